Background: an optimization exercise with open tools, aiming at small area, a short achievable clock period and few clock cycles per item. Do not read the settings as production practice.
Where RTL was checked, it was by simulation tests only, not by an equivalence proof against the original.
Order is by start time. A run may have started before the one above it ended, and the first run may already hold edits.
Not every run is shown, and edits may drop behaviour that the tests do not exercise.
Function not checked in runs 1 to 3, 7, 8, 11, 12, 14, 20, 21, 23, 24, 28, 30, 31, 36, 42 and 43: the RTL went through the layout flow alone.
No activity file was given, so power comes from the tool's default toggle rates.

==> flow/design.v <==
`timescale 1ns/10ps
module mpadd32_shift (CLK, RST_N, s_out, a_in, b_in, write, start, ready);
	input CLK, RST_N;
	input [255:0] a_in, b_in;
	input write, start;
	output [256:0] s_out;
	output ready;
	localparam K  = 8;
	localparam NB = 256 / K;
	reg [255:0]  q;
	reg [NB-1:0] g;      
	reg          cout;
	reg          ready;
	assign s_out = {cout, q};
	wire [NB-1:0] p;
	genvar j, i;
	generate
		for (j = 0; j < NB; j = j + 1) begin : blk
			assign p[j] = &q[j*K +: K];
		end
	endgenerate
	localparam L = $clog2(NB);
	wire [NB-1:0] pg [0:L];
	wire [NB-1:0] pp [0:L];
	assign pg[0] = g;
	assign pp[0] = p;
	generate
		for (j = 0; j < L; j = j + 1) begin : lvl
			for (i = 0; i < NB; i = i + 1) begin : node
				if ((i >> j) & 1) begin : comb
					localparam integer S = ((i >> j) << j) - 1;
					assign pg[j+1][i] = pg[j][i] | (pp[j][i] & pg[j][S]);
					assign pp[j+1][i] = pp[j][i] & pp[j][S];
				end else begin : pass
					assign pg[j+1][i] = pg[j][i];
					assign pp[j+1][i] = pp[j][i];
				end
			end
		end
	endgenerate
	wire [NB:0] c = {pg[L], 1'b0} & {(NB+1){start}};
	wire [255:0] t;
	generate
		for (j = 0; j < NB; j = j + 1) begin : inc
			for (i = 0; i < K; i = i + 1) begin : bit_
				if (j == 0) begin : first
					assign t[i] = 1'b0;
				end else if (i == 0) begin : lsb
					assign t[j*K] = c[j];
				end else begin : up
					assign t[j*K+i] = c[j] & (&q[j*K +: i]);
				end
			end
		end
	endgenerate
	wire [255:0]  ws;
	wire [NB-1:0] wg;
	generate
		for (j = 0; j < NB; j = j + 1) begin : add
			assign {wg[j], ws[j*K +: K]} = {1'b0, a_in[j*K +: K]} + {1'b0, b_in[j*K +: K]};
		end
	endgenerate
	always @(posedge CLK) begin
		q    <= write ? ws : q ^ t;
		g    <= write ? wg : (start ? {NB{1'b0}} : g);
		cout <= write ? 1'b0 : cout | c[NB];
		if (~RST_N)
			ready <= 1'b0;
		else
			ready <= start;
	end
endmodule
==> flow/run.sh <==
#!/bin/bash
# synth_recipe.tcl (not shown) runs the flow's synth.tcl, then flattens the netlist and writes it again
# the make line also repeats each setting of config.mk as NAME=value (left out here)
make -C /OpenROAD-flow-scripts/flow DESIGN_CONFIG=/design/flow/config.mk WORK_HOME=/design/flow/orfs CLKGATE_MAP_FILE= SYNTH_SCRIPT=/design/flow/synth_recipe.tcl finish
==> flow/config.mk <==
export PLATFORM = sky130hd
export DESIGN_NAME = mpadd32_shift
export DESIGN_NICKNAME = mpadd32_shift
export VERILOG_FILES = /design/flow/design.v
export SDC_FILE = /design/flow/constraint.sdc
export NUM_CORES = 4
export LEC_CHECK = 0
export CAP_MARGIN = 20
export CORE_MARGIN = 2
export CORE_UTILIZATION = 40
export SLEW_MARGIN = 20
==> flow/constraint.sdc <==
create_clock -name core_clock -period 5.0 [get_ports {CLK}]
set_input_delay 1.0000 -clock core_clock [delete_from_list [all_inputs] [get_ports {CLK}]]
set_output_delay 1.0000 -clock core_clock [all_outputs]
set_load 0.01 [all_outputs]
==> impl_metrics.toml, run 1 <==
[critical_path]
critPathArrivalTime_ns = 3.93
rrSetupSlack_ns = 1.50
path_delay_family = "compound AO/OA/AOI/OAI gates"
end_kind = "flip-flop"
r2r_end = "q[216]"
worst-path-buf-inv = 1
setup.worst_path.start_class = "flip-flop"
cp_data_required_time_ns = 5.43
cp_slowest_cell = "o31ai_1"
path_max_fanout = 8
reg2reg_from = "q[82]"
worstSetupPathType = "flip-flop to flip-flop"
crit_path_max_incr_delay_ns = 0.69
reg2reg_depth = 10
crit_cells = 10
crit_path_cell_trace = "and3_1 -> and3_1 -> a21oi_1 -> o221ai_2 -> o31ai_1 -> a21boi_1 -> o31ai_1 -> inv_1 -> ha_1 -> mux2_2"

[floorplanning]
placementRows = 87
dieArea_um2 = 58600
dieHeight_um = 242
initial_utilization_pct = 40.3
num_io_pins = 774
core-area_um2 = 56200
die_x_um = 242

[sta]
rsz0062_at_grt = "false"
fmax_mhz = 286
clock_skew_ns = 0.0208
fin_crit_ns = 3.50
final_hold_viol_count = 0
finalSetupViolations = 0
setup_tns_ns = 0
worst_pin_slew_ns = 0.875
maxSlewHeadroom_pct = 41.2
drv_slew = 0
finalCritPeriodShare_pct = 69.9

[grt]
overflow = 0
antenna_found_initial = 18
grt_pass1_wl_um = 134000
track_usage_pct = 29.8
grt_pass1_vias = 22200
grt_start_max_net_pins = 174

[cts]
post_cts_buffers = 0
cts_repair_resize_count = 0
cts_root_buffer = "clkbuf_16"
cts.path.max_buffers = 3
cts-hold-fix-buffers = 0
cts_tree = "built"
cts.sink_count = 290
numCtsBuffers = 38
insertion_delay_ns = 0.56
cts_htree_levels = 2
cts.clk_slew.worst_paths_ns = 0.06

[layout]
seq_area_um2 = 6210
num-fill-cells = 5148
multi_input_area_um2 = 15400
fin_nets = 4229
layout_common_cells = "771 x clkdlybuf4s50_1, 287 x ha_1, 253 x nand2_1, 250 x dfxtp_1, 235 x a21oi_1"
syn_to_final_growth_pct = 43.0
layout-drive-gt1-share_pct = 3.71
stdcell_area_um2 = 32400
final_common_cell = "clkdlybuf4s50_1"

[place]
io_buffers = 773
place_area_um2 = 31100
post-dp-hpwl_um = 75500
place_congestion = 0.949

[hold_path]
worstHoldStart = "q[119]"
min_path_type = "flip-flop to flip-flop"
min_delay_path_depth = 2
whs_endpoint = "q[119]"

[route]
ant_nets = 0
drt-vias-per-instance = 5.17
vias = 21700
routed_wl_um = 89600
drt_iter0_drc = 1043
drc = 0
firstDrtPassIters = 5
avgRoutedWirePerCell_um = 21.4

[synthesis]
synth-edff-count = 40
ys_seq_elements = 290
synth_area_per_cell_um2 = 8.58
synthesis.nets = 3476
synth_flop_cell = "dfxtp_1"
synth_seq_area_share_pct = 27.4
synth_area_um2 = 22700
syn_inst = 2641
ys_types = 71
synth_warnings = 1
synthArstFlopShare_pct = 0

[status]
status = "finished clean"

[pwr]
ir_worst_vdd_mv = 0.271
p_leak_nw = 13.8
power_density_nw_per_um2 = 309

[flow_run]
cap_violations = 0
tightest hold or removal path: stages, from the launching register on:
cell	delay, ns
dfxtp_1	0.36
xnor2_1	0.08
o21ai_1	0.10
layer usage:
metal  part of all wire, %  track usage [%]
met3                   7.0             8.31
met4                   4.1             11.5
met1                    40             33.6
met2                    49             53.0
met5                  0.13                0
metrics by stage:
step           instances  total power [mW]  setup WS [ns]  utilization (%)  hold WS [ns]
2_1_floorplan       2641              5.15           2.02                -         0.527
3_3_place_gp        4110              7.22           1.54             55.5         0.546
3_5_place_dp        4110              7.27           1.50             55.5         0.562
4_1_cts             4178              10.1           1.50             57.7         0.576
5_1_grt             4184              10.6           1.19             57.7         0.597
6_report            4187              10.0           1.50             57.7         0.574
cells by family after synthesis:
family,synth area share (%)
xor gates and xnor gates,15.8
buffers and inverters,4.74
AOI/OAI and AO/OA,18.3
DFF,27.4
adders and majority gates,18.7
muxes,1.68
and+or+nand+nor,13.5
state kept, by name (all words and copies together) (netlist names):
signal,flops
q,256
g,32
cout,1
ready,1
synth_stat cells (32+ instances only):
library cell	instances	area share, %
fa_1	32	2.8
mux2_2	32	1.6
nor2_1	99	1.6
nor2b_1	39	1.1
dfxtp_1	250	22
nand2_1	253	4.2
nand3_1	62	1.4
and3_1	36	0.99
nand4_1	53	1.5
a21o_1	75	2.5
edfxtp_1	40	5.3
a21oi_1	235	5.2
o21ai_0	173	3.8
inv_1	218	3.6
clkbuf_1	57	0.94
xor2_1	210	8.1
ha_1	287	16
o21bai_1	124	4.1
xnor2_1	198	7.7
where the power goes:
| group | internal [mW] | leakage [nW] | switching (mW) |
|---|---|---|---|
| registers | 2.84 | 2.52 | 0.552 |
| logic | 2.00 | 10.7 | 1.84 |
| clock network | 1.66 | 0.612 | 1.11 |
cell type report:
cell class                      instances  share of cell area, %
Clock inverter                         16                  0.494
Antenna cell                            9                 0.0695
Tap cell                              756                   2.92
Sequential cell                       290                   19.1
Inverter                              218                   2.53
Timing Repair Buffer                  779                   24.1
Multi-Input combinational cell       2067                   47.5
Clock buffer                           52                   3.32
how the worst max path moves through the flow:
stage / to / slack (ns) / start
2_1_floorplan: g[0] / 2.02 / write
3_3_place_gp: g[31] / 1.54 / a_in[248]
3_5_place_dp: g[31] / 1.50 / a_in[248]
4_1_cts: q[216] / 1.50 / q[82]
5_1_grt: q[233] / 1.19 / q[138]
6_report: q[216] / 1.50 / q[82]
==> run 2: changes to the inputs <==
--- a/flow/design.v
+++ b/flow/design.v
@@ -58,5 +58,12 @@
 	generate
 		for (j = 0; j < NB; j = j + 1) begin : add
-			assign {wg[j], ws[j*K +: K]} = {1'b0, a_in[j*K +: K]} + {1'b0, b_in[j*K +: K]};
+			wire [K:0] cc;
+			assign cc[0] = 1'b0;
+			for (i = 0; i < K; i = i + 1) begin : fa
+				wire x = a_in[j*K+i] ^ b_in[j*K+i];
+				assign ws[j*K+i] = x ^ cc[i];
+				assign cc[i+1] = (a_in[j*K+i] & b_in[j*K+i]) | (cc[i] & x);
+			end
+			assign wg[j] = cc[K];
 		end
 	endgenerate
==> impl_metrics.toml, run 2 <==
[place]
place_area_um2 = 28400
io_buffers = 773
place_ws_ns = 0.176
place_congestion = 0.945
post-dp-hpwl_um = 65700

[layout]
fin_nets = 3608
reg_top3 = "q x256, g x32"
final_common_cell = "clkdlybuf4s50_1"
seq_area_um2 = 6210
largest-register = "q"
syn_to_final_growth_pct = 48.3
num-fill-cells = 4451
multi_input_area_um2 = 12600
stdcell_area_um2 = 29700
layout_common_cells = "771 x clkdlybuf4s50_1, 261 x inv_1, 250 x dfxtp_1, 229 x nand2_1, 224 x fa_1"
layout-drive-gt1-share_pct = 4.80
largest_register_ffs = 256

[synthesis]
ys_types = 75
synth_warnings = 1
synth-edff-count = 40
synth_fa_ha_area_share_pct = 26.3
synth_area_um2 = 20100
ys_top_cells_by_count = "263 x inv_1, 250 x dfxtp_1, 230 x nand2_1"
synth_area_per_cell_um2 = 9.74
synth_top_area_share_pct = 25.0
synth_flop_cell = "dfxtp_1"
syn_inst = 2060
synth_compound_area_share_pct = 8.98
synth_top_family_by_area = "adder cells"
synth.most_common_cell = "inv_1"
synthArstFlopShare_pct = 0
synth_top_area_cell = "dfxtp_1"
synth_mux_area_share_pct = 4.35
yosys-top-cells-area = "dfxtp_1 25%, fa_1 22%, edfxtp_1 6.0%"
synthesis.nets = 2863
synth_seq_area_share_pct = 30.9
synth_xor_area_share_pct = 8.78
ys_seq_elements = 290
synthSimpleGateAreaFrac_pct = 14.3

[floorplanning]
die_x_um = 228
placementRows = 82
dieHeight_um = 228
dieArea_um2 = 52000
num_io_pins = 774
core-area_um2 = 49900
initial_utilization_pct = 40.2

[route]
vias = 17600
firstDrtPassIters = 6
drt-vias-per-instance = 5.01
avgRoutedWirePerCell_um = 22.4
routed_wl_um = 78900
ant_nets = 0
drc = 0
drt_iter0_drc = 779

[critical_path]
crit_cells = 14
worstSetupPathType = "input pin to flip-flop"
cp-startpoint = "a_in[240]"
cp_slowest_cell = "clkdlybuf4s50_1"
cp_data_required_time_ns = 5.49
reg2reg_from = "q[18]"
path_delay_family = "adder cells"
setup.worst_path.start_class = "input pin"
cp_common_cell = "fa_1"
path_max_fanout = 1
end_kind = "flip-flop"
worst-path-buf-inv = 4
reg2reg_depth = 9
critPathArrivalTime_ns = 4.81
crit_path_max_incr_delay_ns = 0.49
crit_path_cell_trace = "clkdlybuf4s50_1 -> ha_1 -> fa_1 -> fa_1 -> fa_1 -> fa_1 -> inv_1 -> fa_1 -> inv_1 -> fa_1 -> inv_1 -> fa_1 -> and2_1 -> a31oi_1"

[cts]
cts.sink_count = 290
cts_repair_resize_count = 0
cts_htree_levels = 2
cts_tree = "built"
cts.clk_slew.worst_paths_ns = 0.06
post_cts_buffers = 0
insertion_delay_ns = 0.56
numCtsBuffers = 37
cts-hold-fix-buffers = 0
cts.path.max_buffers = 3
cts_root_buffer = "clkbuf_16"

[status]
status = "finished clean"

[pwr]
power_density_nw_per_um2 = 327
p_leak_nw = 12.2
ir_worst_vdd_mv = 0.212

[sta]
setup_tns_ns = 0
fmax_mhz = 232
clock_skew_ns = 0.0265
finalCritPeriodShare_pct = 86.3
fin_crit_ns = 4.31
drv_slew = 0
maxSlewHeadroom_pct = 30.2
rsz0062_at_grt = "false"
worst_slack_ns = 0.685
finalSetupViolations = 0
worst_pin_slew_ns = 1.05
final_hold_viol_count = 0

[grt]
grt_pass1_vias = 18600
overflow = 0
antenna_found_initial = 26
grt_pass1_wl_um = 117000
grt_start_max_net_pins = 214
track_usage_pct = 30.3

[flow_run]
cap_violations = 0

[hold_path]
min_delay_path_depth = 2
min_path_type = "flip-flop to flip-flop"
worstHoldStart = "q[255]"
-- run 2: cell count changes after synthesis, sizes merged, moves of 72 or more --
cell    change
xor2       -96
xnor2     -111
fa        +192
a21o       -72
o21bai    -124
a21oi     -211
ha        -224
-- run 2: final timing paths --
check	end	slack, ns
hold / removal	cout	0.54
setup / recovery	q[247]	0.69
hold reg to reg	cout	0.54
setup reg to reg	q[184]	1.48
-- run 2: logic make-up after synthesis --
group | Yosys count
multiplexers | 83
AO/OA/AOI/OAI | 275
flip-flops | 290
XOR/XNOR | 201
AND/OR/NAND/NOR | 590
buffers and inverters | 334
adder cells (fa/ha/maj) | 287
-- run 2: through the flow --
stage	std cells	total power, mW	utilization (%)	hold WS, ns
2_1_floorplan	2060	4.76	-	0.473
3_3_place_gp	3438	6.83	57.0	0.515
3_5_place_dp	3438	6.88	57.0	0.522
4_1_cts	3506	9.81	59.6	0.535
5_1_grt	3518	10.2	59.6	0.565
6_report	3522	9.72	59.7	0.535
-- run 2: area by class of cell --
class	count	share of cell area (%)
flip-flops and latches	290	20.9
diodes	16	0.135
inverters	263	3.34
clock inverters	16	0.618
clock buffers	52	3.75
repair buffers	777	26.2
multi-input cells	1436	42.3
well taps	672	2.83
-- run 2: power breakdown --
group | internal (mW) | total [mW] | switching [mW]
sequential | 2.86 | 3.42 | 0.559
clock | 1.77 | 2.89 | 1.12
combinational | 1.83 | 3.42 | 1.59
total | 6.46 | 9.72 | 3.27
-- run 2: per-layer routing --
layer  GRT usage (%)  up-vias  share of wire (%)
met3            10.5      150                8.5
met1            33.4     8562                 37
li1                -     8330                  -
met4            12.9       16                4.4
met2            52.8      579                 50
met5               0        -               0.13
-- run 2: worst min-delay path: cells and delay by family (launching register included) --
kind             cells  cell delay, ns
AND/OR/NAND/NOR      1            0.10
flip-flops           1            0.33
AO/OA/AOI/OAI        1            0.06
==> run 3: changes to the inputs <==
--- a/flow/design.v
+++ b/flow/design.v
@@ -58,12 +58,5 @@
 	generate
 		for (j = 0; j < NB; j = j + 1) begin : add
-			wire [K:0] cc;
-			assign cc[0] = 1'b0;
-			for (i = 0; i < K; i = i + 1) begin : fa
-				wire x = a_in[j*K+i] ^ b_in[j*K+i];
-				assign ws[j*K+i] = x ^ cc[i];
-				assign cc[i+1] = (a_in[j*K+i] & b_in[j*K+i]) | (cc[i] & x);
-			end
-			assign wg[j] = cc[K];
+			assign {wg[j], ws[j*K +: K]} = {1'b0, a_in[j*K +: K]} + {1'b0, b_in[j*K +: K]};
 		end
 	endgenerate
==> flow/flow/run.sh (new file) <==
#!/bin/bash
# The standard layout, with the port buffers made from buf_1 cells
# instead of the default delay buffers.
set -euo pipefail
export BUFFER_PORTS_ARGS="-buffer_cell sky130_fd_sc_hd__buf_1"
bash standard.sh > standard.log 2>&1
==> flow/standard.sh (new file) <==
#!/bin/bash
# synth_recipe.tcl (not shown) runs the flow's synth.tcl, then flattens the netlist and writes it again
# the make line also repeats each setting of config.mk as NAME=value (left out here)
make -C /OpenROAD-flow-scripts/flow DESIGN_CONFIG=/design/flow/config.mk WORK_HOME=/design/flow/orfs CLKGATE_MAP_FILE= SYNTH_SCRIPT=/design/flow/synth_recipe.tcl "${@:-finish}"
removed: flow/run.sh
==> impl_metrics.toml, run 3 <==
[synthesis]
syn_inst = 2641
synth_area_per_cell_um2 = 8.58
synth_flop_cell = "dfxtp_1"
synth-edff-count = 40
ys_types = 71
synthArstFlopShare_pct = 0
ys_top_cells_by_count = "287 x ha_1, 253 x nand2_1, 250 x dfxtp_1"
synth_warnings = 1
synth_top_area_cell = "dfxtp_1"
synth.most_common_cell = "ha_1"
synth_seq_area_share_pct = 27.4
synth_top_area_share_pct = 22.1
synth_area_um2 = 22700
yosys-top-cells-area = "dfxtp_1 22%, ha_1 16%, xor2_1 8.1%"
ys_seq_elements = 290
synthesis.nets = 3476

[layout]
stdcell_area_um2 = 27600
syn_to_final_growth_pct = 21.8
final_util_pct = 49.2
final_common_cell = "buf_1"
fin_cells = 4184
multi_input_area_um2 = 15400
seq_area_um2 = 6210
largest_register_ffs = 256
num-fill-cells = 5641
layout-drive-gt1-share_pct = 3.71
reg_top3 = "q x256, g x32"
fin_nets = 4231
largest-register = "q"
layout_common_cells = "771 x buf_1, 287 x ha_1, 253 x nand2_1, 250 x dfxtp_1, 235 x a21oi_1"

[hold_path]
min_path_type = "flip-flop to flip-flop"
min_delay_path_depth = 2

[cts]
cts_repair_resize_count = 0
cts-hold-fix-buffers = 0
insertion_delay_ns = 0.54
cts_htree_levels = 2
post_cts_buffers = 0
cts.path.max_buffers = 3
cts_root_buffer = "clkbuf_16"
cts_tree = "built"
cts.clk_slew.worst_paths_ns = 0.06
numCtsBuffers = 37
cts.sink_count = 290

[sta]
final_hold_viol_count = 0
drv_slew = 0
rsz0062_at_grt = "false"
maxSlewHeadroom_pct = 24.0
worst_pin_slew_ns = 1.14
fin_crit_ns = 3.47
finalSetupViolations = 0
holdWs_ns = 0.574
fmax_mhz = 288
finalCritPeriodShare_pct = 69.4
setup_tns_ns = 0
worst_slack_ns = 1.53
clock_skew_ns = 0.0182

[place]
io_buffers = 773
post-dp-hpwl_um = 62600
place_area_um2 = 26400
dp_cells = 4113
place_ws_ns = 1.44
place_congestion = 0.945

[route]
drt_iter0_drc = 766
drt-vias-per-instance = 4.96
avgRoutedWirePerCell_um = 17.8
routed_wl_um = 74500
drc = 0
firstDrtPassIters = 5
ant_nets = 0
vias = 20700

[critical_path]
reg2reg_from = "q[114]"
worstSetupPathType = "flip-flop to flip-flop"
r2r_end = "q[248]"
crit_end = "q[248]"
cp_data_required_time_ns = 5.43
rrSetupSlack_ns = 1.53
setup.worst_path.start_class = "flip-flop"
reg2reg_depth = 10
cp-startpoint = "q[114]"
critPathArrivalTime_ns = 3.90
path_max_fanout = 8
end_kind = "flip-flop"

[floorplanning]
dieArea_um2 = 58600
num_io_pins = 774
core-area_um2 = 56200
dieHeight_um = 242
initial_utilization_pct = 40.3
placementRows = 87
die_x_um = 242

[pwr]
p_leak_nw = 11.7
ir_worst_vdd_mv = 0.202
power_density_nw_per_um2 = 327
p_total_mw = 9.03

[grt]
antenna_found_initial = 4
grt_pass1_wl_um = 113000
track_usage_pct = 24.6
grt_pass1_vias = 20000
grt_start_max_net_pins = 243
overflow = 0

[status]
status = "finished clean"

[flow_run]
cap_violations = 0
run 3: changes by cell type after synthesis, sizes merged, moves of 48 or more:
cell    before  now
ha          63  287
a21oi       26  237
fa         224   32
o21bai       0  124
xnor2       87  198
xor2       114  210
a21o         3   75
mux2i       50    2
run 3: how the worst min path moves through the flow:
stage                 from      to  slack (ns)
finish              q[214]  q[214]        0.57
global route        q[167]  q[167]        0.60
CTS                 q[214]  q[214]        0.58
detailed placement  q[214]  q[214]        0.56
global placement    q[159]  q[159]        0.56
floorplan             cout    cout        0.53
run 3: cells by family after synthesis:
group,Yosys count,share of synthesized area [%]
xor+xnor,408,15.8
fa+ha+maj,319,18.7
buf+inv,284,4.74
flops,290,27.4
simple gates,629,13.5
compound gates,677,18.3
mux,34,1.68
run 3: report_power, final:
part	switching [mW]	internal [mW]
registers	0.522	2.84
clock network	1.06	1.68
logic	1.70	1.22
run 3: per-layer routing:
metal / up-vias / track usage [%] / wire, um
met2: 526 / 43.8 / 36700
met3: 97 / 5.95 / 4770
met4: 4 / 6.66 / 2010
li1: 10700 / - / -
met5: - / 0 / 30
met1: 9445 / 29.4 / 31000
run 3: final cells by class:
class	instances	area share, %
Clock buffer	54	3.99
Clock inverter	14	0.535
Inverter	218	2.96
Antenna cell	3	0.0272
Sequential cell	290	22.5
Timing Repair Buffer	782	10.9
Tap cell	756	3.43
Multi-Input combinational cell	2067	55.7
run 3: worst max-delay path: stages, from the launching register on:
cell and delay (ns):
dfxtp_1 0.41, nand4_2 0.21, nor4_1 0.70, a21oi_1 0.25, nor4_2 0.37, o31a_1 0.27
o2111ai_2 0.18, a31oi_4 0.32, and2_1 0.17, ha_1 0.21, mux2_2 0.25
==> run 4: changes to the inputs <==
--- a/flow/design.v
+++ b/flow/design.v
@@ -20,5 +20,5 @@
 		end
 	endgenerate
-	localparam L = $clog2(NB);
+	localparam L = 5;   
 	wire [NB-1:0] pg [0:L];
 	wire [NB-1:0] pp [0:L];
==> flow/run.sh (new file) <==
#!/bin/bash
# synth_recipe.tcl (not shown) runs the flow's synth.tcl, then flattens the netlist and writes it again
# the make line also repeats each setting of config.mk as NAME=value (left out here)
make -C /OpenROAD-flow-scripts/flow DESIGN_CONFIG=/design/flow/config.mk WORK_HOME=/design/flow/orfs CLKGATE_MAP_FILE= SYNTH_SCRIPT=/design/flow/synth_recipe.tcl finish
removed: flow/flow/run.sh
removed: flow/standard.sh
==> impl_metrics.toml, run 4 <==
[status]
status = "finished clean"

[route]
wl_met2_um = 44000
drt_iter0_drc = 1043
ant_nets = 0
wl_met1_um = 35500
top_layer_used = "met5"
routed_wl_um = 89600
vias = 21700
drc = 0
route.met3.wl_um = 6230
avgRoutedWirePerCell_um = 21.4
drt-vias-per-instance = 5.17
firstDrtPassIters = 5

[grt]
antenna_found_initial = 18
grt_pass1_vias = 22200
overflow = 0
track_usage_pct = 29.8
grt_pass1_wl_um = 134000
grt_start_max_net_pins = 174

[critical_path]
cp_slowest_cell = "o31ai_1"
setup.worst_path.start_class = "flip-flop"
worstSetupPathType = "flip-flop to flip-flop"
reg2reg_from = "q[82]"
crit_end = "q[216]"
end_kind = "flip-flop"
critPathArrivalTime_ns = 3.93
crit_path_max_incr_delay_ns = 0.69
reg2reg_depth = 10
cp_data_required_time_ns = 5.43
path_max_fanout = 8
crit_path_cell_trace = "and3_1 -> and3_1 -> a21oi_1 -> o221ai_2 -> o31ai_1 -> a21boi_1 -> o31ai_1 -> inv_1 -> ha_1 -> mux2_2"
r2r_end = "q[216]"
cp-startpoint = "q[82]"
rrSetupSlack_ns = 1.50

[cts]
post_cts_buffers = 0
cts_repair_resize_count = 0
insertion_delay_ns = 0.56
cts_root_buffer = "clkbuf_16"
numCtsBuffers = 38
cts_htree_levels = 2
cts.path.max_buffers = 3
cts-hold-fix-buffers = 0
cts_tree = "built"
cts.clk_slew.worst_paths_ns = 0.06
cts.sink_count = 290

[synthesis]
synth_flop_cell = "dfxtp_1"
synth_top_family_by_area = "adder cells"
synth_fa_ha_area_share_pct = 18.7
synthesis.nets = 3476
synthArstFlopShare_pct = 0
yosys-top-cells-area = "dfxtp_1 22%, ha_1 16%, xor2_1 8.1%"
synth_area_um2 = 22700
synth_area_per_cell_um2 = 8.58
synth_seq_area_share_pct = 27.4
synth_xor_area_share_pct = 15.8
synth_top_area_cell = "dfxtp_1"
synth_warnings = 1
ys_seq_elements = 290
ys_top_cells_by_count = "287 x ha_1, 253 x nand2_1, 250 x dfxtp_1"
synth-edff-count = 40
synth_compound_area_share_pct = 18.3
synth_top_area_share_pct = 22.1
synth_mux_area_share_pct = 1.68
ys_types = 71
synth.most_common_cell = "ha_1"
syn_inst = 2641
synthSimpleGateAreaFrac_pct = 13.5

[pwr]
p_leak_nw = 13.8
p_seq_share_pct = 33.9
p_comb_share_pct = 38.4
p_int_mw = 6.51
p_switching_mw = 3.50
p_total_mw = 10.0
ir_worst_vdd_mv = 0.271
swShare_pct = 35.0
pwr-share-clk_pct = 27.7
power_density_nw_per_um2 = 309

[flow_run]
cap_violations = 0

[place]
post-dp-hpwl_um = 75500
dp_cells = 4110
place_area_um2 = 31100
io_buffers = 773
place_congestion = 0.949

[layout]
layout_common_cells = "771 x clkdlybuf4s50_1, 287 x ha_1, 253 x nand2_1, 250 x dfxtp_1, 235 x a21oi_1"
fin_cells = 4187
fin_nets = 4229
syn_to_final_growth_pct = 43.0
final_util_pct = 57.7
final_common_cell = "clkdlybuf4s50_1"
largest-register = "q"
largest_register_ffs = 256
layout-drive-gt1-share_pct = 3.71
stdcell_area_um2 = 32400
num-fill-cells = 5148
reg_top3 = "q x256, g x32"

[floorplanning]
die_x_um = 242
dieArea_um2 = 58600
initial_utilization_pct = 40.3
core-area_um2 = 56200
num_io_pins = 774
placementRows = 87
dieHeight_um = 242

[sta]
clock_skew_ns = 0.0208
finalCritPeriodShare_pct = 69.9
fin_crit_ns = 3.50
finalSetupViolations = 0
drv_slew = 0
fmax_mhz = 286
final_hold_viol_count = 0
rsz0062_at_grt = "false"
setup_tns_ns = 0
worst_pin_slew_ns = 0.875
maxSlewHeadroom_pct = 41.2

[hold_path]
min_path_type = "flip-flop to flip-flop"
==> run 4: worst min-delay path by stage <==
stage                  end    from  slack [ns]  depth (start not counted)
floorplan             cout    cout        0.53                          3
global placement      cout    cout        0.55                          3
detailed placement  q[119]  q[119]        0.56                          2
CTS                 q[214]  q[214]        0.58                          2
global route        q[119]  q[119]        0.60                          2
finish              q[119]  q[119]        0.57                          2
==> run 4: critical path: cells and delay by family, from the launching register on <==
kind	cells	cell delay, ns
AO/OA/AOI/OAI	5	1.87
adder cells (fa/ha/maj)	1	0.29
buffers and inverters	1	0.11
flip-flops	1	0.33
multiplexers	1	0.25
AND/OR/NAND/NOR	2	0.53
==> run 4: power groups by stage <==
stage	Clock (mW)	Sequential (mW)	Combinational [mW]
after floorplan	0	3.52	1.64
after global placement	0	3.39	3.83
after detailed placement	0	3.43	3.84
after CTS	2.82	3.39	3.87
after global routing	2.92	3.47	4.16
final	2.77	3.40	3.84
==> run 4: final cells by class <==
type | count | area (um^2) | share of cell area (%)
antenna | 9 | 22.5 | 0.0695
clock buffer | 52 | 1070 | 3.32
clock inverter | 16 | 160 | 0.494
inverter | 218 | 818 | 2.53
multi-input combinational | 2067 | 15400 | 47.5
sequential | 290 | 6210 | 19.1
tap | 756 | 946 | 2.92
timing repair buffer | 779 | 7790 | 24.1
==> run 4: through the flow <==
stage	worst slack (ns)	hold WS (ns)
CTS	1.50	0.576
floorplan	2.02	0.527
detailed placement	1.50	0.562
finish	1.50	0.574
global route	1.19	0.597
global placement	1.54	0.546
==> run 4: metal layers <==
metal,track usage (%),up-vias
li1,-,10700
met1,33.6,10200
met2,53.0,615
met3,8.31,150
met4,11.5,20
met5,0,-
==> run 4: logic make-up (layout without fill, tap and decap cells) <==
group,count (synthesis),after routing
XOR/XNOR,408,408
buffers and inverters,284,1065
multiplexers,34,34
other,0,9
adder cells (fa/ha/maj),319,319
AND/OR/NAND/NOR,629,629
flip-flops,290,290
AO/OA/AOI/OAI,677,677
Testbench counts for the RTL of run 4, summed over its fixed seeds: cycles 1,032, items 512.
==> run 5: changes to the inputs <==
==> flow/flow/run.sh (new file) <==
#!/bin/bash
# The standard layout, with the port buffers made from buf_1 cells
# instead of the default delay buffers.
set -euo pipefail
export BUFFER_PORTS_ARGS="-buffer_cell sky130_fd_sc_hd__buf_1"
bash standard.sh > standard.log 2>&1
==> flow/standard.sh (new file) <==
#!/bin/bash
# synth_recipe.tcl (not shown) runs the flow's synth.tcl, then flattens the netlist and writes it again
# the make line also repeats each setting of config.mk as NAME=value (left out here)
make -C /OpenROAD-flow-scripts/flow DESIGN_CONFIG=/design/flow/config.mk WORK_HOME=/design/flow/orfs CLKGATE_MAP_FILE= SYNTH_SCRIPT=/design/flow/synth_recipe.tcl "${@:-finish}"
--- a/flow/config.mk
+++ b/flow/config.mk
@@ -9,3 +9,4 @@
 export CORE_MARGIN = 2
 export CORE_UTILIZATION = 40
+export SETUP_SLACK_MARGIN = 2.5
 export SLEW_MARGIN = 20
removed: flow/run.sh
==> impl_metrics.toml, run 5 <==
[route]
drt-vias-per-instance = 5.00
vias = 21600
drt_iter0_drc = 858
avgRoutedWirePerCell_um = 18.2
routed_wl_um = 78800
drc = 0
firstDrtPassIters = 5
ant_nets = 0

[hold_path]
min_path_type = "flip-flop to flip-flop"

[synthesis]
synth-edff-count = 40
synth_flop_cell = "dfxtp_1"
synth_area_per_cell_um2 = 8.58
ys_seq_elements = 290
yosys-top-cells-area = "dfxtp_1 22%, ha_1 16%, xor2_1 8.1%"
ys_top_cells_by_count = "287 x ha_1, 253 x nand2_1, 250 x dfxtp_1"
synth_top_area_share_pct = 22.1
synthArstFlopShare_pct = 0
ys_types = 71
syn_inst = 2641
synthesis.nets = 3476
synth_area_um2 = 22700
synth_warnings = 1
synth_seq_area_share_pct = 27.4
synth_top_area_cell = "dfxtp_1"
synth.most_common_cell = "ha_1"

[sta]
finalCritPeriodShare_pct = 56.7
setup_tns_ns = 0
worst_pin_slew_ns = 0.876
maxSlewHeadroom_pct = 41.6
worst_slack_ns = 2.16
finalSetupViolations = 0
drv_slew = 0
fin_crit_ns = 2.84
rsz0062_at_grt = "true"
final_hold_viol_count = 0
clock_skew_ns = 0.0182
fmax_mhz = 352

[cts]
cts.sink_count = 290
cts-hold-fix-buffers = 0
insertion_delay_ns = 0.55
cts_tree = "built"
cts_htree_levels = 2
numCtsBuffers = 37
cts_root_buffer = "clkbuf_16"
cts.clk_slew.worst_paths_ns = 0.06
cts.path.max_buffers = 3

[layout]
reg_top3 = "q x256, g x32"
final_common_cell = "buf_1"
multi_input_area_um2 = 17400
fin_nets = 4372
num-fill-cells = 5315
largest-register = "q"
seq_area_um2 = 6400
syn_to_final_growth_pct = 37.0
largest_register_ffs = 256
layout_common_cells = "769 x buf_1, 239 x ha_1, 227 x a21oi_1, 226 x nand2_1, 205 x xor2_1"
layout-drive-gt1-share_pct = 19.4

[grt]
grt_start_max_net_pins = 141
grt_pass1_wl_um = 117000
track_usage_pct = 25.4
antenna_found_initial = 11
overflow = 0
grt_pass1_vias = 20700

[critical_path]
end_kind = "flip-flop"
crit_path_max_incr_delay_ns = 0.40
worstSetupPathType = "flip-flop to flip-flop"
setup.worst_path.start_class = "flip-flop"
critPathArrivalTime_ns = 3.28
path_max_fanout = 5
crit_path_cell_trace = "nand4_1 -> nor2_2 -> o211ai_1 -> o221ai_4 -> buf_6 -> o31ai_4 -> a21boi_4 -> o31ai_4 -> inv_2 -> ha_4 -> mux2_4"
cp_data_required_time_ns = 5.44
cp_slowest_cell = "o211ai_1"
cp_common_cell = "o31ai_4"

[pwr]
power_density_nw_per_um2 = 308
p_leak_nw = 12.8
ir_worst_vdd_mv = 0.256

[floorplanning]
dieArea_um2 = 58600
core-area_um2 = 56200
die_x_um = 242
placementRows = 87
dieHeight_um = 242
num_io_pins = 774
initial_utilization_pct = 40.3

[place]
post-dp-hpwl_um = 63100
place_ws_ns = 1.45
place_congestion = 0.906
io_buffers = 773

[flow_run]
cap_violations = 0

[status]
status = "finished clean"
==> run 5: cell types whose count changed in the layout (fill, tap and decap cells not counted), sizes merged <==
cell / delta
diode: -7
clkdlybuf4s50: -771
clkinv: -2
buf: +911
inv: -1
clkinvlp: -1
clkbuf: +4
==> run 5: worst paths after layout <==
kind               start      to  slack, ns  depth (start not counted)
setup / recovery   q[58]  q[216]       2.16                         11
hold / removal    q[135]  q[135]       0.54                          2
setup reg to reg   q[58]  q[216]       2.16                         11
hold reg to reg   q[135]  q[135]       0.54                          2
==> run 5: cell type report <==
| type | count | area share, % |
|---|---|---|
| clock inverters | 12 | 0.459 |
| diodes | 2 | 0.0161 |
| multi-input cells | 2067 | 56.0 |
| inverters | 218 | 2.65 |
| repair buffers | 923 | 13.7 |
| well taps | 756 | 3.05 |
| clock buffers | 52 | 3.45 |
| flip-flops and latches | 290 | 20.6 |
==> run 5: repair_timing <==
item                       4_1_cts  5_1_grt
gates resized for setup        175      307
setup endpoints to repair      193      211
buffers inserted                66       76
pin swaps                       71      145
==> run 5: power by group <==
group          switching, mW  internal, mW
clock                   1.06          1.65
combinational           1.93          1.49
sequential             0.550          2.89
total                   3.54          6.03
==> run 5: worst max-delay path: cells and delay by family, from the launching register on <==
| family | cells | cell delay [ns] |
|---|---|---|
| fa+ha+maj | 1 | 0.22 |
| simple gates | 2 | 0.21 |
| mux | 1 | 0.26 |
| compound gates | 5 | 1.43 |
| buf+inv | 2 | 0.26 |
| flops | 1 | 0.34 |
==> run 5: cells by family (layout without fill, tap and decap cells) <==
logic type,count (synthesis),in the layout,synth area share [%]
compound gates,677,677,18.3
simple gates,629,629,13.5
xor+xnor,408,408,15.8
fa+ha+maj,319,319,18.7
flops,290,290,27.4
buf+inv,284,1205,4.74
mux,34,34,1.68
other cells,0,2,0
==> run 5: through the flow <==
step,instance area (um^2),hold slack [ns],std cells,utilization [%],total power [mW]
2_1_floorplan,23400,0.527,2641,-,5.23
3_3_place_gp,27100,0.530,4112,48.2,6.42
3_5_place_dp,27100,0.546,4112,48.2,6.43
4_1_cts,29400,0.548,4242,52.4,9.35
5_1_grt,31000,0.563,4320,55.3,10.1
6_report,31000,0.541,4320,55.3,9.57
==> run 5: routing by layer <==
metal	global-route usage, %	wire length [um]	part of all wire, %
met5	0	103	0.13
met4	6.06	1670	2.1
met3	6.51	4820	6.1
met2	46.2	40200	51
met1	29.6	32000	41
==> run 6: changes to the inputs <==
--- a/flow/config.mk
+++ b/flow/config.mk
@@ -9,4 +9,4 @@
 export CORE_MARGIN = 2
 export CORE_UTILIZATION = 40
-export SETUP_SLACK_MARGIN = 2.5
+export SETUP_SLACK_MARGIN = 3.0
 export SLEW_MARGIN = 20
==> impl_metrics.toml, run 6 <==
[place]
dp_cells = 4111
io_buffers = 773
place_congestion = 1.01
post-dp-hpwl_um = 70000

[floorplanning]
dieArea_um2 = 58600
placementRows = 87
initial_utilization_pct = 40.3
die_x_um = 242
dieHeight_um = 242
core-area_um2 = 56200
num_io_pins = 774

[synthesis]
synthArstFlopShare_pct = 0
synth_area_per_cell_um2 = 8.58
synth-edff-count = 40
ys_top_cells_by_count = "287 x ha_1, 253 x nand2_1, 250 x dfxtp_1"
synth_warnings = 1
synth_top_area_share_pct = 22.1
synth_top_area_cell = "dfxtp_1"
syn_inst = 2641
yosys-top-cells-area = "dfxtp_1 22%, ha_1 16%, xor2_1 8.1%"
ys_seq_elements = 290
synth.most_common_cell = "ha_1"
synthesis.nets = 3476
synth_seq_area_share_pct = 27.4
ys_types = 71
synth_area_um2 = 22700
synth_flop_cell = "dfxtp_1"

[hold_path]
min_path_type = "flip-flop to flip-flop"

[cts]
cts_tree = "built"
numCtsBuffers = 36
cts.path.max_buffers = 3
insertion_delay_ns = 0.54
cts_htree_levels = 2
cts_root_buffer = "clkbuf_16"
cts-hold-fix-buffers = 0
cts.sink_count = 290
cts.clk_slew.worst_paths_ns = 0.06

[route]
drt_iter0_drc = 1186
drt-vias-per-instance = 5.18
firstDrtPassIters = 5
routed_wl_um = 90400
vias = 23300
drc = 0
avgRoutedWirePerCell_um = 20.1
ant_nets = 0

[flow_run]
cap_violations = 0

[sta]
fin_crit_ns = 2.92
rsz0062_at_grt = "true"
clock_skew_ns = 0.0159
maxSlewHeadroom_pct = 55.0
setup_tns_ns = 0
finalSetupViolations = 0
fmax_mhz = 342
drv_slew = 0
worst_pin_slew_ns = 0.676
final_hold_viol_count = 0
holdWs_ns = 0.544
finalCritPeriodShare_pct = 58.5

[layout]
final_common_cell = "buf_1"
syn_to_final_growth_pct = 56.7
layout_common_cells = "412 x buf_1, 325 x buf_4, 291 x buf_6, 234 x nand2_1, 219 x ha_1"
final_util_pct = 63.2
fin_cells = 4505
largest-register = "q"
largest_register_ffs = 256
layout-drive-gt1-share_pct = 40.2
fin_nets = 4551
reg_top3 = "q x256, g x32"

[critical_path]
cp_common_cell = "buf_4"
cp_data_required_time_ns = 5.42
critPathArrivalTime_ns = 3.35
end_kind = "flip-flop"
worstSetupPathType = "flip-flop to flip-flop"
rrSetupSlack_ns = 2.08
cp_slowest_cell = "edfxtp_1"
path_max_fanout = 7
crit_path_cell_trace = "nor3_2 -> o31ai_2 -> o211ai_1 -> buf_4 -> o221ai_4 -> buf_12 -> o31a_1 -> buf_4 -> buf_4 -> o31ai_4 -> buf_6 -> inv_4 -> ha_4 -> mux2_2"
setup.worst_path.start_class = "flip-flop"
crit_path_max_incr_delay_ns = 0.43

[pwr]
p_total_mw = 10.7
power_density_nw_per_um2 = 301
p_seq_share_pct = 33.7
p_switching_mw = 3.84
ir_worst_vdd_mv = 0.236
p_leak_nw = 15.2
p_int_mw = 6.84
pwr-share-clk_pct = 23.6
p_comb_share_pct = 42.8
swShare_pct = 35.9

[grt]
antenna_found_initial = 16
track_usage_pct = 29.1
overflow = 0
grt_pass1_vias = 23400
grt_start_max_net_pins = 153
grt_pass1_wl_um = 134000

[status]
status = "finished clean"
-- run 6: cells by family after synthesis --
| group | after synthesis | share of synthesized area [%] |
|---|---|---|
| AO/OA/AOI/OAI | 677 | 18.3 |
| AND/OR/NAND/NOR | 629 | 13.5 |
| XOR/XNOR | 408 | 15.8 |
| adder cells (fa/ha/maj) | 319 | 18.7 |
| flip-flops | 290 | 27.4 |
| buffers and inverters | 284 | 4.74 |
| multiplexers | 34 | 1.68 |
-- run 6: what timing repair did --
action	in CTS	in global routing
setup endpoints to repair	571	540
pin swaps	297	212
buffers inserted	188	134
gates cloned	1	0
gates resized for setup	1240	298
-- run 6: area by class of cell --
class | instances | area, um^2
timing repair buffer | 1102 | 7870
antenna | 7 | 17.5
sequential | 290 | 6930
fill | 4739 | 20700
clock inverter | 6 | 33.8
clock buffer | 58 | 1060
multi-input combinational | 2068 | 17800
inverter | 218 | 831
tap | 756 | 946
-- run 6: critical path, delay by kind of cell, from the launching register on --
family	cells	cell delay, ns
DFF	1	0.43
muxes	1	0.25
AOI/OAI and AO/OA	5	0.85
and+or+nand+nor	1	0.24
buffers and inverters	6	0.82
adders and majority gates	1	0.20
-- run 6: worst paths after layout --
| check | startpoint | to | cells past startpoint |
|---|---|---|---|
| min reg2reg | q[127] | q[127] | 2 |
| max | g[6] | q[200] | 14 |
| min | q[127] | q[127] | 2 |
| max reg2reg | g[6] | q[200] | 14 |
-- run 6: per-stage QoR --
stage                     setup WS [ns]  instance area (um^2)
after floorplan                    2.27                 24300
after global placement             1.54                 27800
after detailed placement           1.42                 27800
after CTS                          2.15                 33500
after global routing               1.95                 35500
final                              2.08                 35500
-- run 6: metal layers --
metal,up-vias,global-route usage [%],routed length (um)
li1,11300,-,-
met4,16,10.9,3920
met2,728,52.6,45300
met3,200,7.63,6550
met1,11000,32.6,34500
met5,-,0,105
-- run 6: power by group through the flow --
stage	clock network, mW	logic [mW]	registers, mW
floorplan	0	1.78	3.57
global placement	0	3.15	3.42
detailed placement	0	3.18	3.47
CTS	2.56	4.10	3.55
global route	2.66	4.92	3.66
finish	2.51	4.57	3.60
==> run 7: changes to the inputs <==
--- a/flow/design.v
+++ b/flow/design.v
@@ -10,14 +10,9 @@
 	reg [255:0]  q;
 	reg [NB-1:0] g;      
+	reg [NB-1:0] p;      
 	reg          cout;
 	reg          ready;
 	assign s_out = {cout, q};
-	wire [NB-1:0] p;
 	genvar j, i;
-	generate
-		for (j = 0; j < NB; j = j + 1) begin : blk
-			assign p[j] = &q[j*K +: K];
-		end
-	endgenerate
 	localparam L = 5;   
 	wire [NB-1:0] pg [0:L];
@@ -56,6 +51,8 @@
 	wire [255:0]  ws;
 	wire [NB-1:0] wg;
+	wire [NB-1:0] wp;
 	generate
 		for (j = 0; j < NB; j = j + 1) begin : add
+			assign wp[j] = &(a_in[j*K +: K] ^ b_in[j*K +: K]);
 			assign {wg[j], ws[j*K +: K]} = {1'b0, a_in[j*K +: K]} + {1'b0, b_in[j*K +: K]};
 		end
@@ -64,4 +61,6 @@
 		q    <= write ? ws : q ^ t;
 		g    <= write ? wg : (start ? {NB{1'b0}} : g);
+		if (write)
+			p <= wp;
 		cout <= write ? 1'b0 : cout | c[NB];
 		if (~RST_N)
--- a/flow/config.mk
+++ b/flow/config.mk
@@ -9,4 +9,4 @@
 export CORE_MARGIN = 2
 export CORE_UTILIZATION = 40
-export SETUP_SLACK_MARGIN = 3.0
+export SETUP_SLACK_MARGIN = 2.5
 export SLEW_MARGIN = 20
==> impl_metrics.toml, run 7 <==
[sta]
drv_slew = 0
worst_pin_slew_ns = 0.937
fmax_mhz = 391
clock_skew_ns = 0.0273
maxSlewHeadroom_pct = 37.6
setup_tns_ns = 0
fin_crit_ns = 2.56
final_hold_viol_count = 0
finalCritPeriodShare_pct = 51.1
finalSetupViolations = 0
holdWs_ns = 0.513
rsz0062_at_grt = "true"

[route]
vias = 24100
avgRoutedWirePerCell_um = 19.1
routed_wl_um = 88000
ant_nets = 0
firstDrtPassIters = 5
drt-vias-per-instance = 5.23
drc = 0
drt_iter0_drc = 1444

[cts]
cts.sink_count = 321
cts.clk_slew.worst_paths_ns = 0.06
insertion_delay_ns = 0.56
cts-hold-fix-buffers = 0
cts_root_buffer = "clkbuf_16"
numCtsBuffers = 40
cts.path.max_buffers = 3
cts_htree_levels = 2
cts_tree = "built"

[synthesis]
synth_seq_area_share_pct = 28.7
synth_warnings = 1
synth_top_area_share_pct = 20.1
yosys-top-cells-area = "dfxtp_1 20%, ha_1 14%, edfxtp_1 8.6%"
synth.most_common_cell = "ha_1"
synthesis.nets = 3745
syn_inst = 2910
synth_area_per_cell_um2 = 8.55
synth_flop_cell = "dfxtp_1"
synth_area_um2 = 24900
ys_types = 78
synthArstFlopShare_pct = 0
synth-edff-count = 71
ys_seq_elements = 321
synth_top_area_cell = "dfxtp_1"
ys_top_cells_by_count = "287 x ha_1, 265 x o21ai_0, 264 x nand2_1"

[layout]
layout_common_cells = "771 x buf_1, 276 x ha_1, 262 x nand2_1, 250 x dfxtp_1, 245 x o21ai_0"
fin_nets = 4565
largest_register_ffs = 256
syn_to_final_growth_pct = 26.2
final_util_pct = 50.9
reg_top3 = "q x256, g x32, p x31"
largest-register = "q"
final_common_cell = "buf_1"
fin_cells = 4607
layout-drive-gt1-share_pct = 7.97
stdcell_area_um2 = 31400

[grt]
grt_start_max_net_pins = 163
track_usage_pct = 25.9
grt_pass1_vias = 22600
antenna_found_initial = 9
grt.busiest_layer = "met2"
grt_use_met2_pct = 44.9
grt_pass1_wl_um = 129000
grt_use_met1_pct = 31.7
overflow = 0
gr-usage-met3_pct = 6.06

[critical_path]
cp_data_required_time_ns = 5.45
critPathArrivalTime_ns = 3.01
setup.worst_path.start_class = "flip-flop"
end_kind = "flip-flop"
cp-startpoint = "p[9]"
reg2reg_from = "p[9]"
path_max_fanout = 7
worstSetupPathType = "flip-flop to flip-flop"

[place]
io_buffers = 773
place_congestion = 0.899
post-dp-hpwl_um = 70800
place_area_um2 = 28800
dp_cells = 4455

[floorplanning]
placementRows = 91
num_io_pins = 774
dieArea_um2 = 64200
initial_utilization_pct = 40.4
dieHeight_um = 253
die_x_um = 253
core-area_um2 = 61600

[pwr]
power_density_nw_per_um2 = 327
p_leak_nw = 12.7
ir_worst_vdd_mv = 0.206

[hold_path]
min_path_type = "flip-flop to flip-flop"
worstHoldStart = "q[151]"

[status]
status = "finished clean"

[flow_run]
cap_violations = 0
run 7: changes by cell type after synthesis, sizes merged, moves of 16 or more:
cell,change
edfxtp,+31
o21ai,+86
o21bai,-72
mux2i,+34
and3,-22
nand4,+47
nor2,+59
o211ai,+46
xor2,-62
a211oi,+16
or4,+17
run 7: through the flow:
stage,total power [mW],worst slack [ns]
2_1_floorplan,5.83,2.43
3_3_place_gp,7.15,1.57
3_5_place_dp,7.16,1.51
4_1_cts,10.2,2.41
5_1_grt,10.9,2.31
6_report,10.3,2.44
run 7: cell type report:
cell class | instances | area, um^2
timing repair buffer | 852 | 3680
antenna | 8 | 20.0
clock inverter | 10 | 91.3
clock buffer | 64 | 1220
inverter | 224 | 850
sequential | 321 | 7140
tap | 837 | 1050
multi-input combinational | 2291 | 17300
fill | 6063 | 30200
run 7: report_power, final:
group	switching, mW	internal (mW)
Clock	1.19	1.74
Sequential	0.585	3.19
Combinational	2.07	1.49
run 7: repair_timing:
item,CTS,global route
endpoints found under the setup margin,130,113
pin swaps,18,63
resized for setup,57,95
buffers inserted,37,30
gates cloned,1,2
run 7: final timing paths:
| check | end | slack [ns] | depth (start not counted) |
|---|---|---|---|
| min | q[151] | 0.51 | 2 |
| max reg2reg | q[248] | 2.44 | 10 |
| min reg2reg | q[151] | 0.51 | 2 |
| max | q[248] | 2.44 | 10 |
run 7: cells by family (layout without fill, tap and decap cells):
family / Yosys count / in the layout / share of synthesized area, %
other: 0 / 8 / 0
buffers and inverters: 299 / 1150 / 4.60
muxes: 69 / 69 / 2.94
and+or+nand+nor: 765 / 765 / 14.9
adders and majority gates: 319 / 319 / 17.0
AOI/OAI and AO/OA: 794 / 795 / 19.8
xor gates and xnor gates: 343 / 343 / 12.1
DFF: 321 / 321 / 28.7
run 7: layer usage:
| metal | share of wire, % | routed length (um) |
|---|---|---|
| met5 | 0.025 | 22 |
| met4 | 2.5 | 2200 |
| met3 | 7.3 | 6430 |
| met2 | 49 | 42800 |
| met1 | 42 | 36500 |
run 7: worst max-delay path, stage by stage (launching register included):
cell       delay, ns
edfxtp_1        0.45
a21oi_1         0.21
o21a_2          0.24
a2bb2oi_4       0.17
buf_12          0.15
buf_16          0.16
a211oi_4        0.07
or2_4           0.25
a32o_1          0.22
ha_1            0.27
mux2_2          0.25
==> run 8: changes to the inputs <==
--- a/flow/design.v
+++ b/flow/design.v
@@ -6,5 +6,5 @@
 	output [256:0] s_out;
 	output ready;
-	localparam K  = 8;
+	localparam K  = 16;
 	localparam NB = 256 / K;
 	reg [255:0]  q;
@@ -15,5 +15,5 @@
 	assign s_out = {cout, q};
 	genvar j, i;
-	localparam L = 5;   
+	localparam L = 4;   
 	wire [NB-1:0] pg [0:L];
 	wire [NB-1:0] pp [0:L];
==> impl_metrics.toml, run 8 <==
[critical_path]
rrSetupSlack_ns = 2.45
worstSetupPathType = "input pin to flip-flop"
path_delay_family = "compound AO/OA/AOI/OAI gates"
critPathArrivalTime_ns = 3.33
reg2reg_from = "p[8]"
setup.worst_path.start_class = "input pin"
cp-startpoint = "b_in[128]"
cp_slowest_cell = "a2111oi_2"
cp_data_required_time_ns = 5.47
crit_path_cell_trace = "buf_6 -> ha_4 -> fa_2 -> a21o_1 -> a21oi_2 -> o211ai_1 -> a21oi_2 -> o211ai_1 -> a2111oi_2 -> o32ai_1 -> a311oi_1"
path_max_fanout = 3
worst-path-buf-inv = 1
crit_path_max_incr_delay_ns = 0.43
end_kind = "flip-flop"

[floorplanning]
dieArea_um2 = 61700
num_io_pins = 774
placementRows = 89
core-area_um2 = 59000
dieHeight_um = 248
initial_utilization_pct = 40.5
die_x_um = 248

[layout]
reg_top3 = "q x256, g x16, p x15"
largest-register = "q"
fin_nets = 4571
num-fill-cells = 5728
final_common_cell = "buf_1"
largest_register_ffs = 256
syn_to_final_growth_pct = 36.8
layout-drive-gt1-share_pct = 15.7
layout_common_cells = "716 x buf_1, 303 x nand2_1, 242 x dfxtp_1, 217 x ha_1, 197 x xnor2_1"

[cts]
numCtsBuffers = 37
cts.sink_count = 289
cts-hold-fix-buffers = 0
cts_htree_levels = 2
cts_tree = "built"
insertion_delay_ns = 0.55
cts.clk_slew.worst_paths_ns = 0.05
cts.path.max_buffers = 3
cts_root_buffer = "clkbuf_16"

[sta]
maxSlewHeadroom_pct = 18.0
clock_skew_ns = 0.0203
fin_crit_ns = 2.86
finalCritPeriodShare_pct = 57.2
rsz0062_at_grt = "true"
worst_pin_slew_ns = 1.23
setup_tns_ns = 0
final_hold_viol_count = 0
drv_slew = 0
fmax_mhz = 349
holdWs_ns = 0.492
finalSetupViolations = 0

[synthesis]
yosys-top-cells-area = "dfxtp_1 20%, ha_1 14%, xnor2_1 7.7%"
synth-edff-count = 47
synth_seq_area_share_pct = 26.2
ys_seq_elements = 289
ys_top_cells_by_count = "306 x nand2_1, 271 x ha_1, 257 x o21ai_0"
synthArstFlopShare_pct = 0
synth_area_per_cell_um2 = 8.31
synth_top_area_cell = "dfxtp_1"
synth_area_um2 = 23900
synth.most_common_cell = "nand2_1"
synth_top_area_share_pct = 20.3
synth_warnings = 1
ys_types = 75
synth_flop_cell = "dfxtp_1"
syn_inst = 2875
synthesis.nets = 3678

[route]
drt-vias-per-instance = 5.47
top_layer_used = "met5"
wl_met1_um = 37600
wl_met2_um = 44700
drt_iter0_drc = 1162
routed_wl_um = 93500
firstDrtPassIters = 5
avgRoutedWirePerCell_um = 20.4
route.met3.wl_um = 7070
drc = 0
vias = 25000
ant_nets = 0

[grt]
overflow = 0
antenna_found_initial = 16
grt_pass1_vias = 23600
grt_pass1_wl_um = 135000
grt_start_max_net_pins = 242
track_usage_pct = 28.2

[pwr]
ir_worst_vdd_mv = 0.207
power_density_nw_per_um2 = 311
p_leak_nw = 12.8

[hold_path]
worstHoldStart = "q[219]"
min_path_type = "flip-flop to flip-flop"

[status]
status = "finished clean"

[place]
io_buffers = 773
place_congestion = 0.966
post-dp-hpwl_um = 73500

[flow_run]
cap_violations = 0
[run 8: changes by cell type after synthesis, sizes merged, moves of 27 or more]
cell,before,now
nand3,58,100
nor2,158,192
nor3,26,75
nand4,102,73
o211ai,51,13
a21oi,232,169
inv,223,69
xor2,148,188
nand2,264,306
and4,9,37
nor2b,45,18
[run 8: area by class of cell]
type                            instances  area (um^2)  area share, %
Antenna cell                            9         22.5         0.0689
Clock buffer                           57         1120           3.44
Clock inverter                         11          135          0.414
Inverter                               70          273          0.835
Multi-Input combinational cell       2446        19300           59.1
Sequential cell                       289         6260           19.1
Tap cell                              773          967           2.96
Timing Repair Buffer                  924         4580           14.0
[run 8: where the power goes]
part	switching, mW	total, mW	internal, mW
registers	0.545	3.39	2.85
clock network	1.09	2.80	1.71
logic	2.22	3.96	1.73
[run 8: final timing paths]
kind / depth (start not counted) / endpoint
worst max-delay path: 11 / q[142]
worst min-delay path: 1 / q[219]
worst max register to register: 9 / q[252]
worst min register to register: 1 / q[219]
[run 8: stage by stage]
step	setup slack [ns]	std cells	total power, mW	utilization, %	cell area [um^2]
6_report	2.14	4579	10.1	55.4	32700
5_1_grt	1.98	4576	10.7	55.3	32700
4_1_cts	2.17	4517	10.0	53.3	31500
3_5_place_dp	1.15	4357	6.93	48.8	28800
3_3_place_gp	1.20	4357	6.92	48.8	28800
2_1_floorplan	1.83	2875	5.58	-	25100
[run 8: what timing repair did]
action                                 4_1_cts  5_1_grt
setup endpoints to repair                  196      135
setup buffers                               92       53
gates cloned                                 0        0
resized for setup                          156      187
pin swaps                                  114      167
endpoints found under the hold margin        0        0
[run 8: layer usage]
metal	GRT usage, %	up-vias
met2	48.3	733
met4	12.1	18
met3	7.78	204
met5	0	-
li1	-	12300
met1	32.9	11800
[run 8: worst register-to-register path, delay by kind of cell, from the launching register on]
kind	cells	cell delay (ns)
AO/OA/AOI/OAI	4	1.01
AND/OR/NAND/NOR	3	0.62
XOR/XNOR	1	0.16
flip-flops	1	0.51
buffers and inverters	1	0.12
[run 8: kinds of logic after synthesis]
group	share of synthesized area (%)
flip-flops	26.2
XOR/XNOR	14.6
buffers and inverters	2.23
AO/OA/AOI/OAI	20.2
AND/OR/NAND/NOR	19.3
multiplexers	1.98
adder cells (fa/ha/maj)	15.5
==> run 9: changes to the inputs <==
--- a/flow/design.v
+++ b/flow/design.v
@@ -6,6 +6,7 @@
 	output [256:0] s_out;
 	output ready;
-	localparam K  = 16;
+	localparam K  = 8;
 	localparam NB = 256 / K;
+	localparam L  = 5;   
 	reg [255:0]  q;
 	reg [NB-1:0] g;      
@@ -15,5 +16,4 @@
 	assign s_out = {cout, q};
 	genvar j, i;
-	localparam L = 4;   
 	wire [NB-1:0] pg [0:L];
 	wire [NB-1:0] pp [0:L];
@@ -34,5 +34,5 @@
 		end
 	endgenerate
-	wire [NB:0] c = {pg[L], 1'b0} & {(NB+1){start}};
+	wire [NB:0] c = {pg[L], 1'b0};
 	wire [255:0] t;
 	generate
@@ -54,14 +54,14 @@
 	generate
 		for (j = 0; j < NB; j = j + 1) begin : add
+			assign {wg[j], ws[j*K +: K]} = {1'b0, a_in[j*K +: K]} + {1'b0, b_in[j*K +: K]};
 			assign wp[j] = &(a_in[j*K +: K] ^ b_in[j*K +: K]);
-			assign {wg[j], ws[j*K +: K]} = {1'b0, a_in[j*K +: K]} + {1'b0, b_in[j*K +: K]};
 		end
 	endgenerate
 	always @(posedge CLK) begin
 		q    <= write ? ws : q ^ t;
-		g    <= write ? wg : (start ? {NB{1'b0}} : g);
+		g    <= write ? wg : {NB{1'b0}};
+		cout <= write ? 1'b0 : cout | c[NB];
 		if (write)
 			p <= wp;
-		cout <= write ? 1'b0 : cout | c[NB];
 		if (~RST_N)
 			ready <= 1'b0;
--- a/flow/config.mk
+++ b/flow/config.mk
@@ -8,5 +8,5 @@
 export CAP_MARGIN = 20
 export CORE_MARGIN = 2
-export CORE_UTILIZATION = 40
+export CORE_UTILIZATION = 55
 export SETUP_SLACK_MARGIN = 2.5
 export SLEW_MARGIN = 20
==> impl_metrics.toml, run 9 <==
[synthesis]
synth_top_area_share_pct = 24.1
synth_area_per_cell_um2 = 8.51
ys_seq_elements = 321
synth_warnings = 1
synth.most_common_cell = "nand2_1"
synthesis.nets = 3587
synth_seq_area_share_pct = 29.1
ys_top_cells_by_count = "314 x nand2_1, 287 x ha_1, 282 x dfxtp_1"
synth_area_um2 = 23400
yosys-top-cells-area = "dfxtp_1 24%, ha_1 15%, xor2_1 7.6%"
ys_types = 63
synth_flop_cell = "dfxtp_1"
synthArstFlopShare_pct = 0
syn_inst = 2752
synth_top_area_cell = "dfxtp_1"
synth-edff-count = 39

[floorplanning]
placementRows = 75
dieHeight_um = 210
die_x_um = 210
initial_utilization_pct = 55.8

[status]
status = "stopped before the end"
tool.error = "[ERROR PPL-0024] Number of IO pins (774) exceeds maximum number of available positions (756). Increase the die perimeter from 841.32um to 1052.64um."
haltStage = "I/O pin placement"
run 9: cell types whose count changed after synthesis, sizes merged, moves of 20 or more:
cell    previous run  this run
a211oi            34         9
mux2i             27         3
nor3              75         9
inv               69       206
dfxtp            242       282
a21oi            169       281
o21bai            37        66
and4              37        13
nor4              26         2
a31oi             26         6
nor2             192        85
nand3            100        59
run 9: kinds of logic after synthesis:
group / after synthesis / share of synthesized area (%)
AOI/OAI and AO/OA: 743 / 18.3
xor gates and xnor gates: 401 / 15.0
adders and majority gates: 319 / 18.1
buffers and inverters: 268 / 4.37
DFF: 321 / 29.1
muxes: 35 / 1.68
and+or+nand+nor: 665 / 13.4
Testbench counts for the RTL of run 9, summed over its fixed seeds: cycles 1,032, items 512.
==> run 10: changes to the inputs <==
--- a/flow/config.mk
+++ b/flow/config.mk
@@ -8,5 +8,5 @@
 export CAP_MARGIN = 20
 export CORE_MARGIN = 2
-export CORE_UTILIZATION = 55
+export CORE_UTILIZATION = 40
 export SETUP_SLACK_MARGIN = 2.5
 export SLEW_MARGIN = 20
==> impl_metrics.toml, run 10 <==
[status]
status = "finished clean"

[route]
firstDrtPassIters = 5
vias = 22000
drt_iter0_drc = 783
drt-vias-per-instance = 5.05
drc = 0
routed_wl_um = 81200
ant_nets = 0
avgRoutedWirePerCell_um = 18.7

[layout]
syn_to_final_growth_pct = 24.9
largest_register_ffs = 256
final_common_cell = "buf_1"
stdcell_area_um2 = 29300
largest-register = "q"
fin_nets = 4387
layout_common_cells = "772 x buf_1, 310 x nand2_1, 282 x dfxtp_1, 279 x ha_1, 271 x a21oi_1"
layout-drive-gt1-share_pct = 6.29
num_antenna_cells = 0
reg_top3 = "q x256, g x32, p x31"

[critical_path]
setup.worst_path.start_class = "flip-flop"
path_max_fanout = 4
path_delay_family = "simple AND/OR/NAND/NOR gates"
cp_data_required_time_ns = 5.42
worstSetupPathType = "flip-flop to flip-flop"
crit_path_cell_trace = "and4_4 -> and2_4 -> a32o_4 -> o21a_4 -> or3_4 -> a21o_1 -> ha_4 -> mux2_4"
cp_slowest_cell = "edfxtp_1"
critPathArrivalTime_ns = 3.01
worst-path-buf-inv = 0
crit_path_max_incr_delay_ns = 0.46
end_kind = "flip-flop"

[place]
io_buffers = 773
place_area_um2 = 27100
place_congestion = 0.953
post-dp-hpwl_um = 66500

[synthesis]
synthArstFlopShare_pct = 0
synth_flop_cell = "dfxtp_1"
synthesis.nets = 3587
ys_top_cells_by_count = "314 x nand2_1, 287 x ha_1, 282 x dfxtp_1"
synth_area_um2 = 23400
ys_types = 63
synth_top_area_cell = "dfxtp_1"
ys_seq_elements = 321
synth_seq_area_share_pct = 29.1
synth-edff-count = 39
synth_area_per_cell_um2 = 8.51
synth.most_common_cell = "nand2_1"
yosys-top-cells-area = "dfxtp_1 24%, ha_1 15%, xor2_1 7.6%"
synth_top_area_share_pct = 24.1
syn_inst = 2752
synth_warnings = 1

[floorplanning]
initial_utilization_pct = 40.5
die_x_um = 246
num_io_pins = 774
placementRows = 88
dieArea_um2 = 60500
dieHeight_um = 246
core-area_um2 = 57800

[pwr]
ir_worst_vdd_mv = 0.228
power_density_nw_per_um2 = 341
pwr-share-clk_pct = 28.5
p_switching_mw = 3.70
p_total_mw = 9.98
p_int_mw = 6.27
p_leak_nw = 12.3
p_comb_share_pct = 34.4
swShare_pct = 37.1
p_seq_share_pct = 37.2

[cts]
cts_htree_levels = 2
insertion_delay_ns = 0.55
cts_tree = "built"
cts.sink_count = 321
cts.clk_slew.worst_paths_ns = 0.06
cts-hold-fix-buffers = 0
cts.path.max_buffers = 3
numCtsBuffers = 41
cts_root_buffer = "clkbuf_16"

[sta]
rsz0062_at_grt = "true"
finalSetupViolations = 0
drv_slew = 0
holdWs_ns = 0.451
setup_tns_ns = 0
clock_skew_ns = 0.0185
worst_pin_slew_ns = 0.761
final_hold_viol_count = 0
maxSlewHeadroom_pct = 49.3
finalCritPeriodShare_pct = 51.7
fmax_mhz = 387
fin_crit_ns = 2.58

[grt]
grt_pass1_wl_um = 120000
overflow = 0
grt_pass1_vias = 21200
grt_start_max_net_pins = 157
antenna_found_initial = 3
track_usage_pct = 25.5

[flow_run]
cap_violations = 0

[hold_path]
min_path_type = "flip-flop to flip-flop"
[run 10: repair_timing]
| action | in CTS | in global routing |
|---|---|---|
| cloned | 1 | 0 |
| endpoints found under the hold margin | 0 | 0 |
| setup buffers | 30 | 9 |
| setup endpoints to repair | 122 | 111 |
| gates resized for setup | 68 | 68 |
| pin swaps | 30 | 51 |
[run 10: worst paths after layout]
path	start	to	slack (ns)	depth (start not counted)
worst min-delay path	g[31]	cout	0.45	2
worst max-delay path	p[8]	q[232]	2.42	8
worst max register to register	p[8]	q[232]	2.42	8
worst min register to register	g[31]	cout	0.45	2
[run 10: metrics by stage]
step                cells  setup WS [ns]  util, %
finish               4343           2.42     50.6
floorplan            2752           2.47        -
global route         4343           2.37     50.6
detailed placement   4234           2.07     46.9
global placement     4234           2.14     46.9
CTS                  4334           2.38     50.0
[run 10: tightest hold or removal path, delay by kind of cell, from the launching register on]
family / cells / cell delay [ns]
flops: 1 / 0.32
simple gates: 1 / 0.07
compound gates: 1 / 0.03
[run 10: area by class of cell]
class | count | area [um^2]
multi-input combinational | 2164 | 16100
fill | 5759 | 28600
inverter | 207 | 782
sequential | 321 | 6820
clock inverter | 6 | 55.1
clock buffer | 63 | 1200
tap | 765 | 957
timing repair buffer | 817 | 3350
[run 10: cells by family (layout without fill, tap and decap cells)]
family	count (synthesis)	in the layout	synth area share, %
buffers and inverters	268	1093	4.37
DFF	321	321	29.1
adders and majority gates	319	319	18.1
and+or+nand+nor	665	665	13.4
xor gates and xnor gates	401	401	15.0
AOI/OAI and AO/OA	743	744	18.3
muxes	35	35	1.68
[run 10: power by group through the flow]
stage          clock [mW]  combinational (mW)  sequential (mW)
5_1_grt              3.02                3.79             3.78
2_1_floorplan           0                1.85             3.85
3_5_place_dp            0                3.26             3.74
4_1_cts              2.91                3.38             3.69
3_3_place_gp            0                3.26             3.73
6_report             2.84                3.43             3.71
[run 10: per-layer routing]
metal  up-vias  wire length [um]  track usage (%)
met5         -                41                0
met4         6              1990             6.72
met3        98              6150             6.94
met2       613             40200             45.6
met1     10100             32800             29.7
li1      11200                 -                -
==> run 11: changes to the inputs <==
--- a/flow/design.v
+++ b/flow/design.v
@@ -35,4 +35,5 @@
 	endgenerate
 	wire [NB:0] c = {pg[L], 1'b0};
+	wire [NB:0] cn = c & {(NB+1){~write}};
 	wire [255:0] t;
 	generate
@@ -42,7 +43,7 @@
 					assign t[i] = 1'b0;
 				end else if (i == 0) begin : lsb
-					assign t[j*K] = c[j];
+					assign t[j*K] = cn[j];
 				end else begin : up
-					assign t[j*K+i] = c[j] & (&q[j*K +: i]);
+					assign t[j*K+i] = cn[j] & (&q[j*K +: i]);
 				end
 			end
@@ -59,5 +60,5 @@
 	endgenerate
 	always @(posedge CLK) begin
-		q    <= write ? ws : q ^ t;
+		q    <= (write ? ws : q) ^ t;
 		g    <= write ? wg : {NB{1'b0}};
 		cout <= write ? 1'b0 : cout | c[NB];
==> impl_metrics.toml, run 11 <==
[cts]
cts_root_buffer = "clkbuf_16"
numCtsBuffers = 41
insertion_delay_ns = 0.56
cts.path.max_buffers = 3
cts_htree_levels = 2
cts.clk_slew.worst_paths_ns = 0.06
cts_tree = "built"
cts.sink_count = 321

[sta]
finalSetupViolations = 0
rsz0062_at_grt = "true"
final_hold_viol_count = 0
drv_slew = 0
setup_tns_ns = 0
fmax_mhz = 384
fin_crit_ns = 2.60
clock_skew_ns = 0.0276
maxSlewHeadroom_pct = 25.6
worst_slack_ns = 2.40
finalCritPeriodShare_pct = 52.1
worst_pin_slew_ns = 1.12

[layout]
largest_register_ffs = 256
layout_common_cells = "772 x buf_1, 295 x nand2_1, 282 x dfxtp_1, 255 x ha_1, 235 x o21ai_0"
num-fill-cells = 5781
multi_input_area_um2 = 16300
layout-drive-gt1-share_pct = 6.33
seq_area_um2 = 6820
final_common_cell = "buf_1"
fin_nets = 4375
reg_top3 = "q x256, g x32, p x31"
largest-register = "q"
syn_to_final_growth_pct = 25.6

[synthesis]
syn_inst = 2777
synthArstFlopShare_pct = 0
synth_warnings = 1
synth_seq_area_share_pct = 29.0
synth.most_common_cell = "nand2_1"
synthesis.nets = 3581
ys_top_cells_by_count = "300 x nand2_1, 282 x dfxtp_1, 256 x ha_1"
ys_seq_elements = 321
synth_top_area_cell = "dfxtp_1"
yosys-top-cells-area = "dfxtp_1 24%, ha_1 14%, xor2_1 7.7%"
synth_area_per_cell_um2 = 8.47
ys_types = 74
synth_flop_cell = "dfxtp_1"
synth_top_area_share_pct = 24.0
synth_area_um2 = 23500
synth-edff-count = 39

[grt]
antenna_found_initial = 4
overflow = 0
grt_pass1_wl_um = 121000
grt_pass1_vias = 21500
grt_start_max_net_pins = 239
track_usage_pct = 25.5

[floorplanning]
num_io_pins = 774
dieArea_um2 = 60700
core-area_um2 = 57900
initial_utilization_pct = 40.6
die_x_um = 246
placementRows = 88
dieHeight_um = 246

[hold_path]
min_path_type = "flip-flop to flip-flop"
whs_endpoint = "cout"
worstHoldStart = "g[31]"
min_delay_path_depth = 2

[flow_run]
cap_violations = 0

[pwr]
p_switching_mw = 3.71
p_comb_share_pct = 33.2
pwr-share-clk_pct = 30.5
power_density_nw_per_um2 = 342
p_leak_nw = 12.4
swShare_pct = 36.8
p_seq_share_pct = 36.3
p_int_mw = 6.38
ir_worst_vdd_mv = 0.247

[route]
drt-vias-per-instance = 5.17
firstDrtPassIters = 5
ant_nets = 0
vias = 22600
avgRoutedWirePerCell_um = 18.8
routed_wl_um = 82100
drc = 0
drt_iter0_drc = 922

[critical_path]
critPathArrivalTime_ns = 3.00
cp_data_required_time_ns = 5.39
path_max_fanout = 6
reg2reg_depth = 9
worstSetupPathType = "flip-flop to flip-flop"
reg2reg_from = "p[13]"
rrSetupSlack_ns = 2.40
r2r_end = "q[199]"
setup.worst_path.start_class = "flip-flop"
end_kind = "flip-flop"

[place]
place_ws_ns = 1.83
post-dp-hpwl_um = 67400
io_buffers = 773
place_congestion = 0.965

[status]
status = "finished clean"
==> run 11: routing by layer <==
layer  vias up  part of all wire, %  track usage [%]
met4         2                  2.9             8.13
met5         -                0.016                0
li1      11400                    -                -
met2       661                   49             45.3
met3       113                  6.6             5.28
met1     10400                   41             30.4
==> run 11: worst max path at each step <==
stage	from	endpoint	slack [ns]
floorplan	a_in[9]	q[15]	2.45
global placement	p[7]	q[159]	1.85
detailed placement	p[8]	q[159]	1.83
CTS	p[1]	q[238]	2.40
global route	p[13]	q[236]	2.29
finish	p[13]	q[199]	2.40
==> run 11: timing repair <==
item,CTS,global route
hold buffers,0,0
buffers inserted,12,26
endpoints found under the setup margin,168,161
pin swaps,17,46
resized for setup,43,72
==> run 11: final cells by class <==
class                      count  share of cell area, %
clock buffer                  65                   4.27
tap                          765                   3.24
sequential                   321                   23.1
antenna                        3                 0.0254
timing repair buffer         815                   11.3
clock inverter                11                  0.462
multi-input combinational   2199                   55.1
inverter                     193                   2.46
==> run 11: through the flow <==
stage | area (um^2) | power [mW] | hold slack (ns) | utilization, % | cells
2_1_floorplan | 23600 | 5.62 | 0.417 | - | 2777
3_3_place_gp | 27200 | 6.88 | 0.454 | 47.0 | 4255
3_5_place_dp | 27200 | 6.89 | 0.453 | 47.0 | 4255
4_1_cts | 29000 | 10.1 | 0.464 | 50.0 | 4343
5_1_grt | 29500 | 10.7 | 0.499 | 51.0 | 4370
6_report | 29500 | 10.1 | 0.467 | 51.0 | 4372
==> run 11: power groups by stage <==
stage / Clock [mW] / Sequential [mW] / Combinational (mW)
2_1_floorplan: 0 / 3.79 / 1.83
3_5_place_dp: 0 / 3.70 / 3.19
3_3_place_gp: 0 / 3.69 / 3.19
4_1_cts: 3.14 / 3.65 / 3.27
6_report: 3.08 / 3.66 / 3.34
5_1_grt: 3.24 / 3.74 / 3.68
==> run 11: kinds of logic after synthesis <==
group,after synthesis,synth area share (%)
AO/OA/AOI/OAI,768,20.1
buffers and inverters,257,4.19
flip-flops,321,29.0
AND/OR/NAND/NOR,725,14.7
adder cells (fa/ha/maj),288,16.3
multiplexers,21,0.904
XOR/XNOR,397,14.8
==> run 11: critical path, stage by stage, from the launching register on <==
cell and delay, ns:
edfxtp_1 0.43, buf_4 0.17, a21oi_4 0.19, o21ai_4 0.14, a22o_4 0.32, or3_1 0.48
and4_2 0.34, nand4_1 0.13, xor2_1 0.15, o21ai_0 0.09
==> run 12: changes to the inputs <==
==> flow/design.v (replaced) <==
`timescale 1ns/10ps
module mpadd32_shift (CLK, RST_N, s_out, a_in, b_in, write, start, ready);
	input CLK, RST_N;
	input [255:0] a_in, b_in;
	input write, start;
	output [256:0] s_out;
	output ready;
	localparam K  = 8;
	localparam NB = 256 / K;
	localparam L  = 5;   
	localparam LW = 3;   
	reg [255:0]  q;
	reg [NB-1:0] g;      
	reg [NB-1:0] p;      
	reg          cout;
	reg          ready;
	assign s_out = {cout, q};
	genvar j, i;
	wire [255:0]  ws;
	wire [NB-1:0] bg;
	wire [NB-1:0] bp;
	generate
		for (j = 0; j < NB; j = j + 1) begin : add
			assign {bg[j], ws[j*K +: K]} = {1'b0, a_in[j*K +: K]} + {1'b0, b_in[j*K +: K]};
			assign bp[j] = &(a_in[j*K +: K] ^ b_in[j*K +: K]);
		end
	endgenerate
	wire [NB-1:0] pg [0:L];
	wire [NB-1:0] pp [0:L];
	generate
		for (j = 0; j < L; j = j + 1) begin : lvl
			wire [NB-1:0] gi, pi;
			if (j == 0) begin : in0
				assign gi = bg;
				assign pi = bp;
			end else if (j == LW) begin : inr
				assign gi = g;
				assign pi = p;
			end else begin : inl
				assign gi = pg[j];
				assign pi = pp[j];
			end
			for (i = 0; i < NB; i = i + 1) begin : node
				if (i >= (1 << j)) begin : comb
					assign pg[j+1][i] = gi[i] | (pi[i] & gi[i - (1 << j)]);
					assign pp[j+1][i] = pi[i] & pi[i - (1 << j)];
				end else begin : pass
					assign pg[j+1][i] = gi[i];
					assign pp[j+1][i] = pi[i];
				end
			end
		end
	endgenerate
	wire [NB:0] c = {pg[L], 1'b0};
	wire [255:0] t;
	generate
		for (j = 0; j < NB; j = j + 1) begin : inc
			for (i = 0; i < K; i = i + 1) begin : bit_
				if (j == 0) begin : first
					assign t[i] = 1'b0;
				end else if (i == 0) begin : lsb
					assign t[j*K] = c[j];
				end else begin : up
					assign t[j*K+i] = c[j] & (&q[j*K +: i]);
				end
			end
		end
	endgenerate
	always @(posedge CLK) begin
		q    <= write ? ws : q ^ t;
		g    <= write ? pg[LW] : {NB{1'b0}};
		p    <= pp[LW];
		cout <= write ? 1'b0 : cout | c[NB];
		if (~RST_N)
			ready <= 1'b0;
		else
			ready <= start;
	end
endmodule
==> impl_metrics.toml, run 12 <==
[pwr]
p_total_mw = 10.0
p_seq_share_pct = 35.2
p_switching_mw = 3.63
p_leak_nw = 12.1
pwr-share-clk_pct = 32.2
p_comb_share_pct = 32.6
power_density_nw_per_um2 = 333
p_int_mw = 6.41
swShare_pct = 36.1
ir_worst_vdd_mv = 0.209

[critical_path]
cp-startpoint = "b_in[200]"
end_kind = "flip-flop"
worstSetupPathType = "input pin to flip-flop"
critPathArrivalTime_ns = 2.88
path_max_fanout = 3
setup.worst_path.start_class = "input pin"
reg2reg_from = "g[6]"
cp_data_required_time_ns = 5.43

[floorplanning]
dieHeight_um = 251
placementRows = 90
initial_utilization_pct = 40.4
dieArea_um2 = 63000
num_io_pins = 774
core-area_um2 = 60400
die_x_um = 251

[synthesis]
ys_top_cells_by_count = "306 x dfxtp_1, 287 x ha_1, 283 x nand2_1"
syn_inst = 2776
synth_flop_cell = "dfxtp_1"
ys_types = 71
synth_area_um2 = 24400
synth_top_area_share_pct = 25.1
synth.most_common_cell = "dfxtp_1"
synth_area_per_cell_um2 = 8.79
ys_seq_elements = 314
synthArstFlopShare_pct = 0
synth_top_area_cell = "dfxtp_1"
synth-edff-count = 8
synth_seq_area_share_pct = 26.1
yosys-top-cells-area = "dfxtp_1 25%, ha_1 15%, xor2_1 6.7%"
synth_warnings = 1
synthesis.nets = 3611

[cts]
cts.path.max_buffers = 3
cts.sink_count = 314
insertion_delay_ns = 0.56
cts_tree = "built"
cts_htree_levels = 2
cts.clk_slew.worst_paths_ns = 0.05
cts_root_buffer = "clkbuf_16"
numCtsBuffers = 42

[route]
avgRoutedWirePerCell_um = 20.2
ant_nets = 0
vias = 23500
drt-vias-per-instance = 5.39
firstDrtPassIters = 5
drt_iter0_drc = 1041
routed_wl_um = 88000
drc = 0

[status]
status = "finished clean"

[hold_path]
min_path_type = "flip-flop to flip-flop"
worstHoldStart = "g[31]"

[layout]
largest-register = "q"
largest_register_ffs = 256
layout_common_cells = "771 x buf_1, 306 x dfxtp_1, 283 x nand2_1, 263 x ha_1, 199 x o21ai_0"
final_util_pct = 49.9
num-fill-cells = 6040
final_common_cell = "buf_1"
reg_top3 = "q x256, g x32, p x24"
layout-drive-gt1-share_pct = 9.90
syn_to_final_growth_pct = 23.5
stdcell_area_um2 = 30100
fin_nets = 4379

[grt]
track_usage_pct = 26.9
grt_pass1_wl_um = 132000
grt_pass1_vias = 22800
overflow = 0
antenna_found_initial = 5
grt_start_max_net_pins = 159

[sta]
rsz0062_at_grt = "true"
worst_pin_slew_ns = 0.922
setup_tns_ns = 0
finalCritPeriodShare_pct = 49.0
fmax_mhz = 408
holdWs_ns = 0.445
finalSetupViolations = 0
clock_skew_ns = 0.0124
drv_slew = 0
maxSlewHeadroom_pct = 38.5
final_hold_viol_count = 0
fin_crit_ns = 2.45

[place]
place_area_um2 = 28500
post-dp-hpwl_um = 73200
io_buffers = 773
place_congestion = 0.944

[flow_run]
cap_violations = 0
-- run 12: logic make-up (layout without fill, tap and decap cells) --
| kind of cell | after synthesis | count (layout) | share of synthesized area, % |
|---|---|---|---|
| compound gates | 788 | 788 | 21.0 |
| xor+xnor | 367 | 367 | 13.2 |
| fa+ha+maj | 319 | 319 | 17.3 |
| buf+inv | 154 | 952 | 2.55 |
| flops | 314 | 314 | 26.1 |
| mux | 54 | 54 | 2.37 |
| other cells | 0 | 2 | 0 |
| simple gates | 780 | 780 | 17.5 |
-- run 12: power by group through the flow --
stage | sequential, mW | clock, mW | combinational (mW)
3_3_place_gp | 3.56 | 0 | 3.24
4_1_cts | 3.52 | 3.31 | 3.27
5_1_grt | 3.60 | 3.40 | 3.62
6_report | 3.53 | 3.23 | 3.27
3_5_place_dp | 3.57 | 0 | 3.25
2_1_floorplan | 3.67 | 0 | 1.89
-- run 12: stage by stage --
stage	instances	worst slack, ns
floorplan	2776	2.39
global placement	4277	1.75
detailed placement	4277	1.75
CTS	4351	2.50
global route	4356	2.42
finish	4358	2.55
-- run 12: per-layer routing --
layer	global-route usage, %	wire length [um]
met5	0	56
met4	9.71	3000
met3	5.79	5580
met2	48.5	43900
met1	31.1	35500
-- run 12: worst max-delay path: stages --
cell	delay [ns]
buf_1	0.10
ha_4	0.17
fa_2	0.36
a21o_1	0.20
a21oi_2	0.20
o211a_1	0.24
o21ai_1	0.15
a31oi_2	0.33
o22ai_2	0.13
-- run 12: timing repair --
action / in CTS / in global routing
hold buffers: 0 / 0
setup endpoints to repair: 8 / 23
gates resized for setup: 5 / 17
buffers inserted: 0 / 5
pin swaps: 2 / 8
-- run 12: path summary, 6_finish.rpt --
check,to,slack [ns],cells past startpoint
hold reg to reg,cout,0.45,2
setup reg to reg,q[248],2.80,6
setup / recovery,g[27],2.55,9
hold / removal,cout,0.45,2
-- run 12: final cells by class --
cell class                      instances  area, um^2  area share, %
Antenna cell                            2        5.00         0.0166
Clock buffer                           60        1280           4.26
Clock inverter                         14         199          0.660
Sequential cell                       314        6370           21.1
Tap cell                              782         978           3.25
Multi-Input combinational cell       2308       17900           59.5
Inverter                               95         362           1.20
Timing Repair Buffer                  783        3010           9.98
==> run 13: changes to the inputs <==
--- a/flow/design.v
+++ b/flow/design.v
@@ -9,5 +9,5 @@
 	localparam NB = 256 / K;
 	localparam L  = 5;   
-	localparam LW = 3;   
+	localparam LW = 2;   
 	reg [255:0]  q;
 	reg [NB-1:0] g;      
--- a/flow/config.mk
+++ b/flow/config.mk
@@ -9,4 +9,4 @@
 export CORE_MARGIN = 2
 export CORE_UTILIZATION = 40
-export SETUP_SLACK_MARGIN = 2.5
+export SETUP_SLACK_MARGIN = 2.8
 export SLEW_MARGIN = 20
==> impl_metrics.toml, run 13 <==
[critical_path]
setup.worst_path.start_class = "input pin"
crit_path_max_incr_delay_ns = 0.37
critPathArrivalTime_ns = 2.82
crit_path_cell_trace = "buf_6 -> ha_4 -> fa_2 -> a211oi_2 -> nor2_2 -> o31ai_4 -> a21oi_2 -> nand3b_1 -> a31o_2"
cp_slowest_cell = "fa_2"
worst-path-buf-inv = 1
cp_data_required_time_ns = 5.44
path_max_fanout = 3
worstSetupPathType = "input pin to flip-flop"
path_delay_family = "compound AO/OA/AOI/OAI gates"
end_kind = "flip-flop"

[cts]
cts_htree_levels = 2
cts_tree = "built"
cts-hold-fix-buffers = 0
cts.path.max_buffers = 3
insertion_delay_ns = 0.56
cts.sink_count = 318
cts_root_buffer = "clkbuf_16"
numCtsBuffers = 40
cts.clk_slew.worst_paths_ns = 0.06

[synthesis]
synthArstFlopShare_pct = 0
synth_warnings = 1
ys_top_cells_by_count = "310 x dfxtp_1, 287 x ha_1, 270 x o21ai_0"
synth_flop_cell = "dfxtp_1"
synthSimpleGateAreaFrac_pct = 16.5
synth_seq_area_share_pct = 27.1
synth.most_common_cell = "dfxtp_1"
synth_mux_area_share_pct = 2.48
synth_top_area_share_pct = 26.1
synth_top_family_by_area = "compound AO/OA/AOI/OAI gates"
synth_xor_area_share_pct = 12.0
yosys-top-cells-area = "dfxtp_1 26%, ha_1 15%, xor2_1 6.5%"
synth_area_per_cell_um2 = 8.48
ys_types = 76
synth_fa_ha_area_share_pct = 17.8
ys_seq_elements = 318
synth_top_area_cell = "dfxtp_1"
syn_inst = 2805
synth_area_um2 = 23800
synthesis.nets = 3640
synth_compound_area_share_pct = 21.9
synth-edff-count = 8

[pwr]
p_total_mw = 10.2
p_leak_nw = 12.8
power_density_nw_per_um2 = 314
ir_worst_vdd_mv = 0.224

[sta]
fin_crit_ns = 2.37
rsz0062_at_grt = "true"
setup_tns_ns = 0
fmax_mhz = 421
worst_slack_ns = 2.63
worst_pin_slew_ns = 0.841
clock_skew_ns = 0.0214
holdWs_ns = 0.490
finalSetupViolations = 0
maxSlewHeadroom_pct = 43.5
final_hold_viol_count = 0
finalCritPeriodShare_pct = 47.5
drv_slew = 0

[place]
io_buffers = 773
place_congestion = 0.959
dp_cells = 4309
place_ws_ns = 1.89
post-dp-hpwl_um = 77100

[layout]
seq_area_um2 = 6490
largest-register = "q"
syn_to_final_growth_pct = 36.1
largest_register_ffs = 256
layout_common_cells = "623 x buf_1, 275 x dfxtp_1, 251 x o21ai_0, 231 x nand2_1, 202 x nor2_1"
fin_nets = 4483
num-fill-cells = 5683
reg_top3 = "q x256, g x32, p x28"
fin_cells = 4465
final_common_cell = "buf_1"
multi_input_area_um2 = 19100
layout-drive-gt1-share_pct = 20.8

[route]
routed_wl_um = 93300
drt-vias-per-instance = 5.47
wl_met2_um = 44500
top_layer_used = "met5"
wl_met1_um = 38100
firstDrtPassIters = 6
drc = 0
ant_nets = 0
vias = 24400
route.met3.wl_um = 6950
avgRoutedWirePerCell_um = 20.9
drt_iter0_drc = 1329

[floorplanning]
dieArea_um2 = 61400
initial_utilization_pct = 40.4
die_x_um = 248
num_io_pins = 774
placementRows = 89
core-area_um2 = 58900
dieHeight_um = 248

[grt]
grt_pass1_wl_um = 136000
antenna_found_initial = 16
track_usage_pct = 28.8
grt_pass1_vias = 23200
overflow = 0
grt_start_max_net_pins = 99

[status]
status = "finished clean"

[flow_run]
cap_violations = 0

[hold_path]
min_path_type = "flip-flop to flip-flop"
-- run 13: cell count changes after synthesis, moves of 22 or more --
cell | previous run | this run
buf_2 | 33 | 7
nor2_1 | 114 | 221
clkbuf_1 | 22 | 44
nand2_1 | 283 | 233
o22ai_1 | 24 | 65
a211oi_1 | 9 | 36
o21ai_1 | 41 | 13
o21ai_0 | 206 | 270
xnor2_1 | 180 | 149
o211a_1 | 27 | 0
-- run 13: path summary, 6_finish.rpt --
path,from,endpoint,slack [ns],cells past startpoint
min reg2reg,g[31],cout,0.49,2
min,g[31],cout,0.49,2
max,a_in[8],g[3],2.63,9
max reg2reg,g[3],q[165],2.88,7
-- run 13: per-stage QoR --
step	area (um^2)	util (%)
4_1_cts	31600	53.7
3_3_place_gp	29200	49.6
3_5_place_dp	29200	49.6
6_report	32400	55.0
5_1_grt	32400	55.0
2_1_floorplan	25500	-
-- run 13: routing by layer --
metal,global-route usage [%],up-vias
li1,-,11900
met1,35.2,11500
met2,48.5,842
met3,6.69,189
met4,12.2,2
met5,0,-
-- run 13: repair_timing --
action | 4_1_cts | 5_1_grt
gates resized for setup | 227 | 181
endpoints found under the setup margin | 178 | 110
setup buffers | 43 | 27
pin swaps | 118 | 98
-- run 13: worst min-delay path, cell delays in order, from the launching register on --
cell	delay, ns
dfxtp_1	0.33
a211oi_1	0.05
nor2_1	0.08
-- run 13: kinds of logic (layout without fill, tap and decap cells) --
family          Yosys count  in the layout
compound gates          840            840
xor+xnor                325            325
fa+ha+maj               319            319
buf+inv                 136           1008
flops                   318            318
mux                      55             55
other cells               0             15
simple gates            812            812
-- run 13: area by class of cell --
cell class / instances / area share, %
timing repair buffer: 858 / 12.6
inverter: 79 / 0.923
sequential: 318 / 20.0
antenna: 15 / 0.116
tap: 773 / 2.99
clock buffer: 58 / 3.80
multi-input combinational: 2351 / 59.0
clock inverter: 13 / 0.518
-- run 13: report_power, final --
part | leakage [nW] | total (mW) | internal [mW] | switching, mW
clock network | 0.698 | 3.11 | 1.91 | 1.20
registers | 2.68 | 3.51 | 3.01 | 0.493
logic | 9.47 | 3.56 | 1.58 | 1.98
total | 12.8 | 10.2 | 6.50 | 3.67
Testbench counts for the RTL of run 13, summed over its fixed seeds: cycles 1,032, items 512.
==> run 14: changes to the inputs <==
--- a/flow/design.v
+++ b/flow/design.v
@@ -9,5 +9,5 @@
 	localparam NB = 256 / K;
 	localparam L  = 5;   
-	localparam LW = 2;   
+	localparam LW = 3;   
 	reg [255:0]  q;
 	reg [NB-1:0] g;      
==> impl_metrics.toml, run 14 <==
[place]
post-dp-hpwl_um = 74700
dp_cells = 4277
io_buffers = 773
place_congestion = 0.929
place_ws_ns = 1.85

[pwr]
power_density_nw_per_um2 = 303
p_comb_share_pct = 37.3
swShare_pct = 37.4
p_total_mw = 10.2
p_seq_share_pct = 34.7
p_switching_mw = 3.83
p_int_mw = 6.41
pwr-share-clk_pct = 28.0
ir_worst_vdd_mv = 0.243
p_leak_nw = 13.4

[status]
status = "finished clean"

[grt]
overflow = 0
antenna_found_initial = 7
grt_start_max_net_pins = 198
grt_pass1_wl_um = 136000
track_usage_pct = 27.6
grt_pass1_vias = 23200

[synthesis]
synth.most_common_cell = "dfxtp_1"
synth_area_um2 = 24400
synth_seq_area_share_pct = 26.1
synth_warnings = 1
synth_top_area_cell = "dfxtp_1"
ys_types = 71
synth_area_per_cell_um2 = 8.79
syn_inst = 2776
ys_top_cells_by_count = "306 x dfxtp_1, 287 x ha_1, 283 x nand2_1"
synthArstFlopShare_pct = 0
synthesis.nets = 3611
synth_top_area_share_pct = 25.1
ys_seq_elements = 314
synth_flop_cell = "dfxtp_1"
synth-edff-count = 8
yosys-top-cells-area = "dfxtp_1 25%, ha_1 15%, xor2_1 6.7%"

[critical_path]
end_kind = "flip-flop"
cp_data_required_time_ns = 5.42
path_max_fanout = 3
worstSetupPathType = "input pin to flip-flop"
setup.worst_path.start_class = "input pin"
reg2reg_depth = 6
critPathArrivalTime_ns = 2.72

[route]
vias = 24100
top_layer_used = "met5"
route.met3.wl_um = 5360
drc = 0
wl_met2_um = 46500
wl_met1_um = 36900
firstDrtPassIters = 5
routed_wl_um = 92100
drt-vias-per-instance = 5.38
avgRoutedWirePerCell_um = 20.6
drt_iter0_drc = 1138
ant_nets = 0

[layout]
layout-drive-gt1-share_pct = 25.7
fin_cells = 4482
num-fill-cells = 5647
reg_top3 = "q x256, g x32, p x24"
layout_common_cells = "590 x buf_1, 280 x nand2_1, 236 x dfxtp_1, 187 x xor2_1, 180 x xnor2_1"
largest-register = "q"
syn_to_final_growth_pct = 38.6
fin_nets = 4498
final_common_cell = "buf_1"
largest_register_ffs = 256

[sta]
worst_slack_ns = 2.70
clock_skew_ns = 0.0175
fin_crit_ns = 2.30
finalCritPeriodShare_pct = 46.1
final_hold_viol_count = 0
finalSetupViolations = 0
maxSlewHeadroom_pct = 28.4
setup_tns_ns = 0
worst_pin_slew_ns = 1.07
fmax_mhz = 434
rsz0062_at_grt = "true"
drv_slew = 0

[cts]
cts_root_buffer = "clkbuf_16"
numCtsBuffers = 40
cts.sink_count = 314
cts_tree = "built"
cts-hold-fix-buffers = 0
cts.path.max_buffers = 3
cts.clk_slew.worst_paths_ns = 0.06
cts_htree_levels = 2
insertion_delay_ns = 0.57

[hold_path]
min_path_type = "flip-flop to flip-flop"
min_delay_path_depth = 2

[floorplanning]
initial_utilization_pct = 40.4
die_x_um = 251
placementRows = 90
core-area_um2 = 60400
dieArea_um2 = 63000
dieHeight_um = 251
num_io_pins = 774

[flow_run]
cap_violations = 0
-- run 14: through the flow --
stage	instance area (um^2)	hold WS [ns]	utilization, %
floorplan	25900	0.417	-
global placement	29600	0.465	49.0
detailed placement	29600	0.455	49.0
CTS	32100	0.476	53.2
global route	33800	0.536	56.0
finish	33800	0.478	56.0
-- run 14: per-layer routing --
layer / up-vias / track usage [%]
met5: - / 0
met4: 4 / 8.28
met3: 166 / 5.66
met2: 673 / 51.1
met1: 11300 / 31.8
li1: 12000 / -
-- run 14: logic make-up (layout without fill, tap and decap cells) --
group           count (synthesis)  count (layout)  synth area share [%]
other cells                     0               6                     0
flops                         314             314                  26.1
fa+ha+maj                     319             319                  17.3
simple gates                  780             780                  17.5
compound gates                788             788                  21.0
buf+inv                       154            1072                  2.55
mux                            54              54                  2.37
xor+xnor                      367             367                  13.2
-- run 14: worst max-delay path, cell delays in order --
cell and delay (ns):
buf_6 0.09, ha_4 0.16, fa_2 0.37, a21o_1 0.21, a21oi_4 0.15, o211a_4 0.25
o31ai_4 0.11, a21oi_2 0.26, o22ai_1 0.11
-- run 14: final cells by class --
type | instances | area, um^2 | share of cell area [%]
Antenna cell | 6 | 15.0 | 0.0444
Clock buffer | 61 | 1160 | 3.43
Clock inverter | 12 | 97.6 | 0.289
Inverter | 95 | 364 | 1.08
Multi-Input combinational cell | 2308 | 20300 | 60.0
Sequential cell | 314 | 6450 | 19.1
Tap cell | 782 | 978 | 2.89
Timing Repair Buffer | 904 | 4440 | 13.1
-- run 14: timing repair --
action | CTS | global route
endpoints found under the hold margin | 0 | 0
pin swaps | 116 | 194
resized for setup | 226 | 345
setup endpoints to repair | 148 | 180
setup buffers | 69 | 57
-- run 14: path summary, 6_finish.rpt --
check                               to  slack, ns  startpoint
worst max-delay path             g[21]       2.70   a_in[144]
worst min-delay path              cout       0.48       g[31]
worst min register to register    cout       0.48       g[31]
worst max register to register  q[222]       2.90        g[2]
-- run 14: power groups by stage --
stage / clock network [mW] / logic, mW / registers (mW)
floorplan: 0 / 1.98 / 3.67
global placement: 0 / 3.40 / 3.55
detailed placement: 0 / 3.41 / 3.57
CTS: 2.93 / 3.61 / 3.52
global route: 3.04 / 4.17 / 3.62
finish: 2.87 / 3.82 / 3.55
==> run 15: changes to the inputs <==
--- a/flow/design.v
+++ b/flow/design.v
@@ -9,5 +9,5 @@
 	localparam NB = 256 / K;
 	localparam L  = 5;   
-	localparam LW = 3;   
+	localparam LW = 2;   
 	reg [255:0]  q;
 	reg [NB-1:0] g;      
--- a/flow/config.mk
+++ b/flow/config.mk
@@ -9,4 +9,4 @@
 export CORE_MARGIN = 2
 export CORE_UTILIZATION = 40
-export SETUP_SLACK_MARGIN = 2.8
+export SETUP_SLACK_MARGIN = 2.5
 export SLEW_MARGIN = 20
==> impl_metrics.toml, run 15 <==
[status]
status = "finished clean"

[synthesis]
synth-edff-count = 8
syn_inst = 2805
synth_warnings = 1
synth_top_area_cell = "dfxtp_1"
synth_area_per_cell_um2 = 8.48
synthArstFlopShare_pct = 0
synthesis.nets = 3640
ys_seq_elements = 318
synth_area_um2 = 23800
ys_types = 76
yosys-top-cells-area = "dfxtp_1 26%, ha_1 15%, xor2_1 6.5%"
synth_top_area_share_pct = 26.1
synth_flop_cell = "dfxtp_1"
synth.most_common_cell = "dfxtp_1"
ys_top_cells_by_count = "310 x dfxtp_1, 287 x ha_1, 270 x o21ai_0"
synth_seq_area_share_pct = 27.1

[critical_path]
reg2reg_from = "g[3]"
critPathArrivalTime_ns = 2.89
cp-startpoint = "b_in[64]"
path_max_fanout = 3
end_kind = "flip-flop"
rrSetupSlack_ns = 2.56
cp_data_required_time_ns = 5.45
reg2reg_depth = 6
crit_end = "g[8]"
setup.worst_path.start_class = "input pin"
worstSetupPathType = "input pin to flip-flop"
r2r_end = "q[192]"

[grt]
grt.busiest_layer = "met2"
track_usage_pct = 27.6
grt_start_max_net_pins = 91
grt_use_met2_pct = 48.1
gr-usage-met3_pct = 5.51
grt_use_met1_pct = 33.6
overflow = 0
grt_pass1_wl_um = 130000
grt_pass1_vias = 22700
antenna_found_initial = 3

[flow_run]
cap_violations = 0

[sta]
finalSetupViolations = 0
drv_slew = 0
fin_crit_ns = 2.44
worst_slack_ns = 2.56
clock_skew_ns = 0.0154
rsz0062_at_grt = "true"
final_hold_viol_count = 0
maxSlewHeadroom_pct = 39.6
finalCritPeriodShare_pct = 48.8
fmax_mhz = 410
setup_tns_ns = 0
worst_pin_slew_ns = 0.898

[layout]
syn_to_final_growth_pct = 25.1
fin_nets = 4414
layout_common_cells = "772 x buf_1, 310 x dfxtp_1, 263 x ha_1, 260 x o21ai_0, 233 x nand2_1"
final_common_cell = "buf_1"
largest-register = "q"
layout-drive-gt1-share_pct = 8.73
largest_register_ffs = 256
reg_top3 = "q x256, g x32, p x28"

[cts]
cts_tree = "built"
cts.path.max_buffers = 3
cts_root_buffer = "clkbuf_16"
numCtsBuffers = 40
cts_htree_levels = 2
cts.sink_count = 318
cts.clk_slew.worst_paths_ns = 0.06
insertion_delay_ns = 0.56
cts-hold-fix-buffers = 0

[route]
drt_iter0_drc = 1269
avgRoutedWirePerCell_um = 20.3
drt-vias-per-instance = 5.43
routed_wl_um = 88900
firstDrtPassIters = 5
ant_nets = 0
vias = 23800
drc = 0

[pwr]
power_density_nw_per_um2 = 331
p_leak_nw = 11.9
p_switching_mw = 3.50
p_seq_share_pct = 35.3
p_int_mw = 6.34
swShare_pct = 35.6
pwr-share-clk_pct = 32.7
ir_worst_vdd_mv = 0.259
p_comb_share_pct = 32.0

[floorplanning]
placementRows = 89
num_io_pins = 774
dieArea_um2 = 61400
die_x_um = 248
initial_utilization_pct = 40.4
dieHeight_um = 248
core-area_um2 = 58900

[place]
post-dp-hpwl_um = 74600
io_buffers = 773
place_ws_ns = 1.85
place_congestion = 0.986

[hold_path]
min_path_type = "flip-flop to flip-flop"
==> run 15: cell families (layout without fill, tap and decap cells) <==
kind of cell	Yosys count	after routing	share of synthesized area [%]
compound gates	840	840	21.9
xor+xnor	325	325	12.0
fa+ha+maj	319	319	17.8
buf+inv	136	939	2.20
flops	318	318	27.1
mux	55	55	2.48
other cells	0	4	0
simple gates	812	812	16.5
==> run 15: power by group through the flow <==
| stage | combinational (mW) | clock, mW | sequential [mW] |
|---|---|---|---|
| floorplan | 1.76 | 0 | 3.62 |
| detailed placement | 3.09 | 0 | 3.53 |
| global placement | 3.10 | 0 | 3.52 |
| CTS | 3.13 | 3.28 | 3.47 |
| finish | 3.15 | 3.22 | 3.48 |
| global route | 3.48 | 3.37 | 3.54 |
==> run 15: worst min path at each step <==
stage,start,slack [ns],end,cells past startpoint
floorplan,g[31],0.42,cout,2
global placement,g[31],0.43,cout,2
detailed placement,g[31],0.45,cout,2
CTS,g[31],0.46,cout,2
global route,g[31],0.47,cout,2
finish,g[31],0.45,cout,2
==> run 15: worst max-delay path, stage by stage <==
cell and delay (ns):
buf_1 0.12, ha_4 0.18, fa_2 0.39, a211oi_2 0.27, nor2_1 0.10, o31ai_2 0.27, a21oi_2 0.14, a21o_1 0.20
a31o_2 0.21
==> run 15: per-stage QoR <==
| stage | instance area (um^2) | hold slack, ns | cells | power, mW | utilization (%) |
|---|---|---|---|---|---|
| 2_1_floorplan | 24300 | 0.417 | 2805 | 5.38 | - |
| 3_3_place_gp | 28100 | 0.433 | 4307 | 6.62 | 47.7 |
| 3_5_place_dp | 28100 | 0.448 | 4307 | 6.62 | 47.7 |
| 4_1_cts | 29600 | 0.459 | 4380 | 9.88 | 50.2 |
| 5_1_grt | 29700 | 0.468 | 4383 | 10.4 | 50.5 |
| 6_report | 29800 | 0.452 | 4385 | 9.85 | 50.5 |
==> run 15: final cells by class <==
class	count	area, um^2
inverter	79	299
antenna	4	10.0
fill	5856	29200
clock inverter	13	240
tap	773	967
multi-input combinational	2351	17500
timing repair buffer	789	3060
sequential	318	6450
clock buffer	58	1200
==> run 15: timing repair <==
action,in CTS,in global routing
gates resized for setup,3,35
setup endpoints to repair,9,31
pin swaps,1,9
setup buffers,2,1
==> run 15: layer usage <==
metal / part of all wire (%) / routed length [um] / vias to the layer above
li1: - / - / 11800
met1: 41 / 36700 / 11100
met2: 48 / 43000 / 778
met3: 7.0 / 6190 / 142
met4: 3.4 / 3010 / 0
met5: 0 / 0 / -
Testbench counts for the RTL of run 15, summed over its fixed seeds: cycles 1,032, items 512.
==> run 16: changes to the inputs <==
--- a/flow/config.mk
+++ b/flow/config.mk
@@ -9,4 +9,5 @@
 export CORE_MARGIN = 2
 export CORE_UTILIZATION = 40
+export CTS_BUF_LIST = sky130_fd_sc_hd__clkbuf_4 sky130_fd_sc_hd__clkbuf_8
 export SETUP_SLACK_MARGIN = 2.5
 export SLEW_MARGIN = 20
==> impl_metrics.toml, run 16 <==
[grt]
grt_pass1_wl_um = 131000
antenna_found_initial = 3
grt_start_max_net_pins = 91
track_usage_pct = 27.6
grt_pass1_vias = 22800
overflow = 0

[synthesis]
synth-edff-count = 8
synth_warnings = 1
synthesis.nets = 3640
synth_fa_ha_area_share_pct = 17.8
yosys-top-cells-area = "dfxtp_1 26%, ha_1 15%, xor2_1 6.5%"
synth_top_area_cell = "dfxtp_1"
ys_types = 76
synthArstFlopShare_pct = 0
ys_top_cells_by_count = "310 x dfxtp_1, 287 x ha_1, 270 x o21ai_0"
syn_inst = 2805
synth_top_family_by_area = "compound AO/OA/AOI/OAI gates"
synth_compound_area_share_pct = 21.9
synth_xor_area_share_pct = 12.0
synth_mux_area_share_pct = 2.48
synth_flop_cell = "dfxtp_1"
synth_area_per_cell_um2 = 8.48
synth_area_um2 = 23800
synthSimpleGateAreaFrac_pct = 16.5
ys_seq_elements = 318
synth_seq_area_share_pct = 27.1
synth.most_common_cell = "dfxtp_1"
synth_top_area_share_pct = 26.1

[sta]
worst_pin_slew_ns = 0.885
fin_crit_ns = 2.46
finalSetupViolations = 0
clock_skew_ns = 0.0296
setup_tns_ns = 0
rsz0062_at_grt = "true"
finalCritPeriodShare_pct = 49.2
drv_slew = 0
maxSlewHeadroom_pct = 40.5
final_hold_viol_count = 0
fmax_mhz = 406
worst_slack_ns = 2.54

[floorplanning]
die_x_um = 248
dieHeight_um = 248
num_io_pins = 774
dieArea_um2 = 61400
initial_utilization_pct = 40.4
core-area_um2 = 58900
placementRows = 89

[layout]
fin_nets = 4434
syn_to_final_growth_pct = 24.6
largest_register_ffs = 256
final_common_cell = "buf_1"
seq_area_um2 = 6450
largest-register = "q"
reg_top3 = "q x256, g x32, p x28"
layout_common_cells = "770 x buf_1, 310 x dfxtp_1, 263 x ha_1, 260 x o21ai_0, 233 x nand2_1"
multi_input_area_um2 = 17400
num-fill-cells = 5885
layout-drive-gt1-share_pct = 9.23

[cts]
cts_root_buffer = "clkbuf_8"
cts_tree = "built"
cts-hold-fix-buffers = 0
insertion_delay_ns = 0.67
cts.sink_count = 318
cts.path.max_buffers = 3
numCtsBuffers = 61
cts.clk_slew.worst_paths_ns = 0.06
cts_htree_levels = 2

[critical_path]
worstSetupPathType = "flip-flop to flip-flop"
cp_data_required_time_ns = 5.54
critPathArrivalTime_ns = 3.00
setup.worst_path.start_class = "flip-flop"
path_max_fanout = 7
end_kind = "flip-flop"

[flow_run]
cap_violations = 0

[hold_path]
min_path_type = "flip-flop to flip-flop"

[place]
place_ws_ns = 1.85
post-dp-hpwl_um = 74600
io_buffers = 773
place_congestion = 0.986

[route]
drc = 0
vias = 23900
routed_wl_um = 89100
drt-vias-per-instance = 5.39
firstDrtPassIters = 5
drt_iter0_drc = 1249
avgRoutedWirePerCell_um = 20.1
ant_nets = 0

[pwr]
p_leak_nw = 12.0
power_density_nw_per_um2 = 327
ir_worst_vdd_mv = 0.250

[status]
status = "finished clean"
-- run 16: cell counts after synthesis --
No cell type changed its count.
-- run 16: kinds of logic after synthesis --
group,after synthesis
fa+ha+maj,319
mux,55
flops,318
xor+xnor,325
simple gates,812
buf+inv,136
compound gates,840
-- run 16: worst max-delay path, stage by stage, from the launching register on --
cell	delay, ns
dfxtp_1	0.39
a21o_2	0.31
nand4_2	0.41
a21boi_1	0.56
or2_2	0.21
ha_1	0.21
mux2_2	0.25
-- run 16: stage by stage --
| step | instances | power, mW | utilization [%] | area (um^2) | hold WS [ns] |
|---|---|---|---|---|---|
| 2_1_floorplan | 2805 | 5.38 | - | 24300 | 0.417 |
| 3_3_place_gp | 4307 | 6.62 | 47.7 | 28100 | 0.433 |
| 3_5_place_dp | 4307 | 6.62 | 47.7 | 28100 | 0.448 |
| 4_1_cts | 4425 | 9.74 | 50.2 | 29600 | 0.459 |
| 5_1_grt | 4427 | 10.3 | 50.3 | 29600 | 0.469 |
| 6_report | 4429 | 9.68 | 50.3 | 29600 | 0.451 |
-- run 16: cell type report --
| type | count | area share, % |
|---|---|---|
| antenna | 4 | 0.0338 |
| clock buffer | 96 | 4.18 |
| clock inverter | 20 | 0.777 |
| inverter | 79 | 1.01 |
| multi-input combinational | 2351 | 58.7 |
| sequential | 318 | 21.8 |
| tap | 773 | 3.26 |
| timing repair buffer | 788 | 10.3 |
-- run 16: path summary, 6_finish.rpt --
path / to / startpoint / slack [ns] / cells past startpoint
max: q[192] / g[3] / 2.54 / 6
min: cout / g[31] / 0.45 / 2
max reg2reg: q[192] / g[3] / 2.54 / 6
min reg2reg: cout / g[31] / 0.45 / 2
-- run 16: timing repair --
item	4_1_cts	5_1_grt
gates resized for setup	2	7
setup endpoints to repair	3	12
setup buffers	2	0
pin swaps	1	0
hold endpoints to repair	0	0
-- run 16: per-layer routing --
metal	GRT usage, %	up-vias	share of wire, %
li1	-	11800	-
met1	33.4	11100	41
met2	48.3	755	48
met3	5.85	153	7.2
met4	9.56	0	3.2
met5	0	-	0
-- run 16: power breakdown --
| part | internal, mW | switching, mW | total, mW |
|---|---|---|---|
| Sequential | 3.00 | 0.482 | 3.48 |
| Clock | 1.83 | 1.24 | 3.07 |
| Combinational | 1.32 | 1.81 | 3.13 |
| Total | 6.15 | 3.53 | 9.68 |
==> run 17: changes to the inputs <==
--- a/flow/config.mk
+++ b/flow/config.mk
@@ -9,5 +9,6 @@
 export CORE_MARGIN = 2
 export CORE_UTILIZATION = 40
-export CTS_BUF_LIST = sky130_fd_sc_hd__clkbuf_4 sky130_fd_sc_hd__clkbuf_8
+export CTS_CLUSTER_DIAMETER = 100
+export CTS_CLUSTER_SIZE = 20
 export SETUP_SLACK_MARGIN = 2.5
 export SLEW_MARGIN = 20
==> impl_metrics.toml, run 17 <==
[critical_path]
worst-path-buf-inv = 1
crit_path_cell_trace = "buf_1 -> ha_4 -> fa_2 -> a211oi_2 -> nor2_1 -> o31ai_2 -> a21oi_1 -> a21o_1 -> a31o_2"
r2r_end = "q[192]"
critPathArrivalTime_ns = 2.90
reg2reg_depth = 6
rrSetupSlack_ns = 2.58
path_max_fanout = 3
path_delay_family = "compound AO/OA/AOI/OAI gates"
crit_path_max_incr_delay_ns = 0.39
cp_slowest_cell = "fa_2"
setup.worst_path.start_class = "input pin"
cp_data_required_time_ns = 5.45
reg2reg_from = "g[3]"
worstSetupPathType = "input pin to flip-flop"
end_kind = "flip-flop"

[route]
drt-vias-per-instance = 5.43
vias = 23600
avgRoutedWirePerCell_um = 20.2
drt_iter0_drc = 1239
firstDrtPassIters = 5
drc = 0
ant_nets = 0
routed_wl_um = 88000

[sta]
worst_slack_ns = 2.55
finalSetupViolations = 0
drv_slew = 0
worst_pin_slew_ns = 0.970
finalCritPeriodShare_pct = 48.9
clock_skew_ns = 0.0249
final_hold_viol_count = 0
fmax_mhz = 409
setup_tns_ns = 0
maxSlewHeadroom_pct = 34.8
rsz0062_at_grt = "true"
fin_crit_ns = 2.45

[cts]
cts_root_buffer = "clkbuf_16"
cts.sink_count = 318
cts_tree = "built"
insertion_delay_ns = 0.56
cts.clk_slew.worst_paths_ns = 0.09
cts_htree_levels = 1
numCtsBuffers = 22
cts.path.max_buffers = 3
cts-hold-fix-buffers = 0

[grt]
grt_pass1_wl_um = 129000
overflow = 0
grt_start_max_net_pins = 91
antenna_found_initial = 5
track_usage_pct = 27.2
grt_pass1_vias = 22400

[synthesis]
ys_top_cells_by_count = "310 x dfxtp_1, 287 x ha_1, 270 x o21ai_0"
synth_top_area_share_pct = 26.1
synth_seq_area_share_pct = 27.1
ys_seq_elements = 318
yosys-top-cells-area = "dfxtp_1 26%, ha_1 15%, xor2_1 6.5%"
ys_types = 76
synth.most_common_cell = "dfxtp_1"
synth_top_area_cell = "dfxtp_1"
synthesis.nets = 3640
synth-edff-count = 8
synthArstFlopShare_pct = 0
synth_flop_cell = "dfxtp_1"
syn_inst = 2805
synth_area_um2 = 23800
synth_warnings = 1
synth_area_per_cell_um2 = 8.48

[hold_path]
min_delay_path_depth = 2
whs_endpoint = "cout"
min_path_type = "flip-flop to flip-flop"
worstHoldStart = "g[31]"

[pwr]
p_total_mw = 8.52
power_density_nw_per_um2 = 294
p_leak_nw = 11.5
ir_worst_vdd_mv = 0.233

[place]
post-dp-hpwl_um = 74600
place_ws_ns = 1.85
place_congestion = 0.986
io_buffers = 773

[layout]
layout-drive-gt1-share_pct = 7.84
layout_common_cells = "772 x buf_1, 310 x dfxtp_1, 263 x ha_1, 260 x o21ai_0, 233 x nand2_1"
largest-register = "q"
reg_top3 = "q x256, g x32, p x28"
final_util_pct = 49.2
syn_to_final_growth_pct = 21.8
largest_register_ffs = 256
final_common_cell = "buf_1"
fin_nets = 4396

[floorplanning]
dieArea_um2 = 61400
core-area_um2 = 58900
die_x_um = 248
num_io_pins = 774
initial_utilization_pct = 40.4
dieHeight_um = 248
placementRows = 89

[flow_run]
cap_violations = 0

[status]
status = "finished clean"
-- run 17: cell types whose count changed in the layout (fill, tap and decap cells not counted), moves of 13 or more --
cell / before / now
clkbuf_16: 0 / 23
o31ai_2: 3 / 23
o31ai_1: 28 / 8
clkbuf_8: 83 / 1
clkbuf_4: 14 / 1
clkinv_2: 13 / 0
-- run 17: report_power, final --
group	internal, mW	leakage (nW)	switching [mW]
combinational	1.32	8.52	1.82
clock	0.875	0.322	1.02
sequential	2.99	2.67	0.481
total	5.19	11.5	3.33
-- run 17: routing by layer --
layer	part of all wire [%]	vias to the layer above	track usage (%)
met1	41	11000	33.5
met3	6.7	131	4.84
li1	-	11700	-
met5	0	-	0
met2	49	723	47.9
met4	3.1	0	8.75
-- run 17: area by class of cell --
| type | instances | area, um^2 |
|---|---|---|
| Clock inverter | 7 | 73.8 |
| Clock buffer | 27 | 601 |
| Fill cell | 5942 | 29900 |
| Antenna cell | 5 | 12.5 |
| Inverter | 79 | 299 |
| Sequential cell | 318 | 6450 |
| Multi-Input combinational cell | 2351 | 17500 |
| Tap cell | 773 | 967 |
| Timing Repair Buffer | 789 | 3060 |
-- run 17: repair_timing --
item / in CTS / in global routing
setup endpoints to repair: 10 / 31
pin swaps: 1 / 7
gates resized for setup: 4 / 32
buffers inserted: 2 / 1
-- run 17: worst max-delay path by stage --
stage,from,end,slack [ns],depth (start not counted)
6_report,a_in[120],g[17],2.55,9
5_1_grt,g[3],q[192],2.49,6
4_1_cts,a_in[112],g[17],2.51,9
3_5_place_dp,a_in[200],g[26],1.85,9
3_3_place_gp,a_in[200],g[26],1.84,9
2_1_floorplan,a_in[168],g[22],2.30,8
-- run 17: kinds of logic after synthesis --
logic type                 after synthesis  synth area share [%]
DFF                                    318                  27.1
and+or+nand+nor                        812                  16.5
AOI/OAI and AO/OA                      840                  21.9
xor gates and xnor gates               325                  12.0
buffers and inverters                  136                  2.20
adders and majority gates              319                  17.8
muxes                                   55                  2.48
-- run 17: stage by stage --
step / std cells / hold WS (ns) / area (um^2)
2_1_floorplan: 2805 / 0.417 / 24300
3_3_place_gp: 4307 / 0.433 / 28100
3_5_place_dp: 4307 / 0.448 / 28100
4_1_cts: 4343 / 0.468 / 28800
5_1_grt: 4348 / 0.478 / 29000
6_report: 4349 / 0.460 / 29000
-- run 17: worst min-delay path: stages (launching register included) --
cell and delay, ns:
dfxtp_1 0.32, a211oi_1 0.04, nor2_1 0.07
==> run 18: changes to the inputs <==
--- a/flow/config.mk
+++ b/flow/config.mk
@@ -9,6 +9,6 @@
 export CORE_MARGIN = 2
 export CORE_UTILIZATION = 40
-export CTS_CLUSTER_DIAMETER = 100
-export CTS_CLUSTER_SIZE = 20
+export CTS_CLUSTER_DIAMETER = 80
+export CTS_CLUSTER_SIZE = 25
 export SETUP_SLACK_MARGIN = 2.5
 export SLEW_MARGIN = 20
==> impl_metrics.toml, run 18 <==
[critical_path]
setup.worst_path.start_class = "input pin"
worstSetupPathType = "input pin to flip-flop"
crit_end = "g[6]"
reg2reg_from = "g[3]"
rrSetupSlack_ns = 2.59
reg2reg_depth = 6
cp-startpoint = "a_in[40]"
path_max_fanout = 3
cp_data_required_time_ns = 5.49
end_kind = "flip-flop"
r2r_end = "q[192]"
critPathArrivalTime_ns = 2.94

[layout]
largest_register_ffs = 256
multi_input_area_um2 = 17500
seq_area_um2 = 6450
num-fill-cells = 5910
layout-drive-gt1-share_pct = 8.13
syn_to_final_growth_pct = 22.9
final_common_cell = "buf_1"
reg_top3 = "q x256, g x32, p x28"
largest-register = "q"
layout_common_cells = "772 x buf_1, 310 x dfxtp_1, 263 x ha_1, 260 x o21ai_0, 233 x nand2_1"
fin_nets = 4402
fin_cells = 4367

[route]
avgRoutedWirePerCell_um = 20.2
ant_nets = 0
drc = 0
firstDrtPassIters = 5
drt_iter0_drc = 1234
vias = 23800
routed_wl_um = 88400
drt-vias-per-instance = 5.45

[sta]
fin_crit_ns = 2.45
setup_tns_ns = 0
finalSetupViolations = 0
worst_slack_ns = 2.55
maxSlewHeadroom_pct = 35.6
finalCritPeriodShare_pct = 48.9
drv_slew = 0
worst_pin_slew_ns = 0.957
clock_skew_ns = 0.0155
rsz0062_at_grt = "true"
fmax_mhz = 409
final_hold_viol_count = 0

[grt]
grt_start_max_net_pins = 91
track_usage_pct = 27.3
grt_pass1_wl_um = 130000
grt_pass1_vias = 22600
overflow = 0
antenna_found_initial = 4

[synthesis]
synth_area_um2 = 23800
ys_top_cells_by_count = "310 x dfxtp_1, 287 x ha_1, 270 x o21ai_0"
ys_types = 76
syn_inst = 2805
synth_seq_area_share_pct = 27.1
synth_area_per_cell_um2 = 8.48
synth_flop_cell = "dfxtp_1"
synth_top_area_cell = "dfxtp_1"
synthesis.nets = 3640
ys_seq_elements = 318
synth_warnings = 1
synth.most_common_cell = "dfxtp_1"
synth-edff-count = 8
synth_top_area_share_pct = 26.1
yosys-top-cells-area = "dfxtp_1 26%, ha_1 15%, xor2_1 6.5%"
synthArstFlopShare_pct = 0

[place]
io_buffers = 773
dp_cells = 4307
place_ws_ns = 1.85
place_congestion = 0.986
post-dp-hpwl_um = 74600

[pwr]
p_leak_nw = 11.7
pwr-share-clk_pct = 26.4
p_seq_share_pct = 38.6
swShare_pct = 38.9
p_switching_mw = 3.50
p_int_mw = 5.50
ir_worst_vdd_mv = 0.262
p_comb_share_pct = 34.9
power_density_nw_per_um2 = 308

[cts]
cts.sink_count = 318
cts.path.max_buffers = 3
cts_root_buffer = "clkbuf_16"
cts_htree_levels = 1
cts.clk_slew.worst_paths_ns = 0.07
cts_tree = "built"
cts-hold-fix-buffers = 0
numCtsBuffers = 29
insertion_delay_ns = 0.59

[floorplanning]
dieHeight_um = 248
core-area_um2 = 58900
placementRows = 89
initial_utilization_pct = 40.4
num_io_pins = 774
die_x_um = 248
dieArea_um2 = 61400

[hold_path]
min_delay_path_depth = 2
min_path_type = "flip-flop to flip-flop"

[status]
status = "finished clean"

[flow_run]
cap_violations = 0
run 18: cell types whose count changed in the layout (fill, tap and decap cells not counted), sizes merged:
cell and change:
inv +7, clkinv +6, clkbuf +4, clkinvlp +2, buf -1, bufinv +1, diode -1
run 18: per-stage QoR:
| step | hold WS (ns) | power, mW | instance area (um^2) | utilization (%) |
|---|---|---|---|---|
| after floorplan | 0.417 | 5.38 | 24300 | - |
| after global placement | 0.433 | 6.62 | 28100 | 47.7 |
| after detailed placement | 0.448 | 6.62 | 28100 | 47.7 |
| after CTS | 0.464 | 9.03 | 29100 | 49.4 |
| after global routing | 0.473 | 9.54 | 29200 | 49.6 |
| final | 0.456 | 9.00 | 29200 | 49.6 |
run 18: repair_timing:
| item | 4_1_cts | 5_1_grt |
|---|---|---|
| endpoints found under the setup margin | 4 | 31 |
| buffers inserted | 2 | 0 |
| pin swaps | 1 | 2 |
| resized for setup | 1 | 26 |
run 18: power groups by stage:
stage	clock (mW)	combinational [mW]	sequential, mW
after global placement	0	3.10	3.52
after detailed placement	0	3.09	3.53
after CTS	2.43	3.13	3.47
after floorplan	0	1.76	3.62
final	2.38	3.14	3.48
after global routing	2.52	3.47	3.54
run 18: area by class of cell:
| class | instances | area share, % |
|---|---|---|
| Tap cell | 773 | 3.31 |
| Antenna cell | 4 | 0.0342 |
| Clock inverter | 23 | 0.813 |
| Sequential cell | 318 | 22.0 |
| Inverter | 79 | 1.02 |
| Timing Repair Buffer | 788 | 10.5 |
| Multi-Input combinational cell | 2351 | 59.8 |
| Clock buffer | 31 | 2.54 |
run 18: metal layers:
metal  global-route usage [%]  vias to the layer above  part of all wire (%)
met2                     48.1                      753                    48
met4                     8.33                        0                   3.3
met1                     33.5                    11200                    41
li1                         -                    11700                     -
met3                     5.09                      144                   6.9
met5                        0                        -                     0
run 18: worst min-delay path by stage:
| stage | to | slack (ns) | startpoint |
|---|---|---|---|
| floorplan | cout | 0.42 | g[31] |
| global placement | cout | 0.43 | g[31] |
| detailed placement | cout | 0.45 | g[31] |
| CTS | cout | 0.46 | g[31] |
| global route | cout | 0.47 | g[31] |
| finish | cout | 0.46 | g[31] |
run 18: cell families after synthesis:
group | after synthesis | share of synthesized area (%)
AO/OA/AOI/OAI | 840 | 21.9
AND/OR/NAND/NOR | 812 | 16.5
XOR/XNOR | 325 | 12.0
adder cells (fa/ha/maj) | 319 | 17.8
flip-flops | 318 | 27.1
buffers and inverters | 136 | 2.20
multiplexers | 55 | 2.48
run 18: worst max-delay path, stage by stage:
cell      delay, ns
buf_1          0.10
ha_4           0.17
fa_2           0.39
a211oi_2       0.25
nor2_1         0.10
o31ai_2        0.26
a21oi_1        0.21
a21o_1         0.24
a31o_2         0.22
==> run 19: changes to the inputs <==
--- a/flow/config.mk
+++ b/flow/config.mk
@@ -9,6 +9,6 @@
 export CORE_MARGIN = 2
 export CORE_UTILIZATION = 40
-export CTS_CLUSTER_DIAMETER = 80
-export CTS_CLUSTER_SIZE = 25
+export CTS_CLUSTER_DIAMETER = 150
+export CTS_CLUSTER_SIZE = 20
 export SETUP_SLACK_MARGIN = 2.5
 export SLEW_MARGIN = 20
==> impl_metrics.toml, run 19 <==
[sta]
worst_slack_ns = 2.53
finalSetupViolations = 0
clock_skew_ns = 0.0160
rsz0062_at_grt = "false"
finalCritPeriodShare_pct = 49.4
maxSlewHeadroom_pct = 34.9
drv_slew = 0
worst_pin_slew_ns = 0.968
setup_tns_ns = 0
fin_crit_ns = 2.47
fmax_mhz = 405
final_hold_viol_count = 0

[place]
place_area_um2 = 28100
place_ws_ns = 1.85
post-dp-hpwl_um = 74600
io_buffers = 773
place_congestion = 0.986

[synthesis]
synth.most_common_cell = "dfxtp_1"
synth_compound_area_share_pct = 21.9
synth_area_per_cell_um2 = 8.48
synth_seq_area_share_pct = 27.1
synth_top_area_share_pct = 26.1
ys_seq_elements = 318
ys_top_cells_by_count = "310 x dfxtp_1, 287 x ha_1, 270 x o21ai_0"
synthSimpleGateAreaFrac_pct = 16.5
synth_mux_area_share_pct = 2.48
syn_inst = 2805
synth_top_area_cell = "dfxtp_1"
synth_fa_ha_area_share_pct = 17.8
synth-edff-count = 8
yosys-top-cells-area = "dfxtp_1 26%, ha_1 15%, xor2_1 6.5%"
synth_area_um2 = 23800
synthesis.nets = 3640
ys_types = 76
synth_xor_area_share_pct = 12.0
synth_top_family_by_area = "compound AO/OA/AOI/OAI gates"
synth_warnings = 1
synth_flop_cell = "dfxtp_1"
synthArstFlopShare_pct = 0

[critical_path]
critPathArrivalTime_ns = 2.90
setup.worst_path.start_class = "input pin"
path_max_fanout = 3
end_kind = "flip-flop"
worstSetupPathType = "input pin to flip-flop"
cp_data_required_time_ns = 5.43

[layout]
largest_register_ffs = 256
layout_common_cells = "772 x buf_1, 310 x dfxtp_1, 263 x ha_1, 260 x o21ai_0, 233 x nand2_1"
stdcell_area_um2 = 28800
fin_nets = 4394
final_common_cell = "buf_1"
num-fill-cells = 5942
syn_to_final_growth_pct = 21.2
largest-register = "q"
layout-drive-gt1-share_pct = 7.81
reg_top3 = "q x256, g x32, p x28"

[grt]
grt_pass1_vias = 22400
grt_start_max_net_pins = 91
grt_pass1_wl_um = 129000
grt_use_met2_pct = 48.1
overflow = 0
antenna_found_initial = 3
track_usage_pct = 27.2
gr-usage-met3_pct = 5.06
grt_use_met1_pct = 33.4
grt.busiest_layer = "met2"

[pwr]
ir_worst_vdd_mv = 0.252
power_density_nw_per_um2 = 286
p_total_mw = 8.25
p_leak_nw = 11.4

[floorplanning]
dieHeight_um = 248
placementRows = 89
die_x_um = 248
core-area_um2 = 58900
initial_utilization_pct = 40.4
num_io_pins = 774
dieArea_um2 = 61400

[route]
firstDrtPassIters = 5
vias = 23500
drt_iter0_drc = 1199
ant_nets = 0
drt-vias-per-instance = 5.43
avgRoutedWirePerCell_um = 20.3
drc = 0
routed_wl_um = 88200

[cts]
cts.sink_count = 318
cts_root_buffer = "clkbuf_16"
cts.clk_slew.worst_paths_ns = 0.09
cts-hold-fix-buffers = 0
cts_htree_levels = 1
cts.path.max_buffers = 3
numCtsBuffers = 19
insertion_delay_ns = 0.54
cts_tree = "built"

[status]
status = "finished clean"

[hold_path]
min_path_type = "flip-flop to flip-flop"

[flow_run]
cap_violations = 0
run 19: metrics by stage:
step / std cells / util (%) / hold slack, ns
6_report: 4335 / 48.9 / 0.457
5_1_grt: 4334 / 48.9 / 0.477
4_1_cts: 4330 / 48.6 / 0.467
3_5_place_dp: 4307 / 47.7 / 0.448
3_3_place_gp: 4307 / 47.7 / 0.433
2_1_floorplan: 2805 / - / 0.417
run 19: final timing paths:
check	from	depth (start not counted)	endpoint	slack [ns]
worst max-delay path	b_in[40]	9	g[6]	2.53
worst min-delay path	g[31]	2	cout	0.46
worst max register to register	g[3]	6	q[192]	2.60
worst min register to register	g[31]	2	cout	0.46
run 19: logic make-up (layout without fill, tap and decap cells):
family | after synthesis | in the layout
AOI/OAI and AO/OA | 840 | 840
and+or+nand+nor | 812 | 812
xor gates and xnor gates | 325 | 325
adders and majority gates | 319 | 319
DFF | 318 | 318
buffers and inverters | 136 | 890
muxes | 55 | 55
other | 0 | 3
run 19: timing repair:
item | CTS | global route
buffers inserted | 2 | 2
pin swaps | 1 | 10
gates resized for setup | 5 | 39
endpoints found under the setup margin | 10 | 32
run 19: worst max-delay path, stage by stage:
cell and delay, ns:
buf_1 0.10, ha_4 0.17, fa_2 0.39, a211oi_2 0.25, nor2_1 0.10, o31ai_2 0.30, a21oi_2 0.15, a21o_1 0.22
a31o_2 0.22
run 19: layout make-up:
cell class                      count  area, um^2  share of cell area, %
Antenna cell                        3        7.51                 0.0260
Clock buffer                       21         493                   1.71
Inverter                           79         299                   1.04
Multi-Input combinational cell   2351       17500                   60.9
Sequential cell                   318        6450                   22.4
Tap cell                          773         967                   3.35
Timing Repair Buffer              790        3070                   10.6
run 19: routing by layer:
| layer | vias to the layer above | share of wire [%] |
|---|---|---|
| met5 | - | 0 |
| met4 | 0 | 3.3 |
| met1 | 11100 | 42 |
| met2 | 683 | 49 |
| li1 | 11700 | - |
| met3 | 117 | 6.4 |
run 19: power breakdown:
group	internal (mW)	switching (mW)	leakage, nW
combinational	1.33	1.83	8.52
sequential	2.99	0.482	2.67
clock	0.701	0.923	0.243
==> run 20: changes to the inputs <==
--- a/flow/design.v
+++ b/flow/design.v
@@ -22,6 +22,37 @@
 	generate
 		for (j = 0; j < NB; j = j + 1) begin : add
-			assign {bg[j], ws[j*K +: K]} = {1'b0, a_in[j*K +: K]} + {1'b0, b_in[j*K +: K]};
-			assign bp[j] = &(a_in[j*K +: K] ^ b_in[j*K +: K]);
+			wire [K-1:0] x = a_in[j*K +: K] ^ b_in[j*K +: K];
+			wire [K-1:0] y = a_in[j*K +: K] & b_in[j*K +: K];
+			wire [K-1:0] G1, P1, G2, P2, G3, P3;
+			for (i = 0; i < K; i = i + 1) begin : l1
+				if (i % 2) begin : c1
+					assign G1[i] = y[i] | x[i] & y[i-1];
+					assign P1[i] = x[i] & x[i-1];
+				end else begin : n1
+					assign G1[i] = y[i];
+					assign P1[i] = x[i];
+				end
+			end
+			for (i = 0; i < K; i = i + 1) begin : l2
+				if (i % 4 >= 2) begin : c2
+					assign G2[i] = G1[i] | P1[i] & G1[(i/4)*4+1];
+					assign P2[i] = P1[i] & P1[(i/4)*4+1];
+				end else begin : n2
+					assign G2[i] = G1[i];
+					assign P2[i] = P1[i];
+				end
+			end
+			for (i = 0; i < K; i = i + 1) begin : l3
+				if (i >= 4) begin : c3
+					assign G3[i] = G2[i] | P2[i] & G2[3];
+					assign P3[i] = P2[i] & P2[3];
+				end else begin : n3
+					assign G3[i] = G2[i];
+					assign P3[i] = P2[i];
+				end
+			end
+			assign ws[j*K +: K] = x ^ {G3[K-2:0], 1'b0};
+			assign bg[j] = G3[K-1];
+			assign bp[j] = P3[K-1];
 		end
 	endgenerate
--- a/flow/config.mk
+++ b/flow/config.mk
@@ -9,5 +9,5 @@
 export CORE_MARGIN = 2
 export CORE_UTILIZATION = 40
-export CTS_CLUSTER_DIAMETER = 150
+export CTS_CLUSTER_DIAMETER = 100
 export CTS_CLUSTER_SIZE = 20
 export SETUP_SLACK_MARGIN = 2.5
==> impl_metrics.toml, run 20 <==
[layout]
largest_register_ffs = 256
layout-drive-gt1-share_pct = 6.25
reg_top3 = "q x256, g x32, p x28"
largest-register = "q"
final_common_cell = "buf_1"
stdcell_area_um2 = 28200
layout_common_cells = "772 x buf_1, 339 x nand2_1, 310 x dfxtp_1, 272 x ha_1, 232 x o21ai_0"
fin_nets = 4248
syn_to_final_growth_pct = 20.9

[sta]
fin_crit_ns = 2.43
setup_tns_ns = 0
clock_skew_ns = 0.0203
final_hold_viol_count = 0
drv_slew = 0
rsz0062_at_grt = "false"
worst_pin_slew_ns = 0.728
finalCritPeriodShare_pct = 48.7
finalSetupViolations = 0
fmax_mhz = 411
maxSlewHeadroom_pct = 51.4

[cts]
cts.path.max_buffers = 3
numCtsBuffers = 22
cts-hold-fix-buffers = 0
insertion_delay_ns = 0.56
cts.sink_count = 318
cts_htree_levels = 1
cts_root_buffer = "clkbuf_16"
cts.clk_slew.worst_paths_ns = 0.09
cts_tree = "built"

[synthesis]
synth_top_area_share_pct = 26.7
synth.most_common_cell = "nand2_1"
yosys-top-cells-area = "dfxtp_1 27%, ha_1 15%, fa_1 8.3%"
synth_warnings = 1
synth_area_per_cell_um2 = 8.89
synth_top_area_cell = "dfxtp_1"
synthesis.nets = 3518
synth_flop_cell = "dfxtp_1"
syn_inst = 2620
synth_seq_area_share_pct = 27.7
synth-edff-count = 8
ys_top_cells_by_count = "339 x nand2_1, 310 x dfxtp_1, 286 x ha_1"
synth_area_um2 = 23300
ys_seq_elements = 318
synthArstFlopShare_pct = 0
ys_types = 63

[floorplanning]
placementRows = 88
core-area_um2 = 57600
die_x_um = 245
num_io_pins = 774
dieHeight_um = 245
initial_utilization_pct = 40.4
dieArea_um2 = 60200

[route]
drt_iter0_drc = 905
drc = 0
avgRoutedWirePerCell_um = 19.9
firstDrtPassIters = 5
drt-vias-per-instance = 5.19
vias = 21400
ant_nets = 0
routed_wl_um = 82200

[grt]
grt_pass1_vias = 20400
antenna_found_initial = 2
track_usage_pct = 26.3
grt_pass1_wl_um = 122000
overflow = 0
grt_start_max_net_pins = 165

[critical_path]
cp_data_required_time_ns = 5.46
critPathArrivalTime_ns = 2.89
path_max_fanout = 3
worstSetupPathType = "input pin to flip-flop"
setup.worst_path.start_class = "input pin"
end_kind = "flip-flop"

[place]
place_congestion = 0.943
place_area_um2 = 27400
post-dp-hpwl_um = 69600
io_buffers = 773

[hold_path]
min_path_type = "flip-flop to flip-flop"

[status]
status = "finished clean"

[pwr]
p_total_mw = 8.44
power_density_nw_per_um2 = 300
ir_worst_vdd_mv = 0.199
p_leak_nw = 11.1

[flow_run]
cap_violations = 0
## run 20: cell types whose count changed after synthesis, moves of 62 or more
cell / delta
o22ai_1: -62
a21oi_1: -68
a21o_1: -77
nand2_1: +106
fa_1: +64
nor2_1: -107
## run 20: layout make-up
| type | count | area, um^2 |
|---|---|---|
| Antenna cell | 5 | 12.5 |
| Clock buffer | 26 | 587 |
| Clock inverter | 8 | 83.8 |
| Fill cell | 5774 | 29400 |
| Inverter | 119 | 449 |
| Multi-Input combinational cell | 2111 | 16600 |
| Sequential cell | 318 | 6450 |
| Tap cell | 765 | 957 |
| Timing Repair Buffer | 778 | 2980 |
## run 20: worst paths after layout
kind	startpoint	endpoint	slack, ns	cells past startpoint
hold reg to reg	g[31]	cout	0.46	2
setup / recovery	a_in[8]	g[3]	2.57	9
setup reg to reg	g[2]	q[248]	2.65	6
hold / removal	g[31]	cout	0.46	2
## run 20: report_power, final
part / leakage, nW / internal (mW) / total, mW / switching (mW)
combinational: 8.07 / 1.27 / 3.03 / 1.75
clock: 0.322 / 0.863 / 1.89 / 1.03
sequential: 2.67 / 3.02 / 3.52 / 0.498
## run 20: critical path, stage by stage
cell      delay (ns)
buf_1           0.10
ha_4            0.17
fa_2            0.38
a21o_1          0.23
a221oi_4        0.29
a21oi_1         0.17
a31o_2          0.24
a21o_1          0.16
a21o_1          0.15
## run 20: per-stage QoR
stage / hold slack [ns] / cells / setup WS (ns) / util [%]
floorplan: 0.417 / 2620 / 2.26 / -
global placement: 0.435 / 4091 / 1.89 / 47.5
detailed placement: 0.439 / 4091 / 1.84 / 47.5
CTS: 0.460 / 4125 / 2.50 / 48.8
global route: 0.488 / 4127 / 2.50 / 48.9
finish: 0.456 / 4130 / 2.57 / 48.9
## run 20: cells by family after synthesis
| group | Yosys count | share of synthesized area, % |
|---|---|---|
| xor+xnor | 341 | 12.8 |
| buf+inv | 191 | 3.10 |
| flops | 318 | 27.7 |
| mux | 68 | 3.10 |
| fa+ha+maj | 382 | 23.6 |
| simple gates | 762 | 15.3 |
| compound gates | 558 | 14.3 |
## run 20: repair_timing
action                                  CTS  global route
pin swaps                                 1             0
endpoints found under the setup margin   38            15
gates resized for setup                   8            11
setup buffers                             0             0
## run 20: per-layer routing
metal	up-vias	GRT usage, %	share of wire [%]
met5	-	0	0
met4	0	8.36	3.1
met3	110	4.14	6.1
met2	656	45.3	48
met1	10100	33.5	43
li1	10600	-	-
==> run 21: changes to the inputs <==
--- a/flow/config.mk
+++ b/flow/config.mk
@@ -11,4 +11,4 @@
 export CTS_CLUSTER_DIAMETER = 100
 export CTS_CLUSTER_SIZE = 20
-export SETUP_SLACK_MARGIN = 2.5
+export SETUP_SLACK_MARGIN = 2.6
 export SLEW_MARGIN = 20
==> impl_metrics.toml, run 21 <==
[status]
status = "finished clean"

[layout]
syn_to_final_growth_pct = 23.3
layout_common_cells = "768 x buf_1, 338 x nand2_1, 310 x dfxtp_1, 254 x ha_1, 212 x o21ai_0"
fin_nets = 4255
largest_register_ffs = 256
final_common_cell = "buf_1"
largest-register = "q"
layout-drive-gt1-share_pct = 8.19
reg_top3 = "q x256, g x32, p x28"
stdcell_area_um2 = 28700

[route]
firstDrtPassIters = 5
avgRoutedWirePerCell_um = 20.0
vias = 21500
drt_iter0_drc = 865
ant_nets = 0
drt-vias-per-instance = 5.19
routed_wl_um = 83000
drc = 0

[synthesis]
synth_warnings = 1
ys_top_cells_by_count = "339 x nand2_1, 310 x dfxtp_1, 286 x ha_1"
synth.most_common_cell = "nand2_1"
synth_area_um2 = 23300
syn_inst = 2620
synth_area_per_cell_um2 = 8.89
synth_top_area_cell = "dfxtp_1"
synth_top_area_share_pct = 26.7
ys_seq_elements = 318
ys_types = 63
synthesis.nets = 3518
synth_seq_area_share_pct = 27.7
synth-edff-count = 8
synthArstFlopShare_pct = 0
yosys-top-cells-area = "dfxtp_1 27%, ha_1 15%, fa_1 8.3%"
synth_flop_cell = "dfxtp_1"

[critical_path]
cp-startpoint = "a_in[40]"
setup.worst_path.start_class = "input pin"
crit_path_cell_trace = "buf_1 -> ha_4 -> fa_2 -> a21oi_2 -> o2111ai_1 -> a31o_2 -> a221o_1 -> nand2_1 -> o21ai_1"
worstSetupPathType = "input pin to flip-flop"
crit_end = "g[6]"
r2r_end = "q[200]"
reg2reg_from = "g[0]"
cp_data_required_time_ns = 5.44
crit_path_max_incr_delay_ns = 0.38
end_kind = "flip-flop"
worst-path-buf-inv = 1
crit_cells = 9
cp_slowest_cell = "fa_2"
reg2reg_depth = 6
rrSetupSlack_ns = 2.69
critPathArrivalTime_ns = 2.80
path_delay_family = "compound AO/OA/AOI/OAI gates"
path_max_fanout = 3

[pwr]
p_leak_nw = 11.2
ir_worst_vdd_mv = 0.223
power_density_nw_per_um2 = 303
p_total_mw = 8.69

[sta]
setup_tns_ns = 0
worst_pin_slew_ns = 1.10
drv_slew = 0
final_hold_viol_count = 0
maxSlewHeadroom_pct = 26.5
clock_skew_ns = 0.0213
fin_crit_ns = 2.36
finalCritPeriodShare_pct = 47.2
rsz0062_at_grt = "true"
fmax_mhz = 424
worst_slack_ns = 2.64
finalSetupViolations = 0

[cts]
cts_tree = "built"
cts.path.max_buffers = 3
cts.sink_count = 318
cts-hold-fix-buffers = 0
insertion_delay_ns = 0.57
cts_htree_levels = 1
numCtsBuffers = 23
cts_root_buffer = "clkbuf_16"
cts.clk_slew.worst_paths_ns = 0.09

[place]
post-dp-hpwl_um = 70000
place_congestion = 0.950
place_ws_ns = 1.92
place_area_um2 = 27600
io_buffers = 773

[grt]
grt_pass1_wl_um = 123000
track_usage_pct = 26.4
grt_pass1_vias = 20700
grt_start_max_net_pins = 193
antenna_found_initial = 6
overflow = 0

[hold_path]
min_path_type = "flip-flop to flip-flop"
worstHoldStart = "g[31]"

[floorplanning]
core-area_um2 = 57600
dieHeight_um = 245
num_io_pins = 774
die_x_um = 245
initial_utilization_pct = 40.4
dieArea_um2 = 60200
placementRows = 88

[flow_run]
cap_violations = 0
## run 21: worst register-to-register path, delay by kind of cell (launching register included)
kind                     cells  cell delay (ns)
AO/OA/AOI/OAI                2             0.84
flip-flops                   1             0.43
AND/OR/NAND/NOR              2             0.41
adder cells (fa/ha/maj)      1             0.27
multiplexers                 1             0.25
## run 21: timing repair
| item | 4_1_cts | 5_1_grt |
|---|---|---|
| gates resized for setup | 16 | 35 |
| pin swaps | 0 | 12 |
| setup endpoints to repair | 69 | 39 |
| buffers inserted | 0 | 6 |
## run 21: how the worst min path moves through the flow
| stage | depth (start not counted) | end | slack, ns |
|---|---|---|---|
| after global placement | 2 | cout | 0.44 |
| after global routing | 2 | cout | 0.53 |
| after detailed placement | 2 | cout | 0.44 |
| after floorplan | 2 | cout | 0.42 |
| after CTS | 2 | cout | 0.46 |
| final | 2 | cout | 0.46 |
## run 21: cells by family after synthesis
group                      after synthesis  synth area share, %
xor gates and xnor gates               341                 12.8
muxes                                   68                 3.10
buffers and inverters                  191                 3.10
and+or+nand+nor                        762                 15.3
AOI/OAI and AO/OA                      558                 14.3
DFF                                    318                 27.7
adders and majority gates              382                 23.6
## run 21: where the power goes
part | internal, mW | switching (mW) | total [mW]
sequential | 3.02 | 0.496 | 3.52
clock | 1.02 | 1.07 | 2.09
combinational | 1.31 | 1.77 | 3.08
## run 21: layout make-up
class	count	area [um^2]
fillers	5782	28900
multi-input cells	2111	17100
inverters	119	449
clock buffers	26	618
well taps	765	957
diodes	4	10.0
flip-flops and latches	318	6450
clock inverters	12	161
repair buffers	784	3010
## run 21: routing by layer
metal	global-route usage [%]	up-vias	routed length [um]
met1	33.4	10100	35100
met5	0	-	23
met3	4.22	100	5110
li1	-	10600	-
met4	7.66	4	2400
met2	46.3	605	40300
## run 21: stage by stage
stage	hold slack, ns	cells	util, %
floorplan	0.417	2620	-
finish	0.460	4139	49.9
detailed placement	0.442	4091	48.0
CTS	0.464	4129	49.5
global route	0.525	4139	49.9
global placement	0.444	4091	48.0
==> run 22: changes to the inputs <==
==> flow/design.v (replaced) <==
`timescale 1ns/10ps
module mpadd32_shift (CLK, RST_N, s_out, a_in, b_in, write, start, ready);
	input CLK, RST_N;
	input [255:0] a_in, b_in;
	input write, start;
	output [256:0] s_out;
	output ready;
	localparam K  = 8;
	localparam LK = 3;   
	localparam NB = 256 / K;
	localparam L  = 5;   
	localparam LW = 2;   
	reg [255:0]  q;
	reg [NB-1:0] g;      
	reg [NB-1:0] p;      
	reg          cout;
	reg          ready;
	assign s_out = {cout, q};
	genvar j, i, l;
	wire [255:0]  ws;
	wire [NB-1:0] bg;
	wire [NB-1:0] bp;
	generate
		for (j = 0; j < NB; j = j + 1) begin : add
			wire [K-1:0] x = a_in[j*K +: K] ^ b_in[j*K +: K];
			wire [K-1:0] y = a_in[j*K +: K] & b_in[j*K +: K];
			wire [K-1:0] G [0:LK];
			wire [K-1:0] P [0:LK];
			assign G[0] = y;
			assign P[0] = x;
			for (l = 0; l < LK; l = l + 1) begin : lvl
				for (i = 0; i < K; i = i + 1) begin : node
					if ((i >> l) & 1) begin : comb
						assign G[l+1][i] = G[l][i] | P[l][i] & G[l][((i >> l) << l) - 1];
						assign P[l+1][i] = P[l][i] & P[l][((i >> l) << l) - 1];
					end else begin : pass
						assign G[l+1][i] = G[l][i];
						assign P[l+1][i] = P[l][i];
					end
				end
			end
			assign ws[j*K +: K] = x ^ {G[LK][K-2:0], 1'b0};
			assign bg[j] = G[LK][K-1];
			assign bp[j] = P[LK][K-1];
		end
	endgenerate
	wire [NB-1:0] pg [0:L];
	wire [NB-1:0] pp [0:L];
	assign pg[0] = bg;
	assign pp[0] = bp;
	generate
		for (l = 0; l < L; l = l + 1) begin : lvl
			wire [NB-1:0] gi, pi;
			if (l == LW) begin : inr
				assign gi = g;
				assign pi = p;
			end else begin : inw
				assign gi = pg[l];
				assign pi = pp[l];
			end
			for (i = 0; i < NB; i = i + 1) begin : node
				if (i >= (1 << l)) begin : comb
					assign pg[l+1][i] = gi[i] | (pi[i] & gi[i - (1 << l)]);
					assign pp[l+1][i] = pi[i] & pi[i - (1 << l)];
				end else begin : pass
					assign pg[l+1][i] = gi[i];
					assign pp[l+1][i] = pi[i];
				end
			end
		end
	endgenerate
	wire [NB:0] c = {pg[L], 1'b0};
	wire [255:0] t;
	generate
		for (j = 0; j < NB; j = j + 1) begin : inc
			for (i = 0; i < K; i = i + 1) begin : bit_
				if (j == 0) begin : first
					assign t[i] = 1'b0;
				end else if (i == 0) begin : lsb
					assign t[j*K] = c[j];
				end else begin : up
					assign t[j*K+i] = c[j] & (&q[j*K +: i]);
				end
			end
		end
	endgenerate
	always @(posedge CLK) begin
		q    <= write ? ws : q ^ t;
		g    <= write ? pg[LW] : {NB{1'b0}};
		p    <= pp[LW];
		cout <= write ? 1'b0 : cout | c[NB];
		if (~RST_N)
			ready <= 1'b0;
		else
			ready <= start;
	end
endmodule
==> impl_metrics.toml, run 22 <==
[status]
status = "finished clean"

[hold_path]
worstHoldStart = "g[31]"
min_delay_path_depth = 2
min_path_type = "flip-flop to flip-flop"

[route]
routed_wl_um = 87700
drt-vias-per-instance = 5.30
ant_nets = 0
drt_iter0_drc = 947
avgRoutedWirePerCell_um = 21.4
vias = 21700
drc = 0
firstDrtPassIters = 5

[pwr]
p_seq_share_pct = 40.3
p_int_mw = 5.33
ir_worst_vdd_mv = 0.211
p_leak_nw = 11.7
p_comb_share_pct = 37.4
p_switching_mw = 3.35
power_density_nw_per_um2 = 295
pwr-share-clk_pct = 22.3
swShare_pct = 38.6

[cts]
cts_root_buffer = "clkbuf_16"
cts_tree = "built"
insertion_delay_ns = 0.56
cts_htree_levels = 1
cts.sink_count = 318
cts.path.max_buffers = 3
cts.clk_slew.worst_paths_ns = 0.08
numCtsBuffers = 22

[layout]
largest-register = "q"
syn_to_final_growth_pct = 27.8
final_common_cell = "buf_1"
layout_common_cells = "745 x buf_1, 310 x dfxtp_1, 263 x nand2_1, 254 x ha_1, 172 x xnor2_1"
largest_register_ffs = 256
layout-drive-gt1-share_pct = 12.1
final_util_pct = 52.0
reg_top3 = "q x256, g x32, p x28"
fin_nets = 4219

[critical_path]
critPathArrivalTime_ns = 3.14
worstSetupPathType = "input pin to flip-flop"
reg2reg_from = "g[0]"
reg2reg_depth = 7
cp-startpoint = "b_in[8]"
cp_common_cell = "a21o_1"
crit_path_cell_trace = "buf_8 -> ha_4 -> fa_2 -> a21o_1 -> a311o_1 -> or3_4 -> a31oi_4 -> o31ai_4 -> a21o_1 -> a22o_1"
crit_path_max_incr_delay_ns = 0.36
end_kind = "flip-flop"
path_max_fanout = 2
setup.worst_path.start_class = "input pin"
cp_slowest_cell = "fa_2"
cp_data_required_time_ns = 5.44

[synthesis]
synth.most_common_cell = "dfxtp_1"
synth_top_area_cell = "dfxtp_1"
ys_types = 69
synth_xor_area_share_pct = 12.5
synth_top_area_share_pct = 27.0
synth_warnings = 1
yosys-top-cells-area = "dfxtp_1 27%, ha_1 16%, fa_1 8.4%"
synth_flop_cell = "dfxtp_1"
synthArstFlopShare_pct = 0
synth_compound_area_share_pct = 15.4
synth_mux_area_share_pct = 2.40
synthSimpleGateAreaFrac_pct = 14.8
synth_top_family_by_area = "adder cells"
ys_seq_elements = 318
syn_inst = 2527
synth_area_per_cell_um2 = 9.11
synth_fa_ha_area_share_pct = 23.9
synthesis.nets = 3425
synth-edff-count = 8
synth_seq_area_share_pct = 28.0
ys_top_cells_by_count = "310 x dfxtp_1, 286 x ha_1, 263 x nand2_1"
synth_area_um2 = 23000

[grt]
track_usage_pct = 28.0
grt_start_max_net_pins = 208
grt_pass1_wl_um = 128000
antenna_found_initial = 12
grt_pass1_vias = 22100
overflow = 0

[sta]
finalCritPeriodShare_pct = 54.1
fin_crit_ns = 2.71
worst_pin_slew_ns = 0.968
final_hold_viol_count = 0
clock_skew_ns = 0.0227
finalSetupViolations = 0
maxSlewHeadroom_pct = 35.5
worst_slack_ns = 2.30
rsz0062_at_grt = "true"
drv_slew = 0
setup_tns_ns = 0
fmax_mhz = 370

[floorplanning]
initial_utilization_pct = 40.7
die_x_um = 244
num_io_pins = 774
dieHeight_um = 244
dieArea_um2 = 59500
placementRows = 87
core-area_um2 = 56600

[place]
post-dp-hpwl_um = 73800
place_congestion = 0.969
io_buffers = 773
place_ws_ns = 1.42

[flow_run]
cap_violations = 0
run 22: changes by cell type after synthesis, moves of 15 or more:
cell / delta
nand2_1: -76
a21o_1: +52
o211ai_1: -29
o21bai_1: +22
a21oi_1: -20
o21ai_0: -19
inv_1: -18
mux2i_1: -18
nand4_1: +16
or2_2: +15
run 22: logic make-up (layout without fill, tap and decap cells):
kind of cell	after synthesis	after routing
xor gates and xnor gates	328	328
AOI/OAI and AO/OA	568	568
DFF	318	318
buffers and inverters	173	979
other	0	13
muxes	51	51
and+or+nand+nor	707	707
adders and majority gates	382	382
run 22: worst max-delay path, delay by kind of cell:
family	cells	cell delay [ns]
compound gates	6	1.18
buf+inv	1	0.10
fa+ha+maj	2	0.51
simple gates	1	0.35
run 22: stage by stage:
stage / hold WS, ns / cells / power [mW] / cell area, um^2
detailed placement: 0.444 / 3987 / 6.59 / 27500
global placement: 0.428 / 3987 / 6.52 / 27500
finish: 0.453 / 4102 / 8.67 / 29400
CTS: 0.452 / 4060 / 8.65 / 28900
floorplan: 0.417 / 2527 / 5.29 / 23800
global route: 0.477 / 4097 / 9.19 / 29400
run 22: final timing paths:
check             endpoint  slack, ns
setup / recovery      g[3]       2.30
hold / removal        cout       0.45
setup reg to reg    q[232]       2.67
hold reg to reg       cout       0.45
run 22: area by class of cell:
type,count,area (um^2)
antenna,13,32.5
clock buffer,26,587
clock inverter,10,100
fill,5439,27200
inverter,101,382
multi-input combinational,2036,17300
sequential,318,6450
tap,756,946
timing repair buffer,842,3660
run 22: timing repair:
item                       4_1_cts  5_1_grt
pin swaps                       76       67
gates resized for setup        100       75
setup buffers                   37       29
hold buffers                     0        0
setup endpoints to repair       69       61
cloned                           0        0
run 22: layer usage:
layer / vias to the layer above / GRT usage, % / routed length, um
met3: 170 / 5.14 / 5040
met1: 10400 / 32.2 / 34400
met4: 4 / 11.5 / 3880
met2: 650 / 50.6 / 44300
li1: 10500 / - / -
met5: - / 0 / 28
run 22: power groups by stage:
stage          registers (mW)  logic, mW  clock network (mW)
6_report                 3.50       3.24                1.94
5_1_grt                  3.56       3.56                2.07
4_1_cts                  3.49       3.17                1.99
3_5_place_dp             3.54       3.05                   0
3_3_place_gp             3.51       3.00                   0
2_1_floorplan            3.65       1.64                   0
Testbench counts for the RTL of run 22, summed over its fixed seeds: cycles 1,032, items 512.
==> run 23: changes to the inputs <==
--- a/flow/design.v
+++ b/flow/design.v
@@ -10,5 +10,5 @@
 	localparam NB = 256 / K;
 	localparam L  = 5;   
-	localparam LW = 2;   
+	localparam LW = 1;   
 	reg [255:0]  q;
 	reg [NB-1:0] g;      
==> impl_metrics.toml, run 23 <==
[status]
status = "finished clean"

[cts]
cts_htree_levels = 1
cts.clk_slew.worst_paths_ns = 0.09
cts_root_buffer = "clkbuf_16"
numCtsBuffers = 20
insertion_delay_ns = 0.55
cts.sink_count = 320
cts.path.max_buffers = 3
cts_tree = "built"

[grt]
track_usage_pct = 28.4
antenna_found_initial = 14
grt_start_max_net_pins = 206
overflow = 0
grt_pass1_wl_um = 129000
grt_pass1_vias = 21500

[pwr]
p_comb_share_pct = 37.1
p_total_mw = 8.37
pwr-share-clk_pct = 20.6
ir_worst_vdd_mv = 0.199
p_leak_nw = 11.6
power_density_nw_per_um2 = 294
p_switching_mw = 3.28
swShare_pct = 39.1
p_int_mw = 5.09
p_seq_share_pct = 42.2

[critical_path]
end_kind = "flip-flop"
setup.worst_path.start_class = "input pin"
rrSetupSlack_ns = 2.62
cp_common_cell = "a21o_1"
reg2reg_depth = 6
cp_slowest_cell = "fa_2"
critPathArrivalTime_ns = 2.91
cp_data_required_time_ns = 5.44
crit_path_cell_trace = "buf_6 -> ha_4 -> fa_2 -> a21o_1 -> a21o_1 -> a21o_1 -> o31a_1 -> xnor2_1 -> o21ai_1 -> a311o_1"
worstSetupPathType = "input pin to flip-flop"
crit_path_max_incr_delay_ns = 0.34
path_max_fanout = 2
reg2reg_from = "g[1]"
r2r_end = "q[240]"

[sta]
finalCritPeriodShare_pct = 49.3
drv_slew = 0
maxSlewHeadroom_pct = 37.9
fmax_mhz = 406
setup_tns_ns = 0
fin_crit_ns = 2.46
clock_skew_ns = 0.0198
rsz0062_at_grt = "true"
worst_pin_slew_ns = 0.931
final_hold_viol_count = 0
finalSetupViolations = 0

[synthesis]
synth_top_area_share_pct = 27.3
synthesis.nets = 3424
syn_inst = 2526
ys_types = 71
synthArstFlopShare_pct = 0
synth-edff-count = 8
synth_flop_cell = "dfxtp_1"
ys_seq_elements = 320
yosys-top-cells-area = "dfxtp_1 27%, ha_1 16%, fa_1 8.4%"
synth_area_um2 = 22900
synth_top_area_cell = "dfxtp_1"
synth_seq_area_share_pct = 28.4
synth.most_common_cell = "dfxtp_1"
synth_area_per_cell_um2 = 9.05
ys_top_cells_by_count = "312 x dfxtp_1, 295 x nand2_1, 286 x ha_1"
synth_warnings = 1

[route]
routed_wl_um = 87200
drt_iter0_drc = 1062
vias = 21300
drc = 0
drt-vias-per-instance = 5.25
avgRoutedWirePerCell_um = 21.5
firstDrtPassIters = 5
ant_nets = 0

[hold_path]
min_path_type = "flip-flop to flip-flop"
min_delay_path_depth = 2
worstHoldStart = "g[31]"
whs_endpoint = "cout"

[layout]
final_common_cell = "buf_1"
seq_area_um2 = 6490
largest-register = "q"
num-fill-cells = 5589
reg_top3 = "q x256, g x32, p x30"
fin_cells = 4059
layout_common_cells = "757 x buf_1, 309 x dfxtp_1, 294 x nand2_1, 254 x ha_1, 187 x xor2_1"
largest_register_ffs = 256
fin_nets = 4182
stdcell_area_um2 = 28400
layout-drive-gt1-share_pct = 9.73
syn_to_final_growth_pct = 24.4
multi_input_area_um2 = 16600

[floorplanning]
placementRows = 87
num_io_pins = 774
die_x_um = 243
dieArea_um2 = 59100
dieHeight_um = 243
core-area_um2 = 56400
initial_utilization_pct = 40.5

[place]
place_area_um2 = 27300
io_buffers = 773
post-dp-hpwl_um = 74200
dp_cells = 3997
place_congestion = 0.972

[flow_run]
cap_violations = 0
[run 23: changes by cell type after synthesis, moves of 22 or more]
cell	change
xor2_1	+35
xnor2_1	-31
inv_1	+51
nor2_1	-27
o21ai_0	-27
nand2_1	+32
o21a_1	-22
[run 23: power by group through the flow]
stage               Clock [mW]  Sequential, mW  Combinational, mW
floorplan                    0            3.68               1.62
global placement             0            3.56               3.01
detailed placement           0            3.58               3.04
CTS                       1.78            3.53               3.08
global route              1.85            3.60               3.43
finish                    1.73            3.54               3.11
[run 23: per-layer routing]
layer | routed length [um] | vias up | global-route usage [%]
li1 | - | 10300 | -
met5 | 52 | - | 0
met2 | 44300 | 626 | 51.9
met1 | 34700 | 10300 | 33.3
met4 | 3030 | 8 | 8.91
met3 | 5140 | 116 | 5.27
[run 23: cell type report]
class | instances | area share [%]
diodes | 14 | 0.123
repair buffers | 799 | 11.5
clock inverters | 3 | 0.0880
clock buffers | 24 | 1.89
multi-input cells | 1990 | 58.3
inverters | 153 | 2.03
well taps | 756 | 3.33
flip-flops and latches | 320 | 22.8
[run 23: worst max-delay path: cells and delay by family]
| kind | cells | cell delay, ns |
|---|---|---|
| XOR/XNOR | 1 | 0.14 |
| buffers and inverters | 1 | 0.10 |
| AO/OA/AOI/OAI | 6 | 1.19 |
| adder cells (fa/ha/maj) | 2 | 0.48 |
[run 23: kinds of logic (layout without fill, tap and decap cells)]
| kind of cell | Yosys count | in the layout | share of synthesized area [%] |
|---|---|---|---|
| AND/OR/NAND/NOR | 669 | 669 | 13.9 |
| multiplexers | 45 | 45 | 2.14 |
| AO/OA/AOI/OAI | 562 | 562 | 15.2 |
| buffers and inverters | 216 | 979 | 3.58 |
| other | 0 | 14 | 0 |
| adder cells (fa/ha/maj) | 382 | 382 | 24.1 |
| XOR/XNOR | 332 | 332 | 12.7 |
| flip-flops | 320 | 320 | 28.4 |
[run 23: worst max path at each step]
stage | start | endpoint | cells after the start
after floorplan | a_in[208] | q[215] | 9
after global placement | a_in[208] | q[215] | 10
after detailed placement | a_in[240] | q[245] | 10
after CTS | p[8] | q[111] | 8
after global routing | a_in[208] | q[215] | 10
final | a_in[208] | q[215] | 10
[run 23: timing repair]
| action | in CTS | in global routing |
|---|---|---|
| hold buffers | 0 | 0 |
| buffers inserted | 7 | 14 |
| setup endpoints to repair | 67 | 69 |
| pin swaps | 9 | 63 |
| resized for setup | 18 | 80 |
| gates cloned | 0 | 0 |
[run 23: per-stage QoR]
step | hold WS [ns] | util (%) | worst slack [ns]
after CTS | 0.467 | 49.6 | 2.49
after floorplan | 0.417 | - | 2.19
final | 0.473 | 50.4 | 2.54
after global placement | 0.425 | 48.4 | 1.95
after detailed placement | 0.446 | 48.4 | 1.95
after global routing | 0.504 | 50.4 | 2.49
==> run 24: changes to the inputs <==
--- a/flow/config.mk
+++ b/flow/config.mk
@@ -11,4 +11,4 @@
 export CTS_CLUSTER_DIAMETER = 100
 export CTS_CLUSTER_SIZE = 20
-export SETUP_SLACK_MARGIN = 2.6
+export SETUP_SLACK_MARGIN = 2.7
 export SLEW_MARGIN = 20
==> impl_metrics.toml, run 24 <==
[status]
status = "finished clean"

[floorplanning]
initial_utilization_pct = 40.5
dieArea_um2 = 59100
die_x_um = 243
dieHeight_um = 243
placementRows = 87
num_io_pins = 774
core-area_um2 = 56400

[layout]
syn_to_final_growth_pct = 27.9
fin_nets = 4226
final_common_cell = "buf_1"
multi_input_area_um2 = 16800
largest-register = "q"
stdcell_area_um2 = 29200
num-fill-cells = 5555
layout_common_cells = "722 x buf_1, 308 x dfxtp_1, 292 x nand2_1, 253 x ha_1, 181 x xor2_1"
reg_top3 = "q x256, g x32, p x30"
seq_area_um2 = 6490
largest_register_ffs = 256
layout-drive-gt1-share_pct = 13.2
final_util_pct = 51.8

[cts]
cts_root_buffer = "clkbuf_16"
cts.path.max_buffers = 3
cts_htree_levels = 1
numCtsBuffers = 21
cts_tree = "built"
cts-hold-fix-buffers = 0
cts.clk_slew.worst_paths_ns = 0.09
cts.sink_count = 320
insertion_delay_ns = 0.55

[synthesis]
yosys-top-cells-area = "dfxtp_1 27%, ha_1 16%, fa_1 8.4%"
syn_inst = 2526
ys_top_cells_by_count = "312 x dfxtp_1, 295 x nand2_1, 286 x ha_1"
synth_warnings = 1
synth_top_area_share_pct = 27.3
synth_top_area_cell = "dfxtp_1"
synthesis.nets = 3424
synthArstFlopShare_pct = 0
synth_area_um2 = 22900
ys_seq_elements = 320
ys_types = 71
synth_seq_area_share_pct = 28.4
synth_flop_cell = "dfxtp_1"
synth_area_per_cell_um2 = 9.05
synth.most_common_cell = "dfxtp_1"
synth-edff-count = 8

[critical_path]
setup.worst_path.start_class = "input pin"
cp-startpoint = "b_in[192]"
end_kind = "flip-flop"
reg2reg_from = "g[0]"
path_max_fanout = 2
cp_data_required_time_ns = 5.42
critPathArrivalTime_ns = 2.86
worstSetupPathType = "input pin to flip-flop"

[place]
io_buffers = 773
place_ws_ns = 1.88
place_area_um2 = 27300
place_congestion = 1.00
post-dp-hpwl_um = 74100

[grt]
track_usage_pct = 28.2
grt_pass1_vias = 21700
overflow = 0
antenna_found_initial = 14
grt_pass1_wl_um = 129000
grt_start_max_net_pins = 170

[sta]
worst_slack_ns = 2.56
maxSlewHeadroom_pct = 49.6
finalCritPeriodShare_pct = 48.8
drv_slew = 0
fin_crit_ns = 2.44
final_hold_viol_count = 0
fmax_mhz = 409
rsz0062_at_grt = "true"
worst_pin_slew_ns = 0.756
finalSetupViolations = 0
setup_tns_ns = 0
clock_skew_ns = 0.0198
holdWs_ns = 0.458

[route]
vias = 21500
avgRoutedWirePerCell_um = 21.3
drc = 0
drt-vias-per-instance = 5.25
routed_wl_um = 87500
ant_nets = 0
firstDrtPassIters = 5
drt_iter0_drc = 1007

[flow_run]
cap_violations = 0

[pwr]
p_leak_nw = 12.1
ir_worst_vdd_mv = 0.219
power_density_nw_per_um2 = 293

[hold_path]
worstHoldStart = "g[31]"
min_path_type = "flip-flop to flip-flop"
[run 24: cell counts after synthesis]
No cell type changed its count.
[run 24: timing repair]
action,4_1_cts,5_1_grt
gates resized for setup,74,151
buffers inserted,29,35
setup endpoints to repair,132,151
pin swaps,75,133
[run 24: cell families (layout without fill, tap and decap cells)]
kind of cell | Yosys count | in the layout | share of synthesized area [%]
AOI/OAI and AO/OA | 562 | 562 | 15.2
xor gates and xnor gates | 332 | 332 | 12.7
adders and majority gates | 382 | 382 | 24.1
buffers and inverters | 216 | 1024 | 3.58
DFF | 320 | 320 | 28.4
muxes | 45 | 45 | 2.14
other | 0 | 9 | 0
and+or+nand+nor | 669 | 669 | 13.9
[run 24: area by class of cell]
type                       instances  area share, %
antenna                            9         0.0770
clock buffer                      23           1.82
clock inverter                     6          0.278
inverter                         153           1.98
multi-input combinational       1990           57.3
sequential                       320           22.2
tap                              756           3.24
timing repair buffer             842           13.1
[run 24: worst max-delay path: stages]
cell     delay (ns)
buf_6          0.10
ha_4           0.15
fa_2           0.34
a21o_1         0.17
a21o_1         0.18
a21o_1         0.19
o31a_1         0.34
a21oi_2        0.21
or3_1          0.15
a21oi_2        0.05
[run 24: path summary, 6_finish.rpt]
path / end / slack [ns] / cells past startpoint
setup / recovery: g[25] / 2.56 / 10
hold / removal: cout / 0.46 / 2
setup reg to reg: q[232] / 2.67 / 10
hold reg to reg: cout / 0.46 / 2
[run 24: per-stage QoR]
stage	power [mW]	instances
floorplan	5.30	2526
global placement	6.56	3997
finish	8.56	4099
global route	9.06	4098
detailed placement	6.62	3997
CTS	8.50	4055
[run 24: where the power goes]
| group | internal [mW] | switching (mW) | leakage, nW | total, mW |
|---|---|---|---|---|
| registers | 3.03 | 0.518 | 2.69 | 3.55 |
| clock network | 0.829 | 0.973 | 0.301 | 1.80 |
| logic | 1.37 | 1.83 | 9.10 | 3.20 |
| total | 5.23 | 3.32 | 12.1 | 8.56 |
[run 24: metal layers]
layer | GRT usage [%] | routed length, um
met5 | 0 | 65
met1 | 33.5 | 35600
met4 | 9.82 | 3460
met2 | 50.4 | 43300
met3 | 5.46 | 5000
==> run 25: changes to the inputs <==
--- a/flow/design.v
+++ b/flow/design.v
@@ -10,5 +10,5 @@
 	localparam NB = 256 / K;
 	localparam L  = 5;   
-	localparam LW = 1;   
+	localparam LW = 2;   
 	reg [255:0]  q;
 	reg [NB-1:0] g;      
@@ -31,7 +31,7 @@
 			for (l = 0; l < LK; l = l + 1) begin : lvl
 				for (i = 0; i < K; i = i + 1) begin : node
-					if ((i >> l) & 1) begin : comb
-						assign G[l+1][i] = G[l][i] | P[l][i] & G[l][((i >> l) << l) - 1];
-						assign P[l+1][i] = P[l][i] & P[l][((i >> l) << l) - 1];
+					if (i >= (1 << l)) begin : comb
+						assign G[l+1][i] = G[l][i] | P[l][i] & G[l][i - (1 << l)];
+						assign P[l+1][i] = P[l][i] & P[l][i - (1 << l)];
 					end else begin : pass
 						assign G[l+1][i] = G[l][i];
--- a/flow/config.mk
+++ b/flow/config.mk
@@ -11,4 +11,4 @@
 export CTS_CLUSTER_DIAMETER = 100
 export CTS_CLUSTER_SIZE = 20
-export SETUP_SLACK_MARGIN = 2.7
+export SETUP_SLACK_MARGIN = 2.6
 export SLEW_MARGIN = 20
==> impl_metrics.toml, run 25 <==
[layout]
syn_to_final_growth_pct = 21.2
num-fill-cells = 5790
largest-register = "q"
fin_nets = 4324
seq_area_um2 = 6450
reg_top3 = "q x256, g x32, p x28"
final_common_cell = "buf_1"
stdcell_area_um2 = 28500
layout_common_cells = "771 x buf_1, 310 x dfxtp_1, 290 x nand2_1, 261 x ha_1, 231 x xor2_1"
multi_input_area_um2 = 17200
layout-drive-gt1-share_pct = 5.86
largest_register_ffs = 256

[synthesis]
synth_compound_area_share_pct = 18.3
synth_top_family_by_area = "compound AO/OA/AOI/OAI gates"
synthesis.nets = 3579
syn_inst = 2744
synth-edff-count = 8
synth_fa_ha_area_share_pct = 18.0
synth.most_common_cell = "dfxtp_1"
synth_seq_area_share_pct = 27.4
synth_top_area_cell = "dfxtp_1"
ys_types = 72
synth_xor_area_share_pct = 15.0
synth_area_per_cell_um2 = 8.57
yosys-top-cells-area = "dfxtp_1 26%, ha_1 15%, xor2_1 8.6%"
synthSimpleGateAreaFrac_pct = 15.9
synth_mux_area_share_pct = 3.36
synth_warnings = 1
synth_flop_cell = "dfxtp_1"
synth_area_um2 = 23500
ys_seq_elements = 318
synthArstFlopShare_pct = 0
synth_top_area_share_pct = 26.4
ys_top_cells_by_count = "310 x dfxtp_1, 290 x nand2_1, 287 x ha_1"

[sta]
setup_tns_ns = 0
fin_crit_ns = 2.35
finalSetupViolations = 0
rsz0062_at_grt = "true"
clock_skew_ns = 0.0263
drv_slew = 0
worst_slack_ns = 2.65
worst_pin_slew_ns = 1.05
maxSlewHeadroom_pct = 30.0
finalCritPeriodShare_pct = 47.0
fmax_mhz = 425
final_hold_viol_count = 0

[route]
firstDrtPassIters = 5
vias = 22500
routed_wl_um = 83200
drt_iter0_drc = 954
ant_nets = 0
avgRoutedWirePerCell_um = 19.5
drt-vias-per-instance = 5.27
drc = 0

[critical_path]
cp-startpoint = "q[248]"
path_max_fanout = 6
critPathArrivalTime_ns = 1.35
path_delay_family = "flip-flops"
end_kind = "primary output"
setup.worst_path.start_class = "flip-flop"
worst-path-buf-inv = 1
reg2reg_from = "g[10]"
cp_slowest_cell = "dfxtp_1"
cp_data_required_time_ns = 4.00
crit_path_cell_trace = "buf_1"
worstSetupPathType = "flip-flop to primary output"
crit_path_max_incr_delay_ns = 0.43

[cts]
cts_tree = "built"
cts-hold-fix-buffers = 0
cts_htree_levels = 1
cts.sink_count = 318
insertion_delay_ns = 0.57
numCtsBuffers = 22
cts.path.max_buffers = 3
cts_root_buffer = "clkbuf_16"
cts.clk_slew.worst_paths_ns = 0.09

[place]
place_congestion = 0.939
post-dp-hpwl_um = 70000
io_buffers = 773
place_ws_ns = 1.93
place_area_um2 = 27800

[floorplanning]
num_io_pins = 774
initial_utilization_pct = 40.6
placementRows = 88
die_x_um = 246
core-area_um2 = 57900
dieArea_um2 = 60700
dieHeight_um = 246

[hold_path]
worstHoldStart = "g[31]"
min_path_type = "flip-flop to flip-flop"

[grt]
track_usage_pct = 26.2
grt_start_max_net_pins = 158
grt_pass1_vias = 21700
overflow = 0
grt_pass1_wl_um = 124000
antenna_found_initial = 10

[pwr]
ir_worst_vdd_mv = 0.200
power_density_nw_per_um2 = 305
p_leak_nw = 11.1
p_total_mw = 8.70

[flow_run]
cap_violations = 0

[status]
status = "finished clean"
## run 25: final timing paths
| check | endpoint | slack, ns | cells past startpoint |
|---|---|---|---|
| max reg2reg | q[249] | 2.76 | 8 |
| min | cout | 0.46 | 2 |
| min reg2reg | cout | 0.46 | 2 |
| max | s_out[248] | 2.65 | 1 |
## run 25: per-layer routing
metal	up-vias	track usage (%)	routed length, um
li1	11300	-	-
met1	10500	30.6	34000
met2	587	47.7	41800
met3	119	5.53	4980
met4	10	7.25	2260
met5	-	0	76
## run 25: cells by family after synthesis
family / after synthesis
buf+inv: 125
mux: 75
compound gates: 707
xor+xnor: 402
simple gates: 798
flops: 318
fa+ha+maj: 319
## run 25: tightest hold or removal path: cells and delay by family (launching register included)
family	cells	cell delay (ns)
AND/OR/NAND/NOR	1	0.07
AO/OA/AOI/OAI	1	0.04
flip-flops	1	0.32
## run 25: final cells by class
class / instances / area share (%)
Clock inverter: 7 / 0.268
Tap cell: 765 / 3.36
Antenna cell: 6 / 0.0527
Clock buffer: 25 / 2.08
Inverter: 67 / 0.900
Multi-Input combinational cell: 2301 / 60.3
Sequential cell: 318 / 22.6
Timing Repair Buffer: 779 / 10.4
## run 25: timing repair
item                       CTS  global route
setup endpoints to repair    4            17
setup buffers                0             0
gates resized for setup      3            11
## run 25: through the flow
step | hold WS, ns | utilization, % | instances
floorplan | 0.417 | - | 2744
global placement | 0.440 | 47.9 | 4230
detailed placement | 0.454 | 47.9 | 4230
CTS | 0.469 | 49.1 | 4262
global route | 0.517 | 49.2 | 4267
finish | 0.464 | 49.2 | 4268
## run 25: report_power, final
part	switching (mW)	internal [mW]
Sequential	0.516	3.04
Clock	1.03	0.873
Combinational	1.87	1.37
Testbench counts for the RTL of run 25, summed over its fixed seeds: cycles 1,032, items 512.
==> run 26: changes to the inputs <==
--- a/flow/config.mk
+++ b/flow/config.mk
@@ -11,4 +11,4 @@
 export CTS_CLUSTER_DIAMETER = 100
 export CTS_CLUSTER_SIZE = 20
-export SETUP_SLACK_MARGIN = 2.6
+export SETUP_SLACK_MARGIN = 2.8
 export SLEW_MARGIN = 20
==> impl_metrics.toml, run 26 <==
[grt]
overflow = 0
grt_pass1_vias = 21600
grt_start_max_net_pins = 185
track_usage_pct = 26.9
grt_pass1_wl_um = 126000
antenna_found_initial = 9

[route]
avgRoutedWirePerCell_um = 20.1
ant_nets = 0
drt-vias-per-instance = 5.26
firstDrtPassIters = 5
drt_iter0_drc = 978
routed_wl_um = 86600
drc = 0
vias = 22600

[layout]
layout_common_cells = "631 x buf_1, 289 x nand2_1, 253 x dfxtp_1, 231 x xor2_1, 206 x ha_1"
largest-register = "q"
reg_top3 = "q x256, g x32, p x28"
final_common_cell = "buf_1"
layout-drive-gt1-share_pct = 16.6
largest_register_ffs = 256
stdcell_area_um2 = 30300
fin_nets = 4357
syn_to_final_growth_pct = 29.0

[place]
place_congestion = 0.960
post-dp-hpwl_um = 72400
io_buffers = 773
place_area_um2 = 28700
place_ws_ns = 2.03

[sta]
setup_tns_ns = 0
fin_crit_ns = 2.21
finalSetupViolations = 0
fmax_mhz = 452
finalCritPeriodShare_pct = 44.2
worst_slack_ns = 2.79
worst_pin_slew_ns = 0.940
clock_skew_ns = 0.0330
drv_slew = 0
final_hold_viol_count = 0
maxSlewHeadroom_pct = 37.3
rsz0062_at_grt = "true"

[synthesis]
ys_types = 72
ys_seq_elements = 318
synthesis.nets = 3579
yosys-top-cells-area = "dfxtp_1 26%, ha_1 15%, xor2_1 8.6%"
synth_seq_area_share_pct = 27.4
synth-edff-count = 8
synth_area_um2 = 23500
synth_top_area_cell = "dfxtp_1"
synthArstFlopShare_pct = 0
synth_warnings = 1
synth_area_per_cell_um2 = 8.57
synth.most_common_cell = "dfxtp_1"
syn_inst = 2744
ys_top_cells_by_count = "310 x dfxtp_1, 290 x nand2_1, 287 x ha_1"
synth_flop_cell = "dfxtp_1"
synth_top_area_share_pct = 26.4

[floorplanning]
num_io_pins = 774
dieArea_um2 = 60700
placementRows = 88
core-area_um2 = 57900
dieHeight_um = 246
initial_utilization_pct = 40.6
die_x_um = 246

[hold_path]
min_delay_path_depth = 2
min_path_type = "flip-flop to flip-flop"

[cts]
cts.clk_slew.worst_paths_ns = 0.09
cts.sink_count = 318
numCtsBuffers = 21
cts_htree_levels = 1
cts_root_buffer = "clkbuf_16"
cts_tree = "built"
insertion_delay_ns = 0.58
cts.path.max_buffers = 3

[pwr]
ir_worst_vdd_mv = 0.222
p_leak_nw = 11.8
p_total_mw = 9.00
power_density_nw_per_um2 = 297

[critical_path]
critPathArrivalTime_ns = 2.66
setup.worst_path.start_class = "input pin"
end_kind = "flip-flop"
path_max_fanout = 3
cp_data_required_time_ns = 5.45
worstSetupPathType = "input pin to flip-flop"
reg2reg_depth = 5

[flow_run]
cap_violations = 0

[status]
status = "finished clean"
==> run 26: logic make-up after synthesis <==
logic type / after synthesis / synth area share (%)
simple gates: 798 / 15.9
buf+inv: 125 / 2.05
mux: 75 / 3.36
compound gates: 707 / 18.3
fa+ha+maj: 319 / 18.0
flops: 318 / 27.4
xor+xnor: 402 / 15.0
==> run 26: worst paths after layout <==
path              slack [ns]     start     end
setup / recovery        2.79  b_in[16]    g[3]
hold / removal          0.49     p[31]    cout
setup reg to reg        2.89      g[3]  q[192]
hold reg to reg         0.49     p[31]    cout
==> run 26: through the flow <==
stage                     utilization, %  std cells  hold slack (ns)
after global routing                52.4       4299            0.532
after floorplan                        -       2744            0.417
after CTS                           51.4       4275            0.486
final                               52.4       4299            0.487
after global placement              49.5       4228            0.444
after detailed placement            49.5       4228            0.465
==> run 26: routing by layer <==
metal	up-vias	GRT usage (%)	share of wire [%]
li1	11400	-	-
met1	10500	31.6	40
met2	621	47.4	49
met3	145	6.45	6.8
met4	12	9.25	3.7
met5	-	0	0.085
==> run 26: repair_timing <==
action,4_1_cts,5_1_grt
gates resized for setup,158,151
hold buffers,0,0
setup endpoints to repair,132,123
buffers inserted,15,21
pin swaps,37,94
==> run 26: layout make-up <==
class / count / area, um^2
Multi-Input combinational cell: 2301 / 18400
Timing Repair Buffer: 813 / 3510
Sequential cell: 318 / 6520
Fill cell: 5629 / 27600
Inverter: 67 / 265
Antenna cell: 3 / 7.51
Clock buffer: 24 / 537
Clock inverter: 8 / 91.3
Tap cell: 765 / 957
==> run 26: worst max-delay path, stage by stage <==
cell and delay, ns:
buf_1 0.13, ha_4 0.19, fa_2 0.36, a21o_1 0.17, a21oi_2 0.17, nor2_1 0.06
o21a_1 0.22, a31o_1 0.20, a21o_1 0.15
==> run 26: where the power goes <==
group	internal (mW)	switching (mW)	total [mW]
sequential	3.06	0.519	3.58
clock	0.835	1.02	1.85
combinational	1.57	1.99	3.56
==> run 27: changes to the inputs <==
--- a/flow/config.mk
+++ b/flow/config.mk
@@ -11,4 +11,4 @@
 export CTS_CLUSTER_DIAMETER = 100
 export CTS_CLUSTER_SIZE = 20
-export SETUP_SLACK_MARGIN = 2.8
+export SETUP_SLACK_MARGIN = 2.7
 export SLEW_MARGIN = 20
==> impl_metrics.toml, run 27 <==
[status]
status = "finished clean"

[synthesis]
synth_seq_area_share_pct = 27.4
synth_area_um2 = 23500
ys_seq_elements = 318
syn_inst = 2744
synth_warnings = 1
synth_flop_cell = "dfxtp_1"
synth.most_common_cell = "dfxtp_1"
synthArstFlopShare_pct = 0
synth_area_per_cell_um2 = 8.57
synthesis.nets = 3579
synth-edff-count = 8
yosys-top-cells-area = "dfxtp_1 26%, ha_1 15%, xor2_1 8.6%"
ys_types = 72
synth_top_area_cell = "dfxtp_1"
ys_top_cells_by_count = "310 x dfxtp_1, 290 x nand2_1, 287 x ha_1"
synth_top_area_share_pct = 26.4

[critical_path]
crit_path_max_incr_delay_ns = 0.37
end_kind = "flip-flop"
critPathArrivalTime_ns = 2.72
rrSetupSlack_ns = 2.82
cp_common_cell = "a21o_1"
worstSetupPathType = "input pin to flip-flop"
reg2reg_depth = 6
crit_path_cell_trace = "buf_1 -> ha_4 -> fa_2 -> a21o_1 -> a21oi_2 -> o211a_1 -> o31ai_2 -> a31o_1 -> a21o_1"
setup.worst_path.start_class = "input pin"
path_max_fanout = 2
cp_slowest_cell = "fa_2"
cp_data_required_time_ns = 5.44

[sta]
maxSlewHeadroom_pct = 50.5
rsz0062_at_grt = "false"
setup_tns_ns = 0
clock_skew_ns = 0.0166
worst_slack_ns = 2.73
worst_pin_slew_ns = 0.737
finalSetupViolations = 0
final_hold_viol_count = 0
fin_crit_ns = 2.27
fmax_mhz = 440
holdWs_ns = 0.483
drv_slew = 0
finalCritPeriodShare_pct = 45.5

[layout]
final_common_cell = "buf_1"
syn_to_final_growth_pct = 23.4
largest_register_ffs = 256
num-fill-cells = 5779
stdcell_area_um2 = 29000
layout-drive-gt1-share_pct = 7.77
fin_nets = 4330
largest-register = "q"
layout_common_cells = "758 x buf_1, 310 x dfxtp_1, 290 x nand2_1, 241 x ha_1, 231 x xor2_1"
reg_top3 = "q x256, g x32, p x28"

[cts]
cts.path.max_buffers = 3
cts-hold-fix-buffers = 0
cts.sink_count = 318
cts_htree_levels = 1
cts_tree = "built"
cts.clk_slew.worst_paths_ns = 0.09
cts_root_buffer = "clkbuf_16"
insertion_delay_ns = 0.56
numCtsBuffers = 21

[floorplanning]
initial_utilization_pct = 40.6
dieArea_um2 = 60700
die_x_um = 246
dieHeight_um = 246
placementRows = 88
num_io_pins = 774
core-area_um2 = 57900

[place]
io_buffers = 773
place_area_um2 = 28100
place_ws_ns = 2.01
post-dp-hpwl_um = 70700
place_congestion = 0.923

[pwr]
p_total_mw = 8.76
ir_worst_vdd_mv = 0.185
power_density_nw_per_um2 = 302
p_leak_nw = 11.2

[grt]
grt_pass1_vias = 21600
grt_start_max_net_pins = 140
grt_pass1_wl_um = 124000
overflow = 0
antenna_found_initial = 2
track_usage_pct = 26.2

[route]
vias = 22400
routed_wl_um = 83600
avgRoutedWirePerCell_um = 19.6
ant_nets = 0
drt-vias-per-instance = 5.26
firstDrtPassIters = 4
drt_iter0_drc = 797
drc = 0

[flow_run]
cap_violations = 0

[hold_path]
min_path_type = "flip-flop to flip-flop"
min_delay_path_depth = 2
-- run 27: cell counts after synthesis --
Identical to the previous run, type by type.
-- run 27: cell type report --
class / instances / area, um^2 / area share, %
Antenna cell: 1 / 2.50 / 0.00862
Clock buffer: 24 / 547 / 1.88
Clock inverter: 6 / 75.1 / 0.259
Inverter: 67 / 259 / 0.893
Multi-Input combinational cell: 2301 / 17700 / 60.9
Sequential cell: 318 / 6450 / 22.2
Tap cell: 765 / 957 / 3.30
Timing Repair Buffer: 786 / 3060 / 10.5
-- run 27: where the power goes --
part           switching, mW  total, mW  leakage (nW)  internal [mW]
sequential             0.517       3.56          2.67           3.04
clock                   1.00       1.85         0.302          0.847
combinational           1.92       3.35          8.23           1.43
total                   3.44       8.76          11.2           5.31
-- run 27: metal layers --
metal	global-route usage, %	routed length [um]	vias to the layer above	share of wire, %
met5	0	11	-	0.013
li1	-	-	11300	-
met1	31.3	34500	10400	41
met4	7.30	2440	2	2.9
met2	47.2	41400	616	50
met3	5.31	5190	109	6.2
-- run 27: cells by family after synthesis --
group,Yosys count,share of synthesized area [%]
AND/OR/NAND/NOR,798,15.9
AO/OA/AOI/OAI,707,18.3
XOR/XNOR,402,15.0
adder cells (fa/ha/maj),319,18.0
flip-flops,318,27.4
buffers and inverters,125,2.05
multiplexers,75,3.36
-- run 27: worst paths after layout --
| path | start | endpoint |
|---|---|---|
| max | a_in[8] | g[3] |
| min | g[31] | cout |
| max reg2reg | g[2] | q[248] |
| min reg2reg | g[31] | cout |
-- run 27: worst max-delay path: cells and delay by family --
kind	cells	cell delay [ns]
buffers and inverters	1	0.10
adder cells (fa/ha/maj)	2	0.54
AO/OA/AOI/OAI	6	1.07
-- run 27: repair_timing --
item | CTS | global route
buffers inserted | 0 | 7
gates resized for setup | 20 | 26
endpoints found under the setup margin | 26 | 47
pin swaps | 0 | 22
-- run 27: through the flow --
| stage | std cells | utilization (%) |
|---|---|---|
| floorplan | 2744 | - |
| global placement | 4230 | 48.6 |
| detailed placement | 4230 | 48.6 |
| CTS | 4260 | 49.8 |
| global route | 4268 | 50.1 |
| finish | 4268 | 50.1 |
==> run 28: changes to the inputs <==
--- a/flow/design.v
+++ b/flow/design.v
@@ -10,5 +10,5 @@
 	localparam NB = 256 / K;
 	localparam L  = 5;   
-	localparam LW = 2;   
+	localparam LW = 3;   
 	reg [255:0]  q;
 	reg [NB-1:0] g;      
==> impl_metrics.toml, run 28 <==
[status]
status = "finished clean"

[synthesis]
ys_seq_elements = 314
yosys-top-cells-area = "dfxtp_1 25%, ha_1 15%, xor2_1 6.7%"
synth_warnings = 1
synth.most_common_cell = "dfxtp_1"
synth_top_area_cell = "dfxtp_1"
ys_top_cells_by_count = "306 x dfxtp_1, 293 x nand2_1, 287 x ha_1"
synthArstFlopShare_pct = 0
synth_flop_cell = "dfxtp_1"
synth_top_family_by_area = "compound AO/OA/AOI/OAI gates"
ys_types = 75
synth-edff-count = 8
synth_xor_area_share_pct = 13.1
synth_area_um2 = 24600
synth_area_per_cell_um2 = 8.84
synth_compound_area_share_pct = 21.1
synthSimpleGateAreaFrac_pct = 17.8
synthesis.nets = 3619
synth_fa_ha_area_share_pct = 17.2
syn_inst = 2784
synth_mux_area_share_pct = 2.35
synth_top_area_share_pct = 24.9
synth_seq_area_share_pct = 25.9

[sta]
drv_slew = 0
rsz0062_at_grt = "true"
fmax_mhz = 433
clock_skew_ns = 0.0207
final_hold_viol_count = 0
finalSetupViolations = 0
finalCritPeriodShare_pct = 46.2
fin_crit_ns = 2.31
holdWs_ns = 0.471
worst_slack_ns = 2.69
maxSlewHeadroom_pct = 33.9
worst_pin_slew_ns = 0.991
setup_tns_ns = 0

[critical_path]
end_kind = "flip-flop"
crit_path_max_incr_delay_ns = 0.41
cp_data_required_time_ns = 5.47
setup.worst_path.start_class = "input pin"
critPathArrivalTime_ns = 2.78
worstSetupPathType = "input pin to flip-flop"
crit_path_cell_trace = "buf_1 -> ha_4 -> fa_2 -> a21o_1 -> a21oi_2 -> o211a_1 -> o31ai_1 -> nand4_1 -> o311ai_1"
cp_slowest_cell = "o31ai_1"
path_max_fanout = 2

[route]
routed_wl_um = 90600
firstDrtPassIters = 6
ant_nets = 0
avgRoutedWirePerCell_um = 20.7
drt-vias-per-instance = 5.43
vias = 23700
drt_iter0_drc = 1273
drc = 0

[layout]
final_common_cell = "buf_1"
multi_input_area_um2 = 19500
seq_area_um2 = 6370
num-fill-cells = 5941
layout-drive-gt1-share_pct = 14.5
largest-register = "q"
reg_top3 = "q x256, g x32, p x24"
syn_to_final_growth_pct = 27.4
layout_common_cells = "744 x buf_1, 304 x dfxtp_1, 290 x nand2_1, 202 x ha_1, 187 x xor2_1"
fin_nets = 4408
largest_register_ffs = 256

[cts]
numCtsBuffers = 23
insertion_delay_ns = 0.56
cts_root_buffer = "clkbuf_16"
cts_htree_levels = 1
cts_tree = "built"
cts.clk_slew.worst_paths_ns = 0.09
cts.path.max_buffers = 3
cts.sink_count = 314

[grt]
grt_pass1_wl_um = 133000
grt_start_max_net_pins = 188
grt_pass1_vias = 23100
overflow = 0
antenna_found_initial = 13
track_usage_pct = 26.8

[place]
post-dp-hpwl_um = 75200
place_ws_ns = 1.85
place_congestion = 0.995
io_buffers = 773

[pwr]
p_total_mw = 9.10
p_leak_nw = 12.2
power_density_nw_per_um2 = 290
ir_worst_vdd_mv = 0.233

[floorplanning]
num_io_pins = 774
initial_utilization_pct = 40.6
die_x_um = 252
dieHeight_um = 252
dieArea_um2 = 63500
core-area_um2 = 60600
placementRows = 90

[flow_run]
cap_violations = 0

[hold_path]
min_path_type = "flip-flop to flip-flop"
==> run 28: final timing paths <==
kind | startpoint | to | slack (ns) | cells after the start
setup / recovery | a_in[216] | g[30] | 2.69 | 9
hold / removal | g[31] | cout | 0.47 | 2
setup reg to reg | g[6] | q[191] | 2.84 | 7
hold reg to reg | g[31] | cout | 0.47 | 2
==> run 28: worst max-delay path, delay by kind of cell <==
kind                       cells  cell delay [ns]
buffers and inverters          1             0.20
and+or+nand+nor                1             0.16
AOI/OAI and AO/OA              5             0.99
adders and majority gates      2             0.42
==> run 28: routing by layer <==
layer	global-route usage (%)	routed length [um]	part of all wire, %	up-vias
li1	-	-	-	11800
met1	31.3	36500	40	11100
met2	48.7	45100	50	709
met3	5.21	5640	6.2	153
met4	9.33	3390	3.7	10
met5	0	54	0.060	-
==> run 28: per-stage QoR <==
step	util (%)	instance area, um^2	instances
floorplan	-	25800	2784
global placement	48.6	29500	4285
detailed placement	48.6	29500	4285
CTS	50.6	30600	4342
global route	51.8	31400	4372
finish	51.8	31400	4372
==> run 28: report_power, final <==
| group | internal (mW) | switching [mW] | leakage, nW | total [mW] |
|---|---|---|---|---|
| registers | 2.99 | 0.521 | 2.64 | 3.51 |
| clock network | 0.926 | 1.07 | 0.350 | 1.99 |
| logic | 1.54 | 2.05 | 9.18 | 3.59 |
==> run 28: cell type report <==
type | instances | area share [%]
well taps | 782 | 3.12
multi-input cells | 2315 | 62.3
diodes | 7 | 0.0558
clock inverters | 11 | 0.447
flip-flops and latches | 314 | 20.3
inverters | 96 | 1.16
clock buffers | 24 | 1.85
repair buffers | 823 | 10.8
==> run 28: logic make-up (layout without fill, tap and decap cells) <==
group / after synthesis / count (layout)
flip-flops: 314 / 314
AO/OA/AOI/OAI: 794 / 794
buffers and inverters: 155 / 954
XOR/XNOR: 367 / 367
other: 0 / 7
AND/OR/NAND/NOR: 781 / 781
multiplexers: 54 / 54
adder cells (fa/ha/maj): 319 / 319
==> run 28: repair_timing <==
action | 4_1_cts | 5_1_grt
hold buffers | 0 | 0
pin swaps | 34 | 72
buffers inserted | 22 | 23
gates resized for setup | 55 | 104
endpoints found under the setup margin | 47 | 49
==> run 29: changes to the inputs <==
--- a/flow/design.v
+++ b/flow/design.v
@@ -10,5 +10,5 @@
 	localparam NB = 256 / K;
 	localparam L  = 5;   
-	localparam LW = 3;   
+	localparam LW = 1;   
 	reg [255:0]  q;
 	reg [NB-1:0] g;      
==> impl_metrics.toml, run 29 <==
[grt]
grt_pass1_wl_um = 124000
grt_start_max_net_pins = 161
antenna_found_initial = 8
track_usage_pct = 26.3
overflow = 0
grt_pass1_vias = 21400

[layout]
syn_to_final_growth_pct = 24.6
num-fill-cells = 5817
layout_common_cells = "757 x buf_1, 313 x nand2_1, 300 x dfxtp_1, 233 x xnor2_1, 232 x ha_1"
fin_nets = 4339
final_common_cell = "buf_1"
reg_top3 = "q x256, g x32, p x30"
largest_register_ffs = 256
fin_cells = 4280
layout-drive-gt1-share_pct = 10.3
largest-register = "q"
final_util_pct = 50.5

[floorplanning]
initial_utilization_pct = 40.5
dieArea_um2 = 60400
num_io_pins = 774
core-area_um2 = 57700
die_x_um = 246
dieHeight_um = 246
placementRows = 88

[sta]
finalCritPeriodShare_pct = 45.3
drv_slew = 0
fmax_mhz = 442
fin_crit_ns = 2.26
maxSlewHeadroom_pct = 52.8
rsz0062_at_grt = "true"
final_hold_viol_count = 0
setup_tns_ns = 0
clock_skew_ns = 0.0315
worst_pin_slew_ns = 0.707
finalSetupViolations = 0

[status]
status = "finished clean"

[synthesis]
synth_compound_area_share_pct = 18.2
synth_xor_area_share_pct = 14.5
synth_seq_area_share_pct = 27.7
synth_area_per_cell_um2 = 8.51
yosys-top-cells-area = "dfxtp_1 27%, ha_1 15%, xnor2_1 8.7%"
synth.most_common_cell = "nand2_1"
synth_top_area_cell = "dfxtp_1"
synthArstFlopShare_pct = 0
synthSimpleGateAreaFrac_pct = 16.5
ys_types = 65
synth_warnings = 1
synth-edff-count = 8
synthesis.nets = 3583
ys_top_cells_by_count = "314 x nand2_1, 312 x dfxtp_1, 287 x ha_1"
synth_top_family_by_area = "compound AO/OA/AOI/OAI gates"
ys_seq_elements = 320
synth_mux_area_share_pct = 2.61
syn_inst = 2748
synth_fa_ha_area_share_pct = 18.1
synth_area_um2 = 23400
synth_top_area_share_pct = 26.7
synth_flop_cell = "dfxtp_1"

[cts]
cts.sink_count = 320
cts_tree = "built"
insertion_delay_ns = 0.56
cts_htree_levels = 1
numCtsBuffers = 21
cts.clk_slew.worst_paths_ns = 0.09
cts.path.max_buffers = 3
cts_root_buffer = "clkbuf_16"

[critical_path]
end_kind = "flip-flop"
rrSetupSlack_ns = 2.74
crit_path_cell_trace = "a211oi_4 -> o21ai_4 -> nand4_1 -> buf_4 -> nand2_1 -> a31o_2 -> ha_1 -> mux2_2"
cp_data_required_time_ns = 5.46
crit_path_max_incr_delay_ns = 0.38
path_max_fanout = 4
critPathArrivalTime_ns = 2.72
cp_slowest_cell = "dfxtp_4"
reg2reg_depth = 8
worstSetupPathType = "flip-flop to flip-flop"
setup.worst_path.start_class = "flip-flop"

[route]
drc = 0
avgRoutedWirePerCell_um = 19.5
vias = 22400
routed_wl_um = 83600
firstDrtPassIters = 7
drt_iter0_drc = 889
drt-vias-per-instance = 5.22
ant_nets = 0

[pwr]
p_leak_nw = 11.2
power_density_nw_per_um2 = 293
ir_worst_vdd_mv = 0.212
p_total_mw = 8.55

[place]
dp_cells = 4233
place_congestion = 0.922
io_buffers = 773
post-dp-hpwl_um = 70900

[hold_path]
min_path_type = "flip-flop to flip-flop"
min_delay_path_depth = 2

[flow_run]
cap_violations = 0
[run 29: cell types whose count changed after synthesis, moves of 36 or more]
cell,previous run,this run
o21ai_1,49,4
xnor2_1,180,233
o21ai_0,196,253
or3_1,40,2
a21oi_1,168,204
nor2_1,116,163
or2_2,2,39
[run 29: final timing paths]
kind / start / endpoint
max: g[0] / q[200]
min: g[31] / cout
max reg2reg: g[0] / q[200]
min reg2reg: g[31] / cout
[run 29: final cells by class]
class,count,area (um^2),area share (%)
Antenna cell,6,15.0,0.0515
Multi-Input combinational cell,2289,17600,60.6
Timing Repair Buffer,793,3100,10.7
Clock buffer,23,543,1.86
Clock inverter,5,62.6,0.215
Tap cell,765,957,3.29
Sequential cell,320,6510,22.3
Inverter,79,304,1.04
[run 29: what timing repair did]
| item | in CTS | in global routing |
|---|---|---|
| hold buffers | 0 | 0 |
| setup buffers | 10 | 3 |
| resized for setup | 37 | 46 |
| endpoints found under the setup margin | 93 | 55 |
| pin swaps | 8 | 7 |
| hold endpoints to repair | 0 | 0 |
[run 29: power breakdown]
part           leakage, nW  switching, mW  internal (mW)
sequential            2.70          0.490           3.04
combinational         8.25           1.85           1.38
clock                0.296          0.989          0.795
total                 11.2           3.33           5.22
[run 29: layer usage]
| layer | vias up | global-route usage [%] | share of wire, % |
|---|---|---|---|
| li1 | 11300 | - | - |
| met1 | 10400 | 31.7 | 41 |
| met2 | 610 | 48.0 | 50 |
| met3 | 93 | 5.36 | 6.6 |
| met4 | 2 | 5.60 | 2.3 |
| met5 | - | 0 | 0.012 |
[run 29: logic make-up (layout without fill, tap and decap cells)]
family / after synthesis / after routing
other: 0 / 6
adders and majority gates: 319 / 319
AOI/OAI and AO/OA: 710 / 710
DFF: 320 / 320
muxes: 57 / 57
xor gates and xnor gates: 387 / 387
buffers and inverters: 139 / 900
and+or+nand+nor: 816 / 816
[run 29: worst max-delay path: cells and delay by family (launching register included)]
kind	cells	cell delay, ns
fa+ha+maj	1	0.26
buf+inv	1	0.17
flops	1	0.38
mux	1	0.26
compound gates	3	0.75
simple gates	2	0.35
[run 29: stage by stage]
stage	hold slack [ns]	cell area [um^2]	setup slack [ns]
after floorplan	0.417	24400	2.50
after global placement	0.435	28100	2.11
after detailed placement	0.438	28100	2.08
after CTS	0.459	29000	2.55
after global routing	0.501	29100	2.61
final	0.456	29100	2.74
Testbench counts for the RTL of run 29, summed over its fixed seeds: cycles 1,032, items 512.
==> run 30: changes to the inputs <==
--- a/flow/design.v
+++ b/flow/design.v
@@ -10,5 +10,5 @@
 	localparam NB = 256 / K;
 	localparam L  = 5;   
-	localparam LW = 1;   
+	localparam LW = 0;   
 	reg [255:0]  q;
 	reg [NB-1:0] g;      
==> impl_metrics.toml, run 30 <==
[layout]
syn_to_final_growth_pct = 31.7
num-fill-cells = 5655
multi_input_area_um2 = 18400
layout-drive-gt1-share_pct = 15.7
largest_register_ffs = 256
seq_area_um2 = 6560
stdcell_area_um2 = 31200
fin_nets = 4435
layout_common_cells = "762 x buf_1, 285 x dfxtp_1, 258 x nand2_1, 199 x xor2_1, 199 x ha_1"
reg_top3 = "q x256, g x32, p x31"
final_common_cell = "buf_1"
largest-register = "q"

[pwr]
p_leak_nw = 12.6
power_density_nw_per_um2 = 284
ir_worst_vdd_mv = 0.194

[synthesis]
synth.most_common_cell = "dfxtp_1"
synth_seq_area_share_pct = 27.5
synth-edff-count = 8
ys_seq_elements = 321
synth_flop_cell = "dfxtp_1"
ys_top_cells_by_count = "313 x dfxtp_1, 287 x ha_1, 286 x a21oi_1"
ys_types = 71
synth_top_area_share_pct = 26.5
synthArstFlopShare_pct = 0
yosys-top-cells-area = "dfxtp_1 26%, ha_1 15%, xnor2_1 7.6%"
synth_area_per_cell_um2 = 8.53
synthesis.nets = 3607
synth_area_um2 = 23700
syn_inst = 2772
synth_top_area_cell = "dfxtp_1"
synth_warnings = 1

[place]
place_congestion = 0.957
io_buffers = 773
post-dp-hpwl_um = 69900
place_area_um2 = 28900

[floorplanning]
num_io_pins = 774
die_x_um = 247
placementRows = 89
dieHeight_um = 247
dieArea_um2 = 61100
core-area_um2 = 58700
initial_utilization_pct = 40.3

[cts]
cts_tree = "built"
cts.clk_slew.worst_paths_ns = 0.09
cts.path.max_buffers = 3
numCtsBuffers = 21
cts_root_buffer = "clkbuf_16"
insertion_delay_ns = 0.55
cts-hold-fix-buffers = 0
cts_htree_levels = 1
cts.sink_count = 321

[critical_path]
critPathArrivalTime_ns = 2.92
end_kind = "flip-flop"
path_max_fanout = 4
cp-startpoint = "g[0]"
worstSetupPathType = "flip-flop to flip-flop"
setup.worst_path.start_class = "flip-flop"
reg2reg_from = "g[0]"
cp_data_required_time_ns = 5.44

[grt]
antenna_found_initial = 12
grt_pass1_wl_um = 122000
grt_pass1_vias = 21500
track_usage_pct = 25.7
overflow = 0
grt_start_max_net_pins = 80

[sta]
fin_crit_ns = 2.48
rsz0062_at_grt = "true"
finalCritPeriodShare_pct = 49.6
final_hold_viol_count = 0
drv_slew = 0
maxSlewHeadroom_pct = 47.4
worst_pin_slew_ns = 0.789
setup_tns_ns = 0
fmax_mhz = 403
clock_skew_ns = 0.0237
finalSetupViolations = 0

[route]
route.met3.wl_um = 5870
wl_met1_um = 33200
avgRoutedWirePerCell_um = 19.0
drt_iter0_drc = 870
drc = 0
top_layer_used = "met5"
firstDrtPassIters = 5
ant_nets = 0
vias = 22400
wl_met2_um = 41800
drt-vias-per-instance = 5.09
routed_wl_um = 83300

[hold_path]
min_path_type = "flip-flop to flip-flop"
worstHoldStart = "g[31]"

[flow_run]
cap_violations = 0

[status]
status = "finished clean"
-- run 30: kinds of logic (layout without fill, tap and decap cells) --
kind of cell | count (synthesis) | in the layout | synth area share, %
AO/OA/AOI/OAI | 743 | 743 | 19.1
AND/OR/NAND/NOR | 640 | 640 | 13.1
XOR/XNOR | 403 | 403 | 14.9
flip-flops | 321 | 321 | 27.5
adder cells (fa/ha/maj) | 319 | 319 | 17.9
buffers and inverters | 281 | 1118 | 4.55
multiplexers | 65 | 65 | 2.91
other | 0 | 9 | 0
-- run 30: power breakdown --
part / internal (mW) / total [mW] / leakage [nW] / switching (mW)
Sequential: 3.06 / 3.59 / 2.71 / 0.530
Clock: 0.853 / 1.85 / 0.307 / 0.999
Combinational: 1.48 / 3.40 / 9.62 / 1.91
-- run 30: path summary, 6_finish.rpt --
check | end | slack, ns | cells past startpoint
worst max register to register | q[248] | 2.52 | 9
worst min register to register | cout | 0.50 | 2
worst max-delay path | q[248] | 2.52 | 9
worst min-delay path | cout | 0.50 | 2
-- run 30: through the flow --
stage	cells	utilization [%]	hold WS, ns	worst slack (ns)	power [mW]
2_1_floorplan	2772	-	0.461	2.53	5.62
3_3_place_gp	4278	49.3	0.499	1.76	6.85
3_5_place_dp	4278	49.3	0.488	1.77	6.86
4_1_cts	4355	52.0	0.504	2.49	8.83
5_1_grt	4386	53.1	0.564	2.38	9.41
6_report	4391	53.1	0.497	2.52	8.84
-- run 30: per-layer routing --
layer,vias to the layer above,GRT usage (%)
li1,11300,-
met1,10400,29.6
met2,544,47.1
met3,106,6.16
met4,12,7.15
met5,-,0
-- run 30: worst max-delay path, stage by stage, from the launching register on --
cell,delay (ns)
dfxtp_4,0.39
nand3_4,0.07
a211o_4,0.37
a2111oi_4,0.39
o2111a_2,0.34
o21ai_4,0.08
nand2_2,0.08
a21o_1,0.16
ha_1,0.23
mux2_2,0.25
-- run 30: area by class of cell --
cell class,instances,share of cell area (%)
diodes,9,0.0723
clock buffers,27,1.79
clock inverters,5,0.213
inverters,225,2.71
multi-input cells,2170,59.2
flip-flops and latches,321,21.1
well taps,773,3.10
repair buffers,861,11.9
-- run 30: what timing repair did --
item | 4_1_cts | 5_1_grt
endpoints found under the setup margin | 166 | 151
resized for setup | 150 | 120
pin swaps | 73 | 61
endpoints found under the hold margin | 0 | 0
setup buffers | 45 | 27
gates cloned | 0 | 0
==> run 31: changes to the inputs <==
--- a/flow/design.v
+++ b/flow/design.v
@@ -10,5 +10,5 @@
 	localparam NB = 256 / K;
 	localparam L  = 5;   
-	localparam LW = 0;   
+	localparam LW = 1;   
 	reg [255:0]  q;
 	reg [NB-1:0] g;      
@@ -18,5 +18,6 @@
 	assign s_out = {cout, q};
 	genvar j, i, l;
-	wire [255:0]  ws;
+	wire [255:0]  wx;    
+	wire [255:0]  wc;    
 	wire [NB-1:0] bg;
 	wire [NB-1:0] bp;
@@ -40,5 +41,6 @@
 				end
 			end
-			assign ws[j*K +: K] = x ^ {G[LK][K-2:0], 1'b0};
+			assign wx[j*K +: K] = x;
+			assign wc[j*K +: K] = {G[LK][K-2:0], 1'b0};
 			assign bg[j] = G[LK][K-1];
 			assign bp[j] = P[LK][K-1];
@@ -86,5 +88,5 @@
 	endgenerate
 	always @(posedge CLK) begin
-		q    <= write ? ws : q ^ t;
+		q    <= (write ? wx : q) ^ (write ? wc : t);
 		g    <= write ? pg[LW] : {NB{1'b0}};
 		p    <= pp[LW];
==> impl_metrics.toml, run 31 <==
[status]
status = "finished clean"

[cts]
cts.clk_slew.worst_paths_ns = 0.09
insertion_delay_ns = 0.55
numCtsBuffers = 20
cts_tree = "built"
cts.path.max_buffers = 3
cts_htree_levels = 1
cts.sink_count = 320
cts_root_buffer = "clkbuf_16"

[pwr]
p_int_mw = 5.12
pwr-share-clk_pct = 21.1
p_leak_nw = 11.3
ir_worst_vdd_mv = 0.176
p_comb_share_pct = 37.1
p_switching_mw = 3.23
swShare_pct = 38.7
p_seq_share_pct = 41.8
power_density_nw_per_um2 = 297

[floorplanning]
core-area_um2 = 53700
dieArea_um2 = 56100
initial_utilization_pct = 40.3
die_x_um = 237
num_io_pins = 774
placementRows = 85
dieHeight_um = 237

[synthesis]
synth.most_common_cell = "dfxtp_1"
syn_inst = 2560
ys_types = 70
synth_area_um2 = 21700
ys_top_cells_by_count = "319 x dfxtp_1, 309 x nand2_1, 257 x xor2_1"
ys_seq_elements = 320
synth_flop_cell = "dfxtp_1"
synth_top_area_share_pct = 29.5
synth_top_area_cell = "dfxtp_1"
synth_seq_area_share_pct = 29.6
yosys-top-cells-area = "dfxtp_1 29%, ha_1 15%, xor2_1 10%"
synthesis.nets = 3332
synth_warnings = 1
synth-edff-count = 1
synthArstFlopShare_pct = 0
synth_area_per_cell_um2 = 8.47

[layout]
syn_to_final_growth_pct = 29.7
seq_area_um2 = 6430
layout_common_cells = "737 x buf_1, 310 x dfxtp_1, 304 x nand2_1, 256 x xor2_1, 215 x ha_1"
num-fill-cells = 5200
largest_register_ffs = 256
fin_cells = 4077
largest-register = "q"
fin_nets = 4141
multi_input_area_um2 = 16200
layout-drive-gt1-share_pct = 12.7
final_common_cell = "buf_1"
reg_top3 = "q x256, g x32, p x30"

[route]
top_layer_used = "met5"
drt_iter0_drc = 897
drt-vias-per-instance = 5.19
wl_met1_um = 32900
drc = 0
wl_met2_um = 41100
vias = 21200
route.met3.wl_um = 5800
ant_nets = 0
avgRoutedWirePerCell_um = 20.2
firstDrtPassIters = 5
routed_wl_um = 82300

[grt]
overflow = 0
grt_pass1_wl_um = 122000
grt_start_max_net_pins = 170
track_usage_pct = 27.9
grt_pass1_vias = 21000
antenna_found_initial = 11

[sta]
final_hold_viol_count = 0
fin_crit_ns = 2.47
worst_pin_slew_ns = 0.944
drv_slew = 0
maxSlewHeadroom_pct = 36.6
finalSetupViolations = 0
finalCritPeriodShare_pct = 49.4
setup_tns_ns = 0
rsz0062_at_grt = "true"
fmax_mhz = 405
clock_skew_ns = 0.0171

[critical_path]
critPathArrivalTime_ns = 2.89
cp_data_required_time_ns = 5.42
worstSetupPathType = "flip-flop to flip-flop"
path_max_fanout = 5
reg2reg_depth = 12
setup.worst_path.start_class = "flip-flop"
end_kind = "flip-flop"

[place]
dp_cells = 3971
io_buffers = 773
post-dp-hpwl_um = 69200
place_congestion = 0.982

[flow_run]
cap_violations = 0

[hold_path]
min_path_type = "flip-flop to flip-flop"
min_delay_path_depth = 2
-- run 31: cell count changes in the layout (fill, tap and decap cells not counted), moves of 26 or more --
| cell | before | now |
|---|---|---|
| inv_1 | 195 | 88 |
| a21oi_1 | 175 | 76 |
| o21ai_0 | 117 | 175 |
| xor2_1 | 199 | 256 |
| ha_4 | 87 | 34 |
| nand2_1 | 258 | 304 |
| o21bai_1 | 72 | 27 |
| fa_2 | 32 | 0 |
| a21oi_2 | 106 | 75 |
| inv_2 | 30 | 0 |
| o21bai_2 | 1 | 28 |
| mux2i_1 | 34 | 8 |
-- run 31: critical path: stages (launching register included) --
cell	delay, ns
dfxtp_2	0.36
and2_4	0.16
buf_6	0.10
nand3_4	0.10
a21oi_4	0.22
o2111ai_4	0.22
buf_4	0.20
buf_4	0.13
a21boi_4	0.26
o2111a_2	0.28
nand3_1	0.10
xor2_1	0.15
o21ai_1	0.07
-- run 31: final timing paths --
path,startpoint,end,slack (ns)
max,p[9],q[183],2.53
min reg2reg,g[31],cout,0.48
max reg2reg,p[9],q[183],2.53
min,g[31],cout,0.48
-- run 31: area by class of cell --
cell class | instances | area share [%]
Timing Repair Buffer | 851 | 13.1
Antenna cell | 9 | 0.0801
Inverter | 88 | 1.18
Tap cell | 696 | 3.10
Clock inverter | 4 | 0.183
Clock buffer | 21 | 1.87
Multi-Input combinational cell | 2088 | 57.7
Sequential cell | 320 | 22.9
-- run 31: metrics by stage --
step	power, mW	worst slack, ns	hold WS, ns	cell area [um^2]	util (%)
2_1_floorplan	5.25	2.34	0.417	22400	-
5_1_grt	8.85	2.44	0.513	28100	52.3
4_1_cts	8.29	2.54	0.464	27200	50.6
3_5_place_dp	6.43	1.86	0.441	26000	48.4
3_3_place_gp	6.39	1.94	0.443	26000	48.4
6_report	8.35	2.53	0.475	28100	52.3
-- run 31: metal layers --
metal	GRT usage [%]	vias to the layer above
li1	-	10500
met1	32.4	9923
met2	50.3	587
met3	6.85	114
met4	8.52	6
met5	0	-
-- run 31: logic make-up after synthesis --
family	count (synthesis)	share of synthesized area [%]
multiplexers	14	0.681
flip-flops	320	29.6
adder cells (fa/ha/maj)	256	14.8
AND/OR/NAND/NOR	718	15.7
buffers and inverters	152	2.66
AO/OA/AOI/OAI	645	18.2
XOR/XNOR	455	18.4
-- run 31: timing repair --
| action | 4_1_cts | 5_1_grt |
|---|---|---|
| gates resized for setup | 92 | 172 |
| setup endpoints to repair | 140 | 162 |
| endpoints found under the hold margin | 0 | 0 |
| buffers inserted | 25 | 47 |
| pin swaps | 41 | 111 |
| hold buffers | 0 | 0 |
-- run 31: power groups by stage --
stage	clock, mW	combinational [mW]	sequential [mW]
final	1.76	3.10	3.49
after floorplan	0	1.62	3.63
after CTS	1.82	2.99	3.47
after global routing	1.90	3.39	3.55
after global placement	0	2.90	3.49
after detailed placement	0	2.91	3.52
==> run 32: changes to the inputs <==
--- a/flow/design.v
+++ b/flow/design.v
@@ -18,6 +18,5 @@
 	assign s_out = {cout, q};
 	genvar j, i, l;
-	wire [255:0]  wx;    
-	wire [255:0]  wc;    
+	wire [255:0]  ws;
 	wire [NB-1:0] bg;
 	wire [NB-1:0] bp;
@@ -41,6 +40,5 @@
 				end
 			end
-			assign wx[j*K +: K] = x;
-			assign wc[j*K +: K] = {G[LK][K-2:0], 1'b0};
+			assign ws[j*K +: K] = x ^ {G[LK][K-2:0], 1'b0};
 			assign bg[j] = G[LK][K-1];
 			assign bp[j] = P[LK][K-1];
@@ -88,5 +86,5 @@
 	endgenerate
 	always @(posedge CLK) begin
-		q    <= (write ? wx : q) ^ (write ? wc : t);
+		q    <= write ? ws : q ^ t;
 		g    <= write ? pg[LW] : {NB{1'b0}};
 		p    <= pp[LW];
--- a/flow/config.mk
+++ b/flow/config.mk
@@ -11,4 +11,4 @@
 export CTS_CLUSTER_DIAMETER = 100
 export CTS_CLUSTER_SIZE = 20
-export SETUP_SLACK_MARGIN = 2.7
+export SETUP_SLACK_MARGIN = 2.75
 export SLEW_MARGIN = 20
==> impl_metrics.toml, run 32 <==
[critical_path]
cp_data_required_time_ns = 4.00
rrSetupSlack_ns = 2.78
worstSetupPathType = "flip-flop to primary output"
reg2reg_from = "g[0]"
setup.worst_path.start_class = "flip-flop"
crit_path_max_incr_delay_ns = 0.40
path_delay_family = "flip-flops"
crit_cells = 1
worst-path-buf-inv = 1
r2r_end = "q[239]"
critPathArrivalTime_ns = 1.22
crit_path_cell_trace = "buf_1"
cp_slowest_cell = "dfxtp_1"
end_kind = "primary output"
path_max_fanout = 3
reg2reg_depth = 7

[route]
drt_iter0_drc = 908
firstDrtPassIters = 5
ant_nets = 0
avgRoutedWirePerCell_um = 19.8
routed_wl_um = 84900
drc = 0
drt-vias-per-instance = 5.26
vias = 22600

[synthesis]
yosys-top-cells-area = "dfxtp_1 27%, ha_1 15%, xnor2_1 8.7%"
synth_area_per_cell_um2 = 8.51
ys_seq_elements = 320
synth_seq_area_share_pct = 27.7
synthSimpleGateAreaFrac_pct = 16.5
synth_top_area_cell = "dfxtp_1"
synth.most_common_cell = "nand2_1"
synth_top_area_share_pct = 26.7
synth_warnings = 1
synth_fa_ha_area_share_pct = 18.1
synthesis.nets = 3583
synth_top_family_by_area = "compound AO/OA/AOI/OAI gates"
ys_top_cells_by_count = "314 x nand2_1, 312 x dfxtp_1, 287 x ha_1"
synth-edff-count = 8
synth_compound_area_share_pct = 18.2
ys_types = 65
synthArstFlopShare_pct = 0
synth_mux_area_share_pct = 2.61
synth_area_um2 = 23400
synth_flop_cell = "dfxtp_1"
syn_inst = 2748
synth_xor_area_share_pct = 14.5

[layout]
final_common_cell = "buf_1"
largest-register = "q"
fin_cells = 4295
layout_common_cells = "725 x buf_1, 311 x nand2_1, 292 x dfxtp_1, 233 x xnor2_1, 212 x ha_1"
largest_register_ffs = 256
layout-drive-gt1-share_pct = 12.7
reg_top3 = "q x256, g x32, p x30"
final_util_pct = 51.6
fin_nets = 4351
syn_to_final_growth_pct = 27.4
stdcell_area_um2 = 29800

[status]
status = "finished clean"

[cts]
cts.clk_slew.worst_paths_ns = 0.09
insertion_delay_ns = 0.55
cts_root_buffer = "clkbuf_16"
cts.path.max_buffers = 3
numCtsBuffers = 21
cts.sink_count = 320
cts-hold-fix-buffers = 0
cts_tree = "built"
cts_htree_levels = 1

[grt]
track_usage_pct = 26.6
grt_pass1_wl_um = 125000
overflow = 0
grt_start_max_net_pins = 172
grt_pass1_vias = 21700
antenna_found_initial = 12

[sta]
worst_slack_ns = 2.78
drv_slew = 0
maxSlewHeadroom_pct = 54.9
rsz0062_at_grt = "true"
holdWs_ns = 0.454
finalSetupViolations = 0
final_hold_viol_count = 0
finalCritPeriodShare_pct = 44.4
fmax_mhz = 450
worst_pin_slew_ns = 0.676
clock_skew_ns = 0.0221
fin_crit_ns = 2.22
setup_tns_ns = 0

[place]
post-dp-hpwl_um = 71300
place_area_um2 = 28400
dp_cells = 4232
place_congestion = 0.923
place_ws_ns = 2.11
io_buffers = 773

[hold_path]
worstHoldStart = "g[31]"
whs_endpoint = "cout"
min_path_type = "flip-flop to flip-flop"
min_delay_path_depth = 2

[pwr]
ir_worst_vdd_mv = 0.199
p_switching_mw = 3.36
pwr-share-clk_pct = 21.5
p_leak_nw = 11.4
power_density_nw_per_um2 = 292
swShare_pct = 38.6
p_seq_share_pct = 40.5
p_int_mw = 5.35
p_total_mw = 8.71
p_comb_share_pct = 38.0

[floorplanning]
placementRows = 88
dieHeight_um = 246
core-area_um2 = 57700
die_x_um = 246
initial_utilization_pct = 40.5
num_io_pins = 774
dieArea_um2 = 60400

[flow_run]
cap_violations = 0
==> run 32: cell count changes after synthesis, moves of 31 or more <==
cell,change
ha_1,+31
nor2_1,+46
a21oi_1,+40
fa_1,+32
xnor2_1,+35
xor2_1,-103
==> run 32: per-layer routing <==
| layer | wire length [um] | track usage [%] | share of wire [%] |
|---|---|---|---|
| met1 | 35100 | 32.1 | 41 |
| met4 | 2790 | 7.66 | 3.3 |
| met5 | 38 | 0 | 0.045 |
| met3 | 5490 | 5.69 | 6.5 |
| met2 | 41500 | 47.1 | 49 |
==> run 32: repair_timing <==
item | in CTS | in global routing
buffers inserted | 12 | 13
gates cloned | 0 | 1
gates resized for setup | 77 | 82
setup endpoints to repair | 142 | 103
pin swaps | 8 | 24
==> run 32: power by group through the flow <==
stage / clock network, mW / logic [mW] / registers, mW
6_report: 1.88 / 3.31 / 3.52
5_1_grt: 2.02 / 3.65 / 3.59
4_1_cts: 1.93 / 3.28 / 3.51
2_1_floorplan: 0 / 1.83 / 3.69
3_3_place_gp: 0 / 3.21 / 3.56
3_5_place_dp: 0 / 3.22 / 3.57
==> run 32: logic make-up (layout without fill, tap and decap cells) <==
logic type,after synthesis,in the layout
buf+inv,139,914
flops,320,320
mux,57,57
compound gates,710,710
fa+ha+maj,319,319
simple gates,816,816
other cells,0,7
xor+xnor,387,387
==> run 32: area by class of cell <==
| cell class | instances | area [um^2] |
|---|---|---|
| multi-input cells | 2289 | 18100 |
| clock buffers | 23 | 533 |
| repair buffers | 805 | 3270 |
| clock inverters | 7 | 100 |
| well taps | 765 | 957 |
| fillers | 5684 | 27900 |
| flip-flops and latches | 320 | 6520 |
| diodes | 7 | 17.5 |
| inverters | 79 | 304 |
==> run 32: how the worst max path moves through the flow <==
stage	startpoint	endpoint	slack, ns
global route	a_in[73]	q[79]	2.68
finish	q[249]	s_out[249]	2.78
detailed placement	write	q[175]	2.11
floorplan	a_in[208]	q[214]	2.50
CTS	p[14]	q[248]	2.70
global placement	g[9]	q[160]	2.10
Testbench counts for the RTL of run 32, summed over its fixed seeds: cycles 1,032, items 512.
==> run 33: changes to the inputs <==
--- a/flow/config.mk
+++ b/flow/config.mk
@@ -11,4 +11,5 @@
 export CTS_CLUSTER_DIAMETER = 100
 export CTS_CLUSTER_SIZE = 20
-export SETUP_SLACK_MARGIN = 2.75
+export PLACE_DENSITY = 0.7
+export SETUP_SLACK_MARGIN = 2.7
 export SLEW_MARGIN = 20
==> impl_metrics.toml, run 33 <==
[grt]
overflow = 0
grt_pass1_vias = 22000
antenna_found_initial = 11
track_usage_pct = 26.7
grt_start_max_net_pins = 226
grt_pass1_wl_um = 126000

[synthesis]
synthSimpleGateAreaFrac_pct = 16.5
synth_area_um2 = 23400
synthArstFlopShare_pct = 0
synthesis.nets = 3583
synth_top_area_cell = "dfxtp_1"
synth_mux_area_share_pct = 2.61
synth_fa_ha_area_share_pct = 18.1
ys_seq_elements = 320
synth_top_area_share_pct = 26.7
yosys-top-cells-area = "dfxtp_1 27%, ha_1 15%, xnor2_1 8.7%"
ys_types = 65
synth_compound_area_share_pct = 18.2
synth_flop_cell = "dfxtp_1"
synth_seq_area_share_pct = 27.7
synth-edff-count = 8
synth.most_common_cell = "nand2_1"
synth_area_per_cell_um2 = 8.51
ys_top_cells_by_count = "314 x nand2_1, 312 x dfxtp_1, 287 x ha_1"
syn_inst = 2748
synth_top_family_by_area = "compound AO/OA/AOI/OAI gates"
synth_warnings = 1
synth_xor_area_share_pct = 14.5

[critical_path]
end_kind = "flip-flop"
cp_data_required_time_ns = 5.41
critPathArrivalTime_ns = 2.69
path_max_fanout = 2
worstSetupPathType = "input pin to flip-flop"
setup.worst_path.start_class = "input pin"

[sta]
holdWs_ns = 0.493
worst_pin_slew_ns = 1.15
fin_crit_ns = 2.28
drv_slew = 0
final_hold_viol_count = 0
worst_slack_ns = 2.72
fmax_mhz = 438
clock_skew_ns = 0.0241
finalSetupViolations = 0
rsz0062_at_grt = "true"
setup_tns_ns = 0
finalCritPeriodShare_pct = 45.7
maxSlewHeadroom_pct = 23.0

[layout]
layout_common_cells = "762 x buf_1, 312 x nand2_1, 297 x dfxtp_1, 233 x xnor2_1, 231 x ha_1"
largest_register_ffs = 256
final_util_pct = 50.7
reg_top3 = "q x256, g x32, p x30"
syn_to_final_growth_pct = 25.1
stdcell_area_um2 = 29200
fin_nets = 4340
largest-register = "q"
layout-drive-gt1-share_pct = 10.5
final_common_cell = "buf_1"

[floorplanning]
initial_utilization_pct = 40.5
num_io_pins = 774
dieHeight_um = 246
dieArea_um2 = 60400
placementRows = 88
core-area_um2 = 57700
die_x_um = 246

[cts]
cts-hold-fix-buffers = 0
numCtsBuffers = 21
cts_htree_levels = 1
cts_tree = "built"
insertion_delay_ns = 0.55
cts.sink_count = 320
cts.clk_slew.worst_paths_ns = 0.09
cts_root_buffer = "clkbuf_16"
cts.path.max_buffers = 3

[route]
drc = 0
ant_nets = 0
routed_wl_um = 84900
drt_iter0_drc = 960
avgRoutedWirePerCell_um = 19.8
firstDrtPassIters = 5
vias = 22800
drt-vias-per-instance = 5.31

[pwr]
p_int_mw = 5.23
p_leak_nw = 11.2
p_seq_share_pct = 41.3
power_density_nw_per_um2 = 294
ir_worst_vdd_mv = 0.194
pwr-share-clk_pct = 20.8
p_switching_mw = 3.36
p_comb_share_pct = 37.9
swShare_pct = 39.1

[flow_run]
cap_violations = 0

[place]
io_buffers = 773
place_area_um2 = 28100
place_congestion = 0.950
place_ws_ns = 1.86
post-dp-hpwl_um = 71200

[status]
status = "finished clean"

[hold_path]
min_path_type = "flip-flop to flip-flop"
## run 33: cell counts after synthesis
No cell type changed its count.
## run 33: worst paths after layout
path                               start     end  slack [ns]  cells after the start
worst max-delay path            a_in[81]   q[87]        2.72                      9
worst min-delay path               p[31]    cout        0.49                      2
worst max register to register      g[1]  q[160]        2.77                      8
worst min register to register     p[31]    cout        0.49                      2
## run 33: worst max-delay path: stages
cell and delay (ns):
buf_1 0.21, ha_4 0.25, a21o_1 0.16, a21oi_2 0.16, o21bai_1 0.13, a2111oi_0 0.45
nor3_1 0.11, xnor2_1 0.17, a21oi_1 0.07
## run 33: logic make-up after synthesis
logic type / after synthesis
and+or+nand+nor: 816
AOI/OAI and AO/OA: 710
xor gates and xnor gates: 387
DFF: 320
adders and majority gates: 319
buffers and inverters: 139
muxes: 57
## run 33: metrics by stage
stage                     std cells  power (mW)
after global placement         4230        6.74
final                          4286        8.59
after floorplan                2748        5.51
after global routing           4283        9.13
after detailed placement       4230        6.77
after CTS                      4269        8.61
## run 33: area by class of cell
class	instances	area (um^2)
clock buffers	26	554
inverters	79	299
well taps	765	957
repair buffers	794	3130
multi-input cells	2289	17700
flip-flops and latches	320	6520
clock inverters	5	47.5
diodes	8	20.0
fillers	5549	28500
## run 33: power by group through the flow
stage | Clock, mW | Combinational (mW) | Sequential, mW
2_1_floorplan | 0 | 1.81 | 3.69
3_3_place_gp | 0 | 3.16 | 3.57
3_5_place_dp | 0 | 3.18 | 3.59
4_1_cts | 1.85 | 3.23 | 3.54
5_1_grt | 1.93 | 3.59 | 3.61
6_report | 1.78 | 3.26 | 3.55
## run 33: layer usage
layer | part of all wire [%] | global-route usage, % | up-vias
met5 | 0.027 | 0 | -
met4 | 3.8 | 9.16 | 4
met3 | 6.8 | 5.38 | 156
met2 | 48 | 46.8 | 751
met1 | 41 | 32.5 | 10600
li1 | - | - | 11300
## run 33: timing repair
action / CTS / global route
pin swaps: 10 / 20
gates resized for setup: 43 / 53
setup buffers: 8 / 9
setup endpoints to repair: 127 / 56
==> run 34: changes to the inputs <==
--- a/flow/config.mk
+++ b/flow/config.mk
@@ -10,6 +10,5 @@
 export CORE_UTILIZATION = 40
 export CTS_CLUSTER_DIAMETER = 100
-export CTS_CLUSTER_SIZE = 20
-export PLACE_DENSITY = 0.7
+export CTS_CLUSTER_SIZE = 25
 export SETUP_SLACK_MARGIN = 2.7
 export SLEW_MARGIN = 20
==> impl_metrics.toml, run 34 <==
[critical_path]
rrSetupSlack_ns = 2.72
cp_data_required_time_ns = 5.45
end_kind = "flip-flop"
worst-path-buf-inv = 1
crit_path_max_incr_delay_ns = 0.37
critPathArrivalTime_ns = 2.72
setup.worst_path.start_class = "flip-flop"
path_delay_family = "compound AO/OA/AOI/OAI gates"
reg2reg_depth = 8
worstSetupPathType = "flip-flop to flip-flop"
cp_slowest_cell = "dfxtp_4"
path_max_fanout = 4
crit_path_cell_trace = "a211oi_4 -> o21ai_4 -> nand4_1 -> buf_4 -> nand2_1 -> a31o_2 -> ha_1 -> mux2_2"
reg2reg_from = "g[0]"
r2r_end = "q[200]"

[layout]
largest_register_ffs = 256
layout-drive-gt1-share_pct = 10.5
layout_common_cells = "759 x buf_1, 313 x nand2_1, 299 x dfxtp_1, 233 x xnor2_1, 232 x ha_1"
final_common_cell = "buf_1"
num-fill-cells = 5796
fin_cells = 4283
reg_top3 = "q x256, g x32, p x30"
stdcell_area_um2 = 29200
fin_nets = 4341
syn_to_final_growth_pct = 24.9
final_util_pct = 50.6
largest-register = "q"

[synthesis]
ys_types = 65
synth_top_area_cell = "dfxtp_1"
synth_flop_cell = "dfxtp_1"
syn_inst = 2748
synthesis.nets = 3583
ys_seq_elements = 320
synth_area_um2 = 23400
synth-edff-count = 8
synth_warnings = 1
synth_seq_area_share_pct = 27.7
yosys-top-cells-area = "dfxtp_1 27%, ha_1 15%, xnor2_1 8.7%"
ys_top_cells_by_count = "314 x nand2_1, 312 x dfxtp_1, 287 x ha_1"
synth.most_common_cell = "nand2_1"
synth_top_area_share_pct = 26.7
synth_area_per_cell_um2 = 8.51
synthArstFlopShare_pct = 0

[sta]
final_hold_viol_count = 0
fmax_mhz = 439
drv_slew = 0
finalSetupViolations = 0
finalCritPeriodShare_pct = 45.6
worst_pin_slew_ns = 0.714
clock_skew_ns = 0.0240
fin_crit_ns = 2.28
rsz0062_at_grt = "true"
setup_tns_ns = 0
maxSlewHeadroom_pct = 52.4

[cts]
cts.path.max_buffers = 3
numCtsBuffers = 18
cts_tree = "built"
cts-hold-fix-buffers = 0
cts_htree_levels = 1
cts.sink_count = 320
cts_root_buffer = "clkbuf_16"
cts.clk_slew.worst_paths_ns = 0.11
insertion_delay_ns = 0.55

[pwr]
power_density_nw_per_um2 = 294
p_total_mw = 8.58
ir_worst_vdd_mv = 0.210
p_leak_nw = 11.2

[floorplanning]
core-area_um2 = 57700
die_x_um = 246
num_io_pins = 774
placementRows = 88
initial_utilization_pct = 40.5
dieHeight_um = 246
dieArea_um2 = 60400

[route]
avgRoutedWirePerCell_um = 19.5
drc = 0
routed_wl_um = 83600
drt_iter0_drc = 847
ant_nets = 0
drt-vias-per-instance = 5.22
vias = 22400
firstDrtPassIters = 5

[grt]
antenna_found_initial = 7
track_usage_pct = 26.3
overflow = 0
grt_pass1_vias = 21300
grt_start_max_net_pins = 161
grt_pass1_wl_um = 124000

[place]
post-dp-hpwl_um = 70900
place_congestion = 0.922
dp_cells = 4233
io_buffers = 773
place_area_um2 = 28100

[flow_run]
cap_violations = 0

[status]
status = "finished clean"

[hold_path]
min_path_type = "flip-flop to flip-flop"
whs_endpoint = "cout"
worstHoldStart = "g[31]"
min_delay_path_depth = 2
run 34: cell counts after synthesis:
No cell type changed its count.
run 34: worst max path at each step:
stage                         start  cells after the start  slack [ns]  endpoint
after floorplan           a_in[208]                      9        2.50    q[214]
after global placement        write                      5        2.11    q[239]
after detailed placement      write                      5        2.08    q[239]
after CTS                     p[14]                      8        2.55    q[248]
after global routing       a_in[97]                      9        2.60    q[103]
final                          g[0]                      8        2.72    q[200]
run 34: cells by family after synthesis:
group,synth area share [%]
adders and majority gates,18.1
muxes,2.61
buffers and inverters,2.28
DFF,27.7
xor gates and xnor gates,14.5
AOI/OAI and AO/OA,18.2
and+or+nand+nor,16.5
run 34: power breakdown:
group          total, mW  internal [mW]  leakage, nW  switching, mW
Clock               1.81          0.836        0.296          0.972
Sequential          3.53           3.04         2.70          0.491
Combinational       3.24           1.39         8.26           1.86
run 34: layout make-up:
type,count,area (um^2),share of cell area [%]
Inverter,79,304,1.04
Clock buffer,21,493,1.69
Sequential cell,320,6510,22.3
Multi-Input combinational cell,2289,17700,60.5
Clock inverter,6,113,0.386
Antenna cell,5,12.5,0.0429
Timing Repair Buffer,798,3140,10.8
Tap cell,765,957,3.28
run 34: metal layers:
metal	part of all wire, %	up-vias	GRT usage (%)	wire [um]
met5	0.016	-	0	13
met4	2.5	2	5.81	2130
met3	6.2	89	5.04	5170
met2	50	561	47.9	41400
met1	42	10500	31.8	34900
li1	-	11300	-	-
run 34: worst reg2reg max path, cell delays in order (launching register included):
cell and delay (ns):
dfxtp_4 0.37, a211oi_4 0.36, o21ai_4 0.15, nand4_1 0.23, buf_4 0.18, nand2_1 0.12, a31o_2 0.26, ha_1 0.26
mux2_2 0.26
run 34: what timing repair did:
action | 4_1_cts | 5_1_grt
setup buffers | 12 | 6
pin swaps | 9 | 11
setup endpoints to repair | 98 | 49
gates resized for setup | 41 | 45
run 34: metrics by stage:
stage / setup WS, ns / hold WS (ns)
6_report: 2.72 / 0.461
5_1_grt: 2.60 / 0.504
4_1_cts: 2.55 / 0.462
3_5_place_dp: 2.08 / 0.438
3_3_place_gp: 2.11 / 0.435
2_1_floorplan: 2.50 / 0.417
==> run 35: changes to the inputs <==
--- a/flow/config.mk
+++ b/flow/config.mk
@@ -10,5 +10,6 @@
 export CORE_UTILIZATION = 40
 export CTS_CLUSTER_DIAMETER = 100
-export CTS_CLUSTER_SIZE = 25
+export CTS_CLUSTER_SIZE = 20
+export GPL_ROUTABILITY_DRIVEN = 0
 export SETUP_SLACK_MARGIN = 2.7
 export SLEW_MARGIN = 20
==> impl_metrics.toml, run 35 <==
[cts]
cts.sink_count = 320
cts_root_buffer = "clkbuf_16"
cts.path.max_buffers = 3
cts_htree_levels = 1
insertion_delay_ns = 0.56
cts.clk_slew.worst_paths_ns = 0.09
cts_tree = "built"
cts-hold-fix-buffers = 0
numCtsBuffers = 21

[layout]
reg_top3 = "q x256, g x32, p x30"
layout-drive-gt1-share_pct = 10.3
fin_nets = 4339
num-fill-cells = 5817
final_util_pct = 50.5
largest_register_ffs = 256
syn_to_final_growth_pct = 24.6
final_common_cell = "buf_1"
largest-register = "q"
layout_common_cells = "757 x buf_1, 313 x nand2_1, 300 x dfxtp_1, 233 x xnor2_1, 232 x ha_1"

[synthesis]
ys_seq_elements = 320
synth_warnings = 1
synth_top_area_cell = "dfxtp_1"
syn_inst = 2748
yosys-top-cells-area = "dfxtp_1 27%, ha_1 15%, xnor2_1 8.7%"
synth_area_um2 = 23400
synth.most_common_cell = "nand2_1"
synthesis.nets = 3583
synth-edff-count = 8
synth_flop_cell = "dfxtp_1"
ys_types = 65
synth_area_per_cell_um2 = 8.51
synthArstFlopShare_pct = 0
synth_seq_area_share_pct = 27.7
synth_top_area_share_pct = 26.7
ys_top_cells_by_count = "314 x nand2_1, 312 x dfxtp_1, 287 x ha_1"

[grt]
antenna_found_initial = 8
grt_pass1_wl_um = 124000
grt_start_max_net_pins = 161
track_usage_pct = 26.3
overflow = 0
grt_pass1_vias = 21400

[route]
drt_iter0_drc = 889
wl_met2_um = 41500
routed_wl_um = 83600
wl_met1_um = 34600
firstDrtPassIters = 7
vias = 22400
top_layer_used = "met5"
drc = 0
drt-vias-per-instance = 5.22
avgRoutedWirePerCell_um = 19.5
route.met3.wl_um = 5530
ant_nets = 0

[floorplanning]
core-area_um2 = 57700
die_x_um = 246
dieHeight_um = 246
initial_utilization_pct = 40.5
dieArea_um2 = 60400
num_io_pins = 774
placementRows = 88

[place]
post-dp-hpwl_um = 70900
io_buffers = 773

[critical_path]
setup.worst_path.start_class = "flip-flop"
worstSetupPathType = "flip-flop to flip-flop"
cp_slowest_cell = "dfxtp_4"
end_kind = "flip-flop"
path_delay_family = "compound AO/OA/AOI/OAI gates"
reg2reg_from = "g[0]"
reg2reg_depth = 8
worst-path-buf-inv = 1
crit_path_max_incr_delay_ns = 0.38
path_max_fanout = 4
crit_path_cell_trace = "a211oi_4 -> o21ai_4 -> nand4_1 -> buf_4 -> nand2_1 -> a31o_2 -> ha_1 -> mux2_2"
critPathArrivalTime_ns = 2.72
cp_data_required_time_ns = 5.46
cp-startpoint = "g[0]"
crit_cells = 8

[sta]
final_hold_viol_count = 0
finalCritPeriodShare_pct = 45.3
worst_pin_slew_ns = 0.707
setup_tns_ns = 0
finalSetupViolations = 0
drv_slew = 0
fmax_mhz = 442
fin_crit_ns = 2.26
clock_skew_ns = 0.0315
rsz0062_at_grt = "true"
maxSlewHeadroom_pct = 52.8

[hold_path]
min_path_type = "flip-flop to flip-flop"
min_delay_path_depth = 2
worstHoldStart = "g[31]"

[status]
status = "finished clean"

[pwr]
power_density_nw_per_um2 = 293
ir_worst_vdd_mv = 0.212
p_leak_nw = 11.2

[flow_run]
cap_violations = 0
## run 35: cell types whose count changed in the layout (fill, tap and decap cells not counted), sizes merged
cell / previous run / this run
clkbuf: 25 / 30
diode: 5 / 6
inv: 82 / 80
bufinv: 2 / 0
clkinv: 1 / 4
buf: 794 / 786
## run 35: cells by family after synthesis
| family | share of synthesized area [%] |
|---|---|
| compound gates | 18.2 |
| buf+inv | 2.28 |
| flops | 27.7 |
| fa+ha+maj | 18.1 |
| mux | 2.61 |
| simple gates | 16.5 |
| xor+xnor | 14.5 |
## run 35: worst min-delay path: stages (launching register included)
cell and delay [ns]:
dfxtp_1 0.32, a211oi_1 0.04, nor2_1 0.07
## run 35: final cells by class
type,count,area [um^2],share of cell area (%)
Multi-Input combinational cell,2289,17600,60.6
Sequential cell,320,6510,22.3
Timing Repair Buffer,793,3100,10.7
Tap cell,765,957,3.29
Clock buffer,23,543,1.86
Inverter,79,304,1.04
Clock inverter,5,62.6,0.215
Antenna cell,6,15.0,0.0515
## run 35: through the flow
stage	std cells	hold WS, ns	total power, mW	setup slack [ns]	instance area [um^2]
floorplan	2748	0.417	5.51	2.50	24400
global placement	4233	0.435	6.76	2.11	28100
detailed placement	4233	0.438	6.77	2.08	28100
CTS	4271	0.459	8.60	2.55	29000
global route	4276	0.501	9.10	2.61	29100
finish	4280	0.456	8.55	2.74	29100
## run 35: where the power goes
| group | total [mW] | switching [mW] | internal [mW] |
|---|---|---|---|
| registers | 3.53 | 0.490 | 3.04 |
| clock network | 1.78 | 0.989 | 0.795 |
| logic | 3.23 | 1.85 | 1.38 |
## run 35: final timing paths
check | slack (ns) | endpoint
worst max-delay path | 2.74 | q[200]
worst min-delay path | 0.46 | cout
worst max register to register | 2.74 | q[200]
worst min register to register | 0.46 | cout
## run 35: per-layer routing
metal	GRT usage [%]	vias up
met2	48.0	610
met5	0	-
met1	31.7	10400
li1	-	11300
met3	5.36	93
met4	5.60	2
## run 35: repair_timing
item | 4_1_cts | 5_1_grt
gates resized for setup | 37 | 46
gates cloned | 0 | 0
endpoints found under the hold margin | 0 | 0
setup buffers | 10 | 3
pin swaps | 8 | 7
setup endpoints to repair | 93 | 55
==> run 36: changes to the inputs <==
--- a/flow/design.v
+++ b/flow/design.v
@@ -60,7 +60,10 @@
 			end
 			for (i = 0; i < NB; i = i + 1) begin : node
-				if (i >= (1 << l)) begin : comb
+				if (l < LW && i >= (1 << l)) begin : ks
 					assign pg[l+1][i] = gi[i] | (pi[i] & gi[i - (1 << l)]);
 					assign pp[l+1][i] = pi[i] & pi[i - (1 << l)];
+				end else if (l >= LW && ((i >> l) & 1)) begin : sk
+					assign pg[l+1][i] = gi[i] | (pi[i] & gi[((i >> l) << l) - 1]);
+					assign pp[l+1][i] = pi[i] & pi[((i >> l) << l) - 1];
 				end else begin : pass
 					assign pg[l+1][i] = gi[i];
--- a/flow/config.mk
+++ b/flow/config.mk
@@ -11,5 +11,4 @@
 export CTS_CLUSTER_DIAMETER = 100
 export CTS_CLUSTER_SIZE = 20
-export GPL_ROUTABILITY_DRIVEN = 0
 export SETUP_SLACK_MARGIN = 2.7
 export SLEW_MARGIN = 20
==> impl_metrics.toml, run 36 <==
[pwr]
p_comb_share_pct = 37.4
p_seq_share_pct = 41.0
p_switching_mw = 3.27
p_int_mw = 5.29
p_leak_nw = 11.3
ir_worst_vdd_mv = 0.223
power_density_nw_per_um2 = 296
pwr-share-clk_pct = 21.6
swShare_pct = 38.2
p_total_mw = 8.57

[route]
avgRoutedWirePerCell_um = 18.6
drt-vias-per-instance = 5.06
firstDrtPassIters = 4
ant_nets = 0
vias = 21700
routed_wl_um = 79400
drc = 0
drt_iter0_drc = 957

[synthesis]
syn_inst = 2739
synth_area_per_cell_um2 = 8.36
synth_flop_cell = "dfxtp_1"
ys_seq_elements = 320
synthArstFlopShare_pct = 0
synth_seq_area_share_pct = 28.3
ys_types = 66
synth-edff-count = 8
synth_area_um2 = 22900
synth_top_area_cell = "dfxtp_1"
synth_top_area_share_pct = 27.3
synth_warnings = 1
ys_top_cells_by_count = "327 x nand2_1, 312 x dfxtp_1, 287 x ha_1"
synth.most_common_cell = "nand2_1"
synthesis.nets = 3574
yosys-top-cells-area = "dfxtp_1 27%, ha_1 16%, xnor2_1 8.8%"

[place]
dp_cells = 4214
place_congestion = 0.959
place_area_um2 = 27500
place_ws_ns = 2.05
io_buffers = 773
post-dp-hpwl_um = 67200

[sta]
finalSetupViolations = 0
holdWs_ns = 0.482
drv_slew = 0
worst_pin_slew_ns = 0.812
final_hold_viol_count = 0
worst_slack_ns = 2.61
finalCritPeriodShare_pct = 47.8
fin_crit_ns = 2.39
rsz0062_at_grt = "true"
clock_skew_ns = 0.0271
setup_tns_ns = 0
maxSlewHeadroom_pct = 45.9
fmax_mhz = 418

[critical_path]
critPathArrivalTime_ns = 2.82
setup.worst_path.start_class = "flip-flop"
worstSetupPathType = "flip-flop to flip-flop"
worst-path-buf-inv = 3
crit_path_max_incr_delay_ns = 0.38
path_delay_family = "compound AO/OA/AOI/OAI gates"
cp_data_required_time_ns = 5.43
cp_slowest_cell = "a211o_4"
path_max_fanout = 6
end_kind = "flip-flop"
crit_path_cell_trace = "a21oi_4 -> o22ai_4 -> a21o_4 -> a211o_4 -> a31oi_4 -> inv_2 -> buf_4 -> buf_6 -> ha_4 -> mux2_4"

[grt]
grt_start_max_net_pins = 155
grt_pass1_vias = 21000
track_usage_pct = 25.6
antenna_found_initial = 11
grt_pass1_wl_um = 119000
overflow = 0

[floorplanning]
placementRows = 87
core-area_um2 = 56500
initial_utilization_pct = 40.5
die_x_um = 243
dieHeight_um = 243
num_io_pins = 774
dieArea_um2 = 59200

[status]
status = "finished clean"

[cts]
numCtsBuffers = 21
cts_root_buffer = "clkbuf_16"
cts.path.max_buffers = 3
cts-hold-fix-buffers = 0
cts.clk_slew.worst_paths_ns = 0.09
cts_tree = "built"
cts_htree_levels = 1
insertion_delay_ns = 0.54
cts.sink_count = 320

[layout]
reg_top3 = "q x256, g x32, p x30"
layout_common_cells = "758 x buf_1, 327 x nand2_1, 303 x dfxtp_1, 240 x ha_1, 224 x xnor2_1"
fin_cells = 4279
largest_register_ffs = 256
layout-drive-gt1-share_pct = 11.8
seq_area_um2 = 6500
num-fill-cells = 5585
fin_nets = 4343
largest-register = "q"
final_util_pct = 51.3
final_common_cell = "buf_1"
stdcell_area_um2 = 29000
multi_input_area_um2 = 17200
syn_to_final_growth_pct = 26.5

[hold_path]
min_path_type = "flip-flop to flip-flop"

[flow_run]
cap_violations = 0
==> run 36: tightest hold or removal path: cells and delay by family (launching register included) <==
kind	cells	cell delay, ns
simple gates	1	0.07
compound gates	1	0.04
flops	1	0.34
==> run 36: cells by family (layout without fill, tap and decap cells) <==
kind of cell / after synthesis / in the layout / synth area share, %
xor+xnor: 400 / 400 / 15.3
buf+inv: 164 / 939 / 2.75
flops: 320 / 320 / 28.3
other cells: 0 / 9 / 0
fa+ha+maj: 319 / 319 / 18.5
simple gates: 844 / 844 / 17.0
mux: 36 / 36 / 1.74
compound gates: 656 / 656 / 16.4
==> run 36: final timing paths <==
check        slack [ns]   from      to  cells past startpoint
min                0.48  g[31]    cout                      2
max                2.61   g[1]  q[240]                     10
max reg2reg        2.61   g[1]  q[240]                     10
min reg2reg        0.48  g[31]    cout                      2
==> run 36: layer usage <==
metal / vias to the layer above / global-route usage, % / share of wire, %
met5: - / 0 / 0.12
met4: 14 / 8.70 / 3.5
met3: 133 / 6.72 / 7.2
met1: 9893 / 30.5 / 41
met2: 586 / 44.6 / 48
li1: 11000 / - / -
==> run 36: cell type report <==
type,count,area share (%)
antenna,9,0.0777
clock buffer,25,1.87
clock inverter,4,0.332
inverter,103,1.33
multi-input combinational,2255,59.5
sequential,320,22.4
tap,756,3.26
timing repair buffer,807,11.2
==> run 36: power groups by stage <==
stage               clock network, mW  registers (mW)  logic (mW)
floorplan                           0            3.66        1.78
global placement                    0            3.54        3.08
detailed placement                  0            3.54        3.08
CTS                              1.92            3.49        3.13
global route                     2.00            3.58        3.54
finish                           1.85            3.51        3.20
==> run 36: timing repair <==
item                       4_1_cts  5_1_grt
pin swaps                       15       46
setup endpoints to repair      119      110
gates cloned                     0        0
gates resized for setup         40      118
buffers inserted                11       16
==> run 37: changes to the inputs <==
--- a/flow/design.v
+++ b/flow/design.v
@@ -10,5 +10,5 @@
 	localparam NB = 256 / K;
 	localparam L  = 5;   
-	localparam LW = 1;   
+	localparam LW = 2;   
 	reg [255:0]  q;
 	reg [NB-1:0] g;      
@@ -18,5 +18,6 @@
 	assign s_out = {cout, q};
 	genvar j, i, l;
-	wire [255:0]  ws;
+	wire [255:0]  wx;    
+	wire [255:0]  wc;    
 	wire [NB-1:0] bg;
 	wire [NB-1:0] bp;
@@ -40,5 +41,6 @@
 				end
 			end
-			assign ws[j*K +: K] = x ^ {G[LK][K-2:0], 1'b0};
+			assign wx[j*K +: K] = x;
+			assign wc[j*K +: K] = {G[LK][K-2:0], 1'b0};
 			assign bg[j] = G[LK][K-1];
 			assign bp[j] = P[LK][K-1];
@@ -60,10 +62,7 @@
 			end
 			for (i = 0; i < NB; i = i + 1) begin : node
-				if (l < LW && i >= (1 << l)) begin : ks
+				if (i >= (1 << l)) begin : comb
 					assign pg[l+1][i] = gi[i] | (pi[i] & gi[i - (1 << l)]);
 					assign pp[l+1][i] = pi[i] & pi[i - (1 << l)];
-				end else if (l >= LW && ((i >> l) & 1)) begin : sk
-					assign pg[l+1][i] = gi[i] | (pi[i] & gi[((i >> l) << l) - 1]);
-					assign pp[l+1][i] = pi[i] & pi[((i >> l) << l) - 1];
 				end else begin : pass
 					assign pg[l+1][i] = gi[i];
@@ -89,5 +88,5 @@
 	endgenerate
 	always @(posedge CLK) begin
-		q    <= write ? ws : q ^ t;
+		q    <= (write ? wx : q) ^ (write ? wc : t);
 		g    <= write ? pg[LW] : {NB{1'b0}};
 		p    <= pp[LW];
==> impl_metrics.toml, run 37 <==
[status]
status = "finished clean"

[sta]
rsz0062_at_grt = "true"
drv_slew = 0
finalCritPeriodShare_pct = 45.4
worst_slack_ns = 2.73
final_hold_viol_count = 0
finalSetupViolations = 0
setup_tns_ns = 0
clock_skew_ns = 0.0174
fmax_mhz = 440
worst_pin_slew_ns = 0.748
fin_crit_ns = 2.27
maxSlewHeadroom_pct = 50.1

[cts]
cts_htree_levels = 1
cts-hold-fix-buffers = 0
insertion_delay_ns = 0.55
cts_tree = "built"
cts.sink_count = 318
cts.clk_slew.worst_paths_ns = 0.09
cts.path.max_buffers = 3
cts_root_buffer = "clkbuf_16"
numCtsBuffers = 20

[hold_path]
min_path_type = "flip-flop to flip-flop"

[layout]
syn_to_final_growth_pct = 24.2
layout_common_cells = "753 x buf_1, 313 x dfxtp_1, 310 x nand2_1, 243 x xor2_1, 233 x o21ai_0"
layout-drive-gt1-share_pct = 7.83
final_common_cell = "buf_1"
fin_nets = 4215
largest-register = "q"
largest_register_ffs = 256
fin_cells = 4202
reg_top3 = "q x256, g x32, p x28"

[route]
drc = 0
firstDrtPassIters = 5
avgRoutedWirePerCell_um = 20.8
drt_iter0_drc = 912
routed_wl_um = 87500
drt-vias-per-instance = 5.40
ant_nets = 0
vias = 22700

[pwr]
power_density_nw_per_um2 = 298
p_switching_mw = 3.26
p_int_mw = 5.05
pwr-share-clk_pct = 20.8
ir_worst_vdd_mv = 0.198
p_seq_share_pct = 42.2
p_comb_share_pct = 37.0
p_total_mw = 8.31
p_leak_nw = 10.6
swShare_pct = 39.2

[critical_path]
path_max_fanout = 4
cp_data_required_time_ns = 5.44
cp_slowest_cell = "a21oi_2"
end_kind = "flip-flop"
critPathArrivalTime_ns = 2.72
setup.worst_path.start_class = "input pin"
worstSetupPathType = "input pin to flip-flop"
cp_common_cell = "o21ai_1"
crit_path_max_incr_delay_ns = 0.30
crit_path_cell_trace = "buf_1 -> ha_4 -> a211o_1 -> a21oi_2 -> nor2_1 -> o21ai_1 -> o21ai_1 -> a21o_1"

[synthesis]
synth.most_common_cell = "dfxtp_1"
synth_flop_cell = "dfxtp_1"
synthesis.nets = 3478
yosys-top-cells-area = "dfxtp_1 28%, ha_1 14%, xor2_1 9.5%"
syn_inst = 2706
ys_types = 71
synth_area_um2 = 22400
synth_warnings = 1
synthArstFlopShare_pct = 0
synth_area_per_cell_um2 = 8.29
ys_seq_elements = 318
synth-edff-count = 1
synth_seq_area_share_pct = 28.4
ys_top_cells_by_count = "317 x dfxtp_1, 310 x nand2_1, 296 x o21ai_0"
synth_top_area_cell = "dfxtp_1"
synth_top_area_share_pct = 28.3

[place]
io_buffers = 773
place_ws_ns = 1.97
place_congestion = 0.960
dp_cells = 4159
post-dp-hpwl_um = 73600

[floorplanning]
dieHeight_um = 241
initial_utilization_pct = 40.5
num_io_pins = 774
die_x_um = 241
core-area_um2 = 55300
dieArea_um2 = 58000
placementRows = 86

[grt]
track_usage_pct = 28.7
grt_start_max_net_pins = 178
overflow = 0
grt_pass1_vias = 22200
grt_pass1_wl_um = 129000
antenna_found_initial = 8

[flow_run]
cap_violations = 0
run 37: changes by cell type after synthesis, moves of 34 or more:
| cell | previous run | this run |
|---|---|---|
| xor2_1 | 171 | 243 |
| o21ai_0 | 262 | 296 |
| nor2_1 | 239 | 139 |
| a21oi_1 | 240 | 186 |
| nand3_1 | 47 | 86 |
| xnor2_1 | 229 | 169 |
| inv_1 | 101 | 52 |
run 37: kinds of logic after synthesis:
| kind of cell | count (synthesis) | share of synthesized area [%] |
|---|---|---|
| AND/OR/NAND/NOR | 815 | 17.4 |
| AO/OA/AOI/OAI | 743 | 20.0 |
| XOR/XNOR | 412 | 16.1 |
| flip-flops | 318 | 28.4 |
| adder cells (fa/ha/maj) | 256 | 14.3 |
| buffers and inverters | 126 | 2.17 |
| multiplexers | 36 | 1.63 |
run 37: stage by stage:
| step | cell area [um^2] | utilization (%) | hold slack (ns) |
|---|---|---|---|
| detailed placement | 27000 | 48.7 | 0.444 |
| CTS | 27600 | 50.0 | 0.471 |
| finish | 27900 | 50.4 | 0.468 |
| global placement | 27000 | 48.7 | 0.439 |
| global route | 27800 | 50.4 | 0.498 |
| floorplan | 23300 | - | 0.417 |
run 37: layer usage:
| layer | vias up | track usage [%] | routed length (um) |
|---|---|---|---|
| li1 | 11200 | - | - |
| met1 | 10800 | 34.2 | 35900 |
| met3 | 129 | 5.86 | 5570 |
| met5 | - | 0 | 30 |
| met2 | 612 | 51.8 | 43200 |
| met4 | 4 | 8.72 | 2810 |
run 37: critical path: cells and delay by family:
family | cells | cell delay, ns
and+or+nand+nor | 1 | 0.07
buffers and inverters | 1 | 0.17
adders and majority gates | 1 | 0.25
AOI/OAI and AO/OA | 5 | 1.22
run 37: path summary, 6_finish.rpt:
| check | from | slack, ns | end | depth (start not counted) |
|---|---|---|---|---|
| setup / recovery | a_in[49] | 2.73 | g[9] | 8 |
| hold / removal | g[31] | 0.47 | cout | 2 |
| setup reg to reg | p[16] | 2.84 | q[239] | 6 |
| hold reg to reg | g[31] | 0.47 | cout | 2 |
run 37: power by group through the flow:
stage / clock network, mW / logic [mW] / registers (mW)
floorplan: 0 / 1.71 / 3.63
global placement: 0 / 2.98 / 3.53
detailed placement: 0 / 3.01 / 3.55
CTS: 1.78 / 3.05 / 3.50
global route: 1.87 / 3.38 / 3.57
finish: 1.73 / 3.08 / 3.51
run 37: layout make-up:
class,count,area [um^2]
antenna,7,17.5
clock buffer,23,543
clock inverter,3,28.8
fill,5542,27500
inverter,52,203
multi-input combinational,2262,16600
sequential,318,6380
tap,748,936
timing repair buffer,789,3090
run 37: what timing repair did:
action                     CTS  global route
pin swaps                    1             8
buffers inserted             1             9
setup endpoints to repair   79            80
resized for setup           24            39
Testbench counts for the RTL of run 37, summed over its fixed seeds: cycles 1,032, items 512.
==> run 38: changes to the inputs <==
--- a/flow/config.mk
+++ b/flow/config.mk
@@ -11,4 +11,4 @@
 export CTS_CLUSTER_DIAMETER = 100
 export CTS_CLUSTER_SIZE = 20
-export SETUP_SLACK_MARGIN = 2.7
+export SETUP_SLACK_MARGIN = 2.9
 export SLEW_MARGIN = 20
==> impl_metrics.toml, run 38 <==
[grt]
grt_pass1_wl_um = 132000
track_usage_pct = 29.4
grt_start_max_net_pins = 192
antenna_found_initial = 5
grt_pass1_vias = 22800
overflow = 0

[cts]
insertion_delay_ns = 0.55
cts_tree = "built"
cts_htree_levels = 1
cts_root_buffer = "clkbuf_16"
cts.path.max_buffers = 3
cts.sink_count = 318
numCtsBuffers = 20
cts.clk_slew.worst_paths_ns = 0.09

[synthesis]
synthArstFlopShare_pct = 0
synth_top_area_cell = "dfxtp_1"
synthesis.nets = 3478
ys_top_cells_by_count = "317 x dfxtp_1, 310 x nand2_1, 296 x o21ai_0"
ys_seq_elements = 318
ys_types = 71
synth.most_common_cell = "dfxtp_1"
synthSimpleGateAreaFrac_pct = 17.4
synth-edff-count = 1
synth_compound_area_share_pct = 20.0
synth_flop_cell = "dfxtp_1"
synth_warnings = 1
synth_fa_ha_area_share_pct = 14.3
synth_area_per_cell_um2 = 8.29
synth_seq_area_share_pct = 28.4
synth_top_family_by_area = "compound AO/OA/AOI/OAI gates"
synth_xor_area_share_pct = 16.1
syn_inst = 2706
synth_mux_area_share_pct = 1.63
synth_area_um2 = 22400
synth_top_area_share_pct = 28.3
yosys-top-cells-area = "dfxtp_1 28%, ha_1 14%, xor2_1 9.5%"

[layout]
fin_cells = 4307
layout-drive-gt1-share_pct = 29.4
layout_common_cells = "483 x buf_1, 310 x nand2_1, 243 x xor2_1, 216 x buf_4, 214 x o21ai_0"
largest-register = "q"
largest_register_ffs = 256
syn_to_final_growth_pct = 40.7
reg_top3 = "q x256, g x32, p x28"
fin_nets = 4318
final_common_cell = "buf_1"

[place]
place_congestion = 0.974
place_ws_ns = 2.05
post-dp-hpwl_um = 75100
io_buffers = 773
dp_cells = 4160

[critical_path]
crit_path_max_incr_delay_ns = 0.31
setup.worst_path.start_class = "input pin"
path_max_fanout = 3
end_kind = "flip-flop"
rrSetupSlack_ns = 2.98
worstSetupPathType = "input pin to flip-flop"
cp_slowest_cell = "o31ai_1"
critPathArrivalTime_ns = 2.58
cp_data_required_time_ns = 5.41
crit_path_cell_trace = "buf_2 -> ha_4 -> buf_4 -> a21oi_1 -> o21ai_1 -> a21oi_2 -> nor2_1 -> o31ai_1 -> o21ai_0"

[sta]
setup_tns_ns = 0
fmax_mhz = 461
worst_pin_slew_ns = 0.630
clock_skew_ns = 0.0222
finalCritPeriodShare_pct = 43.4
rsz0062_at_grt = "true"
finalSetupViolations = 0
fin_crit_ns = 2.17
drv_slew = 0
maxSlewHeadroom_pct = 57.4
final_hold_viol_count = 0
worst_slack_ns = 2.83

[route]
ant_nets = 0
routed_wl_um = 92500
firstDrtPassIters = 6
drc = 0
avgRoutedWirePerCell_um = 21.5
vias = 23600
drt-vias-per-instance = 5.47
drt_iter0_drc = 1129

[floorplanning]
num_io_pins = 774
core-area_um2 = 55300
dieHeight_um = 241
initial_utilization_pct = 40.5
die_x_um = 241
dieArea_um2 = 58000
placementRows = 86

[status]
status = "finished clean"

[hold_path]
min_path_type = "flip-flop to flip-flop"

[pwr]
power_density_nw_per_um2 = 289
p_total_mw = 9.14
p_leak_nw = 12.2
ir_worst_vdd_mv = 0.236

[flow_run]
cap_violations = 0
-- run 38: cell counts after synthesis --
No cell type changed its count.
-- run 38: kinds of logic after synthesis --
family	Yosys count
AND/OR/NAND/NOR	815
flip-flops	318
buffers and inverters	126
multiplexers	36
XOR/XNOR	412
adder cells (fa/ha/maj)	256
AO/OA/AOI/OAI	743
-- run 38: final timing paths --
kind / start / cells past startpoint / end
worst min register to register: g[31] / 2 / cout
worst min-delay path: g[31] / 2 / cout
worst max register to register: g[3] / 8 / q[225]
worst max-delay path: b_in[177] / 9 / q[182]
-- run 38: area by class of cell --
cell class | count | area [um^2]
clock inverter | 2 | 20.0
tap | 748 | 936
fill | 5131 | 23700
clock buffer | 25 | 571
inverter | 52 | 211
timing repair buffer | 892 | 4610
antenna | 8 | 20.0
multi-input combinational | 2262 | 18300
sequential | 318 | 6890
-- run 38: stage by stage --
step / area [um^2] / hold slack [ns] / util [%]
6_report: 31600 / 0.480 / 57.1
5_1_grt: 31600 / 0.494 / 57.1
4_1_cts: 30200 / 0.472 / 54.6
3_5_place_dp: 28100 / 0.437 / 50.9
3_3_place_gp: 28100 / 0.438 / 50.9
2_1_floorplan: 24700 / 0.417 / -
-- run 38: metal layers --
metal	GRT usage [%]	vias to the layer above	part of all wire [%]
li1	-	11400	-
met1	34.6	11200	40
met2	52.5	797	49
met3	5.36	188	6.6
met4	12.2	0	4.6
met5	0	-	0
-- run 38: power by group --
part / switching [mW] / internal, mW
Clock: 0.956 / 0.810
Combinational: 2.01 / 1.78
Sequential: 0.472 / 3.10
-- run 38: repair_timing --
action / in CTS / in global routing
pin swaps: 28 / 64
resized for setup: 630 / 245
setup buffers: 31 / 79
endpoints found under the setup margin: 364 / 222
gates cloned: 0 / 2
hold endpoints to repair: 0 / 0
hold buffers: 0 / 0
-- run 38: worst max-delay path, delay by kind of cell --
family | cells | cell delay, ns
buffers and inverters | 2 | 0.27
AND/OR/NAND/NOR | 1 | 0.06
AO/OA/AOI/OAI | 5 | 0.98
adder cells (fa/ha/maj) | 1 | 0.26
==> run 39: changes to the inputs <==
--- a/flow/config.mk
+++ b/flow/config.mk
@@ -8,7 +8,7 @@
 export CAP_MARGIN = 20
 export CORE_MARGIN = 2
-export CORE_UTILIZATION = 40
+export CORE_UTILIZATION = 43
 export CTS_CLUSTER_DIAMETER = 100
 export CTS_CLUSTER_SIZE = 20
-export SETUP_SLACK_MARGIN = 2.9
+export SETUP_SLACK_MARGIN = 2.8
 export SLEW_MARGIN = 20
==> impl_metrics.toml, run 39 <==
[status]
status = "finished clean"

[floorplanning]
dieHeight_um = 232
core-area_um2 = 51400
die_x_um = 232
initial_utilization_pct = 43.6
placementRows = 83
num_io_pins = 774
dieArea_um2 = 54000

[sta]
final_hold_viol_count = 0
finalSetupViolations = 0
maxSlewHeadroom_pct = 52.0
worst_pin_slew_ns = 0.716
clock_skew_ns = 0.0183
setup_tns_ns = 0
rsz0062_at_grt = "true"
fin_crit_ns = 2.18
finalCritPeriodShare_pct = 43.7
drv_slew = 0
fmax_mhz = 458

[cts]
numCtsBuffers = 20
cts-hold-fix-buffers = 0
cts_htree_levels = 1
cts_root_buffer = "clkbuf_16"
cts.sink_count = 318
insertion_delay_ns = 0.55
cts.clk_slew.worst_paths_ns = 0.09
cts.path.max_buffers = 3
cts_tree = "built"

[layout]
syn_to_final_growth_pct = 27.0
seq_area_um2 = 6450
stdcell_area_um2 = 28500
final_common_cell = "buf_1"
fin_nets = 4218
layout-drive-gt1-share_pct = 13.3
layout_common_cells = "666 x buf_1, 310 x nand2_1, 262 x dfxtp_1, 243 x xor2_1, 226 x o21ai_0"
largest_register_ffs = 256
num-fill-cells = 4921
largest-register = "q"
reg_top3 = "q x256, g x32, p x28"
multi_input_area_um2 = 17100

[route]
ant_nets = 0
wl_met2_um = 43700
top_layer_used = "met5"
avgRoutedWirePerCell_um = 21.3
route.met3.wl_um = 5630
firstDrtPassIters = 5
routed_wl_um = 88000
vias = 22900
drc = 0
drt-vias-per-instance = 5.55
wl_met1_um = 34800
drt_iter0_drc = 991

[synthesis]
synthArstFlopShare_pct = 0
ys_seq_elements = 318
synthesis.nets = 3478
synth_top_area_share_pct = 28.3
synth_top_area_cell = "dfxtp_1"
ys_types = 71
ys_top_cells_by_count = "317 x dfxtp_1, 310 x nand2_1, 296 x o21ai_0"
synth_warnings = 1
synth_area_um2 = 22400
yosys-top-cells-area = "dfxtp_1 28%, ha_1 14%, xor2_1 9.5%"
synth.most_common_cell = "dfxtp_1"
synth_flop_cell = "dfxtp_1"
synth_seq_area_share_pct = 28.4
syn_inst = 2706
synth_area_per_cell_um2 = 8.29
synth-edff-count = 1

[pwr]
pwr-share-clk_pct = 21.0
power_density_nw_per_um2 = 298
p_leak_nw = 10.9
p_comb_share_pct = 37.7
p_seq_share_pct = 41.3
p_int_mw = 5.21
p_switching_mw = 3.29
swShare_pct = 38.7
ir_worst_vdd_mv = 0.181

[grt]
overflow = 0
grt_start_max_net_pins = 102
antenna_found_initial = 11
grt_pass1_wl_um = 129000
track_usage_pct = 30.9
grt_pass1_vias = 22500

[flow_run]
cap_violations = 0

[critical_path]
crit_path_max_incr_delay_ns = 0.36
reg2reg_from = "g[0]"
crit_cells = 1
crit_path_cell_trace = "buf_1"
reg2reg_depth = 6
path_delay_family = "flip-flops"
cp_data_required_time_ns = 4.00
critPathArrivalTime_ns = 1.18
crit_end = "s_out[2]"
cp-startpoint = "q[2]"
cp_slowest_cell = "dfxtp_1"
end_kind = "primary output"
path_max_fanout = 2
r2r_end = "q[239]"
rrSetupSlack_ns = 2.88
setup.worst_path.start_class = "flip-flop"
worst-path-buf-inv = 1
worstSetupPathType = "flip-flop to primary output"

[place]
io_buffers = 773
place_area_um2 = 27200
post-dp-hpwl_um = 73700
place_congestion = 0.939

[hold_path]
min_path_type = "flip-flop to flip-flop"
==> run 39: cell counts after synthesis <==
No cell type changed its count.
==> run 39: timing repair <==
item / CTS / global route
gates resized for setup: 122 / 111
endpoints found under the setup margin: 195 / 124
pin swaps: 4 / 14
gates cloned: 0 / 1
buffers inserted: 3 / 6
==> run 39: through the flow <==
| stage | power, mW | cells | hold WS [ns] | utilization (%) | setup WS [ns] |
|---|---|---|---|---|---|
| 2_1_floorplan | 5.37 | 2706 | 0.417 | - | 2.58 |
| 3_3_place_gp | 6.55 | 4094 | 0.444 | 52.9 | 1.89 |
| 3_5_place_dp | 6.60 | 4094 | 0.444 | 52.9 | 1.87 |
| 4_1_cts | 8.44 | 4125 | 0.472 | 54.6 | 2.78 |
| 5_1_grt | 8.97 | 4135 | 0.500 | 55.4 | 2.75 |
| 6_report | 8.50 | 4135 | 0.473 | 55.4 | 2.82 |
==> run 39: worst min path at each step <==
stage	from	to	slack, ns	cells past startpoint
2_1_floorplan	g[31]	cout	0.42	2
3_3_place_gp	p[31]	cout	0.44	2
3_5_place_dp	g[31]	cout	0.44	2
4_1_cts	g[31]	cout	0.47	2
5_1_grt	q[3]	q[3]	0.50	2
6_report	q[3]	q[3]	0.47	2
==> run 39: layer usage <==
metal  global-route usage [%]  vias to the layer above
met5                        0                        -
met4                     12.0                       16
met3                     6.12                      168
met2                     55.9                      703
met1                     35.5                    10900
li1                         -                    11200
==> run 39: power by group through the flow <==
stage                     clock network [mW]  registers (mW)  logic, mW
after floorplan                            0            3.63       1.74
final                                   1.79            3.51       3.20
after global placement                     0            3.52       3.03
after global routing                    1.90            3.58       3.49
after detailed placement                   0            3.54       3.06
after CTS                               1.82            3.49       3.13
==> run 39: logic make-up after synthesis <==
group                    synth area share [%]
adder cells (fa/ha/maj)                  14.3
AND/OR/NAND/NOR                          17.4
buffers and inverters                    2.17
XOR/XNOR                                 16.1
flip-flops                               28.4
AO/OA/AOI/OAI                            20.0
multiplexers                             1.63
==> run 39: layout make-up <==
cell class,count,area share [%]
timing repair buffer,792,11.4
tap,680,2.99
inverter,52,0.711
multi-input combinational,2262,60.2
clock buffer,25,1.93
sequential,318,22.6
antenna,3,0.0264
clock inverter,3,0.162
==> run 40: changes to the inputs <==
--- a/flow/config.mk
+++ b/flow/config.mk
@@ -8,5 +8,5 @@
 export CAP_MARGIN = 20
 export CORE_MARGIN = 2
-export CORE_UTILIZATION = 43
+export CORE_UTILIZATION = 40
 export CTS_CLUSTER_DIAMETER = 100
 export CTS_CLUSTER_SIZE = 20
==> impl_metrics.toml, run 40 <==
[place]
post-dp-hpwl_um = 72200
io_buffers = 773
place_congestion = 0.985

[synthesis]
syn_inst = 2706
ys_types = 71
synthArstFlopShare_pct = 0
ys_top_cells_by_count = "317 x dfxtp_1, 310 x nand2_1, 296 x o21ai_0"
synthesis.nets = 3478
synth_area_um2 = 22400
synth_seq_area_share_pct = 28.4
yosys-top-cells-area = "dfxtp_1 28%, ha_1 14%, xor2_1 9.5%"
ys_seq_elements = 318
synth.most_common_cell = "dfxtp_1"
synth_warnings = 1
synth_area_per_cell_um2 = 8.29
synth_flop_cell = "dfxtp_1"
synth-edff-count = 1
synth_top_area_cell = "dfxtp_1"
synth_top_area_share_pct = 28.3

[pwr]
ir_worst_vdd_mv = 0.258
p_leak_nw = 11.0
power_density_nw_per_um2 = 297
p_total_mw = 8.54

[layout]
layout_common_cells = "656 x buf_1, 310 x nand2_1, 254 x dfxtp_1, 243 x xor2_1, 227 x o21ai_0"
layout-drive-gt1-share_pct = 14.1
final_common_cell = "buf_1"
largest-register = "q"
fin_nets = 4225
largest_register_ffs = 256
syn_to_final_growth_pct = 28.1
reg_top3 = "q x256, g x32, p x28"
num-fill-cells = 5372

[critical_path]
cp_data_required_time_ns = 5.43
path_max_fanout = 4
setup.worst_path.start_class = "input pin"
crit_path_cell_trace = "buf_1 -> ha_4 -> a211oi_4 -> o21bai_2 -> a221o_1 -> a221oi_2 -> o22ai_1"
worst-path-buf-inv = 1
path_delay_family = "compound AO/OA/AOI/OAI gates"
end_kind = "flip-flop"
crit_path_max_incr_delay_ns = 0.41
critPathArrivalTime_ns = 2.62
cp_slowest_cell = "a221o_1"
worstSetupPathType = "input pin to flip-flop"

[sta]
clock_skew_ns = 0.0175
maxSlewHeadroom_pct = 57.5
finalSetupViolations = 0
drv_slew = 0
setup_tns_ns = 0
final_hold_viol_count = 0
worst_pin_slew_ns = 0.636
rsz0062_at_grt = "true"
fmax_mhz = 458
fin_crit_ns = 2.18
finalCritPeriodShare_pct = 43.7

[route]
routed_wl_um = 87100
firstDrtPassIters = 5
avgRoutedWirePerCell_um = 20.7
ant_nets = 0
drt_iter0_drc = 962
drc = 0
drt-vias-per-instance = 5.40
vias = 22800

[cts]
cts.path.max_buffers = 3
insertion_delay_ns = 0.56
numCtsBuffers = 21
cts-hold-fix-buffers = 0
cts_tree = "built"
cts_htree_levels = 1
cts.sink_count = 318
cts_root_buffer = "clkbuf_16"
cts.clk_slew.worst_paths_ns = 0.08

[floorplanning]
die_x_um = 241
dieArea_um2 = 58000
num_io_pins = 774
core-area_um2 = 55300
initial_utilization_pct = 40.5
placementRows = 86
dieHeight_um = 241

[status]
status = "finished clean"

[hold_path]
min_path_type = "flip-flop to flip-flop"

[grt]
grt_start_max_net_pins = 180
grt_pass1_vias = 22100
overflow = 0
antenna_found_initial = 9
track_usage_pct = 27.8
grt_pass1_wl_um = 125000

[flow_run]
cap_violations = 0
run 40: final timing paths:
kind | start | end | slack, ns | cells past startpoint
worst min register to register | g[31] | cout | 0.47 | 2
worst max-delay path | b_in[241] | g[31] | 2.82 | 7
worst max register to register | p[16] | q[239] | 2.87 | 6
worst min-delay path | g[31] | cout | 0.47 | 2
run 40: cells by family after synthesis:
logic type | count (synthesis) | synth area share [%]
AOI/OAI and AO/OA | 743 | 20.0
xor gates and xnor gates | 412 | 16.1
adders and majority gates | 256 | 14.3
buffers and inverters | 126 | 2.17
DFF | 318 | 28.4
muxes | 36 | 1.63
and+or+nand+nor | 815 | 17.4
run 40: timing repair:
| action | 4_1_cts | 5_1_grt |
|---|---|---|
| setup buffers | 3 | 12 |
| gates resized for setup | 149 | 107 |
| cloned | 0 | 2 |
| pin swaps | 6 | 17 |
| setup endpoints to repair | 205 | 133 |
run 40: layer usage:
metal / vias to the layer above / track usage (%) / routed length, um
met1: 10700 / 32.0 / 34700
met5: - / 0 / 13
met3: 143 / 5.26 / 5400
met4: 2 / 10.3 / 3270
li1: 11200 / - / -
met2: 679 / 50.8 / 43800
run 40: where the power goes:
| part | switching [mW] | total [mW] | internal [mW] | leakage [nW] |
|---|---|---|---|---|
| Sequential | 0.507 | 3.52 | 3.01 | 2.67 |
| Clock | 0.985 | 1.82 | 0.837 | 0.303 |
| Combinational | 1.81 | 3.20 | 1.38 | 8.03 |
| Total | 3.31 | 8.54 | 5.23 | 11.0 |
run 40: through the flow:
| stage | area, um^2 | hold WS, ns | utilization (%) | setup slack, ns | instances |
|---|---|---|---|---|---|
| floorplan | 23700 | 0.417 | - | 2.58 | 2706 |
| global placement | 27300 | 0.429 | 49.3 | 2.06 | 4161 |
| detailed placement | 27300 | 0.448 | 49.3 | 2.00 | 4161 |
| CTS | 28200 | 0.471 | 51.0 | 2.77 | 4194 |
| global route | 28700 | 0.503 | 51.9 | 2.77 | 4215 |
| finish | 28700 | 0.470 | 51.9 | 2.82 | 4217 |
run 40: worst register-to-register path: cells and delay by family, from the launching register on:
kind | cells | cell delay, ns
compound gates | 3 | 0.71
flops | 1 | 0.41
simple gates | 3 | 0.91
run 40: area by class of cell:
cell class	instances	area, um^2	share of cell area, %
clock buffers	24	537	1.87
inverters	52	203	0.706
multi-input cells	2262	17100	59.7
repair buffers	798	3350	11.7
well taps	748	936	3.26
clock inverters	6	83.8	0.292
diodes	9	22.5	0.0784
flip-flops and latches	318	6450	22.5
==> run 41: changes to the inputs <==
--- a/flow/config.mk
+++ b/flow/config.mk
@@ -11,4 +11,4 @@
 export CTS_CLUSTER_DIAMETER = 100
 export CTS_CLUSTER_SIZE = 20
-export SETUP_SLACK_MARGIN = 2.8
+export SETUP_SLACK_MARGIN = 2.85
 export SLEW_MARGIN = 20
==> impl_metrics.toml, run 41 <==
[status]
status = "finished clean"

[layout]
reg_top3 = "q x256, g x32, p x28"
syn_to_final_growth_pct = 34.2
num-fill-cells = 5271
final_common_cell = "buf_1"
fin_cells = 4236
layout-drive-gt1-share_pct = 22.4
stdcell_area_um2 = 30100
seq_area_um2 = 6630
largest_register_ffs = 256
final_util_pct = 54.4
largest-register = "q"
multi_input_area_um2 = 18000
fin_nets = 4254
layout_common_cells = "563 x buf_1, 310 x nand2_1, 243 x xor2_1, 219 x o21ai_0, 168 x xnor2_1"

[grt]
grt_pass1_vias = 22600
overflow = 0
track_usage_pct = 30.3
grt_pass1_wl_um = 134000
grt_start_max_net_pins = 98
antenna_found_initial = 3

[critical_path]
path_max_fanout = 2
setup.worst_path.start_class = "input pin"
critPathArrivalTime_ns = 2.68
cp_data_required_time_ns = 5.43
end_kind = "flip-flop"
worstSetupPathType = "input pin to flip-flop"

[cts]
insertion_delay_ns = 0.55
cts.path.max_buffers = 3
cts_tree = "built"
cts_root_buffer = "clkbuf_16"
numCtsBuffers = 20
cts.sink_count = 318
cts_htree_levels = 1
cts.clk_slew.worst_paths_ns = 0.09

[sta]
maxSlewHeadroom_pct = 55.1
worst_pin_slew_ns = 0.672
finalCritPeriodShare_pct = 44.8
clock_skew_ns = 0.0282
finalSetupViolations = 0
rsz0062_at_grt = "true"
fmax_mhz = 446
setup_tns_ns = 0
drv_slew = 0
fin_crit_ns = 2.24
final_hold_viol_count = 0

[hold_path]
min_path_type = "flip-flop to flip-flop"

[synthesis]
syn_inst = 2706
synth_top_area_share_pct = 28.3
ys_top_cells_by_count = "317 x dfxtp_1, 310 x nand2_1, 296 x o21ai_0"
synth-edff-count = 1
synthArstFlopShare_pct = 0
synthesis.nets = 3478
synth_warnings = 1
ys_seq_elements = 318
synth_area_um2 = 22400
synth.most_common_cell = "dfxtp_1"
synth_seq_area_share_pct = 28.4
synth_flop_cell = "dfxtp_1"
yosys-top-cells-area = "dfxtp_1 28%, ha_1 14%, xor2_1 9.5%"
synth_area_per_cell_um2 = 8.29
synth_top_area_cell = "dfxtp_1"
ys_types = 71

[place]
dp_cells = 4162
place_area_um2 = 27900
post-dp-hpwl_um = 76800
io_buffers = 773
place_congestion = 0.954

[route]
drt_iter0_drc = 1064
avgRoutedWirePerCell_um = 21.9
firstDrtPassIters = 5
vias = 23200
routed_wl_um = 92900
drc = 0
drt-vias-per-instance = 5.48
ant_nets = 0

[pwr]
p_switching_mw = 3.41
p_int_mw = 5.40
p_leak_nw = 11.5
swShare_pct = 38.7
p_comb_share_pct = 39.3
ir_worst_vdd_mv = 0.238
power_density_nw_per_um2 = 293
p_seq_share_pct = 40.6
pwr-share-clk_pct = 20.1

[flow_run]
cap_violations = 0

[floorplanning]
initial_utilization_pct = 40.5
dieArea_um2 = 58000
placementRows = 86
core-area_um2 = 55300
dieHeight_um = 241
num_io_pins = 774
die_x_um = 241
-- run 41: area by class of cell --
type | count | area share [%]
inverter | 52 | 0.690
clock buffer | 24 | 1.85
tap | 748 | 3.11
timing repair buffer | 828 | 12.6
antenna | 3 | 0.0249
clock inverter | 1 | 0.0665
multi-input combinational | 2262 | 59.6
sequential | 318 | 22.0
-- run 41: path summary, 6_finish.rpt --
check	depth (start not counted)	slack, ns	to	from
hold reg to reg	2	0.49	cout	g[31]
hold / removal	2	0.49	cout	g[31]
setup / recovery	8	2.76	g[21]	b_in[169]
setup reg to reg	6	2.92	q[239]	p[16]
-- run 41: power groups by stage --
stage,sequential (mW),clock (mW),combinational (mW)
5_1_grt,3.64,1.89,3.77
4_1_cts,3.54,1.81,3.34
6_report,3.58,1.77,3.46
2_1_floorplan,3.63,0,1.79
3_3_place_gp,3.54,0,3.14
3_5_place_dp,3.56,0,3.17
-- run 41: critical path, cell delays in order --
cell,delay (ns)
buf_8,0.10
ha_4,0.23
a21o_4,0.24
a21o_1,0.21
a221oi_4,0.43
o21bai_2,0.15
a22oi_2,0.22
o21ai_1,0.09
-- run 41: metrics by stage --
| stage | setup slack, ns | total power [mW] | hold WS, ns |
|---|---|---|---|
| 2_1_floorplan | 2.58 | 5.42 | 0.417 |
| 4_1_cts | 2.78 | 8.68 | 0.481 |
| 6_report | 2.76 | 8.81 | 0.485 |
| 3_5_place_dp | 1.89 | 6.73 | 0.458 |
| 5_1_grt | 2.72 | 9.30 | 0.500 |
| 3_3_place_gp | 1.90 | 6.68 | 0.444 |
-- run 41: cell families (layout without fill, tap and decap cells) --
group | after synthesis | after routing | share of synthesized area [%]
adder cells (fa/ha/maj) | 256 | 256 | 14.3
AO/OA/AOI/OAI | 743 | 743 | 20.0
multiplexers | 36 | 36 | 1.63
XOR/XNOR | 412 | 412 | 16.1
other | 0 | 3 | 0
flip-flops | 318 | 318 | 28.4
buffers and inverters | 126 | 905 | 2.17
AND/OR/NAND/NOR | 815 | 815 | 17.4
-- run 41: layer usage --
layer / GRT usage [%] / part of all wire [%]
met1: 35.5 / 40
met2: 54.7 / 49
met3: 5.52 / 6.4
met4: 11.1 / 4.3
met5: 0 / 0
-- run 41: timing repair --
action / in CTS / in global routing
setup buffers: 12 / 33
hold buffers: 0 / 0
hold endpoints to repair: 0 / 0
pin swaps: 18 / 51
gates resized for setup: 351 / 193
endpoints found under the setup margin: 309 / 192
cloned: 1 / 0
==> run 42: changes to the inputs <==
--- a/flow/design.v
+++ b/flow/design.v
@@ -10,5 +10,5 @@
 	localparam NB = 256 / K;
 	localparam L  = 5;   
-	localparam LW = 2;   
+	localparam LW = 1;   
 	reg [255:0]  q;
 	reg [NB-1:0] g;      
--- a/flow/config.mk
+++ b/flow/config.mk
@@ -11,4 +11,4 @@
 export CTS_CLUSTER_DIAMETER = 100
 export CTS_CLUSTER_SIZE = 20
-export SETUP_SLACK_MARGIN = 2.85
+export SETUP_SLACK_MARGIN = 2.8
 export SLEW_MARGIN = 20
==> impl_metrics.toml, run 42 <==
[status]
status = "finished clean"

[hold_path]
min_delay_path_depth = 2
worstHoldStart = "g[31]"
whs_endpoint = "cout"
min_path_type = "flip-flop to flip-flop"

[cts]
insertion_delay_ns = 0.54
cts_tree = "built"
cts_htree_levels = 1
cts_root_buffer = "clkbuf_16"
numCtsBuffers = 20
cts-hold-fix-buffers = 0
cts.clk_slew.worst_paths_ns = 0.09
cts.sink_count = 320
cts.path.max_buffers = 3

[floorplanning]
placementRows = 85
core-area_um2 = 53700
dieArea_um2 = 56100
dieHeight_um = 237
die_x_um = 237
initial_utilization_pct = 40.3
num_io_pins = 774

[layout]
num-fill-cells = 5181
largest-register = "q"
reg_top3 = "q x256, g x32, p x30"
layout-drive-gt1-share_pct = 21.3
largest_register_ffs = 256
fin_nets = 4221
layout_common_cells = "634 x buf_1, 300 x nand2_1, 256 x xor2_1, 249 x dfxtp_1, 203 x ha_1"
syn_to_final_growth_pct = 35.2
final_common_cell = "buf_1"

[synthesis]
synth-edff-count = 1
ys_top_cells_by_count = "319 x dfxtp_1, 309 x nand2_1, 257 x xor2_1"
ys_seq_elements = 320
synth_flop_cell = "dfxtp_1"
synth_warnings = 1
yosys-top-cells-area = "dfxtp_1 29%, ha_1 15%, xor2_1 10%"
ys_types = 70
syn_inst = 2560
synth_area_um2 = 21700
synth.most_common_cell = "dfxtp_1"
synth_top_area_share_pct = 29.5
synthesis.nets = 3332
synth_top_area_cell = "dfxtp_1"
synth_area_per_cell_um2 = 8.47
synth_seq_area_share_pct = 29.6
synthArstFlopShare_pct = 0

[grt]
track_usage_pct = 27.5
overflow = 0
grt_pass1_wl_um = 121000
grt_start_max_net_pins = 122
antenna_found_initial = 9
grt_pass1_vias = 21400

[pwr]
p_leak_nw = 12.1
ir_worst_vdd_mv = 0.217
power_density_nw_per_um2 = 291

[critical_path]
end_kind = "flip-flop"
cp_data_required_time_ns = 5.42
worstSetupPathType = "flip-flop to flip-flop"
critPathArrivalTime_ns = 2.90
setup.worst_path.start_class = "flip-flop"
path_max_fanout = 5
reg2reg_depth = 9
rrSetupSlack_ns = 2.52
reg2reg_from = "p[7]"
r2r_end = "q[246]"

[sta]
final_hold_viol_count = 0
worst_pin_slew_ns = 1.31
maxSlewHeadroom_pct = 11.8
holdWs_ns = 0.475
clock_skew_ns = 0.0248
setup_tns_ns = 0
drv_slew = 0
rsz0062_at_grt = "true"
fmax_mhz = 402
fin_crit_ns = 2.48
finalCritPeriodShare_pct = 49.7
finalSetupViolations = 0

[route]
avgRoutedWirePerCell_um = 19.8
firstDrtPassIters = 5
drc = 0
drt_iter0_drc = 932
vias = 21700
drt-vias-per-instance = 5.23
ant_nets = 0
routed_wl_um = 82200

[place]
place_congestion = 0.971
io_buffers = 773
post-dp-hpwl_um = 67600

[flow_run]
cap_violations = 0
[run 42: layer usage]
metal	global-route usage, %	wire length [um]
met5	0	0
met4	8.84	2870
met3	5.64	4840
met2	50.3	41400
met1	32.0	33100
[run 42: layout make-up]
| type | count | area, um^2 | share of cell area (%) |
|---|---|---|---|
| inverter | 88 | 330 | 1.13 |
| sequential | 320 | 6510 | 22.2 |
| multi-input combinational | 2088 | 16500 | 56.4 |
| antenna | 8 | 20.0 | 0.0683 |
| timing repair buffer | 931 | 4480 | 15.3 |
| tap | 696 | 871 | 2.97 |
| clock inverter | 3 | 22.5 | 0.0768 |
| clock buffer | 23 | 543 | 1.85 |
[run 42: power breakdown]
group / switching (mW) / internal [mW]
registers: 0.510 / 3.02
logic: 1.80 / 1.46
clock network: 0.960 / 0.778
total: 3.27 / 5.26
[run 42: cells by family after synthesis]
logic type | synth area share [%]
AOI/OAI and AO/OA | 18.2
xor gates and xnor gates | 18.4
adders and majority gates | 14.8
buffers and inverters | 2.66
DFF | 29.6
muxes | 0.681
and+or+nand+nor | 15.7
[run 42: worst max path at each step]
| stage | from | end | slack (ns) |
|---|---|---|---|
| after floorplan | a_in[241] | q[247] | 2.34 |
| after global placement | a_in[145] | g[18] | 1.91 |
| after detailed placement | a_in[145] | g[18] | 1.88 |
| after CTS | p[7] | q[227] | 2.51 |
| after global routing | p[7] | q[226] | 2.42 |
| final | p[7] | q[246] | 2.52 |
[run 42: critical path, stage by stage (launching register included)]
cell and delay [ns]:
dfxtp_2 0.33, and2_4 0.17, a221oi_4 0.33, a21oi_4 0.13, o2111ai_4 0.32, a21oi_4 0.13
o2111ai_4 0.34, nand2_4 0.11, and3_4 0.22, a221o_1 0.28
[run 42: timing repair]
action / in CTS / in global routing
endpoints found under the setup margin: 260 / 240
pin swaps: 101 / 193
setup buffers: 68 / 84
resized for setup: 250 / 289
[run 42: metrics by stage]
stage	cell area [um^2]	utilization (%)	total power, mW	instances	setup slack [ns]
floorplan	22500	-	5.26	2560	2.34
global placement	26100	48.6	6.37	3971	1.91
detailed placement	26100	48.6	6.43	3971	1.88
CTS	27900	51.9	8.34	4065	2.51
global route	29300	54.6	9.02	4156	2.42
finish	29300	54.6	8.53	4157	2.52
==> run 43: changes to the inputs <==
--- a/flow/design.v
+++ b/flow/design.v
@@ -10,5 +10,5 @@
 	localparam NB = 256 / K;
 	localparam L  = 5;   
-	localparam LW = 1;   
+	localparam LW = 2;   
 	reg [255:0]  q;
 	reg [NB-1:0] g;      
@@ -32,7 +32,7 @@
 			for (l = 0; l < LK; l = l + 1) begin : lvl
 				for (i = 0; i < K; i = i + 1) begin : node
-					if (i >= (1 << l)) begin : comb
-						assign G[l+1][i] = G[l][i] | P[l][i] & G[l][i - (1 << l)];
-						assign P[l+1][i] = P[l][i] & P[l][i - (1 << l)];
+					if ((i >> l) & 1) begin : comb
+						assign G[l+1][i] = G[l][i] | P[l][i] & G[l][((i >> l) << l) - 1];
+						assign P[l+1][i] = P[l][i] & P[l][((i >> l) << l) - 1];
 					end else begin : pass
 						assign G[l+1][i] = G[l][i];
==> impl_metrics.toml, run 43 <==
[status]
status = "finished clean"

[synthesis]
synth_area_per_cell_um2 = 8.26
ys_types = 70
synthArstFlopShare_pct = 0
synth.most_common_cell = "nand2_1"
synthesis.nets = 3525
synth_warnings = 1
synth_top_area_share_pct = 27.9
ys_seq_elements = 318
ys_top_cells_by_count = "353 x nand2_1, 317 x dfxtp_1, 280 x o21ai_0"
synth-edff-count = 1
synth_seq_area_share_pct = 28.0
synth_top_area_cell = "dfxtp_1"
syn_inst = 2753
synth_flop_cell = "dfxtp_1"
synth_area_um2 = 22700
yosys-top-cells-area = "dfxtp_1 28%, ha_1 14%, xor2_1 8.8%"

[layout]
syn_to_final_growth_pct = 30.2
reg_top3 = "q x256, g x32, p x28"
largest_register_ffs = 256
final_common_cell = "buf_1"
largest-register = "q"
final_util_pct = 52.6
layout-drive-gt1-share_pct = 15.3
layout_common_cells = "631 x buf_1, 349 x nand2_1, 259 x dfxtp_1, 228 x xor2_1, 226 x o21ai_0"
fin_nets = 4293

[cts]
cts_root_buffer = "clkbuf_16"
cts.sink_count = 318
cts.path.max_buffers = 3
numCtsBuffers = 20
cts-hold-fix-buffers = 0
cts_htree_levels = 1
cts_tree = "built"
cts.clk_slew.worst_paths_ns = 0.09
insertion_delay_ns = 0.55

[floorplanning]
dieHeight_um = 242
core-area_um2 = 56300
placementRows = 87
initial_utilization_pct = 40.4
num_io_pins = 774
dieArea_um2 = 58800
die_x_um = 242

[sta]
fmax_mhz = 448
drv_slew = 0
setup_tns_ns = 0
final_hold_viol_count = 0
finalSetupViolations = 0
fin_crit_ns = 2.23
worst_pin_slew_ns = 0.743
finalCritPeriodShare_pct = 44.6
rsz0062_at_grt = "true"
maxSlewHeadroom_pct = 50.5
holdWs_ns = 0.470
clock_skew_ns = 0.0207

[critical_path]
setup.worst_path.start_class = "input pin"
cp-startpoint = "b_in[120]"
critPathArrivalTime_ns = 2.66
r2r_end = "cout"
cp_data_required_time_ns = 5.43
reg2reg_depth = 6
reg2reg_from = "g[3]"
path_max_fanout = 3
worstSetupPathType = "input pin to flip-flop"
end_kind = "flip-flop"
rrSetupSlack_ns = 2.85

[place]
post-dp-hpwl_um = 76800
io_buffers = 773
place_congestion = 0.996

[grt]
grt_pass1_wl_um = 136000
antenna_found_initial = 4
overflow = 0
grt_pass1_vias = 22900
track_usage_pct = 29.4
grt_start_max_net_pins = 202

[pwr]
swShare_pct = 39.1
p_seq_share_pct = 40.4
p_int_mw = 5.31
power_density_nw_per_um2 = 294
p_total_mw = 8.73
ir_worst_vdd_mv = 0.264
p_comb_share_pct = 38.9
p_leak_nw = 11.3
p_switching_mw = 3.41
pwr-share-clk_pct = 20.7

[route]
drc = 0
drt-vias-per-instance = 5.50
avgRoutedWirePerCell_um = 21.6
firstDrtPassIters = 5
ant_nets = 0
routed_wl_um = 92400
vias = 23600
drt_iter0_drc = 1226

[hold_path]
min_path_type = "flip-flop to flip-flop"
min_delay_path_depth = 1
worstHoldStart = "g[31]"
whs_endpoint = "cout"

[flow_run]
cap_violations = 0
[run 43: per-stage QoR]
stage                     area, um^2  std cells  setup WS [ns]
final                          29600       4286           2.77
after global routing           29600       4285           2.74
after CTS                      28900       4260           2.80
after detailed placement       27900       4224           1.97
after global placement         27900       4224           1.98
after floorplan                24200       2753           2.43
[run 43: repair_timing]
action | 4_1_cts | 5_1_grt
gates resized for setup | 152 | 158
setup buffers | 8 | 22
endpoints found under the setup margin | 188 | 136
cloned | 0 | 1
pin swaps | 12 | 43
hold endpoints to repair | 0 | 0
[run 43: final cells by class]
| cell class | count | area (um^2) |
|---|---|---|
| Antenna cell | 3 | 7.51 |
| Clock inverter | 3 | 47.5 |
| Clock buffer | 25 | 561 |
| Fill cell | 5585 | 26600 |
| Sequential cell | 318 | 6450 |
| Tap cell | 756 | 946 |
| Inverter | 60 | 233 |
| Multi-Input combinational cell | 2310 | 17900 |
| Timing Repair Buffer | 811 | 3440 |
[run 43: cell families after synthesis]
family                     share of synthesized area, %
and+or+nand+nor                                    18.2
AOI/OAI and AO/OA                                  19.9
xor gates and xnor gates                           16.0
DFF                                                28.0
adders and majority gates                          14.1
buffers and inverters                              2.09
muxes                                              1.66
[run 43: worst max path at each step]
stage	end	slack (ns)	cells after the start
floorplan	g[30]	2.43	7
detailed placement	g[6]	1.97	6
global placement	q[191]	1.98	7
finish	g[17]	2.77	8
CTS	q[135]	2.80	6
global route	g[22]	2.74	8
[run 43: worst max-delay path, cell delays in order]
cell and delay (ns):
buf_1 0.08, ha_1 0.34, nand4_1 0.18, nor2_4 0.08, a221o_1 0.35, a311oi_4 0.37
o31ai_1 0.10, and2_1 0.16
[run 43: power groups by stage]
| stage | combinational [mW] | sequential (mW) | clock, mW |
|---|---|---|---|
| after floorplan | 1.80 | 3.64 | 0 |
| after global placement | 3.15 | 3.53 | 0 |
| after detailed placement | 3.17 | 3.55 | 0 |
| after CTS | 3.28 | 3.50 | 1.86 |
| after global routing | 3.68 | 3.59 | 1.94 |
| final | 3.39 | 3.52 | 1.81 |
[run 43: routing by layer]
layer / GRT usage, % / vias to the layer above / part of all wire, %
met3: 4.65 / 142 / 5.7
met1: 35.3 / 11200 / 41
met5: 0 / - / 0.029
met4: 9.42 / 4 / 3.7
met2: 53.2 / 758 / 50
li1: - / 11500 / -

## separate check: timing with driven ports
In the flow no input, the clock included, has a driving cell. The finished layouts below were timed again as built, in two steps. Step 1 assumes that a clkbuf_16 drives the clock port and a buf_2 every other input. Step 2 moves the port delays by t, midway between the first and last clock arrival at a register: inputs arrive t later, outputs are due t later. That takes back most of the time a late clock gives input paths. Slacks: no drivers / after step 1 / after step 2; pairs: no drivers / after step 1.
run	t, ns	setup WS [ns]	worst register clock-pin slew, ns	worst slew at a driven data input, ns
run 1	0.606	1.504 / 1.504 / 1.458	0.06 / 0.06	0.21
run 2	0.607	0.685 / 0.713 / 0.106	0.06 / 0.06	0.20
run 3	0.597	1.530 / 1.530 / 1.530	0.06 / 0.06	0.14
run 4	0.606	1.504 / 1.504 / 1.458	0.06 / 0.06	0.21
run 5	0.602	2.163 / 2.163 / 1.902	0.06 / 0.06	0.14
run 6	0.595	2.077 / 2.077 / 1.977	0.06 / 0.06	0.17
run 7	0.613	2.444 / 2.444 / 1.876	0.06 / 0.06	0.19
run 8	0.605	2.138 / 2.159 / 1.554	0.06 / 0.06	0.13
run 10	0.598	2.416 / 2.416 / 2.090	0.06 / 0.06	0.15
run 11	0.608	2.397 / 2.397 / 2.071	0.06 / 0.06	0.11
run 12	0.615	2.549 / 2.579 / 1.964	0.06 / 0.06	0.16
run 13	0.616	2.627 / 2.654 / 2.038	0.06 / 0.06	0.10
run 14	0.628	2.696 / 2.715 / 2.087	0.06 / 0.06	0.09
run 15	0.617	2.562 / 2.564 / 1.984	0.06 / 0.06	0.12
run 16	0.718	2.539 / 2.539 / 1.882	0.07 / 0.07	0.11
run 17	0.611	2.553 / 2.580 / 1.982	0.09 / 0.09	0.12
run 18	0.647	2.554 / 2.541 / 1.938	0.09 / 0.09	0.12
run 19	0.596	2.530 / 2.560 / 1.964	0.09 / 0.09	0.11
run 20	0.611	2.566 / 2.602 / 1.991	0.09 / 0.09	0.13
run 21	0.615	2.639 / 2.659 / 2.064	0.09 / 0.09	0.14
run 22	0.615	2.295 / 2.318 / 1.703	0.10 / 0.10	0.12
run 23	0.594	2.536 / 2.557 / 1.963	0.10 / 0.10	0.14
run 24	0.595	2.558 / 2.574 / 1.980	0.09 / 0.09	0.12
run 25	0.613	2.648 / 2.587 / 2.066	0.09 / 0.09	0.12
run 26	0.621	2.789 / 2.769 / 2.197	0.10 / 0.10	0.13
run 27	0.609	2.725 / 2.694 / 2.137	0.10 / 0.10	0.12
run 28	0.617	2.692 / 2.674 / 2.117	0.10 / 0.10	0.13
run 29	0.604	2.736 / 2.690 / 2.176	0.09 / 0.09	0.22
run 30	0.601	2.520 / 2.520 / 2.045	0.10 / 0.10	0.20
run 31	0.597	2.530 / 2.530 / 2.085	0.10 / 0.10	0.12
run 32	0.600	2.780 / 2.717 / 2.189	0.09 / 0.09	0.20
run 33	0.593	2.717 / 2.671 / 2.143	0.09 / 0.09	0.20
run 34	0.597	2.722 / 2.691 / 2.182	0.11 / 0.11	0.21
run 35	0.604	2.736 / 2.690 / 2.176	0.09 / 0.09	0.22
run 36	0.585	2.608 / 2.608 / 2.167	0.09 / 0.09	0.13
run 37	0.599	2.728 / 2.697 / 2.162	0.09 / 0.09	0.13
run 38	0.599	2.831 / 2.863 / 2.270	0.10 / 0.10	0.09
run 39	0.611	2.817 / 2.752 / 2.226	0.09 / 0.09	0.14
run 40	0.608	2.815 / 2.765 / 2.239	0.10 / 0.10	0.12
run 41	0.603	2.760 / 2.784 / 2.181	0.10 / 0.10	0.11
run 42	0.596	2.515 / 2.515 / 2.034	0.10 / 0.10	0.12
run 43	0.605	2.769 / 2.745 / 2.196	0.10 / 0.10	0.09
After both steps every run listed still meets setup and hold. The setup slack of run 16, which loses most, moves by 0.000 ns with the drivers and by -0.657 ns with both steps.
